From an optimization exercise on the open Yosys and OpenROAD flow, aimed at small area and a short achievable clock period; shortcuts taken in it are not production practice. Where RTL was checked, it was by simulation tests only, not by an equivalence proof against the original. The runs stand in the order in which they began. Some may have run side by side, so a run need not build on the results above it, and the first need not be the original design. Some runs may be left out. An edit can pass the tests and still lose a function that they never use. No functional check of the RTL was part of runs 2 to 6, 8, 9, 18 to 27, 30, 32, 33, 35, 38 and 46 to 48. The clock port is modelled as an ideal driver; clocking choices that lean on that would not hold on a real chip.

==> flow/design.v <==
`timescale 1ns / 1ps
module top_module(
    input clk,
    input rst,
    input [15:0] sw,
    input btnC,
    output reg [6:0]seg,
    output reg[3:0] an,
    output reg bitti,
    output reg [1:0]p
    );
    localparam ZERO  = 7'b000_0001;   
    localparam ONE   = 7'b100_1111;   
    localparam TWO   = 7'b001_0010;   
    localparam THREE = 7'b000_0110;   
    localparam FOUR  = 7'b100_1100;   
    localparam FIVE  = 7'b010_0100;   
    localparam SIX   = 7'b010_0000;   
    localparam SEVEN = 7'b000_1111;   
    localparam EIGHT = 7'b000_0000;   
    localparam NINE  = 7'b000_0100;   
    localparam A= 7'b000_1000;
    localparam b= 7'b110_0000;
    localparam C= 7'b011_0001;
    localparam d= 7'b100_0010;
    localparam E= 7'b011_0000;
    localparam F= 7'b011_1000;
    reg [3:0] bull;
    reg [3:0] cow;
    reg[15:0] sayi0;
    reg[15:0] sayi1;
    reg[15:0] tahmin;
    reg s0 ,s1;
    reg btnC_prev;
    reg sira;
    integer i;
    integer j;
    wire gir = (btnC == 1'b1 && btnC_prev == 1'b0);
    always@(posedge clk) begin
        if(rst)
            btnC_prev <= 1'b0;
        else
            btnC_prev <= btnC;
    end
    reg [3:0] bull_n, cow_n;
    reg [15:0] sayi0_n, sayi1_n, tahmin_n;
    reg s0_n, s1_n, sira_n, bitti_n;
    reg [1:0] p_n;
    always@(*) begin
        bull_n = bull;
        cow_n = cow;
        sayi0_n = sayi0;
        sayi1_n = sayi1;
        tahmin_n = tahmin;
        s0_n = s0;
        s1_n = s1;
        sira_n = sira;
        bitti_n = bitti;
        p_n = p;
        if(gir == 1'b1) begin
             if(s0_n == 1'b0) begin
                sayi0_n = sw;
                s0_n = 1'b1;
             end
             else if(s1_n == 1'b0) begin
                sayi1_n = sw;
                s1_n = 1'b1;
             end
             else begin
                tahmin_n = sw;
             end
            if(bitti_n == 1'b0 && s1_n == 1'b1 && s0_n == 1'b1) begin
                bull_n = 0;
                cow_n = 0;
                if(sira_n == 1'b0) begin
                    bull_n = bull_n + &(sayi1_n[15:12]~^tahmin_n[15:12]);
                    bull_n = bull_n + &(sayi1_n[11:8]~^tahmin_n[11:8]);
                    bull_n = bull_n + &(sayi1_n[7:4]~^tahmin_n[7:4]);
                    bull_n = bull_n + &(sayi1_n[3:0]~^tahmin_n[3:0]);
                    for(i = 0; i<4; i = i+1) begin
                        for(j = 0; j<4; j = j+1) begin
                             if(i != j) begin
                                cow_n = cow_n + &(tahmin_n[(i*4)+3 -:4]~^sayi1_n[4*j+3 -:4]);
                            end
                        end
                    end
                end
             if(sira_n == 1'b1) begin
                bull_n = bull_n + &(sayi0_n[15:12]~^tahmin_n[15:12]);
                bull_n = bull_n + &(sayi0_n[11:8]~^tahmin_n[11:8]);
                bull_n = bull_n + &(sayi0_n[7:4]~^tahmin_n[7:4]);
                bull_n = bull_n + &(sayi0_n[3:0]~^tahmin_n[3:0]);
                for(i = 0; i<4; i =i+1) begin
                    for(j = 0; j<4; j = j+1) begin
                        if(i != j) begin
                        cow_n = cow_n + &(tahmin_n[(i*4)+3 -:4]~^sayi0_n[4*j+3 -:4]);
                        end
                    end
                end
              end
             if(bull_n == 3'd4) begin
                bitti_n = 1'b1;
             end
                if(sira_n == 0) begin
                    p_n = 2'b10;
                end
                else begin
                    p_n = 2'b00;
                end
            end
            sira_n = ~sira_n;
        end
    end
    always@(posedge clk) begin
        if(rst) begin
            bull <= 4'd0;
            cow <= 4'd0;
            sayi0 <= 16'd0;
            sayi1 <= 16'd0;
            tahmin <= 16'd0;
            s0 <= 1'b0;
            s1 <= 1'b0;
            sira <= 1'b0;
            bitti <= 1'b0;
            p <= 2'b11;
        end
        else begin
            bull <= bull_n;
            cow <= cow_n;
            sayi0 <= sayi0_n;
            sayi1 <= sayi1_n;
            tahmin <= tahmin_n;
            s0 <= s0_n;
            s1 <= s1_n;
            sira <= sira_n;
            bitti <= bitti_n;
            p <= p_n;
        end
    end
    reg[1:0] k;
    always@(posedge clk) begin
      if(rst) begin
         k <= 2'b00;
         an <= 4'b1111;
         seg <= 7'b000_0000;
      end
      else begin
      if(k == 2'b00) begin
         an <= 4'b1110;
        case(cow)
            4'h0:seg <= ZERO;
            4'h1:seg <= ONE;
            4'h2:seg <= TWO;
            4'h3:seg <= THREE;
            4'h4:seg <= FOUR;
            4'h5:seg <= FIVE;
            4'h6:seg <= SIX;
            4'h7:seg <= SEVEN;
            4'h8:seg <= EIGHT;
            4'h9:seg <= NINE;
            4'hA:seg <= A;
            4'hB:seg <= b;
            4'hC:seg <= C;
            4'hD:seg <= d;
            4'hE:seg <= E;
            4'hF:seg <= F;
        endcase
        end
        if(k == 2'b01) begin
            an <= 4'b1101;
            seg <= C;
        end
        if(k == 2'b10) begin
        an <= 4'b1011;
        case(bull)
            4'h0:seg <= ZERO;
            4'h1:seg <= ONE;
            4'h2:seg <= TWO;
            4'h3:seg <= THREE;
            4'h4:seg <= FOUR;
            4'h5:seg <= FIVE;
            4'h6:seg <= SIX;
            4'h7:seg <= SEVEN;
            4'h8:seg <= EIGHT;
            4'h9:seg <= NINE;
            4'hA:seg <= A;
            4'hB:seg <= b;
            4'hC:seg <= C;
            4'hD:seg <= d;
            4'hE:seg <= E;
            4'hF:seg <= F;
        endcase
        end
        if(k == 2'b11) begin
            an <= 4'b0111;
            seg <= b;
        end
        k <= k+1;
      end
    end
endmodule
==> flow/run.sh <==
#!/bin/bash
# synth_recipe.tcl (not shown) runs the flow's synth.tcl, then flattens the netlist and writes it again
# the make line also repeats each setting of config.mk as NAME=value (left out here)
make -C /OpenROAD-flow-scripts/flow DESIGN_CONFIG=/design/flow/config.mk WORK_HOME=/design/flow/orfs CLKGATE_MAP_FILE= SYNTH_SCRIPT=/design/flow/synth_recipe.tcl finish
==> flow/config.mk <==
export PLATFORM = sky130hd
export DESIGN_NAME = top_module
export DESIGN_NICKNAME = top_module
export VERILOG_FILES = /design/flow/design.v
export SDC_FILE = /design/flow/constraint.sdc
export NUM_CORES = 4
export LEC_CHECK = 0
export CAP_MARGIN = 20
export CORE_MARGIN = 2
export CORE_UTILIZATION = 40
export SLEW_MARGIN = 20
==> flow/constraint.sdc <==
create_clock -name core_clock -period 12.5 [get_ports {clk}]
set_input_delay 2.5000 -clock core_clock [delete_from_list [all_inputs] [get_ports {clk}]]
set_output_delay 2.5000 -clock core_clock [all_outputs]
set_load 0.01 [all_outputs]
==> results of run 1 <==
==> final cells by class <==
class                      count  area, sq um
clock buffer                  10          239
tap                          225          282
timing repair buffer         129         1060
sequential                    90         1800
fill                        1598         8460
clock inverter                 5         40.0
inverter                      21         78.8
multi-input combinational    636         5220
==> routing by layer <==
metal  vias up  global-route usage [%]
li1       2958                       -
met3        25                    3.54
met1      2757                    25.5
met5         -                       0
met2       123                    34.7
met4         0                    5.15
==> layout by cell type (no fill, tap or decap), drive strengths merged, types with 4 or more instances in the layout <==
| cell type | instances |
|---|---|
| xor2 | 110 |
| nor2 | 101 |
| buf | 98 |
| dfxtp | 90 |
| ha | 61 |
| mux2i | 59 |
| a211oi | 54 |
| xnor2 | 50 |
| a21oi | 28 |
| nand2 | 27 |
| nor4 | 27 |
| clkdlybuf4s50 | 27 |
| inv | 22 |
| nand3 | 17 |
| o21ai | 12 |
| nor3 | 10 |
| clkbuf | 10 |
| o22ai | 9 |
| nor2b | 8 |
| nand4 | 6 |
| fa | 6 |
| nand2b | 5 |
| xnor3 | 5 |
| a22oi | 4 |
| mux2 | 4 |
| dlymetal6s2s | 4 |
| and2 | 4 |
==> worst paths after layout <==
check                           start     to  depth (start not counted)
worst max-delay path            sw[4]   flop                         44
worst min-delay path            an[3]  an[3]                          1
worst max register to register     s1   flop                         44
worst min register to register  an[3]  an[3]                          1
==> logic make-up after synthesis <==
logic type | Yosys count
AND/OR/NAND/NOR | 216
XOR/XNOR | 167
AO/OA/AOI/OAI | 123
flip-flops | 90
adder cells (fa/ha/maj) | 67
multiplexers | 63
buffers and inverters | 55
==> worst max-delay path: cells and delay by family <==
kind / cells / cell delay, ns
AOI/OAI and AO/OA: 6 / 0.67
xor gates and xnor gates: 2 / 0.39
adders and majority gates: 22 / 6.36
buffers and inverters: 6 / 0.89
muxes: 2 / 0.52
and+or+nand+nor: 6 / 0.95
==> what timing repair did <==
item	CTS	global route
gates resized for setup	8	13
buffers inserted	8	1
setup endpoints to repair	8	8
pin swaps	4	7
==> stage by stage <==
step	hold WS, ns	util, %	cell area (sq um)	TNS, ns
final	0.459	50.7	8710	0
after global placement	0.446	47.6	8180	-4.32
after CTS	0.466	50.0	8590	0
after global routing	0.487	50.7	8710	0
after floorplan	0.433	-	7050	0
after detailed placement	0.447	47.6	8180	-5.40
==> summary.txt, run 1 <==
- Hold bufs inserted after CTS: 0
- Syn_nets: 867
- M1 WL: 8.29 mm
- Syn Inst Count: 781
- Crit Path Class: in -> reg
- Xor-xnor portion of the synthesized cell area: 22.7%
- HP Class: reg -> reg
- Tmin final: 12.01 ns
- Seq cells post-synth: 90
- Met2 routed WL: 8.79 mm
- Slew margin rel.: 33.4%
- Pre-CTS setup slack: -0.776 ns
- Final ANT Viol Nets: 0
- RSZ-0062 raised after global routing: false
- Worst Tran Pin Value: 0.999 ns
- Vias per cell: 5.25
- Top sig layer: met4
- Total wire length: 18.1 mm
- Most common cell in the netlist: xor2_1
- Skew final: 0.00783 ns
- Area of the mapped netlist: 0.00697 sq mm
- CTS Buf Count: 9
- Synth async-reset ratio: 0%
- Vias in the first global route: 5649
- Seq/Total Area, Yosys: 25.9%
- Critical path's slowest cell: fa_1
- Primary FF master, synth: dfxtp_1
- Placed Cells: 1092
- Share of cells above drive strength 1: 17.3%
- Top Ports: 33
- Wirelength per Cell: 16.2 microns
- CTS tree: yes
- Fin crit share: 96.0%
- Max-slew violations: 0
- Global-route wire length before repair: 28.9 mm
- Synth-to-layout area growth: 25.1%
- Most frequent CP cell: ha_4
- Critical Path RT: 12.79 ns
- Syn_area_per_cell: 8.92 sq um
- Nets: 973
- Iteration-0 DRC Markers: 341
- Clock sinks: 90
- Initial DRT Pass Iterations: 5
- Yosys top cell area share: 25.9%
- DIE HEIGHT: 136 microns
- IO Port Bufs: 32
- Final Setup Violations: 0
- Synth area leaders: dfxtp_1 26%, xor2_1 14%, ha_1 11%
- Antenna violations before repair: 0
- Max Cap Viol: 0
- CTS clk-pin slew, worst paths: 0.07 ns
- Die X: 136 microns
- Largest area contributor in the netlist: dfxtp_1
- Overflow after GRT: 0
- Die Area: 0.0185 sq mm
- Startpoint Class: input pin
- Max incr delay on CP: 0.53 ns
- Largest net degree at the start of global routing: 103
- Final Hold Fails: 0
- Via count: 5863
- Number of synthesized flops with an enable pin: 0
- Multiplexer share of the synthesized area: 9.13%
- Ys Warns: 1
- Final worst slack: 0.495 ns
- Clk latency of the worst-skew pair: 0.35 ns
- Antenna diodes: 0
- Largest family of logic cells by synthesized area: XOR/XNOR gates
- Most frequent cells after synthesis: 110 x xor2_1, 100 x nor2_1, 90 x dfxtp_1
- Residual DRC: 0
- Status: complete, no violations
- Hpwl dp: 13.4 mm
- Post-Synth Adder-Cell Area: 12.7%
- Met3 wire len: 722 microns
- Max frequency: 83.3 MHz
- Crit path DAT: 12.29 ns
- Crit end category: flop
- Gpl congestion: 0.828
- Synth unique cells: 52
- CP max FO: 7
- CORE AREA: 0.0172 sq mm
- Layout Cells excl Fill: 1116
- Bufs on Longest Clock Path: 2
- Compound-Gate Fraction of Synth Area: 11.9%
- Row cnt: 48
- H-tree levels: 3
- Simple-gate area share of the yosys netlist: 14.6%
- GRT Util Overall: 19.9%
- Worst R2R Setup Slack: 2.05 ns
- Initial Util: 40.6%
- CTS root buf: clkbuf_16
Power of run 1 is not shown: the default activity estimate is doubtful for this run.
==> run 2, diff against run 1 <==
==> flow/design.v (replaced) <==
`timescale 1ns / 1ps
module top_module(
    input clk,
    input rst,
    input [15:0] sw,
    input btnC,
    output reg [6:0] seg,
    output reg [3:0] an,
    output reg bitti,
    output [1:0] p
    );
    reg btnC_prev;
    reg s0, s1, sira, p1;
    reg [15:0] sayi0, sayi1, g;
    wire gir = btnC & ~btnC_prev;
    wire cmp = gir & s0 & ~bitti;
    wire [15:0] tah = s1 ? sw : 16'd0;
    wire [15:0] sa = sira ? sayi0 : sayi1;
    assign p = {p1, ~s1};
    always @(posedge clk) begin
        if (rst) begin
            btnC_prev <= 1'b0;
            s0 <= 1'b0;
            s1 <= 1'b0;
            sira <= 1'b0;
            p1 <= 1'b1;
            bitti <= 1'b0;
        end else begin
            btnC_prev <= btnC;
            if (gir) begin
                s0 <= 1'b1;
                if (s0) s1 <= 1'b1;
                sira <= ~sira;
            end
            if (cmp) begin
                p1 <= ~sira;
                if (tah == sa) bitti <= 1'b1;
            end
        end
    end
    always @(posedge clk) begin
        if (!s0) sayi0 <= sw;
        if (!s1) sayi1 <= sw;
        if (cmp) g <= tah;
    end
    wire [15:0] sd = p1 ? sayi1 : sayi0;
    reg [2:0] bull;
    reg [3:0] cow;
    integer i, j;
    always @(*) begin
        bull = 3'd0;
        cow = 4'd0;
        for (i = 0; i < 4; i = i + 1)
            for (j = 0; j < 4; j = j + 1)
                if (i == j) bull = bull + (g[4*i +: 4] == sd[4*j +: 4]);
                else cow = cow + (g[4*i +: 4] == sd[4*j +: 4]);
        if (!s1) begin
            bull = 3'd0;
            cow = 4'd0;
        end
    end
    function [6:0] hex(input [3:0] v);
        case (v)
            4'h0: hex = 7'b000_0001;
            4'h1: hex = 7'b100_1111;
            4'h2: hex = 7'b001_0010;
            4'h3: hex = 7'b000_0110;
            4'h4: hex = 7'b100_1100;
            4'h5: hex = 7'b010_0100;
            4'h6: hex = 7'b010_0000;
            4'h7: hex = 7'b000_1111;
            4'h8: hex = 7'b000_0000;
            4'h9: hex = 7'b000_0100;
            4'hA: hex = 7'b000_1000;
            4'hB: hex = 7'b110_0000;
            4'hC: hex = 7'b011_0001;
            4'hD: hex = 7'b100_0010;
            4'hE: hex = 7'b011_0000;
            default: hex = 7'b011_1000;
        endcase
    endfunction
    always @(posedge clk) begin
        if (rst) begin
            an <= 4'b1111;
            seg <= 7'b000_0000;
        end else if (!an[0]) begin
            an <= 4'b1101;
            seg <= 7'b011_0001;
        end else if (!an[1]) begin
            an <= 4'b1011;
            seg <= hex({1'b0, bull});
        end else if (!an[2]) begin
            an <= 4'b0111;
            seg <= 7'b110_0000;
        end else begin
            an <= 4'b1110;
            seg <= hex(cow);
        end
    end
endmodule
==> run 2 against run 1 <==
  * Synthesized cell count down 54%
  * Flip-flop and latch count fell by 25
  * Cell count fell by 52%
  * First-iteration DRC count is 66% lower
  * Worst setup slack better by 6.1 ns
  * Maximum frequency up 100%
  * Clock skew up 0.0050 ns
  * Final area down 44%
  * Global-route usage is 3.0 points lower
  * Wire length down 51%
  * Area after synthesis fell by 40%
  * Core utilization decreased by 3.2 points
  * Critical path type is now reg -> reg
  * Largest cell class unchanged
  * Highest routed layer unchanged
==> summary.txt, run 2 <==
- Area of the mapped netlist: 0.00419 sq mm (-40%)
- Crit end category: flop
- Synth area leaders: edfxtp_1 34%, xor2_1 10%, dfxtp_1 8.1%
- H-tree levels: 3 (unchanged)
- Cts repair resizes: 0 (-8)
- Wirelength per Cell: 16.7 microns (+3.0%)
- Top Ports: 33 (unchanged)
- Antenna violations before repair: 0 (unchanged)
- Multiplexer share of the synthesized area: 9.22% (+0.099 points)
- Overflow after GRT: 0 (unchanged)
- Iteration-0 DRC Markers: 116 (-66%)
- Syn_nets: 401 (-54%)
- Largest family of logic cells by synthesized area: XOR/XNOR gates
- Clk latency of the worst-skew pair: 0.34 ns (about the same)
- Ys Warns: 1 (unchanged)
- Xor-xnor portion of the synthesized cell area: 17.5% (-5.2 points)
- Fill count: 963 (-40%)
- Primary FF master, synth: edfxtp_1
- Yosys top cell area share: 34.4% (+8.5 points)
- Max-slew violations: 0 (unchanged)
- Slew margin rel.: 45.6% (+12 points)
- Setup TNS: 0 ns (unchanged)
- Crit path DAT: 6.15 ns (-6.14 ns)
- RSZ-0062 raised after global routing: false
- Hpwl dp: 6.60 mm (-51%)
- Syn_area_per_cell: 11.7 sq um (+32%)
- Seq/Total Area, Yosys: 42.5% (+17 points)
- Critical Path RT: 12.77 ns (-0.02 ns)
- DIE HEIGHT: 106 microns (-22%)
- Most frequent cells in the layout: 50 x xor2_1, 48 x edfxtp_1, 32 x xnor2_1, 32 x clkdlybuf4s50_1, 24 x mux2i_1
- Syn Inst Count: 357 (-54%)
- Max Cap Viol: 0 (unchanged)
- Most frequent cells after synthesis: 50 x xor2_1, 48 x edfxtp_1, 32 x xnor2_1
- Hold Startpoint: bitti
- Antenna diodes: 0 (unchanged)
- Simple-gate area share of the yosys netlist: 12.1% (-2.5 points)
- Final Setup Violations: 0 (unchanged)
- Max frequency: 170 MHz (+100%)
- Final Hold Fails: 0 (unchanged)
- Gpl congestion: 0.875 (+5.6%)
- Most common cell in the netlist: xor2_1
- Largest area contributor in the netlist: edfxtp_1
- HP Class: reg -> reg
- Via count: 2726 (-54%)
- Post-Synth Adder-Cell Area: 8.90% (-3.8 points)
- CTS Buf Count: 9 (unchanged)
- Crit Path Class: reg -> reg
- Worst R2R Setup Slack: 6.62 ns (+4.57 ns)
- Row cnt: 37 (-23%)
- Share of cells above drive strength 1: 8.82% (-8.5 points)
- Most common cell after layout, fill and taps aside: xor2_1
- Die X: 106 microns (-22%)
- Synth-to-layout area growth: 16.0%
- Compound-Gate Fraction of Synth Area: 5.79% (-6.1 points)
- Initial DRT Pass Iterations: 4 (-1)
- Final ANT Viol Nets: 0 (unchanged)
- Critical R2R Launch: p1
- GRT Util Overall: 16.9% (-3.0 points)
- IO Port Bufs: 32 (unchanged)
- CTS tree: yes
- Worst-case reg-to-reg path depth: 18 (-59%)
- Synth unique cells: 49 (-5.8%)
- Worst Tran Pin Value: 0.793 ns (-0.206 ns)
- Vias per cell: 5.11 (-2.6%)
- Leading registers by flop count: g (16), sayi0 (16), sayi1 (16)
- Hold Path End: bitti
- Status: complete, no violations
- Skew final: 0.0129 ns (+0.00503 ns)
- CORE AREA: 0.0102 sq mm (-40%)
- Postcts setup bufs: 0 (-8)
- Vias in the first global route: 2822 (-50%)
- Synth async-reset ratio: 0% (unchanged)
- Worst reg2reg endpoint: seg[0]
- Hold bufs inserted after CTS: 0 (unchanged)
- Startpoint Class: flop
- Initial Util: 41.0% (+0.42 points)
- Largest net degree at the start of global routing: 33 (-68%)
- Seq cells post-synth: 65 (-28%)
- Bufs on Longest Clock Path: 2 (unchanged)
- Tmin final: 5.88 ns (-6.12 ns)
- Global-route wire length before repair: 14.6 mm (-50%)
- Total wire length: 8.91 mm (-51%)
- Residual DRC: 0 (unchanged)
- WHS Path Cells: 1 (unchanged)
- Fin crit share: 47.0% (-49 points)
- Die Area: 0.0113 sq mm (-39%)
- CTS root buf: clkbuf_8
- Number of synthesized flops with an enable pin: 48 (+48)
- CTS clk-pin slew, worst paths: 0.08 ns (about the same)
- Clock sinks: 65 (-28%)
- CP max FO: 18 (+11)
- Nets: 436 (-55%)
## run 2: cell type report
type	count	area, sq um	share of cell area (%)
Clock inverter	7	133	2.73
Clock buffer	9	124	2.55
Multi-Input combinational cell	264	2240	46.1
Tap cell	136	170	3.50
Timing Repair Buffer	36	350	7.21
Sequential cell	65	1780	36.7
Inverter	16	60.1	1.24
## run 2: layer usage
layer / GRT usage (%) / part of all wire, % / vias to the layer above
li1: - / - / 1329
met1: 21.0 / 46 / 1314
met2: 28.3 / 47 / 58
met3: 3.99 / 3.6 / 25
met4: 7.05 / 3.4 / 0
met5: 0 / 0 / -
## run 2: critical path, stage by stage (launching register included)
cell and delay (ns):
dfxtp_1 0.31, buf_4 0.34, mux2i_1 0.73, xor2_1 0.19, nand4_1 0.12, fa_1 0.51
fa_1 0.52, inv_1 0.05, fa_1 0.50, fa_1 0.49, ha_1 0.23, fa_1 0.54
nand2_1 0.11, inv_1 0.13, ha_1 0.24, or3b_1 0.37, a21oi_1 0.15, o311ai_1 0.10
a31oi_1 0.17
## run 2: cells by family (layout without fill, tap and decap cells)
family,count (synthesis),count (layout)
AO/OA/AOI/OAI,35,35
AND/OR/NAND/NOR,87,87
multiplexers,34,34
adder cells (fa/ha/maj),25,25
flip-flops,65,65
XOR/XNOR,83,83
buffers and inverters,28,68
## run 2: worst max-delay path by stage
stage / startpoint / end / slack [ns] / cells after the start
floorplan: p1 / seg[0] / 7.13 / 19
global placement: p1 / seg[0] / 6.72 / 18
detailed placement: p1 / seg[0] / 6.63 / 18
CTS: p1 / seg[0] / 6.65 / 18
global route: p1 / seg[0] / 6.23 / 18
finish: p1 / seg[0] / 6.62 / 18
## run 2: per-stage QoR
stage	utilization, %	hold WS (ns)	cells	setup WS (ns)	area, sq um
final	47.5	0.511	533	6.62	4860
after global placement	45.0	0.484	517	6.72	4600
after global routing	47.5	0.537	533	6.23	4860
after detailed placement	45.0	0.492	517	6.63	4600
after CTS	47.5	0.510	533	6.65	4860
after floorplan	-	0.486	357	7.13	4190
Power of run 2 is not shown: the default activity estimate is doubtful for this run.
==> run 3, diff against run 2 <==
--- a/flow/design.v
+++ b/flow/design.v
@@ -11,16 +11,23 @@
     );
     reg btnC_prev;
-    reg s0, s1, sira, p1;
-    reg [15:0] sayi0, sayi1, g;
+    reg s0, p0, sira, p1;
+    reg [15:0] sayi0, sayi1;
+    reg [15:0] m;
+    assign p = {p1, p0};
     wire gir = btnC & ~btnC_prev;
     wire cmp = gir & s0 & ~bitti;
-    wire [15:0] tah = s1 ? sw : 16'd0;
+    wire [15:0] tah = p0 ? 16'd0 : sw;
     wire [15:0] sa = sira ? sayi0 : sayi1;
-    assign p = {p1, ~s1};
+    reg [15:0] m_n;
+    integer i, j;
+    always @(*)
+        for (i = 0; i < 4; i = i + 1)
+            for (j = 0; j < 4; j = j + 1)
+                m_n[4*i+j] = tah[4*i +: 4] == sa[4*j +: 4];
     always @(posedge clk) begin
         if (rst) begin
             btnC_prev <= 1'b0;
             s0 <= 1'b0;
-            s1 <= 1'b0;
+            p0 <= 1'b1;
             sira <= 1'b0;
             p1 <= 1'b1;
@@ -30,10 +37,10 @@
             if (gir) begin
                 s0 <= 1'b1;
-                if (s0) s1 <= 1'b1;
+                if (s0) p0 <= 1'b0;
                 sira <= ~sira;
             end
             if (cmp) begin
                 p1 <= ~sira;
-                if (tah == sa) bitti <= 1'b1;
+                if (m_n[0] & m_n[5] & m_n[10] & m_n[15]) bitti <= 1'b1;
             end
         end
@@ -41,23 +48,11 @@
     always @(posedge clk) begin
         if (!s0) sayi0 <= sw;
-        if (!s1) sayi1 <= sw;
-        if (cmp) g <= tah;
+        if (p0) sayi1 <= sw;
+        if (cmp) m <= m_n;
     end
-    wire [15:0] sd = p1 ? sayi1 : sayi0;
-    reg [2:0] bull;
-    reg [3:0] cow;
-    integer i, j;
-    always @(*) begin
-        bull = 3'd0;
-        cow = 4'd0;
-        for (i = 0; i < 4; i = i + 1)
-            for (j = 0; j < 4; j = j + 1)
-                if (i == j) bull = bull + (g[4*i +: 4] == sd[4*j +: 4]);
-                else cow = cow + (g[4*i +: 4] == sd[4*j +: 4]);
-        if (!s1) begin
-            bull = 3'd0;
-            cow = 4'd0;
-        end
-    end
+    wire [2:0] bull = p0 ? 3'd0 : m[0] + m[5] + m[10] + m[15];
+    wire [3:0] cow = p0 ? 4'd0 :
+        m[1] + m[2] + m[3] + m[4] + m[6] + m[7] +
+        m[8] + m[9] + m[11] + m[12] + m[13] + m[14];
     function [6:0] hex(input [3:0] v);
         case (v)
==> run 3 against run 2 <==
  * Still clean on timing, DRC and antenna
  * Wire length decreased by 2.8%
  * First-iteration DRC count rose by 19%
  * Clock skew is 0.0033 ns lower
  * Core utilization shrank 0.62 points
  * Global-route usage fell by 0.73 points
==> summary.txt, run 3 <==
- Number of synthesized flops with an enable pin: 48 (unchanged)
- CTS Buf Count: 9 (unchanged)
- Share of cells above drive strength 1: 10.3% (+1.5 points)
- IO Port Bufs: 32 (unchanged)
- CTS root buf: clkbuf_8
- Crit end category: flop
- RSZ-0062 raised after global routing: false
- Synth unique cells: 52 (+6.1%)
- Bufs on Longest Clock Path: 2 (unchanged)
- Wirelength per Cell: 15.4 microns (-7.8%)
- Via count: 3000 (+10%)
- Die Area: 0.0116 sq mm (+2.2%)
- H-tree levels: 3 (unchanged)
- Residual DRC: 0 (unchanged)
- Tmin final: 4.46 ns (-1.42 ns)
- Most frequent cells in the layout: 48 x edfxtp_1, 32 x clkdlybuf4s50_1, 30 x nor2_1
- CP max FO: 3 (-15)
- Hold bufs inserted after CTS: 0 (unchanged)
- Clock sinks: 65 (unchanged)
- Seq/Total Area, Yosys: 41.6% (-0.93 points)
- Crit Path Class: reg -> reg
- Postcts setup bufs: 0 (unchanged)
- Initial Util: 41.3% (+0.36 points)
- Slew margin rel.: 55.0% (+9.4 points)
- Max Cap Viol: 0 (unchanged)
- Iteration-0 DRC Markers: 138 (+19%)
- Antenna violations before repair: 0 (unchanged)
- Ys Warns: 1 (unchanged)
- Overflow after GRT: 0 (unchanged)
- Final Setup Violations: 0 (unchanged)
- HP Class: reg -> reg
- Syn Inst Count: 395 (+11%)
- Fin crit share: 35.7% (-11 points)
- Synth async-reset ratio: 0% (unchanged)
- Startpoint Class: flop
- Area of the mapped netlist: 0.00429 sq mm (+2.2%)
- Initial DRT Pass Iterations: 4 (unchanged)
- Fill count: 989 (+2.7%)
- Total wire length: 8.66 mm (-2.8%)
- Leading registers by flop count: m (16), sayi0 (16), sayi1 (16)
- Gpl congestion: 0.900 (+2.9%)
- Vias in the first global route: 2918 (+3.4%)
- Hpwl dp: 6.35 mm (-3.9%)
- Largest net degree at the start of global routing: 61 (+85%)
- Synth area leaders: edfxtp_1 34%, dfxtp_1 7.9%, ha_1 5.0%
- Status: complete, no violations
- Row cnt: 37 (unchanged)
- Clk latency of the worst-skew pair: 0.35 ns (about the same)
- Primary FF master, synth: edfxtp_1
- Nets: 465 (+6.7%)
- Top Ports: 33 (unchanged)
- CTS tree: yes
- CORE AREA: 0.0104 sq mm (+1.4%)
- Placed Cells: 546 (+5.6%)
- Global-route wire length before repair: 14.5 mm (-0.75%)
- Seq cells post-synth: 65 (unchanged)
- Yosys top cell area share: 33.6% (-0.75 points)
- Most frequent cells after synthesis: 48 x edfxtp_1, 30 x nor2_1, 23 x a31oi_1, 23 x inv_1, 23 x nand2_1
- Synth-to-layout area growth: 13.5%
- Skew final: 0.00958 ns (-0.00327 ns)
- GRT Util Overall: 16.2% (-0.73 points)
- Die X: 108 microns (+1.1%)
- Final ANT Viol Nets: 0 (unchanged)
- Max frequency: 224 MHz (+32%)
- DIE HEIGHT: 108 microns (+1.1%)
- Largest area contributor in the netlist: edfxtp_1
- Critical Path RT: 12.74 ns (-0.03 ns)
- Most common cell after layout, fill and taps aside: edfxtp_1
- CTS clk-pin slew, worst paths: 0.07 ns (about the same)
- Syn_area_per_cell: 10.8 sq um (-7.6%)
- Most common cell in the netlist: edfxtp_1
- Layout Cells excl Fill: 562 (+5.4%)
- Crit path DAT: 4.70 ns (-1.45 ns)
- Area of the multi-input gates: 0.00229 sq mm (+2.1%)
- Worst Tran Pin Value: 0.674 ns (-0.119 ns)
- Antenna diodes: 0 (unchanged)
- Cts repair resizes: 0 (unchanged)
- Vias per cell: 5.34 (+4.4%)
- Setup TNS: 0 ns (unchanged)
- Register area: 0.00178 sq mm (about the same)
- Final Hold Fails: 0 (unchanged)
- Max-slew violations: 0 (unchanged)
- Syn_nets: 439 (+9.5%)
==> run 3: cell types whose count changed after synthesis, moves of 10 or more <==
| cell | change |
|---|---|
| xnor2_1 | -10 |
| a31oi_1 | +20 |
| mux2i_1 | -20 |
| a2bb2oi_1 | +20 |
| nand4_1 | -13 |
| nand2b_1 | +13 |
| and2_1 | -16 |
| nor3_1 | +19 |
| nor2_1 | +17 |
| xor2_1 | -29 |
| clkbuf_1 | +11 |
| nand2_1 | +10 |
==> run 3: final timing paths <==
path                  to  slack [ns]  cells after the start  from
hold reg to reg       p1        0.50                      2    p1
hold / removal        p1        0.50                      2    p1
setup reg to reg  seg[3]        8.04                     13  m[1]
setup / recovery  seg[3]        8.04                     13  m[1]
==> run 3: metrics by stage <==
step	util, %	area (sq um)	worst slack (ns)	hold WS [ns]
3_5_place_dp	45.2	4680	8.03	0.499
4_1_cts	46.9	4860	8.01	0.514
3_3_place_gp	45.1	4680	7.82	0.476
2_1_floorplan	-	4290	8.22	0.458
5_1_grt	46.9	4860	7.87	0.546
6_report	46.9	4860	8.04	0.503
==> run 3: worst max-delay path, cell delays in order, from the launching register on <==
cell      delay, ns
edfxtp_1       0.40
fa_1           0.51
fa_1           0.51
inv_1          0.05
fa_1           0.45
fa_1           0.49
inv_1          0.04
ha_1           0.20
fa_1           0.55
nand2_1        0.11
ha_1           0.32
inv_1          0.04
mux4_2         0.44
a22o_1         0.23
==> run 3: logic make-up after synthesis <==
logic type	share of synthesized area, %
DFF	41.6
AOI/OAI and AO/OA	13.7
muxes	8.20
and+or+nand+nor	13.6
adders and majority gates	8.70
xor gates and xnor gates	9.17
buffers and inverters	4.99
==> run 3: cell type report <==
cell class,instances,share of cell area [%]
Tap cell,136,3.50
Sequential cell,65,36.7
Timing Repair Buffer,35,7.05
Clock buffer,12,2.78
Inverter,26,2.01
Multi-Input combinational cell,284,47.1
Clock inverter,4,0.901
==> run 3: metal layers <==
metal	up-vias	part of all wire [%]	GRT usage, %
met1	1425	44	19.7
met4	0	2.4	6.59
met2	72	49	27.2
met3	17	4.5	4.30
li1	1486	-	-
met5	-	0	0
Power of run 3 is not shown: the default activity estimate is doubtful for this run.
==> run 4, diff against run 3 <==
--- a/flow/design.v
+++ b/flow/design.v
@@ -7,40 +7,34 @@
     output reg [6:0] seg,
     output reg [3:0] an,
-    output reg bitti,
+    output bitti,
     output [1:0] p
     );
     reg btnC_prev;
-    reg s0, p0, sira, p1;
+    reg [2:0] bull;
+    reg [3:0] cow;
+    reg s0, s1, sira, p1;
     reg [15:0] sayi0, sayi1;
-    reg [15:0] m;
-    assign p = {p1, p0};
     wire gir = btnC & ~btnC_prev;
-    wire cmp = gir & s0 & ~bitti;
-    wire [15:0] tah = p0 ? 16'd0 : sw;
+    wire cmp = gir & s0 & ~bull[2];
+    wire [15:0] tah = s1 ? sw : 16'd0;
     wire [15:0] sa = sira ? sayi0 : sayi1;
-    reg [15:0] m_n;
-    integer i, j;
-    always @(*)
-        for (i = 0; i < 4; i = i + 1)
-            for (j = 0; j < 4; j = j + 1)
-                m_n[4*i+j] = tah[4*i +: 4] == sa[4*j +: 4];
+    assign p = {p1, ~s1};
+    assign bitti = bull[2];
     always @(posedge clk) begin
         if (rst) begin
             btnC_prev <= 1'b0;
             s0 <= 1'b0;
-            p0 <= 1'b1;
+            s1 <= 1'b0;
             sira <= 1'b0;
             p1 <= 1'b1;
-            bitti <= 1'b0;
         end else begin
             btnC_prev <= btnC;
             if (gir) begin
                 s0 <= 1'b1;
-                if (s0) p0 <= 1'b0;
+                if (s0) s1 <= 1'b1;
                 sira <= ~sira;
             end
             if (cmp) begin
                 p1 <= ~sira;
-                if (m_n[0] & m_n[5] & m_n[10] & m_n[15]) bitti <= 1'b1;
             end
         end
@@ -48,11 +42,26 @@
     always @(posedge clk) begin
         if (!s0) sayi0 <= sw;
-        if (p0) sayi1 <= sw;
-        if (cmp) m <= m_n;
+        if (!s1) sayi1 <= sw;
     end
-    wire [2:0] bull = p0 ? 3'd0 : m[0] + m[5] + m[10] + m[15];
-    wire [3:0] cow = p0 ? 4'd0 :
-        m[1] + m[2] + m[3] + m[4] + m[6] + m[7] +
-        m[8] + m[9] + m[11] + m[12] + m[13] + m[14];
+    reg [2:0] bull_n;
+    reg [3:0] cow_n;
+    integer i, j;
+    always @(*) begin
+        bull_n = 3'd0;
+        cow_n = 4'd0;
+        for (i = 0; i < 4; i = i + 1)
+            for (j = 0; j < 4; j = j + 1)
+                if (i == j) bull_n = bull_n + (tah[4*i +: 4] == sa[4*j +: 4]);
+                else cow_n = cow_n + (tah[4*i +: 4] == sa[4*j +: 4]);
+    end
+    always @(posedge clk) begin
+        if (rst) begin
+            bull <= 3'd0;
+            cow <= 4'd0;
+        end else if (cmp) begin
+            bull <= bull_n;
+            cow <= cow_n;
+        end
+    end
     function [6:0] hex(input [3:0] v);
         case (v)
==> run 4 against run 3 <==
  * Still clean on timing, DRC and antenna
  * Worst setup slack got worse by 3.2 ns
  * Maximum frequency fell by 42%
  * Non-clock buffer count fell by 1
  * Wire length rose by 12%
  * First-iteration DRC count rose by 36%
  * Synthesized cell count rose by 12%
  * Die area barely moved
  * Critical path depth rose by 4
  * Clock skew rose by 0.0023 ns
  * Final area fell by 0.18%
  * Area after synthesis barely moved
  * Critical path type is now in -> reg
  * Largest cell class unchanged
  * Highest routed layer unchanged
==> summary.txt, run 4 <==
- CTS tree: yes
- Iteration-0 DRC Markers: 187 (+36%)
- IO Port Bufs: 32 (unchanged)
- Simple-gate area share of the yosys netlist: 15.2% (+1.5 points)
- Initial Util: 41.3% (about the same)
- Met1 GRT Util: 27.2% (+7.5 points)
- Max frequency: 130 MHz (-42%)
- Critical Path RT: 12.74 ns (about the same)
- Met3 Use GR: 3.09% (-1.2 points)
- Seq/Total Area, Yosys: 39.7% (-1.9 points)
- CORE AREA: 0.0104 sq mm (unchanged)
- Overflow after GRT: 0 (unchanged)
- Most common cell after layout, fill and taps aside: nand2_1
- Largest net degree at the start of global routing: 47 (-23%)
- Multiplexer share of the synthesized area: 7.36% (-0.85 points)
- Number of synthesized flops with an enable pin: 32 (-33%)
- Area of the mapped netlist: 0.00429 sq mm (about the same)
- Syn_area_per_cell: 9.70 sq um (-11%)
- CTS clk-pin slew, worst paths: 0.07 ns (about the same)
- Max incr delay on CP: 0.72 ns (+0.17 ns)
- Most frequent cells in the layout: 52 x nand2_1, 37 x dfxtp_1, 32 x clkdlybuf4s50_1, 32 x edfxtp_1, 26 x o22ai_1
- Most frequent CP cell: fa_1
- Crit Path Class: in -> reg
- Yosys top cell area share: 22.4% (-11 points)
- Max-slew violations: 0 (unchanged)
- Hold Slack: 0.452 ns (-0.0503 ns)
- RSZ-0062 raised after global routing: false
- Share of cells above drive strength 1: 10.5% (+0.16 points)
- Total wire length: 9.68 mm (+12%)
- Synth unique cells: 50 (-3.8%)
- DIE HEIGHT: 108 microns (about the same)
- Vias per cell: 5.40 (+1.2%)
- Gpl congestion: 0.872 (-3.1%)
- Syn Inst Count: 442 (+12%)
- Max Cap Viol: 0 (unchanged)
- Fin crit share: 61.6% (+26 points)
- Residual DRC: 0 (unchanged)
- HP Class: reg -> reg
- CTS Buf Count: 9 (unchanged)
- Antenna diodes: 0 (unchanged)
- Tmin final: 7.70 ns (+3.24 ns)
- Startpoint Class: input pin
- Compound-Gate Fraction of Synth Area: 17.6% (+3.8 points)
- Most common cell in the netlist: nand2_1
- GR Util met2: 26.5% (-0.72 points)
- Largest area contributor in the netlist: edfxtp_1
- H-tree levels: 3 (unchanged)
- CTS root buf: clkbuf_8
- Critical path's slowest cell: clkdlybuf4s50_1
- Final Setup Violations: 0 (unchanged)
- CP Cell Sequence: clkdlybuf4s50_1 > xnor2_1 > o32ai_1 > a22o_1 > nand2_1 > fa_1 > fa_1 > fa_1 > inv_1 > fa_1 > ha_1 > fa_1 > xor2_1 > mux2i_2 > nor2_2 > mux2_2 > a22o_1
- GRT Util Overall: 18.6% (+2.4 points)
- CP max FO: 11 (+8)
- Busiest layer in global routing: met1
- Top Family by Delay on Critical Path: adder cells
- Global-route wire length before repair: 16.4 mm (+13%)
- Status: complete, no violations
- Crit end category: flop
- Post-Synth Adder-Cell Area: 8.41% (-0.29 points)
- Crit path DAT: 7.94 ns (+3.24 ns)
- Top Ports: 33 (unchanged)
- Die X: 108 microns (about the same)
- Vias in the first global route: 3205 (+9.8%)
- Register area: 0.00170 sq mm (-4.6%)
- Final worst slack: 4.80 ns (-3.24 ns)
- Syn_nets: 485 (+10%)
- Setup TNS: 0 ns (unchanged)
- Wirelength per Cell: 16.1 microns (+4.2%)
- Worst path bufs/invs: 2 (-1)
- Synth area leaders: edfxtp_1 22%, dfxtp_1 17%, xnor2_1 4.9%
- Final ANT Viol Nets: 0 (unchanged)
- Primary FF master, synth: dfxtp_1
- Ys Warns: 1 (unchanged)
- Final Hold Fails: 0 (unchanged)
- Cts repair resizes: 0 (unchanged)
- Hpwl dp: 6.92 mm (+8.9%)
- Placed inst area: 0.00467 sq mm (-0.32%)
- Row cnt: 37 (unchanged)
- Via count: 3257 (+8.6%)
- Non-Filler Cell Area, Final: 0.00485 sq mm (-0.18%)
- Synth async-reset ratio: 0% (unchanged)
- Area of the multi-input gates: 0.00239 sq mm (+4.2%)
- Skew final: 0.0119 ns (+0.00229 ns)
- Seq cells post-synth: 69 (+6.2%)
- Fill count: 973 (-1.6%)
- Worst Tran Pin Value: 0.980 ns (+0.307 ns)
- Nets: 505 (+8.6%)
- Xor-xnor portion of the synthesized cell area: 7.15% (-2.0 points)
- Die Area: 0.0116 sq mm (about the same)
- Hold bufs inserted after CTS: 0 (unchanged)
- Postcts setup bufs: 0 (unchanged)
- Bufs on Longest Clock Path: 2 (unchanged)
- Clk latency of the worst-skew pair: 0.36 ns (about the same)
- Largest family of logic cells by synthesized area: compound AO/OA/AOI/OAI gates
- Antenna violations before repair: 0 (unchanged)
- Synth-to-layout area growth: 13.2%
- Most frequent cells after synthesis: 52 x nand2_1, 37 x dfxtp_1, 32 x edfxtp_1
- Initial DRT Pass Iterations: 4 (unchanged)
- Clock sinks: 69 (+6.2%)
- Slew margin rel.: 34.4% (-21 points)
- Pre-CTS setup slack: 4.56 ns (-3.47 ns)
-- run 4: cell count changes after synthesis, sizes merged, moves of 11 or more --
cell,change
a22o,+18
a2bb2oi,-21
a31oi,-16
dfxtp,+20
edfxtp,-16
nand2,+29
nor3,-16
o21ai,+13
o22ai,+26
xor2,-11
-- run 4: worst paths after layout --
| kind | start | end | slack (ns) | cells after the start |
|---|---|---|---|---|
| setup / recovery | sw[2] | flop | 4.80 | 17 |
| hold reg to reg | flop | seg[2] | 0.45 | 1 |
| hold / removal | flop | seg[2] | 0.45 | 1 |
| setup reg to reg | sira | flop | 6.46 | 18 |
-- run 4: final cells by class --
cell class	instances	area share, %
multi-input combinational	328	49.2
sequential	69	35.1
timing repair buffer	34	6.91
tap	136	3.51
clock buffer	11	3.12
inverter	20	1.55
clock inverter	5	0.696
-- run 4: kinds of logic after synthesis --
| group | Yosys count |
|---|---|
| AO/OA/AOI/OAI | 113 |
| XOR/XNOR | 35 |
| adder cells (fa/ha/maj) | 24 |
| buffers and inverters | 45 |
| flip-flops | 69 |
| multiplexers | 26 |
| AND/OR/NAND/NOR | 130 |
-- run 4: per-stage QoR --
stage | cells | utilization, %
2_1_floorplan | 442 | -
3_3_place_gp | 587 | 45.0
3_5_place_dp | 587 | 45.0
4_1_cts | 603 | 46.8
5_1_grt | 603 | 46.8
6_report | 603 | 46.8
-- run 4: per-layer routing --
metal	part of all wire [%]	vias to the layer above
li1	-	1624
met1	50	1557
met2	43	63
met3	5.2	13
met4	1.9	0
met5	0	-
Power of run 4 is not shown: the default activity estimate is doubtful for this run.
==> run 5, diff against run 4 <==
==> flow/design.v: back to that of run 3 <==
==> flow/flow/run.sh (new file) <==
#!/bin/bash
# Standard ORFS layout, with plain buffers (not delay cells) on the ports.
set -euo pipefail
bash standard.sh synth > synth.log 2>&1
bash standard.sh "BUFFER_PORTS_ARGS=-buffer_cell sky130_fd_sc_hd__buf_1" finish > layout.log 2>&1
==> flow/standard.sh (new file) <==
#!/bin/bash
# synth_recipe.tcl (not shown) runs the flow's synth.tcl, then flattens the netlist and writes it again
# the make line also repeats each setting of config.mk as NAME=value (left out here)
make -C /OpenROAD-flow-scripts/flow DESIGN_CONFIG=/design/flow/config.mk WORK_HOME=/design/flow/orfs CLKGATE_MAP_FILE= SYNTH_SCRIPT=/design/flow/synth_recipe.tcl "${@:-finish}"
removed: flow/run.sh
==> run 5 against run 4 <==
  * Register-to-register slack improved by 1.6 ns
  * Hold slack gained 0.051 ns
  * Maximum frequency increased by 72%
  * Cell count shrank 7.0%
  * Core utilization down 1.8 points
  * First-iteration DRC count is 42% lower
  * Wire length decreased by 8.5%
  * Synthesized cell count decreased by 11%
  * Critical path type is now reg -> reg
  * Flip-flop and latch count down 4
  * Count of clock-buffer cells in the layout decreased by 2
  * Via count is 7.6% lower
==> summary.txt, run 5 <==
- Status: complete, no violations
- RSZ-0062 raised after global routing: false
- CTS Buf Count: 9 (unchanged)
- Ys Warns: 1 (unchanged)
- Hold Slack: 0.503 ns (+0.0507 ns)
- Fin crit share: 35.7% (-26 points)
- Area of the mapped netlist: 0.00429 sq mm (about the same)
- Worst-case reg-to-reg path depth: 13 (-5)
- Most common cell after layout, fill and taps aside: edfxtp_1
- Most common cell in the netlist: edfxtp_1
- Slew margin rel.: 46.8% (+12 points)
- IO Port Bufs: 32 (unchanged)
- CORE AREA: 0.0104 sq mm (unchanged)
- Gpl congestion: 0.880 (+0.91%)
- Hold Startpoint: p1
- Worst Tran Pin Value: 0.797 ns (-0.184 ns)
- CTS clk-pin slew, worst paths: 0.07 ns (about the same)
- Largest net degree at the start of global routing: 61 (+30%)
- DIE HEIGHT: 108 microns (about the same)
- Hold Path End: p1
- Nets: 464 (-8.1%)
- WHS Path Cells: 2 (+1)
- Max Cap Viol: 0 (unchanged)
- Syn_nets: 439 (-9.5%)
- Leading registers by flop count: m (16), sayi0 (16), sayi1 (16)
- Final Hold Fails: 0 (unchanged)
- Hpwl dp: 6.42 mm (-7.1%)
- Antenna diodes: 0 (unchanged)
- Iteration-0 DRC Markers: 108 (-42%)
- Critical Path RT: 12.74 ns (about the same)
- Crit Path Class: reg -> reg
- Yosys top cell area share: 33.6% (+11 points)
- Setup TNS: 0 ns (unchanged)
- Antenna violations before repair: 0 (unchanged)
- Residual DRC: 0 (unchanged)
- CTS tree: yes
- Synth unique cells: 52 (+4.0%)
- Seq/Total Area, Yosys: 41.6% (+1.9 points)
- CTS root buf: clkbuf_8
- Largest area contributor in the netlist: edfxtp_1
- Die X: 108 microns (about the same)
- Clk latency of the worst-skew pair: 0.34 ns (-0.02 ns)
- Syn_area_per_cell: 10.8 sq um (+12%)
- Cts repair resizes: 0 (unchanged)
- Die Area: 0.0116 sq mm (about the same)
- Via count: 3009 (-7.6%)
- Most frequent cells in the layout: 48 x edfxtp_1, 32 x buf_1, 29 x nor2_1
- Synth-to-layout area growth: 8.82%
- Global-route wire length before repair: 14.3 mm (-13%)
- Worst reg2reg endpoint: seg[3]
- Postcts setup bufs: 0 (unchanged)
- Seq cells post-synth: 65 (-5.8%)
- H-tree levels: 3 (unchanged)
- Top Ports: 33 (unchanged)
- Synth async-reset ratio: 0% (unchanged)
- Synth area leaders: edfxtp_1 34%, dfxtp_1 7.9%, ha_1 5.0%
- HP Class: reg -> reg
- Tmin final: 4.47 ns (-3.23 ns)
- Worst R2R Setup Slack: 8.03 ns (+1.57 ns)
- Vias in the first global route: 2878 (-10%)
- Initial Util: 41.3% (about the same)
- Initial DRT Pass Iterations: 4 (unchanged)
- Critical R2R Launch: m[1]
- Crit path DAT: 4.71 ns (-3.23 ns)
- Vias per cell: 5.36 (-0.70%)
- Most frequent cells after synthesis: 48 x edfxtp_1, 30 x nor2_1, 23 x a31oi_1, 23 x inv_1, 23 x nand2_1
- Fill count: 999 (+2.7%)
- Row cnt: 37 (unchanged)
- Startpoint Class: flop
- Max-slew violations: 0 (unchanged)
- Overflow after GRT: 0 (unchanged)
- Final Setup Violations: 0 (unchanged)
- Max frequency: 224 MHz (+72%)
- Crit end category: flop
- Hold bufs inserted after CTS: 0 (unchanged)
- Skew final: 0.00830 ns (-0.00358 ns)
- Clock sinks: 65 (-5.8%)
- Share of cells above drive strength 1: 10.6% (+0.096 points)
- Primary FF master, synth: edfxtp_1
- Syn Inst Count: 395 (-11%)
- Wirelength per Cell: 15.8 microns (-1.7%)
- Number of synthesized flops with an enable pin: 48 (+50%)
- CP max FO: 3 (-8)
- Final ANT Viol Nets: 0 (unchanged)
- Total wire length: 8.86 mm (-8.5%)
- GRT Util Overall: 16.1% (-2.5 points)
- Bufs on Longest Clock Path: 2 (unchanged)
run 5: changes by cell type after synthesis, moves of 17 or more:
cell,previous run,this run
o22ai_1,26,0
dfxtp_1,37,17
a2bb2oi_1,0,21
nand2_1,52,23
nor3_1,4,21
a22o_1,19,1
run 5: stage by stage:
stage	util (%)	worst slack (ns)	std cells	instance area, sq um
final	45.0	8.03	561	4660
after global placement	43.2	8.14	545	4480
after global routing	45.0	7.86	561	4660
after detailed placement	43.2	8.00	545	4480
after CTS	45.0	8.00	561	4660
after floorplan	-	8.22	395	4290
run 5: worst max-delay path: stages (launching register included):
cell      delay (ns)
edfxtp_1        0.40
fa_1            0.53
fa_1            0.52
inv_1           0.05
fa_1            0.45
fa_1            0.50
inv_1           0.04
ha_1            0.20
fa_1            0.54
nand2_1         0.11
ha_1            0.33
inv_1           0.04
mux4_2          0.44
a22o_1          0.23
run 5: worst max-delay path by stage:
stage	startpoint	to	depth (start not counted)
3_5_place_dp	m[1]	seg[3]	13
2_1_floorplan	m[1]	seg[3]	13
3_3_place_gp	m[1]	seg[3]	13
6_report	m[1]	seg[3]	13
4_1_cts	m[1]	seg[3]	13
5_1_grt	m[1]	seg[3]	13
run 5: routing by layer:
metal | GRT usage, % | routed length, microns | vias to the layer above
li1 | - | - | 1480
met1 | 19.8 | 4000 | 1431
met2 | 26.5 | 4250 | 79
met3 | 3.87 | 353 | 19
met4 | 7.33 | 257 | 0
met5 | 0 | 0 | -
run 5: logic make-up after synthesis:
group / share of synthesized area [%]
DFF: 41.6
xor gates and xnor gates: 9.17
buffers and inverters: 4.99
adders and majority gates: 8.70
AOI/OAI and AO/OA: 13.7
muxes: 8.20
and+or+nand+nor: 13.6
run 5: area by class of cell:
class	instances	area [sq um]	area share (%)
flip-flops and latches	65	1780	38.2
multi-input cells	284	2290	49.2
repair buffers	34	135	2.90
well taps	136	170	3.65
clock inverters	7	61.3	1.31
inverters	26	97.6	2.09
clock buffers	9	124	2.66
Power of run 5 is not shown: the default activity estimate is doubtful for this run.
==> run 6, diff against run 5 <==
--- a/flow/design.v
+++ b/flow/design.v
@@ -11,11 +11,13 @@
     );
     reg btnC_prev;
-    reg s0, p0, sira, p1;
+    reg s0, sira, p0, p1;
+    reg s1n;             
+    reg arm;             
     reg [15:0] sayi0, sayi1;
     reg [15:0] m;
     assign p = {p1, p0};
     wire gir = btnC & ~btnC_prev;
-    wire cmp = gir & s0 & ~bitti;
-    wire [15:0] tah = p0 ? 16'd0 : sw;
+    wire cmp = btnC & arm;
+    wire [15:0] tah = s1n ? 16'd0 : sw;
     wire [15:0] sa = sira ? sayi0 : sayi1;
     reg [15:0] m_n;
@@ -30,12 +32,18 @@
             s0 <= 1'b0;
             p0 <= 1'b1;
+            s1n <= 1'b1;
             sira <= 1'b0;
             p1 <= 1'b1;
             bitti <= 1'b0;
+            arm <= 1'b0;
         end else begin
             btnC_prev <= btnC;
+            arm <= ~btnC & s0 & ~bitti;
             if (gir) begin
                 s0 <= 1'b1;
-                if (s0) p0 <= 1'b0;
+                if (s0) begin
+                    p0 <= 1'b0;
+                    s1n <= 1'b0;
+                end
                 sira <= ~sira;
             end
@@ -48,11 +56,22 @@
     always @(posedge clk) begin
         if (!s0) sayi0 <= sw;
-        if (p0) sayi1 <= sw;
+        if (s1n) sayi1 <= sw;
         if (cmp) m <= m_n;
     end
-    wire [2:0] bull = p0 ? 3'd0 : m[0] + m[5] + m[10] + m[15];
-    wire [3:0] cow = p0 ? 4'd0 :
-        m[1] + m[2] + m[3] + m[4] + m[6] + m[7] +
-        m[8] + m[9] + m[11] + m[12] + m[13] + m[14];
+    wire [2:0] bull = s1n ? 3'd0 : m[0] + m[5] + m[10] + m[15];
+    wire [3:0] rs, rc;
+    genvar r;
+    generate
+        for (r = 0; r < 4; r = r + 1) begin : row
+            wire a = m[4*r + (r+1)%4];
+            wire b = m[4*r + (r+2)%4];
+            wire c = m[4*r + (r+3)%4];
+            assign rs[r] = a ^ b ^ c;
+            assign rc[r] = (a & b) | (a & c) | (b & c);
+        end
+    endgenerate
+    wire [2:0] ss = (rs[0] + rs[1]) + (rs[2] + rs[3]);
+    wire [2:0] sc = (rc[0] + rc[1]) + (rc[2] + rc[3]);
+    wire [3:0] cow = s1n ? 4'd0 : ss + {sc, 1'b0};
     function [6:0] hex(input [3:0] v);
         case (v)
==> run 6 against run 5 <==
  * Count of clock-buffer cells in the layout unchanged
  * Non-clock buffer count did not move
  * Hold slack worse by 0.026 ns
  * Final area increased by 2.5%
  * Core utilization fell by 0.49 points
  * Maximum frequency is 13% higher
  * Critical endpoint is now p[0]
==> summary.txt, run 6 <==
- Status: complete, no violations
- Overflow after GRT: 0 (unchanged)
- Initial DRT Pass Iterations: 5 (+1)
- Hold bufs inserted after CTS: 0 (unchanged)
- Top Ports: 33 (unchanged)
- Initial Util: 40.6% (-0.68 points)
- Synth async-reset ratio: 0% (unchanged)
- Clk latency of the worst-skew pair: 0.35 ns (about the same)
- Most common cell after layout, fill and taps aside: edfxtp_1
- Crit Path Class: reg -> out
- Worst-case reg-to-reg path depth: 11 (-2)
- Hpwl dp: 6.93 mm (+7.9%)
- Ys Warns: 1 (unchanged)
- Synth-to-layout area growth: 9.42%
- Startpoint Class: flop
- Top sig layer: met4
- Tmin final: 3.94 ns (-0.525 ns)
- Pre-CTS setup slack: 8.59 ns (+0.586 ns)
- Max Cap Viol: 0 (unchanged)
- Bufs on Longest Clock Path: 2 (unchanged)
- Placed inst area: 0.00456 sq mm (+1.9%)
- Final worst slack: 8.56 ns (+0.525 ns)
- Critical R2R Launch: m[1]
- Most frequent cells after synthesis: 48 x edfxtp_1, 31 x nor2_1, 27 x inv_1
- CTS root buf: clkbuf_8
- GRT Util Overall: 17.7% (+1.7 points)
- Via count: 3171 (+5.4%)
- Final Setup Violations: 0 (unchanged)
- Final Hold Fails: 0 (unchanged)
- Syn Inst Count: 413 (+4.6%)
- Total wire length: 9.56 mm (+7.9%)
- Worst reg2reg endpoint: seg[3]
- Max frequency: 254 MHz (+13%)
- DIE HEIGHT: 109 microns (+0.93%)
- Number of synthesized flops with an enable pin: 48 (unchanged)
- CTS Buf Count: 9 (unchanged)
- M1 WL: 4.24 mm (+5.9%)
- Die Area: 0.0118 sq mm (+1.9%)
- WHS Path Cells: 1 (-1)
- Largest net degree at the start of global routing: 64 (+4.9%)
- Crit path DAT: 1.44 ns (-3.27 ns)
- Seq/Total Area, Yosys: 41.2% (-0.33 points)
- Syn_nets: 457 (+4.1%)
- Residual DRC: 0 (unchanged)
- Vias in the first global route: 3031 (+5.3%)
- Most frequent cells in the layout: 48 x edfxtp_1, 32 x buf_1, 31 x nor2_1, 27 x inv_1, 26 x nor3_1
- Worst R2R Setup Slack: 8.91 ns (+0.88 ns)
- Cts repair resizes: 0 (unchanged)
- Nets: 482 (+3.9%)
- Postcts setup bufs: 0 (unchanged)
- Iteration-0 DRC Markers: 166 (+54%)
- Worst Tran Pin Value: 0.747 ns (-0.0501 ns)
- H-tree levels: 3 (unchanged)
- CTS tree: yes
- Row cnt: 38 (+2.7%)
- Met3 wire len: 496 microns (+41%)
- Global-route wire length before repair: 15.8 mm (+11%)
- Slew margin rel.: 50.2% (+3.3 points)
- Synth area leaders: edfxtp_1 33%, dfxtp_1 8.2%, ha_1 4.9%
- Skew final: 0.0128 ns (+0.00447 ns)
- Wirelength per Cell: 16.4 microns (+3.8%)
- Hold Path End: p1
- Syn_area_per_cell: 10.6 sq um (-2.5%)
- Critical Path RT: 10.00 ns (-2.74 ns)
- Gpl congestion: 0.898 (+2.0%)
- Antenna diodes: 0 (unchanged)
- Setup TNS: 0 ns (unchanged)
- IO Port Bufs: 32 (unchanged)
- Synth unique cells: 51 (-1.9%)
- Hold Startpoint: sira
- Largest area contributor in the netlist: edfxtp_1
- Final ANT Viol Nets: 0 (unchanged)
- Non-Filler Cell Area, Final: 0.00478 sq mm (+2.5%)
- Antenna violations before repair: 0 (unchanged)
- Primary FF master, synth: edfxtp_1
- Fin crit share: 31.5% (-4.2 points)
- CTS clk-pin slew, worst paths: 0.07 ns (about the same)
- Vias per cell: 5.44 (+1.4%)
- Max-slew violations: 0 (unchanged)
- Most common cell in the netlist: edfxtp_1
- Clock sinks: 66 (+1.5%)
- Seq cells post-synth: 66 (+1.5%)
- Crit end category: primary output
- Area of the mapped netlist: 0.00437 sq mm (+1.9%)
- CORE AREA: 0.0107 sq mm (+3.6%)
- HP Class: reg -> reg
- RSZ-0062 raised after global routing: false
- Die X: 109 microns (+0.93%)
- CP max FO: 63 (+60)
- Yosys top cell area share: 33.0% (-0.64 points)
- Leading registers by flop count: m (16), sayi0 (16), sayi1 (16)
- Share of cells above drive strength 1: 9.03% (-1.6 points)
- Met2 routed WL: 4.62 mm (+8.7%)
==> run 6: per-stage QoR <==
step / instances / utilization, % / hold slack [ns]
global placement: 567 / 42.5 / 0.467
global route: 583 / 44.5 / 0.509
detailed placement: 567 / 42.5 / 0.465
finish: 583 / 44.5 / 0.477
floorplan: 413 / - / 0.456
CTS: 583 / 44.5 / 0.479
==> run 6: worst max path at each step <==
| stage | start | endpoint | slack [ns] | depth (start not counted) |
|---|---|---|---|---|
| 5_1_grt | p0 | p[0] | 8.46 | 2 |
| 4_1_cts | p0 | p[0] | 8.53 | 2 |
| 3_3_place_gp | sw[7] | bitti | 8.66 | 6 |
| 2_1_floorplan | sw[7] | bitti | 8.88 | 6 |
| 6_report | p0 | p[0] | 8.56 | 2 |
| 3_5_place_dp | sw[7] | bitti | 8.59 | 6 |
==> run 6: cell families after synthesis <==
group                      Yosys count  synth area share, %
buffers and inverters               47                 4.98
and+or+nand+nor                    118                 13.9
adders and majority gates           25                 8.54
DFF                                 66                 41.2
AOI/OAI and AO/OA                   92                 15.1
muxes                               21                 7.45
xor gates and xnor gates            44                 8.82
==> run 6: cell type report <==
cell class,count,area [sq um]
multi-input combinational,300,2350
tap,140,175
timing repair buffer,34,135
clock inverter,7,92.6
fill,1057,5970
clock buffer,9,124
inverter,27,101
sequential,66,1800
==> run 6: critical path, cell delays in order, from the launching register on <==
cell	delay, ns
dfxtp_2	0.32
buf_4	0.53
buf_1	0.21
==> run 6: routing by layer <==
layer,up-vias,GRT usage [%]
li1,1556,-
met1,1501,23.0
met2,96,29.0
met3,18,4.40
met4,0,5.86
met5,-,0
Power of run 6 is not shown: the default activity estimate is doubtful for this run.
==> run 7, diff against run 6 <==
--- a/flow/design.v
+++ b/flow/design.v
@@ -12,5 +12,5 @@
     reg btnC_prev;
     reg s0, sira, p0, p1;
-    reg s1n;             
+    reg s1;              
     reg arm;             
     reg [15:0] sayi0, sayi1;
@@ -19,5 +19,5 @@
     wire gir = btnC & ~btnC_prev;
     wire cmp = btnC & arm;
-    wire [15:0] tah = s1n ? 16'd0 : sw;
+    wire [15:0] tah = s1 ? sw : 16'd0;
     wire [15:0] sa = sira ? sayi0 : sayi1;
     reg [15:0] m_n;
@@ -32,5 +32,5 @@
             s0 <= 1'b0;
             p0 <= 1'b1;
-            s1n <= 1'b1;
+            s1 <= 1'b0;
             sira <= 1'b0;
             p1 <= 1'b1;
@@ -44,5 +44,5 @@
                 if (s0) begin
                     p0 <= 1'b0;
-                    s1n <= 1'b0;
+                    s1 <= 1'b1;
                 end
                 sira <= ~sira;
@@ -56,8 +56,8 @@
     always @(posedge clk) begin
         if (!s0) sayi0 <= sw;
-        if (s1n) sayi1 <= sw;
+        if (!s1) sayi1 <= sw;
         if (cmp) m <= m_n;
     end
-    wire [2:0] bull = s1n ? 3'd0 : m[0] + m[5] + m[10] + m[15];
+    wire [2:0] bull = !s1 ? 3'd0 : m[0] + m[5] + m[10] + m[15];
     wire [3:0] rs, rc;
     genvar r;
@@ -73,5 +73,5 @@
     wire [2:0] ss = (rs[0] + rs[1]) + (rs[2] + rs[3]);
     wire [2:0] sc = (rc[0] + rc[1]) + (rc[2] + rc[3]);
-    wire [3:0] cow = s1n ? 4'd0 : ss + {sc, 1'b0};
+    wire [3:0] cow = !s1 ? 4'd0 : ss + {sc, 1'b0};
     function [6:0] hex(input [3:0] v);
         case (v)
==> run 7 against run 6 <==
  * Non-clock buffer count is 1 lower
  * Still clean
  * First-iteration DRC count increased by 7.2%
  * Hold slack lost 0.033 ns
  * Register-to-register slack got worse by 0.11 ns
  * Global-route usage is 0.39 points lower
  * Worst setup slack better by 0.24 ns
  * Largest cell class unchanged
  * Sequential share of layout area increased by 1.9 points
  * Critical path type is now reg -> reg
  * Die area shrank 2.7%
  * Area after synthesis shrank 2.8%
  * Synthesized cell count increased by 2.7%
  * Final area down 3.8%
==> summary.txt, run 7 <==
- Via count: 3145 (-0.82%)
- Most frequent CP cell: fa_1
- Most frequent cells in the layout: 61 x nand2_1, 48 x edfxtp_1, 34 x xnor2_1, 32 x buf_1, 28 x nor2_1
- Syn Inst Count: 424 (+2.7%)
- CTS Buf Count: 9 (unchanged)
- Hpwl dp: 6.84 mm (-1.3%)
- Worst reg2reg endpoint: seg[3]
- M1 WL: 4.00 mm (-5.7%)
- Share of cells above drive strength 1: 9.51% (+0.48 points)
- Clock sinks: 67 (+1.5%)
- Area of the multi-input gates: 0.00221 sq mm (-6.0%)
- Bufs on Longest Clock Path: 2 (unchanged)
- Final Hold Fails: 0 (unchanged)
- Status: complete, no violations
- Global-route wire length before repair: 15.2 mm (-3.9%)
- Placed Cells: 572 (+0.88%)
- Max-slew violations: 0 (unchanged)
- Max frequency: 270 MHz (+6.5%)
- Final Setup Violations: 0 (unchanged)
- Max Cap Viol: 0 (unchanged)
- Layout Cells excl Fill: 588 (+0.86%)
- Overflow after GRT: 0 (unchanged)
- Crit path DAT: 3.99 ns (+2.55 ns)
- Row cnt: 37 (-2.6%)
- Pre-CTS setup slack: 8.55 ns (-0.0340 ns)
- Most common cell after layout, fill and taps aside: nand2_1
- Largest family of logic cells by synthesized area: simple AND/OR/NAND/NOR gates
- Largest area contributor in the netlist: edfxtp_1
- Seq cells post-synth: 67 (+1.5%)
- Postcts setup bufs: 0 (unchanged)
- CP Cell Sequence: fa_1 > fa_1 > ha_1 > inv_1 > fa_1 > nand2b_1 > ha_1 > or4_1 > a211o_1 > nand3_1
- Xor-xnor portion of the synthesized cell area: 8.87% (+0.049 points)
- Ys Warns: 1 (unchanged)
- Top sig layer: met4
- Antenna diodes: 0 (unchanged)
- CTS root buf: clkbuf_8
- CP max FO: 3 (-95%)
- Hold bufs inserted after CTS: 0 (unchanged)
- Leading registers by flop count: m (16), sayi0 (16), sayi1 (16)
- Die Area: 0.0115 sq mm (-2.7%)
- Worst R2R Setup Slack: 8.80 ns (-0.11 ns)
- Max incr delay on CP: 0.55 ns (+0.02 ns)
- DIE HEIGHT: 107 microns (-1.4%)
- Simple-gate area share of the yosys netlist: 15.1% (+1.3 points)
- Setup TNS: 0 ns (unchanged)
- Seq/Total Area, Yosys: 42.9% (+1.7 points)
- Nets: 491 (+1.9%)
- Skew final: 0.0126 ns (-0.000145 ns)
- Compound-Gate Fraction of Synth Area: 13.4% (-1.7 points)
- Antenna violations before repair: 0 (unchanged)
- Worst Tran Pin Value: 1.00 ns (+0.256 ns)
- HP Class: reg -> reg
- Worst-case reg-to-reg path depth: 10 (-1)
- Final worst slack: 8.80 ns (+0.242 ns)
- Slew margin rel.: 33.1% (-17 points)
- Fin crit share: 29.6% (-1.9 points)
- WHS Path Cells: 2 (+1)
- Syn_nets: 468 (+2.4%)
- CTS clk-pin slew, worst paths: 0.07 ns (about the same)
- GRT Util Overall: 17.3% (-0.39 points)
- Hold Startpoint: p0
- Critical R2R Launch: m[1]
- Multiplexer share of the synthesized area: 5.84% (-1.6 points)
- Most common cell in the netlist: nand2_1
- Yosys top cell area share: 34.0% (+0.95 points)
- Critical path's slowest cell: fa_1
- Die X: 107 microns (-1.4%)
- Final ANT Viol Nets: 0 (unchanged)
- Crit end category: flop
- Critical Path RT: 12.79 ns (+2.79 ns)
- Startpoint Class: flop
- Residual DRC: 0 (unchanged)
- CTS tree: yes
- Synth area leaders: edfxtp_1 34%, dfxtp_1 9.0%, xnor2_1 7.0%
- Crit Path Class: reg -> reg
- H-tree levels: 3 (unchanged)
- Fill count: 1009 (-4.5%)
- Met2 routed WL: 4.52 mm (-2.1%)
- Register area: 0.00182 sq mm (+1.1%)
- RSZ-0062 raised after global routing: false
- Initial DRT Pass Iterations: 5 (unchanged)
- IO Port Bufs: 32 (unchanged)
- Largest net degree at the start of global routing: 62 (-3.1%)
- Post-Synth Adder-Cell Area: 8.78% (+0.25 points)
- Tmin final: 3.70 ns (-0.242 ns)
- Hold Slack: 0.444 ns (-0.0329 ns)
- Cts repair resizes: 0 (unchanged)
- Synth async-reset ratio: 0% (unchanged)
- Hold Path End: p0
- Gpl congestion: 0.852 (-5.1%)
- Met3 wire len: 423 microns (-15%)
- Vias per cell: 5.35 (-1.7%)
- CORE AREA: 0.0103 sq mm (-3.9%)
- Wirelength per Cell: 15.7 microns (-4.5%)
- Initial Util: 41.1% (+0.47 points)
- Syn_area_per_cell: 10.0 sq um (-5.3%)
- Primary FF master, synth: edfxtp_1
- Synth-to-layout area growth: 8.34%
- Top Ports: 33 (unchanged)
- Clk latency of the worst-skew pair: 0.35 ns (about the same)
- Iteration-0 DRC Markers: 178 (+7.2%)
- Area of the mapped netlist: 0.00425 sq mm (-2.8%)
- Total wire length: 9.20 mm (-3.7%)
- Number of synthesized flops with an enable pin: 48 (unchanged)
- Vias in the first global route: 3041 (+0.33%)
- Most frequent cells after synthesis: 61 x nand2_1, 48 x edfxtp_1, 34 x xnor2_1
- Synth unique cells: 48 (-5.9%)
[run 7: cell count changes after synthesis, moves of 13 or more]
cell,delta
nor3_1,-23
a2bb2oi_1,-21
a22oi_1,+20
nand2_1,+40
o22ai_1,+23
a31oi_1,-20
xor2_1,-13
[run 7: worst max-delay path, delay by kind of cell, from the launching register on]
kind / cells / cell delay [ns]
AOI/OAI and AO/OA: 1 / 0.32
adders and majority gates: 5 / 2.06
DFF: 1 / 0.40
and+or+nand+nor: 3 / 0.81
buffers and inverters: 1 / 0.05
[run 7: cells by family (layout without fill, tap and decap cells)]
logic type	count (synthesis)	after routing
adders and majority gates	25	25
and+or+nand+nor	136	136
AOI/OAI and AO/OA	85	85
DFF	67	67
muxes	20	20
buffers and inverters	48	76
xor gates and xnor gates	43	43
[run 7: through the flow]
stage / util, % / cell area (sq um)
finish: 44.6 / 4600
global route: 44.6 / 4600
CTS: 44.6 / 4600
detailed placement: 42.9 / 4430
global placement: 42.9 / 4430
floorplan: - / 4250
[run 7: cell type report]
cell class	count	area share, %
inverter	27	2.20
clock inverter	6	0.925
clock buffer	10	2.77
tap	136	3.70
sequential	67	39.6
timing repair buffer	33	2.77
multi-input combinational	309	48.0
[run 7: per-layer routing]
layer	vias up	GRT usage, %
met5	-	0
met3	19	3.53
met1	1482	21.7
met2	97	28.8
li1	1547	-
met4	0	7.79
[run 7: worst max path at each step]
stage	to	depth (start not counted)	start	slack, ns
2_1_floorplan	bitti	6	sw[7]	8.89
3_3_place_gp	seg[2]	7	rst	8.62
3_5_place_dp	bitti	6	sw[11]	8.55
4_1_cts	seg[3]	10	m[1]	8.79
5_1_grt	seg[3]	12	m[12]	8.62
6_report	seg[3]	10	m[1]	8.80
Power of run 7 is not shown: the default activity estimate is doubtful for this run.
==> run 8, diff against run 7 <==
==> flow/design.v (replaced) <==
`timescale 1ns / 1ps
module top_module(
    input clk,
    input rst,
    input [15:0] sw,
    input btnC,
    output reg [6:0] seg,
    output reg [3:0] an,
    output reg bitti,
    output [1:0] p
    );
    reg btnC_prev;
    reg s0, sira, p0, p1;
    reg s1;              
    reg arm;             
    reg [15:0] sayi0, sayi1;
    reg [15:0] m;
    assign p = {p1, p0};
    wire gir = btnC & ~btnC_prev;
    wire cmp = btnC & arm;
    wire [15:0] tah = s1 ? sw : 16'd0;
    wire [15:0] sa = sira ? sayi0 : sayi1;
    reg [15:0] m_n;
    integer i, j;
    always @(*)
        for (i = 0; i < 4; i = i + 1)
            for (j = 0; j < 4; j = j + 1)
                m_n[4*i+j] = tah[4*i +: 4] == sa[4*j +: 4];
    always @(posedge clk) begin
        if (rst) begin
            btnC_prev <= 1'b0;
            s0 <= 1'b0;
            p0 <= 1'b1;
            s1 <= 1'b0;
            sira <= 1'b0;
            p1 <= 1'b1;
            bitti <= 1'b0;
            arm <= 1'b0;
        end else begin
            btnC_prev <= btnC;
            arm <= ~btnC & s0 & ~bitti;
            if (gir) begin
                s0 <= 1'b1;
                if (s0) begin
                    p0 <= 1'b0;
                    s1 <= 1'b1;
                end
                sira <= ~sira;
            end
            if (cmp) begin
                p1 <= ~sira;
                if (m_n[0] & m_n[5] & m_n[10] & m_n[15]) bitti <= 1'b1;
            end
        end
    end
    always @(posedge clk) begin
        if (!s0) sayi0 <= sw;
        if (!s1) sayi1 <= sw;
        if (cmp) m <= m_n;
    end
    wire [2:0] bull = m[0] + m[5] + m[10] + m[15];
    function [1:0] fa(input x, input y, input z);
        fa = {(x & y) | (x & z) | (y & z), x ^ y ^ z};
    endfunction
    wire [1:0] f0 = fa(m[1], m[2], m[3]);
    wire [1:0] f1 = fa(m[4], m[6], m[7]);
    wire [1:0] f2 = fa(m[8], m[9], m[11]);
    wire [1:0] f3 = fa(m[12], m[13], m[14]);
    wire [1:0] f4 = fa(f0[0], f1[0], f2[0]);
    wire c0 = f4[0] ^ f3[0];
    wire h0 = f4[0] & f3[0];
    wire [1:0] f5 = fa(f0[1], f1[1], f2[1]);
    wire [1:0] f6 = fa(f3[1], f4[1], h0);
    wire c1 = f5[0] ^ f6[0];
    wire h1 = f5[0] & f6[0];
    wire [1:0] f7 = fa(f5[1], f6[1], h1);
    wire [3:0] cow = {f7[1], f7[0], c1, c0};
    reg [3:0] v;
    always @(*)
        if (!an[0]) v = 4'hC;
        else if (!an[1]) v = s1 ? {1'b0, bull} : 4'h0;
        else if (!an[2]) v = 4'hB;
        else v = s1 ? cow : 4'h0;
    always @(posedge clk) begin
        if (rst) begin
            an <= 4'b1111;
            seg <= 7'b000_0000;
        end else begin
            an <= {an[2:0], an[3] & ~&an[2:0]};
            case (v)
                4'h0: seg <= 7'b000_0001;
                4'h1: seg <= 7'b100_1111;
                4'h2: seg <= 7'b001_0010;
                4'h3: seg <= 7'b000_0110;
                4'h4: seg <= 7'b100_1100;
                4'h5: seg <= 7'b010_0100;
                4'h6: seg <= 7'b010_0000;
                4'h7: seg <= 7'b000_1111;
                4'h8: seg <= 7'b000_0000;
                4'h9: seg <= 7'b000_0100;
                4'hA: seg <= 7'b000_1000;
                4'hB: seg <= 7'b110_0000;
                4'hC: seg <= 7'b011_0001;
                4'hD: seg <= 7'b100_0010;
                4'hE: seg <= 7'b011_0000;
                default: seg <= 7'b011_1000;
            endcase
        end
    end
endmodule
--- a/flow/config.mk
+++ b/flow/config.mk
@@ -6,6 +6,9 @@
 export NUM_CORES = 4
 export LEC_CHECK = 0
+export ABC_AREA = 1
 export CAP_MARGIN = 20
 export CORE_MARGIN = 2
 export CORE_UTILIZATION = 40
+export CTS_CLUSTER_DIAMETER = 200
+export CTS_CLUSTER_SIZE = 40
 export SLEW_MARGIN = 20
==> run 8 against run 7 <==
  * Clock skew rose by 0.010 ns
  * Maximum frequency fell by 6.0%
  * Cell count fell by 2.6%
  * Sequential share of layout area rose by 3.0 points
  * Critical endpoint is now seg[0]
  * Area after synthesis fell by 8.9%
  * Worst setup slack got worse by 0.24 ns
  * Critical path type unchanged
  * Still clean
  * Wire length fell by 17%
  * Final area fell by 7.1%
  * Non-clock buffer count fell by 1
==> summary.txt, run 8 <==
- Primary FF master, synth: edfxtp_1
- HP Class: reg -> reg
- Die Area: 0.0105 sq mm (-8.6%)
- Vias per cell: 4.52 (-15%)
- Leading registers by flop count: m (16), sayi0 (16), sayi1 (16)
- RSZ-0062 raised after global routing: false
- Most common cell in the netlist: nand2_1
- Most common cell after layout, fill and taps aside: nand2_1
- Row cnt: 35 (-5.4%)
- Critical Path RT: 12.73 ns (-0.06 ns)
- Synth unique cells: 32 (-33%)
- CTS tree: yes
- Seq/Total Area, Yosys: 47.1% (+4.2 points)
- Bufs on Longest Clock Path: 2 (unchanged)
- GRT Util Overall: 16.4% (-0.99 points)
- Postcts setup bufs: 0 (unchanged)
- Clk latency of the worst-skew pair: 0.35 ns (about the same)
- Final Hold Fails: 0 (unchanged)
- Slew margin rel.: 36.6% (+3.5 points)
- Initial Util: 41.5% (+0.34 points)
- Via count: 2591 (-18%)
- Syn Inst Count: 404 (-4.7%)
- Worst Tran Pin Value: 0.949 ns (-0.0539 ns)
- Share of cells above drive strength 1: 11.0% (+1.5 points)
- Register area: 0.00182 sq mm (about the same)
- Status: complete, no violations
- Antenna diodes: 0 (unchanged)
- CORE AREA: 0.00933 sq mm (-9.6%)
- Max-slew violations: 0 (unchanged)
- Top Family by Delay on Critical Path: adder cells
- CTS root buf: clkbuf_8
- Iteration-0 DRC Markers: 72 (-60%)
- Clock sinks: 67 (unchanged)
- Crit end category: flop
- Max frequency: 254 MHz (-6.0%)
- Crit path DAT: 4.17 ns (+0.18 ns)
- H-tree levels: 3 (unchanged)
- Top Ports: 33 (unchanged)
- Skew final: 0.0226 ns (+0.00999 ns)
- Hpwl dp: 5.69 mm (-17%)
- CP max FO: 9 (+6)
- DIE HEIGHT: 102 microns (-4.4%)
- Worst path bufs/invs: 2 (+1)
- Largest net degree at the start of global routing: 23 (-63%)
- Number of synthesized flops with an enable pin: 48 (unchanged)
- Max Cap Viol: 0 (unchanged)
- Most frequent CP cell: fa_1
- Global-route wire length before repair: 12.7 mm (-16%)
- Final ANT Viol Nets: 0 (unchanged)
- Synth async-reset ratio: 0% (unchanged)
- Area of the mapped netlist: 0.00387 sq mm (-8.9%)
- Area of the multi-input gates: 0.00173 sq mm (-22%)
- Synth-to-layout area growth: 10.5%
- Die X: 102 microns (-4.4%)
- Synth area leaders: edfxtp_1 37%, xor2_1 11%, dfxtp_1 9.8%
- Overflow after GRT: 0 (unchanged)
- Crit Path Class: reg -> reg
- Antenna violations before repair: 0 (unchanged)
- Wirelength per Cell: 13.3 microns (-15%)
- CTS Buf Count: 9 (unchanged)
- CP Cell Sequence: fa_1 > fa_1 > ha_1 > fa_1 > ha_1 > inv_1 > fa_1 > o21ai_1 > a21oi_2 > inv_2 > nand2_1 > o21ai_1 > a21oi_1 > nor2_1
- Final Setup Violations: 0 (unchanged)
- Total wire length: 7.62 mm (-17%)
- Setup TNS: 0 ns (unchanged)
- Fin crit share: 31.5% (+1.9 points)
- Hold bufs inserted after CTS: 0 (unchanged)
- Vias in the first global route: 2624 (-14%)
- Max incr delay on CP: 0.58 ns (+0.03 ns)
- Yosys top cell area share: 37.3% (+3.3 points)
- Ys Warns: 1 (unchanged)
- Tmin final: 3.94 ns (+0.237 ns)
- Seq cells post-synth: 67 (unchanged)
- Residual DRC: 0 (unchanged)
- Initial DRT Pass Iterations: 4 (-1)
- Largest area contributor in the netlist: edfxtp_1
- IO Port Bufs: 32 (unchanged)
- Fill count: 902 (-11%)
- Most frequent cells in the layout: 101 x nand2_1, 56 x inv_1, 48 x edfxtp_1, 47 x xor2_1, 32 x buf_1
- Syn_nets: 441 (-5.8%)
- Gpl congestion: 0.917 (+7.6%)
- Critical path's slowest cell: fa_1
- Cts repair resizes: 0 (unchanged)
- Nets: 476 (-3.1%)
- Startpoint Class: flop
- Syn_area_per_cell: 9.57 sq um (-4.4%)
- Most frequent cells after synthesis: 101 x nand2_1, 56 x inv_1, 48 x edfxtp_1
- Hold Slack: 0.456 ns (+0.0119 ns)
- CTS clk-pin slew, worst paths: 0.09 ns (+0.02 ns)
==> run 8: layout make-up <==
cell class,count,share of cell area [%]
Multi-Input combinational cell,267,40.5
Sequential cell,67,42.6
Clock inverter,6,1.17
Clock buffer,10,3.48
Inverter,62,5.62
Timing Repair Buffer,32,2.81
Tap cell,129,3.78
==> run 8: path summary, 6_finish.rpt <==
kind         startpoint  endpoint  slack [ns]  cells past startpoint
max                m[4]    seg[0]        8.56                     14
min                  p0        p0        0.46                      2
max reg2reg        m[4]    seg[0]        8.56                     14
min reg2reg          p0        p0        0.46                      2
==> run 8: logic make-up (layout without fill, tap and decap cells) <==
| logic type | Yosys count | count (layout) | share of synthesized area [%] |
|---|---|---|---|
| simple gates | 177 | 177 | 22.7 |
| buf+inv | 70 | 110 | 8.12 |
| flops | 67 | 67 | 47.1 |
| xor+xnor | 50 | 50 | 11.3 |
| compound gates | 22 | 22 | 3.17 |
| fa+ha+maj | 18 | 18 | 7.57 |
==> run 8: through the flow <==
| step | area, sq um | util, % | setup WS, ns | instances |
|---|---|---|---|---|
| floorplan | 3870 | - | 8.81 | 404 |
| CTS | 4270 | 45.8 | 8.58 | 573 |
| global route | 4270 | 45.8 | 8.34 | 573 |
| finish | 4270 | 45.8 | 8.56 | 573 |
| global placement | 4080 | 43.7 | 8.68 | 557 |
| detailed placement | 4080 | 43.7 | 8.59 | 557 |
==> run 8: metal layers <==
layer  part of all wire, %  wire [microns]  up-vias  GRT usage [%]
met4                   1.1              85        0           4.82
met5                     0               0        -              0
met3                   2.6             201        8           3.90
met2                    49            3770       42           28.9
met1                    47            3560     1188           19.8
li1                      -               -     1353              -
==> run 8: worst min-delay path, stage by stage (launching register included) <==
cell     delay, ns
dfxtp_1       0.32
nand2_1       0.06
nand2_1       0.04
Power of run 8 is not shown: the default activity estimate is doubtful for this run.
==> run 9, diff against run 8 <==
--- a/flow/config.mk
+++ b/flow/config.mk
@@ -10,5 +10,3 @@
 export CORE_MARGIN = 2
 export CORE_UTILIZATION = 40
-export CTS_CLUSTER_DIAMETER = 200
-export CTS_CLUSTER_SIZE = 40
 export SLEW_MARGIN = 20
==> run 9 against run 8 <==
  * Flip-flop and latch count is the same
  * Global-route usage unchanged
  * Worst setup slack did not move
  * Critical endpoint unchanged
  * Cell count did not move
  * Maximum frequency unchanged
  * Largest cell class unchanged
==> summary.txt, run 9 <==
- WHS Path Cells: 2 (unchanged)
- Leading registers by flop count: m (16), sayi0 (16), sayi1 (16)
- IO Port Bufs: 32 (unchanged)
- Busiest layer in global routing: met2
- DIE HEIGHT: 102 microns (unchanged)
- Hpwl dp: 5.69 mm (unchanged)
- Top Family by Delay on Critical Path: adder cells
- Crit Path Class: reg -> reg
- Most frequent cells in the layout: 101 x nand2_1, 56 x inv_1, 48 x edfxtp_1, 47 x xor2_1, 32 x buf_1
- Global-route wire length before repair: 12.7 mm (unchanged)
- Postcts setup bufs: 0 (unchanged)
- Fin crit share: 31.5% (unchanged)
- Slew margin rel.: 36.6% (unchanged)
- Clock sinks: 67 (unchanged)
- Largest area contributor in the netlist: edfxtp_1
- Setup TNS: 0 ns (unchanged)
- Wirelength per Cell: 13.3 microns (unchanged)
- Critical path's slowest cell: fa_1
- Critical R2R Launch: m[4]
- Pre-CTS setup slack: 8.59 ns (unchanged)
- Iteration-0 DRC Markers: 72 (unchanged)
- CTS tree: yes
- Most frequent cells after synthesis: 101 x nand2_1, 56 x inv_1, 48 x edfxtp_1
- CORE AREA: 0.00933 sq mm (unchanged)
- CTS Buf Count: 9 (unchanged)
- Area of the mapped netlist: 0.00387 sq mm (unchanged)
- Status: complete, no violations
- Yosys top cell area share: 37.3% (unchanged)
- Hold Startpoint: p0
- Via count: 2591 (unchanged)
- RSZ-0062 raised after global routing: false
- Max-slew violations: 0 (unchanged)
- Crit path DAT: 4.17 ns (about the same)
- Met1 GRT Util: 19.8% (unchanged)
- Synth async-reset ratio: 0% (unchanged)
- Hold bufs inserted after CTS: 0 (unchanged)
- Top Ports: 33 (unchanged)
- Ys Warns: 1 (unchanged)
- CTS root buf: clkbuf_8
- Die Area: 0.0105 sq mm (unchanged)
- Die X: 102 microns (unchanged)
- Most common cell after layout, fill and taps aside: nand2_1
- Tmin final: 3.94 ns (unchanged)
- Final Hold Fails: 0 (unchanged)
- Synth-to-layout area growth: 10.5% (unchanged)
- Final Setup Violations: 0 (unchanged)
- Most frequent CP cell: fa_1
- Synth unique cells: 32 (unchanged)
- H-tree levels: 3 (unchanged)
- Seq/Total Area, Yosys: 47.1% (unchanged)
- Final worst slack: 8.56 ns (unchanged)
- CP Cell Sequence: fa_1 > fa_1 > ha_1 > fa_1 > ha_1 > inv_1 > fa_1 > o21ai_1 > a21oi_2 > inv_2 > nand2_1 > o21ai_1 > a21oi_1 > nor2_1
- Initial DRT Pass Iterations: 4 (unchanged)
- Critical path depth: 14 (unchanged)
- Gpl congestion: 0.917 (unchanged)
- Max frequency: 254 MHz (unchanged)
- Primary FF master, synth: edfxtp_1
- Critical Path RT: 12.73 ns (about the same)
- Vias in the first global route: 2624 (unchanged)
- GR Util met2: 28.9% (unchanged)
- Startpoint Class: flop
- Skew final: 0.0226 ns (unchanged)
- Seq cells post-synth: 67 (unchanged)
- Residual DRC: 0 (unchanged)
- Cts repair resizes: 0 (unchanged)
- Total wire length: 7.62 mm (unchanged)
- Syn Inst Count: 404 (unchanged)
- Most common cell in the netlist: nand2_1
- Met3 Use GR: 3.90% (unchanged)
- Initial Util: 41.5% (unchanged)
- Max Cap Viol: 0 (unchanged)
- Worst Setup SP: m[4]
- Syn_nets: 441 (unchanged)
- Synth area leaders: edfxtp_1 37%, xor2_1 11%, dfxtp_1 9.8%
- Bufs on Longest Clock Path: 2 (unchanged)
- CTS clk-pin slew, worst paths: 0.09 ns (about the same)
- Largest net degree at the start of global routing: 23 (unchanged)
- GRT Util Overall: 16.4% (unchanged)
- Share of cells above drive strength 1: 11.0% (unchanged)
- Antenna diodes: 0 (unchanged)
- Vias per cell: 4.52 (unchanged)
- Final ANT Viol Nets: 0 (unchanged)
- Overflow after GRT: 0 (unchanged)
- Clk latency of the worst-skew pair: 0.35 ns (about the same)
- HP Class: reg -> reg
- Crit end category: flop
- Antenna violations before repair: 0 (unchanged)
- CP max FO: 9 (unchanged)
- Row cnt: 35 (unchanged)
- Number of synthesized flops with an enable pin: 48 (unchanged)
- Nets: 476 (unchanged)
- Worst-case reg-to-reg path depth: 14 (unchanged)
- Worst path bufs/invs: 2 (unchanged)
- Syn_area_per_cell: 9.57 sq um (unchanged)
- Worst Tran Pin Value: 0.949 ns (unchanged)
- Max incr delay on CP: 0.58 ns (about the same)
run 9: cell counts after synthesis:
Identical to the previous run, type by type.
run 9: worst paths after layout:
path / endpoint / slack, ns
setup reg to reg: seg[0] / 8.56
hold reg to reg: p0 / 0.46
setup / recovery: seg[0] / 8.56
hold / removal: p0 / 0.46
run 9: through the flow:
step                cells  hold WS [ns]  utilization (%)  instance area (sq um)
floorplan             404         0.420                -                   3870
global placement      557         0.439             43.7                   4080
detailed placement    557         0.443             43.7                   4080
CTS                   573         0.460             45.8                   4270
global route          573         0.487             45.8                   4270
finish                573         0.456             45.8                   4270
run 9: worst register-to-register path, cell delays in order, from the launching register on:
cell      delay (ns)
edfxtp_1        0.41
fa_1            0.58
fa_1            0.43
ha_1            0.21
fa_1            0.54
ha_1            0.14
inv_1           0.05
fa_1            0.53
o21ai_1         0.08
a21oi_2         0.34
inv_2           0.12
nand2_1         0.11
o21ai_1         0.08
a21oi_1         0.13
nor2_1          0.05
run 9: kinds of logic (layout without fill, tap and decap cells):
group                      Yosys count  count (layout)  share of synthesized area [%]
xor gates and xnor gates            50              50                           11.3
AOI/OAI and AO/OA                   22              22                           3.17
DFF                                 67              67                           47.1
and+or+nand+nor                    177             177                           22.7
adders and majority gates           18              18                           7.57
buffers and inverters               70             110                           8.12
run 9: final cells by class:
cell class / count / area [sq um]
flip-flops and latches: 67 / 1820
inverters: 62 / 240
fillers: 902 / 5050
multi-input cells: 267 / 1730
clock inverters: 6 / 50.0
repair buffers: 32 / 120
clock buffers: 10 / 149
well taps: 129 / 161
run 9: routing by layer:
metal,up-vias,share of wire [%]
met3,8,2.6
met2,42,49
met5,-,0
met1,1188,47
met4,0,1.1
li1,1353,-
Power of run 9 is not shown: the default activity estimate is doubtful for this run.
==> run 10, diff against run 9 <==
==> flow/design.v: back to that of run 7 <==
==> run 10 against run 9 <==
  * Count of clock-buffer cells in the layout decreased by 1
  * Non-clock buffer count unchanged
  * Sequential share of layout area decreased by 1.6 points
  * First-iteration DRC count increased by 42%
  * Maximum frequency increased by 14%
  * Critical endpoint is now an[1]
  * Die area increased by 4.4%
  * Flip-flop and latch count unchanged
  * Largest cell class is now multi-input gates
  * Worst setup slack improved by 0.49 ns
  * Cell count increased by 7.2%
  * Final area increased by 3.8%
==> summary.txt, run 10 <==
- Status: complete, no violations
- Row cnt: 36 (+2.9%)
- Initial DRT Pass Iterations: 4 (unchanged)
- Antenna violations before repair: 0 (unchanged)
- Top Ports: 33 (unchanged)
- Max Cap Viol: 0 (unchanged)
- Global-route wire length before repair: 13.2 mm (+4.4%)
- Yosys top cell area share: 35.6% (-1.6 points)
- Iteration-0 DRC Markers: 102 (+42%)
- Die Area: 0.0109 sq mm (+4.4%)
- Leading registers by flop count: m (16), sayi0 (16), sayi1 (16)
- Fin crit share: 27.6% (-3.9 points)
- Primary FF master, synth: edfxtp_1
- Syn_area_per_cell: 9.18 sq um (-4.2%)
- Antenna diodes: 0 (unchanged)
- Total wire length: 8.01 mm (+5.1%)
- Final ANT Viol Nets: 0 (unchanged)
- Placed inst area: 0.00426 sq mm (+4.5%)
- Non-Filler Cell Area, Final: 0.00444 sq mm (+3.8%)
- Largest net degree at the start of global routing: 24 (+4.3%)
- Critical path depth: 1 (-13)
- Area of the mapped netlist: 0.00405 sq mm (+4.6%)
- Clk latency of the worst-skew pair: 0.36 ns (about the same)
- Crit end category: primary output
- Tmin final: 3.45 ns (-0.490 ns)
- Most frequent cells after synthesis: 117 x nand2_1, 64 x inv_1, 48 x edfxtp_1
- Residual DRC: 0 (unchanged)
- Overflow after GRT: 0 (unchanged)
- Syn Inst Count: 441 (+9.2%)
- CTS root buf: clkbuf_8
- Slew margin rel.: 39.7% (+3.0 points)
- Top Family by Delay on Critical Path: flip-flops
- IO Port Bufs: 32 (unchanged)
- Largest area contributor in the netlist: edfxtp_1
- CTS clk-pin slew, worst paths: 0.08 ns (about the same)
- Crit path DAT: 0.95 ns (-3.22 ns)
- Fill count: 1029 (+14%)
- Hold bufs inserted after CTS: 0 (unchanged)
- Critical Path RT: 10.00 ns (-2.73 ns)
- Worst R2R Setup Slack: 9.06 ns (+0.50 ns)
- CTS Buf Count: 9 (unchanged)
- Bufs on Longest Clock Path: 2 (unchanged)
- Vias per cell: 4.67 (+3.2%)
- Clock sinks: 67 (unchanged)
- Syn_nets: 485 (+10%)
- Worst reg2reg endpoint: seg[3]
- Area of the multi-input gates: 0.00189 sq mm (+8.9%)
- Share of cells above drive strength 1: 8.73% (-2.3 points)
- Synth async-reset ratio: 0% (unchanged)
- Via count: 2865 (+11%)
- Postcts setup bufs: 0 (unchanged)
- CP Cell Sequence: buf_1
- WHS Path Cells: 1 (-1)
- Final Hold Fails: 0 (unchanged)
- Most frequent cells in the layout: 117 x nand2_1, 64 x inv_1, 48 x edfxtp_1, 47 x xor2_1, 32 x buf_1
- Worst Tran Pin Value: 0.904 ns (-0.0455 ns)
- Cts repair resizes: 0 (unchanged)
- Most common cell in the netlist: nand2_1
- Hpwl dp: 6.23 mm (+9.5%)
- Hold Startpoint: bitti
- Setup TNS: 0 ns (unchanged)
- Nets: 520 (+9.2%)
- H-tree levels: 3 (unchanged)
- CP max FO: 5 (-4)
- CORE AREA: 0.00982 sq mm (+5.3%)
- Max frequency: 290 MHz (+14%)
- Ys Warns: 1 (unchanged)
- Critical path's slowest cell: dfxtp_1
- Worst-case reg-to-reg path depth: 16 (+2)
- Post-route core utilization: 45.2% (-0.64 points)
- Hold Path End: arm
- Number of synthesized flops with an enable pin: 48 (unchanged)
- Critical R2R Launch: m[6]
- Die X: 105 microns (+2.2%)
- Synth-to-layout area growth: 9.65%
- Seq/Total Area, Yosys: 45.0% (-2.1 points)
- Gpl congestion: 0.853 (-7.0%)
- Most common cell after layout, fill and taps aside: nand2_1
- Wirelength per Cell: 13.0 microns (-1.9%)
- Synth unique cells: 29 (-9.4%)
- Vias in the first global route: 2717 (+3.5%)
- HP Class: reg -> reg
- Worst path bufs/invs: 1 (-1)
- Skew final: 0.0126 ns (-0.0101 ns)
- GRT Util Overall: 15.5% (-0.82 points)
- Max-slew violations: 0 (unchanged)
- Final Setup Violations: 0 (unchanged)
- Startpoint Class: flop
- Register area: 0.00182 sq mm (unchanged)
- Synth area leaders: edfxtp_1 36%, nand2_1 11%, xor2_1 10%
- Seq cells post-synth: 67 (unchanged)
- Crit Path Class: reg -> out
- DIE HEIGHT: 105 microns (+2.2%)
- CTS tree: yes
- Max incr delay on CP: 0.42 ns (-0.16 ns)
- Initial Util: 41.2% (-0.25 points)
- RSZ-0062 raised after global routing: false
## run 10: cell count changes in the layout (fill, tap and decap cells not counted), sizes merged, moves of 2 or more
cell / previous run / this run
ha: 9 / 17
o21ai: 8 / 16
inv: 66 / 74
o21bai: 0 / 2
a31oi: 0 / 2
o211ai: 2 / 0
nand2: 122 / 135
## run 10: area by class of cell
cell class,instances,area share [%]
clock inverter,7,1.27
clock buffer,9,2.79
tap,133,3.75
sequential,67,41.1
inverter,68,5.92
timing repair buffer,32,2.71
multi-input combinational,298,42.5
## run 10: worst max path at each step
stage,slack [ns],start,end
after floorplan,9.23,btnC,m[0]
after global placement,8.86,sw[1],bitti
after detailed placement,8.79,sw[0],m[2]
after CTS,9.01,an[1],an[1]
after global routing,8.80,m[6],seg[3]
final,9.05,an[1],an[1]
## run 10: layer usage
metal,track usage (%),vias up,part of all wire [%]
met3,3.56,6,3.4
li1,-,1474,-
met4,5.71,0,1.1
met1,18.4,1334,44
met5,0,-,0
met2,27.5,51,52
## run 10: kinds of logic after synthesis
kind of cell	Yosys count	synth area share, %
AO/OA/AOI/OAI	34	4.55
XOR/XNOR	50	10.8
adder cells (fa/ha/maj)	25	9.21
buffers and inverters	76	8.38
flip-flops	67	45.0
AND/OR/NAND/NOR	189	22.0
## run 10: through the flow
step	hold slack (ns)	setup WS [ns]	std cells
6_report	0.452	9.05	614
5_1_grt	0.490	8.80	614
4_1_cts	0.456	9.01	614
3_5_place_dp	0.438	8.79	598
3_3_place_gp	0.433	8.86	598
2_1_floorplan	0.420	9.23	441
Power of run 10 is not shown: the default activity estimate is doubtful for this run.
==> run 11, diff against run 10 <==
==> flow/design.v (replaced) <==
`timescale 1ns / 1ps
module top_module(
    input clk,
    input rst,
    input [15:0] sw,
    input btnC,
    output reg [6:0] seg,
    output reg [3:0] an,
    output reg bitti,
    output [1:0] p
    );
    reg btnC_prev;
    reg s0, sira, p0, p1;
    reg s1;              
    reg arm;             
    reg [15:0] sayi0, sayi1;
    reg [15:0] m;
    assign p = {p1, p0};
    wire gir = btnC & ~btnC_prev;
    wire cmp = btnC & arm;
    wire [15:0] tah = sw & {16{s1}};
    wire [15:0] sa;
    mux16 smux(.sel(sira), .a(sayi0), .b(sayi1), .y(sa));
    wire [15:0] m_n;
    match_matrix mm(.g(tah), .s(sa), .m(m_n));
    always @(posedge clk) begin
        if (rst) begin
            btnC_prev <= 1'b0;
            s0 <= 1'b0;
            p0 <= 1'b1;
            s1 <= 1'b0;
            sira <= 1'b0;
            p1 <= 1'b1;
            bitti <= 1'b0;
            arm <= 1'b0;
        end else begin
            btnC_prev <= btnC;
            arm <= ~btnC & s0 & ~bitti;
            if (gir) begin
                s0 <= 1'b1;
                if (s0) begin
                    p0 <= 1'b0;
                    s1 <= 1'b1;
                end
                sira <= ~sira;
            end
            if (cmp) begin
                p1 <= ~sira;
                if (m_n[0] & m_n[5] & m_n[10] & m_n[15]) bitti <= 1'b1;
            end
        end
    end
    always @(posedge clk) begin
        if (!s0) sayi0 <= sw;
        if (!s1) sayi1 <= sw;
        if (cmp) m <= m_n;
    end
    wire [3:0] v;
    digit_sel ds(.m(m), .s1(s1), .an(an), .v(v));
    wire [6:0] seg_n;
    hex7 hx(.v(v), .seg(seg_n));
    always @(posedge clk) begin
        if (rst) begin
            an <= 4'b1111;
            seg <= 7'b000_0000;
        end else begin
            an <= {an[2:0], an[3] & ~&an[2:0]};
            seg <= seg_n;
        end
    end
endmodule
module mux16(
    input sel,
    input [15:0] a,
    input [15:0] b,
    output [15:0] y
    );
    assign y = sel ? a : b;
endmodule
module match_matrix(
    input [15:0] g,
    input [15:0] s,
    output [15:0] m
    );
    genvar i, j;
    generate
        for (i = 0; i < 4; i = i + 1) begin : gi
            for (j = 0; j < 4; j = j + 1) begin : gj
                eq4 e(.a(g[4*i +: 4]), .b(s[4*j +: 4]), .y(m[4*i+j]));
            end
        end
    endgenerate
endmodule
module eq4(
    input [3:0] a,
    input [3:0] b,
    output y
    );
    assign y = a == b;
endmodule
module digit_sel(
    input [15:0] m,
    input s1,
    input [3:0] an,
    output reg [3:0] v
    );
    function [1:0] fa(input x, input y, input z);
        fa = {(x & y) | (x & z) | (y & z), x ^ y ^ z};
    endfunction
    wire [2:0] bull = m[0] + m[5] + m[10] + m[15];
    wire [1:0] r0 = fa(m[1], m[2], m[3]);
    wire [1:0] r1 = fa(m[4], m[6], m[7]);
    wire [1:0] r2 = fa(m[8], m[9], m[11]);
    wire [1:0] r3 = fa(m[12], m[13], m[14]);
    wire [2:0] ss = (r0[0] + r1[0]) + (r2[0] + r3[0]);
    wire [2:0] sc = (r0[1] + r1[1]) + (r2[1] + r3[1]);
    wire [3:0] cow = ss + {sc, 1'b0};
    always @(*)
        if (!an[0]) v = 4'hC;
        else if (!an[1]) v = s1 ? {1'b0, bull} : 4'h0;
        else if (!an[2]) v = 4'hB;
        else v = s1 ? cow : 4'h0;
endmodule
module hex7(
    input [3:0] v,
    output [6:0] seg
    );
    assign seg[0] = (~v[3] & ~v[2] & ~v[1]) | (v[3] & v[2]) | (v[2] & v[1] & v[0]);
    assign seg[1] = (~v[3] & ~v[2] & v[0]) | (~v[3] & ~v[2] & v[1]) | (~v[3] & v[1] & v[0]);
    assign seg[2] = (~v[3] & v[0]) | (~v[1] & v[0]) | (~v[3] & v[2] & ~v[1]);
    assign seg[3] = (v[3] & v[1] & ~v[0]) | (v[2] & v[1] & v[0]) | (~v[3] & v[2] & ~v[1] & ~v[0]) | (~v[3] & ~v[2] & ~v[1] & v[0]);
    assign seg[4] = (v[3] & v[2]) | (~v[3] & ~v[2] & v[1] & ~v[0]);
    assign seg[5] = (v[3] & v[2]) | (v[2] & v[1] & ~v[0]) | (v[3] & v[1] & v[0]) | (v[2] & ~v[1] & v[0]);
    assign seg[6] = (v[3] & v[1] & v[0]) | (~v[3] & v[2] & ~v[1] & ~v[0]) | (~v[3] & ~v[2] & ~v[1] & v[0]);
endmodule
--- a/flow/config.mk
+++ b/flow/config.mk
@@ -6,7 +6,8 @@
 export NUM_CORES = 4
 export LEC_CHECK = 0
-export ABC_AREA = 1
+export ABC_AREA = 0
 export CAP_MARGIN = 20
 export CORE_MARGIN = 2
 export CORE_UTILIZATION = 40
 export SLEW_MARGIN = 20
+export SYNTH_HIERARCHICAL = 1
==> run 11 against run 10 <==
  * Still clean on timing, DRC and antenna
  * Register-to-register slack lost 0.40 ns
  * Global-route usage shrank 0.75 points
  * Final area shrank 7.7%
  * Critical endpoint is now seg[5]
  * Largest cell class is now flip-flops and latches
==> summary.txt, run 11 <==
- Critical R2R Launch: m[1]
- Clock sinks: 67 (unchanged)
- Synth async-reset ratio: 0% (unchanged)
- Area of the mapped netlist: 0.00373 sq mm (-7.8%)
- Global-route wire length before repair: 11.2 mm (-16%)
- Top Ports: 33 (unchanged)
- Syn_nets: 317 (-35%)
- CTS Buf Count: 9 (unchanged)
- Hold bufs inserted after CTS: 0 (unchanged)
- Synth unique cells: 45 (+55%)
- Final Hold Fails: 0 (unchanged)
- Worst-case reg-to-reg path depth: 13 (-3)
- Vias per cell: 4.98 (+6.8%)
- H-tree levels: 3 (unchanged)
- Bufs on Longest Clock Path: 2 (unchanged)
- Yosys top cell area share: 38.6% (+3.0 points)
- Final Setup Violations: 0 (unchanged)
- Hpwl dp: 4.84 mm (-22%)
- Number of synthesized flops with an enable pin: 48 (unchanged)
- CORE AREA: 0.00915 sq mm (-6.8%)
- Critical Path RT: 12.75 ns (+2.75 ns)
- Status: complete, no violations
- Worst Tran Pin Value: 1.08 ns (+0.176 ns)
- Ys Warns: 8 (+7)
- Largest net degree at the start of global routing: 22 (-8.3%)
- CTS tree: yes
- Postcts setup bufs: 0 (unchanged)
- Wirelength per Cell: 15.7 microns (+20%)
- Worst R2R Setup Slack: 8.66 ns (-0.40 ns)
- Seq/Total Area, Yosys: 48.8% (+3.8 points)
- Max Cap Viol: 0 (unchanged)
- Total wire length: 6.77 mm (-15%)
- Initial Util: 40.8% (-0.43 points)
- Antenna violations before repair: 0 (unchanged)
- Clk latency of the worst-skew pair: 0.35 ns (about the same)
- Tmin final: 3.84 ns (+0.394 ns)
- Max-slew violations: 0 (unchanged)
- Most common cell in the netlist: xor2_1
- Most frequent cells in the layout: 65 x xor2_1, 48 x edfxtp_1, 32 x buf_1, 19 x dfxtp_1, 17 x and2_1
- Slew margin rel.: 27.9% (-12 points)
- Overflow after GRT: 0 (unchanged)
- Die X: 101 microns (-3.8%)
- Iteration-0 DRC Markers: 56 (-45%)
- Primary FF master, synth: edfxtp_1
- Skew final: 0.0166 ns (+0.00404 ns)
- Leading registers by flop count: m (16), sayi0 (16), sayi1 (16)
- Worst Setup SP: m[1]
- CP max FO: 5 (unchanged)
- Cts repair resizes: 0 (unchanged)
- Setup TNS: 0 ns (unchanged)
- Antenna diodes: 0 (unchanged)
- Row cnt: 35 (-2.8%)
- Placed Cells: 416 (-30%)
- Via count: 2152 (-25%)
- GRT Util Overall: 14.8% (-0.75 points)
- Nets: 349 (-33%)
- CTS root buf: clkbuf_8
- Critical path endpoint: seg[5]
- Most frequent cells after synthesis: 65 x xor2_1, 48 x edfxtp_1, 19 x dfxtp_1
- Gpl congestion: 0.813 (-4.7%)
- Startpoint Class: flop
- Layout Cells excl Fill: 432 (-30%)
- Hold Slack: 0.451 ns (-0.00108 ns)
- Crit end category: flop
- Syn_area_per_cell: 13.1 sq um (+43%)
- Synth-to-layout area growth: 9.69% (about the same)
- Share of cells above drive strength 1: 18.1% (+9.3 points)
- Synth area leaders: edfxtp_1 39%, xor2_1 15%, dfxtp_1 10%
- Max frequency: 260 MHz (-10%)
- Die Area: 0.0101 sq mm (-7.5%)
- Syn Inst Count: 284 (-36%)
- Largest area contributor in the netlist: edfxtp_1
- Residual DRC: 0 (unchanged)
- Seq cells post-synth: 67 (unchanged)
- Vias in the first global route: 2115 (-22%)
- Worst reg2reg endpoint: seg[5]
- Crit Path Class: reg -> reg
- CTS clk-pin slew, worst paths: 0.08 ns (about the same)
- Fin crit share: 30.7% (+3.1 points)
- Most common cell after layout, fill and taps aside: xor2_1
- Crit path DAT: 4.09 ns (+3.14 ns)
- HP Class: reg -> reg
- DIE HEIGHT: 101 microns (-3.8%)
- Final ANT Viol Nets: 0 (unchanged)
- IO Port Bufs: 32 (unchanged)
- RSZ-0062 raised after global routing: false
- Initial DRT Pass Iterations: 4 (unchanged)
## run 11: changes by cell type in the layout (fill, tap and decap cells not counted), moves of 10 or more
cell / before / now
nand3_1: 23 / 2
ha_1: 17 / 6
nand2_1: 117 / 5
nor4_1: 13 / 2
inv_1: 64 / 12
mux2_4: 0 / 10
and2_1: 0 / 17
xor2_1: 47 / 65
nor4_2: 0 / 16
o21ai_0: 15 / 1
nand2_4: 13 / 0
## run 11: Yosys stat by module, one instance, submodules excluded, excerpt
| module | cells inside | flip-flops and latches |
|---|---|---|
| top_module | 119 | 67 |
| mux16 | 18 | 0 |
| hex7 | 26 | 0 |
| digit_sel | 41 | 0 |
| eq4 | 5 | 0 |
## run 11: worst min path at each step
stage | from | endpoint | slack (ns) | cells past startpoint
floorplan | p0 | p0 | 0.43 | 1
global placement | an[3] | an[0] | 0.43 | 1
detailed placement | p0 | p0 | 0.44 | 1
CTS | p0 | p0 | 0.46 | 1
global route | an[3] | an[0] | 0.48 | 1
finish | p0 | p0 | 0.45 | 1
## run 11: critical path: stages, from the launching register on
cell	delay (ns)
edfxtp_1	0.41
fa_1	0.52
fa_1	0.55
ha_1	0.16
inv_1	0.05
fa_1	0.43
nand2_1	0.08
o211ai_1	0.08
a21boi_0	0.61
buf_2	0.29
and2_4	0.19
nor2_1	0.05
o22a_1	0.17
and2b_1	0.16
## run 11: cell type report
type	count	area [sq um]
well taps	111	139
clock buffers	11	174
inverters	14	57.6
clock inverters	5	37.5
fillers	849	5060
repair buffers	33	125
multi-input cells	191	1740
flip-flops and latches	67	1820
## run 11: logic make-up (layout without fill, tap and decap cells)
family,Yosys count,count (layout),synth area share [%]
AOI/OAI and AO/OA,21,21,3.76
xor gates and xnor gates,67,67,15.7
adders and majority gates,15,15,6.60
buffers and inverters,26,63,4.59
DFF,67,67,48.8
muxes,17,17,6.10
and+or+nand+nor,71,71,14.4
## run 11: routing by layer
layer  track usage [%]  up-vias  part of all wire [%]
met3              3.61        7                   2.7
met2              24.6       36                    50
li1                  -     1056                     -
met5                 0        -                     0
met4              5.48        0                   1.3
met1              18.7     1053                    46
## run 11: metrics by stage
| stage | area, sq um | util [%] | worst slack, ns |
|---|---|---|---|
| 3_3_place_gp | 3880 | 42.4 | 8.45 |
| 2_1_floorplan | 3730 | - | 8.96 |
| 3_5_place_dp | 3880 | 42.4 | 8.54 |
| 6_report | 4090 | 44.7 | 8.66 |
| 5_1_grt | 4090 | 44.7 | 8.42 |
| 4_1_cts | 4090 | 44.7 | 8.54 |
Power of run 11 is not shown: the default activity estimate is doubtful for this run.
==> run 12, diff against run 11 <==
--- a/flow/config.mk
+++ b/flow/config.mk
@@ -6,5 +6,5 @@
 export NUM_CORES = 4
 export LEC_CHECK = 0
-export ABC_AREA = 0
+export ABC_AREA = 1
 export CAP_MARGIN = 20
 export CORE_MARGIN = 2
==> run 12 against run 11 <==
  * Count of clock-buffer cells in the layout is 1 lower
  * Core utilization is 0.41 points higher
  * Maximum frequency is 8.3% higher
  * Cell count grew 61%
  * Largest cell class unchanged
  * Highest routed layer unchanged
==> summary.txt, run 12 <==
- Primary FF master, synth: edfxtp_1
- GR Util met2: 27.4% (+2.8 points)
- Synth async-reset ratio: 0% (unchanged)
- Worst Tran Pin Value: 0.856 ns (-0.224 ns)
- Seq cells post-synth: 67 (unchanged)
- Most frequent cells after synthesis: 214 x nand2_1, 109 x inv_1, 48 x edfxtp_1
- Busiest layer in global routing: met2
- Ys Warns: 8 (unchanged)
- Clk latency of the worst-skew pair: 0.36 ns (about the same)
- Crit Path Class: reg -> reg
- Nets: 589 (+69%)
- Hold Path End: an[0]
- Setup TNS: 0 ns (unchanged)
- RSZ-0062 raised after global routing: false
- Worst reg2reg endpoint: seg[0]
- Total wire length: 7.68 mm (+14%)
- Critical Path RT: 12.79 ns (+0.04 ns)
- Die Area: 0.0109 sq mm (+7.4%)
- Global-route wire length before repair: 13.3 mm (+19%)
- Status: complete, no violations
- Via count: 3027 (+41%)
- Initial DRT Pass Iterations: 6 (+2)
- Antenna diodes: 0 (unchanged)
- Hold bufs inserted after CTS: 0 (unchanged)
- Seq/Total Area, Yosys: 45.3% (-3.5 points)
- Max-slew violations: 0 (unchanged)
- Share of cells above drive strength 1: 6.06% (-12 points)
- Syn_area_per_cell: 7.70 sq um (-41%)
- Row cnt: 36 (+2.9%)
- Leading registers by flop count: m (16), sayi0 (16), sayi1 (16)
- CTS Buf Count: 9 (unchanged)
- Overflow after GRT: 0 (unchanged)
- Critical R2R Launch: m[1]
- Vias in the first global route: 2874 (+36%)
- CTS root buf: clkbuf_8
- GRT Util Overall: 15.5% (+0.75 points)
- Tmin final: 3.55 ns (-0.296 ns)
- CP max FO: 7 (+2)
- Synth-to-layout area growth: 9.71% (about the same)
- Hold Startpoint: an[3]
- Gpl congestion: 0.882 (+8.6%)
- Hpwl dp: 5.87 mm (+21%)
- CORE AREA: 0.00977 sq mm (+6.8%)
- Largest area contributor in the netlist: edfxtp_1
- Non-Filler Cell Area, Final: 0.00441 sq mm (+7.8%)
- Startpoint Class: flop
- Synth unique cells: 27 (-40%)
- Placed inst area: 0.00422 sq mm (+8.6%)
- Antenna violations before repair: 0 (unchanged)
- CTS tree: yes
- Most frequent cells in the layout: 214 x nand2_1, 109 x inv_1, 48 x edfxtp_1, 32 x xnor2_1, 32 x buf_1
- Cts repair resizes: 0 (unchanged)
- Iteration-0 DRC Markers: 83 (+48%)
- Max Cap Viol: 0 (unchanged)
- H-tree levels: 3 (unchanged)
- Largest net degree at the start of global routing: 24 (+9.1%)
- Yosys top cell area share: 35.8% (-2.8 points)
- HP Class: reg -> reg
- Critical path's slowest cell: nor3_1
- Area of the mapped netlist: 0.00402 sq mm (+7.7%)
- Die X: 104 microns (+3.6%)
- CP Cell Sequence: fa_1 > fa_1 > ha_1 > inv_1 > fa_1 > inv_1 > a21oi_1 > nor3_1 > nand2_1 > o211ai_1 > inv_1 > nor2_1
- Most common cell after layout, fill and taps aside: nand2_1
- Worst-case reg-to-reg path depth: 12 (-1)
- Fin crit share: 28.4% (-2.4 points)
- Met1 GRT Util: 17.9% (-0.79 points)
- DIE HEIGHT: 104 microns (+3.6%)
- Syn_nets: 555 (+75%)
- Met3 Use GR: 4.64% (+1.0 points)
- Syn Inst Count: 522 (+84%)
- Worst R2R Setup Slack: 8.95 ns (+0.30 ns)
- Max incr delay on CP: 0.68 ns (+0.07 ns)
- Vias per cell: 4.36 (-12%)
- Crit path DAT: 3.83 ns (-0.26 ns)
- Wirelength per Cell: 11.1 microns (-29%)
- Number of synthesized flops with an enable pin: 48 (unchanged)
- Slew margin rel.: 42.5% (+15 points)
- Final Hold Fails: 0 (unchanged)
- Initial Util: 41.1% (+0.36 points)
- Synth area leaders: edfxtp_1 36%, nand2_1 20%, inv_1 10%
- Crit end category: flop
- IO Port Bufs: 32 (unchanged)
- Top Ports: 33 (unchanged)
- Final ANT Viol Nets: 0 (unchanged)
- Final Setup Violations: 0 (unchanged)
- Clock sinks: 67 (unchanged)
- Residual DRC: 0 (unchanged)
- Bufs on Longest Clock Path: 2 (unchanged)
- Skew final: 0.0131 ns (-0.00349 ns)
- CTS clk-pin slew, worst paths: 0.08 ns (about the same)
- Worst Setup SP: m[1]
- Most common cell in the netlist: nand2_1
- Max frequency: 282 MHz (+8.3%)
- Postcts setup bufs: 0 (unchanged)
- WHS Path Cells: 2 (+1)
==> run 12: cell count changes in the layout (fill, tap and decap cells not counted), moves of 16 or more <==
cell     delta
nor2_1     +20
inv_1      +97
and2_1     -17
xor2_1     -64
nor4_2     -16
nand2_1   +209
xnor2_1    +30
==> run 12: routing by layer <==
metal | up-vias | part of all wire [%]
li1 | 1611 | -
met1 | 1377 | 46
met2 | 27 | 49
met3 | 12 | 2.9
met4 | 0 | 1.7
met5 | - | 0
==> run 12: cell type report <==
| cell class | instances | area, sq um |
|---|---|---|
| tap | 133 | 166 |
| multi-input combinational | 332 | 1680 |
| clock buffer | 10 | 149 |
| inverter | 114 | 433 |
| fill | 999 | 5360 |
| clock inverter | 6 | 45.0 |
| sequential | 67 | 1820 |
| timing repair buffer | 32 | 120 |
==> run 12: kinds of logic (layout without fill, tap and decap cells) <==
logic type	after synthesis	count (layout)	synth area share, %
AO/OA/AOI/OAI	15	15	2.18
AND/OR/NAND/NOR	270	270	26.5
XOR/XNOR	33	33	7.19
flip-flops	67	67	45.3
adder cells (fa/ha/maj)	14	14	5.85
buffers and inverters	123	162	13.0
==> run 12: how the worst max path moves through the flow <==
stage / endpoint / depth (start not counted) / slack (ns)
2_1_floorplan: bitti / 9 / 9.16
3_3_place_gp: bitti / 11 / 8.74
3_5_place_dp: bitti / 11 / 8.67
4_1_cts: seg[0] / 12 / 8.97
5_1_grt: seg[6] / 13 / 8.65
6_report: seg[0] / 12 / 8.95
==> run 12: critical path: cells and delay by family, from the launching register on <==
kind	cells	cell delay, ns
simple gates	3	0.91
fa+ha+maj	4	1.73
flops	1	0.40
buf+inv	3	0.18
compound gates	2	0.27
==> run 12: per-module statistics from Yosys (local to each module, per instance), excerpt <==
module | copies in the design | cell area, sq um | cells | flops+latches
eq4 | 16 | 66.3 | 15 | 0
top_module | 1 | 2200 | 151 | 67
hex7 | 1 | 131 | 29 | 0
digit_sel | 1 | 388 | 50 | 0
mux16 | 1 | 244 | 52 | 0
==> run 12: stage by stage <==
| stage | hold WS [ns] | instances | worst slack [ns] | utilization [%] |
|---|---|---|---|---|
| 6_report | 0.474 | 694 | 8.95 | 45.1 |
| 3_5_place_dp | 0.466 | 678 | 8.67 | 43.2 |
| 2_1_floorplan | 0.420 | 522 | 9.16 | - |
| 3_3_place_gp | 0.448 | 678 | 8.74 | 43.2 |
| 5_1_grt | 0.510 | 694 | 8.65 | 45.1 |
| 4_1_cts | 0.480 | 694 | 8.97 | 45.1 |
Power of run 12 is not shown: the default activity estimate is doubtful for this run.
==> run 13, diff against run 12 <==
==> flow/flow/run.sh (replaced) <==
#!/bin/bash
# ORFS layout with plain buffers on the ports, a small clock tree, and after
# clock tree synthesis a resizing pass (flow/post_cts.tcl) that trades slack
# for area and then sizes the critical paths up to a tighter target.
set -euo pipefail
here=$(pwd)
bash standard.sh synth > synth.log 2>&1
bash standard.sh \
  "BUFFER_PORTS_ARGS=-buffer_cell sky130_fd_sc_hd__buf_1" \
  "CTS_ARGS=-sink_clustering_enable -repair_clock_nets -dont_use_dummy_load" \
  "POST_CTS_TCL=$here/flow/post_cts.tcl" \
  finish > layout.log 2>&1
==> flow/flow/margin.txt (new file) <==
9.0
==> flow/flow/post_cts.tcl (new file) <==
set fp [open [file join [file dirname [info script]] margin.txt]]
set margin [string trim [read $fp]]
close $fp
estimate_parasitics -placement
puts "post_cts: worst slack before [worst_slack -max]"
repair_timing -setup -recover_power 100 -setup_margin $margin
estimate_parasitics -placement
puts "post_cts: worst slack after recovery [worst_slack -max]"
repair_timing -setup -setup_margin $margin -skip_last_gasp
estimate_parasitics -placement
puts "post_cts: worst slack after repair [worst_slack -max]"
repair_timing -hold
detailed_placement
check_placement -verbose
estimate_parasitics -placement
puts "post_cts: worst slack final [worst_slack -max] hold [worst_slack -min]"
--- a/flow/config.mk
+++ b/flow/config.mk
@@ -6,8 +6,8 @@
 export NUM_CORES = 4
 export LEC_CHECK = 0
-export ABC_AREA = 1
+export ABC_AREA = 0
 export CAP_MARGIN = 20
 export CORE_MARGIN = 2
-export CORE_UTILIZATION = 40
+export CORE_UTILIZATION = 65
 export SLEW_MARGIN = 20
 export SYNTH_HIERARCHICAL = 1
==> run 13 against run 12 <==
  * Still clean on timing, DRC and antenna
  * Synthesized cell count shrank 46%
  * Hold slack worse by 0.021 ns
  * Global-route usage up 7.5 points
  * Register-to-register slack improved by 0.06 ns
  * Die area down 41%
  * Non-clock buffer count rose by 1
  * Flip-flop and latch count unchanged
  * Critical path depth shrank 5
  * Worst setup slack gained 0.032 ns
  * Final area fell by 10%
  * Sequential share of layout area grew 4.8 points
  * Core utilization is 26 points higher
  * Critical endpoint is now bitti
==> summary.txt, run 13 <==
- Status: complete, no violations
- Seq/Total Area, Yosys: 48.8% (+3.5 points)
- Syn_nets: 317 (-43%)
- Max incr delay on CP: 0.35 ns (-0.33 ns)
- Gpl congestion: 0.805 (-8.8%)
- Total wire length: 6.58 mm (-14%)
- GR Util met2: 34.4% (+7.0 points)
- RSZ-0062 raised after global routing: false
- Yosys top cell area share: 38.6% (+2.8 points)
- Critical Path RT: 12.76 ns (-0.03 ns)
- Die X: 79.8 microns (-23%)
- Final Hold Fails: 0 (unchanged)
- CTS tree: yes
- Crit path DAT: 3.77 ns (-0.06 ns)
- Vias in the first global route: 2112 (-27%)
- Synth-to-layout area growth: 5.97%
- Overflow after GRT: 0 (unchanged)
- Setup TNS: 0 ns (unchanged)
- CTS clk-pin slew, worst paths: 0.07 ns (about the same)
- Max Cap Viol: 0 (unchanged)
- Number of synthesized flops with an enable pin: 48 (unchanged)
- CP Cell Sequence: buf_1 > and2_2 > xor2_1 > nor4_2 > and4_1 > a31oi_1 > nor2_1
- Initial Util: 67.4% (+26 points)
- Seq cells post-synth: 67 (unchanged)
- Global-route wire length before repair: 10.7 mm (-19%)
- Clk latency of the worst-skew pair: 0.34 ns (-0.02 ns)
- Fin crit share: 28.1% (-0.26 points)
- Synth unique cells: 45 (+67%)
- Critical R2R Launch: m[1]
- Critical path depth: 7 (-5)
- Top Ports: 33 (unchanged)
- GRT Util Overall: 23.0% (+7.5 points)
- Row cnt: 27 (-25%)
- Worst path bufs/invs: 1 (-2)
- Leading registers by flop count: m (16), sayi0 (16), sayi1 (16)
- Worst Setup SP: sw[13]
- Largest area contributor in the netlist: edfxtp_1
- Skew final: 0.0185 ns (+0.00538 ns)
- Area of the mapped netlist: 0.00373 sq mm (-7.2%)
- Residual DRC: 0 (unchanged)
- Via count: 2161 (-29%)
- Antenna diodes: 0 (unchanged)
- Largest net degree at the start of global routing: 22 (-8.3%)
- Clock sinks: 67 (unchanged)
- Ys Warns: 8 (unchanged)
- CORE AREA: 0.00554 sq mm (-43%)
- CP max FO: 4 (-3)
- Tmin final: 3.51 ns (-0.0322 ns)
- Busiest layer in global routing: met2
- HP Class: reg -> reg
- Wirelength per Cell: 17.0 microns (+54%)
- Vias per cell: 5.60 (+28%)
- Worst-case reg-to-reg path depth: 12 (unchanged)
- Synth async-reset ratio: 0% (unchanged)
- Hpwl dp: 4.83 mm (-18%)
- Synth area leaders: edfxtp_1 39%, xor2_1 15%, dfxtp_1 10%
- Most frequent cells after synthesis: 65 x xor2_1, 48 x edfxtp_1, 19 x dfxtp_1
- DIE HEIGHT: 79.8 microns (-23%)
- Initial DRT Pass Iterations: 4 (-2)
- Antenna violations before repair: 0 (unchanged)
- Crit Path Class: in -> reg
- Met3 Use GR: 3.62% (-1.0 points)
- Iteration-0 DRC Markers: 129 (+55%)
- WHS Path Cells: 1 (-1)
- Nets: 349 (-41%)
- Hold Startpoint: p0
- Most frequent cells in the layout: 65 x xor2_1, 48 x edfxtp_1, 31 x buf_1, 18 x dfxtp_1, 12 x inv_1
- Primary FF master, synth: edfxtp_1
- Max frequency: 285 MHz (+0.92%)
- Most common cell in the netlist: xor2_1
- Final ANT Viol Nets: 0 (unchanged)
- Crit end category: flop
- Final Setup Violations: 0 (unchanged)
- Top Family by Delay on Critical Path: simple AND/OR/NAND/NOR gates
- Share of cells above drive strength 1: 18.5% (+12 points)
- Die Area: 0.00636 sq mm (-41%)
- Met1 GRT Util: 33.0% (+15 points)
- Most common cell after layout, fill and taps aside: xor2_1
- Syn_area_per_cell: 13.1 sq um (+71%)
- Worst Tran Pin Value: 1.13 ns (+0.276 ns)
- Max-slew violations: 0 (unchanged)
- Critical path's slowest cell: nor4_2
- IO Port Bufs: 32 (unchanged)
- Syn Inst Count: 284 (-46%)
- Slew margin rel.: 24.4% (-18 points)
- Startpoint Class: input pin
-- run 13: changes by cell type in the layout (fill, tap and decap cells not counted), sizes merged, moves of 5 or more --
cell / delta
nand3: -11
nand2: -216
xor2: +64
xnor2: -30
a21oi: -5
and2: +18
inv: -102
nor4: +17
and2b: +9
mux2: +16
nor2: -20
-- run 13: final cells by class --
cell class	instances	area [sq um]
sequential	67	1820
inverter	14	57.6
timing repair buffer	33	128
multi-input combinational	191	1730
tap	72	90.1
clock buffer	9	124
fill	404	1590
-- run 13: metrics by stage --
stage | worst slack (ns) | hold WS (ns) | std cells | instance area [sq um] | util [%]
after global placement | 8.53 | 0.432 | 376 | 3830 | 69.1
after detailed placement | 8.49 | 0.437 | 376 | 3830 | 69.1
after global routing | 8.78 | 0.483 | 386 | 3960 | 71.4
after floorplan | 8.96 | 0.427 | 284 | 3730 | -
final | 8.99 | 0.453 | 386 | 3960 | 71.4
-- run 13: cells by family after synthesis --
kind of cell,count (synthesis),synth area share (%)
simple gates,71,14.4
xor+xnor,67,15.7
fa+ha+maj,15,6.60
buf+inv,26,4.59
mux,17,6.10
compound gates,21,3.76
flops,67,48.8
-- run 13: worst paths after layout --
path / to / slack [ns]
hold / removal: p0 / 0.45
setup / recovery: bitti / 8.99
hold reg to reg: p0 / 0.45
setup reg to reg: seg[5] / 9.01
-- run 13: per-module statistics from Yosys, one instance, submodules excluded, a selection --
module | flops+latches | cells | times used | area (sq um)
hex7 | 0 | 26 | 1 | 181
top_module | 67 | 119 | 1 | 2150
digit_sel | 0 | 41 | 1 | 390
mux16 | 0 | 18 | 1 | 249
eq4 | 0 | 5 | 16 | 47.5
-- run 13: metal layers --
layer  vias to the layer above  wire (microns)
met4                         0             170
met1                      1060            3230
met5                         -               0
met2                        41            3010
li1                       1047               -
met3                        13             165
Power of run 13 is not shown: the default activity estimate is doubtful for this run.
==> run 14, diff against run 13 <==
--- a/flow/config.mk
+++ b/flow/config.mk
@@ -9,5 +9,5 @@
 export CAP_MARGIN = 20
 export CORE_MARGIN = 2
-export CORE_UTILIZATION = 65
+export CORE_UTILIZATION = 40
 export SLEW_MARGIN = 20
 export SYNTH_HIERARCHICAL = 1
==> run 14 against run 13 <==
  * Still clean on timing, DRC and antenna
  * Sequential share of layout area fell by 0.38 points
  * Synthesized cell count did not move
  * Clock skew up 0.015 ns
  * First-iteration DRC count shrank 46%
  * Core utilization shrank 28 points
  * Non-clock buffer count grew 3
  * Wire length is 3.0% higher
  * Worst setup slack worse by 0.037 ns
  * Cell count is 11% higher
  * Via count decreased by 1.7%
  * Count of clock-buffer cells in the layout unchanged
  * Critical path type unchanged
==> summary.txt, run 14 <==
- Antenna violations before repair: 0 (unchanged)
- CORE AREA: 0.00915 sq mm (+65%)
- Iteration-0 DRC Markers: 70 (-46%)
- Final Hold Fails: 0 (unchanged)
- DIE HEIGHT: 101 microns (+26%)
- Vias per cell: 4.96 (-11%)
- Syn_area_per_cell: 13.1 sq um (unchanged)
- Overflow after GRT: 0 (unchanged)
- Total wire length: 6.77 mm (+3.0%)
- Vias in the first global route: 2157 (+2.1%)
- CTS clk-pin slew, worst paths: 0.07 ns (about the same)
- Antenna diodes: 0 (unchanged)
- Global-route wire length before repair: 11.4 mm (+5.9%)
- Skew final: 0.0337 ns (+0.0152 ns)
- HP Class: reg -> reg
- Share of cells above drive strength 1: 15.8% (-2.7 points)
- Syn_nets: 317 (unchanged)
- Row cnt: 35 (+30%)
- Clock sinks: 67 (unchanged)
- Final ANT Viol Nets: 0 (unchanged)
- Initial Util: 40.8% (-27 points)
- Most frequent cells in the layout: 65 x xor2_1, 48 x edfxtp_1, 31 x buf_1, 18 x dfxtp_1, 15 x and2_1
- Final Setup Violations: 0 (unchanged)
- Max-slew violations: 0 (unchanged)
- Most common cell in the netlist: xor2_1
- CP max FO: 4 (unchanged)
- Leading registers by flop count: m (16), sayi0 (16), sayi1 (16)
- Synth area leaders: edfxtp_1 39%, xor2_1 15%, dfxtp_1 10%
- Tmin final: 3.55 ns (+0.0368 ns)
- Startpoint Class: input pin
- Residual DRC: 0 (unchanged)
- CTS tree: yes
- Primary FF master, synth: edfxtp_1
- Worst Tran Pin Value: 1.07 ns (-0.0634 ns)
- Synth unique cells: 45 (unchanged)
- Die Area: 0.0101 sq mm (+59%)
- Die X: 101 microns (+26%)
- Slew margin rel.: 28.6% (+4.2 points)
- Setup TNS: 0 ns (unchanged)
- Crit Path Class: in -> reg
- Most common cell after layout, fill and taps aside: xor2_1
- Nets: 352 (+0.86%)
- Critical Path RT: 12.77 ns (about the same)
- Area of the mapped netlist: 0.00373 sq mm (unchanged)
- Fin crit share: 28.4% (+0.29 points)
- Crit end category: flop
- Largest net degree at the start of global routing: 22 (unchanged)
- Syn Inst Count: 284 (unchanged)
- Ys Warns: 8 (unchanged)
- IO Port Bufs: 32 (unchanged)
- Initial DRT Pass Iterations: 4 (unchanged)
- Seq/Total Area, Yosys: 48.8% (unchanged)
- Largest area contributor in the netlist: edfxtp_1
- Top Ports: 33 (unchanged)
- Wirelength per Cell: 15.8 microns (-7.1%)
- Hpwl dp: 4.84 mm (+0.16%)
- Synth async-reset ratio: 0% (unchanged)
- RSZ-0062 raised after global routing: false
- Synth-to-layout area growth: 6.84%
- Clk latency of the worst-skew pair: 0.34 ns (about the same)
- Via count: 2125 (-1.7%)
- Number of synthesized flops with an enable pin: 48 (unchanged)
- Max Cap Viol: 0 (unchanged)
- GRT Util Overall: 15.0% (-8.0 points)
- Yosys top cell area share: 38.6% (unchanged)
- Most frequent cells after synthesis: 65 x xor2_1, 48 x edfxtp_1, 19 x dfxtp_1
- Status: complete, no violations
- Gpl congestion: 0.813 (+0.94%)
- Crit path DAT: 3.82 ns (+0.05 ns)
- Seq cells post-synth: 67 (unchanged)
- Fill count: 866 (+110%)
- Max frequency: 282 MHz (-1.0%)
[run 14: per-module statistics from Yosys, one instance, submodules excluded, a selection]
module      copies in the design  cells
top_module                     1    119
digit_sel                      1     41
mux16                          1     18
hex7                           1     26
eq4                           16      5
[run 14: kinds of logic after synthesis]
family / after synthesis / synth area share (%)
AND/OR/NAND/NOR: 71 / 14.4
XOR/XNOR: 67 / 15.7
flip-flops: 67 / 48.8
buffers and inverters: 26 / 4.59
AO/OA/AOI/OAI: 21 / 3.76
multiplexers: 17 / 6.10
adder cells (fa/ha/maj): 15 / 6.60
[run 14: metrics by stage]
| stage | setup slack, ns | std cells | cell area (sq um) | utilization [%] | hold WS [ns] |
|---|---|---|---|---|---|
| 2_1_floorplan | 8.96 | 284 | 3730 | - | 0.427 |
| 3_3_place_gp | 8.45 | 415 | 3880 | 42.4 | 0.431 |
| 3_5_place_dp | 8.54 | 416 | 3880 | 42.4 | 0.438 |
| 5_1_grt | 8.85 | 428 | 3990 | 43.6 | 0.482 |
| 6_report | 8.95 | 428 | 3990 | 43.6 | 0.449 |
[run 14: final timing paths]
kind,startpoint,end,slack (ns),cells past startpoint
max reg2reg,m[1],seg[1],9.10,13
min reg2reg,p0,p0,0.45,1
min,p0,p0,0.45,1
max,sw[14],bitti,8.95,7
[run 14: layer usage]
layer / up-vias / GRT usage [%] / share of wire [%]
li1: 1053 / - / -
met1: 1033 / 19.4 / 45
met2: 28 / 24.5 / 51
met3: 11 / 3.33 / 2.4
met4: 0 / 5.90 / 1.9
met5: - / 0 / 0
[run 14: layout make-up]
type | count | area (sq um) | area share, %
tap | 111 | 139 | 3.48
inverter | 14 | 56.3 | 1.41
sequential | 67 | 1820 | 45.7
multi-input combinational | 191 | 1700 | 42.6
clock buffer | 9 | 124 | 3.11
timing repair buffer | 36 | 148 | 3.70
[run 14: worst max-delay path: stages]
cell	delay (ns)
buf_1	0.10
and2_2	0.25
xor2_1	0.16
nor4_2	0.39
and4_1	0.25
a31oi_1	0.08
nor2_1	0.09
Power of run 14 is not shown: the default activity estimate is doubtful for this run.
==> run 15, diff against run 14 <==
==> flow/design.v: back to that of run 7 <==
==> flow/flow/downsize.tcl (new file) <==
# greedy downsizing: each cell to the smallest same-function cell that keeps
# the worst setup slack at or above the floor and adds no slew/cap violation
proc my_downsize {floor} {
  set n 0
  foreach inst [get_cells *] {
    set ref [get_property $inst ref_name]
    if {![regexp {^(sky130_fd_sc_hd__[a-z0-9]+)_([0-9]+)$} $ref -> base size]} { continue }
    if {[string match "*clkbuf*" $base] || [string match "*dfxtp*" $base] || [string match "*edfxtp*" $base]} { continue }
    if {[string match "*buf*" $base] && [regexp {^(input|output)} [get_property $inst full_name]]} { continue }
    set lcs [get_lib_cells -quiet $ref]
    if {[llength $lcs] == 0} { continue }
    set cur_area [get_property [lindex $lcs 0] area]
    set cands {}
    foreach lc [get_lib_cells ${base}_*] {
      set nm [get_property $lc name]
      if {![regexp "^${base}_(\[0-9\]+)\$" $nm]} { continue }
      set a [get_property $lc area]
      if {$a < $cur_area} { lappend cands [list $a $nm] }
    }
    foreach c [lsort -real -index 0 $cands] {
      set nm [lindex $c 1]
      replace_cell $inst $nm
      if {[worst_slack -max] >= $floor && [sta::max_slew_violation_count] == 0 && [sta::max_capacitance_violation_count] == 0} {
        incr n
        set ref $nm
        break
      }
      replace_cell $inst $ref
    }
  }
  return $n
}
==> flow/flow/margin.txt (replaced) <==
9.1
==> flow/flow/post_cts.tcl (replaced) <==
set here [file dirname [info script]]
source [file join $here downsize.tcl]
set fp [open [file join $here margin.txt]]
set margin [string trim [read $fp]]
close $fp
estimate_parasitics -placement
puts "post_cts: worst slack before [worst_slack -max]"
repair_timing -setup -setup_margin $margin -skip_last_gasp
set ws [worst_slack -max]
puts "post_cts: worst slack after repair $ws"
puts "post_cts: downsized [my_downsize [expr {min($ws, $margin)}]] cells"
repair_timing -setup -setup_margin $margin -skip_last_gasp
puts "post_cts: worst slack after downsizing [worst_slack -max]"
repair_timing -hold
detailed_placement
check_placement -verbose
estimate_parasitics -placement
puts "post_cts: worst slack final [worst_slack -max] hold [worst_slack -min]"
--- a/flow/config.mk
+++ b/flow/config.mk
@@ -6,8 +6,7 @@
 export NUM_CORES = 4
 export LEC_CHECK = 0
-export ABC_AREA = 0
+export ABC_AREA = 1
 export CAP_MARGIN = 20
 export CORE_MARGIN = 2
-export CORE_UTILIZATION = 40
+export CORE_UTILIZATION = 65
 export SLEW_MARGIN = 20
-export SYNTH_HIERARCHICAL = 1
==> run 15 against run 14 <==
  * Clock skew is 0.0059 ns lower
  * Highest routed layer unchanged
  * Hold slack better by 0.0071 ns
  * Cell count up 28%
  * Still clean
  * Core utilization up 27 points
  * Maximum frequency is 5.3% higher
  * Final area up 5.1%
  * Via count is 35% higher
  * Largest cell class unchanged
==> summary.txt, run 15 <==
- Residual DRC: 0 (unchanged)
- Top Family by Delay on Critical Path: flip-flops
- M1 WL: 3.38 mm (+11%)
- Register area: 0.00182 sq mm (about the same)
- Top sig layer: met4
- Crit Path Class: reg -> out
- Vias in the first global route: 2771 (+28%)
- Critical R2R Launch: m[6]
- CORE AREA: 0.00596 sq mm (-35%)
- Via count: 2879 (+35%)
- CP max FO: 5 (+1)
- Primary FF master, synth: edfxtp_1
- Crit path DAT: 0.87 ns (-2.95 ns)
- Critical path depth: 1 (-6)
- Global-route wire length before repair: 13.0 mm (+15%)
- Synth async-reset ratio: 0% (unchanged)
- Row cnt: 28 (-20%)
- Yosys top cell area share: 35.6% (-3.0 points)
- Syn Inst Count: 441 (+55%)
- Most common cell after layout, fill and taps aside: nand2_1
- Final Setup Violations: 0 (unchanged)
- Largest net degree at the start of global routing: 24 (+9.1%)
- Synth area leaders: edfxtp_1 36%, nand2_1 11%, xor2_1 10%
- Worst R2R Setup Slack: 9.15 ns (+0.05 ns)
- Hold Path End: p0
- Max frequency: 297 MHz (+5.3%)
- Worst reg2reg endpoint: seg[3]
- Worst path bufs/invs: 1 (unchanged)
- Area of the mapped netlist: 0.00405 sq mm (+8.4%)
- Most frequent cells after synthesis: 117 x nand2_1, 64 x inv_1, 48 x edfxtp_1
- Nets: 520 (+48%)
- Synth-to-layout area growth: 3.59%
- Total wire length: 7.92 mm (+17%)
- Share of cells above drive strength 1: 3.38% (-12 points)
- Critical Path RT: 10.00 ns (-2.77 ns)
- Initial DRT Pass Iterations: 5 (+1)
- Wirelength per Cell: 14.4 microns (-8.8%)
- Gpl congestion: 0.947 (+17%)
- RSZ-0062 raised after global routing: false
- Tmin final: 3.37 ns (-0.180 ns)
- Hold Startpoint: p0
- Clock sinks: 67 (unchanged)
- Max incr delay on CP: 0.37 ns (-0.02 ns)
- Vias per cell: 5.24 (+5.6%)
- Area of the multi-input gates: 0.00177 sq mm (+4.5%)
- Worst Tran Pin Value: 0.889 ns (-0.180 ns)
- Met3 wire len: 424 microns (+160%)
- Status: complete, no violations
- Initial Util: 67.9% (+27 points)
- Most frequent cells in the layout: 135 x nand2_1, 65 x inv_1, 48 x edfxtp_1, 47 x xor2_1, 32 x buf_1
- Ys Warns: 1 (-7)
- HP Class: reg -> reg
- Overflow after GRT: 0 (unchanged)
- Number of synthesized flops with an enable pin: 48 (unchanged)
- Iteration-0 DRC Markers: 112 (+60%)
- Seq cells post-synth: 67 (unchanged)
- Leading registers by flop count: m (16), sayi0 (16), sayi1 (16)
- Max Cap Viol: 0 (unchanged)
- Worst-case reg-to-reg path depth: 16 (+3)
- CP Cell Sequence: buf_1
- Die X: 82.9 microns (-18%)
- GRT Util Overall: 24.2% (+9.2 points)
- Final ANT Viol Nets: 0 (unchanged)
- Syn_nets: 485 (+53%)
- IO Port Bufs: 32 (unchanged)
- Setup TNS: 0 ns (unchanged)
- Largest area contributor in the netlist: edfxtp_1
- Startpoint Class: flop
- Critical path's slowest cell: dfxtp_2
- Slew margin rel.: 40.7% (+12 points)
- Max-slew violations: 0 (unchanged)
- Clk latency of the worst-skew pair: 0.34 ns (about the same)
- Final Hold Fails: 0 (unchanged)
- Seq/Total Area, Yosys: 45.0% (-3.8 points)
- Syn_area_per_cell: 9.18 sq um (-30%)
- Top Ports: 33 (unchanged)
- CTS clk-pin slew, worst paths: 0.08 ns (about the same)
- WHS Path Cells: 2 (+1)
- Antenna diodes: 0 (unchanged)
- Die Area: 0.00687 sq mm (-32%)
- Fin crit share: 27.0% (-1.4 points)
- CTS tree: yes
- Skew final: 0.0278 ns (-0.00590 ns)
- Most common cell in the netlist: nand2_1
- Antenna violations before repair: 0 (unchanged)
- Hpwl dp: 6.06 mm (+25%)
- Met2 routed WL: 3.95 mm (+15%)
- Synth unique cells: 29 (-36%)
- DIE HEIGHT: 82.9 microns (-18%)
- Fill count: 494 (-43%)
- Crit end category: primary output
==> run 15: per-layer routing <==
layer  global-route usage (%)  vias up
li1                         -     1466
met1                     30.2     1322
met2                     41.3       73
met3                     4.27       18
met4                     10.3        0
met5                        0        -
==> run 15: stage by stage <==
stage                     hold slack (ns)  setup WS, ns  utilization [%]  instances  area (sq um)
after floorplan                     0.420          9.23                -        441          4050
after global placement              0.428          8.87             70.3        540          4180
after detailed placement            0.437          8.84             70.3        540          4180
after global routing                0.482          8.88             70.4        549          4190
final                               0.456          9.13             70.4        549          4190
==> run 15: cells by family after synthesis <==
family / synth area share [%]
flops: 45.0
compound gates: 4.55
buf+inv: 8.38
xor+xnor: 10.8
simple gates: 22.0
fa+ha+maj: 9.21
==> run 15: final cells by class <==
| type | count | area share (%) |
|---|---|---|
| flip-flops and latches | 67 | 43.5 |
| multi-input cells | 298 | 42.3 |
| inverters | 68 | 6.09 |
| clock buffers | 9 | 2.96 |
| repair buffers | 32 | 2.87 |
| well taps | 75 | 2.24 |
==> run 15: worst max-delay path by stage <==
stage                        end  slack (ns)   from
final                      an[1]        9.13  an[1]
after global routing      seg[3]        8.88   m[6]
after detailed placement    m[3]        8.84  sw[2]
after global placement     bitti        8.87  sw[0]
after floorplan             m[0]        9.23   btnC
Power of run 15 is not shown: the default activity estimate is doubtful for this run.
==> run 16, diff against run 15 <==
==> flow/design.v: back to that of run 11 <==
==> flow/flow/run.sh (replaced) <==
#!/bin/bash
# ORFS layout with plain buffers on the ports, a small clock tree, and after
# clock tree synthesis a resizing pass (flow/post_cts.tcl) that trades slack
# for area and then sizes the critical paths up to a tighter target; the
# same again after global routing (flow/post_grt.tcl).
set -euo pipefail
here=$(pwd)
bash standard.sh synth > synth.log 2>&1
bash standard.sh \
  "BUFFER_PORTS_ARGS=-buffer_cell sky130_fd_sc_hd__buf_1" \
  "CTS_ARGS=-sink_clustering_enable -repair_clock_nets -dont_use_dummy_load" \
  "POST_CTS_TCL=$here/flow/post_cts.tcl" \
  "POST_GLOBAL_ROUTE_TCL=$here/flow/post_grt.tcl" \
  finish > layout.log 2>&1
==> flow/flow/post_grt.tcl (new file) <==
# Runs at the end of ORFS's global route step (POST_GLOBAL_ROUTE_TCL): the
# same resizing as post_cts.tcl, now with global-route parasitics, then the
# changed nets are routed again.
set here [file dirname [info script]]
source [file join $here downsize.tcl]
set fp [open [file join $here margin.txt]]
set margin [string trim [read $fp]]
close $fp
set_propagated_clock [all_clocks]
estimate_parasitics -global_routing
puts "post_grt: worst slack before [worst_slack -max]"
global_route -start_incremental
repair_timing -setup -setup_margin $margin -skip_last_gasp
set ws [worst_slack -max]
puts "post_grt: worst slack after repair $ws"
puts "post_grt: downsized [my_downsize [expr {min($ws, $margin)}]] cells"
repair_timing -setup -setup_margin $margin -skip_last_gasp
repair_timing -hold
detailed_placement
global_route -end_incremental
check_placement -verbose
estimate_parasitics -global_routing
puts "post_grt: worst slack final [worst_slack -max] hold [worst_slack -min]"
--- a/flow/config.mk
+++ b/flow/config.mk
@@ -6,7 +6,8 @@
 export NUM_CORES = 4
 export LEC_CHECK = 0
-export ABC_AREA = 1
+export ABC_AREA = 0
 export CAP_MARGIN = 20
 export CORE_MARGIN = 2
 export CORE_UTILIZATION = 65
 export SLEW_MARGIN = 20
+export SYNTH_HIERARCHICAL = 1
==> run 16 against run 15 <==
  * Still clean
  * Largest cell class unchanged
  * Clock skew down 0.013 ns
  * Area after synthesis decreased by 7.8%
  * Cell count decreased by 26%
==> summary.txt, run 16 <==
- WHS Path Cells: 1 (-1)
- Final ANT Viol Nets: 0 (unchanged)
- Seq/Total Area, Yosys: 48.8% (+3.8 points)
- Antenna violations before repair: 0 (unchanged)
- Most frequent cells in the layout: 64 x xor2_1, 48 x edfxtp_1, 41 x buf_1, 16 x dfxtp_1
- Critical R2R Launch: m[12]
- Most frequent cells after synthesis: 65 x xor2_1, 48 x edfxtp_1, 19 x dfxtp_1
- Wirelength per Cell: 17.3 microns (+20%)
- Slew margin rel.: 36.6% (-4.0 points)
- Vias in the first global route: 2159 (-22%)
- Syn_area_per_cell: 13.1 sq um (+43%)
- Antenna diodes: 0 (unchanged)
- Xor-xnor portion of the synthesized cell area: 15.7% (+4.9 points)
- Final Hold Fails: 0 (unchanged)
- Seq cells post-synth: 67 (unchanged)
- Final Setup Violations: 0 (unchanged)
- Worst R2R Setup Slack: 9.15 ns (about the same)
- Leading registers by flop count: m (16), sayi0 (16), sayi1 (16)
- Initial Util: 67.4% (-0.57 points)
- Syn_nets: 317 (-35%)
- Hold Path End: p0
- Critical Path RT: 12.69 ns (+2.69 ns)
- Synth unique cells: 45 (+55%)
- Max frequency: 288 MHz (-3.1%)
- Synth area leaders: edfxtp_1 39%, xor2_1 15%, dfxtp_1 10%
- Multiplexer share of the synthesized area: 6.10% (+6.1 points)
- Compound-Gate Fraction of Synth Area: 3.75% (-0.79 points)
- Synth-to-layout area growth: 7.88%
- Die Area: 0.00636 sq mm (-7.4%)
- Setup TNS: 0 ns (unchanged)
- Initial DRT Pass Iterations: 4 (-1)
- Synth async-reset ratio: 0% (unchanged)
- Largest family of logic cells by synthesized area: XOR/XNOR gates
- Status: complete, no violations
- Max Cap Viol: 0 (unchanged)
- Simple-gate area share of the yosys netlist: 14.4% (-7.6 points)
- DIE HEIGHT: 79.8 microns (-3.8%)
- Total wire length: 7.02 mm (-11%)
- Skew final: 0.0145 ns (-0.0133 ns)
- Residual DRC: 0 (unchanged)
- Primary FF master, synth: edfxtp_1
- Area of the mapped netlist: 0.00373 sq mm (-7.8%)
- CTS clk-pin slew, worst paths: 0.07 ns (about the same)
- Clock sinks: 67 (unchanged)
- Hold Startpoint: p0
- Syn Inst Count: 284 (-36%)
- HP Class: reg -> reg
- Vias per cell: 5.58 (+6.4%)
- GRT Util Overall: 23.7% (-0.50 points)
- CTS tree: yes
- Crit path DAT: 3.66 ns (+2.79 ns)
- Crit Path Class: in -> reg
- Most common cell in the netlist: xor2_1
- Number of synthesized flops with an enable pin: 48 (unchanged)
- Worst reg2reg endpoint: seg[3]
- Largest area contributor in the netlist: edfxtp_1
- Worst Tran Pin Value: 0.950 ns (+0.0604 ns)
- CP max FO: 4 (-1)
- Row cnt: 27 (-3.6%)
- Hpwl dp: 4.83 mm (-20%)
- Global-route wire length before repair: 11.0 mm (-15%)
- Yosys top cell area share: 38.6% (+3.0 points)
- Share of cells above drive strength 1: 18.3% (+15 points)
- Nets: 369 (-29%)
- Post-Synth Adder-Cell Area: 6.60% (-2.6 points)
- Tmin final: 3.48 ns (+0.107 ns)
- IO Port Bufs: 32 (unchanged)
- Crit end category: flop
- Ys Warns: 8 (+7)
- Largest net degree at the start of global routing: 22 (-8.3%)
- Most common cell after layout, fill and taps aside: xor2_1
- Die X: 79.8 microns (-3.8%)
- Worst-case reg-to-reg path depth: 13 (-3)
- Via count: 2265 (-21%)
- Gpl congestion: 0.805 (-15%)
- Startpoint Class: input pin
- Iteration-0 DRC Markers: 147 (+31%)
- Top Ports: 33 (unchanged)
- Clk latency of the worst-skew pair: 0.33 ns (about the same)
- Fin crit share: 27.8% (+0.86 points)
- CORE AREA: 0.00554 sq mm (-7.0%)
- Overflow after GRT: 0 (unchanged)
- Max-slew violations: 0 (unchanged)
run 16: cell type report:
cell class                      count  area, sq um
Sequential cell                    67         1830
Multi-Input combinational cell    192         1690
Fill cell                         415         1510
Timing Repair Buffer               52          236
Clock buffer                        9          124
Tap cell                           72         90.1
Inverter                           14         56.3
run 16: worst max-delay path, stage by stage:
cell	delay, ns
buf_1	0.13
and2_0	0.35
xor2_1	0.21
nor4_2	0.06
and4_1	0.19
a31oi_1	0.17
nor2_1	0.05
run 16: worst max-delay path by stage:
stage          cells after the start    from  slack, ns      to
2_1_floorplan                      6  sw[13]       8.96   bitti
3_3_place_gp                      12    m[1]       8.53  seg[5]
3_5_place_dp                      12    m[1]       8.49  seg[5]
6_report                           7   sw[3]       9.02   bitti
run 16: per-module statistics from Yosys (local to each module, per instance), excerpt:
| module | cells | flops+latches | times used |
|---|---|---|---|
| hex7 | 26 | 0 | 1 |
| eq4 | 5 | 0 | 16 |
| top_module | 119 | 67 | 1 |
| mux16 | 18 | 0 | 1 |
| digit_sel | 41 | 0 | 1 |
run 16: stage by stage:
step | instance area [sq um] | hold WS [ns] | instances | utilization, % | setup WS [ns]
finish | 4030 | 0.453 | 406 | 72.7 | 9.02
detailed placement | 3830 | 0.437 | 376 | 69.1 | 8.49
global placement | 3830 | 0.432 | 376 | 69.1 | 8.53
floorplan | 3730 | 0.427 | 284 | - | 8.96
run 16: cells by family (layout without fill, tap and decap cells):
| group | after synthesis | in the layout |
|---|---|---|
| AOI/OAI and AO/OA | 21 | 22 |
| xor gates and xnor gates | 67 | 67 |
| adders and majority gates | 15 | 15 |
| buffers and inverters | 26 | 75 |
| DFF | 67 | 67 |
| muxes | 17 | 17 |
| and+or+nand+nor | 71 | 71 |
run 16: metal layers:
layer | vias up | routed length [microns] | GRT usage [%]
met2 | 55 | 3210 | 35.0
met4 | 0 | 142 | 11.4
met1 | 1109 | 3470 | 34.3
met3 | 10 | 203 | 3.62
met5 | - | 0 | 0
li1 | 1091 | - | -
Power of run 16 is not shown: the default activity estimate is doubtful for this run.
==> run 17, diff against run 16 <==
==> flow/flow/run.sh (replaced) <==
#!/bin/bash
# ORFS layout with plain buffers on the ports, a small clock tree, and after
# clock tree synthesis a resizing pass (flow/post_cts.tcl) that trades slack
# for area and then sizes the critical paths up to a tighter target.
set -euo pipefail
here=$(pwd)
bash standard.sh synth > synth.log 2>&1
bash standard.sh \
  "BUFFER_PORTS_ARGS=-buffer_cell sky130_fd_sc_hd__buf_1" \
  "CTS_ARGS=-sink_clustering_enable -repair_clock_nets -dont_use_dummy_load" \
  "POST_CTS_TCL=$here/flow/post_cts.tcl" \
  finish > layout.log 2>&1
removed: flow/flow/post_grt.tcl
==> run 17 against run 16 <==
  * Still clean
  * Core utilization shrank 1.6 points
  * Synthesized cell count stayed put
  * Flip-flop and latch count stayed put
  * First-iteration DRC count down 18%
  * Final area decreased by 2.1%
  * Die area did not move
  * Register-to-register slack worse by 0.05 ns
  * Critical path type unchanged
  * Largest cell class unchanged
==> summary.txt, run 17 <==
- Clk latency of the worst-skew pair: 0.34 ns (about the same)
- Busiest layer in global routing: met2
- Overflow after GRT: 0 (unchanged)
- HP Class: reg -> reg
- Synth unique cells: 45 (unchanged)
- Skew final: 0.0176 ns (+0.00309 ns)
- Startpoint Class: input pin
- Most common cell after layout, fill and taps aside: xor2_1
- Slew margin rel.: 37.0% (+0.42 points)
- Die Area: 0.00636 sq mm (unchanged)
- Global-route wire length before repair: 11.0 mm (unchanged)
- Vias per cell: 5.62 (+0.73%)
- Worst Tran Pin Value: 0.943 ns (-0.00622 ns)
- Syn_nets: 317 (unchanged)
- Syn_area_per_cell: 13.1 sq um (unchanged)
- RSZ-0062 raised after global routing: false
- Antenna diodes: 0 (unchanged)
- Nets: 357 (-3.3%)
- GR Util met2: 35.0% (unchanged)
- Seq/Total Area, Yosys: 48.8% (unchanged)
- Post-route core utilization: 71.1% (-1.6 points)
- Via count: 2214 (-2.3%)
- CTS clk-pin slew, worst paths: 0.07 ns (about the same)
- Final Setup Violations: 0 (unchanged)
- Iteration-0 DRC Markers: 121 (-18%)
- Yosys top cell area share: 38.6% (unchanged)
- Max-slew violations: 0 (unchanged)
- CORE AREA: 0.00554 sq mm (unchanged)
- Crit Path Class: in -> reg
- Crit path DAT: 3.64 ns (-0.02 ns)
- Fin crit share: 28.3% (+0.49 points)
- Synth async-reset ratio: 0% (unchanged)
- Largest net degree at the start of global routing: 22 (unchanged)
- Met1 GRT Util: 34.3% (unchanged)
- Critical Path RT: 12.60 ns (-0.09 ns)
- Most frequent cells after synthesis: 65 x xor2_1, 48 x edfxtp_1, 19 x dfxtp_1
- DIE HEIGHT: 79.8 microns (unchanged)
- Fill count: 421 (+1.4%)
- Largest area contributor in the netlist: edfxtp_1
- Gpl congestion: 0.805 (unchanged)
- Ys Warns: 8 (unchanged)
- CP max FO: 3 (-1)
- Seq cells post-synth: 67 (unchanged)
- Row cnt: 27 (unchanged)
- Max frequency: 283 MHz (-1.7%)
- Status: complete, no violations
- Final ANT Viol Nets: 0 (unchanged)
- Total wire length: 6.77 mm (-3.6%)
- Synth-to-layout area growth: 5.56%
- Leading registers by flop count: m (16), sayi0 (16), sayi1 (16)
- Clock sinks: 67 (unchanged)
- Initial DRT Pass Iterations: 4 (unchanged)
- GRT Util Overall: 23.7% (unchanged)
- CTS tree: yes
- Most common cell in the netlist: xor2_1
- Synth area leaders: edfxtp_1 39%, xor2_1 15%, dfxtp_1 10%
- Wirelength per Cell: 17.2 microns (-0.71%)
- Residual DRC: 0 (unchanged)
- Die X: 79.8 microns (unchanged)
- Antenna violations before repair: 0 (unchanged)
- Area of the mapped netlist: 0.00373 sq mm (unchanged)
- Tmin final: 3.54 ns (+0.0609 ns)
- Max Cap Viol: 0 (unchanged)
- Hold Slack: 0.453 ns (+0.000532 ns)
- Initial Util: 67.4% (unchanged)
- Most frequent cells in the layout: 65 x xor2_1, 48 x edfxtp_1, 34 x buf_1, 16 x dfxtp_1, 14 x inv_1
- Setup TNS: 0 ns (unchanged)
- Vias in the first global route: 2159 (unchanged)
- Primary FF master, synth: edfxtp_1
- Hpwl dp: 4.83 mm (unchanged)
- Syn Inst Count: 284 (unchanged)
- Final Hold Fails: 0 (unchanged)
- Met3 Use GR: 3.62% (unchanged)
- Crit end category: flop
- Share of cells above drive strength 1: 14.3% (-4.0 points)
- Top Ports: 33 (unchanged)
- IO Port Bufs: 32 (unchanged)
- Number of synthesized flops with an enable pin: 48 (unchanged)
[run 17: changes by cell type in the layout (fill, tap and decap cells not counted), sizes merged]
| cell | change |
|---|---|
| clkinvlp | -1 |
| clkbuf | -4 |
| buf | -7 |
| inv | +1 |
| o2111ai | -1 |
[run 17: area by class of cell]
type	count	area (sq um)	share of cell area (%)
tap	72	90.1	2.29
clock buffer	9	124	3.14
timing repair buffer	41	189	4.80
multi-input combinational	191	1660	42.0
sequential	67	1830	46.4
inverter	14	52.6	1.33
[run 17: critical path: stages]
cell and delay (ns):
buf_1 0.11, and2_0 0.25, buf_1 0.26, xor2_1 0.13
nor4_2 0.40
[run 17: cell families (layout without fill, tap and decap cells)]
kind of cell | count (synthesis) | in the layout | synth area share, %
adder cells (fa/ha/maj) | 15 | 15 | 6.60
buffers and inverters | 26 | 64 | 4.59
AO/OA/AOI/OAI | 21 | 21 | 3.76
multiplexers | 17 | 17 | 6.10
XOR/XNOR | 67 | 67 | 15.7
AND/OR/NAND/NOR | 71 | 71 | 14.4
flip-flops | 67 | 67 | 48.8
[run 17: final timing paths]
kind,slack (ns),cells past startpoint,start,end
min reg2reg,0.45,1,p0,p0
min,0.45,1,p0,p0
max reg2reg,9.10,12,m[1],seg[5]
max,8.96,5,sw[8],m[11]
[run 17: per-module statistics from Yosys, one instance, submodules excluded, a selection]
module / cells / copies in the design / cell area (sq um)
mux16: 18 / 1 / 249
eq4: 5 / 16 / 47.5
hex7: 26 / 1 / 181
digit_sel: 41 / 1 / 390
top_module: 119 / 1 / 2150
[run 17: per-layer routing]
metal	vias up	share of wire [%]
met5	-	0
met4	0	2.7
met3	14	2.7
met2	44	45
met1	1095	49
li1	1061	-
[run 17: through the flow]
step	instance area [sq um]	worst slack, ns	std cells
after floorplan	3730	8.96	284
after global placement	3830	8.53	376
after detailed placement	3830	8.49	376
after global routing	3940	8.87	394
final	3940	8.96	394
Power of run 17 is not shown: the default activity estimate is doubtful for this run.
==> run 18, diff against run 17 <==
--- a/flow/design.v
+++ b/flow/design.v
@@ -13,15 +13,22 @@
     reg s0, sira, p0, p1;
     reg s1;              
-    reg arm;             
+    reg zp;              
+    reg [1:0] k;         
     reg [15:0] sayi0, sayi1;
     reg [15:0] m;
     assign p = {p1, p0};
     wire gir = btnC & ~btnC_prev;
-    wire cmp = btnC & arm;
-    wire [15:0] tah = sw & {16{s1}};
+    wire cmp = gir & s0 & ~bitti;
     wire [15:0] sa;
     mux16 smux(.sel(sira), .a(sayi0), .b(sayi1), .y(sa));
     wire [15:0] m_n;
-    match_matrix mm(.g(tah), .s(sa), .m(m_n));
+    match_matrix mm(.g(sw), .s(sa), .m(m_n));
+    wire [3:0] z;
+    genvar d;
+    generate
+        for (d = 0; d < 4; d = d + 1) begin : zd
+            assign z[d] = ~|sayi0[4*d +: 4];
+        end
+    endgenerate
     always @(posedge clk) begin
         if (rst) begin
@@ -33,8 +40,7 @@
             p1 <= 1'b1;
             bitti <= 1'b0;
-            arm <= 1'b0;
+            zp <= 1'b0;
         end else begin
             btnC_prev <= btnC;
-            arm <= ~btnC & s0 & ~bitti;
             if (gir) begin
                 s0 <= 1'b1;
@@ -47,5 +53,6 @@
             if (cmp) begin
                 p1 <= ~sira;
-                if (m_n[0] & m_n[5] & m_n[10] & m_n[15]) bitti <= 1'b1;
+                zp <= ~s1;
+                if (s1 ? m_n[0] & m_n[5] & m_n[10] & m_n[15] : &z) bitti <= 1'b1;
             end
         end
@@ -57,13 +64,15 @@
     end
     wire [3:0] v;
-    digit_sel ds(.m(m), .s1(s1), .an(an), .v(v));
+    digit_sel ds(.m(m), .z(z), .s1(s1), .zp(zp), .k(k), .v(v));
     wire [6:0] seg_n;
     hex7 hx(.v(v), .seg(seg_n));
     always @(posedge clk) begin
         if (rst) begin
+            k <= 2'd0;
             an <= 4'b1111;
             seg <= 7'b000_0000;
         end else begin
-            an <= {an[2:0], an[3] & ~&an[2:0]};
+            k <= k + 2'd1;
+            an <= ~(4'b0001 << k);
             seg <= seg_n;
         end
@@ -101,6 +110,8 @@
 module digit_sel(
     input [15:0] m,
+    input [3:0] z,
     input s1,
-    input [3:0] an,
+    input zp,
+    input [1:0] k,
     output reg [3:0] v
     );
@@ -108,5 +119,5 @@
         fa = {(x & y) | (x & z) | (y & z), x ^ y ^ z};
     endfunction
-    wire [2:0] bull = m[0] + m[5] + m[10] + m[15];
+    wire [2:0] bm = m[0] + m[5] + m[10] + m[15];
     wire [1:0] r0 = fa(m[1], m[2], m[3]);
     wire [1:0] r1 = fa(m[4], m[6], m[7]);
@@ -115,10 +126,15 @@
     wire [2:0] ss = (r0[0] + r1[0]) + (r2[0] + r3[0]);
     wire [2:0] sc = (r0[1] + r1[1]) + (r2[1] + r3[1]);
-    wire [3:0] cow = ss + {sc, 1'b0};
+    wire [3:0] cm = ss + {sc, 1'b0};
+    wire [2:0] zc = z[0] + z[1] + z[2] + z[3];
+    wire [3:0] bull = zp ? {1'b0, zc} : s1 ? {1'b0, bm} : 4'h0;
+    wire [3:0] cow = zp ? {1'b0, zc} + {zc, 1'b0} : s1 ? cm : 4'h0;
     always @(*)
-        if (!an[0]) v = 4'hC;
-        else if (!an[1]) v = s1 ? {1'b0, bull} : 4'h0;
-        else if (!an[2]) v = 4'hB;
-        else v = s1 ? cow : 4'h0;
+        case (k)
+            2'd0: v = cow;
+            2'd1: v = 4'hC;
+            2'd2: v = bull;
+            default: v = 4'hB;
+        endcase
 endmodule
 module hex7(
==> flow/flow/run.sh (replaced) <==
#!/bin/bash
# ORFS layout with plain buffers on the ports, a small clock tree, and after
# clock tree synthesis a resizing pass (flow/post_cts.tcl) that trades slack
# for area and then sizes the critical paths up to a tighter target; the
# same again after global routing (flow/post_grt.tcl).
set -euo pipefail
here=$(pwd)
bash standard.sh synth > synth.log 2>&1
bash standard.sh \
  "BUFFER_PORTS_ARGS=-buffer_cell sky130_fd_sc_hd__buf_1" \
  "CTS_ARGS=-sink_clustering_enable -repair_clock_nets -dont_use_dummy_load" \
  "POST_CTS_TCL=$here/flow/post_cts.tcl" \
  "POST_GLOBAL_ROUTE_TCL=$here/flow/post_grt.tcl" \
  finish > layout.log 2>&1
--- a/flow/flow/downsize.tcl
+++ b/flow/flow/downsize.tcl
@@ -31,2 +31,38 @@
   return $n
 }
+
+# the largest early or late slew, either edge, at any flip-flop clock pin
+proc my_clock_slew {} {
+  set w 0
+  foreach pin [all_registers -clock_pins -edge_triggered] {
+    foreach e {rise fall} {
+      set s [get_property $pin slew_max_$e]
+      if {$s > $w} { set w $s }
+    }
+  }
+  return $w
+}
+
+# clock buffers to a smaller size where the clock-pin slew stays under
+# max_slew and the worst setup and hold slacks stay at or above the floors
+proc my_downsize_clock {floor max_slew} {
+  set n 0
+  foreach inst [get_cells *] {
+    set ref [get_property $inst ref_name]
+    if {![regexp {^sky130_fd_sc_hd__clkbuf_([0-9]+)$} $ref -> size]} { continue }
+    foreach cand {sky130_fd_sc_hd__clkbuf_2 sky130_fd_sc_hd__clkbuf_4} {
+      regexp {_([0-9]+)$} $cand -> csize
+      if {$csize >= $size} { continue }
+      replace_cell $inst $cand
+      if {[worst_slack -max] >= $floor && [worst_slack -min] >= 0.1 && [my_clock_slew] <= $max_slew
+          && [sta::max_slew_violation_count] == 0 && [sta::max_capacitance_violation_count] == 0} {
+        incr n
+        set ref $cand
+        set size $csize
+        break
+      }
+      replace_cell $inst $ref
+    }
+  }
+  return $n
+}
==> flow/flow/margin.txt (replaced) <==
9.15
--- a/flow/flow/post_cts.tcl
+++ b/flow/flow/post_cts.tcl
@@ -6,4 +6,6 @@
 estimate_parasitics -placement
 puts "post_cts: worst slack before [worst_slack -max]"
+puts "post_cts: clock buffers downsized [my_downsize_clock [expr {[worst_slack -max] - 0.02}] 0.100]"
+puts "post_cts: clock-pin slew [my_clock_slew]"
 repair_timing -setup -setup_margin $margin -skip_last_gasp
 set ws [worst_slack -max]
==> flow/flow/post_grt.tcl (new file) <==
# Runs at the end of ORFS's global route step (POST_GLOBAL_ROUTE_TCL): the
# same resizing as post_cts.tcl, now with global-route parasitics, then the
# changed nets are routed again.
set here [file dirname [info script]]
source [file join $here downsize.tcl]
set fp [open [file join $here margin.txt]]
set margin [string trim [read $fp]]
close $fp
set_propagated_clock [all_clocks]
estimate_parasitics -global_routing
puts "post_grt: worst slack before [worst_slack -max]"
global_route -start_incremental
repair_timing -setup -setup_margin $margin -skip_last_gasp
set ws [worst_slack -max]
puts "post_grt: worst slack after repair $ws"
puts "post_grt: downsized [my_downsize [expr {min($ws, $margin)}]] cells"
repair_timing -setup -setup_margin $margin -skip_last_gasp
repair_timing -hold
detailed_placement
global_route -end_incremental
check_placement -verbose
estimate_parasitics -global_routing
puts "post_grt: worst slack final [worst_slack -max] hold [worst_slack -min]"
==> run 18 against run 17 <==
  * The run now fails in clock tree synthesis (4_1_cts)
  * Synthesized cell count is 8.1% higher
  * Area after synthesis rose by 7.5%
==> summary.txt, run 18 <==
- Largest area contributor in the netlist: edfxtp_1
- Status: stopped before the end
- Seq/Total Area, Yosys: 46.4% (-2.4 points)
- Compound-Gate Fraction of Synth Area: 5.58% (+1.8 points)
- Primary FF master, synth: edfxtp_1
- Most frequent cells after synthesis: 65 x xor2_1, 48 x edfxtp_1, 22 x inv_1
- Area of the mapped netlist: 0.00401 sq mm (+7.5%)
- Number of synthesized flops with an enable pin: 48 (unchanged)
- Last stage: clock tree synthesis (4_1_cts)
- Initial Util: 67.4% (about the same)
- Hpwl dp: 5.48 mm (+13%)
- Xor-xnor portion of the synthesized cell area: 14.6% (-1.1 points)
- First Err: [ERROR EST-0104] inconsistent parasitics state
- Multiplexer share of the synthesized area: 5.80% (-0.30 points)
- Die X: 82.6 microns (+3.5%)
- Most common cell in the netlist: xor2_1
- Pre-CTS setup slack: 8.41 ns (-0.0748 ns)
- Synth area leaders: edfxtp_1 36%, xor2_1 14%, dfxtp_1 10%
- IO Port Bufs: 32 (unchanged)
- Seq cells post-synth: 69 (+3.0%)
- Row cnt: 28 (+3.7%)
- Simple-gate area share of the yosys netlist: 12.7% (-1.8 points)
- Top Ports: 33 (unchanged)
- Syn_area_per_cell: 13.1 sq um (-0.58%)
- Gpl congestion: 0.754 (-6.4%)
- Largest family of logic cells by synthesized area: XOR/XNOR gates
- Post-Synth Adder-Cell Area: 9.83% (+3.2 points)
- Syn Inst Count: 307 (+8.1%)
- Clock sinks: 69 (+3.0%)
- DIE HEIGHT: 82.6 microns (+3.5%)
- Syn_nets: 350 (+10%)
- Synth async-reset ratio: 0% (unchanged)
- Synth unique cells: 49 (+8.9%)
- Yosys top cell area share: 35.9% (-2.7 points)
- Ys Warns: 8 (unchanged)
[run 18: cell types whose count changed after synthesis, moves of 4 or more]
| cell | before | now |
|---|---|---|
| and2_1 | 17 | 0 |
| inv_1 | 12 | 22 |
| nor2b_1 | 2 | 12 |
| and2b_1 | 9 | 0 |
| ha_1 | 6 | 13 |
| a21oi_1 | 3 | 7 |
[run 18: how the worst max path moves through the flow]
stage | end | slack, ns
after floorplan | m[0] | 8.80
after global placement | m[12] | 8.39
after detailed placement | seg[5] | 8.41
[run 18: metrics by stage]
stage | util, % | hold WS [ns] | cells | cell area, sq um
detailed placement | 69.6 | 0.465 | 402 | 4140
global placement | 69.4 | 0.449 | 401 | 4130
floorplan | - | 0.428 | 307 | 4010
[run 18: Yosys stat by module, one instance, submodules excluded, excerpt]
module	copies in the design	flops+latches
digit_sel	1	0
hex7	1	0
top_module	1	69
mux16	1	0
eq4	16	0
[run 18: cell families after synthesis]
group | count (synthesis)
adders and majority gates | 25
xor gates and xnor gates | 67
and+or+nand+nor | 62
AOI/OAI and AO/OA | 30
buffers and inverters | 37
DFF | 69
muxes | 17
==> run 19, diff against run 18 <==
--- a/flow/flow/post_cts.tcl
+++ b/flow/flow/post_cts.tcl
@@ -8,4 +8,5 @@
 puts "post_cts: clock buffers downsized [my_downsize_clock [expr {[worst_slack -max] - 0.02}] 0.100]"
 puts "post_cts: clock-pin slew [my_clock_slew]"
+estimate_parasitics -placement
 repair_timing -setup -setup_margin $margin -skip_last_gasp
 set ws [worst_slack -max]
==> run 19 against run 18 <==
  * The run now finishes clean
  * Synthesized cell count is the same
  * Area after synthesis unchanged
==> summary.txt, run 19 <==
- Status: complete, no violations
- Max Cap Viol: 0
- Vias in the first global route: 2378
- Hpwl dp: 5.48 mm (unchanged)
- Seq cells post-synth: 69 (unchanged)
- WHS Path Cells: 2
- Synth-to-layout area growth: 7.89%
- Iteration-0 DRC Markers: 153
- Hold Path End: p1
- Residual DRC: 0
- Max-slew violations: 0
- Fill count: 443
- Synth area leaders: edfxtp_1 36%, xor2_1 14%, dfxtp_1 10%
- Gpl congestion: 0.754 (unchanged)
- CORE AREA: 0.00596 sq mm
- Met2 routed WL: 3.87 mm
- Final ANT Viol Nets: 0
- Yosys top cell area share: 35.9% (unchanged)
- CP max FO: 4
- Worst Tran Pin Value: 0.900 ns
- Crit Path Class: reg -> reg
- Antenna violations before repair: 0
- Vias per cell: 5.70
- Slew margin rel.: 40.0%
- Post-route core utilization: 72.7%
- Met3 wire len: 379 microns
- Critical Path RT: 12.83 ns
- Via count: 2449
- Skew final: 0.0284 ns
- Most frequent cells after synthesis: 65 x xor2_1, 48 x edfxtp_1, 22 x inv_1
- Syn_area_per_cell: 13.1 sq um (unchanged)
- Synth unique cells: 49 (unchanged)
- Worst R2R Setup Slack: 8.91 ns
- Crit path DAT: 3.92 ns
- Seq/Total Area, Yosys: 46.4% (unchanged)
- Clock sinks: 69 (unchanged)
- Clk latency of the worst-skew pair: 0.47 ns
- Antenna diodes: 0
- DIE HEIGHT: 82.6 microns (unchanged)
- Most frequent cells in the layout: 64 x xor2_1, 48 x edfxtp_1, 18 x inv_1, 16 x nor4_1, 16 x buf_1
- Total wire length: 8.02 mm
- Fin crit share: 28.7%
- Most common cell in the netlist: xor2_1
- Initial Util: 67.4% (unchanged)
- Final Setup Violations: 0
- Crit end category: flop
- GRT Util Overall: 25.5%
- Top Ports: 33 (unchanged)
- CTS tree: yes
- Hold Startpoint: p1
- Synth async-reset ratio: 0% (unchanged)
- Nets: 400
- IO Port Bufs: 32 (unchanged)
- Layout Cells excl Fill: 430
- Worst-case reg-to-reg path depth: 16
- Setup TNS: 0 ns
- Tmin final: 3.59 ns
- M1 WL: 3.76 mm
- Leading registers by flop count: m (16), sayi0 (16), sayi1 (16)
- Final Hold Fails: 0
- Initial DRT Pass Iterations: 4
- Die X: 82.6 microns (unchanged)
- Placed Cells: 402 (unchanged)
- Ys Warns: 8 (unchanged)
- Largest net degree at the start of global routing: 21
- Overflow after GRT: 0
- Primary FF master, synth: edfxtp_1
- Row cnt: 28 (unchanged)
- Max frequency: 278 MHz
- Wirelength per Cell: 18.6 microns
- HP Class: reg -> reg
- Critical R2R Launch: m[1]
- Syn_nets: 350 (unchanged)
- Syn Inst Count: 307 (unchanged)
- Startpoint Class: flop
- Die Area: 0.00682 sq mm
- Most common cell after layout, fill and taps aside: xor2_1
- Global-route wire length before repair: 12.3 mm
- CTS clk-pin slew, worst paths: 0.08 ns
- Share of cells above drive strength 1: 22.8%
- Area of the mapped netlist: 0.00401 sq mm (unchanged)
- Largest area contributor in the netlist: edfxtp_1
- Number of synthesized flops with an enable pin: 48 (unchanged)
- Worst reg2reg endpoint: seg[5]
- Top sig layer: met4
-- run 19: cell counts after synthesis --
No cell type changed its count.
-- run 19: final cells by class --
cell class / instances / area, sq um / share of cell area, %
Multi-Input combinational cell: 201 / 1880 / 43.4
Sequential cell: 69 / 1870 / 43.2
Timing Repair Buffer: 52 / 309 / 7.14
Tap cell: 75 / 93.8 / 2.17
Inverter: 24 / 90.1 / 2.08
Clock buffer: 9 / 83.8 / 1.94
-- run 19: worst max-delay path by stage --
stage	start	endpoint	slack, ns	depth (start not counted)
after floorplan	btnC	m[0]	8.80	2
final	m[1]	seg[5]	8.91	16
after global placement	btnC	m[12]	8.39	3
after detailed placement	m[1]	seg[5]	8.41	14
-- run 19: kinds of logic (layout without fill, tap and decap cells) --
logic type | Yosys count | in the layout | synth area share (%)
DFF | 69 | 69 | 46.4
and+or+nand+nor | 62 | 62 | 12.7
adders and majority gates | 25 | 25 | 9.83
muxes | 17 | 17 | 5.80
buffers and inverters | 37 | 85 | 5.08
AOI/OAI and AO/OA | 30 | 30 | 5.58
xor gates and xnor gates | 67 | 67 | 14.6
-- run 19: Yosys stat by module, one instance, submodules excluded, a selection --
module / flip-flops and latches / cells inside
digit_sel: 0 / 64
hex7: 0 / 26
eq4: 0 / 5
mux16: 0 / 18
top_module: 69 / 119
-- run 19: metal layers --
| layer | global-route usage [%] | up-vias |
|---|---|---|
| li1 | - | 1177 |
| met1 | 35.2 | 1213 |
| met2 | 40.0 | 57 |
| met3 | 6.52 | 2 |
| met4 | 7.38 | 0 |
| met5 | 0 | - |
-- run 19: worst max-delay path, stage by stage (launching register included) --
cell	delay, ns
edfxtp_1	0.42
fa_2	0.59
inv_2	0.04
fa_1	0.51
inv_2	0.05
ha_4	0.15
inv_2	0.05
fa_1	0.43
nor2_1	0.12
a21oi_1	0.07
o41ai_2	0.27
buf_4	0.18
buf_1	0.10
and2_4	0.16
nor2_2	0.03
o22a_1	0.17
nor2b_1	0.12
-- run 19: through the flow --
stage               worst slack [ns]  hold WS, ns  instance area (sq um)
floorplan                       8.80        0.428                   4010
global placement                8.39        0.449                   4130
detailed placement              8.41        0.465                   4140
finish                          8.91        0.527                   4330
Power of run 19 is not shown: the default activity estimate is doubtful for this run.
==> run 20, diff against run 19 <==
--- a/flow/design.v
+++ b/flow/design.v
@@ -13,22 +13,15 @@
     reg s0, sira, p0, p1;
     reg s1;              
-    reg zp;              
-    reg [1:0] k;         
+    reg arm;             
     reg [15:0] sayi0, sayi1;
     reg [15:0] m;
     assign p = {p1, p0};
     wire gir = btnC & ~btnC_prev;
-    wire cmp = gir & s0 & ~bitti;
+    wire cmp = btnC & arm;
+    wire [15:0] tah = sw & {16{s1}};
     wire [15:0] sa;
     mux16 smux(.sel(sira), .a(sayi0), .b(sayi1), .y(sa));
     wire [15:0] m_n;
-    match_matrix mm(.g(sw), .s(sa), .m(m_n));
-    wire [3:0] z;
-    genvar d;
-    generate
-        for (d = 0; d < 4; d = d + 1) begin : zd
-            assign z[d] = ~|sayi0[4*d +: 4];
-        end
-    endgenerate
+    match_matrix mm(.g(tah), .s(sa), .m(m_n));
     always @(posedge clk) begin
         if (rst) begin
@@ -40,7 +33,8 @@
             p1 <= 1'b1;
             bitti <= 1'b0;
-            zp <= 1'b0;
+            arm <= 1'b0;
         end else begin
             btnC_prev <= btnC;
+            arm <= ~btnC & s0 & ~bitti;
             if (gir) begin
                 s0 <= 1'b1;
@@ -53,6 +47,5 @@
             if (cmp) begin
                 p1 <= ~sira;
-                zp <= ~s1;
-                if (s1 ? m_n[0] & m_n[5] & m_n[10] & m_n[15] : &z) bitti <= 1'b1;
+                if (m_n[0] & m_n[5] & m_n[10] & m_n[15]) bitti <= 1'b1;
             end
         end
@@ -64,15 +57,13 @@
     end
     wire [3:0] v;
-    digit_sel ds(.m(m), .z(z), .s1(s1), .zp(zp), .k(k), .v(v));
+    digit_sel ds(.m(m), .s1(s1), .an(an), .v(v));
     wire [6:0] seg_n;
     hex7 hx(.v(v), .seg(seg_n));
     always @(posedge clk) begin
         if (rst) begin
-            k <= 2'd0;
             an <= 4'b1111;
             seg <= 7'b000_0000;
         end else begin
-            k <= k + 2'd1;
-            an <= ~(4'b0001 << k);
+            an <= {an[2:0], an[3] & ~&an[2:0]};
             seg <= seg_n;
         end
@@ -110,8 +101,6 @@
 module digit_sel(
     input [15:0] m,
-    input [3:0] z,
     input s1,
-    input zp,
-    input [1:0] k,
+    input [3:0] an,
     output reg [3:0] v
     );
@@ -119,22 +108,26 @@
         fa = {(x & y) | (x & z) | (y & z), x ^ y ^ z};
     endfunction
-    wire [2:0] bm = m[0] + m[5] + m[10] + m[15];
-    wire [1:0] r0 = fa(m[1], m[2], m[3]);
-    wire [1:0] r1 = fa(m[4], m[6], m[7]);
-    wire [1:0] r2 = fa(m[8], m[9], m[11]);
-    wire [1:0] r3 = fa(m[12], m[13], m[14]);
-    wire [2:0] ss = (r0[0] + r1[0]) + (r2[0] + r3[0]);
-    wire [2:0] sc = (r0[1] + r1[1]) + (r2[1] + r3[1]);
-    wire [3:0] cm = ss + {sc, 1'b0};
-    wire [2:0] zc = z[0] + z[1] + z[2] + z[3];
-    wire [3:0] bull = zp ? {1'b0, zc} : s1 ? {1'b0, bm} : 4'h0;
-    wire [3:0] cow = zp ? {1'b0, zc} + {zc, 1'b0} : s1 ? cm : 4'h0;
+    wire [1:0] d0 = fa(m[0], m[5], m[10]);
+    wire b0 = d0[0] ^ m[15];
+    wire e0 = d0[0] & m[15];
+    wire [2:0] bull = {d0[1] & e0, d0[1] ^ e0, b0};
+    wire [1:0] f0 = fa(m[1], m[2], m[3]);
+    wire [1:0] f1 = fa(m[4], m[6], m[7]);
+    wire [1:0] f2 = fa(m[8], m[9], m[11]);
+    wire [1:0] f3 = fa(m[12], m[13], m[14]);
+    wire [1:0] g0 = fa(f0[0], f1[0], f2[0]);
+    wire [1:0] g1 = fa(f0[1], f1[1], f2[1]);
+    wire c0 = g0[0] ^ f3[0];
+    wire k0 = g0[0] & f3[0];
+    wire [1:0] g2 = fa(g0[1], g1[0], f3[1]);
+    wire c1 = g2[0] ^ k0;
+    wire k1 = g2[0] & k0;
+    wire [1:0] g3 = fa(g1[1], g2[1], k1);
+    wire [3:0] cow = {g3[1], g3[0], c1, c0};
     always @(*)
-        case (k)
-            2'd0: v = cow;
-            2'd1: v = 4'hC;
-            2'd2: v = bull;
-            default: v = 4'hB;
-        endcase
+        if (!an[0]) v = 4'hC;
+        else if (!an[1]) v = s1 ? {1'b0, bull} : 4'h0;
+        else if (!an[2]) v = 4'hB;
+        else v = s1 ? cow : 4'h0;
 endmodule
 module hex7(
==> flow/flow/margin.txt (replaced) <==
9.1
==> run 20 against run 19 <==
  * Global-route usage is 1.7 points lower
  * Die area fell by 7.5%
  * Maximum frequency hardly changed
  * Cell count fell by 9.8%
  * Core utilization is 2.4 points lower
  * Synthesized cell count shrank 8.8%
  * Sequential share of layout area is 4.3 points higher
  * Wire length shrank 16%
  * Count of clock-buffer cells in the layout is the same
  * Largest cell class is now flip-flops and latches
==> summary.txt, run 20 <==
- Most frequent cells in the layout: 65 x xor2_1, 48 x edfxtp_1, 23 x buf_1, 15 x nor4_1, 14 x inv_1
- Top Family by Delay on Critical Path: simple AND/OR/NAND/NOR gates
- Synth-to-layout area growth: 4.74%
- Synth area leaders: edfxtp_1 39%, xor2_1 15%, dfxtp_1 10%
- IO Port Bufs: 32 (unchanged)
- Largest area contributor in the netlist: edfxtp_1
- Vias in the first global route: 2146 (-9.8%)
- Fin crit share: 28.8% (about the same)
- Hold Startpoint: p0
- Seq/Total Area, Yosys: 49.3% (+2.9 points)
- Critical Path RT: 12.90 ns (+0.07 ns)
- Row cnt: 27 (-3.6%)
- Largest net degree at the start of global routing: 24 (+14%)
- Overflow after GRT: 0 (unchanged)
- Startpoint Class: input pin
- Hold Path End: p0
- Vias per cell: 5.56 (-2.4%)
- Residual DRC: 0 (unchanged)
- Syn_nets: 312 (-11%)
- Slew margin rel.: 40.7% (+0.73 points)
- Via count: 2157 (-12%)
- Nets: 350 (-13%)
- Wirelength per Cell: 17.4 microns (-6.8%)
- GRT Util Overall: 23.9% (-1.7 points)
- Multiplexer share of the synthesized area: 6.16% (+0.36 points)
- Clk latency of the worst-skew pair: 0.46 ns (about the same)
- Max frequency: 278 MHz (about the same)
- Die X: 79.4 microns (-3.8%)
- Simple-gate area share of the yosys netlist: 14.2% (+1.5 points)
- Ys Warns: 8 (unchanged)
- Clock sinks: 67 (-2.9%)
- Antenna violations before repair: 0 (unchanged)
- HP Class: reg -> reg
- Seq cells post-synth: 67 (-2.9%)
- Gpl congestion: 0.861 (+14%)
- Primary FF master, synth: edfxtp_1
- Xor-xnor portion of the synthesized cell area: 15.6% (+1.0 points)
- Number of synthesized flops with an enable pin: 48 (unchanged)
- WHS Path Cells: 1 (-1)
- Synth async-reset ratio: 0% (unchanged)
- Final Setup Violations: 0 (unchanged)
- CP Cell Sequence: buf_1 > and2_0 > xor2_1 > nor4_1 > and4_1 > a31oi_1 > nor2_1
- CORE AREA: 0.00551 sq mm (-7.5%)
- Die Area: 0.00630 sq mm (-7.5%)
- Crit end category: flop
- Leading registers by flop count: m (16), sayi0 (16), sayi1 (16)
- Most common cell in the netlist: xor2_1
- Worst Tran Pin Value: 0.888 ns (-0.0122 ns)
- Compound-Gate Fraction of Synth Area: 3.52% (-2.1 points)
- Critical path's slowest cell: nor4_1
- Final Hold Fails: 0 (unchanged)
- Synth unique cells: 45 (-8.2%)
- Worst reg2reg endpoint: seg[1]
- Initial Util: 67.1% (-0.25 points)
- Total wire length: 6.74 mm (-16%)
- Global-route wire length before repair: 11.0 mm (-11%)
- Setup TNS: 0 ns (unchanged)
- Skew final: 0.0392 ns (+0.0107 ns)
- Status: complete, no violations
- Iteration-0 DRC Markers: 126 (-18%)
- Hpwl dp: 4.85 mm (-11%)
- Largest family of logic cells by synthesized area: XOR/XNOR gates
- Final ANT Viol Nets: 0 (unchanged)
- Syn Inst Count: 280 (-8.8%)
- CP max FO: 4 (unchanged)
- Post-Synth Adder-Cell Area: 6.54% (-3.3 points)
- Top Ports: 33 (unchanged)
- Crit Path Class: in -> reg
- Most frequent cells after synthesis: 65 x xor2_1, 48 x edfxtp_1, 19 x dfxtp_1
- Area of the mapped netlist: 0.00369 sq mm (-7.9%)
- Initial DRT Pass Iterations: 4 (unchanged)
- Yosys top cell area share: 39.0% (+3.1 points)
- Max incr delay on CP: 0.43 ns (-0.16 ns)
- CTS clk-pin slew, worst paths: 0.09 ns (about the same)
- Crit path DAT: 4.00 ns (+0.08 ns)
- Most common cell after layout, fill and taps aside: xor2_1
- Hold Slack: 0.460 ns (-0.0665 ns)
- Max Cap Viol: 0 (unchanged)
- Worst R2R Setup Slack: 8.90 ns (about the same)
- Worst path bufs/invs: 1 (-4)
- Max-slew violations: 0 (unchanged)
- Critical R2R Launch: m[6]
- CTS tree: yes
- Tmin final: 3.60 ns (+0.00280 ns)
- Worst-case reg-to-reg path depth: 12 (-4)
- Share of cells above drive strength 1: 16.1% (-6.7 points)
- Antenna diodes: 0 (unchanged)
- Syn_area_per_cell: 13.2 sq um (+0.99%)
- DIE HEIGHT: 79.4 microns (-3.8%)
## run 20: cells by family (layout without fill, tap and decap cells)
| group | Yosys count | in the layout |
|---|---|---|
| AO/OA/AOI/OAI | 19 | 19 |
| multiplexers | 17 | 17 |
| XOR/XNOR | 66 | 66 |
| AND/OR/NAND/NOR | 70 | 70 |
| adder cells (fa/ha/maj) | 14 | 14 |
| flip-flops | 67 | 67 |
| buffers and inverters | 27 | 63 |
## run 20: routing by layer
metal  global-route usage, %  routed length, microns  share of wire, %  up-vias
li1                        -                       -                 -     1040
met1                    32.4                    3140                47     1062
met2                    38.8                    3270                49       43
met3                    3.51                     212               3.1       12
met4                    9.66                     114               1.7        0
met5                       0                       0                 0        -
## run 20: metrics by stage
step,util [%],cell area (sq um),instances,worst slack [ns]
floorplan,-,3690,280,8.96
global placement,69.0,3800,373,8.68
detailed placement,69.0,3800,373,8.64
finish,70.3,3870,388,8.90
## run 20: layout make-up
class                   count  area (sq um)
inverters                  15          56.3
fillers                   438          1640
clock buffers               9          83.8
flip-flops and latches     67          1840
well taps                  72          90.1
multi-input cells         186          1570
repair buffers             39           228
## run 20: worst max-delay path by stage
| stage | slack (ns) | from | cells past startpoint | endpoint |
|---|---|---|---|---|
| after global placement | 8.68 | sw[1] | 7 | bitti |
| after detailed placement | 8.64 | sw[0] | 7 | bitti |
| final | 8.90 | sw[0] | 7 | bitti |
| after floorplan | 8.96 | sw[13] | 6 | bitti |
## run 20: Yosys stat by module (local to each module, per instance), a selection
module / flops+latches / times used
hex7: 0 / 1
digit_sel: 0 / 1
mux16: 0 / 1
top_module: 67 / 1
eq4: 0 / 16
Power of run 20 is not shown: the default activity estimate is doubtful for this run.
==> run 21, diff against run 20 <==
==> flow/flow/run.sh (replaced) <==
#!/bin/bash
# ORFS layout with plain buffers on the ports, a small clock tree, and after
# clock tree synthesis a resizing pass (flow/post_cts.tcl) that trades slack
# for area and then sizes the critical paths up to a tighter target.
set -euo pipefail
here=$(pwd)
bash standard.sh synth > synth.log 2>&1
bash standard.sh \
  "BUFFER_PORTS_ARGS=-buffer_cell sky130_fd_sc_hd__buf_1" \
  "CTS_ARGS=-sink_clustering_enable -repair_clock_nets -dont_use_dummy_load" \
  "POST_CTS_TCL=$here/flow/post_cts.tcl" \
  finish > layout.log 2>&1
removed: flow/flow/post_grt.tcl
==> run 21 against run 20 <==
  * Still clean
  * Critical path depth rose by 8
  * Core utilization is 0.59 points lower
  * Global-route usage unchanged
  * Cell count stayed put
  * Register-to-register slack better by 0.02 ns
  * Worst setup slack better by 0.024 ns
  * Die area unchanged
  * Count of clock-buffer cells in the layout unchanged
  * Non-clock buffer count is the same
  * Sequential share of layout area increased by 0.31 points
  * Final area down 0.84%
  * Synthesized cell count stayed put
==> summary.txt, run 21 <==
- Max-slew violations: 0 (unchanged)
- Area of the mapped netlist: 0.00369 sq mm (unchanged)
- HP Class: reg -> reg
- CP max FO: 8 (+4)
- Placed inst area: 0.00380 sq mm (unchanged)
- Iteration-0 DRC Markers: 130 (+3.2%)
- Total wire length: 6.74 mm (about the same)
- Global-route wire length before repair: 11.0 mm (unchanged)
- Startpoint Class: flop
- Vias per cell: 5.61 (+0.83%)
- Top Ports: 33 (unchanged)
- Overflow after GRT: 0 (unchanged)
- Setup TNS: 0 ns (unchanged)
- Final ANT Viol Nets: 0 (unchanged)
- Worst Tran Pin Value: 0.895 ns (+0.00639 ns)
- Synth unique cells: 45 (unchanged)
- Ys Warns: 8 (unchanged)
- Nets: 350 (unchanged)
- Hpwl dp: 4.85 mm (unchanged)
- Status: complete, no violations
- Final Hold Fails: 0 (unchanged)
- Yosys top cell area share: 39.0% (unchanged)
- DIE HEIGHT: 79.4 microns (unchanged)
- Seq/Total Area, Yosys: 49.3% (unchanged)
- GRT Util Overall: 23.9% (unchanged)
- Row cnt: 27 (unchanged)
- Critical Path RT: 12.90 ns (about the same)
- Antenna violations before repair: 0 (unchanged)
- Crit path DAT: 3.97 ns (-0.03 ns)
- Syn_nets: 312 (unchanged)
- Max frequency: 280 MHz (+0.67%)
- Worst R2R Setup Slack: 8.93 ns (+0.02 ns)
- Tmin final: 3.57 ns (-0.0238 ns)
- Seq cells post-synth: 67 (unchanged)
- Die Area: 0.00630 sq mm (unchanged)
- Vias in the first global route: 2146 (unchanged)
- Initial DRT Pass Iterations: 4 (unchanged)
- Critical R2R Launch: m[8]
- Syn_area_per_cell: 13.2 sq um (unchanged)
- Critical path endpoint: seg[3]
- Fin crit share: 28.6% (-0.19 points)
- Synth async-reset ratio: 0% (unchanged)
- Leading registers by flop count: m (16), sayi0 (16), sayi1 (16)
- Worst Setup SP: m[8]
- Gpl congestion: 0.861 (unchanged)
- Wirelength per Cell: 17.4 microns (about the same)
- Skew final: 0.0387 ns (-0.000457 ns)
- Clk latency of the worst-skew pair: 0.46 ns (about the same)
- Most common cell after layout, fill and taps aside: xor2_1
- Number of synthesized flops with an enable pin: 48 (unchanged)
- Worst reg2reg endpoint: seg[3]
- RSZ-0062 raised after global routing: false
- Primary FF master, synth: edfxtp_1
- Synth area leaders: edfxtp_1 39%, xor2_1 15%, dfxtp_1 10%
- Slew margin rel.: 40.3% (-0.43 points)
- Crit Path Class: reg -> reg
- Most frequent cells in the layout: 65 x xor2_1, 48 x edfxtp_1, 23 x buf_1, 17 x and2_1, 16 x nor4_1
- CTS clk-pin slew, worst paths: 0.09 ns (about the same)
- Final Setup Violations: 0 (unchanged)
- Most frequent cells after synthesis: 65 x xor2_1, 48 x edfxtp_1, 19 x dfxtp_1
- Largest net degree at the start of global routing: 24 (unchanged)
- Max Cap Viol: 0 (unchanged)
- Clock sinks: 67 (unchanged)
- CORE AREA: 0.00551 sq mm (unchanged)
- Non-Filler Cell Area, Final: 0.00384 sq mm (-0.84%)
- Worst-case reg-to-reg path depth: 15 (+3)
- Syn Inst Count: 280 (unchanged)
- Synth-to-layout area growth: 3.86%
- Antenna diodes: 0 (unchanged)
- Residual DRC: 0 (unchanged)
- Fill count: 443 (+1.1%)
- Largest area contributor in the netlist: edfxtp_1
- Share of cells above drive strength 1: 14.6% (-1.6 points)
- Crit end category: flop
- Die X: 79.4 microns (unchanged)
- Most common cell in the netlist: xor2_1
- Initial Util: 67.1% (unchanged)
- IO Port Bufs: 32 (unchanged)
- Via count: 2175 (+0.83%)
- CTS tree: yes
## run 21: how the worst min path moves through the flow
stage | cells after the start | end | start | slack, ns
final | 1 | p0 | p0 | 0.46
after global routing | 1 | p0 | p0 | 0.48
after floorplan | 1 | p0 | p0 | 0.43
after global placement | 1 | p0 | p0 | 0.43
after detailed placement | 1 | p0 | p0 | 0.44
## run 21: critical path, cell delays in order (launching register included)
cell	delay (ns)
edfxtp_1	0.33
inv_1	0.05
fa_1	0.53
inv_1	0.05
fa_2	0.35
fa_1	0.55
ha_1	0.14
inv_1	0.05
fa_1	0.48
nand4b_1	0.12
o211ai_1	0.11
buf_4	0.19
nor4b_1	0.29
a31oi_1	0.08
nand2_1	0.08
and2b_1	0.11
## run 21: kinds of logic after synthesis
| family | synth area share, % |
|---|---|
| adder cells (fa/ha/maj) | 6.54 |
| AND/OR/NAND/NOR | 14.2 |
| flip-flops | 49.3 |
| AO/OA/AOI/OAI | 3.52 |
| XOR/XNOR | 15.6 |
| buffers and inverters | 4.67 |
| multiplexers | 6.16 |
## run 21: area by class of cell
cell class / count / area [sq um] / share of cell area, %
Sequential cell: 67 / 1840 / 47.8
Tap cell: 72 / 90.1 / 2.35
Inverter: 15 / 56.3 / 1.47
Multi-Input combinational cell: 186 / 1570 / 40.8
Timing Repair Buffer: 39 / 206 / 5.38
Clock buffer: 9 / 83.8 / 2.18
## run 21: metrics by stage
step / hold slack, ns / utilization (%) / instances / setup slack (ns)
after global routing: 0.479 / 69.7 / 388 / 8.77
after detailed placement: 0.440 / 69.0 / 373 / 8.64
after global placement: 0.432 / 69.0 / 373 / 8.68
after floorplan: 0.427 / - / 280 / 8.96
final: 0.460 / 69.7 / 388 / 8.93
## run 21: per-module statistics from Yosys, one instance, submodules excluded, a selection
module	times used	cells inside	cell area, sq um	flip-flops and latches
digit_sel	1	37	353	0
hex7	1	26	181	0
eq4	16	5	47.5	0
mux16	1	18	249	0
top_module	1	119	2150	67
## run 21: per-layer routing
metal,wire [microns],GRT usage [%]
met5,0,0
met4,103,9.66
met3,227,3.51
met2,3280,38.8
met1,3130,32.4
Power of run 21 is not shown: the default activity estimate is doubtful for this run.
==> run 22, diff against run 21 <==
--- a/flow/design.v
+++ b/flow/design.v
@@ -57,15 +57,11 @@
     end
     wire [3:0] v;
-    digit_sel ds(.m(m), .s1(s1), .an(an), .v(v));
+    digit_sel ds(.m(m), .s1(s1), .rst(rst), .an(an), .v(v));
     wire [6:0] seg_n;
     hex7 hx(.v(v), .seg(seg_n));
     always @(posedge clk) begin
-        if (rst) begin
-            an <= 4'b1111;
-            seg <= 7'b000_0000;
-        end else begin
-            an <= {an[2:0], an[3] & ~&an[2:0]};
-            seg <= seg_n;
-        end
+        if (rst) an <= 4'b1111;
+        else an <= {an[2:0], an[3] & ~&an[2:0]};
+        seg <= seg_n;
     end
 endmodule
@@ -102,4 +98,5 @@
     input [15:0] m,
     input s1,
+    input rst,
     input [3:0] an,
     output reg [3:0] v
@@ -126,5 +123,6 @@
     wire [3:0] cow = {g3[1], g3[0], c1, c0};
     always @(*)
-        if (!an[0]) v = 4'hC;
+        if (rst) v = 4'h8;
+        else if (!an[0]) v = 4'hC;
         else if (!an[1]) v = s1 ? {1'b0, bull} : 4'h0;
         else if (!an[2]) v = 4'hB;
==> flow/flow/margin.txt (replaced) <==
9.05
--- a/flow/flow/post_cts.tcl
+++ b/flow/flow/post_cts.tcl
@@ -6,7 +6,4 @@
 estimate_parasitics -placement
 puts "post_cts: worst slack before [worst_slack -max]"
-puts "post_cts: clock buffers downsized [my_downsize_clock [expr {[worst_slack -max] - 0.02}] 0.100]"
-puts "post_cts: clock-pin slew [my_clock_slew]"
-estimate_parasitics -placement
 repair_timing -setup -setup_margin $margin -skip_last_gasp
 set ws [worst_slack -max]
==> run 22 against run 21 <==
  * Non-clock buffer count up 6
  * First-iteration DRC count down 30%
  * Count of clock-buffer cells in the layout unchanged
  * Register-to-register slack better by 0.04 ns
  * Die area down 1.7%
  * Critical path depth down 9
  * Synthesized cell count down 3.2%
  * Highest routed layer unchanged
  * Final area about the same
  * Still clean
==> summary.txt, run 22 <==
- Worst path bufs/invs: 2 (-2)
- Synth unique cells: 43 (-4.4%)
- Seq/Total Area, Yosys: 50.2% (+0.90 points)
- Fill count: 441 (-0.45%)
- Status: complete, no violations
- Tmin final: 3.56 ns (-0.0128 ns)
- IO Port Bufs: 32 (unchanged)
- Max Cap Viol: 0 (unchanged)
- Clk latency of the worst-skew pair: 0.35 ns (-0.11 ns)
- Residual DRC: 0 (unchanged)
- Pre-CTS setup slack: 8.25 ns (-0.388 ns)
- Number of synthesized flops with an enable pin: 48 (unchanged)
- Most frequent cells after synthesis: 65 x xor2_1, 48 x edfxtp_1, 19 x dfxtp_1
- Synth async-reset ratio: 0% (unchanged)
- Largest net degree at the start of global routing: 21 (-13%)
- Worst Tran Pin Value: 0.885 ns (-0.00935 ns)
- Most common cell after layout, fill and taps aside: xor2_1
- CTS tree: yes
- Largest area contributor in the netlist: edfxtp_1
- Top Family by Delay on Critical Path: simple AND/OR/NAND/NOR gates
- Critical Path RT: 12.78 ns (-0.12 ns)
- Overflow after GRT: 0 (unchanged)
- Crit path DAT: 3.84 ns (-0.13 ns)
- Crit end category: flop
- Leading registers by flop count: m (16), sayi0 (16), sayi1 (16)
- Placed inst area: 0.00375 sq mm (-1.3%)
- Vias in the first global route: 2155 (+0.42%)
- WHS Path Cells: 1 (unchanged)
- Max frequency: 281 MHz (+0.36%)
- Final Setup Violations: 0 (unchanged)
- CP max FO: 14 (+6)
- Syn_area_per_cell: 13.4 sq um (+1.5%)
- Synth area leaders: edfxtp_1 40%, xor2_1 16%, dfxtp_1 10%
- Setup TNS: 0 ns (unchanged)
- Startpoint Class: input pin
- Yosys top cell area share: 39.7% (+0.71 points)
- Total wire length: 6.73 mm (about the same)
- CTS clk-pin slew, worst paths: 0.08 ns (about the same)
- HP Class: reg -> reg
- Most common cell in the netlist: xor2_1
- Global-route wire length before repair: 10.8 mm (-1.9%)
- Vias per cell: 5.55 (-0.99%)
- Area of the mapped netlist: 0.00363 sq mm (-1.8%)
- Crit Path Class: in -> reg
- Seq cells post-synth: 67 (unchanged)
- Register area: 0.00183 sq mm (-0.41%)
- Synth-to-layout area growth: 5.69%
- Max-slew violations: 0 (unchanged)
- Row cnt: 27 (unchanged)
- Iteration-0 DRC Markers: 91 (-30%)
- Critical path depth: 6 (-9)
- Worst-case reg-to-reg path depth: 11 (-4)
- Critical path's slowest cell: maj3_1
- Non-Filler Cell Area, Final: 0.00383 sq mm (about the same)
- Syn_nets: 303 (-2.9%)
- Most frequent cells in the layout: 65 x xor2_1, 48 x edfxtp_1, 42 x buf_1, 16 x dfxtp_1
- CP Cell Sequence: clkbuf_2 > nand2b_1 > nor2_2 > inv_1 > maj3_1 > nor2_1
- Final ANT Viol Nets: 0 (unchanged)
- Die X: 78.7 microns (-0.86%)
- Skew final: 0.0266 ns (-0.0121 ns)
- Hold Slack: 0.459 ns (-0.00187 ns)
- CORE AREA: 0.00544 sq mm (-1.2%)
- Antenna diodes: 0 (unchanged)
- Area of the multi-input gates: 0.00156 sq mm (about the same)
- Gpl congestion: 0.804 (-6.6%)
- Top Ports: 33 (unchanged)
- Initial DRT Pass Iterations: 6 (+2)
- Syn Inst Count: 271 (-3.2%)
- Final worst slack: 8.94 ns (+0.0128 ns)
- Hpwl dp: 4.78 mm (-1.4%)
- Initial Util: 66.7% (-0.39 points)
- Primary FF master, synth: edfxtp_1
- Fin crit share: 28.5% (-0.10 points)
- Wirelength per Cell: 17.4 microns (+0.17%)
- GRT Util Overall: 23.6% (-0.30 points)
- Die Area: 0.00620 sq mm (-1.7%)
- Via count: 2148 (-1.2%)
- Clock sinks: 67 (unchanged)
- Antenna violations before repair: 0 (unchanged)
- Final Hold Fails: 0 (unchanged)
- DIE HEIGHT: 78.7 microns (-0.86%)
- Ys Warns: 8 (unchanged)
- Max incr delay on CP: 0.38 ns (-0.17 ns)
- Nets: 349 (-0.29%)
- Share of cells above drive strength 1: 12.1% (-2.5 points)
- Slew margin rel.: 40.9% (+0.62 points)
- RSZ-0062 raised after global routing: false
run 22: per-module statistics from Yosys, one instance, submodules excluded, a selection:
| module | flip-flops and latches | cells |
|---|---|---|
| hex7 | 0 | 26 |
| mux16 | 0 | 18 |
| digit_sel | 0 | 36 |
| top_module | 67 | 111 |
| eq4 | 0 | 5 |
run 22: path summary, 6_finish.rpt:
check,start,endpoint,slack (ns)
max,rst,seg[1],8.94
min reg2reg,an[3],an[0],0.46
max reg2reg,m[1],seg[1],8.97
min,an[3],an[0],0.46
run 22: stage by stage:
stage	instances	util (%)
2_1_floorplan	271	-
3_3_place_gp	365	68.9
3_5_place_dp	365	68.9
5_1_grt	387	70.5
6_report	387	70.5
run 22: logic make-up after synthesis:
group           share of synthesized area, %
xor+xnor                                15.9
mux                                     6.62
simple gates                            12.8
fa+ha+maj                               6.66
flops                                   50.2
compound gates                          3.69
buf+inv                                 4.14
run 22: per-layer routing:
metal	track usage [%]	vias up	wire [microns]
met1	31.5	1070	3120
met4	10.5	0	119
met3	3.75	11	171
met2	38.2	39	3320
met5	0	-	0
li1	-	1028	-
run 22: area by class of cell:
| class | count | area share, % |
|---|---|---|
| clock buffer | 9 | 3.23 |
| inverter | 15 | 1.47 |
| multi-input combinational | 179 | 40.8 |
| sequential | 67 | 47.7 |
| tap | 72 | 2.35 |
| timing repair buffer | 45 | 4.50 |
Power of run 22 is not shown: the default activity estimate is doubtful for this run.
==> run 23, diff against run 22 <==
--- a/flow/design.v
+++ b/flow/design.v
@@ -57,11 +57,15 @@
     end
     wire [3:0] v;
-    digit_sel ds(.m(m), .s1(s1), .rst(rst), .an(an), .v(v));
+    digit_sel ds(.m(m), .s1(s1), .an(an), .v(v));
     wire [6:0] seg_n;
     hex7 hx(.v(v), .seg(seg_n));
     always @(posedge clk) begin
-        if (rst) an <= 4'b1111;
-        else an <= {an[2:0], an[3] & ~&an[2:0]};
-        seg <= seg_n;
+        if (rst) begin
+            an <= 4'b1111;
+            seg <= 7'b000_0000;
+        end else begin
+            an <= {an[2:0], an[3] & ~&an[2:0]};
+            seg <= seg_n;
+        end
     end
 endmodule
@@ -98,5 +102,4 @@
     input [15:0] m,
     input s1,
-    input rst,
     input [3:0] an,
     output reg [3:0] v
@@ -123,6 +126,5 @@
     wire [3:0] cow = {g3[1], g3[0], c1, c0};
     always @(*)
-        if (rst) v = 4'h8;
-        else if (!an[0]) v = 4'hC;
+        if (!an[0]) v = 4'hC;
         else if (!an[1]) v = s1 ? {1'b0, bull} : 4'h0;
         else if (!an[2]) v = 4'hB;
==> run 23 against run 22 <==
  * Still clean on timing, DRC and antenna
  * Area after synthesis increased by 1.8%
  * Global-route usage increased by 0.15 points
  * Register-to-register slack is essentially flat
  * Cell count down 0.52%
  * First-iteration DRC count increased by 24%
==> summary.txt, run 23 <==
- Hpwl dp: 4.85 mm (+1.4%)
- CTS tree: yes
- Status: complete, no violations
- CP max FO: 4 (-10)
- Simple-gate area share of the yosys netlist: 14.2% (+1.4 points)
- Most frequent cells after synthesis: 65 x xor2_1, 48 x edfxtp_1, 19 x dfxtp_1
- Max frequency: 283 MHz (+0.73%)
- Synth unique cells: 45 (+4.7%)
- GR Util met2: 37.8% (-0.41 points)
- Synth async-reset ratio: 0% (unchanged)
- Most common cell after layout, fill and taps aside: xor2_1
- Leading registers by flop count: m (16), sayi0 (16), sayi1 (16)
- Row cnt: 27 (unchanged)
- Die X: 79.4 microns (+0.86%)
- Total wire length: 6.72 mm (-0.21%)
- Seq/Total Area, Yosys: 49.3% (-0.90 points)
- Top Ports: 33 (unchanged)
- IO Port Bufs: 32 (unchanged)
- Max Cap Viol: 0 (unchanged)
- Primary FF master, synth: edfxtp_1
- Die Area: 0.00630 sq mm (+1.7%)
- Yosys top cell area share: 39.0% (-0.71 points)
- Busiest layer in global routing: met2
- Met3 Use GR: 4.52% (+0.77 points)
- Wirelength per Cell: 17.4 microns (+0.31%)
- Syn_nets: 312 (+3.0%)
- Syn_area_per_cell: 13.2 sq um (-1.4%)
- Compound-Gate Fraction of Synth Area: 3.52% (-0.17 points)
- Clk latency of the worst-skew pair: 0.34 ns (about the same)
- Most common cell in the netlist: xor2_1
- Critical Path RT: 12.54 ns (-0.24 ns)
- Xor-xnor portion of the synthesized cell area: 15.6% (-0.29 points)
- Seq cells post-synth: 67 (unchanged)
- Slew margin rel.: 40.1% (-0.81 points)
- Final Setup Violations: 0 (unchanged)
- DIE HEIGHT: 79.4 microns (+0.86%)
- Crit end category: flop
- Skew final: 0.0234 ns (-0.00317 ns)
- Antenna diodes: 0 (unchanged)
- Via count: 2148 (unchanged)
- Area of the mapped netlist: 0.00369 sq mm (+1.8%)
- Final ANT Viol Nets: 0 (unchanged)
- Residual DRC: 0 (unchanged)
- Initial Util: 67.1% (+0.39 points)
- Synth-to-layout area growth: 3.25%
- Share of cells above drive strength 1: 9.90% (-2.2 points)
- Synth area leaders: edfxtp_1 39%, xor2_1 15%, dfxtp_1 10%
- Final Hold Fails: 0 (unchanged)
- Crit path DAT: 3.57 ns (-0.27 ns)
- Worst R2R Setup Slack: 8.97 ns (about the same)
- Multiplexer share of the synthesized area: 6.16% (-0.46 points)
- Number of synthesized flops with an enable pin: 48 (unchanged)
- Overflow after GRT: 0 (unchanged)
- Nets: 347 (-0.57%)
- Largest family of logic cells by synthesized area: XOR/XNOR gates
- Tmin final: 3.53 ns (-0.0259 ns)
- Max-slew violations: 0 (unchanged)
- Vias per cell: 5.58 (+0.52%)
- Met1 GRT Util: 32.1% (+0.65 points)
- Post-Synth Adder-Cell Area: 6.54% (-0.12 points)
- Antenna violations before repair: 0 (unchanged)
- Vias in the first global route: 2108 (-2.2%)
- CORE AREA: 0.00551 sq mm (+1.2%)
- Initial DRT Pass Iterations: 4 (-2)
- Ys Warns: 8 (unchanged)
- Largest net degree at the start of global routing: 24 (+14%)
- Setup TNS: 0 ns (unchanged)
- Global-route wire length before repair: 10.9 mm (+0.44%)
- Fin crit share: 28.3% (-0.21 points)
- CTS clk-pin slew, worst paths: 0.08 ns (about the same)
- GRT Util Overall: 23.7% (+0.15 points)
- Gpl congestion: 0.861 (+7.1%)
- Largest area contributor in the netlist: edfxtp_1
- Startpoint Class: input pin
- Syn Inst Count: 280 (+3.3%)
- Iteration-0 DRC Markers: 113 (+24%)
- Fill count: 436 (-1.1%)
- Clock sinks: 67 (unchanged)
- HP Class: reg -> reg
- RSZ-0062 raised after global routing: false
- Worst Tran Pin Value: 0.897 ns (+0.0121 ns)
- Crit Path Class: in -> reg
- Most frequent cells in the layout: 65 x xor2_1, 48 x edfxtp_1, 34 x buf_1, 17 x dfxtp_1, 15 x inv_1
## run 23: changes by cell type after synthesis, sizes merged, moves of 2 or more
cell / change
and2b: +7
mux2: -2
nand2: +4
nor2: -2
## run 23: per-layer routing
layer	share of wire, %	up-vias
met1	48	1068
met2	48	40
met5	0	-
met4	1.5	0
met3	2.8	9
li1	-	1031
## run 23: final timing paths
path,startpoint,end,depth (start not counted)
setup / recovery,sw[5],m[7],4
hold / removal,p0,p0,1
setup reg to reg,m[1],seg[6],12
hold reg to reg,p0,p0,1
## run 23: cell type report
type,instances,area [sq um],area share (%)
Clock buffer,9,124,3.25
Inverter,15,56.3,1.48
Multi-Input combinational cell,186,1580,41.4
Sequential cell,67,1820,47.8
Tap cell,72,90.1,2.36
Timing Repair Buffer,36,140,3.67
## run 23: kinds of logic (layout without fill, tap and decap cells)
kind of cell	count (synthesis)	count (layout)
DFF	67	67
buffers and inverters	27	60
and+or+nand+nor	70	70
xor gates and xnor gates	66	66
muxes	17	17
AOI/OAI and AO/OA	19	19
adders and majority gates	14	14
## run 23: through the flow
step / instances / hold slack (ns) / area [sq um] / util [%] / setup slack (ns)
floorplan: 280 / 0.427 / 3690 / - / 8.96
global placement: 373 / 0.432 / 3800 / 69.0 / 8.68
detailed placement: 373 / 0.440 / 3800 / 69.0 / 8.64
global route: 385 / 0.475 / 3810 / 69.3 / 8.79
finish: 385 / 0.456 / 3810 / 69.3 / 8.97
## run 23: Yosys stat by module (local to each module, per instance), excerpt
module | flops+latches | times used | cells
top_module | 67 | 1 | 119
eq4 | 0 | 16 | 5
hex7 | 0 | 1 | 26
digit_sel | 0 | 1 | 37
mux16 | 0 | 1 | 18
## run 23: worst max-delay path: stages
cell,delay (ns)
buf_1,0.09
and2_1,0.23
xor2_1,0.18
nor4_1,0.58
Power of run 23 is not shown: the default activity estimate is doubtful for this run.
==> run 24, diff against run 23 <==
--- a/flow/config.mk
+++ b/flow/config.mk
@@ -9,5 +9,5 @@
 export CAP_MARGIN = 20
 export CORE_MARGIN = 2
-export CORE_UTILIZATION = 65
+export CORE_UTILIZATION = 75
 export SLEW_MARGIN = 20
 export SYNTH_HIERARCHICAL = 1
==> run 24 against run 23 <==
  * Critical endpoint is now seg[5]
  * Global-route usage rose by 3.4 points
  * Flip-flop and latch count did not move
  * Cell count fell by 1.3%
  * Count of clock-buffer cells in the layout did not move
  * Area after synthesis did not move
  * Sequential share of layout area barely moved
  * Register-to-register slack barely moved
  * Core utilization rose by 11 points
  * Die area fell by 13%
  * Non-clock buffer count did not move
  * Worst setup slack got worse by 0.0011 ns
==> summary.txt, run 24 <==
- Status: complete, no violations
- Crit path DAT: 3.77 ns (+0.20 ns)
- Share of cells above drive strength 1: 11.2% (+1.3 points)
- Max incr delay on CP: 0.53 ns (-0.05 ns)
- Largest net degree at the start of global routing: 24 (unchanged)
- Antenna diodes: 0 (unchanged)
- Syn_nets: 312 (unchanged)
- Worst Tran Pin Value: 0.871 ns (-0.0269 ns)
- Most common cell in the netlist: xor2_1
- CORE AREA: 0.00472 sq mm (-14%)
- Critical path depth: 11 (+7)
- Synth unique cells: 45 (unchanged)
- Most frequent CP cell: fa_1
- Total wire length: 6.68 mm (-0.48%)
- Leading registers by flop count: m (16), sayi0 (16), sayi1 (16)
- HP Class: reg -> reg
- Skew final: 0.0205 ns (-0.00287 ns)
- Vias in the first global route: 2093 (-0.71%)
- Hpwl dp: 4.75 mm (-2.2%)
- Crit end category: flop
- CTS clk-pin slew, worst paths: 0.07 ns (about the same)
- Slew margin rel.: 41.9% (+1.8 points)
- RSZ-0062 raised after global routing: false
- Syn_area_per_cell: 13.2 sq um (unchanged)
- Synth async-reset ratio: 0% (unchanged)
- Die Area: 0.00550 sq mm (-13%)
- Max-slew violations: 0 (unchanged)
- Ys Warns: 8 (unchanged)
- Area of the mapped netlist: 0.00369 sq mm (unchanged)
- Seq cells post-synth: 67 (unchanged)
- GRT Util Overall: 27.1% (+3.4 points)
- Initial DRT Pass Iterations: 4 (unchanged)
- Critical Path RT: 12.73 ns (+0.19 ns)
- Most common cell after layout, fill and taps aside: xor2_1
- Global-route wire length before repair: 10.5 mm (-3.4%)
- Top Ports: 33 (unchanged)
- Seq/Total Area, Yosys: 49.3% (unchanged)
- CP Cell Sequence: fa_2 > fa_1 > fa_1 > ha_2 > nand2_1 > a311oi_1 > buf_4 > and2_1 > nor2_1 > o22a_1 > and2b_1
- Most frequent cells after synthesis: 65 x xor2_1, 48 x edfxtp_1, 19 x dfxtp_1
- Fin crit share: 28.3% (about the same)
- Residual DRC: 0 (unchanged)
- Clock sinks: 67 (unchanged)
- DIE HEIGHT: 74.2 microns (-6.6%)
- IO Port Bufs: 32 (unchanged)
- Number of synthesized flops with an enable pin: 48 (unchanged)
- Synth-to-layout area growth: 3.18% (about the same)
- Worst path bufs/invs: 1 (unchanged)
- Crit Path Class: reg -> reg
- Vias per cell: 5.53 (-0.85%)
- Top Family by Delay on Critical Path: adder cells
- Yosys top cell area share: 39.0% (unchanged)
- Worst-case reg-to-reg path depth: 11 (-1)
- Critical path's slowest cell: fa_1
- Final Setup Violations: 0 (unchanged)
- Fill count: 315 (-28%)
- CTS tree: yes
- Gpl congestion: 0.921 (+7.0%)
- Largest area contributor in the netlist: edfxtp_1
- Overflow after GRT: 0 (unchanged)
- CP max FO: 9 (+5)
- Startpoint Class: flop
- Syn Inst Count: 280 (unchanged)
- WHS Path Cells: 1 (unchanged)
- Nets: 347 (unchanged)
- Max Cap Viol: 0 (unchanged)
- Die X: 74.2 microns (-6.6%)
- Row cnt: 25 (-7.4%)
- Wirelength per Cell: 17.6 microns (+0.83%)
- Synth area leaders: edfxtp_1 39%, xor2_1 15%, dfxtp_1 10%
- Primary FF master, synth: edfxtp_1
- Via count: 2102 (-2.1%)
- Initial Util: 78.2% (+11 points)
- Final ANT Viol Nets: 0 (unchanged)
- Antenna violations before repair: 0 (unchanged)
- Final Hold Fails: 0 (unchanged)
- Clk latency of the worst-skew pair: 0.33 ns (about the same)
- Most frequent cells in the layout: 65 x xor2_1, 48 x edfxtp_1, 34 x buf_1, 17 x dfxtp_1, 16 x and2_1
- Setup TNS: 0 ns (unchanged)
- Max frequency: 283 MHz (about the same)
- Iteration-0 DRC Markers: 147 (+30%)
- Tmin final: 3.53 ns (+0.00107 ns)
run 24: cell types whose count changed in the layout (fill, tap and decap cells not counted), moves of 2 or more:
| cell | previous run | this run |
|---|---|---|
| and2_0 | 2 | 0 |
| and2_1 | 13 | 16 |
| and2_2 | 2 | 0 |
| inv_1 | 15 | 12 |
| inv_2 | 0 | 3 |
run 24: area by class of cell:
cell class	count	area [sq um]	share of cell area [%]
clock buffers	9	124	3.25
flip-flops and latches	67	1820	47.9
well taps	67	83.8	2.20
repair buffers	36	143	3.74
multi-input cells	186	1580	41.5
inverters	15	56.3	1.48
run 24: cells by family after synthesis:
group / synth area share (%)
multiplexers: 6.16
XOR/XNOR: 15.6
AO/OA/AOI/OAI: 3.52
flip-flops: 49.3
buffers and inverters: 4.67
adder cells (fa/ha/maj): 6.54
AND/OR/NAND/NOR: 14.2
run 24: final timing paths:
path | from | to | slack [ns]
max | m[3] | seg[5] | 8.97
min | bitti | arm | 0.47
max reg2reg | m[3] | seg[5] | 8.97
min reg2reg | bitti | arm | 0.47
run 24: metal layers:
metal  global-route usage, %  up-vias  part of all wire, %
li1                        -     1031                    -
met1                    36.1     1001                   45
met2                    42.8       58                   48
met3                    7.59       12                  4.6
met4                    9.90        0                  1.6
met5                       0        -                    0
run 24: worst reg2reg max path, delay by kind of cell (launching register included):
kind                     cells  cell delay [ns]
buffers and inverters        1             0.23
AND/OR/NAND/NOR              4             0.51
flip-flops                   1             0.42
AO/OA/AOI/OAI                2             0.56
adder cells (fa/ha/maj)      4             1.72
run 24: per-stage QoR:
stage / setup WS, ns / hold slack [ns] / util (%) / std cells / instance area, sq um
after floorplan: 8.96 / 0.427 / - / 280 / 3690
after detailed placement: 8.65 / 0.449 / 80.3 / 368 / 3790
final: 8.97 / 0.467 / 80.7 / 380 / 3810
after global placement: 8.70 / 0.435 / 80.3 / 368 / 3790
after global routing: 8.80 / 0.485 / 80.7 / 380 / 3810
run 24: Yosys stat by module, one instance, submodules excluded, excerpt:
module / cells / area, sq um / times used / flip-flops and latches
top_module: 119 / 2150 / 1 / 67
hex7: 26 / 181 / 1 / 0
mux16: 18 / 249 / 1 / 0
digit_sel: 37 / 353 / 1 / 0
eq4: 5 / 47.5 / 16 / 0
Power of run 24 is not shown: the default activity estimate is doubtful for this run.
==> run 25, diff against run 24 <==
==> flow/flow/margin.txt (replaced) <==
8.95
--- a/flow/config.mk
+++ b/flow/config.mk
@@ -9,5 +9,5 @@
 export CAP_MARGIN = 20
 export CORE_MARGIN = 2
-export CORE_UTILIZATION = 75
+export CORE_UTILIZATION = 65
 export SLEW_MARGIN = 20
 export SYNTH_HIERARCHICAL = 1
==> run 25 against run 24 <==
  * Sequential share of layout area increased by 0.19 points
  * Worst setup slack got worse by 0.090 ns
  * Count of clock-buffer cells in the layout unchanged
  * Wire length about the same
  * Maximum frequency decreased by 2.5%
  * Clock skew increased by 0.0031 ns
  * Area after synthesis unchanged
  * Non-clock buffer count unchanged
  * Cell count increased by 1.3%
==> summary.txt, run 25 <==
- Initial Util: 67.1% (-11 points)
- Final Hold Fails: 0 (unchanged)
- Most common cell in the netlist: xor2_1
- Yosys top cell area share: 39.0% (unchanged)
- HP Class: reg -> reg
- Crit path DAT: 3.86 ns (+0.09 ns)
- Ys Warns: 8 (unchanged)
- Residual DRC: 0 (unchanged)
- Antenna violations before repair: 0 (unchanged)
- Setup TNS: 0 ns (unchanged)
- Iteration-0 DRC Markers: 128 (-13%)
- Simple-gate area share of the yosys netlist: 14.2% (unchanged)
- GRT Util Overall: 23.7% (-3.4 points)
- CP max FO: 9 (unchanged)
- Hold Startpoint: p0
- Worst reg2reg endpoint: seg[5]
- Final Setup Violations: 0 (unchanged)
- Xor-xnor portion of the synthesized cell area: 15.6% (unchanged)
- Startpoint Class: flop
- Primary FF master, synth: edfxtp_1
- Skew final: 0.0236 ns (+0.00311 ns)
- CTS tree: yes
- Largest net degree at the start of global routing: 24 (unchanged)
- Worst Tran Pin Value: 0.896 ns (+0.0254 ns)
- Clk latency of the worst-skew pair: 0.34 ns (about the same)
- Syn_nets: 312 (unchanged)
- Row cnt: 27 (+8.0%)
- Largest area contributor in the netlist: edfxtp_1
- IO Port Bufs: 32 (unchanged)
- Post-Synth Adder-Cell Area: 6.54% (unchanged)
- Compound-Gate Fraction of Synth Area: 3.52% (unchanged)
- Syn Inst Count: 280 (unchanged)
- WHS Path Cells: 1 (unchanged)
- Synth async-reset ratio: 0% (unchanged)
- Vias in the first global route: 2089 (-0.19%)
- Worst R2R Setup Slack: 8.88 ns (-0.09 ns)
- Critical R2R Launch: m[3]
- Seq cells post-synth: 67 (unchanged)
- Leading registers by flop count: m (16), sayi0 (16), sayi1 (16)
- Share of cells above drive strength 1: 7.35% (-3.8 points)
- Syn_area_per_cell: 13.2 sq um (unchanged)
- Synth area leaders: edfxtp_1 39%, xor2_1 15%, dfxtp_1 10%
- Clock sinks: 67 (unchanged)
- Most common cell after layout, fill and taps aside: xor2_1
- Status: complete, no violations
- Global-route wire length before repair: 10.9 mm (+3.4%)
- Max-slew violations: 0 (unchanged)
- Wirelength per Cell: 17.4 microns (-1.2%)
- Crit Path Class: reg -> reg
- Initial DRT Pass Iterations: 4 (unchanged)
- Most frequent cells after synthesis: 65 x xor2_1, 48 x edfxtp_1, 19 x dfxtp_1
- Final ANT Viol Nets: 0 (unchanged)
- Worst-case reg-to-reg path depth: 11 (unchanged)
- Area of the mapped netlist: 0.00369 sq mm (unchanged)
- Synth unique cells: 45 (unchanged)
- RSZ-0062 raised after global routing: false
- CORE AREA: 0.00551 sq mm (+17%)
- Die X: 79.4 microns (+7.0%)
- Antenna diodes: 0 (unchanged)
- Total wire length: 6.69 mm (about the same)
- Hpwl dp: 4.85 mm (+2.2%)
- Via count: 2133 (+1.5%)
- Max Cap Viol: 0 (unchanged)
- Hold Path End: p0
- Largest family of logic cells by synthesized area: XOR/XNOR gates
- Die Area: 0.00630 sq mm (+15%)
- Top Ports: 33 (unchanged)
- CTS clk-pin slew, worst paths: 0.08 ns (about the same)
- Tmin final: 3.62 ns (+0.0899 ns)
- Critical Path RT: 12.74 ns (about the same)
- Max frequency: 276 MHz (-2.5%)
- Synth-to-layout area growth: 2.64%
- Gpl congestion: 0.861 (-6.5%)
- Most frequent cells in the layout: 65 x xor2_1, 48 x edfxtp_1, 35 x buf_1, 19 x dfxtp_1
- DIE HEIGHT: 79.4 microns (+7.0%)
- Crit end category: flop
- Number of synthesized flops with an enable pin: 48 (unchanged)
- Slew margin rel.: 40.2% (-1.7 points)
- Vias per cell: 5.54 (+0.16%)
- Nets: 347 (unchanged)
- Seq/Total Area, Yosys: 49.3% (unchanged)
- Overflow after GRT: 0 (unchanged)
- Multiplexer share of the synthesized area: 6.16% (unchanged)
- Fin crit share: 29.0% (+0.72 points)
==> run 25: cell counts after synthesis <==
No cell type changed its count.
==> run 25: final cells by class <==
| type | count | area (sq um) |
|---|---|---|
| multi-input cells | 186 | 1560 |
| well taps | 72 | 90.1 |
| fillers | 442 | 1710 |
| clock buffers | 9 | 124 |
| repair buffers | 36 | 136 |
| inverters | 15 | 56.3 |
| flip-flops and latches | 67 | 1820 |
==> run 25: worst max path at each step <==
| stage | startpoint | cells after the start | endpoint | slack [ns] |
|---|---|---|---|---|
| after floorplan | sw[13] | 6 | bitti | 8.96 |
| after global placement | sw[1] | 7 | bitti | 8.68 |
| after detailed placement | sw[0] | 7 | bitti | 8.64 |
| after global routing | m[3] | 11 | seg[5] | 8.63 |
| final | m[3] | 11 | seg[5] | 8.88 |
==> run 25: modules after synthesis, one instance, submodules excluded, excerpt <==
module	cells inside	flops+latches	cell area (sq um)
mux16	18	0	249
eq4	5	0	47.5
hex7	26	0	181
top_module	119	67	2150
digit_sel	37	0	353
==> run 25: critical path, stage by stage, from the launching register on <==
cell and delay, ns:
edfxtp_1 0.40, fa_2 0.42, fa_1 0.58, fa_1 0.42, ha_1 0.31, nand2_1 0.05
a311oi_1 0.34, buf_1 0.33, and2_0 0.30, nor2_1 0.08, o22a_1 0.17, and2b_1 0.15
==> run 25: kinds of logic after synthesis <==
family	count (synthesis)
xor+xnor	66
fa+ha+maj	14
simple gates	70
compound gates	19
buf+inv	27
mux	17
flops	67
==> run 25: stage by stage <==
step           utilization, %  instance area [sq um]  instances  setup slack, ns  hold WS (ns)
2_1_floorplan               -                   3690        280             8.96         0.427
3_3_place_gp             69.0                   3800        373             8.68         0.432
3_5_place_dp             69.0                   3800        373             8.64         0.440
5_1_grt                  68.9                   3790        385             8.63         0.475
6_report                 68.9                   3790        385             8.88         0.456
==> run 25: per-layer routing <==
layer,up-vias,part of all wire (%),global-route usage (%),routed length [microns]
li1,1030,-,-,-
met1,1051,47,32.3,3140
met2,44,48,37.5,3220
met3,8,3.6,4.52,244
met4,0,1.4,9.66,91
met5,-,0,0,0
Power of run 25 is not shown: the default activity estimate is doubtful for this run.
==> run 26, diff against run 25 <==
--- a/flow/design.v
+++ b/flow/design.v
@@ -56,8 +56,6 @@
         if (cmp) m <= m_n;
     end
-    wire [3:0] v;
-    digit_sel ds(.m(m), .s1(s1), .an(an), .v(v));
     wire [6:0] seg_n;
-    hex7 hx(.v(v), .seg(seg_n));
+    display dp(.m(m), .s1(s1), .an(an), .seg(seg_n));
     always @(posedge clk) begin
         if (rst) begin
@@ -99,46 +97,75 @@
     assign y = a == b;
 endmodule
-module digit_sel(
+module display(
     input [15:0] m,
     input s1,
     input [3:0] an,
-    output reg [3:0] v
+    output reg [6:0] seg
     );
     function [1:0] fa(input x, input y, input z);
         fa = {(x & y) | (x & z) | (y & z), x ^ y ^ z};
     endfunction
-    wire [1:0] d0 = fa(m[0], m[5], m[10]);
-    wire b0 = d0[0] ^ m[15];
-    wire e0 = d0[0] & m[15];
-    wire [2:0] bull = {d0[1] & e0, d0[1] ^ e0, b0};
-    wire [1:0] f0 = fa(m[1], m[2], m[3]);
-    wire [1:0] f1 = fa(m[4], m[6], m[7]);
-    wire [1:0] f2 = fa(m[8], m[9], m[11]);
-    wire [1:0] f3 = fa(m[12], m[13], m[14]);
-    wire [1:0] g0 = fa(f0[0], f1[0], f2[0]);
-    wire [1:0] g1 = fa(f0[1], f1[1], f2[1]);
-    wire c0 = g0[0] ^ f3[0];
-    wire k0 = g0[0] & f3[0];
-    wire [1:0] g2 = fa(g0[1], g1[0], f3[1]);
-    wire c1 = g2[0] ^ k0;
-    wire k1 = g2[0] & k0;
-    wire [1:0] g3 = fa(g1[1], g2[1], k1);
-    wire [3:0] cow = {g3[1], g3[0], c1, c0};
+    wire [1:0] pq = fa(m[0], m[5], m[10]);
+    wire [2:0] bv = {pq[1], m[15], pq[0]};
+    wire [1:0] r0 = fa(m[1], m[2], m[3]);
+    wire [1:0] r1 = fa(m[4], m[6], m[7]);
+    wire [1:0] r2 = fa(m[8], m[9], m[11]);
+    wire [1:0] r3 = fa(m[12], m[13], m[14]);
+    wire [1:0] xy = fa(r0[0], r1[0], r2[0]);
+    wire [1:0] ab = fa(r0[1], r1[1], r2[1]);
+    wire [1:0] w = fa(xy[1], ab[0], r3[1]);
+    wire [1:0] u = {xy[0] & r3[0], xy[0] ^ r3[0]};
+    wire [4:0] cv = {ab[1], w[1], w[0], u[1], u[0]};
+    reg [6:0] segc, segb;
     always @(*)
-        if (!an[0]) v = 4'hC;
-        else if (!an[1]) v = s1 ? {1'b0, bull} : 4'h0;
-        else if (!an[2]) v = 4'hB;
-        else v = s1 ? cow : 4'h0;
+        case (cv)
+            5'd0: segc = 7'b0000001;
+            5'd1: segc = 7'b1001111;
+            5'd2: segc = 7'b0010010;
+            5'd3: segc = 7'b0000110;
+            5'd4: segc = 7'b0010010;
+            5'd5: segc = 7'b0000110;
+            5'd6: segc = 7'b1001100;
+            5'd7: segc = 7'b0100100;
+            5'd8: segc = 7'b1001100;
+            5'd9: segc = 7'b0100100;
+            5'd10: segc = 7'b0100000;
+            5'd11: segc = 7'b0001111;
+            5'd12: segc = 7'b0100000;
+            5'd13: segc = 7'b0001111;
+            5'd14: segc = 7'b0000000;
+            5'd15: segc = 7'b0000100;
+            5'd16: segc = 7'b1001100;
+            5'd17: segc = 7'b0100100;
+            5'd18: segc = 7'b0100000;
+            5'd19: segc = 7'b0001111;
+            5'd20: segc = 7'b0100000;
+            5'd21: segc = 7'b0001111;
+            5'd22: segc = 7'b0000000;
+            5'd23: segc = 7'b0000100;
+            5'd24: segc = 7'b0000000;
+            5'd25: segc = 7'b0000100;
+            5'd26: segc = 7'b0001000;
+            5'd27: segc = 7'b1100000;
+            5'd28: segc = 7'b0001000;
+            5'd29: segc = 7'b1100000;
+            5'd30: segc = 7'b0110001;
+            5'd31: segc = 7'b1000010;
+        endcase
+    always @(*)
+        case (bv)
+            3'd0: segb = 7'b0000001;
+            3'd1: segb = 7'b1001111;
+            3'd2: segb = 7'b1001111;
+            3'd3: segb = 7'b0010010;
+            3'd4: segb = 7'b0010010;
+            3'd5: segb = 7'b0000110;
+            3'd6: segb = 7'b0000110;
+            3'd7: segb = 7'b1001100;
+        endcase
+    always @(*)
+        if (!an[0]) seg = 7'b011_0001;
+        else if (!an[1]) seg = s1 ? segb : 7'b000_0001;
+        else if (!an[2]) seg = 7'b110_0000;
+        else seg = s1 ? segc : 7'b000_0001;
 endmodule
-module hex7(
-    input [3:0] v,
-    output [6:0] seg
-    );
-    assign seg[0] = (~v[3] & ~v[2] & ~v[1]) | (v[3] & v[2]) | (v[2] & v[1] & v[0]);
-    assign seg[1] = (~v[3] & ~v[2] & v[0]) | (~v[3] & ~v[2] & v[1]) | (~v[3] & v[1] & v[0]);
-    assign seg[2] = (~v[3] & v[0]) | (~v[1] & v[0]) | (~v[3] & v[2] & ~v[1]);
-    assign seg[3] = (v[3] & v[1] & ~v[0]) | (v[2] & v[1] & v[0]) | (~v[3] & v[2] & ~v[1] & ~v[0]) | (~v[3] & ~v[2] & ~v[1] & v[0]);
-    assign seg[4] = (v[3] & v[2]) | (~v[3] & ~v[2] & v[1] & ~v[0]);
-    assign seg[5] = (v[3] & v[2]) | (v[2] & v[1] & ~v[0]) | (v[3] & v[1] & v[0]) | (v[2] & ~v[1] & v[0]);
-    assign seg[6] = (v[3] & v[1] & v[0]) | (~v[3] & v[2] & ~v[1] & ~v[0]) | (~v[3] & ~v[2] & ~v[1] & v[0]);
-endmodule
==> flow/flow/margin.txt (replaced) <==
9.2
--- a/flow/config.mk
+++ b/flow/config.mk
@@ -9,5 +9,5 @@
 export CAP_MARGIN = 20
 export CORE_MARGIN = 2
-export CORE_UTILIZATION = 65
+export CORE_UTILIZATION = 70
 export SLEW_MARGIN = 20
 export SYNTH_HIERARCHICAL = 1
==> run 26 against run 25 <==
  * Hold slack better by 0.0014 ns
  * Register-to-register slack better by 0.37 ns
  * Core utilization is 7.6 points higher
  * Global-route usage is 3.3 points higher
  * Sequential share of layout area is 4.4 points lower
  * Worst setup slack better by 0.13 ns
  * First-iteration DRC count stayed put
  * Maximum frequency is 3.7% higher
  * Final area is 11% higher
==> summary.txt, run 26 <==
- Status: complete, no violations
- Worst Setup SP: sw[12]
- Antenna violations before repair: 0 (unchanged)
- Syn_area_per_cell: 12.3 sq um (-7.1%)
- Seq/Total Area, Yosys: 45.7% (-3.6 points)
- Syn Inst Count: 325 (+16%)
- CORE AREA: 0.00551 sq mm (unchanged)
- CP Cell Sequence: buf_1 > and2_1 > xor2_1 > nor4_2 > and4_1 > a31oi_1 > nor2_1
- Clk latency of the worst-skew pair: 0.35 ns (about the same)
- Crit end category: flop
- Total wire length: 7.67 mm (+15%)
- Number of synthesized flops with an enable pin: 48 (unchanged)
- Worst-case reg-to-reg path depth: 9 (-2)
- Synth-to-layout area growth: 5.71%
- Max incr delay on CP: 0.32 ns (-0.26 ns)
- Most common cell in the netlist: xor2_1
- Pre-CTS setup slack: 8.64 ns (+0.000450 ns)
- CP max FO: 4 (-5)
- Startpoint Class: input pin
- Largest net degree at the start of global routing: 29 (+21%)
- Nets: 399 (+15%)
- Hold Startpoint: an[3]
- Final ANT Viol Nets: 0 (unchanged)
- Hpwl dp: 5.40 mm (+11%)
- Critical path's slowest cell: nor4_2
- Crit Path Class: in -> reg
- Share of cells above drive strength 1: 15.5% (+8.1 points)
- Most frequent cells after synthesis: 64 x xor2_1, 48 x edfxtp_1, 20 x inv_1
- Final Hold Fails: 0 (unchanged)
- Row cnt: 27 (unchanged)
- Crit path DAT: 3.76 ns (-0.10 ns)
- Yosys top cell area share: 36.2% (-2.8 points)
- Clock sinks: 67 (unchanged)
- Setup TNS: 0 ns (unchanged)
- Gpl congestion: 0.897 (+4.1%)
- Top Family by Delay on Critical Path: simple AND/OR/NAND/NOR gates
- Synth unique cells: 46 (+2.2%)
- CTS clk-pin slew, worst paths: 0.07 ns (about the same)
- Worst path bufs/invs: 1 (unchanged)
- Seq cells post-synth: 67 (unchanged)
- GRT Util Overall: 27.0% (+3.3 points)
- Worst R2R Setup Slack: 9.25 ns (+0.37 ns)
- Initial DRT Pass Iterations: 4 (unchanged)
- Leading registers by flop count: m (16), sayi0 (16), sayi1 (16)
- IO Port Bufs: 32 (unchanged)
- Vias in the first global route: 2589 (+24%)
- Residual DRC: 0 (unchanged)
- RSZ-0062 raised after global routing: false
- Max frequency: 286 MHz (+3.7%)
- Die Area: 0.00631 sq mm (+0.14%)
- Max Cap Viol: 0 (unchanged)
- Worst reg2reg endpoint: seg[5]
- Via count: 2504 (+17%)
- Slew margin rel.: 37.3% (-2.9 points)
- WHS Path Cells: 1 (unchanged)
- Max-slew violations: 0 (unchanged)
- Skew final: 0.0250 ns (+0.00135 ns)
- Antenna diodes: 0 (unchanged)
- Synth async-reset ratio: 0% (unchanged)
- HP Class: reg -> reg
- Most common cell after layout, fill and taps aside: xor2_1
- Critical Path RT: 12.77 ns (+0.03 ns)
- Fin crit share: 28.0% (-1.0 points)
- Initial Util: 72.4% (+5.3 points)
- Overflow after GRT: 0 (unchanged)
- Final Setup Violations: 0 (unchanged)
- Tmin final: 3.49 ns (-0.129 ns)
- Most frequent cells in the layout: 64 x xor2_1, 48 x edfxtp_1, 27 x buf_1, 20 x inv_1, 13 x nor4_1
- Area of the mapped netlist: 0.00399 sq mm (+7.9%)
- Vias per cell: 5.77 (+4.1%)
- Critical R2R Launch: m[8]
- Largest area contributor in the netlist: edfxtp_1
- Global-route wire length before repair: 12.7 mm (+17%)
- CTS tree: yes
- Worst Tran Pin Value: 0.939 ns (+0.0434 ns)
- Top Ports: 33 (unchanged)
- DIE HEIGHT: 79.5 microns (about the same)
- Primary FF master, synth: edfxtp_1
- Syn_nets: 360 (+15%)
- Hold Path End: an[0]
- Final worst slack: 9.01 ns (+0.129 ns)
- Iteration-0 DRC Markers: 128 (unchanged)
- Wirelength per Cell: 17.7 microns (+1.7%)
- Synth area leaders: edfxtp_1 36%, xor2_1 14%, dfxtp_1 9.5%
- Die X: 79.5 microns (about the same)
- Ys Warns: 8 (unchanged)
[run 26: cell types whose count changed in the layout (fill, tap and decap cells not counted), sizes merged, moves of 3 or more]
cell / previous run / this run
inv: 15 / 20
nand2b: 0 / 3
ha: 4 / 8
mux2i: 1 / 6
o21ai: 4 / 8
clkbuf: 9 / 17
a21oi: 3 / 7
[run 26: worst max path at each step]
stage                     cells after the start     to  slack, ns
final                                         7  bitti       9.01
after global placement                        7  bitti       8.68
after global routing                          7  bitti       8.89
after floorplan                               6  bitti       8.96
after detailed placement                      7  bitti       8.64
[run 26: per-stage QoR]
stage | util [%] | hold slack [ns] | instance area, sq um | std cells
final | 76.5 | 0.458 | 4210 | 434
after global routing | 76.5 | 0.469 | 4210 | 434
after detailed placement | 73.6 | 0.438 | 4050 | 414
after global placement | 73.6 | 0.428 | 4050 | 414
after floorplan | - | 0.427 | 3990 | 325
[run 26: logic make-up (layout without fill, tap and decap cells)]
family,Yosys count,count (layout),synth area share [%]
adders and majority gates,16,16,6.53
and+or+nand+nor,79,79,13.9
DFF,67,67,45.7
muxes,22,22,6.97
xor gates and xnor gates,67,67,14.7
buffers and inverters,35,72,5.46
AOI/OAI and AO/OA,39,39,6.69
[run 26: metal layers]
metal  GRT usage [%]  vias up  share of wire, %
met5               0        -                 0
met2            44.6       67                51
met3            4.86       18               3.4
met4            13.6        0               2.5
met1            34.0     1202                44
li1                -     1217                 -
[run 26: layout make-up]
cell class / instances / area (sq um)
multi-input cells: 223 / 1860
flip-flops and latches: 67 / 1840
fillers: 404 / 1290
repair buffers: 43 / 228
clock buffers: 9 / 124
well taps: 72 / 90.1
inverters: 20 / 75.1
[run 26: modules after synthesis, one instance, submodules excluded, a selection]
module      copies in the design  cells inside  flip-flops and latches
top_module                     1           119                      67
display                        1           108                       0
mux16                          1            18                       0
eq4                           16             5                       0
Power of run 26 is not shown: the default activity estimate is doubtful for this run.
==> run 27, diff against run 26 <==
==> flow/design.v (replaced) <==
`timescale 1ns / 1ps
module top_module(
    input clk,
    input rst,
    input [15:0] sw,
    input btnC,
    output reg [6:0] seg,
    output reg [3:0] an,
    output reg bitti,
    output [1:0] p
    );
    reg btnC_prev;
    reg s0, sira, p0, p1;
    reg s1;              
    reg arm;             
    reg [15:0] sayi0, sayi1;
    reg [15:0] m;
    assign p = {p1, p0};
    wire gir = btnC & ~btnC_prev;
    wire cmp = btnC & arm;
    wire [15:0] tah = sw & {16{s1}};
    wire [15:0] sa;
    mux16 smux(.sel(sira), .a(sayi0), .b(sayi1), .y(sa));
    wire [15:0] m_n;
    match_matrix mm(.g(tah), .s(sa), .m(m_n));
    always @(posedge clk) begin
        if (rst) begin
            btnC_prev <= 1'b0;
            s0 <= 1'b0;
            p0 <= 1'b1;
            s1 <= 1'b0;
            sira <= 1'b0;
            p1 <= 1'b1;
            bitti <= 1'b0;
            arm <= 1'b0;
        end else begin
            btnC_prev <= btnC;
            arm <= ~btnC & s0 & ~bitti;
            if (gir) begin
                s0 <= 1'b1;
                if (s0) begin
                    p0 <= 1'b0;
                    s1 <= 1'b1;
                end
                sira <= ~sira;
            end
            if (cmp) begin
                p1 <= ~sira;
                if (m_n[0] & m_n[5] & m_n[10] & m_n[15]) bitti <= 1'b1;
            end
        end
    end
    always @(posedge clk) begin
        if (!s0) sayi0 <= sw;
        if (!s1) sayi1 <= sw;
        if (cmp) m <= m_n;
    end
    function [1:0] fa(input x, input y, input z);
        fa = {(x & y) | (x & z) | (y & z), x ^ y ^ z};
    endfunction
    wire [1:0] d0 = fa(m[0], m[5], m[10]);
    wire b0 = d0[0] ^ m[15];
    wire e0 = d0[0] & m[15];
    wire [2:0] bull = {d0[1] & e0, d0[1] ^ e0, b0};
    wire [1:0] f0 = fa(m[1], m[2], m[3]);
    wire [1:0] f1 = fa(m[4], m[6], m[7]);
    wire [1:0] f2 = fa(m[8], m[9], m[11]);
    wire [1:0] f3 = fa(m[12], m[13], m[14]);
    wire [1:0] g0 = fa(f0[0], f1[0], f2[0]);
    wire [1:0] g1 = fa(f0[1], f1[1], f2[1]);
    wire c0 = g0[0] ^ f3[0];
    wire k0 = g0[0] & f3[0];
    wire [1:0] g2 = fa(g0[1], g1[0], f3[1]);
    wire c1 = g2[0] ^ k0;
    wire k1 = g2[0] & k0;
    wire [1:0] g3 = fa(g1[1], g2[1], k1);
    wire [3:0] cow = {g3[1], g3[0], c1, c0};
    reg [3:0] v;
    always @(*)
        if (!an[0]) v = 4'hC;
        else if (!an[1]) v = s1 ? {1'b0, bull} : 4'h0;
        else if (!an[2]) v = 4'hB;
        else v = s1 ? cow : 4'h0;
    wire [6:0] seg_n;
    assign seg_n[0] = (~v[3] & ~v[2] & ~v[1]) | (v[3] & v[2]) | (v[2] & v[1] & v[0]);
    assign seg_n[1] = (~v[3] & ~v[2] & v[0]) | (~v[3] & ~v[2] & v[1]) | (~v[3] & v[1] & v[0]);
    assign seg_n[2] = (~v[3] & v[0]) | (~v[1] & v[0]) | (~v[3] & v[2] & ~v[1]);
    assign seg_n[3] = (v[3] & v[1] & ~v[0]) | (v[2] & v[1] & v[0]) | (~v[3] & v[2] & ~v[1] & ~v[0]) | (~v[3] & ~v[2] & ~v[1] & v[0]);
    assign seg_n[4] = (v[3] & v[2]) | (~v[3] & ~v[2] & v[1] & ~v[0]);
    assign seg_n[5] = (v[3] & v[2]) | (v[2] & v[1] & ~v[0]) | (v[3] & v[1] & v[0]) | (v[2] & ~v[1] & v[0]);
    assign seg_n[6] = (v[3] & v[1] & v[0]) | (~v[3] & v[2] & ~v[1] & ~v[0]) | (~v[3] & ~v[2] & ~v[1] & v[0]);
    always @(posedge clk) begin
        if (rst) begin
            an <= 4'b1111;
            seg <= 7'b000_0000;
        end else begin
            an <= {an[2:0], an[3] & ~&an[2:0]};
            seg <= seg_n;
        end
    end
endmodule
module mux16(
    input sel,
    input [15:0] a,
    input [15:0] b,
    output [15:0] y
    );
    assign y = sel ? a : b;
endmodule
module match_matrix(
    input [15:0] g,
    input [15:0] s,
    output [15:0] m
    );
    genvar i, j;
    generate
        for (i = 0; i < 4; i = i + 1) begin : gi
            for (j = 0; j < 4; j = j + 1) begin : gj
                eq4 e(.a(g[4*i +: 4]), .b(s[4*j +: 4]), .y(m[4*i+j]));
            end
        end
    endgenerate
endmodule
module eq4(
    input [3:0] a,
    input [3:0] b,
    output y
    );
    assign y = a == b;
endmodule
==> flow/flow/margin.txt (replaced) <==
9.05
==> run 27 against run 26 <==
  * Final area shrank 8.1%
  * Largest cell class is now flip-flops and latches
  * Area after synthesis shrank 7.2%
  * Wire length shrank 11%
==> summary.txt, run 27 <==
- Register area: 0.00183 sq mm (-0.61%)
- Largest net degree at the start of global routing: 27 (-6.9%)
- Final ANT Viol Nets: 0 (unchanged)
- Row cnt: 26 (-3.7%)
- Iteration-0 DRC Markers: 114 (-11%)
- Max Cap Viol: 0 (unchanged)
- Crit end category: flop
- Max frequency: 278 MHz (-2.8%)
- Initial Util: 72.4% (about the same)
- Simple-gate area share of the yosys netlist: 13.1% (-0.82 points)
- Final Hold Fails: 0 (unchanged)
- RSZ-0062 raised after global routing: false
- Met2 routed WL: 3.33 mm (-14%)
- Most common cell after layout, fill and taps aside: xor2_1
- Area of the mapped netlist: 0.00370 sq mm (-7.2%)
- Most common cell in the netlist: xor2_1
- Skew final: 0.0252 ns (+0.000249 ns)
- Largest area contributor in the netlist: edfxtp_1
- Final Setup Violations: 0 (unchanged)
- CORE AREA: 0.00511 sq mm (-7.2%)
- Fin crit share: 28.8% (+0.80 points)
- IO Port Bufs: 32 (unchanged)
- Ys Warns: 7 (-1)
- Top sig layer: met4
- Antenna violations before repair: 0 (unchanged)
- Tmin final: 3.59 ns (+0.101 ns)
- Residual DRC: 0 (unchanged)
- Initial DRT Pass Iterations: 4 (unchanged)
- Via count: 2187 (-13%)
- Number of synthesized flops with an enable pin: 48 (unchanged)
- Top Ports: 33 (unchanged)
- Syn_area_per_cell: 13.1 sq um (+7.0%)
- Met3 wire len: 264 microns (+1.9%)
- Max incr delay on CP: 0.35 ns (+0.03 ns)
- DIE HEIGHT: 76.7 microns (-3.5%)
- Post-Synth Adder-Cell Area: 6.22% (-0.31 points)
- Startpoint Class: input pin
- Die X: 76.7 microns (-3.5%)
- Gpl congestion: 0.893 (-0.39%)
- Status: complete, no violations
- Multiplexer share of the synthesized area: 6.46% (-0.51 points)
- CTS clk-pin slew, worst paths: 0.07 ns (about the same)
- Nets: 349 (-13%)
- Most frequent cells in the layout: 64 x xor2_1, 48 x edfxtp_1, 32 x buf_1, 17 x and2_1, 17 x dfxtp_1
- CP max FO: 4 (unchanged)
- M1 WL: 3.15 mm (-5.5%)
- Primary FF master, synth: edfxtp_1
- Seq/Total Area, Yosys: 49.3% (+3.5 points)
- Area of the multi-input gates: 0.00164 sq mm (-12%)
- Crit path DAT: 3.84 ns (+0.08 ns)
- Wirelength per Cell: 17.6 microns (-0.16%)
- Worst-case reg-to-reg path depth: 14 (+5)
- Yosys top cell area share: 39.0% (+2.8 points)
- CP Cell Sequence: buf_1 > and2_0 > xor2_1 > nor4_2 > nand4_1 > nor2_1 > nor2_1 > nor2_1
- Syn_nets: 314 (-13%)
- WHS Path Cells: 1 (unchanged)
- Critical Path RT: 12.75 ns (-0.02 ns)
- Xor-xnor portion of the synthesized cell area: 15.6% (+0.90 points)
- Synth async-reset ratio: 0% (unchanged)
- Fill count: 386 (-4.5%)
- Total wire length: 6.79 mm (-11%)
- Max-slew violations: 0 (unchanged)
- Clock sinks: 67 (unchanged)
- Antenna diodes: 0 (unchanged)
- Largest family of logic cells by synthesized area: XOR/XNOR gates
- Slew margin rel.: 28.9% (-8.4 points)
- Syn Inst Count: 282 (-13%)
- Hpwl dp: 4.98 mm (-7.8%)
- Leading registers by flop count: m (16), sayi0 (16), sayi1 (16)
- CTS tree: yes
- GRT Util Overall: 26.1% (-0.91 points)
- Vias per cell: 5.68 (-1.5%)
- Most frequent CP cell: nor2_1
- Die Area: 0.00588 sq mm (-6.8%)
- Share of cells above drive strength 1: 13.0% (-2.5 points)
- Synth unique cells: 47 (+2.2%)
- Setup TNS: 0 ns (unchanged)
- Overflow after GRT: 0 (unchanged)
- Synth area leaders: edfxtp_1 39%, xor2_1 15%, dfxtp_1 10%
- Critical path's slowest cell: and2_0
- Most frequent cells after synthesis: 64 x xor2_1, 48 x edfxtp_1, 19 x dfxtp_1
- Worst Tran Pin Value: 1.06 ns (+0.116 ns)
- Crit Path Class: in -> reg
- HP Class: reg -> reg
- Vias in the first global route: 2352 (-9.2%)
- Clk latency of the worst-skew pair: 0.33 ns (-0.02 ns)
- Synth-to-layout area growth: 4.63%
- Seq cells post-synth: 67 (unchanged)
- Compound-Gate Fraction of Synth Area: 5.85% (-0.84 points)
- Global-route wire length before repair: 11.6 mm (-8.5%)
## run 27: worst max-delay path, delay by kind of cell
family | cells | cell delay, ns
AND/OR/NAND/NOR | 6 | 1.06
buffers and inverters | 1 | 0.13
XOR/XNOR | 1 | 0.13
## run 27: routing by layer
layer	track usage, %	up-vias
met5	0	-
met4	8.36	0
met3	6.59	4
met2	41.7	51
met1	35.2	1071
li1	-	1061
## run 27: modules after synthesis (local to each module, per instance), a selection
module	times used	flops+latches	cells inside
top_module	1	67	184
eq4	16	0	5
mux16	1	0	18
## run 27: layout make-up
type | instances | share of cell area (%)
clock buffer | 9 | 3.20
inverter | 15 | 1.45
tap | 70 | 2.26
timing repair buffer | 34 | 3.43
sequential | 67 | 47.2
multi-input combinational | 190 | 42.5
## run 27: worst paths after layout
path | to | slack, ns | start
worst max-delay path | bitti | 8.91 | sw[4]
worst min-delay path | p1 | 0.46 | p1
worst max register to register | seg[4] | 8.92 | m[8]
worst min register to register | p1 | 0.46 | p1
## run 27: metrics by stage
| step | hold slack (ns) | cells | cell area, sq um | utilization [%] | worst slack [ns] |
|---|---|---|---|---|---|
| after global placement | 0.431 | 374 | 3830 | 75.1 | 8.71 |
| after global routing | 0.502 | 385 | 3870 | 75.8 | 8.77 |
| after detailed placement | 0.449 | 374 | 3830 | 75.1 | 8.66 |
| final | 0.465 | 385 | 3870 | 75.8 | 8.91 |
| after floorplan | 0.428 | 282 | 3700 | - | 8.96 |
## run 27: kinds of logic after synthesis
kind of cell / after synthesis
buffers and inverters: 25
DFF: 67
xor gates and xnor gates: 66
and+or+nand+nor: 65
muxes: 18
AOI/OAI and AO/OA: 28
adders and majority gates: 13
Power of run 27 is not shown: the default activity estimate is doubtful for this run.
==> run 28, diff against run 27 <==
==> flow/design.v (replaced) <==
`timescale 1ns / 1ps
module top_module(
    input clk,
    input rst,
    input [15:0] sw,
    input btnC,
    output reg [6:0] seg,
    output reg [3:0] an,
    output reg bitti,
    output [1:0] p
    );
    reg btnC_prev;
    reg s0, sira, p0, p1;
    reg s1;              
    reg arm;             
    reg [15:0] sayi0, sayi1;
    reg [15:0] m;
    assign p = {p1, p0};
    wire gir = btnC & ~btnC_prev;
    wire cmp = btnC & arm;
    wire [15:0] tah_n = ~(sw & {16{s1}});
    wire [15:0] sa;
    mux16 smux(.sel(sira), .a(sayi0), .b(sayi1), .y(sa));
    wire [15:0] m_n;
    match_matrix mm(.g_n(tah_n), .s(sa), .m(m_n));
    always @(posedge clk) begin
        if (rst) begin
            btnC_prev <= 1'b0;
            s0 <= 1'b0;
            p0 <= 1'b1;
            s1 <= 1'b0;
            sira <= 1'b0;
            p1 <= 1'b1;
            arm <= 1'b0;
        end else begin
            btnC_prev <= btnC;
            arm <= ~btnC & s0 & ~bitti;
            if (gir) begin
                s0 <= 1'b1;
                if (s0) begin
                    p0 <= 1'b0;
                    s1 <= 1'b1;
                end
                sira <= ~sira;
            end
            if (cmp) p1 <= ~sira;
        end
    end
    wire win = btnC & arm & ~rst;
    always @(posedge clk)
        bitti <= (bitti & ~rst) | (win & m_n[0] & m_n[5] & m_n[10] & m_n[15]);
    always @(posedge clk) begin
        if (!s0) sayi0 <= sw;
        if (!s1) sayi1 <= sw;
        if (cmp) m <= m_n;
    end
    wire [3:0] v;
    digit_sel ds(.m(m), .s1(s1), .an(an), .v(v));
    wire [6:0] seg_n;
    hex7 hx(.v(v), .seg(seg_n));
    always @(posedge clk) begin
        if (rst) begin
            an <= 4'b1111;
            seg <= 7'b000_0000;
        end else begin
            an <= {an[2:0], an[3] & ~&an[2:0]};
            seg <= seg_n;
        end
    end
endmodule
module mux16(
    input sel,
    input [15:0] a,
    input [15:0] b,
    output [15:0] y
    );
    assign y = sel ? a : b;
endmodule
module match_matrix(
    input [15:0] g_n,
    input [15:0] s,
    output [15:0] m
    );
    genvar i, j;
    generate
        for (i = 0; i < 4; i = i + 1) begin : gi
            for (j = 0; j < 4; j = j + 1) begin : gj
                eq4 e(.a_n(g_n[4*i +: 4]), .b(s[4*j +: 4]), .y(m[4*i+j]));
            end
        end
    endgenerate
endmodule
module eq4(
    input [3:0] a_n,
    input [3:0] b,
    output y
    );
    assign y = a_n == ~b;
endmodule
module digit_sel(
    input [15:0] m,
    input s1,
    input [3:0] an,
    output reg [3:0] v
    );
    function [1:0] fa(input x, input y, input z);
        fa = {(x & y) | (x & z) | (y & z), x ^ y ^ z};
    endfunction
    wire [1:0] d0 = fa(m[0], m[5], m[10]);
    wire b0 = d0[0] ^ m[15];
    wire e0 = d0[0] & m[15];
    wire [2:0] bull = {d0[1] & e0, d0[1] ^ e0, b0};
    wire [1:0] f0 = fa(m[1], m[2], m[3]);
    wire [1:0] f1 = fa(m[4], m[6], m[7]);
    wire [1:0] f2 = fa(m[8], m[9], m[11]);
    wire [1:0] f3 = fa(m[12], m[13], m[14]);
    wire [1:0] g0 = fa(f0[0], f1[0], f2[0]);
    wire [1:0] g1 = fa(f0[1], f1[1], f2[1]);
    wire c0 = g0[0] ^ f3[0];
    wire k0 = g0[0] & f3[0];
    wire [1:0] g2 = fa(g0[1], g1[0], f3[1]);
    wire c1 = g2[0] ^ k0;
    wire k1 = g2[0] & k0;
    wire [1:0] g3 = fa(g1[1], g2[1], k1);
    wire [3:0] cow = {g3[1], g3[0], c1, c0};
    always @(*)
        if (!an[0]) v = 4'hC;
        else if (!an[1]) v = s1 ? {1'b0, bull} : 4'h0;
        else if (!an[2]) v = 4'hB;
        else v = s1 ? cow : 4'h0;
endmodule
module hex7(
    input [3:0] v,
    output [6:0] seg
    );
    assign seg[0] = (~v[3] & ~v[2] & ~v[1]) | (v[3] & v[2]) | (v[2] & v[1] & v[0]);
    assign seg[1] = (~v[3] & ~v[2] & v[0]) | (~v[3] & ~v[2] & v[1]) | (~v[3] & v[1] & v[0]);
    assign seg[2] = (~v[3] & v[0]) | (~v[1] & v[0]) | (~v[3] & v[2] & ~v[1]);
    assign seg[3] = (v[3] & v[1] & ~v[0]) | (v[2] & v[1] & v[0]) | (~v[3] & v[2] & ~v[1] & ~v[0]) | (~v[3] & ~v[2] & ~v[1] & v[0]);
    assign seg[4] = (v[3] & v[2]) | (~v[3] & ~v[2] & v[1] & ~v[0]);
    assign seg[5] = (v[3] & v[2]) | (v[2] & v[1] & ~v[0]) | (v[3] & v[1] & v[0]) | (v[2] & ~v[1] & v[0]);
    assign seg[6] = (v[3] & v[1] & v[0]) | (~v[3] & v[2] & ~v[1] & ~v[0]) | (~v[3] & ~v[2] & ~v[1] & v[0]);
endmodule
==> flow/flow/margin.txt (replaced) <==
9.15
==> run 28 against run 27 <==
  * Still clean on timing, DRC and antenna
  * Cell count down 0.26%
  * Wire length down 6.4%
  * Worst setup slack better by 0.058 ns
  * Hold slack got worse by 0.011 ns
  * Synthesized cell count decreased by 0.35%
  * First-iteration DRC count is 19% higher
  * Flip-flop and latch count unchanged
  * Core utilization grew 3.4 points
  * Count of clock-buffer cells in the layout is the same
  * Sequential share of layout area is 0.94 points higher
  * Critical path type unchanged
  * Highest routed layer unchanged
==> summary.txt, run 28 <==
- Crit end category: flop
- Die Area: 0.00567 sq mm (-3.6%)
- Final worst slack: 8.96 ns (+0.0577 ns)
- Die X: 75.3 microns (-1.8%)
- Setup TNS: 0 ns (unchanged)
- Crit Path Class: in -> reg
- Residual DRC: 0 (unchanged)
- Tmin final: 3.54 ns (-0.0577 ns)
- Critical R2R Launch: m[3]
- Max Cap Viol: 0 (unchanged)
- Antenna violations before repair: 0 (unchanged)
- Wirelength per Cell: 16.5 microns (-6.2%)
- Top Ports: 33 (unchanged)
- Critical path's slowest cell: nor4_2
- Worst Setup SP: sw[10]
- GR Util met2: 41.2% (-0.51 points)
- Critical Path RT: 12.77 ns (+0.02 ns)
- Share of cells above drive strength 1: 12.6% (-0.40 points)
- Hold Startpoint: p0
- Hold Slack: 0.453 ns (-0.0114 ns)
- Yosys top cell area share: 40.5% (+1.5 points)
- Final Hold Fails: 0 (unchanged)
- Busiest layer in global routing: met2
- Seq/Total Area, Yosys: 51.2% (+1.9 points)
- Clock sinks: 67 (unchanged)
- Ys Warns: 8 (+1)
- Slew margin rel.: 42.2% (+13 points)
- Synth area leaders: edfxtp_1 40%, xnor2_1 16%, dfxtp_1 11%
- Status: complete, no violations
- Row cnt: 25 (-3.8%)
- CTS tree: yes
- RSZ-0062 raised after global routing: false
- Met1 GRT Util: 33.8% (-1.4 points)
- Nets: 351 (+0.57%)
- IO Port Bufs: 32 (unchanged)
- Post-route core utilization: 79.1% (+3.4 points)
- Fill count: 324 (-16%)
- Worst R2R Setup Slack: 8.97 ns (+0.05 ns)
- Syn_nets: 313 (-0.32%)
- GRT Util Overall: 25.8% (-0.25 points)
- Seq cells post-synth: 67 (unchanged)
- Leading registers by flop count: m (16), sayi0 (16), sayi1 (16)
- Crit path DAT: 3.80 ns (-0.04 ns)
- Number of synthesized flops with an enable pin: 48 (unchanged)
- Startpoint Class: input pin
- Total wire length: 6.35 mm (-6.4%)
- Synth-to-layout area growth: 7.10%
- Critical path endpoint: bitti
- Final Setup Violations: 0 (unchanged)
- Clk latency of the worst-skew pair: 0.34 ns (about the same)
- Skew final: 0.0192 ns (-0.00604 ns)
- Largest net degree at the start of global routing: 24 (-11%)
- Most common cell after layout, fill and taps aside: xnor2_1
- Synth unique cells: 43 (-8.5%)
- Critical path depth: 7 (-1)
- Initial DRT Pass Iterations: 4 (unchanged)
- Overflow after GRT: 0 (unchanged)
- Max frequency: 283 MHz (+1.6%)
- Met3 Use GR: 7.41% (+0.82 points)
- Worst Tran Pin Value: 0.866 ns (-0.190 ns)
- Fin crit share: 28.3% (-0.46 points)
- Max incr delay on CP: 0.34 ns (about the same)
- Final ANT Viol Nets: 0 (unchanged)
- Pre-CTS setup slack: 8.45 ns (-0.210 ns)
- Syn_area_per_cell: 12.7 sq um (-3.4%)
- HP Class: reg -> reg
- Initial Util: 73.9% (+1.5 points)
- Most frequent cells after synthesis: 65 x xnor2_1, 48 x edfxtp_1, 23 x nand2_1
- Vias per cell: 5.54 (-2.4%)
- Max-slew violations: 0 (unchanged)
- Worst-case reg-to-reg path depth: 12 (-2)
- Worst path bufs/invs: 1 (unchanged)
- Global-route wire length before repair: 10.2 mm (-12%)
- Via count: 2128 (-2.7%)
- Hpwl dp: 4.57 mm (-8.3%)
- Most common cell in the netlist: xnor2_1
- Most frequent cells in the layout: 65 x xnor2_1, 48 x edfxtp_1, 32 x buf_1, 23 x nand2_1
- Iteration-0 DRC Markers: 136 (+19%)
- Syn Inst Count: 281 (-0.35%)
- Primary FF master, synth: edfxtp_1
- Synth async-reset ratio: 0% (unchanged)
- Largest area contributor in the netlist: edfxtp_1
- CP Cell Sequence: buf_1 > nand2_1 > xnor2_1 > nor4_2 > and4_1 > a31oi_1 > nor2_1
- CP max FO: 4 (unchanged)
- Area of the mapped netlist: 0.00356 sq mm (-3.8%)
- Worst reg2reg endpoint: seg[1]
- Top Family by Delay on Critical Path: simple AND/OR/NAND/NOR gates
- Gpl congestion: 0.960 (+7.5%)
- Vias in the first global route: 2105 (-11%)
- CTS clk-pin slew, worst paths: 0.07 ns (about the same)
- CORE AREA: 0.00482 sq mm (-5.7%)
- Antenna diodes: 0 (unchanged)
- DIE HEIGHT: 75.3 microns (-1.8%)
[run 28: changes by cell type in the layout (fill, tap and decap cells not counted), sizes merged, moves of 3 or more]
cell / change
a211oi: -3
a21oi: -4
and2: -17
and2b: +8
clkbuf: +5
nand2: +17
xnor2: +63
xor2: -63
[run 28: routing by layer]
layer / vias up / wire, microns
li1: 1041 / -
met1: 1009 / 2790
met2: 64 / 3040
met3: 14 / 387
met4: 0 / 135
met5: - / 0
[run 28: cell type report]
type | instances | area, sq um | share of cell area [%]
sequential | 67 | 1840 | 48.1
multi-input combinational | 186 | 1550 | 40.5
timing repair buffer | 40 | 168 | 4.40
clock buffer | 9 | 124 | 3.25
tap | 67 | 83.8 | 2.20
inverter | 15 | 56.3 | 1.48
[run 28: modules after synthesis (local to each module, per instance), excerpt]
module | copies in the design | flip-flops and latches
hex7 | 1 | 0
digit_sel | 1 | 0
mux16 | 1 | 0
top_module | 1 | 67
eq4 | 16 | 0
[run 28: worst min-delay path by stage]
stage / slack [ns] / to / depth (start not counted)
6_report: 0.45 / p0 / 1
5_1_grt: 0.49 / p1 / 1
3_5_place_dp: 0.44 / p0 / 1
3_3_place_gp: 0.43 / p0 / 1
2_1_floorplan: 0.43 / p0 / 1
[run 28: cell families after synthesis]
| family | count (synthesis) | share of synthesized area (%) |
|---|---|---|
| simple gates | 70 | 10.8 |
| flops | 67 | 51.2 |
| xor+xnor | 66 | 16.2 |
| buf+inv | 28 | 4.99 |
| compound gates | 19 | 3.66 |
| mux | 17 | 6.40 |
| fa+ha+maj | 14 | 6.78 |
[run 28: per-stage QoR]
step	cell area, sq um	instances
after floorplan	3560	281
after global placement	3650	368
after detailed placement	3650	368
after global routing	3810	384
final	3810	384
Power of run 28 is not shown: the default activity estimate is doubtful for this run.
==> run 29, diff against run 28 <==
==> flow/flow/margin.txt (replaced) <==
9.05
==> run 29 against run 28 <==
  * Still clean on timing, DRC and antenna
  * Area after synthesis unchanged
  * Sequential share of layout area increased by 0.13 points
  * Global-route usage barely moved
  * Register-to-register slack got worse by 0.02 ns
  * Core utilization shrank 0.70 points
  * First-iteration DRC count fell by 10%
  * Count of clock-buffer cells in the layout did not move
  * Via count fell by 0.61%
  * Hold slack is essentially flat
  * Non-clock buffer count fell by 3
  * Flip-flop and latch count unchanged
  * Critical endpoint is now seg[1]
  * Highest routed layer unchanged
==> summary.txt, run 29 <==
- Crit path DAT: 3.84 ns (+0.04 ns)
- Synth async-reset ratio: 0% (unchanged)
- Status: complete, no violations
- Max incr delay on CP: 0.53 ns (+0.19 ns)
- Area of the mapped netlist: 0.00356 sq mm (unchanged)
- Compound-Gate Fraction of Synth Area: 3.66% (unchanged)
- Multiplexer share of the synthesized area: 6.40% (unchanged)
- Critical path's slowest cell: fa_1
- Max-slew violations: 0 (unchanged)
- Synth area leaders: edfxtp_1 40%, xnor2_1 16%, dfxtp_1 11%
- Largest family of logic cells by synthesized area: XOR/XNOR gates
- Die X: 75.3 microns (unchanged)
- RSZ-0062 raised after global routing: false
- Total wire length: 6.39 mm (+0.52%)
- CP Cell Sequence: fa_2 > fa_1 > fa_1 > ha_2 > inv_2 > fa_1 > nand4b_1 > o211ai_1 > buf_4 > maj3_1 > nor2_1 > and2b_1
- Initial DRT Pass Iterations: 4 (unchanged)
- Number of synthesized flops with an enable pin: 48 (unchanged)
- Final Setup Violations: 0 (unchanged)
- Worst Tran Pin Value: 0.861 ns (-0.00420 ns)
- Syn_area_per_cell: 12.7 sq um (unchanged)
- Critical Path RT: 12.79 ns (+0.02 ns)
- Overflow after GRT: 0 (unchanged)
- Syn Inst Count: 281 (unchanged)
- Top Ports: 33 (unchanged)
- HP Class: reg -> reg
- Syn_nets: 313 (unchanged)
- Max frequency: 282 MHz (-0.41%)
- CORE AREA: 0.00482 sq mm (unchanged)
- Gpl congestion: 0.960 (unchanged)
- Global-route wire length before repair: 10.2 mm (about the same)
- CTS clk-pin slew, worst paths: 0.07 ns (about the same)
- Nets: 348 (-0.85%)
- CTS tree: yes
- Crit Path Class: reg -> reg
- Most frequent CP cell: fa_1
- Clk latency of the worst-skew pair: 0.34 ns (about the same)
- Yosys top cell area share: 40.5% (unchanged)
- Most frequent cells in the layout: 65 x xnor2_1, 48 x edfxtp_1, 35 x buf_1, 22 x nand2_1, 17 x dfxtp_1
- Antenna diodes: 0 (unchanged)
- Synth-to-layout area growth: 6.15%
- Tmin final: 3.55 ns (+0.0147 ns)
- Non-Filler Cell Area, Final: 0.00378 sq mm (-0.89%)
- CP max FO: 8 (+4)
- IO Port Bufs: 32 (unchanged)
- Setup TNS: 0 ns (unchanged)
- Most common cell after layout, fill and taps aside: xnor2_1
- Via count: 2115 (-0.61%)
- Max Cap Viol: 0 (unchanged)
- Hpwl dp: 4.57 mm (unchanged)
- Vias per cell: 5.55 (+0.17%)
- Most common cell in the netlist: xnor2_1
- Slew margin rel.: 42.5% (+0.28 points)
- Share of cells above drive strength 1: 10.5% (-2.1 points)
- GRT Util Overall: 25.8% (+0.028 points)
- Iteration-0 DRC Markers: 122 (-10%)
- Largest net degree at the start of global routing: 24 (unchanged)
- DIE HEIGHT: 75.3 microns (unchanged)
- Post-Synth Adder-Cell Area: 6.78% (unchanged)
- Xor-xnor portion of the synthesized cell area: 16.2% (unchanged)
- Row cnt: 25 (unchanged)
- Seq cells post-synth: 67 (unchanged)
- Initial Util: 73.9% (unchanged)
- Primary FF master, synth: edfxtp_1
- Seq/Total Area, Yosys: 51.2% (unchanged)
- Fin crit share: 28.4% (+0.12 points)
- Vias in the first global route: 2106 (+0.048%)
- Leading registers by flop count: m (16), sayi0 (16), sayi1 (16)
- Synth unique cells: 43 (unchanged)
- Skew final: 0.0194 ns (+0.000210 ns)
- Final Hold Fails: 0 (unchanged)
- Placed inst area: 0.00365 sq mm (unchanged)
- Residual DRC: 0 (unchanged)
- Final ANT Viol Nets: 0 (unchanged)
- Die Area: 0.00567 sq mm (unchanged)
- Simple-gate area share of the yosys netlist: 10.8% (unchanged)
- Clock sinks: 67 (unchanged)
- Startpoint Class: flop
- Most frequent cells after synthesis: 65 x xnor2_1, 48 x edfxtp_1, 23 x nand2_1
- Largest area contributor in the netlist: edfxtp_1
- Wirelength per Cell: 16.8 microns (+1.3%)
- Antenna violations before repair: 0 (unchanged)
- Crit end category: flop
- Ys Warns: 8 (unchanged)
run 29: per-module statistics from Yosys, one instance, submodules excluded, a selection:
module / cells / area (sq um) / times used / flip-flops and latches
mux16: 18 / 249 / 1 / 0
eq4: 5 / 41.3 / 16 / 0
digit_sel: 37 / 353 / 1 / 0
top_module: 120 / 2120 / 1 / 67
hex7: 26 / 181 / 1 / 0
run 29: kinds of logic (layout without fill, tap and decap cells):
kind of cell / count (synthesis) / after routing
compound gates: 19 / 19
xor+xnor: 66 / 66
fa+ha+maj: 14 / 14
buf+inv: 28 / 61
flops: 67 / 67
mux: 17 / 17
simple gates: 70 / 70
run 29: worst max-delay path: cells and delay by family, from the launching register on:
kind	cells	cell delay (ns)
AO/OA/AOI/OAI	1	0.10
buffers and inverters	2	0.21
flip-flops	1	0.41
AND/OR/NAND/NOR	3	0.33
adder cells (fa/ha/maj)	6	2.47
run 29: cell type report:
cell class,instances,area (sq um)
sequential,67,1820
multi-input combinational,186,1540
fill,332,1040
timing repair buffer,37,146
clock buffer,9,124
tap,67,83.8
inverter,15,56.3
run 29: routing by layer:
metal  global-route usage, %  wire length [microns]
met5                       0                      0
met4                    9.36                     97
met3                    7.80                    348
met2                    41.4                   3090
met1                    33.7                   2850
run 29: stage by stage:
stage,hold slack [ns],std cells,setup WS [ns],utilization (%)
floorplan,0.427,281,9.03,-
global placement,0.432,368,8.55,75.9
detailed placement,0.439,368,8.45,75.9
global route,0.486,381,8.83,78.4
finish,0.453,381,8.95,78.4
run 29: final timing paths:
| path | depth (start not counted) | from | slack [ns] | end |
|---|---|---|---|---|
| min | 1 | p0 | 0.45 | p0 |
| max | 12 | m[1] | 8.95 | seg[1] |
| min reg2reg | 1 | p0 | 0.45 | p0 |
| max reg2reg | 12 | m[1] | 8.95 | seg[1] |
Power of run 29 is not shown: the default activity estimate is doubtful for this run.
==> run 30, diff against run 29 <==
--- a/flow/design.v
+++ b/flow/design.v
@@ -48,6 +48,8 @@
     end
     wire win = btnC & arm & ~rst;
+    wire bitti_n;
+    win_set ws(.keep(bitti & ~rst), .win(win), .d({m_n[15], m_n[10], m_n[5], m_n[0]}), .y(bitti_n));
     always @(posedge clk)
-        bitti <= (bitti & ~rst) | (win & m_n[0] & m_n[5] & m_n[10] & m_n[15]);
+        bitti <= bitti_n;
     always @(posedge clk) begin
         if (!s0) sayi0 <= sw;
@@ -142,2 +144,10 @@
     assign seg[6] = (v[3] & v[1] & v[0]) | (~v[3] & v[2] & ~v[1] & ~v[0]) | (~v[3] & ~v[2] & ~v[1] & v[0]);
 endmodule
+module win_set(
+    input keep,
+    input win,
+    input [3:0] d,
+    output y
+    );
+    assign y = ~((~win | ~&d) & ~keep);
+endmodule
==> run 30 against run 29 <==
  * Still clean
  * Synthesized cell count fell by 0.36%
  * Final area fell by 0.46%
  * First-iteration DRC count rose by 26%
  * Wire length rose by 2.7%
  * Hold slack improved by 0.017 ns
  * Register-to-register slack got worse by 0.02 ns
  * Die area barely moved
  * Critical path depth rose by 1
  * Core utilization fell by 0.36 points
  * Clock skew fell by 0.0027 ns
  * Area after synthesis fell by 0.11%
  * Maximum frequency fell by 0.45%
==> summary.txt, run 30 <==
- Status: complete, no violations
- Nets: 344 (-1.1%)
- Residual DRC: 0 (unchanged)
- Area of the mapped netlist: 0.00356 sq mm (-0.11%)
- Wirelength per Cell: 17.4 microns (+3.8%)
- Critical path's slowest cell: fa_1
- Antenna violations before repair: 0 (unchanged)
- Clock sinks: 67 (unchanged)
- CORE AREA: 0.00482 sq mm (unchanged)
- RSZ-0062 raised after global routing: false
- Largest area contributor in the netlist: edfxtp_1
- Skew final: 0.0167 ns (-0.00275 ns)
- Critical path endpoint: seg[3]
- Top Ports: 33 (unchanged)
- Total wire length: 6.56 mm (+2.7%)
- Setup TNS: 0 ns (unchanged)
- Overflow after GRT: 0 (unchanged)
- Final ANT Viol Nets: 0 (unchanged)
- Final Hold Fails: 0 (unchanged)
- Most frequent cells after synthesis: 64 x xnor2_1, 48 x edfxtp_1, 21 x nand2_1
- Gpl congestion: 0.962 (+0.20%)
- Vias per cell: 5.62 (+1.3%)
- Leading registers by flop count: m (16), sayi0 (16), sayi1 (16)
- Synth unique cells: 46 (+7.0%)
- IO Port Bufs: 32 (unchanged)
- Antenna diodes: 0 (unchanged)
- Worst Tran Pin Value: 0.845 ns (-0.0162 ns)
- Most common cell in the netlist: xnor2_1
- Seq/Total Area, Yosys: 51.2% (+0.054 points)
- Vias in the first global route: 2060 (-2.2%)
- Global-route wire length before repair: 10.3 mm (+0.74%)
- Number of synthesized flops with an enable pin: 48 (unchanged)
- Max frequency: 280 MHz (-0.45%)
- Via count: 2120 (+0.24%)
- Syn Inst Count: 280 (-0.36%)
- Synth area leaders: edfxtp_1 41%, xnor2_1 16%, dfxtp_1 11%
- Seq cells post-synth: 67 (unchanged)
- Most common cell after layout, fill and taps aside: xnor2_1
- GRT Util Overall: 26.0% (+0.17 points)
- Crit path DAT: 3.76 ns (-0.08 ns)
- Worst reg2reg endpoint: seg[3]
- Initial Util: 73.8% (-0.078 points)
- Row cnt: 25 (unchanged)
- Syn_nets: 312 (-0.32%)
- CP Cell Sequence: fa_2 > fa_1 > fa_1 > ha_1 > inv_1 > fa_1 > nand4b_1 > o211ai_1 > buf_4 > nor4b_2 > a31oi_1 > nand2_1 > nor2b_1
- Most frequent cells in the layout: 64 x xnor2_1, 48 x edfxtp_1, 32 x buf_1, 21 x nand2_1, 18 x dfxtp_1
- Yosys top cell area share: 40.5% (+0.043 points)
- Share of cells above drive strength 1: 9.68% (-0.83 points)
- Crit Path Class: reg -> reg
- Crit end category: flop
- Fin crit share: 28.5% (+0.13 points)
- Most frequent CP cell: fa_1
- Synth async-reset ratio: 0% (unchanged)
- CTS clk-pin slew, worst paths: 0.07 ns (about the same)
- Worst-case reg-to-reg path depth: 13 (+1)
- Syn_area_per_cell: 12.7 sq um (+0.25%)
- Worst R2R Setup Slack: 8.93 ns (-0.02 ns)
- Hpwl dp: 4.72 mm (+3.4%)
- Initial DRT Pass Iterations: 4 (unchanged)
- Ys Warns: 8 (unchanged)
- Die X: 75.3 microns (about the same)
- Critical Path RT: 12.70 ns (-0.09 ns)
- Synth-to-layout area growth: 5.77%
- Max-slew violations: 0 (unchanged)
- CTS tree: yes
- Critical R2R Launch: m[4]
- Slew margin rel.: 43.7% (+1.2 points)
- DIE HEIGHT: 75.3 microns (about the same)
- Worst Setup SP: m[4]
- Iteration-0 DRC Markers: 154 (+26%)
- CP max FO: 7 (-1)
- Clk latency of the worst-skew pair: 0.34 ns (about the same)
- Max incr delay on CP: 0.54 ns (about the same)
- Die Area: 0.00567 sq mm (about the same)
- HP Class: reg -> reg
- Final Setup Violations: 0 (unchanged)
- Largest net degree at the start of global routing: 22 (-8.3%)
- Startpoint Class: flop
- Max Cap Viol: 0 (unchanged)
- Tmin final: 3.57 ns (+0.0161 ns)
- Primary FF master, synth: edfxtp_1
==> run 30: cell count changes after synthesis, sizes merged, moves of 2 or more <==
cell	delta
and2b	-8
o21ai	+2
nand2	-2
nor2	-4
nor2b	+9
==> run 30: cell type report <==
cell class	count	area [sq um]
multi-input cells	186	1550
clock buffers	9	124
flip-flops and latches	67	1820
fillers	337	1060
inverters	14	52.6
repair buffers	34	133
well taps	67	83.8
==> run 30: worst max-delay path, delay by kind of cell, from the launching register on <==
family	cells	cell delay (ns)
fa+ha+maj	5	2.01
flops	1	0.42
simple gates	4	0.42
compound gates	2	0.33
buf+inv	2	0.26
==> run 30: per-module statistics from Yosys (local to each module, per instance), excerpt <==
module | flops+latches | cells | cell area (sq um)
top_module | 67 | 119 | 2100
win_set | 0 | 2 | 15.0
mux16 | 0 | 18 | 249
digit_sel | 0 | 35 | 349
eq4 | 0 | 5 | 41.3
hex7 | 0 | 26 | 181
==> run 30: metrics by stage <==
| step | hold slack (ns) | instances | cell area, sq um | setup slack, ns | util [%] |
|---|---|---|---|---|---|
| after global placement | 0.427 | 366 | 3650 | 8.73 | 75.8 |
| after floorplan | 0.428 | 280 | 3560 | 9.08 | - |
| after detailed placement | 0.458 | 366 | 3650 | 8.66 | 75.8 |
| after global routing | 0.488 | 377 | 3760 | 8.75 | 78.1 |
| final | 0.470 | 377 | 3760 | 8.93 | 78.1 |
==> run 30: cells by family (layout without fill, tap and decap cells) <==
logic type / after synthesis / after routing / synth area share, %
compound gates: 21 / 21 / 4.01
xor+xnor: 65 / 65 / 16.0
fa+ha+maj: 14 / 14 / 6.79
buf+inv: 27 / 57 / 4.64
flops: 67 / 67 / 51.2
mux: 18 / 18 / 6.69
simple gates: 68 / 68 / 10.6
==> run 30: worst min path at each step <==
stage	startpoint	end	slack, ns	cells past startpoint
after floorplan	p0	p0	0.43	1
after global placement	an[3]	an[0]	0.43	1
after detailed placement	an[3]	an[0]	0.46	1
after global routing	bitti	arm	0.49	1
final	bitti	arm	0.47	1
==> run 30: layer usage <==
metal | up-vias | global-route usage, % | share of wire [%]
met5 | - | 0 | 0
met1 | 1018 | 36.5 | 47
met3 | 11 | 4.15 | 4.5
met4 | 0 | 10.1 | 1.6
met2 | 63 | 41.0 | 47
li1 | 1028 | - | -
Power of run 30 is not shown: the default activity estimate is doubtful for this run.
==> run 31, diff against run 30 <==
--- a/flow/design.v
+++ b/flow/design.v
@@ -122,8 +122,11 @@
     wire k0 = g0[0] & f3[0];
     wire [1:0] g2 = fa(g0[1], g1[0], f3[1]);
-    wire c1 = g2[0] ^ k0;
-    wire k1 = g2[0] & k0;
-    wire [1:0] g3 = fa(g1[1], g2[1], k1);
-    wire [3:0] cow = {g3[1], g3[0], c1, c0};
+    wire c1, k1, h, c2, c3;
+    g_xor2 x1(.a(g2[0]), .b(k0), .y(c1));
+    g_and2 a1(.a(g2[0]), .b(k0), .y(k1));
+    g_xor2 x2(.a(g1[1]), .b(g2[1]), .y(h));
+    g_xor2 x3(.a(h), .b(k1), .y(c2));
+    g_maj3 j3(.a(g1[1]), .b(g2[1]), .c(k1), .y(c3));
+    wire [3:0] cow = {c3, c2, c1, c0};
     always @(*)
         if (!an[0]) v = 4'hC;
@@ -150,4 +153,21 @@
     output y
     );
-    assign y = ~((~win | ~&d) & ~keep);
+    wire nd;
+    g_nand4 n(.a(d), .y(nd));
+    g_o21ai o(.a1(~win), .a2(nd), .b1(~keep), .y(y));
 endmodule
+module g_xor2(input a, input b, output y);
+    assign y = a ^ b;
+endmodule
+module g_and2(input a, input b, output y);
+    assign y = a & b;
+endmodule
+module g_maj3(input a, input b, input c, output y);
+    assign y = (a & b) | (a & c) | (b & c);
+endmodule
+module g_nand4(input [3:0] a, output y);
+    assign y = ~&a;
+endmodule
+module g_o21ai(input a1, input a2, input b1, output y);
+    assign y = ~((a1 | a2) & b1);
+endmodule
==> flow/flow/margin.txt (replaced) <==
9.2
==> run 31 against run 30 <==
  * Maximum frequency is 3.9% higher
  * Via count increased by 5.8%
  * Final area rose by 3.8%
  * Global-route usage increased by 2.3 points
  * Still clean on timing, DRC and antenna
  * Die area is essentially flat
  * Worst setup slack better by 0.13 ns
  * Non-clock buffer count rose by 18
  * Critical path type is now in -> reg
  * Area after synthesis about the same
  * Hold slack worse by 0.016 ns
  * Clock skew increased by 0.0084 ns
==> summary.txt, run 31 <==
- Status: complete, no violations
- Antenna diodes: 0 (unchanged)
- Most frequent cells in the layout: 64 x xnor2_1, 48 x edfxtp_1, 35 x buf_1, 20 x nand2_1, 17 x nor4_1
- Multiplexer share of the synthesized area: 6.69% (about the same)
- Seq/Total Area, Yosys: 51.3% (about the same)
- Post-route core utilization: 81.0% (+3.0 points)
- Final Setup Violations: 0 (unchanged)
- CTS tree: yes
- Final worst slack: 9.07 ns (+0.134 ns)
- GRT Util Overall: 28.3% (+2.3 points)
- Largest family of logic cells by synthesized area: XOR/XNOR gates
- IO Port Bufs: 32 (unchanged)
- Startpoint Class: input pin
- Syn_area_per_cell: 12.6 sq um (-0.43%)
- Critical Path RT: 12.57 ns (-0.13 ns)
- Number of synthesized flops with an enable pin: 48 (unchanged)
- Fin crit share: 27.5% (-1.1 points)
- Share of cells above drive strength 1: 15.5% (+5.8 points)
- Max Cap Viol: 0 (unchanged)
- Max-slew violations: 0 (unchanged)
- Top Ports: 33 (unchanged)
- Skew final: 0.0250 ns (+0.00836 ns)
- Initial Util: 73.8% (about the same)
- Pre-CTS setup slack: 8.61 ns (-0.0452 ns)
- Largest area contributor in the netlist: edfxtp_1
- Crit end category: flop
- Xor-xnor portion of the synthesized cell area: 16.8% (+0.75 points)
- Placed Cells: 367 (+0.27%)
- Initial DRT Pass Iterations: 4 (unchanged)
- Hpwl dp: 4.76 mm (+0.92%)
- Synth area leaders: edfxtp_1 41%, xnor2_1 16%, dfxtp_1 11%
- Area of the multi-input gates: 0.00155 sq mm (+0.41%)
- Largest net degree at the start of global routing: 22 (unchanged)
- Vias per cell: 5.65 (+0.43%)
- Register area: 0.00184 sq mm (+0.69%)
- Max incr delay on CP: 0.47 ns (-0.07 ns)
- Syn Inst Count: 281 (+0.36%)
- Primary FF master, synth: edfxtp_1
- Tmin final: 3.43 ns (-0.134 ns)
- Crit Path Class: in -> reg
- Syn_nets: 311 (-0.32%)
- Simple-gate area share of the yosys netlist: 10.5% (-0.098 points)
- Setup TNS: 0 ns (unchanged)
- Clk latency of the worst-skew pair: 0.35 ns (about the same)
- Residual DRC: 0 (unchanged)
- Most common cell in the netlist: xnor2_1
- CTS clk-pin slew, worst paths: 0.07 ns (about the same)
- Nets: 362 (+5.2%)
- Global-route wire length before repair: 11.1 mm (+7.5%)
- RSZ-0062 raised after global routing: false
- Synth async-reset ratio: 0% (unchanged)
- CORE AREA: 0.00482 sq mm (unchanged)
- Post-Synth Adder-Cell Area: 6.20% (-0.59 points)
- Overflow after GRT: 0 (unchanged)
- Slew margin rel.: 44.7% (+1.1 points)
- Fill count: 325 (-3.6%)
- Vias in the first global route: 2239 (+8.7%)
- Final Hold Fails: 0 (unchanged)
- Layout Cells excl Fill: 397 (+5.3%)
- Wirelength per Cell: 17.5 microns (+0.48%)
- Worst Tran Pin Value: 0.829 ns (-0.0161 ns)
- Synth unique cells: 47 (+2.2%)
- DIE HEIGHT: 75.3 microns (about the same)
- Final ANT Viol Nets: 0 (unchanged)
- Via count: 2242 (+5.8%)
- Crit path DAT: 3.50 ns (-0.26 ns)
- Leading registers by flop count: m (16), sayi0 (16), sayi1 (16)
- Most common cell after layout, fill and taps aside: xnor2_1
- CP max FO: 4 (-3)
- Die X: 75.3 microns (about the same)
- Antenna violations before repair: 0 (unchanged)
- Critical path's slowest cell: nor4_1
- Max frequency: 291 MHz (+3.9%)
- Synth-to-layout area growth: 9.86%
- Seq cells post-synth: 67 (unchanged)
- Gpl congestion: 0.888 (-7.7%)
- Most frequent cells after synthesis: 64 x xnor2_1, 48 x edfxtp_1, 20 x nand2_1
- Clock sinks: 67 (unchanged)
- Ys Warns: 8 (unchanged)
- Area of the mapped netlist: 0.00355 sq mm (about the same)
- Row cnt: 25 (unchanged)
- HP Class: reg -> reg
- Die Area: 0.00566 sq mm (about the same)
- Total wire length: 6.94 mm (+5.8%)
- Yosys top cell area share: 40.6% (about the same)
- Iteration-0 DRC Markers: 136 (-12%)
- CP Cell Sequence: buf_1 > nand2_1 > xnor2_1 > nor4_1
- Compound-Gate Fraction of Synth Area: 4.12% (+0.11 points)
==> run 31: cell families (layout without fill, tap and decap cells) <==
group | Yosys count | count (layout)
xor+xnor | 68 | 68
flops | 67 | 67
simple gates | 67 | 67
buf+inv | 26 | 74
compound gates | 22 | 23
mux | 18 | 18
fa+ha+maj | 13 | 13
==> run 31: path summary, 6_finish.rpt <==
| check | start | to | slack [ns] | cells after the start |
|---|---|---|---|---|
| max | sw[0] | m[2] | 9.07 | 4 |
| min | bitti | arm | 0.45 | 1 |
| max reg2reg | m[1] | seg[6] | 9.14 | 11 |
| min reg2reg | bitti | arm | 0.45 | 1 |
==> run 31: worst max-delay path: cells and delay by family <==
| kind | cells | cell delay, ns |
|---|---|---|
| buffers and inverters | 1 | 0.13 |
| AND/OR/NAND/NOR | 2 | 0.66 |
| XOR/XNOR | 1 | 0.21 |
==> run 31: routing by layer <==
layer	global-route usage (%)	routed length (microns)
met4	9.55	114
met2	45.8	3450
met3	9.64	391
met5	0	0
met1	36.0	2980
==> run 31: stage by stage <==
stage | hold slack, ns | instance area [sq um]
after floorplan | 0.428 | 3550
after global placement | 0.435 | 3650
after detailed placement | 0.464 | 3650
after global routing | 0.477 | 3900
final | 0.454 | 3900
==> run 31: final cells by class <==
class                           instances  share of cell area, %
Clock buffer                            9                   3.17
Multi-Input combinational cell        189                   39.7
Inverter                               13                   1.35
Tap cell                               67                   2.15
Sequential cell                        67                   47.0
Timing Repair Buffer                   52                   6.57
==> run 31: per-module statistics from Yosys (local to each module, per instance), excerpt <==
module      times used  cells inside  flops+latches
top_module           1           119             67
g_maj3               1             1              0
g_nand4              1             1              0
eq4                 16             5              0
g_xor2               3             1              0
digit_sel            1            29              0
g_and2               1             1              0
g_o21ai              1             1              0
hex7                 1            26              0
win_set              1             2              0
mux16                1            18              0
Power of run 31 is not shown: the default activity estimate is doubtful for this run.
==> run 32, diff against run 31 <==
--- a/flow/design.v
+++ b/flow/design.v
@@ -117,9 +117,10 @@
     wire [1:0] f2 = fa(m[8], m[9], m[11]);
     wire [1:0] f3 = fa(m[12], m[13], m[14]);
-    wire [1:0] g0 = fa(f0[0], f1[0], f2[0]);
-    wire [1:0] g1 = fa(f0[1], f1[1], f2[1]);
+    wire [1:0] g0, g1, g2;
+    g_fa s0(.a(f0[0]), .b(f1[0]), .c(f2[0]), .s(g0[0]), .co(g0[1]));
+    g_fa s1a(.a(f0[1]), .b(f1[1]), .c(f2[1]), .s(g1[0]), .co(g1[1]));
     wire c0 = g0[0] ^ f3[0];
     wire k0 = g0[0] & f3[0];
-    wire [1:0] g2 = fa(g0[1], g1[0], f3[1]);
+    g_fa s2(.a(g0[1]), .b(g1[0]), .c(f3[1]), .s(g2[0]), .co(g2[1]));
     wire c1, k1, h, c2, c3;
     g_xor2 x1(.a(g2[0]), .b(k0), .y(c1));
@@ -157,4 +158,10 @@
     g_o21ai o(.a1(~win), .a2(nd), .b1(~keep), .y(y));
 endmodule
+module g_fa(input a, input b, input c, output s, output co);
+    wire h;
+    g_xor2 x0(.a(a), .b(b), .y(h));
+    g_xor2 x1(.a(h), .b(c), .y(s));
+    g_maj3 j(.a(a), .b(b), .c(c), .y(co));
+endmodule
 module g_xor2(input a, input b, output y);
     assign y = a ^ b;
==> flow/flow/margin.txt (replaced) <==
9.25
==> run 32 against run 31 <==
  * Cell count shrank 0.50%
  * Still clean on timing, DRC and antenna
  * Flip-flop and latch count unchanged
  * Area after synthesis increased by 0.56%
  * Largest cell class unchanged
  * Worst setup slack gained 0.029 ns
==> summary.txt, run 32 <==
- Initial DRT Pass Iterations: 4 (unchanged)
- Syn Inst Count: 286 (+1.8%)
- Most common cell after layout, fill and taps aside: xnor2_1
- Crit end category: flop
- Share of cells above drive strength 1: 19.4% (+3.9 points)
- Skew final: 0.0262 ns (+0.00123 ns)
- Hpwl dp: 4.47 mm (-6.2%)
- Synth area leaders: edfxtp_1 40%, xnor2_1 16%, dfxtp_1 11%
- Worst Tran Pin Value: 0.883 ns (+0.0542 ns)
- Max frequency: 294 MHz (+0.86%)
- CORE AREA: 0.00501 sq mm (+4.0%)
- Synth async-reset ratio: 0% (unchanged)
- CTS tree: yes
- Seq/Total Area, Yosys: 51.0% (-0.29 points)
- Area of the mapped netlist: 0.00357 sq mm (+0.56%)
- Clock sinks: 67 (unchanged)
- Die Area: 0.00569 sq mm (+0.53%)
- Syn_nets: 313 (+0.64%)
- Max Cap Viol: 0 (unchanged)
- Overflow after GRT: 0 (unchanged)
- Crit Path Class: in -> reg
- Largest net degree at the start of global routing: 22 (unchanged)
- Status: complete, no violations
- Die X: 75.5 microns (+0.27%)
- Largest area contributor in the netlist: edfxtp_1
- Global-route wire length before repair: 10.3 mm (-7.0%)
- Vias per cell: 5.47 (-3.1%)
- Final ANT Viol Nets: 0 (unchanged)
- Row cnt: 26 (+4.0%)
- Antenna diodes: 0 (unchanged)
- Wirelength per Cell: 16.2 microns (-7.2%)
- HP Class: reg -> reg
- DIE HEIGHT: 75.5 microns (+0.27%)
- Via count: 2162 (-3.6%)
- Crit path DAT: 3.67 ns (+0.17 ns)
- Seq cells post-synth: 67 (unchanged)
- Slew margin rel.: 41.0% (-3.7 points)
- Max-slew violations: 0 (unchanged)
- CP Cell Sequence: buf_1 > nand2_1 > xnor2_1 > nor4_2 > nand4_1 > o21ai_1
- Residual DRC: 0 (unchanged)
- Startpoint Class: input pin
- Gpl congestion: 0.884 (-0.45%)
- Total wire length: 6.40 mm (-7.7%)
- Syn_area_per_cell: 12.5 sq um (-1.2%)
- Leading registers by flop count: m (16), sayi0 (16), sayi1 (16)
- Most frequent cells after synthesis: 64 x xnor2_1, 48 x edfxtp_1, 19 x dfxtp_1, 19 x nand2_1, 18 x nor4_1
- Critical Path RT: 12.76 ns (+0.19 ns)
- Top Ports: 33 (unchanged)
- Antenna violations before repair: 0 (unchanged)
- Most common cell in the netlist: xnor2_1
- Final Setup Violations: 0 (unchanged)
- RSZ-0062 raised after global routing: false
- Setup TNS: 0 ns (unchanged)
- CP max FO: 4 (unchanged)
- Primary FF master, synth: edfxtp_1
- Ys Warns: 8 (unchanged)
- Most frequent cells in the layout: 62 x xnor2_1, 48 x edfxtp_1, 22 x buf_1, 14 x nand2_1
- Fill count: 334 (+2.8%)
- Synth-to-layout area growth: 11.2%
- Vias in the first global route: 2169 (-3.1%)
- Fin crit share: 27.2% (-0.24 points)
- CTS clk-pin slew, worst paths: 0.07 ns (about the same)
- GRT Util Overall: 25.6% (-2.7 points)
- Iteration-0 DRC Markers: 161 (+18%)
- Worst path bufs/invs: 1 (unchanged)
- Top Family by Delay on Critical Path: simple AND/OR/NAND/NOR gates
- Number of synthesized flops with an enable pin: 48 (unchanged)
- Max incr delay on CP: 0.36 ns (-0.11 ns)
- Nets: 354 (-2.2%)
- Initial Util: 71.3% (-2.4 points)
- Tmin final: 3.40 ns (-0.0294 ns)
- IO Port Bufs: 32 (unchanged)
- Critical path's slowest cell: nor4_2
- Final Hold Fails: 0 (unchanged)
- Synth unique cells: 45 (-4.3%)
- Yosys top cell area share: 40.3% (-0.23 points)
- Clk latency of the worst-skew pair: 0.34 ns (about the same)
==> run 32: layout make-up <==
class                           count  area [sq um]  share of cell area (%)
Sequential cell                    67          1840                    46.3
Multi-Input combinational cell    194          1640                    41.2
Timing Repair Buffer               42           235                    5.92
Clock buffer                        9           124                    3.12
Tap cell                           70          87.6                    2.20
Inverter                           13          52.6                    1.32
==> run 32: stage by stage <==
stage	setup slack (ns)	hold WS (ns)	cell area, sq um	utilization (%)	instances
finish	9.10	0.457	3970	79.3	395
global route	8.99	0.484	3970	79.3	395
detailed placement	8.62	0.438	3690	73.7	377
global placement	8.71	0.432	3690	73.7	377
floorplan	9.11	0.428	3570	-	286
==> run 32: layer usage <==
layer  vias to the layer above  global-route usage (%)  part of all wire, %
li1                       1069                       -                    -
met1                      1035                    33.9                   46
met2                        52                    40.5                   49
met3                         6                    6.75                  4.0
met4                         0                    10.7                 0.91
met5                         -                       0                    0
==> run 32: path summary, 6_finish.rpt <==
| check | from | cells after the start | to | slack (ns) |
|---|---|---|---|---|
| min | p0 | 1 | p0 | 0.46 |
| min reg2reg | p0 | 1 | p0 | 0.46 |
| max reg2reg | m[11] | 13 | seg[3] | 9.19 |
| max | sw[12] | 6 | bitti | 9.10 |
==> run 32: cells by family (layout without fill, tap and decap cells) <==
family / Yosys count / in the layout / synth area share [%]
buffers and inverters: 25 / 64 / 4.20
and+or+nand+nor: 68 / 68 / 10.7
DFF: 67 / 67 / 51.0
xor gates and xnor gates: 74 / 74 / 18.1
muxes: 18 / 18 / 6.65
AOI/OAI and AO/OA: 21 / 21 / 3.89
adders and majority gates: 13 / 13 / 5.43
==> run 32: Yosys stat by module (local to each module, per instance), a selection <==
module | cells | area, sq um | flops+latches | copies in the design
g_xor2 | 1 | 8.76 | 0 | 9
g_o21ai | 1 | 5.00 | 0 | 1
g_and2 | 1 | 6.26 | 0 | 1
hex7 | 26 | 181 | 0 | 1
eq4 | 5 | 41.3 | 0 | 16
digit_sel | 25 | 233 | 0 | 1
g_maj3 | 1 | 11.3 | 0 | 4
g_nand4 | 1 | 6.26 | 0 | 1
mux16 | 18 | 249 | 0 | 1
win_set | 2 | 7.51 | 0 | 1
Power of run 32 is not shown: the default activity estimate is doubtful for this run.
==> run 33, diff against run 32 <==
==> flow/flow/margin.txt (replaced) <==
9.15
==> run 33 against run 32 <==
  * Via count rose by 0.37%
  * Final area fell by 3.4%
  * Still clean
  * Synthesized cell count is the same
  * First-iteration DRC count down 16%
  * Sequential share of layout area increased by 1.4 points
  * Clock skew decreased by 0.0025 ns
  * Largest cell class unchanged
==> summary.txt, run 33 <==
- CP max FO: 12 (+8)
- Most frequent cells in the layout: 62 x xnor2_1, 48 x edfxtp_1, 29 x buf_1, 17 x nand2_1, 16 x dfxtp_1
- Xor-xnor portion of the synthesized cell area: 18.1% (unchanged)
- Hold Startpoint: p0
- Global-route wire length before repair: 10.1 mm (-1.5%)
- Vias per cell: 5.59 (+2.2%)
- Compound-Gate Fraction of Synth Area: 3.89% (unchanged)
- Most frequent cells after synthesis: 64 x xnor2_1, 48 x edfxtp_1, 19 x dfxtp_1, 19 x nand2_1, 18 x nor4_1
- Crit Path Class: reg -> reg
- Busiest layer in global routing: met2
- Syn_nets: 313 (unchanged)
- Most common cell after layout, fill and taps aside: xnor2_1
- Worst Tran Pin Value: 0.857 ns (-0.0266 ns)
- Max frequency: 292 MHz (-0.64%)
- Seq cells post-synth: 67 (unchanged)
- Critical R2R Launch: m[8]
- Nets: 347 (-2.0%)
- Slew margin rel.: 42.8% (+1.8 points)
- Worst Setup SP: m[8]
- Antenna diodes: 0 (unchanged)
- Clk latency of the worst-skew pair: 0.34 ns (about the same)
- Die Area: 0.00569 sq mm (unchanged)
- Clock sinks: 67 (unchanged)
- Syn_area_per_cell: 12.5 sq um (unchanged)
- Number of synthesized flops with an enable pin: 48 (unchanged)
- Leading registers by flop count: m (16), sayi0 (16), sayi1 (16)
- IO Port Bufs: 32 (unchanged)
- Final ANT Viol Nets: 0 (unchanged)
- Synth async-reset ratio: 0% (unchanged)
- Initial Util: 71.3% (unchanged)
- Residual DRC: 0 (unchanged)
- Primary FF master, synth: edfxtp_1
- Post-Synth Adder-Cell Area: 5.43% (unchanged)
- Share of cells above drive strength 1: 12.3% (-7.1 points)
- Most common cell in the netlist: xnor2_1
- Simple-gate area share of the yosys netlist: 10.7% (unchanged)
- Skew final: 0.0238 ns (-0.00248 ns)
- Synth-to-layout area growth: 7.39%
- Tmin final: 3.43 ns (+0.0219 ns)
- Max-slew violations: 0 (unchanged)
- RSZ-0062 raised after global routing: false
- Wirelength per Cell: 16.0 microns (-1.1%)
- Via count: 2170 (+0.37%)
- Startpoint Class: flop
- GRT Util Overall: 25.1% (-0.53 points)
- Syn Inst Count: 286 (unchanged)
- Seq/Total Area, Yosys: 51.0% (unchanged)
- Met1 GRT Util: 33.6% (-0.26 points)
- Synth unique cells: 45 (unchanged)
- Critical Path RT: 12.77 ns (about the same)
- Met3 Use GR: 6.75% (unchanged)
- Area of the mapped netlist: 0.00357 sq mm (unchanged)
- Max Cap Viol: 0 (unchanged)
- Setup TNS: 0 ns (unchanged)
- HP Class: reg -> reg
- DIE HEIGHT: 75.5 microns (unchanged)
- Multiplexer share of the synthesized area: 6.65% (unchanged)
- Fill count: 357 (+6.9%)
- GR Util met2: 38.6% (-1.9 points)
- CTS tree: yes
- CORE AREA: 0.00501 sq mm (unchanged)
- Die X: 75.5 microns (unchanged)
- Final Hold Fails: 0 (unchanged)
- Initial DRT Pass Iterations: 4 (unchanged)
- Largest family of logic cells by synthesized area: XOR/XNOR gates
- Largest net degree at the start of global routing: 22 (unchanged)
- Final Setup Violations: 0 (unchanged)
- Vias in the first global route: 2137 (-1.5%)
- Yosys top cell area share: 40.3% (unchanged)
- Largest area contributor in the netlist: edfxtp_1
- Hpwl dp: 4.47 mm (unchanged)
- Antenna violations before repair: 0 (unchanged)
- Total wire length: 6.22 mm (-2.8%)
- Iteration-0 DRC Markers: 135 (-16%)
- Crit end category: flop
- Status: complete, no violations
- Row cnt: 26 (unchanged)
- CTS clk-pin slew, worst paths: 0.07 ns (about the same)
- Overflow after GRT: 0 (unchanged)
- Fin crit share: 27.4% (+0.17 points)
- Crit path DAT: 3.69 ns (+0.02 ns)
- Synth area leaders: edfxtp_1 40%, xnor2_1 16%, dfxtp_1 11%
- Top Ports: 33 (unchanged)
- Ys Warns: 8 (unchanged)
- Gpl congestion: 0.884 (unchanged)
## run 33: cell families after synthesis
logic type | count (synthesis)
fa+ha+maj | 13
simple gates | 68
compound gates | 21
mux | 18
xor+xnor | 74
buf+inv | 25
flops | 67
## run 33: worst paths after layout
check | to | slack [ns] | cells past startpoint
max reg2reg | seg[3] | 9.07 | 13
max | seg[3] | 9.07 | 13
min | p0 | 0.46 | 1
min reg2reg | p0 | 0.46 | 1
## run 33: critical path, stage by stage (launching register included)
cell and delay, ns:
edfxtp_1 0.42, fa_1 0.53, maj3_1 0.41, xor2_1 0.17, xor2_1 0.16, and2_1 0.19
maj3_1 0.36, a21boi_0 0.17, o21ai_0 0.09, buf_2 0.19, nor4b_1 0.39, a31oi_1 0.10
nand2_1 0.08, nor2b_1 0.11
## run 33: layout make-up
| class | count | area (sq um) | area share (%) |
|---|---|---|---|
| clock buffer | 9 | 124 | 3.23 |
| timing repair buffer | 35 | 141 | 3.68 |
| inverter | 13 | 52.6 | 1.37 |
| multi-input combinational | 194 | 1600 | 41.7 |
| sequential | 67 | 1830 | 47.7 |
| tap | 70 | 87.6 | 2.28 |
## run 33: modules after synthesis (local to each module, per instance), a selection
module	cells	copies in the design	cell area [sq um]	flops+latches
top_module	119	1	2100	67
digit_sel	25	1	233	0
g_and2	1	1	6.26	0
win_set	2	1	7.51	0
g_o21ai	1	1	5.00	0
g_xor2	1	9	8.76	0
g_nand4	1	1	6.26	0
hex7	26	1	181	0
## run 33: metal layers
metal  vias to the layer above  wire length (microns)  part of all wire [%]
li1                       1060                      -                     -
met1                      1044                   2870                    46
met2                        55                   2930                    47
met3                        11                    322                   5.2
met4                         0                    101                   1.6
met5                         -                      0                     0
## run 33: stage by stage
| stage | hold WS (ns) | util, % | cell area, sq um | cells | setup WS [ns] |
|---|---|---|---|---|---|
| finish | 0.455 | 76.6 | 3840 | 388 | 9.07 |
| global route | 0.478 | 76.6 | 3840 | 388 | 8.95 |
| detailed placement | 0.438 | 73.7 | 3690 | 377 | 8.62 |
| global placement | 0.432 | 73.7 | 3690 | 377 | 8.71 |
| floorplan | 0.428 | - | 3570 | 286 | 9.11 |
Power of run 33 is not shown: the default activity estimate is doubtful for this run.
==> run 34, diff against run 33 <==
--- a/flow/design.v
+++ b/flow/design.v
@@ -117,10 +117,9 @@
     wire [1:0] f2 = fa(m[8], m[9], m[11]);
     wire [1:0] f3 = fa(m[12], m[13], m[14]);
-    wire [1:0] g0, g1, g2;
-    g_fa s0(.a(f0[0]), .b(f1[0]), .c(f2[0]), .s(g0[0]), .co(g0[1]));
-    g_fa s1a(.a(f0[1]), .b(f1[1]), .c(f2[1]), .s(g1[0]), .co(g1[1]));
+    wire [1:0] g0 = fa(f0[0], f1[0], f2[0]);
+    wire [1:0] g1 = fa(f0[1], f1[1], f2[1]);
     wire c0 = g0[0] ^ f3[0];
     wire k0 = g0[0] & f3[0];
-    g_fa s2(.a(g0[1]), .b(g1[0]), .c(f3[1]), .s(g2[0]), .co(g2[1]));
+    wire [1:0] g2 = fa(g0[1], g1[0], f3[1]);
     wire c1, k1, h, c2, c3;
     g_xor2 x1(.a(g2[0]), .b(k0), .y(c1));
@@ -158,10 +157,4 @@
     g_o21ai o(.a1(~win), .a2(nd), .b1(~keep), .y(y));
 endmodule
-module g_fa(input a, input b, input c, output s, output co);
-    wire h;
-    g_xor2 x0(.a(a), .b(b), .y(h));
-    g_xor2 x1(.a(h), .b(c), .y(s));
-    g_maj3 j(.a(a), .b(b), .c(c), .y(co));
-endmodule
 module g_xor2(input a, input b, output y);
     assign y = a ^ b;
==> flow/flow/margin.txt (replaced) <==
9.1
==> run 34 against run 33 <==
  * Still clean
  * Final area is 1.5% lower
  * Area after synthesis is 0.56% lower
  * Register-to-register slack worse by 0.04 ns
  * Critical endpoint unchanged
==> summary.txt, run 34 <==
- Status: complete, no violations
- Gpl congestion: 0.888 (+0.45%)
- Clock sinks: 67 (unchanged)
- Primary FF master, synth: edfxtp_1
- Largest net degree at the start of global routing: 22 (unchanged)
- Critical path endpoint: seg[3]
- CTS tree: yes
- Most frequent cells after synthesis: 64 x xnor2_1, 48 x edfxtp_1, 20 x nand2_1
- Worst Tran Pin Value: 0.820 ns (-0.0369 ns)
- Row cnt: 25 (-3.8%)
- WHS Path Cells: 1 (unchanged)
- Worst R2R Setup Slack: 9.03 ns (-0.04 ns)
- Yosys top cell area share: 40.6% (+0.23 points)
- Global-route wire length before repair: 10.6 mm (+4.4%)
- CORE AREA: 0.00482 sq mm (-3.8%)
- Residual DRC: 0 (unchanged)
- Synth async-reset ratio: 0% (unchanged)
- DIE HEIGHT: 75.3 microns (-0.27%)
- CP max FO: 9 (-3)
- Largest area contributor in the netlist: edfxtp_1
- Crit path DAT: 3.66 ns (-0.03 ns)
- GRT Util Overall: 27.1% (+2.0 points)
- Final ANT Viol Nets: 0 (unchanged)
- Placed inst area: 0.00365 sq mm (-1.1%)
- Syn Inst Count: 281 (-1.7%)
- Antenna violations before repair: 0 (unchanged)
- Crit Path Class: reg -> reg
- Total wire length: 6.61 mm (+6.3%)
- Max incr delay on CP: 0.58 ns (+0.05 ns)
- IO Port Bufs: 32 (unchanged)
- HP Class: reg -> reg
- Setup TNS: 0 ns (unchanged)
- Synth-to-layout area growth: 6.34%
- Most frequent CP cell: fa_1
- Seq/Total Area, Yosys: 51.3% (+0.29 points)
- Ys Warns: 8 (unchanged)
- Max frequency: 288 MHz (-1.2%)
- Max-slew violations: 0 (unchanged)
- Met3 Use GR: 9.64% (+2.9 points)
- Via count: 2146 (-1.1%)
- Non-Filler Cell Area, Final: 0.00378 sq mm (-1.5%)
- Area of the mapped netlist: 0.00355 sq mm (-0.56%)
- Initial Util: 73.8% (+2.4 points)
- Wirelength per Cell: 17.4 microns (+8.3%)
- Worst reg2reg endpoint: seg[3]
- CP Cell Sequence: fa_1 > fa_1 > fa_1 > and2_1 > xor2_1 > nand4_1 > o211ai_1 > buf_1 > nor4b_1 > a31oi_1 > nand2_1 > nor2b_1
- Syn_area_per_cell: 12.6 sq um (+1.2%)
- Post-route core utilization: 78.4% (+1.8 points)
- Critical R2R Launch: m[1]
- Placed Cells: 367 (-2.7%)
- Skew final: 0.0242 ns (+0.000432 ns)
- Vias per cell: 5.63 (+0.71%)
- Final Setup Violations: 0 (unchanged)
- Critical path depth: 12 (-1)
- Layout Cells excl Fill: 381 (-1.8%)
- Vias in the first global route: 2125 (-0.56%)
- Most frequent cells in the layout: 64 x xnor2_1, 48 x edfxtp_1, 33 x buf_1, 20 x nand2_1, 16 x dfxtp_1
- Startpoint Class: flop
- Most common cell in the netlist: xnor2_1
- Number of synthesized flops with an enable pin: 48 (unchanged)
- Seq cells post-synth: 67 (unchanged)
- Clk latency of the worst-skew pair: 0.35 ns (about the same)
- RSZ-0062 raised after global routing: false
- Slew margin rel.: 45.3% (+2.5 points)
- GR Util met2: 43.0% (+4.4 points)
- Syn_nets: 311 (-0.64%)
- Die X: 75.3 microns (-0.27%)
- Crit end category: flop
- Critical path's slowest cell: fa_1
- Synth area leaders: edfxtp_1 41%, xnor2_1 16%, dfxtp_1 11%
- Iteration-0 DRC Markers: 130 (-3.7%)
- Final Hold Fails: 0 (unchanged)
- Worst-case reg-to-reg path depth: 12 (-1)
- Antenna diodes: 0 (unchanged)
- Critical Path RT: 12.69 ns (-0.08 ns)
- Synth unique cells: 47 (+4.4%)
- Share of cells above drive strength 1: 10.2% (-2.1 points)
- Top Family by Delay on Critical Path: adder cells
- Met1 GRT Util: 35.3% (+1.7 points)
- Busiest layer in global routing: met2
- Tmin final: 3.47 ns (+0.0433 ns)
- Top Ports: 33 (unchanged)
- Die Area: 0.00566 sq mm (-0.53%)
- Overflow after GRT: 0 (unchanged)
- Max Cap Viol: 0 (unchanged)
- Worst Setup SP: m[1]
- Hpwl dp: 4.76 mm (+6.6%)
- Most common cell after layout, fill and taps aside: xnor2_1
- Leading registers by flop count: m (16), sayi0 (16), sayi1 (16)
- Worst path bufs/invs: 1 (unchanged)
- CTS clk-pin slew, worst paths: 0.06 ns (about the same)
- Nets: 346 (-0.29%)
- Initial DRT Pass Iterations: 4 (unchanged)
- Fin crit share: 27.8% (+0.35 points)
-- run 34: cell count changes after synthesis, sizes merged --
cell	change
xor2	-6
fa	+3
maj3	-3
buf	+1
nand2	+1
nand3	-1
nand3b	-1
o211ai	+1
-- run 34: layout make-up --
class / instances / area, sq um
Inverter: 13 / 48.8
Timing Repair Buffer: 36 / 139
Tap cell: 67 / 83.8
Sequential cell: 67 / 1830
Clock buffer: 9 / 124
Multi-Input combinational cell: 189 / 1560
Fill cell: 350 / 1040
-- run 34: metrics by stage --
step                      worst slack [ns]  hold WS [ns]
final                                 9.03         0.478
after global routing                  8.80         0.490
after detailed placement              8.61         0.464
after global placement                8.72         0.435
after floorplan                       9.11         0.428
-- run 34: cells by family after synthesis --
logic type | after synthesis | synth area share (%)
xor+xnor | 68 | 16.8
mux | 18 | 6.69
simple gates | 67 | 10.5
buf+inv | 26 | 4.44
compound gates | 22 | 4.12
fa+ha+maj | 13 | 6.20
flops | 67 | 51.3
-- run 34: routing by layer --
layer,up-vias,routed length [microns]
met2,70,3160
met4,0,136
met5,-,0
met3,13,348
met1,1024,2960
li1,1039,-
-- run 34: Yosys stat by module (local to each module, per instance), a selection --
module / flip-flops and latches / area (sq um) / cells / copies in the design
g_maj3: 0 / 11.3 / 1 / 1
g_and2: 0 / 6.26 / 1 / 1
mux16: 0 / 249 / 18 / 1
g_nand4: 0 / 6.26 / 1 / 1
top_module: 67 / 2100 / 119 / 1
hex7: 0 / 181 / 26 / 1
g_xor2: 0 / 8.76 / 1 / 3
g_o21ai: 0 / 5.00 / 1 / 1
digit_sel: 0 / 299 / 29 / 1
-- run 34: worst min path at each step --
| stage | startpoint | to | slack, ns |
|---|---|---|---|
| 2_1_floorplan | p0 | p0 | 0.43 |
| 3_3_place_gp | p0 | p0 | 0.43 |
| 3_5_place_dp | an[3] | an[0] | 0.46 |
| 5_1_grt | p0 | p0 | 0.49 |
| 6_report | an[3] | an[0] | 0.48 |
Power of run 34 is not shown: the default activity estimate is doubtful for this run.
==> run 35, diff against run 34 <==
--- a/flow/design.v
+++ b/flow/design.v
@@ -117,9 +117,10 @@
     wire [1:0] f2 = fa(m[8], m[9], m[11]);
     wire [1:0] f3 = fa(m[12], m[13], m[14]);
-    wire [1:0] g0 = fa(f0[0], f1[0], f2[0]);
-    wire [1:0] g1 = fa(f0[1], f1[1], f2[1]);
+    wire [1:0] g0, g1, g2;
+    g_fa s0(.a(f0[0]), .b(f1[0]), .c(f2[0]), .s(g0[0]), .co(g0[1]));
+    g_fa s1a(.a(f0[1]), .b(f1[1]), .c(f2[1]), .s(g1[0]), .co(g1[1]));
     wire c0 = g0[0] ^ f3[0];
     wire k0 = g0[0] & f3[0];
-    wire [1:0] g2 = fa(g0[1], g1[0], f3[1]);
+    g_fa s2(.a(g0[1]), .b(g1[0]), .c(f3[1]), .s(g2[0]), .co(g2[1]));
     wire c1, k1, h, c2, c3;
     g_xor2 x1(.a(g2[0]), .b(k0), .y(c1));
@@ -157,4 +158,10 @@
     g_o21ai o(.a1(~win), .a2(nd), .b1(~keep), .y(y));
 endmodule
+module g_fa(input a, input b, input c, output s, output co);
+    wire h;
+    g_xor2 x0(.a(a), .b(b), .y(h));
+    g_xor2 x1(.a(h), .b(c), .y(s));
+    g_maj3 j(.a(a), .b(b), .c(c), .y(co));
+endmodule
 module g_xor2(input a, input b, output y);
     assign y = a ^ b;
--- a/flow/config.mk
+++ b/flow/config.mk
@@ -9,5 +9,5 @@
 export CAP_MARGIN = 20
 export CORE_MARGIN = 2
-export CORE_UTILIZATION = 70
+export CORE_UTILIZATION = 80
 export SLEW_MARGIN = 20
 export SYNTH_HIERARCHICAL = 1
==> run 35 against run 34 <==
  * Non-clock buffer count shrank 3
  * Cell count down 3.4%
  * Sequential share of layout area is 0.24 points higher
  * Highest routed layer unchanged
==> summary.txt, run 35 <==
- Syn_area_per_cell: 12.5 sq um (-1.2%)
- Overflow after GRT: 0 (unchanged)
- Most common cell after layout, fill and taps aside: xnor2_1
- Final Hold Fails: 0 (unchanged)
- Slew margin rel.: 39.7% (-5.6 points)
- Seq cells post-synth: 67 (unchanged)
- Via count: 2302 (+7.3%)
- Area of the mapped netlist: 0.00357 sq mm (+0.56%)
- Crit Path Class: in -> reg
- Seq/Total Area, Yosys: 51.0% (-0.29 points)
- Ys Warns: 8 (unchanged)
- GRT Util Overall: 31.8% (+4.7 points)
- Most frequent cells after synthesis: 64 x xnor2_1, 48 x edfxtp_1, 19 x dfxtp_1, 19 x nand2_1, 18 x nor4_1
- Leading registers by flop count: m (16), sayi0 (16), sayi1 (16)
- Setup TNS: 0 ns (unchanged)
- Syn Inst Count: 286 (+1.8%)
- Hpwl dp: 5.05 mm (+6.0%)
- Max incr delay on CP: 0.38 ns (-0.20 ns)
- Worst Tran Pin Value: 0.905 ns (+0.0854 ns)
- Worst R2R Setup Slack: 9.01 ns (-0.02 ns)
- Iteration-0 DRC Markers: 202 (+55%)
- Worst reg2reg endpoint: seg[3]
- Max frequency: 283 MHz (-1.7%)
- Critical path endpoint: bitti
- RSZ-0062 raised after global routing: false
- Die X: 70.8 microns (-5.9%)
- CP max FO: 4 (-5)
- WHS Path Cells: 1 (unchanged)
- Wirelength per Cell: 20.1 microns (+16%)
- Synth unique cells: 45 (-4.3%)
- Synth area leaders: edfxtp_1 40%, xnor2_1 16%, dfxtp_1 11%
- Nets: 345 (-0.29%)
- Die Area: 0.00502 sq mm (-11%)
- Fill count: 215 (-39%)
- Tmin final: 3.53 ns (+0.0594 ns)
- Post-Synth Adder-Cell Area: 5.43% (-0.77 points)
- Gpl congestion: 0.924 (+4.1%)
- Primary FF master, synth: edfxtp_1
- Status: complete, no violations
- Largest net degree at the start of global routing: 22 (unchanged)
- Final ANT Viol Nets: 0 (unchanged)
- Final Setup Violations: 0 (unchanged)
- Critical R2R Launch: m[4]
- Largest family of logic cells by synthesized area: XOR/XNOR gates
- CORE AREA: 0.00432 sq mm (-10%)
- Antenna diodes: 0 (unchanged)
- Global-route wire length before repair: 11.8 mm (+11%)
- DIE HEIGHT: 70.8 microns (-5.9%)
- Number of synthesized flops with an enable pin: 48 (unchanged)
- Critical Path RT: 12.76 ns (+0.07 ns)
- Share of cells above drive strength 1: 8.54% (-1.6 points)
- CTS clk-pin slew, worst paths: 0.07 ns (about the same)
- Synth async-reset ratio: 0% (unchanged)
- Clk latency of the worst-skew pair: 0.35 ns (about the same)
- Vias per cell: 6.26 (+11%)
- Worst Setup SP: sw[5]
- Simple-gate area share of the yosys netlist: 10.7% (+0.19 points)
- Critical path's slowest cell: nor4_2
- Largest area contributor in the netlist: edfxtp_1
- Synth-to-layout area growth: 5.15%
- Top Family by Delay on Critical Path: simple AND/OR/NAND/NOR gates
- HP Class: reg -> reg
- Crit end category: flop
- Most common cell in the netlist: xnor2_1
- Multiplexer share of the synthesized area: 6.65% (-0.037 points)
- CTS tree: yes
- Clock sinks: 67 (unchanged)
- Max-slew violations: 0 (unchanged)
- Syn_nets: 313 (+0.64%)
- Residual DRC: 0 (unchanged)
- Row cnt: 24 (-4.0%)
- Vias in the first global route: 2379 (+12%)
- Yosys top cell area share: 40.3% (-0.23 points)
- Most frequent cells in the layout: 64 x xnor2_1, 48 x edfxtp_1, 33 x buf_1, 19 x nand2_1
- Initial Util: 82.6% (+8.9 points)
- Worst-case reg-to-reg path depth: 14 (+2)
- Startpoint Class: input pin
- Skew final: 0.0259 ns (+0.00165 ns)
- Initial DRT Pass Iterations: 5 (+1)
- Top Ports: 33 (unchanged)
- CP Cell Sequence: buf_1 > nand2_1 > xnor2_1 > nor4_2 > nand4_1 > o21ai_1
- Max Cap Viol: 0 (unchanged)
- Critical path depth: 6 (-6)
- Compound-Gate Fraction of Synth Area: 3.89% (-0.23 points)
- Total wire length: 7.40 mm (+12%)
- Worst path bufs/invs: 1 (unchanged)
- Antenna violations before repair: 0 (unchanged)
- IO Port Bufs: 32 (unchanged)
- Crit path DAT: 3.79 ns (+0.13 ns)
- Xor-xnor portion of the synthesized cell area: 18.1% (+1.4 points)
- Fin crit share: 28.2% (+0.48 points)
==> run 35: area by class of cell <==
cell class | instances | area, sq um | area share (%)
timing repair buffer | 33 | 124 | 3.30
sequential | 67 | 1830 | 48.6
tap | 52 | 65.1 | 1.73
clock buffer | 9 | 124 | 3.30
inverter | 13 | 52.6 | 1.40
multi-input combinational | 194 | 1570 | 41.7
==> run 35: metrics by stage <==
step / worst slack, ns / util, % / area, sq um / cells / hold slack (ns)
2_1_floorplan: 9.11 / - / 3570 / 286 / 0.428
3_3_place_gp: 8.73 / 84.9 / 3670 / 359 / 0.434
3_5_place_dp: 8.62 / 84.9 / 3670 / 359 / 0.444
5_1_grt: 8.76 / 86.9 / 3760 / 368 / 0.476
6_report: 8.97 / 86.9 / 3760 / 368 / 0.453
==> run 35: worst register-to-register path, cell delays in order (launching register included) <==
cell	delay (ns)
edfxtp_1	0.39
fa_1	0.47
xor2_1	0.20
xor2_1	0.25
xor2_1	0.19
xor2_1	0.24
and2_1	0.20
maj3_1	0.19
a21boi_0	0.08
o21ai_0	0.25
buf_1	0.43
nor4b_1	0.11
a31oi_1	0.17
nand2_1	0.06
nor2b_1	0.12
==> run 35: cell families after synthesis <==
kind of cell / count (synthesis)
flops: 67
simple gates: 68
xor+xnor: 74
buf+inv: 25
mux: 18
compound gates: 21
fa+ha+maj: 13
==> run 35: modules after synthesis, one instance, submodules excluded, a selection <==
module | times used | flip-flops and latches | area [sq um] | cells
top_module | 1 | 67 | 2100 | 119
mux16 | 1 | 0 | 249 | 18
digit_sel | 1 | 0 | 233 | 25
hex7 | 1 | 0 | 181 | 26
eq4 | 16 | 0 | 41.3 | 5
g_maj3 | 4 | 0 | 11.3 | 1
g_xor2 | 9 | 0 | 8.76 | 1
win_set | 1 | 0 | 7.51 | 2
g_and2 | 1 | 0 | 6.26 | 1
g_nand4 | 1 | 0 | 6.26 | 1
g_o21ai | 1 | 0 | 5.00 | 1
==> run 35: worst min path at each step <==
stage          start  endpoint  slack, ns
5_1_grt        an[3]     an[0]       0.48
2_1_floorplan     p0        p0       0.43
6_report       an[3]     an[0]       0.45
3_3_place_gp   an[3]     an[0]       0.43
3_5_place_dp      p0        p0       0.44
==> run 35: routing by layer <==
layer / part of all wire (%) / track usage [%]
met1: 40 / 39.5
met2: 51 / 55.7
met3: 6.9 / 5.98
met4: 1.9 / 12.2
met5: 0 / 0
Power of run 35 is not shown: the default activity estimate is doubtful for this run.
==> run 36, diff against run 35 <==
--- a/flow/design.v
+++ b/flow/design.v
@@ -117,10 +117,9 @@
     wire [1:0] f2 = fa(m[8], m[9], m[11]);
     wire [1:0] f3 = fa(m[12], m[13], m[14]);
-    wire [1:0] g0, g1, g2;
-    g_fa s0(.a(f0[0]), .b(f1[0]), .c(f2[0]), .s(g0[0]), .co(g0[1]));
-    g_fa s1a(.a(f0[1]), .b(f1[1]), .c(f2[1]), .s(g1[0]), .co(g1[1]));
+    wire [1:0] g0 = fa(f0[0], f1[0], f2[0]);
+    wire [1:0] g1 = fa(f0[1], f1[1], f2[1]);
     wire c0 = g0[0] ^ f3[0];
     wire k0 = g0[0] & f3[0];
-    g_fa s2(.a(g0[1]), .b(g1[0]), .c(f3[1]), .s(g2[0]), .co(g2[1]));
+    wire [1:0] g2 = fa(g0[1], g1[0], f3[1]);
     wire c1, k1, h, c2, c3;
     g_xor2 x1(.a(g2[0]), .b(k0), .y(c1));
@@ -158,10 +157,4 @@
     g_o21ai o(.a1(~win), .a2(nd), .b1(~keep), .y(y));
 endmodule
-module g_fa(input a, input b, input c, output s, output co);
-    wire h;
-    g_xor2 x0(.a(a), .b(b), .y(h));
-    g_xor2 x1(.a(h), .b(c), .y(s));
-    g_maj3 j(.a(a), .b(b), .c(c), .y(co));
-endmodule
 module g_xor2(input a, input b, output y);
     assign y = a ^ b;
==> flow/flow/margin.txt (replaced) <==
9.05
--- a/flow/config.mk
+++ b/flow/config.mk
@@ -9,5 +9,5 @@
 export CAP_MARGIN = 20
 export CORE_MARGIN = 2
-export CORE_UTILIZATION = 80
+export CORE_UTILIZATION = 70
 export SLEW_MARGIN = 20
 export SYNTH_HIERARCHICAL = 1
==> run 36 against run 35 <==
  * Critical path depth up 5
  * Largest cell class unchanged
  * Still clean on timing, DRC and antenna
  * Register-to-register slack about the same
  * Hold slack better by 0.025 ns
  * Sequential share of layout area about the same
==> summary.txt, run 36 <==
- Most frequent cells after synthesis: 64 x xnor2_1, 48 x edfxtp_1, 20 x nand2_1
- DIE HEIGHT: 75.3 microns (+6.2%)
- Most frequent cells in the layout: 64 x xnor2_1, 48 x edfxtp_1, 36 x buf_1, 20 x nand2_1, 18 x dfxtp_1
- Row cnt: 25 (+4.2%)
- Skew final: 0.0247 ns (-0.00112 ns)
- Crit path DAT: 3.75 ns (-0.04 ns)
- Ys Warns: 8 (unchanged)
- Wirelength per Cell: 17.2 microns (-14%)
- Syn Inst Count: 281 (-1.7%)
- Hold Startpoint: an[3]
- Clock sinks: 67 (unchanged)
- Crit end category: flop
- Antenna diodes: 0 (unchanged)
- Tmin final: 3.49 ns (-0.0421 ns)
- Gpl congestion: 0.888 (-3.9%)
- Worst Tran Pin Value: 0.827 ns (-0.0784 ns)
- Setup TNS: 0 ns (unchanged)
- Seq/Total Area, Yosys: 51.3% (+0.29 points)
- Antenna violations before repair: 0 (unchanged)
- Final Setup Violations: 0 (unchanged)
- Synth area leaders: edfxtp_1 41%, xnor2_1 16%, dfxtp_1 11%
- Primary FF master, synth: edfxtp_1
- CTS clk-pin slew, worst paths: 0.06 ns (about the same)
- Critical R2R Launch: m[1]
- GRT Util Overall: 26.9% (-5.0 points)
- Crit Path Class: reg -> reg
- Die X: 75.3 microns (+6.2%)
- Number of synthesized flops with an enable pin: 48 (unchanged)
- Largest net degree at the start of global routing: 22 (unchanged)
- Global-route wire length before repair: 10.5 mm (-11%)
- Initial DRT Pass Iterations: 4 (-1)
- Critical Path RT: 12.77 ns (about the same)
- Final ANT Viol Nets: 0 (unchanged)
- Residual DRC: 0 (unchanged)
- Synth unique cells: 47 (+4.4%)
- Synth-to-layout area growth: 5.60%
- CTS tree: yes
- Syn_area_per_cell: 12.6 sq um (+1.2%)
- Status: complete, no violations
- Fin crit share: 27.9% (-0.34 points)
- Share of cells above drive strength 1: 7.99% (-0.56 points)
- Final Hold Fails: 0 (unchanged)
- Startpoint Class: flop
- Slew margin rel.: 44.8% (+5.1 points)
- Max frequency: 287 MHz (+1.2%)
- Clk latency of the worst-skew pair: 0.35 ns (about the same)
- Seq cells post-synth: 67 (unchanged)
- IO Port Bufs: 32 (unchanged)
- Max-slew violations: 0 (unchanged)
- Yosys top cell area share: 40.6% (+0.23 points)
- CP max FO: 10 (+6)
- Top Ports: 33 (unchanged)
- Synth async-reset ratio: 0% (unchanged)
- RSZ-0062 raised after global routing: false
- Max Cap Viol: 0 (unchanged)
- Fill count: 353 (+64%)
- CORE AREA: 0.00482 sq mm (+11%)
- Most common cell after layout, fill and taps aside: xnor2_1
- Nets: 345 (unchanged)
- Iteration-0 DRC Markers: 104 (-49%)
- Largest area contributor in the netlist: edfxtp_1
- HP Class: reg -> reg
- Leading registers by flop count: m (16), sayi0 (16), sayi1 (16)
- Hpwl dp: 4.76 mm (-5.6%)
- Area of the mapped netlist: 0.00355 sq mm (-0.56%)
- Initial Util: 73.8% (-8.9 points)
- Overflow after GRT: 0 (unchanged)
- Total wire length: 6.55 mm (-11%)
- Vias per cell: 5.59 (-11%)
- Most common cell in the netlist: xnor2_1
- Syn_nets: 311 (-0.64%)
- Die Area: 0.00566 sq mm (+13%)
- Vias in the first global route: 2108 (-11%)
- Via count: 2124 (-7.7%)
- Worst Setup SP: m[1]
run 36: critical path, stage by stage (launching register included):
cell,delay [ns]
edfxtp_1,0.40
fa_1,0.51
fa_1,0.46
fa_1,0.51
and2_1,0.21
maj3_2,0.31
a21boi_0,0.23
o21ai_2,0.18
nor4b_1,0.35
a31oi_1,0.07
nand2_1,0.07
nor2b_1,0.11
run 36: kinds of logic (layout without fill, tap and decap cells):
group / count (synthesis) / after routing / share of synthesized area [%]
xor gates and xnor gates: 68 / 68 / 16.8
DFF: 67 / 67 / 51.3
and+or+nand+nor: 67 / 67 / 10.5
adders and majority gates: 13 / 13 / 6.20
buffers and inverters: 26 / 58 / 4.44
AOI/OAI and AO/OA: 22 / 22 / 4.12
muxes: 18 / 18 / 6.69
run 36: modules after synthesis, one instance, submodules excluded, a selection:
module | area, sq um | flip-flops and latches | copies in the design
hex7 | 181 | 0 | 1
top_module | 2100 | 67 | 1
g_xor2 | 8.76 | 0 | 3
g_nand4 | 6.26 | 0 | 1
g_maj3 | 11.3 | 0 | 1
g_o21ai | 5.00 | 0 | 1
g_and2 | 6.26 | 0 | 1
win_set | 7.51 | 0 | 1
eq4 | 41.3 | 0 | 16
digit_sel | 299 | 0 | 1
mux16 | 249 | 0 | 1
run 36: routing by layer:
layer,up-vias,GRT usage (%),share of wire (%)
met5,-,0,0
met4,0,8.97,1.7
met1,1013,34.9,45
li1,1036,-,-
met2,63,42.4,48
met3,12,9.64,5.6
run 36: cell type report:
cell class / count / area (sq um) / area share, %
Multi-Input combinational cell: 188 / 1540 / 41.0
Clock buffer: 9 / 124 / 3.30
Sequential cell: 67 / 1820 / 48.6
Inverter: 13 / 48.8 / 1.30
Tap cell: 67 / 83.8 / 2.23
Timing Repair Buffer: 36 / 135 / 3.60
run 36: final timing paths:
path | end | slack, ns | depth (start not counted)
hold / removal | an[0] | 0.48 | 1
setup reg to reg | seg[3] | 9.01 | 11
hold reg to reg | an[0] | 0.48 | 1
setup / recovery | seg[3] | 9.01 | 11
run 36: through the flow:
| step | std cells | hold slack, ns | utilization [%] | area (sq um) | worst slack, ns |
|---|---|---|---|---|---|
| after floorplan | 281 | 0.428 | - | 3550 | 9.11 |
| after global placement | 367 | 0.435 | 75.8 | 3650 | 8.72 |
| after detailed placement | 367 | 0.464 | 75.8 | 3650 | 8.61 |
| after global routing | 380 | 0.490 | 77.9 | 3750 | 8.74 |
| final | 380 | 0.478 | 77.9 | 3750 | 9.01 |
Power of run 36 is not shown: the default activity estimate is doubtful for this run.
==> run 37, diff against run 36 <==
==> flow/flow/margin.txt (replaced) <==
9.15
==> run 37 against run 36 <==
  * Still clean on timing, DRC and antenna
  * Global-route usage is 0.37 points higher
  * Sequential share of layout area is 0.39 points lower
  * Count of clock-buffer cells in the layout stayed put
  * Critical path type is now in -> reg
==> summary.txt, run 37 <==
- Largest net degree at the start of global routing: 22 (unchanged)
- Hpwl dp: 4.76 mm (unchanged)
- Setup TNS: 0 ns (unchanged)
- Skew final: 0.0237 ns (-0.00107 ns)
- Max Cap Viol: 0 (unchanged)
- Synth unique cells: 47 (unchanged)
- Tmin final: 3.47 ns (-0.0184 ns)
- Crit path DAT: 3.73 ns (-0.02 ns)
- Die X: 75.3 microns (unchanged)
- Syn_nets: 311 (unchanged)
- Seq cells post-synth: 67 (unchanged)
- Top Ports: 33 (unchanged)
- Seq/Total Area, Yosys: 51.3% (unchanged)
- Startpoint Class: input pin
- Placed Cells: 367 (unchanged)
- Die Area: 0.00566 sq mm (unchanged)
- Fin crit share: 27.7% (-0.15 points)
- Syn Inst Count: 281 (unchanged)
- Max frequency: 288 MHz (+0.53%)
- Crit end category: flop
- Slew margin rel.: 44.6% (-0.16 points)
- Synth-to-layout area growth: 7.11%
- Gpl congestion: 0.888 (unchanged)
- Overflow after GRT: 0 (unchanged)
- Antenna diodes: 0 (unchanged)
- Via count: 2147 (+1.1%)
- Most frequent cells after synthesis: 64 x xnor2_1, 48 x edfxtp_1, 20 x nand2_1
- Wirelength per Cell: 17.5 microns (+1.2%)
- Total wire length: 6.69 mm (+2.0%)
- Clock sinks: 67 (unchanged)
- Clk latency of the worst-skew pair: 0.35 ns (about the same)
- CTS clk-pin slew, worst paths: 0.07 ns (about the same)
- Iteration-0 DRC Markers: 147 (+41%)
- Worst Tran Pin Value: 0.829 ns (+0.00241 ns)
- HP Class: reg -> reg
- RSZ-0062 raised after global routing: false
- Final Hold Fails: 0 (unchanged)
- Initial Util: 73.8% (unchanged)
- Vias per cell: 5.61 (+0.29%)
- Final ANT Viol Nets: 0 (unchanged)
- Final Setup Violations: 0 (unchanged)
- Residual DRC: 0 (unchanged)
- Hold Slack: 0.439 ns (-0.0387 ns)
- Number of synthesized flops with an enable pin: 48 (unchanged)
- Global-route wire length before repair: 10.6 mm (+1.3%)
- Yosys top cell area share: 40.6% (unchanged)
- Ys Warns: 8 (unchanged)
- CORE AREA: 0.00482 sq mm (unchanged)
- IO Port Bufs: 32 (unchanged)
- Area of the mapped netlist: 0.00355 sq mm (unchanged)
- Vias in the first global route: 2132 (+1.1%)
- Nets: 348 (+0.87%)
- Leading registers by flop count: m (16), sayi0 (16), sayi1 (16)
- DIE HEIGHT: 75.3 microns (unchanged)
- Share of cells above drive strength 1: 12.0% (+4.0 points)
- Antenna violations before repair: 0 (unchanged)
- Largest area contributor in the netlist: edfxtp_1
- Primary FF master, synth: edfxtp_1
- Most frequent cells in the layout: 64 x xnor2_1, 48 x edfxtp_1, 30 x buf_1, 20 x nand2_1
- Syn_area_per_cell: 12.6 sq um (unchanged)
- Synth area leaders: edfxtp_1 41%, xnor2_1 16%, dfxtp_1 11%
- Crit Path Class: in -> reg
- Most common cell after layout, fill and taps aside: xnor2_1
- Max-slew violations: 0 (unchanged)
- Critical Path RT: 12.77 ns (about the same)
- Status: complete, no violations
- Initial DRT Pass Iterations: 4 (unchanged)
- CP max FO: 4 (-6)
- CTS tree: yes
- Synth async-reset ratio: 0% (unchanged)
- GRT Util Overall: 27.2% (+0.37 points)
- Layout Cells excl Fill: 383 (+0.79%)
- Row cnt: 25 (unchanged)
- Most common cell in the netlist: xnor2_1
## run 37: modules after synthesis (local to each module, per instance), excerpt
module	area, sq um	times used	cells	flops+latches
g_nand4	6.26	1	1	0
digit_sel	299	1	29	0
win_set	7.51	1	2	0
g_o21ai	5.00	1	1	0
top_module	2100	1	119	67
mux16	249	1	18	0
g_and2	6.26	1	1	0
eq4	41.3	16	5	0
hex7	181	1	26	0
g_maj3	11.3	1	1	0
g_xor2	8.76	3	1	0
## run 37: path summary, 6_finish.rpt
| check | start | endpoint | slack [ns] | depth (start not counted) |
|---|---|---|---|---|
| worst min register to register | bitti | arm | 0.44 | 1 |
| worst max register to register | m[1] | seg[3] | 9.04 | 11 |
| worst max-delay path | sw[15] | bitti | 9.03 | 6 |
| worst min-delay path | bitti | arm | 0.44 | 1 |
## run 37: final cells by class
cell class | instances | area [sq um]
timing repair buffer | 38 | 153
sequential | 67 | 1830
tap | 67 | 83.8
fill | 348 | 1010
multi-input combinational | 189 | 1560
inverter | 13 | 48.8
clock buffer | 9 | 124
## run 37: logic make-up after synthesis
logic type                 share of synthesized area (%)
buffers and inverters                               4.44
adders and majority gates                           6.20
AOI/OAI and AO/OA                                   4.12
muxes                                               6.69
xor gates and xnor gates                            16.8
and+or+nand+nor                                     10.5
DFF                                                 51.3
## run 37: critical path, cell delays in order
cell and delay [ns]:
buf_1 0.14, nand2_1 0.21, xnor2_1 0.23, nor4_1 0.35, nand4_1 0.15, o21ai_1 0.16
## run 37: per-stage QoR
stage / util, % / area (sq um) / worst slack, ns
floorplan: - / 3550 / 9.11
global placement: 75.8 / 3650 / 8.72
detailed placement: 75.8 / 3650 / 8.61
global route: 79.0 / 3810 / 8.83
finish: 79.0 / 3810 / 9.03
## run 37: metal layers
layer,GRT usage [%],share of wire (%),up-vias
met3,9.64,5.4,11
met2,43.4,48,64
met1,35.2,45,1027
met5,0,0,-
met4,8.97,1.7,0
li1,-,-,1045
Power of run 37 is not shown: the default activity estimate is doubtful for this run.
==> run 38, diff against run 37 <==
--- a/flow/design.v
+++ b/flow/design.v
@@ -117,9 +117,10 @@
     wire [1:0] f2 = fa(m[8], m[9], m[11]);
     wire [1:0] f3 = fa(m[12], m[13], m[14]);
-    wire [1:0] g0 = fa(f0[0], f1[0], f2[0]);
-    wire [1:0] g1 = fa(f0[1], f1[1], f2[1]);
+    wire [1:0] g0, g1, g2;
+    g_fa s0(.a(f0[0]), .b(f1[0]), .c(f2[0]), .s(g0[0]), .co(g0[1]));
+    g_fa s1a(.a(f0[1]), .b(f1[1]), .c(f2[1]), .s(g1[0]), .co(g1[1]));
     wire c0 = g0[0] ^ f3[0];
     wire k0 = g0[0] & f3[0];
-    wire [1:0] g2 = fa(g0[1], g1[0], f3[1]);
+    g_fa s2(.a(g0[1]), .b(g1[0]), .c(f3[1]), .s(g2[0]), .co(g2[1]));
     wire c1, k1, h, c2, c3;
     g_xor2 x1(.a(g2[0]), .b(k0), .y(c1));
@@ -157,4 +158,10 @@
     g_o21ai o(.a1(~win), .a2(nd), .b1(~keep), .y(y));
 endmodule
+module g_fa(input a, input b, input c, output s, output co);
+    wire h;
+    g_xor2 x0(.a(a), .b(b), .y(h));
+    g_xor2 x1(.a(h), .b(c), .y(s));
+    g_maj3 j(.a(a), .b(b), .c(c), .y(co));
+endmodule
 module g_xor2(input a, input b, output y);
     assign y = a ^ b;
==> flow/flow/margin.txt (replaced) <==
9.1
==> run 38 against run 37 <==
  * First-iteration DRC count is 4.1% lower
  * Final area is 0.76% lower
  * Synthesized cell count is 1.8% higher
  * Hold slack better by 0.010 ns
  * Critical path depth is 7 higher
  * Register-to-register slack worse by 0.03 ns
  * Worst setup slack worse by 0.025 ns
==> summary.txt, run 38 <==
- Status: complete, no violations
- Final Hold Fails: 0 (unchanged)
- Global-route wire length before repair: 9.99 mm (-5.9%)
- Final ANT Viol Nets: 0 (unchanged)
- Compound-Gate Fraction of Synth Area: 3.89% (-0.23 points)
- Gpl congestion: 0.884 (-0.45%)
- Vias in the first global route: 2094 (-1.8%)
- Worst Tran Pin Value: 0.842 ns (+0.0131 ns)
- Max incr delay on CP: 0.53 ns (+0.18 ns)
- Post-route core utilization: 75.4% (-3.6 points)
- Primary FF master, synth: edfxtp_1
- Seq/Total Area, Yosys: 51.0% (-0.29 points)
- Largest family of logic cells by synthesized area: XOR/XNOR gates
- Die X: 75.5 microns (+0.27%)
- Seq cells post-synth: 67 (unchanged)
- Yosys top cell area share: 40.3% (-0.23 points)
- Antenna diodes: 0 (unchanged)
- Synth-to-layout area growth: 5.71%
- Vias per cell: 5.56 (-0.78%)
- Nets: 345 (-0.86%)
- Leading registers by flop count: m (16), sayi0 (16), sayi1 (16)
- Startpoint Class: flop
- Top Ports: 33 (unchanged)
- HP Class: reg -> reg
- Wirelength per Cell: 15.9 microns (-8.7%)
- CP max FO: 12 (+8)
- Hold Slack: 0.450 ns (+0.0105 ns)
- Most frequent cells in the layout: 64 x xnor2_1, 48 x edfxtp_1, 33 x buf_1, 19 x nand2_1, 16 x dfxtp_1
- Final Setup Violations: 0 (unchanged)
- Initial Util: 71.3% (-2.4 points)
- Largest area contributor in the netlist: edfxtp_1
- Crit path DAT: 3.76 ns (+0.03 ns)
- Max-slew violations: 0 (unchanged)
- Ys Warns: 8 (unchanged)
- Syn_area_per_cell: 12.5 sq um (-1.2%)
- CORE AREA: 0.00501 sq mm (+4.0%)
- RSZ-0062 raised after global routing: false
- Clk latency of the worst-skew pair: 0.34 ns (about the same)
- Syn Inst Count: 286 (+1.8%)
- Setup TNS: 0 ns (unchanged)
- Share of cells above drive strength 1: 7.91% (-4.1 points)
- Post-Synth Adder-Cell Area: 5.43% (-0.77 points)
- Syn_nets: 313 (+0.64%)
- Hpwl dp: 4.47 mm (-6.2%)
- Fin crit share: 27.9% (+0.20 points)
- Residual DRC: 0 (unchanged)
- Synth area leaders: edfxtp_1 40%, xnor2_1 16%, dfxtp_1 11%
- Worst R2R Setup Slack: 9.01 ns (-0.03 ns)
- Overflow after GRT: 0 (unchanged)
- Simple-gate area share of the yosys netlist: 10.7% (+0.19 points)
- Total wire length: 6.16 mm (-7.9%)
- Initial DRT Pass Iterations: 4 (unchanged)
- Synth unique cells: 45 (-4.3%)
- Most common cell after layout, fill and taps aside: xnor2_1
- IO Port Bufs: 32 (unchanged)
- CTS tree: yes
- Most frequent cells after synthesis: 64 x xnor2_1, 48 x edfxtp_1, 19 x dfxtp_1, 19 x nand2_1, 18 x nor4_1
- Crit end category: flop
- Iteration-0 DRC Markers: 141 (-4.1%)
- Non-Filler Cell Area, Final: 0.00378 sq mm (-0.76%)
- Max Cap Viol: 0 (unchanged)
- Row cnt: 26 (+4.0%)
- CP Cell Sequence: fa_1 > maj3_1 > xor2_1 > xor2_1 > and2_1 > maj3_1 > a21boi_0 > o21ai_0 > buf_1 > nor4b_1 > a31oi_1 > nand2_1 > nor2b_1
- Area of the mapped netlist: 0.00357 sq mm (+0.56%)
- Synth async-reset ratio: 0% (unchanged)
- Die Area: 0.00569 sq mm (+0.53%)
- Critical path's slowest cell: fa_1
- DIE HEIGHT: 75.5 microns (+0.27%)
- Max frequency: 286 MHz (-0.71%)
- CTS clk-pin slew, worst paths: 0.07 ns (about the same)
- Most common cell in the netlist: xnor2_1
- Tmin final: 3.49 ns (+0.0249 ns)
- Antenna violations before repair: 0 (unchanged)
- Crit Path Class: reg -> reg
- Skew final: 0.0249 ns (+0.00126 ns)
- Via count: 2147 (unchanged)
- Multiplexer share of the synthesized area: 6.65% (-0.037 points)
- Clock sinks: 67 (unchanged)
- Number of synthesized flops with an enable pin: 48 (unchanged)
- Xor-xnor portion of the synthesized cell area: 18.1% (+1.4 points)
- Placed inst area: 0.00369 sq mm (+1.1%)
- Slew margin rel.: 43.8% (-0.88 points)
- Critical Path RT: 12.77 ns (about the same)
- GRT Util Overall: 24.8% (-2.4 points)
- Largest net degree at the start of global routing: 22 (unchanged)
run 38: path summary, 6_finish.rpt:
path                                to  start  cells after the start
worst max-delay path            seg[3]   m[8]                     13
worst min-delay path               arm  bitti                      1
worst max register to register  seg[3]   m[8]                     13
worst min register to register     arm  bitti                      1
run 38: cell type report:
class	instances	area, sq um
sequential	67	1830
clock buffer	9	124
inverter	13	48.8
fill	365	1230
timing repair buffer	33	124
multi-input combinational	194	1570
tap	70	87.6
run 38: metrics by stage:
| stage | std cells | worst slack [ns] |
|---|---|---|
| after floorplan | 286 | 9.11 |
| after global placement | 377 | 8.71 |
| after detailed placement | 377 | 8.62 |
| after global routing | 386 | 8.80 |
| final | 386 | 9.01 |
run 38: cell families after synthesis:
group	after synthesis
buffers and inverters	25
muxes	18
xor gates and xnor gates	74
and+or+nand+nor	68
adders and majority gates	13
DFF	67
AOI/OAI and AO/OA	21
run 38: Yosys stat by module (local to each module, per instance), excerpt:
| module | cell area (sq um) | times used | cells inside | flops+latches |
|---|---|---|---|---|
| top_module | 2100 | 1 | 119 | 67 |
| mux16 | 249 | 1 | 18 | 0 |
| digit_sel | 233 | 1 | 25 | 0 |
| hex7 | 181 | 1 | 26 | 0 |
| eq4 | 41.3 | 16 | 5 | 0 |
| g_maj3 | 11.3 | 4 | 1 | 0 |
| g_xor2 | 8.76 | 9 | 1 | 0 |
| win_set | 7.51 | 1 | 2 | 0 |
| g_and2 | 6.26 | 1 | 1 | 0 |
| g_nand4 | 6.26 | 1 | 1 | 0 |
| g_o21ai | 5.00 | 1 | 1 | 0 |
run 38: per-layer routing:
layer	up-vias	global-route usage, %	routed length, microns
met3	11	6.75	270
met2	54	38.1	2910
li1	1056	-	-
met1	1026	33.3	2880
met4	0	11.1	92
met5	-	0	0
run 38: critical path, delay by kind of cell (launching register included):
kind,cells,cell delay [ns]
and+or+nand+nor,4,0.77
AOI/OAI and AO/OA,3,0.36
buffers and inverters,1,0.24
DFF,1,0.42
xor gates and xnor gates,2,0.33
adders and majority gates,3,1.30
Power of run 38 is not shown: the default activity estimate is doubtful for this run.
==> run 39, diff against run 38 <==
--- a/flow/design.v
+++ b/flow/design.v
@@ -20,8 +20,8 @@
     wire cmp = btnC & arm;
     wire [15:0] tah_n = ~(sw & {16{s1}});
-    wire [15:0] sa;
-    mux16 smux(.sel(sira), .a(sayi0), .b(sayi1), .y(sa));
+    wire [15:0] sa_n;    
+    mux16 smux(.sel(sira), .a(sayi0), .b(sayi1), .y_n(sa_n));
     wire [15:0] m_n;
-    match_matrix mm(.g_n(tah_n), .s(sa), .m(m_n));
+    match_matrix mm(.g_n(tah_n), .s_n(sa_n), .m(m_n));
     always @(posedge clk) begin
         if (rst) begin
@@ -75,11 +75,11 @@
     input [15:0] a,
     input [15:0] b,
-    output [15:0] y
+    output [15:0] y_n
     );
-    assign y = sel ? a : b;
+    assign y_n = ~(sel ? a : b);
 endmodule
 module match_matrix(
     input [15:0] g_n,
-    input [15:0] s,
+    input [15:0] s_n,
     output [15:0] m
     );
@@ -88,5 +88,5 @@
         for (i = 0; i < 4; i = i + 1) begin : gi
             for (j = 0; j < 4; j = j + 1) begin : gj
-                eq4 e(.a_n(g_n[4*i +: 4]), .b(s[4*j +: 4]), .y(m[4*i+j]));
+                eq4 e(.a(g_n[4*i +: 4]), .b(s_n[4*j +: 4]), .y(m[4*i+j]));
             end
         end
@@ -94,9 +94,9 @@
 endmodule
 module eq4(
-    input [3:0] a_n,
+    input [3:0] a,
     input [3:0] b,
     output y
     );
-    assign y = a_n == ~b;
+    assign y = a == b;
 endmodule
 module digit_sel(
@@ -117,10 +117,9 @@
     wire [1:0] f2 = fa(m[8], m[9], m[11]);
     wire [1:0] f3 = fa(m[12], m[13], m[14]);
-    wire [1:0] g0, g1, g2;
-    g_fa s0(.a(f0[0]), .b(f1[0]), .c(f2[0]), .s(g0[0]), .co(g0[1]));
-    g_fa s1a(.a(f0[1]), .b(f1[1]), .c(f2[1]), .s(g1[0]), .co(g1[1]));
+    wire [1:0] g0 = fa(f0[0], f1[0], f2[0]);
+    wire [1:0] g1 = fa(f0[1], f1[1], f2[1]);
     wire c0 = g0[0] ^ f3[0];
     wire k0 = g0[0] & f3[0];
-    g_fa s2(.a(g0[1]), .b(g1[0]), .c(f3[1]), .s(g2[0]), .co(g2[1]));
+    wire [1:0] g2 = fa(g0[1], g1[0], f3[1]);
     wire c1, k1, h, c2, c3;
     g_xor2 x1(.a(g2[0]), .b(k0), .y(c1));
@@ -158,10 +157,4 @@
     g_o21ai o(.a1(~win), .a2(nd), .b1(~keep), .y(y));
 endmodule
-module g_fa(input a, input b, input c, output s, output co);
-    wire h;
-    g_xor2 x0(.a(a), .b(b), .y(h));
-    g_xor2 x1(.a(h), .b(c), .y(s));
-    g_maj3 j(.a(a), .b(b), .c(c), .y(co));
-endmodule
 module g_xor2(input a, input b, output y);
     assign y = a ^ b;
==> run 39 against run 38 <==
  * Via count is 0.51% lower
  * Core utilization is 0.61 points lower
  * Final area is 0.17% lower
  * Count of clock-buffer cells in the layout stayed put
  * Critical endpoint unchanged
==> summary.txt, run 39 <==
- Critical Path RT: 12.76 ns (about the same)
- Share of cells above drive strength 1: 7.94% (+0.025 points)
- Syn_nets: 311 (-0.64%)
- Total wire length: 6.40 mm (+3.9%)
- DIE HEIGHT: 75.7 microns (+0.30%)
- CP Cell Sequence: fa_1 > inv_1 > fa_1 > inv_1 > fa_1 > and2_1 > maj3_2 > a21boi_2 > o21ai_1 > nor4b_1 > a31oi_1 > nand2_1 > nor2b_1
- Setup TNS: 0 ns (unchanged)
- Hpwl dp: 4.62 mm (+3.2%)
- Synth async-reset ratio: 0% (unchanged)
- Worst Tran Pin Value: 1.05 ns (+0.208 ns)
- Placed inst area: 0.00370 sq mm (+0.20%)
- Initial Util: 71.3% (about the same)
- Max frequency: 289 MHz (+0.94%)
- Most frequent cells in the layout: 68 x xor2_1, 48 x edfxtp_1, 37 x buf_1, 19 x nand2_1, 18 x mux2i_1
- IO Port Bufs: 32 (unchanged)
- Final ANT Viol Nets: 0 (unchanged)
- Via count: 2136 (-0.51%)
- Antenna violations before repair: 0 (unchanged)
- Busiest layer in global routing: met2
- Overflow after GRT: 0 (unchanged)
- Crit end category: flop
- Startpoint Class: flop
- Die Area: 0.00573 sq mm (+0.60%)
- Non-Filler Cell Area, Final: 0.00377 sq mm (-0.17%)
- GRT Util Overall: 24.8% (unchanged)
- Yosys top cell area share: 40.1% (-0.25 points)
- Register area: 0.00183 sq mm (unchanged)
- Crit Path Class: reg -> reg
- Fin crit share: 27.7% (-0.26 points)
- Met3 Use GR: 5.95% (-0.79 points)
- Residual DRC: 0 (unchanged)
- Synth area leaders: edfxtp_1 40%, xor2_1 17%, dfxtp_1 11%
- Wirelength per Cell: 16.6 microns (+4.2%)
- Most frequent CP cell: fa_1
- Area of the mapped netlist: 0.00360 sq mm (+0.63%)
- HP Class: reg -> reg
- Initial DRT Pass Iterations: 4 (unchanged)
- Final Setup Violations: 0 (unchanged)
- Number of synthesized flops with an enable pin: 48 (unchanged)
- Global-route wire length before repair: 10.0 mm (about the same)
- Gpl congestion: 0.885 (+0.14%)
- Skew final: 0.0220 ns (-0.00296 ns)
- Most common cell after layout, fill and taps aside: xor2_1
- RSZ-0062 raised after global routing: false
- Antenna diodes: 0 (unchanged)
- Leading registers by flop count: m (16), sayi0 (16), sayi1 (16)
- Largest area contributor in the netlist: edfxtp_1
- CP max FO: 6 (-6)
- Die X: 75.7 microns (+0.30%)
- Max incr delay on CP: 0.44 ns (-0.09 ns)
- CTS tree: yes
- Primary FF master, synth: edfxtp_1
- Vias per cell: 5.55 (-0.25%)
- Most frequent cells after synthesis: 68 x xor2_1, 48 x edfxtp_1, 20 x nand2_1
- Tmin final: 3.46 ns (-0.0324 ns)
- GR Util met2: 38.4% (+0.29 points)
- Seq/Total Area, Yosys: 50.7% (-0.32 points)
- Synth unique cells: 45 (unchanged)
- Max Cap Viol: 0 (unchanged)
- Ys Warns: 8 (unchanged)
- Top Ports: 33 (unchanged)
- Final Hold Fails: 0 (unchanged)
- Max-slew violations: 0 (unchanged)
- Syn_area_per_cell: 12.8 sq um (+2.4%)
- Iteration-0 DRC Markers: 119 (-16%)
- Critical path's slowest cell: fa_1
- Fill count: 355 (-2.7%)
- Slew margin rel.: 29.9% (-14 points)
- Clock sinks: 67 (unchanged)
- Clk latency of the worst-skew pair: 0.33 ns (about the same)
- Crit path DAT: 3.72 ns (-0.04 ns)
- Row cnt: 26 (unchanged)
- Vias in the first global route: 2066 (-1.3%)
- CORE AREA: 0.00504 sq mm (+0.65%)
- Status: complete, no violations
- CTS clk-pin slew, worst paths: 0.07 ns (about the same)
- Met1 GRT Util: 34.0% (+0.70 points)
- Syn Inst Count: 281 (-1.7%)
- Most common cell in the netlist: xor2_1
- Area of the multi-input gates: 0.00154 sq mm (-1.4%)
- Largest net degree at the start of global routing: 22 (unchanged)
- Seq cells post-synth: 67 (unchanged)
- Synth-to-layout area growth: 4.87%
- Nets: 347 (+0.58%)
[run 39: cell types whose count changed in the layout (fill, tap and decap cells not counted), sizes merged, moves of 3 or more]
cell   change
xnor2     -64
xor2      +58
mux2      -16
mux2i     +16
buf        +4
fa         +3
maj3       -3
[run 39: worst paths after layout]
check | slack (ns) | startpoint | end | cells after the start
max reg2reg | 9.04 | m[4] | seg[3] | 13
min reg2reg | 0.46 | p0 | p0 | 1
min | 0.46 | p0 | p0 | 1
max | 9.04 | m[4] | seg[3] | 13
[run 39: cells by family after synthesis]
| logic type | count (synthesis) | share of synthesized area (%) |
|---|---|---|
| AOI/OAI and AO/OA | 22 | 4.07 |
| xor gates and xnor gates | 68 | 16.6 |
| adders and majority gates | 13 | 6.12 |
| buffers and inverters | 26 | 4.38 |
| DFF | 67 | 50.7 |
| muxes | 18 | 5.01 |
| and+or+nand+nor | 67 | 13.2 |
[run 39: critical path, delay by kind of cell (launching register included)]
family	cells	cell delay [ns]
AO/OA/AOI/OAI	3	0.45
adder cells (fa/ha/maj)	4	1.61
buffers and inverters	2	0.19
flip-flops	1	0.41
AND/OR/NAND/NOR	4	0.73
[run 39: per-module statistics from Yosys, one instance, submodules excluded, excerpt]
module,cell area (sq um),times used,cells
digit_sel,299,1,29
eq4,47.5,16,5
g_and2,6.26,1,1
g_maj3,11.3,1,1
g_nand4,6.26,1,1
g_o21ai,5.00,1,1
g_xor2,8.76,3,1
hex7,181,1,26
mux16,191,1,18
top_module,2100,1,119
win_set,7.51,1,2
[run 39: area by class of cell]
class,count,area share (%)
Multi-Input combinational cell,189,40.9
Tap cell,70,2.32
Timing Repair Buffer,37,3.68
Sequential cell,67,48.5
Clock buffer,9,3.28
Inverter,13,1.29
[run 39: per-layer routing]
metal	share of wire (%)	vias up
li1	-	1039
met1	46	1045
met2	49	42
met3	3.7	10
met4	1.4	0
met5	0	-
[run 39: stage by stage]
stage | hold slack [ns] | utilization [%] | cells | setup slack (ns)
finish | 0.461 | 74.8 | 385 | 9.04
global route | 0.473 | 74.8 | 385 | 8.79
detailed placement | 0.449 | 73.4 | 370 | 8.74
global placement | 0.433 | 73.4 | 370 | 8.80
floorplan | 0.428 | - | 281 | 9.12
Power of run 39 is not shown: the default activity estimate is doubtful for this run.
==> run 40, diff against run 39 <==
==> flow/flow/run.sh (replaced) <==
#!/bin/bash
# The standard ORFS layout (standard.sh) with three changes: plain
# buffers (not delay cells) on the ports, no dummy loads in the clock tree,
# and after clock tree synthesis a resizing pass (flow/post_cts.tcl) that
# sizes the critical paths up to a tighter target and then downsizes the
# cells that are larger than the timing needs. Each step's full output goes
# to its own log here (synth.log, layout.log) and to ORFS's logs/.
set -euo pipefail
here=$(pwd)
bash standard.sh synth > synth.log 2>&1
bash standard.sh \
  "BUFFER_PORTS_ARGS=-buffer_cell sky130_fd_sc_hd__buf_1" \
  "CTS_ARGS=-sink_clustering_enable -repair_clock_nets -dont_use_dummy_load" \
  "POST_CTS_TCL=$here/flow/post_cts.tcl" \
  finish > layout.log 2>&1
--- a/flow/flow/downsize.tcl
+++ b/flow/flow/downsize.tcl
@@ -32,37 +32,2 @@
 }
 
-# the largest early or late slew, either edge, at any flip-flop clock pin
-proc my_clock_slew {} {
-  set w 0
-  foreach pin [all_registers -clock_pins -edge_triggered] {
-    foreach e {rise fall} {
-      set s [get_property $pin slew_max_$e]
-      if {$s > $w} { set w $s }
-    }
-  }
-  return $w
-}
-
-# clock buffers to a smaller size where the clock-pin slew stays under
-# max_slew and the worst setup and hold slacks stay at or above the floors
-proc my_downsize_clock {floor max_slew} {
-  set n 0
-  foreach inst [get_cells *] {
-    set ref [get_property $inst ref_name]
-    if {![regexp {^sky130_fd_sc_hd__clkbuf_([0-9]+)$} $ref -> size]} { continue }
-    foreach cand {sky130_fd_sc_hd__clkbuf_2 sky130_fd_sc_hd__clkbuf_4} {
-      regexp {_([0-9]+)$} $cand -> csize
-      if {$csize >= $size} { continue }
-      replace_cell $inst $cand
-      if {[worst_slack -max] >= $floor && [worst_slack -min] >= 0.1 && [my_clock_slew] <= $max_slew
-          && [sta::max_slew_violation_count] == 0 && [sta::max_capacitance_violation_count] == 0} {
-        incr n
-        set ref $cand
-        set size $csize
-        break
-      }
-      replace_cell $inst $ref
-    }
-  }
-  return $n
-}
==> run 40 against run 39 <==
  * Final area did not move
  * Maximum frequency unchanged
  * Synthesized cell count did not move
  * Critical path depth unchanged
  * Via count did not move
  * Worst setup slack is the same
  * Cell count did not move
  * Register-to-register slack barely moved
  * Non-clock buffer count stayed put
  * Area after synthesis unchanged
  * Flip-flop and latch count unchanged
  * First-iteration DRC count is the same
==> summary.txt, run 40 <==
- Crit Path Class: reg -> reg
- Final Hold Fails: 0 (unchanged)
- CTS tree: yes
- CORE AREA: 0.00504 sq mm (unchanged)
- Most common cell in the netlist: xor2_1
- Hpwl dp: 4.62 mm (unchanged)
- Clock sinks: 67 (unchanged)
- Synth area leaders: edfxtp_1 40%, xor2_1 17%, dfxtp_1 11%
- Critical R2R Launch: m[4]
- Die X: 75.7 microns (unchanged)
- Crit end category: flop
- IO Port Bufs: 32 (unchanged)
- Gpl congestion: 0.885 (unchanged)
- Vias in the first global route: 2066 (unchanged)
- Top Ports: 33 (unchanged)
- CTS clk-pin slew, worst paths: 0.07 ns (about the same)
- Synth async-reset ratio: 0% (unchanged)
- Skew final: 0.0220 ns (unchanged)
- Residual DRC: 0 (unchanged)
- Max frequency: 289 MHz (unchanged)
- Max Cap Viol: 0 (unchanged)
- Critical Path RT: 12.76 ns (about the same)
- Antenna violations before repair: 0 (unchanged)
- Worst-case reg-to-reg path depth: 13 (unchanged)
- HP Class: reg -> reg
- Fill count: 355 (unchanged)
- Hold Slack: 0.461 ns (unchanged)
- Register area: 0.00183 sq mm (unchanged)
- Iteration-0 DRC Markers: 119 (unchanged)
- Most frequent cells after synthesis: 68 x xor2_1, 48 x edfxtp_1, 20 x nand2_1
- Largest area contributor in the netlist: edfxtp_1
- Wirelength per Cell: 16.6 microns (unchanged)
- Max incr delay on CP: 0.44 ns (about the same)
- Clk latency of the worst-skew pair: 0.33 ns (about the same)
- Startpoint Class: flop
- Global-route wire length before repair: 10.0 mm (unchanged)
- Area of the mapped netlist: 0.00360 sq mm (unchanged)
- Critical path's slowest cell: fa_1
- Most frequent CP cell: fa_1
- Initial Util: 71.3% (unchanged)
- Final Setup Violations: 0 (unchanged)
- Tmin final: 3.46 ns (unchanged)
- Worst R2R Setup Slack: 9.04 ns (about the same)
- Final ANT Viol Nets: 0 (unchanged)
- GRT Util Overall: 24.8% (unchanged)
- Worst Setup SP: m[4]
- Yosys top cell area share: 40.1% (unchanged)
- Total wire length: 6.40 mm (unchanged)
- Via count: 2136 (unchanged)
- Synth unique cells: 45 (unchanged)
- Primary FF master, synth: edfxtp_1
- Vias per cell: 5.55 (unchanged)
- Seq cells post-synth: 67 (unchanged)
- Antenna diodes: 0 (unchanged)
- Status: complete, no violations
- Syn Inst Count: 281 (unchanged)
- Syn_nets: 311 (unchanged)
- Largest net degree at the start of global routing: 22 (unchanged)
- Max-slew violations: 0 (unchanged)
- Critical path depth: 13 (unchanged)
- Synth-to-layout area growth: 4.87% (unchanged)
- Most frequent cells in the layout: 68 x xor2_1, 48 x edfxtp_1, 37 x buf_1, 19 x nand2_1, 18 x mux2i_1
- Nets: 347 (unchanged)
- Worst path bufs/invs: 2 (unchanged)
- Die Area: 0.00573 sq mm (unchanged)
- Critical path endpoint: seg[3]
- Setup TNS: 0 ns (unchanged)
- Top Family by Delay on Critical Path: adder cells
- CP max FO: 6 (unchanged)
- Slew margin rel.: 29.9% (unchanged)
- DIE HEIGHT: 75.7 microns (unchanged)
- CP Cell Sequence: fa_1 > inv_1 > fa_1 > inv_1 > fa_1 > and2_1 > maj3_2 > a21boi_2 > o21ai_1 > nor4b_1 > a31oi_1 > nand2_1 > nor2b_1
- Row cnt: 26 (unchanged)
- Share of cells above drive strength 1: 7.94% (unchanged)
- Most common cell after layout, fill and taps aside: xor2_1
- Area of the multi-input gates: 0.00154 sq mm (unchanged)
- Syn_area_per_cell: 12.8 sq um (unchanged)
- Fin crit share: 27.7% (unchanged)
- Worst reg2reg endpoint: seg[3]
- Ys Warns: 8 (unchanged)
- Seq/Total Area, Yosys: 50.7% (unchanged)
- Number of synthesized flops with an enable pin: 48 (unchanged)
- Leading registers by flop count: m (16), sayi0 (16), sayi1 (16)
- Initial DRT Pass Iterations: 4 (unchanged)
- Overflow after GRT: 0 (unchanged)
- Crit path DAT: 3.72 ns (about the same)
- RSZ-0062 raised after global routing: false
- Worst Tran Pin Value: 1.05 ns (unchanged)
==> run 40: through the flow <==
| step | utilization, % | setup slack, ns | instance area [sq um] | cells |
|---|---|---|---|---|
| 5_1_grt | 74.8 | 8.79 | 3770 | 385 |
| 6_report | 74.8 | 9.04 | 3770 | 385 |
| 2_1_floorplan | - | 9.12 | 3600 | 281 |
| 3_5_place_dp | 73.4 | 8.74 | 3700 | 370 |
| 3_3_place_gp | 73.4 | 8.80 | 3700 | 370 |
==> run 40: cells by family after synthesis <==
group | after synthesis | share of synthesized area, %
fa+ha+maj | 13 | 6.12
buf+inv | 26 | 4.38
mux | 18 | 5.01
xor+xnor | 68 | 16.6
compound gates | 22 | 4.07
flops | 67 | 50.7
simple gates | 67 | 13.2
==> run 40: metal layers <==
| metal | share of wire, % | wire [microns] | GRT usage (%) |
|---|---|---|---|
| met5 | 0 | 0 | 0 |
| met4 | 1.4 | 91 | 10.1 |
| met3 | 3.7 | 234 | 5.95 |
| met2 | 49 | 3130 | 38.4 |
| met1 | 46 | 2950 | 34.0 |
==> run 40: how the worst min path moves through the flow <==
| stage | endpoint | from | depth (start not counted) |
|---|---|---|---|
| global route | arm | bitti | 1 |
| detailed placement | p0 | p0 | 1 |
| floorplan | p0 | p0 | 1 |
| finish | p0 | p0 | 1 |
| global placement | p0 | p0 | 1 |
==> run 40: final cells by class <==
cell class,instances,share of cell area (%)
inverter,13,1.29
tap,70,2.32
multi-input combinational,189,40.9
sequential,67,48.5
timing repair buffer,37,3.68
clock buffer,9,3.28
==> run 40: worst register-to-register path, stage by stage (launching register included) <==
cell and delay [ns]:
edfxtp_1 0.41, fa_1 0.43, inv_1 0.10, fa_1 0.43
inv_1 0.09, fa_1 0.44, and2_1 0.20, maj3_2 0.31
a21boi_2 0.18, o21ai_1 0.19, nor4b_1 0.35, a31oi_1 0.08
nand2_1 0.07, nor2b_1 0.11
==> run 40: modules after synthesis (local to each module, per instance), excerpt <==
module / copies in the design / cells
top_module: 1 / 119
digit_sel: 1 / 29
mux16: 1 / 18
hex7: 1 / 26
eq4: 16 / 5
g_maj3: 1 / 1
g_xor2: 3 / 1
win_set: 1 / 2
g_and2: 1 / 1
g_nand4: 1 / 1
g_o21ai: 1 / 1
Power of run 40 is not shown: the default activity estimate is doubtful for this run.
==> run 41, diff against run 40 <==
--- a/flow/flow/post_cts.tcl
+++ b/flow/flow/post_cts.tcl
@@ -10,5 +10,5 @@
 puts "post_cts: worst slack after repair $ws"
 puts "post_cts: downsized [my_downsize [expr {min($ws, $margin)}]] cells"
-repair_timing -setup -setup_margin $margin -skip_last_gasp
+repair_timing -setup -setup_margin $margin
 puts "post_cts: worst slack after downsizing [worst_slack -max]"
 repair_timing -hold
==> run 41 against run 40 <==
  * Still clean
  * Global-route usage did not move
  * Cell count did not move
  * Count of clock-buffer cells in the layout did not move
  * Clock skew did not move
  * Die area did not move
  * Hold slack did not move
  * Register-to-register slack barely moved
  * Worst setup slack did not move
  * Area after synthesis did not move
  * Wire length did not move
  * First-iteration DRC count did not move
  * Critical path depth did not move
==> summary.txt, run 41 <==
- Worst path bufs/invs: 2 (unchanged)
- Top Family by Delay on Critical Path: adder cells
- Synth unique cells: 45 (unchanged)
- Final Hold Fails: 0 (unchanged)
- Seq cells post-synth: 67 (unchanged)
- Hold Path End: p0
- Hold Slack: 0.461 ns (unchanged)
- Syn_nets: 311 (unchanged)
- Crit end category: flop
- Largest area contributor in the netlist: edfxtp_1
- CP max FO: 6 (unchanged)
- Area of the mapped netlist: 0.00360 sq mm (unchanged)
- CTS tree: yes
- Final Setup Violations: 0 (unchanged)
- Clk latency of the worst-skew pair: 0.33 ns (about the same)
- Syn Inst Count: 281 (unchanged)
- Share of cells above drive strength 1: 7.94% (unchanged)
- Worst R2R Setup Slack: 9.04 ns (about the same)
- Antenna diodes: 0 (unchanged)
- Iteration-0 DRC Markers: 119 (unchanged)
- Gpl congestion: 0.885 (unchanged)
- Initial Util: 71.3% (unchanged)
- Crit path DAT: 3.72 ns (about the same)
- Critical R2R Launch: m[4]
- CP Cell Sequence: fa_1 > inv_1 > fa_1 > inv_1 > fa_1 > and2_1 > maj3_2 > a21boi_2 > o21ai_1 > nor4b_1 > a31oi_1 > nand2_1 > nor2b_1
- Critical path's slowest cell: fa_1
- Via count: 2136 (unchanged)
- CORE AREA: 0.00504 sq mm (unchanged)
- Setup TNS: 0 ns (unchanged)
- Initial DRT Pass Iterations: 4 (unchanged)
- Total wire length: 6.40 mm (unchanged)
- Vias in the first global route: 2066 (unchanged)
- Synth area leaders: edfxtp_1 40%, xor2_1 17%, dfxtp_1 11%
- Max incr delay on CP: 0.44 ns (about the same)
- Post-route core utilization: 74.8% (unchanged)
- Final ANT Viol Nets: 0 (unchanged)
- Vias per cell: 5.55 (unchanged)
- Most frequent cells in the layout: 68 x xor2_1, 48 x edfxtp_1, 37 x buf_1, 19 x nand2_1, 18 x mux2i_1
- Critical Path RT: 12.76 ns (about the same)
- Top Ports: 33 (unchanged)
- Synth-to-layout area growth: 4.87% (unchanged)
- DIE HEIGHT: 75.7 microns (unchanged)
- Row cnt: 26 (unchanged)
- Max-slew violations: 0 (unchanged)
- Worst reg2reg endpoint: seg[3]
- Most frequent CP cell: fa_1
- Ys Warns: 8 (unchanged)
- Number of synthesized flops with an enable pin: 48 (unchanged)
- Tmin final: 3.46 ns (unchanged)
- RSZ-0062 raised after global routing: false
- Synth async-reset ratio: 0% (unchanged)
- Die Area: 0.00573 sq mm (unchanged)
- CTS clk-pin slew, worst paths: 0.07 ns (about the same)
- Yosys top cell area share: 40.1% (unchanged)
- Skew final: 0.0220 ns (unchanged)
- GRT Util Overall: 24.8% (unchanged)
- Most common cell in the netlist: xor2_1
- Wirelength per Cell: 16.6 microns (unchanged)
- Most common cell after layout, fill and taps aside: xor2_1
- Clock sinks: 67 (unchanged)
- Status: complete, no violations
- Overflow after GRT: 0 (unchanged)
- WHS Path Cells: 1 (unchanged)
- Slew margin rel.: 29.9% (unchanged)
- Primary FF master, synth: edfxtp_1
- Crit Path Class: reg -> reg
- Fin crit share: 27.7% (unchanged)
- Worst Tran Pin Value: 1.05 ns (unchanged)
- Hpwl dp: 4.62 mm (unchanged)
- Worst Setup SP: m[4]
- Die X: 75.7 microns (unchanged)
- Max frequency: 289 MHz (unchanged)
- Leading registers by flop count: m (16), sayi0 (16), sayi1 (16)
- IO Port Bufs: 32 (unchanged)
- Largest net degree at the start of global routing: 22 (unchanged)
- Seq/Total Area, Yosys: 50.7% (unchanged)
- Hold Startpoint: p0
- Fill count: 355 (unchanged)
- Syn_area_per_cell: 12.8 sq um (unchanged)
- Antenna violations before repair: 0 (unchanged)
- Residual DRC: 0 (unchanged)
- Nets: 347 (unchanged)
- Startpoint Class: flop
- Worst-case reg-to-reg path depth: 13 (unchanged)
- Global-route wire length before repair: 10.0 mm (unchanged)
- Max Cap Viol: 0 (unchanged)
- HP Class: reg -> reg
- Most frequent cells after synthesis: 68 x xor2_1, 48 x edfxtp_1, 20 x nand2_1
## run 41: cell counts after synthesis
Identical to the previous run, type by type.
## run 41: Yosys stat by module, one instance, submodules excluded, excerpt
module / copies in the design / cells inside / flops+latches
g_and2: 1 / 1 / 0
hex7: 1 / 26 / 0
g_xor2: 3 / 1 / 0
eq4: 16 / 5 / 0
g_maj3: 1 / 1 / 0
digit_sel: 1 / 29 / 0
g_nand4: 1 / 1 / 0
top_module: 1 / 119 / 67
mux16: 1 / 18 / 0
g_o21ai: 1 / 1 / 0
win_set: 1 / 2 / 0
## run 41: per-layer routing
metal	track usage, %	up-vias	share of wire (%)
met1	34.0	1045	46
li1	-	1039	-
met5	0	-	0
met2	38.4	42	49
met4	10.1	0	1.4
met3	5.95	10	3.7
## run 41: metrics by stage
step                      worst slack [ns]  instance area (sq um)  std cells
after detailed placement              8.74                   3700        370
final                                 9.04                   3770        385
after global placement                8.80                   3700        370
after global routing                  8.79                   3770        385
after floorplan                       9.12                   3600        281
## run 41: layout make-up
cell class / count / area, sq um / area share [%]
Tap cell: 70 / 87.6 / 2.32
Inverter: 13 / 48.8 / 1.29
Clock buffer: 9 / 124 / 3.28
Multi-Input combinational cell: 189 / 1540 / 40.9
Sequential cell: 67 / 1830 / 48.5
Timing Repair Buffer: 37 / 139 / 3.68
## run 41: worst max path at each step
stage                  end  cells past startpoint
floorplan            bitti                      5
global placement     bitti                      6
detailed placement   bitti                      6
global route        seg[3]                     14
finish              seg[3]                     13
## run 41: worst register-to-register path: cells and delay by family (launching register included)
family,cells,cell delay [ns]
adder cells (fa/ha/maj),4,1.61
AO/OA/AOI/OAI,3,0.45
buffers and inverters,2,0.19
flip-flops,1,0.41
AND/OR/NAND/NOR,4,0.73
## run 41: kinds of logic after synthesis
| kind of cell | synth area share (%) |
|---|---|
| xor+xnor | 16.6 |
| simple gates | 13.2 |
| flops | 50.7 |
| buf+inv | 4.38 |
| compound gates | 4.07 |
| mux | 5.01 |
| fa+ha+maj | 6.12 |
Power of run 41 is not shown: the default activity estimate is doubtful for this run.
==> run 42, diff against run 41 <==
--- a/flow/flow/run.sh
+++ b/flow/flow/run.sh
@@ -13,3 +13,4 @@
   "CTS_ARGS=-sink_clustering_enable -repair_clock_nets -dont_use_dummy_load" \
   "POST_CTS_TCL=$here/flow/post_cts.tcl" \
+  "POST_GLOBAL_ROUTE_TCL=$here/flow/post_grt.tcl" \
   finish > layout.log 2>&1
--- a/flow/flow/post_cts.tcl
+++ b/flow/flow/post_cts.tcl
@@ -10,5 +10,5 @@
 puts "post_cts: worst slack after repair $ws"
 puts "post_cts: downsized [my_downsize [expr {min($ws, $margin)}]] cells"
-repair_timing -setup -setup_margin $margin
+repair_timing -setup -setup_margin $margin -skip_last_gasp
 puts "post_cts: worst slack after downsizing [worst_slack -max]"
 repair_timing -hold
==> flow/flow/post_grt.tcl (new file) <==
# Runs at the end of ORFS's global route step (POST_GLOBAL_ROUTE_TCL): the
# setup repair of post_cts.tcl again, with global-route parasitics; the nets
# it changes are routed again.
set fp [open [file join [file dirname [info script]] margin.txt]]
set margin [string trim [read $fp]]
close $fp
set_propagated_clock [all_clocks]
estimate_parasitics -global_routing
puts "post_grt: worst slack before [worst_slack -max]"
global_route -start_incremental
repair_timing -setup -setup_margin $margin -skip_last_gasp
repair_timing -hold
detailed_placement
global_route -end_incremental
estimate_parasitics -global_routing
puts "post_grt: worst slack final [worst_slack -max] hold [worst_slack -min]"
==> run 42 against run 41 <==
  * Flip-flop and latch count stayed put
  * Worst setup slack improved by 0.041 ns
  * Largest cell class unchanged
  * Still clean on timing, DRC and antenna
  * Count of clock-buffer cells in the layout unchanged
  * Synthesized cell count unchanged
  * Hold slack worse by 0.00068 ns
  * Wire length increased by 4.8%
  * Core utilization grew 6.7 points
  * Critical endpoint is now m[1]
  * Non-clock buffer count up 21
  * Register-to-register slack better by 0.21 ns
==> summary.txt, run 42 <==
- Final Setup Violations: 0 (unchanged)
- Hpwl dp: 4.62 mm (unchanged)
- Die Area: 0.00573 sq mm (unchanged)
- Total wire length: 6.71 mm (+4.8%)
- Initial Util: 71.3% (unchanged)
- CP Cell Sequence: clkbuf_2 > nand2_2 > buf_4 > xor2_1 > nor4_1
- Max Cap Viol: 0 (unchanged)
- Startpoint Class: input pin
- Synth unique cells: 45 (unchanged)
- Skew final: 0.0218 ns (-0.000220 ns)
- Crit Path Class: in -> reg
- Setup TNS: 0 ns (unchanged)
- Critical Path RT: 12.59 ns (-0.17 ns)
- Hold Startpoint: bitti
- Largest area contributor in the netlist: edfxtp_1
- Gpl congestion: 0.885 (unchanged)
- Top Family by Delay on Critical Path: simple AND/OR/NAND/NOR gates
- Nets: 368 (+6.1%)
- Critical path's slowest cell: nor4_1
- Seq/Total Area, Yosys: 50.7% (unchanged)
- Wirelength per Cell: 16.5 microns (-0.61%)
- Most frequent cells in the layout: 60 x xor2_1, 48 x edfxtp_1, 22 x buf_4, 21 x buf_1, 18 x mux2i_1
- Initial DRT Pass Iterations: 4 (unchanged)
- Residual DRC: 0 (unchanged)
- CTS clk-pin slew, worst paths: 0.06 ns (about the same)
- Crit path DAT: 3.51 ns (-0.21 ns)
- Fin crit share: 27.4% (-0.33 points)
- GRT Util Overall: 24.8% (unchanged)
- Overflow after GRT: 0 (unchanged)
- Largest net degree at the start of global routing: 22 (unchanged)
- Antenna diodes: 0 (unchanged)
- DIE HEIGHT: 75.7 microns (unchanged)
- Synth area leaders: edfxtp_1 40%, xor2_1 17%, dfxtp_1 11%
- Vias in the first global route: 2066 (unchanged)
- Worst R2R Setup Slack: 9.25 ns (+0.21 ns)
- Slew margin rel.: 15.3% (-15 points)
- Synth async-reset ratio: 0% (unchanged)
- Clock sinks: 67 (unchanged)
- Leading registers by flop count: m (16), sayi0 (16), sayi1 (16)
- Row cnt: 26 (unchanged)
- Vias per cell: 5.58 (+0.64%)
- Most frequent cells after synthesis: 68 x xor2_1, 48 x edfxtp_1, 20 x nand2_1
- Synth-to-layout area growth: 14.3%
- Most common cell in the netlist: xor2_1
- Worst Tran Pin Value: 1.27 ns (+0.218 ns)
- Most common cell after layout, fill and taps aside: xor2_1
- Worst reg2reg endpoint: seg[5]
- Via count: 2267 (+6.1%)
- Syn_nets: 311 (unchanged)
- Clk latency of the worst-skew pair: 0.34 ns (about the same)
- Syn Inst Count: 281 (unchanged)
- Worst path bufs/invs: 2 (unchanged)
- Final ANT Viol Nets: 0 (unchanged)
- Area of the mapped netlist: 0.00360 sq mm (unchanged)
- Seq cells post-synth: 67 (unchanged)
- Max frequency: 292 MHz (+1.2%)
- Die X: 75.7 microns (unchanged)
- Max-slew violations: 0 (unchanged)
- Top Ports: 33 (unchanged)
- Syn_area_per_cell: 12.8 sq um (unchanged)
- Tmin final: 3.42 ns (-0.0414 ns)
- Crit end category: flop
- HP Class: reg -> reg
- Number of synthesized flops with an enable pin: 48 (unchanged)
- Antenna violations before repair: 0 (unchanged)
- Share of cells above drive strength 1: 28.0% (+20 points)
- Status: complete, no violations
- Placed inst area: 0.00370 sq mm (unchanged)
- Fill count: 310 (-13%)
- CORE AREA: 0.00504 sq mm (unchanged)
- IO Port Bufs: 32 (unchanged)
- Primary FF master, synth: edfxtp_1
- Max incr delay on CP: 0.40 ns (-0.04 ns)
- Critical R2R Launch: m[1]
- Final Hold Fails: 0 (unchanged)
- CP max FO: 4 (-2)
- WHS Path Cells: 1 (unchanged)
- Worst-case reg-to-reg path depth: 10 (-3)
- Yosys top cell area share: 40.1% (unchanged)
- Non-Filler Cell Area, Final: 0.00411 sq mm (+9.0%)
- Ys Warns: 8 (unchanged)
- Iteration-0 DRC Markers: 159 (+34%)
- Hold Path End: arm
- Global-route wire length before repair: 10.0 mm (unchanged)
- CTS tree: yes
[run 42: cell counts after synthesis]
Identical to the previous run, type by type.
[run 42: metal layers]
| metal | track usage [%] | vias to the layer above | part of all wire, % |
|---|---|---|---|
| li1 | - | 1075 | - |
| met5 | 0 | - | 0 |
| met2 | 38.4 | 72 | 50 |
| met1 | 34.0 | 1106 | 42 |
| met4 | 10.1 | 0 | 2.0 |
| met3 | 5.95 | 14 | 5.8 |
[run 42: through the flow]
step | setup slack (ns) | utilization [%] | hold WS [ns] | cells
final | 9.08 | 81.5 | 0.460 | 406
after floorplan | 9.12 | - | 0.428 | 281
after global placement | 8.80 | 73.4 | 0.433 | 370
after detailed placement | 8.74 | 73.4 | 0.449 | 370
[run 42: how the worst max path moves through the flow]
| stage | start | endpoint | slack (ns) | cells past startpoint |
|---|---|---|---|---|
| 3_5_place_dp | sw[13] | bitti | 8.74 | 6 |
| 2_1_floorplan | sw[13] | bitti | 9.12 | 5 |
| 3_3_place_gp | sw[1] | bitti | 8.80 | 6 |
| 6_report | sw[3] | m[1] | 9.08 | 5 |
[run 42: cells by family after synthesis]
group | Yosys count | synth area share [%]
XOR/XNOR | 68 | 16.6
AND/OR/NAND/NOR | 67 | 13.2
flip-flops | 67 | 50.7
buffers and inverters | 26 | 4.38
AO/OA/AOI/OAI | 22 | 4.07
multiplexers | 18 | 5.01
adder cells (fa/ha/maj) | 13 | 6.12
[run 42: cell type report]
type / count / area, sq um / share of cell area, %
sequential: 67 / 1830 / 44.6
multi-input combinational: 189 / 1690 / 41.2
timing repair buffer: 58 / 319 / 7.76
clock buffer: 9 / 124 / 3.01
tap: 70 / 87.6 / 2.13
inverter: 13 / 52.6 / 1.28
[run 42: per-module statistics from Yosys, one instance, submodules excluded, excerpt]
module	cell area (sq um)	cells	times used
hex7	181	26	1
mux16	191	18	1
eq4	47.5	5	16
g_xor2	8.76	1	3
win_set	7.51	2	1
g_and2	6.26	1	1
g_o21ai	5.00	1	1
g_maj3	11.3	1	1
g_nand4	6.26	1	1
[run 42: worst reg2reg max path, cell delays in order (launching register included)]
cell	delay, ns
edfxtp_1	0.39
fa_1	0.52
fa_2	0.41
fa_1	0.58
xor2_1	0.18
mux2i_1	0.12
o21ai_2	0.29
and2_1	0.27
nor2_1	0.07
o22a_1	0.17
nor2b_1	0.12
Power of run 42 is not shown: the default activity estimate is doubtful for this run.
==> run 43, diff against run 42 <==
--- a/flow/flow/run.sh
+++ b/flow/flow/run.sh
@@ -13,4 +13,3 @@
   "CTS_ARGS=-sink_clustering_enable -repair_clock_nets -dont_use_dummy_load" \
   "POST_CTS_TCL=$here/flow/post_cts.tcl" \
-  "POST_GLOBAL_ROUTE_TCL=$here/flow/post_grt.tcl" \
   finish > layout.log 2>&1
==> flow/flow/margin.txt (replaced) <==
9.15
--- a/flow/flow/post_cts.tcl
+++ b/flow/flow/post_cts.tcl
@@ -14,4 +14,8 @@
 repair_timing -hold
 detailed_placement
+estimate_parasitics -placement
+repair_timing -setup -setup_margin $margin -skip_last_gasp
+repair_timing -hold
+detailed_placement
 check_placement -verbose
 estimate_parasitics -placement
removed: flow/flow/post_grt.tcl
==> run 43 against run 42 <==
  * Area after synthesis did not move
  * Flip-flop and latch count is the same
  * Count of clock-buffer cells in the layout stayed put
  * Hold slack got worse by 0.031 ns
  * Die area did not move
==> summary.txt, run 43 <==
- Status: complete, no violations
- Initial DRT Pass Iterations: 4 (unchanged)
- RSZ-0062 raised after global routing: false
- Wirelength per Cell: 16.6 microns (+0.21%)
- Row cnt: 26 (unchanged)
- Worst Tran Pin Value: 1.05 ns (-0.221 ns)
- Most frequent cells after synthesis: 68 x xor2_1, 48 x edfxtp_1, 20 x nand2_1
- Largest area contributor in the netlist: edfxtp_1
- Vias per cell: 5.51 (-1.3%)
- Crit end category: flop
- Worst reg2reg endpoint: seg[3]
- Initial Util: 71.3% (unchanged)
- Max-slew violations: 0 (unchanged)
- Compound-Gate Fraction of Synth Area: 4.07% (unchanged)
- Iteration-0 DRC Markers: 135 (-15%)
- CTS clk-pin slew, worst paths: 0.07 ns (about the same)
- Synth unique cells: 45 (unchanged)
- Skew final: 0.0219 ns (+0.000120 ns)
- Hold Path End: arm
- Startpoint Class: input pin
- Vias in the first global route: 2151 (+4.1%)
- Overflow after GRT: 0 (unchanged)
- Max frequency: 293 MHz (about the same)
- Syn Inst Count: 281 (unchanged)
- Syn_nets: 311 (unchanged)
- Register area: 0.00183 sq mm (about the same)
- Critical Path RT: 12.58 ns (about the same)
- Seq cells post-synth: 67 (unchanged)
- Worst R2R Setup Slack: 9.16 ns (-0.09 ns)
- IO Port Bufs: 32 (unchanged)
- Largest family of logic cells by synthesized area: XOR/XNOR gates
- Crit path DAT: 3.50 ns (about the same)
- Total wire length: 6.54 mm (-2.5%)
- Syn_area_per_cell: 12.8 sq um (unchanged)
- Setup TNS: 0 ns (unchanged)
- WHS Path Cells: 1 (unchanged)
- Synth area leaders: edfxtp_1 40%, xor2_1 17%, dfxtp_1 11%
- CORE AREA: 0.00504 sq mm (unchanged)
- Tmin final: 3.42 ns (-0.00278 ns)
- Seq/Total Area, Yosys: 50.7% (unchanged)
- Yosys top cell area share: 40.1% (unchanged)
- Most frequent cells in the layout: 68 x xor2_1, 48 x edfxtp_1, 38 x buf_1, 18 x mux2i_1, 16 x nand2_1
- Share of cells above drive strength 1: 12.9% (-15 points)
- Layout Cells excl Fill: 395 (-2.7%)
- Hold Startpoint: bitti
- Synth async-reset ratio: 0% (unchanged)
- Simple-gate area share of the yosys netlist: 13.2% (unchanged)
- Post-Synth Adder-Cell Area: 6.12% (unchanged)
- Area of the mapped netlist: 0.00360 sq mm (unchanged)
- Primary FF master, synth: edfxtp_1
- Residual DRC: 0 (unchanged)
- Slew margin rel.: 30.0% (+15 points)
- Ys Warns: 8 (unchanged)
- Antenna diodes: 0 (unchanged)
- Max Cap Viol: 0 (unchanged)
- Area of the multi-input gates: 0.00157 sq mm (-7.5%)
- DIE HEIGHT: 75.7 microns (unchanged)
- Final Setup Violations: 0 (unchanged)
- Fill count: 342 (+10%)
- Clk latency of the worst-skew pair: 0.34 ns (about the same)
- Nets: 357 (-3.0%)
- Synth-to-layout area growth: 7.38%
- Hpwl dp: 4.62 mm (unchanged)
- Final worst slack: 9.08 ns (+0.00278 ns)
- Pre-CTS setup slack: 8.74 ns (unchanged)
- Number of synthesized flops with an enable pin: 48 (unchanged)
- CTS tree: yes
- Leading registers by flop count: m (16), sayi0 (16), sayi1 (16)
- Global-route wire length before repair: 10.3 mm (+3.3%)
- Multiplexer share of the synthesized area: 5.01% (unchanged)
- GRT Util Overall: 25.6% (+0.82 points)
- Most common cell after layout, fill and taps aside: xor2_1
- CP max FO: 3 (-1)
- Hold Slack: 0.430 ns (-0.0307 ns)
- Placed Cells: 370 (unchanged)
- Clock sinks: 67 (unchanged)
- Via count: 2178 (-3.9%)
- Most common cell in the netlist: xor2_1
- Xor-xnor portion of the synthesized cell area: 16.6% (unchanged)
- Gpl congestion: 0.885 (unchanged)
- Worst-case reg-to-reg path depth: 13 (+3)
- Antenna violations before repair: 0 (unchanged)
- Die Area: 0.00573 sq mm (unchanged)
- Crit Path Class: in -> reg
- Top Ports: 33 (unchanged)
- Fin crit share: 27.3% (about the same)
- HP Class: reg -> reg
- Final ANT Viol Nets: 0 (unchanged)
- Final Hold Fails: 0 (unchanged)
- Critical R2R Launch: m[7]
- Die X: 75.7 microns (unchanged)
- Largest net degree at the start of global routing: 22 (unchanged)
==> run 43: cell families (layout without fill, tap and decap cells) <==
family | after synthesis | count (layout)
buffers and inverters | 26 | 70
xor gates and xnor gates | 68 | 68
muxes | 18 | 18
AOI/OAI and AO/OA | 22 | 22
adders and majority gates | 13 | 13
DFF | 67 | 67
and+or+nand+nor | 67 | 67
==> run 43: how the worst max path moves through the flow <==
| stage | start | endpoint | slack (ns) | cells past startpoint |
|---|---|---|---|---|
| global placement | sw[1] | bitti | 8.80 | 6 |
| global route | m[7] | seg[3] | 8.96 | 14 |
| floorplan | sw[13] | bitti | 9.12 | 5 |
| finish | sw[10] | m[9] | 9.08 | 5 |
| detailed placement | sw[13] | bitti | 8.74 | 6 |
==> run 43: per-module statistics from Yosys (local to each module, per instance), excerpt <==
module,flip-flops and latches,cells
mux16,0,18
hex7,0,26
eq4,0,5
g_maj3,0,1
win_set,0,2
g_nand4,0,1
g_and2,0,1
g_o21ai,0,1
==> run 43: stage by stage <==
step                      instance area, sq um  util [%]
after detailed placement                  3700      73.4
after floorplan                           3600         -
after global placement                    3700      73.4
final                                     3860      76.6
after global routing                      3860      76.6
==> run 43: worst max-delay path, stage by stage <==
cell and delay, ns:
buf_1 0.10, nand2_1 0.11, buf_1 0.23, xor2_1 0.17
nor4_1 0.39
==> run 43: layout make-up <==
type / count / area share, %
multi-input cells: 188 / 40.6
inverters: 13 / 1.26
flip-flops and latches: 67 / 47.5
repair buffers: 48 / 5.18
well taps: 70 / 2.27
clock buffers: 9 / 3.21
==> run 43: metal layers <==
| metal | up-vias | global-route usage, % | part of all wire, % |
|---|---|---|---|
| li1 | 1058 | - | - |
| met3 | 14 | 6.61 | 5.6 |
| met4 | 0 | 11.1 | 2.2 |
| met5 | - | 0 | 0 |
| met1 | 1045 | 33.7 | 43 |
| met2 | 61 | 40.5 | 49 |
Power of run 43 is not shown: the default activity estimate is doubtful for this run.
==> run 44, diff against run 43 <==
==> flow/flow/margin.txt (replaced) <==
9.1
==> run 44 against run 43 <==
  * Register-to-register slack about the same
  * Final area shrank 1.8%
  * Die area did not move
  * Wire length down 2.9%
  * Critical path type unchanged
  * Maximum frequency shrank 0.33%
  * Cell count decreased by 2.5%
  * Sequential share of layout area increased by 0.73 points
  * Worst setup slack worse by 0.011 ns
==> summary.txt, run 44 <==
- Final Setup Violations: 0 (unchanged)
- Largest net degree at the start of global routing: 22 (unchanged)
- Most frequent cells after synthesis: 68 x xor2_1, 48 x edfxtp_1, 20 x nand2_1
- Total wire length: 6.35 mm (-2.9%)
- Yosys top cell area share: 40.1% (unchanged)
- Top Ports: 33 (unchanged)
- Row cnt: 26 (unchanged)
- Max incr delay on CP: 0.35 ns (-0.04 ns)
- Share of cells above drive strength 1: 9.84% (-3.1 points)
- Synth-to-layout area growth: 5.39%
- Skew final: 0.0235 ns (+0.00161 ns)
- Overflow after GRT: 0 (unchanged)
- Synth unique cells: 45 (unchanged)
- Syn_area_per_cell: 12.8 sq um (unchanged)
- Wirelength per Cell: 16.5 microns (-0.35%)
- Die Area: 0.00573 sq mm (unchanged)
- Top Family by Delay on Critical Path: simple AND/OR/NAND/NOR gates
- Final ANT Viol Nets: 0 (unchanged)
- Antenna violations before repair: 0 (unchanged)
- Via count: 2135 (-2.0%)
- Max Cap Viol: 0 (unchanged)
- CTS clk-pin slew, worst paths: 0.06 ns (about the same)
- Syn_nets: 311 (unchanged)
- Crit path DAT: 3.69 ns (+0.19 ns)
- Setup TNS: 0 ns (unchanged)
- Critical path's slowest cell: nor4_2
- Initial DRT Pass Iterations: 4 (unchanged)
- HP Class: reg -> reg
- Worst Tran Pin Value: 1.06 ns (+0.00851 ns)
- Vias in the first global route: 2058 (-4.3%)
- Most common cell in the netlist: xor2_1
- RSZ-0062 raised after global routing: false
- Seq/Total Area, Yosys: 50.7% (unchanged)
- Synth area leaders: edfxtp_1 40%, xor2_1 17%, dfxtp_1 11%
- Leading registers by flop count: m (16), sayi0 (16), sayi1 (16)
- Max-slew violations: 0 (unchanged)
- Gpl congestion: 0.885 (unchanged)
- Clock sinks: 67 (unchanged)
- Critical Path RT: 12.76 ns (+0.18 ns)
- Initial Util: 71.3% (unchanged)
- CTS tree: yes
- Die X: 75.7 microns (unchanged)
- Iteration-0 DRC Markers: 133 (-1.5%)
- Seq cells post-synth: 67 (unchanged)
- CP max FO: 4 (+1)
- Max frequency: 292 MHz (-0.33%)
- Number of synthesized flops with an enable pin: 48 (unchanged)
- Largest area contributor in the netlist: edfxtp_1
- Syn Inst Count: 281 (unchanged)
- Crit Path Class: in -> reg
- Slew margin rel.: 29.5% (-0.57 points)
- Global-route wire length before repair: 9.99 mm (-3.3%)
- Area of the mapped netlist: 0.00360 sq mm (unchanged)
- Final Hold Fails: 0 (unchanged)
- Nets: 347 (-2.8%)
- Most common cell after layout, fill and taps aside: xor2_1
- Hpwl dp: 4.62 mm (unchanged)
- IO Port Bufs: 32 (unchanged)
- Worst path bufs/invs: 1 (-1)
- Tmin final: 3.43 ns (+0.0113 ns)
- Antenna diodes: 0 (unchanged)
- Startpoint Class: input pin
- Clk latency of the worst-skew pair: 0.34 ns (about the same)
- Crit end category: flop
- Synth async-reset ratio: 0% (unchanged)
- Most frequent cells in the layout: 68 x xor2_1, 48 x edfxtp_1, 36 x buf_1, 18 x mux2i_1
- GRT Util Overall: 24.8% (-0.82 points)
- Ys Warns: 8 (unchanged)
- Vias per cell: 5.55 (+0.57%)
- Status: complete, no violations
- CP Cell Sequence: buf_1 > nand2_1 > xor2_1 > nor4_2 > nand4_1 > o21ai_1
- Residual DRC: 0 (unchanged)
- CORE AREA: 0.00504 sq mm (unchanged)
- Primary FF master, synth: edfxtp_1
- DIE HEIGHT: 75.7 microns (unchanged)
- Fin crit share: 27.4% (+0.090 points)
[run 44: cell counts after synthesis]
No cell type changed its count.
[run 44: per-layer routing]
layer / vias to the layer above / global-route usage [%] / part of all wire [%]
met4: 0 / 10.1 / 1.7
met5: - / 0 / 0
met1: 1027 / 34.1 / 45
li1: 1041 / - / -
met3: 11 / 5.95 / 4.7
met2: 56 / 38.3 / 49
[run 44: cells by family after synthesis]
kind of cell / count (synthesis) / share of synthesized area [%]
multiplexers: 18 / 5.01
AND/OR/NAND/NOR: 67 / 13.2
AO/OA/AOI/OAI: 22 / 4.07
flip-flops: 67 / 50.7
buffers and inverters: 26 / 4.38
XOR/XNOR: 68 / 16.6
adder cells (fa/ha/maj): 13 / 6.12
[run 44: worst paths after layout]
check         start  cells after the start  slack, ns      to
max          sw[12]                      6       9.07   bitti
min reg2reg      p0                      1       0.46      p0
max reg2reg    m[4]                     10       9.16  seg[5]
min              p0                      1       0.46      p0
[run 44: area by class of cell]
cell class / instances / area (sq um)
Fill cell: 351 / 1250
Sequential cell: 67 / 1830
Tap cell: 70 / 87.6
Inverter: 13 / 48.8
Timing Repair Buffer: 37 / 140
Multi-Input combinational cell: 189 / 1560
Clock buffer: 9 / 124
[run 44: through the flow]
stage	hold WS, ns	instance area [sq um]	utilization [%]	worst slack (ns)	std cells
after floorplan	0.428	3600	-	9.12	281
after global placement	0.433	3700	73.4	8.80	370
after detailed placement	0.449	3700	73.4	8.74	370
after global routing	0.473	3790	75.2	8.93	385
final	0.461	3790	75.2	9.07	385
[run 44: Yosys stat by module, one instance, submodules excluded, excerpt]
module / cells inside / times used
g_maj3: 1 / 1
g_nand4: 1 / 1
win_set: 2 / 1
g_xor2: 1 / 3
digit_sel: 29 / 1
g_and2: 1 / 1
mux16: 18 / 1
g_o21ai: 1 / 1
eq4: 5 / 16
Power of run 44 is not shown: the default activity estimate is doubtful for this run.
==> run 45, diff against run 44 <==
==> flow/flow/margin.txt (replaced) <==
9.05
==> run 45 against run 44 <==
  * Area after synthesis unchanged
  * Flip-flop and latch count unchanged
  * Via count decreased by 0.19%
  * Core utilization decreased by 0.42 points
  * Synthesized cell count unchanged
  * Clock skew decreased by 0.0028 ns
  * Final area decreased by 0.56%
  * Critical path type is now reg -> out
  * Sequential share of layout area increased by 0.14 points
  * Hold slack about the same
  * Count of clock-buffer cells in the layout unchanged
  * Die area unchanged
  * Worst setup slack got worse by 0.024 ns
  * Still clean on timing, DRC and antenna
  * Largest cell class unchanged
==> summary.txt, run 45 <==
- Global-route wire length before repair: 9.99 mm (unchanged)
- Die X: 75.7 microns (unchanged)
- Gpl congestion: 0.885 (unchanged)
- Slew margin rel.: 31.1% (+1.6 points)
- Post-route core utilization: 74.7% (-0.42 points)
- Skew final: 0.0207 ns (-0.00278 ns)
- Row cnt: 26 (unchanged)
- Max-slew violations: 0 (unchanged)
- Antenna diodes: 0 (unchanged)
- HP Class: reg -> reg
- CTS clk-pin slew, worst paths: 0.06 ns (about the same)
- Initial DRT Pass Iterations: 4 (unchanged)
- Max incr delay on CP: 0.45 ns (+0.10 ns)
- Leading registers by flop count: m (16), sayi0 (16), sayi1 (16)
- Status: complete, no violations
- Final Setup Violations: 0 (unchanged)
- Crit Path Class: reg -> out
- Crit end category: primary output
- Largest net degree at the start of global routing: 22 (unchanged)
- Area of the mapped netlist: 0.00360 sq mm (unchanged)
- Critical R2R Launch: m[4]
- CP Cell Sequence: buf_1
- Total wire length: 6.37 mm (+0.36%)
- Critical path depth: 1 (-5)
- Hold Slack: 0.461 ns (-0.000468 ns)
- Critical path's slowest cell: dfxtp_1
- Wirelength per Cell: 16.6 microns (+0.62%)
- Synth async-reset ratio: 0% (unchanged)
- Via count: 2131 (-0.19%)
- CP max FO: 8 (+4)
- Synth-to-layout area growth: 4.80%
- Critical Path RT: 10.00 ns (-2.76 ns)
- Vias in the first global route: 2058 (unchanged)
- Die Area: 0.00573 sq mm (unchanged)
- Most frequent cells after synthesis: 68 x xor2_1, 48 x edfxtp_1, 20 x nand2_1
- Seq cells post-synth: 67 (unchanged)
- CORE AREA: 0.00504 sq mm (unchanged)
- Synth unique cells: 45 (unchanged)
- Largest area contributor in the netlist: edfxtp_1
- Antenna violations before repair: 0 (unchanged)
- Final Hold Fails: 0 (unchanged)
- Hold Startpoint: p0
- Top Family by Delay on Critical Path: flip-flops
- Share of cells above drive strength 1: 7.32% (-2.5 points)
- Most common cell in the netlist: xor2_1
- Worst-case reg-to-reg path depth: 12 (+2)
- Yosys top cell area share: 40.1% (unchanged)
- CTS tree: yes
- DIE HEIGHT: 75.7 microns (unchanged)
- Worst path bufs/invs: 1 (unchanged)
- Ys Warns: 8 (unchanged)
- Residual DRC: 0 (unchanged)
- Overflow after GRT: 0 (unchanged)
- Hpwl dp: 4.62 mm (unchanged)
- Max frequency: 290 MHz (-0.70%)
- Worst Tran Pin Value: 1.03 ns (-0.0241 ns)
- Nets: 346 (-0.29%)
- Clk latency of the worst-skew pair: 0.34 ns (about the same)
- Clock sinks: 67 (unchanged)
- Tmin final: 3.45 ns (+0.0240 ns)
- Setup TNS: 0 ns (unchanged)
- Number of synthesized flops with an enable pin: 48 (unchanged)
- RSZ-0062 raised after global routing: false
- GRT Util Overall: 24.9% (+0.028 points)
- Iteration-0 DRC Markers: 137 (+3.0%)
- Vias per cell: 5.55 (about the same)
- IO Port Bufs: 32 (unchanged)
- WHS Path Cells: 1 (unchanged)
- Startpoint Class: flop
- Max Cap Viol: 0 (unchanged)
- Worst Setup SP: an[0]
- Top Ports: 33 (unchanged)
- Syn_nets: 311 (unchanged)
- Initial Util: 71.3% (unchanged)
- Syn_area_per_cell: 12.8 sq um (unchanged)
- Most common cell after layout, fill and taps aside: xor2_1
- Final ANT Viol Nets: 0 (unchanged)
- Seq/Total Area, Yosys: 50.7% (unchanged)
- Synth area leaders: edfxtp_1 40%, xor2_1 17%, dfxtp_1 11%
- Syn Inst Count: 281 (unchanged)
- Crit path DAT: 0.95 ns (-2.74 ns)
- Primary FF master, synth: edfxtp_1
- Most frequent cells in the layout: 68 x xor2_1, 48 x edfxtp_1, 36 x buf_1, 20 x nand2_1
- Fin crit share: 27.6% (+0.19 points)
-- run 45: cell counts after synthesis --
Identical to the previous run, type by type.
-- run 45: final timing paths --
| check | end | slack, ns |
|---|---|---|
| worst max register to register | seg[3] | 9.07 |
| worst min-delay path | p0 | 0.46 |
| worst min register to register | p0 | 0.46 |
| worst max-delay path | an[0] | 9.05 |
-- run 45: logic make-up after synthesis --
kind of cell | Yosys count | share of synthesized area (%)
compound gates | 22 | 4.07
fa+ha+maj | 13 | 6.12
xor+xnor | 68 | 16.6
mux | 18 | 5.01
flops | 67 | 50.7
buf+inv | 26 | 4.38
simple gates | 67 | 13.2
-- run 45: stage by stage --
| stage | instances | worst slack (ns) | instance area, sq um |
|---|---|---|---|
| finish | 384 | 9.05 | 3770 |
| global route | 384 | 8.79 | 3770 |
| detailed placement | 370 | 8.74 | 3700 |
| global placement | 370 | 8.80 | 3700 |
| floorplan | 281 | 9.12 | 3600 |
-- run 45: area by class of cell --
cell class	count	area (sq um)
flip-flops and latches	67	1820
clock buffers	9	124
multi-input cells	189	1550
fillers	355	1270
repair buffers	36	135
well taps	70	87.6
inverters	13	48.8
-- run 45: routing by layer --
metal | track usage, % | share of wire, % | vias to the layer above
li1 | - | - | 1039
met1 | 34.0 | 45 | 1035
met2 | 38.2 | 50 | 47
met3 | 6.08 | 4.5 | 10
met4 | 10.5 | 1.3 | 0
met5 | 0 | 0 | -
-- run 45: Yosys stat by module (local to each module, per instance), excerpt --
module,flops+latches,cells inside
digit_sel,0,29
eq4,0,5
g_and2,0,1
g_maj3,0,1
g_nand4,0,1
g_o21ai,0,1
g_xor2,0,1
hex7,0,26
mux16,0,18
top_module,67,119
win_set,0,2
Power of run 45 is not shown: the default activity estimate is doubtful for this run.
==> run 46, diff against run 45 <==
--- a/flow/design.v
+++ b/flow/design.v
@@ -11,5 +11,5 @@
     );
     reg btnC_prev;
-    reg s0, sira, p0, p1;
+    reg sira, p0, p1;
     reg s1;              
     reg arm;             
@@ -17,4 +17,5 @@
     reg [15:0] m;
     assign p = {p1, p0};
+    wire s0 = sira | s1;
     wire gir = btnC & ~btnC_prev;
     wire cmp = btnC & arm;
@@ -27,5 +28,4 @@
         if (rst) begin
             btnC_prev <= 1'b0;
-            s0 <= 1'b0;
             p0 <= 1'b1;
             s1 <= 1'b0;
@@ -37,5 +37,4 @@
             arm <= ~btnC & s0 & ~bitti;
             if (gir) begin
-                s0 <= 1'b1;
                 if (s0) begin
                     p0 <= 1'b0;
==> flow/flow/margin.txt (replaced) <==
9.1
==> run 46 against run 45 <==
  * Final area shrank 0.27%
  * Worst setup slack improved by 0.0032 ns
  * Via count decreased by 0.14%
  * Count of clock-buffer cells in the layout unchanged
  * Flip-flop and latch count shrank 1
  * Critical endpoint is now m[11]
==> summary.txt, run 46 <==
- Status: complete, no violations
- Iteration-0 DRC Markers: 70 (-49%)
- Critical path's slowest cell: nor4_1
- Setup TNS: 0 ns (unchanged)
- Slew margin rel.: 32.1% (+1.0 points)
- Final Hold Fails: 0 (unchanged)
- CP Cell Sequence: buf_1 > nand2_1 > xor2_1 > nor4_1
- Antenna diodes: 0 (unchanged)
- Gpl congestion: 0.776 (-12%)
- GRT Util Overall: 24.9% (+0.063 points)
- Primary FF master, synth: edfxtp_1
- Max incr delay on CP: 0.44 ns (about the same)
- Startpoint Class: input pin
- Syn_area_per_cell: 12.8 sq um (+0.37%)
- Most frequent cells in the layout: 68 x xor2_1, 48 x edfxtp_1, 41 x buf_1, 19 x nand2_1, 18 x mux2i_1
- Worst path bufs/invs: 1 (unchanged)
- Yosys top cell area share: 40.2% (+0.14 points)
- Overflow after GRT: 0 (unchanged)
- IO Port Bufs: 32 (unchanged)
- CORE AREA: 0.00501 sq mm (-0.65%)
- Via count: 2128 (-0.14%)
- Max-slew violations: 0 (unchanged)
- DIE HEIGHT: 75.6 microns (-0.17%)
- Tmin final: 3.45 ns (-0.00324 ns)
- Max Cap Viol: 0 (unchanged)
- Clock sinks: 66 (-1.5%)
- CP max FO: 4 (-4)
- Max frequency: 290 MHz (about the same)
- Met2 routed WL: 3.14 mm (-0.66%)
- Synth unique cells: 41 (-8.9%)
- Ys Warns: 8 (unchanged)
- Pre-CTS setup slack: 8.68 ns (-0.0584 ns)
- Most common cell after layout, fill and taps aside: xor2_1
- CTS clk-pin slew, worst paths: 0.06 ns (about the same)
- Fin crit share: 27.6% (about the same)
- CTS tree: yes
- Residual DRC: 0 (unchanged)
- Initial Util: 71.5% (+0.21 points)
- Antenna violations before repair: 0 (unchanged)
- Clk latency of the worst-skew pair: 0.34 ns (about the same)
- Vias in the first global route: 2134 (+3.7%)
- Critical Path RT: 12.58 ns (+2.58 ns)
- Seq cells post-synth: 66 (-1.5%)
- Skew final: 0.0255 ns (+0.00479 ns)
- Nets: 349 (+0.87%)
- Share of cells above drive strength 1: 7.26% (-0.069 points)
- Final Setup Violations: 0 (unchanged)
- Crit end category: flop
- Top sig layer: met4
- Top Family by Delay on Critical Path: simple AND/OR/NAND/NOR gates
- RSZ-0062 raised after global routing: false
- Die Area: 0.00571 sq mm (-0.33%)
- Global-route wire length before repair: 10.1 mm (+1.5%)
- Die X: 75.6 microns (-0.17%)
- Syn_nets: 309 (-0.64%)
- Top Ports: 33 (unchanged)
- M1 WL: 2.88 mm (+1.5%)
- Initial DRT Pass Iterations: 4 (unchanged)
- Leading registers by flop count: m (16), sayi0 (16), sayi1 (16)
- Largest net degree at the start of global routing: 25 (+14%)
- Largest area contributor in the netlist: edfxtp_1
- Hpwl dp: 4.51 mm (-2.4%)
- Crit path DAT: 3.53 ns (+2.58 ns)
- HP Class: reg -> reg
- Total wire length: 6.27 mm (-1.7%)
- Synth async-reset ratio: 0% (unchanged)
- Crit Path Class: in -> reg
- Wirelength per Cell: 16.2 microns (-2.4%)
- Area of the mapped netlist: 0.00358 sq mm (-0.35%)
- Seq/Total Area, Yosys: 50.3% (-0.38 points)
- Met3 wire len: 177 microns (-39%)
- Synth area leaders: edfxtp_1 40%, xor2_1 17%, dfxtp_1 10%
- Number of synthesized flops with an enable pin: 48 (unchanged)
- Vias per cell: 5.50 (-0.91%)
- Row cnt: 26 (unchanged)
- Most frequent cells after synthesis: 68 x xor2_1, 48 x edfxtp_1, 20 x nand2_1
- Synth-to-layout area growth: 4.89% (about the same)
- Final worst slack: 9.05 ns (+0.00324 ns)
- Most common cell in the netlist: xor2_1
- Final ANT Viol Nets: 0 (unchanged)
- Syn Inst Count: 279 (-0.71%)
- Worst Tran Pin Value: 1.02 ns (-0.0139 ns)
==> run 46: worst reg2reg max path, stage by stage, from the launching register on <==
cell      delay, ns
edfxtp_1       0.39
fa_1           0.52
fa_1           0.47
fa_1           0.52
and2_1         0.20
maj3_1         0.35
a21boi_1       0.18
o21ai_2        0.16
nor4_1         0.27
a21o_1         0.11
nor2b_1        0.13
==> run 46: area by class of cell <==
| cell class | count | area [sq um] |
|---|---|---|
| sequential | 66 | 1810 |
| multi-input combinational | 188 | 1530 |
| fill | 366 | 1250 |
| timing repair buffer | 42 | 159 |
| clock buffer | 9 | 124 |
| tap | 70 | 87.6 |
| inverter | 12 | 45.0 |
==> run 46: per-layer routing <==
layer,up-vias,GRT usage (%)
met2,41,43.0
met1,1037,31.8
met4,0,8.19
li1,1043,-
met3,7,4.76
met5,-,0
==> run 46: logic make-up (layout without fill, tap and decap cells) <==
logic type      Yosys count  after routing  synth area share [%]
mux                      18             18                  5.03
flops                    66             66                  50.3
buf+inv                  25             63                  4.89
compound gates           20             20                  3.60
fa+ha+maj                13             13                  6.15
simple gates             68             68                  13.2
xor+xnor                 69             69                  16.9
==> run 46: per-stage QoR <==
step	std cells	hold WS, ns	utilization, %	cell area (sq um)
final	387	0.452	75.0	3760
after global routing	387	0.485	75.0	3760
after detailed placement	369	0.443	73.3	3670
after global placement	369	0.437	73.3	3670
after floorplan	279	0.427	-	3580
==> run 46: per-module statistics from Yosys, one instance, submodules excluded, a selection <==
module	flip-flops and latches	cells inside
g_o21ai	0	1
hex7	0	26
eq4	0	5
g_nand4	0	1
top_module	66	117
digit_sel	0	29
g_maj3	0	1
g_and2	0	1
g_xor2	0	1
mux16	0	18
win_set	0	2
==> run 46: path summary, 6_finish.rpt <==
path | slack [ns] | cells after the start | start | to
setup / recovery | 9.05 | 4 | sw[9] | m[11]
hold / removal | 0.45 | 1 | an[3] | an[0]
setup reg to reg | 9.12 | 10 | m[1] | seg[4]
hold reg to reg | 0.45 | 1 | an[3] | an[0]
Power of run 46 is not shown: the default activity estimate is doubtful for this run.
==> run 47, diff against run 46 <==
--- a/flow/design.v
+++ b/flow/design.v
@@ -11,5 +11,5 @@
     );
     reg btnC_prev;
-    reg sira, p0, p1;
+    reg s0, sira, p0, p1;
     reg s1;              
     reg arm;             
@@ -17,5 +17,4 @@
     reg [15:0] m;
     assign p = {p1, p0};
-    wire s0 = sira | s1;
     wire gir = btnC & ~btnC_prev;
     wire cmp = btnC & arm;
@@ -28,4 +27,5 @@
         if (rst) begin
             btnC_prev <= 1'b0;
+            s0 <= 1'b0;
             p0 <= 1'b1;
             s1 <= 1'b0;
@@ -37,4 +37,5 @@
             arm <= ~btnC & s0 & ~bitti;
             if (gir) begin
+                s0 <= 1'b1;
                 if (s0) begin
                     p0 <= 1'b0;
@@ -116,9 +117,10 @@
     wire [1:0] f2 = fa(m[8], m[9], m[11]);
     wire [1:0] f3 = fa(m[12], m[13], m[14]);
-    wire [1:0] g0 = fa(f0[0], f1[0], f2[0]);
-    wire [1:0] g1 = fa(f0[1], f1[1], f2[1]);
+    wire [1:0] g0, g1, g2;
+    g_fa ad0(.a(f0[0]), .b(f1[0]), .c(f2[0]), .s(g0[0]), .co(g0[1]));
+    g_fa ad1(.a(f0[1]), .b(f1[1]), .c(f2[1]), .s(g1[0]), .co(g1[1]));
     wire c0 = g0[0] ^ f3[0];
     wire k0 = g0[0] & f3[0];
-    wire [1:0] g2 = fa(g0[1], g1[0], f3[1]);
+    g_fa ad2(.a(g0[1]), .b(g1[0]), .c(f3[1]), .s(g2[0]), .co(g2[1]));
     wire c1, k1, h, c2, c3;
     g_xor2 x1(.a(g2[0]), .b(k0), .y(c1));
@@ -156,4 +158,10 @@
     g_o21ai o(.a1(~win), .a2(nd), .b1(~keep), .y(y));
 endmodule
+module g_fa(input a, input b, input c, output s, output co);
+    wire h;
+    g_xor2 x0(.a(a), .b(b), .y(h));
+    g_xor2 x1(.a(h), .b(c), .y(s));
+    g_maj3 j(.a(a), .b(b), .c(c), .y(co));
+endmodule
 module g_xor2(input a, input b, output y);
     assign y = a ^ b;
==> run 47 against run 46 <==
  * Via count is 2.4% higher
  * Maximum frequency is 0.86% lower
  * Worst setup slack worse by 0.030 ns
  * Largest cell class unchanged
  * Still clean
  * Cell count stayed put
  * Final area is 0.50% higher
  * Register-to-register slack worse by 0.03 ns
  * Highest routed layer unchanged
  * Synthesized cell count is 2.5% higher
  * Area after synthesis is 0.91% higher
  * Hold slack worse by 0.0017 ns
  * Wire length is 6.3% higher
==> summary.txt, run 47 <==
- Via count: 2179 (+2.4%)
- Crit end category: flop
- Number of synthesized flops with an enable pin: 48 (unchanged)
- Largest net degree at the start of global routing: 22 (-12%)
- Synth async-reset ratio: 0% (unchanged)
- WHS Path Cells: 1 (unchanged)
- Seq cells post-synth: 67 (+1.5%)
- Final worst slack: 9.02 ns (-0.0298 ns)
- Most frequent cells after synthesis: 74 x xor2_1, 48 x edfxtp_1, 19 x dfxtp_1, 19 x nand2_1, 18 x mux2i_1
- Critical Path RT: 12.56 ns (-0.02 ns)
- Vias in the first global route: 2037 (-4.5%)
- Antenna violations before repair: 0 (unchanged)
- Post-route core utilization: 74.9% (-0.11 points)
- Overflow after GRT: 0 (unchanged)
- Max frequency: 287 MHz (-0.86%)
- Syn Inst Count: 286 (+2.5%)
- Area of the multi-input gates: 0.00156 sq mm (+1.7%)
- Syn_area_per_cell: 12.6 sq um (-1.6%)
- Fin crit share: 27.8% (+0.24 points)
- Critical R2R Launch: m[4]
- DIE HEIGHT: 75.9 microns (+0.42%)
- CTS tree: yes
- Max Cap Viol: 0 (unchanged)
- Skew final: 0.0211 ns (-0.00441 ns)
- CP Cell Sequence: buf_1 > nand2_1 > xor2_1 > nor4_1
- Hold Path End: an[0]
- Nets: 346 (-0.86%)
- Most common cell in the netlist: xor2_1
- Pre-CTS setup slack: 8.72 ns (+0.0429 ns)
- Tmin final: 3.48 ns (+0.0298 ns)
- Worst R2R Setup Slack: 9.09 ns (-0.03 ns)
- Top Ports: 33 (unchanged)
- Clock sinks: 67 (+1.5%)
- Startpoint Class: input pin
- Most frequent cells in the layout: 74 x xor2_1, 48 x edfxtp_1, 33 x buf_1, 18 x nand2_1, 18 x mux2i_1
- Slew margin rel.: 28.1% (-4.0 points)
- Final Hold Fails: 0 (unchanged)
- Area of the mapped netlist: 0.00362 sq mm (+0.91%)
- Synth area leaders: edfxtp_1 40%, xor2_1 18%, dfxtp_1 11%
- Final Setup Violations: 0 (unchanged)
- RSZ-0062 raised after global routing: false
- Placed Cells: 377 (+2.2%)
- Status: complete, no violations
- Hpwl dp: 4.69 mm (+4.2%)
- Register area: 0.00183 sq mm (+1.0%)
- Worst-case reg-to-reg path depth: 12 (+2)
- CP max FO: 4 (unchanged)
- Seq/Total Area, Yosys: 50.4% (+0.10 points)
- Fill count: 371 (+1.4%)
- Initial Util: 71.7% (+0.18 points)
- Synth-to-layout area growth: 4.46%
- Largest area contributor in the netlist: edfxtp_1
- Die X: 75.9 microns (+0.42%)
- Total wire length: 6.66 mm (+6.3%)
- HP Class: reg -> reg
- Hold Startpoint: an[3]
- Row cnt: 26 (unchanged)
- Syn_nets: 313 (+1.3%)
- Crit path DAT: 3.54 ns (about the same)
- Critical path's slowest cell: nor4_1
- Initial DRT Pass Iterations: 4 (unchanged)
- Max incr delay on CP: 0.50 ns (+0.06 ns)
- Setup TNS: 0 ns (unchanged)
- Final ANT Viol Nets: 0 (unchanged)
- Yosys top cell area share: 39.9% (-0.36 points)
- Worst Tran Pin Value: 1.08 ns (+0.0585 ns)
- Ys Warns: 8 (unchanged)
- Gpl congestion: 0.886 (+14%)
- CTS clk-pin slew, worst paths: 0.06 ns (about the same)
- Antenna diodes: 0 (unchanged)
- Most common cell after layout, fill and taps aside: xor2_1
- Crit Path Class: in -> reg
- Vias per cell: 5.63 (+2.4%)
- GRT Util Overall: 24.9% (about the same)
- Synth unique cells: 43 (+4.9%)
- Layout Cells excl Fill: 387 (unchanged)
- IO Port Bufs: 32 (unchanged)
- Primary FF master, synth: edfxtp_1
- Leading registers by flop count: m (16), sayi0 (16), sayi1 (16)
- Iteration-0 DRC Markers: 117 (+67%)
- Clk latency of the worst-skew pair: 0.34 ns (about the same)
- Die Area: 0.00576 sq mm (+0.85%)
- Max-slew violations: 0 (unchanged)
- Global-route wire length before repair: 10.2 mm (+0.20%)
- Worst reg2reg endpoint: seg[5]
- Wirelength per Cell: 17.2 microns (+6.3%)
- Residual DRC: 0 (unchanged)
- Share of cells above drive strength 1: 7.26% (unchanged)
- CORE AREA: 0.00504 sq mm (+0.65%)
[run 47: changes by cell type after synthesis, sizes merged, moves of 2 or more]
cell,delta
xor2,+6
nor2,-4
buf,-3
fa,-3
maj3,+3
clkbuf,+2
nand3b,+2
[run 47: through the flow]
step	instance area (sq um)	hold WS, ns
detailed placement	3730	0.439
floorplan	3620	0.428
global placement	3730	0.428
finish	3780	0.451
global route	3780	0.482
[run 47: layer usage]
metal	vias to the layer above	global-route usage (%)	part of all wire, %
met3	8	5.42	4.4
met1	1055	35.0	48
li1	1055	-	-
met2	61	37.3	47
met5	-	0	0
met4	0	11.3	1.3
[run 47: layout make-up]
| class | count | share of cell area [%] |
|---|---|---|
| Clock buffer | 9 | 3.28 |
| Inverter | 13 | 1.29 |
| Timing Repair Buffer | 34 | 3.41 |
| Sequential cell | 67 | 48.4 |
| Multi-Input combinational cell | 194 | 41.3 |
| Tap cell | 70 | 2.32 |
[run 47: how the worst max path moves through the flow]
stage,startpoint,end,cells past startpoint
3_5_place_dp,sw[13],bitti,6
6_report,sw[5],m[7],4
5_1_grt,m[4],seg[5],12
2_1_floorplan,sw[13],bitti,5
3_3_place_gp,sw[13],bitti,6
[run 47: per-module statistics from Yosys (local to each module, per instance), excerpt]
module	flops+latches	cells inside
eq4	0	5
g_o21ai	0	1
hex7	0	26
g_maj3	0	1
g_nand4	0	1
win_set	0	2
g_xor2	0	1
mux16	0	18
g_and2	0	1
top_module	67	119
digit_sel	0	25
[run 47: cell families after synthesis]
| family | synth area share, % |
|---|---|
| xor gates and xnor gates | 17.9 |
| muxes | 4.98 |
| DFF | 50.4 |
| and+or+nand+nor | 13.4 |
| adders and majority gates | 5.36 |
| buffers and inverters | 4.15 |
| AOI/OAI and AO/OA | 3.84 |
[run 47: critical path: cells and delay by family]
| kind | cells | cell delay [ns] |
|---|---|---|
| buffers and inverters | 1 | 0.12 |
| xor gates and xnor gates | 1 | 0.23 |
| and+or+nand+nor | 2 | 0.69 |
Power of run 47 is not shown: the default activity estimate is doubtful for this run.
==> run 48, diff against run 47 <==
==> flow/flow/margin.txt (replaced) <==
9.15
==> run 48 against run 47 <==
  * Count of clock-buffer cells in the layout stayed put
  * Via count is 1.2% higher
  * Highest routed layer unchanged
  * Still clean
  * Critical path type unchanged
  * Maximum frequency is 2.2% higher
  * Wire length is 0.32% higher
==> summary.txt, run 48 <==
- Via count: 2206 (+1.2%)
- Syn_area_per_cell: 12.6 sq um (unchanged)
- Gpl congestion: 0.886 (unchanged)
- Final Hold Fails: 0 (unchanged)
- Ys Warns: 8 (unchanged)
- Vias per cell: 5.58 (-0.81%)
- Fill count: 355 (-4.3%)
- Largest net degree at the start of global routing: 22 (unchanged)
- Non-Filler Cell Area, Final: 0.00386 sq mm (+2.2%)
- Seq/Total Area, Yosys: 50.4% (unchanged)
- Initial DRT Pass Iterations: 4 (unchanged)
- Total wire length: 6.68 mm (+0.32%)
- CTS tree: yes
- Register area: 0.00183 sq mm (+0.21%)
- Residual DRC: 0 (unchanged)
- Crit path DAT: 3.48 ns (-0.06 ns)
- Iteration-0 DRC Markers: 91 (-22%)
- Wirelength per Cell: 16.9 microns (-1.7%)
- Global-route wire length before repair: 10.3 mm (+1.4%)
- Hpwl dp: 4.69 mm (unchanged)
- IO Port Bufs: 32 (unchanged)
- Seq cells post-synth: 67 (unchanged)
- Most frequent cells in the layout: 74 x xor2_1, 48 x edfxtp_1, 34 x buf_1, 18 x mux2i_1, 15 x dfxtp_1
- Max frequency: 294 MHz (+2.2%)
- Tmin final: 3.40 ns (-0.0756 ns)
- Die X: 75.9 microns (unchanged)
- Max Cap Viol: 0 (unchanged)
- Critical Path RT: 12.58 ns (+0.02 ns)
- CTS clk-pin slew, worst paths: 0.07 ns (about the same)
- GRT Util Overall: 25.3% (+0.34 points)
- Antenna violations before repair: 0 (unchanged)
- CP max FO: 4 (unchanged)
- Most common cell in the netlist: xor2_1
- Worst Tran Pin Value: 1.05 ns (-0.0282 ns)
- Die Area: 0.00576 sq mm (unchanged)
- Final Setup Violations: 0 (unchanged)
- Nets: 354 (+2.3%)
- Vias in the first global route: 2094 (+2.8%)
- Syn_nets: 313 (unchanged)
- CORE AREA: 0.00504 sq mm (unchanged)
- Placed inst area: 0.00373 sq mm (unchanged)
- Synth area leaders: edfxtp_1 40%, xor2_1 18%, dfxtp_1 11%
- Area of the mapped netlist: 0.00362 sq mm (unchanged)
- Initial Util: 71.7% (unchanged)
- Antenna diodes: 0 (unchanged)
- Crit Path Class: in -> reg
- Setup TNS: 0 ns (unchanged)
- Leading registers by flop count: m (16), sayi0 (16), sayi1 (16)
- Clk latency of the worst-skew pair: 0.33 ns (about the same)
- Top Ports: 33 (unchanged)
- Syn Inst Count: 286 (unchanged)
- Max-slew violations: 0 (unchanged)
- DIE HEIGHT: 75.9 microns (unchanged)
- Clock sinks: 67 (unchanged)
- Most common cell after layout, fill and taps aside: xor2_1
- Number of synthesized flops with an enable pin: 48 (unchanged)
- Largest area contributor in the netlist: edfxtp_1
- Skew final: 0.0204 ns (-0.000699 ns)
- Share of cells above drive strength 1: 12.6% (+5.4 points)
- Slew margin rel.: 30.0% (+1.9 points)
- Synth async-reset ratio: 0% (unchanged)
- Hold Slack: 0.431 ns (-0.0193 ns)
- Status: complete, no violations
- Crit end category: flop
- RSZ-0062 raised after global routing: false
- HP Class: reg -> reg
- Area of the multi-input gates: 0.00160 sq mm (+2.4%)
- Yosys top cell area share: 39.9% (unchanged)
- Synth-to-layout area growth: 6.75%
- Row cnt: 26 (unchanged)
- Final ANT Viol Nets: 0 (unchanged)
- Most frequent cells after synthesis: 74 x xor2_1, 48 x edfxtp_1, 19 x dfxtp_1, 19 x nand2_1, 18 x mux2i_1
- Overflow after GRT: 0 (unchanged)
- Fin crit share: 27.2% (-0.61 points)
- Synth unique cells: 43 (unchanged)
- Primary FF master, synth: edfxtp_1
- Startpoint Class: input pin
run 48: layout make-up:
| cell class | count | share of cell area [%] |
|---|---|---|
| Timing Repair Buffer | 42 | 4.41 |
| Clock buffer | 9 | 3.21 |
| Multi-Input combinational cell | 194 | 41.4 |
| Sequential cell | 67 | 47.5 |
| Inverter | 13 | 1.26 |
| Tap cell | 70 | 2.27 |
run 48: modules after synthesis (local to each module, per instance), excerpt:
module      cells inside  area [sq um]  flops+latches
g_o21ai                1          5.00              0
win_set                2          7.51              0
g_xor2                 1          8.76              0
mux16                 18           191              0
g_and2                 1          6.26              0
digit_sel             25           233              0
top_module           119          2100             67
g_nand4                1          6.26              0
hex7                  26           181              0
g_maj3                 1          11.3              0
eq4                    5          47.5              0
run 48: stage by stage:
step,utilization (%),cells,worst slack [ns]
6_report,76.6,395,9.10
5_1_grt,76.6,395,8.91
3_5_place_dp,74.1,377,8.72
3_3_place_gp,74.1,377,8.79
2_1_floorplan,-,286,9.12
run 48: worst paths after layout:
kind         start     end  slack (ns)  cells past startpoint
max          sw[8]    m[9]        9.10                      4
min          bitti     arm        0.43                      1
max reg2reg   m[8]  seg[3]        9.20                     13
min reg2reg  bitti     arm        0.43                      1
run 48: critical path, cell delays in order:
cell and delay (ns):
buf_1 0.13, nand2_1 0.16, xor2_1 0.23, nor4_1 0.46
run 48: logic make-up (layout without fill, tap and decap cells):
kind of cell / count (synthesis) / in the layout / synth area share, %
XOR/XNOR: 74 / 74 / 17.9
flip-flops: 67 / 67 / 50.4
adder cells (fa/ha/maj): 13 / 13 / 5.36
AND/OR/NAND/NOR: 68 / 68 / 13.4
AO/OA/AOI/OAI: 21 / 21 / 3.84
multiplexers: 18 / 18 / 4.98
buffers and inverters: 25 / 64 / 4.15
run 48: metal layers:
| metal | vias up | global-route usage, % | part of all wire, % |
|---|---|---|---|
| li1 | 1069 | - | - |
| met3 | 7 | 4.89 | 3.8 |
| met1 | 1070 | 35.4 | 48 |
| met4 | 0 | 11.1 | 1.2 |
| met5 | - | 0 | 0 |
| met2 | 60 | 38.5 | 47 |
Power of run 48 is not shown: the default activity estimate is doubtful for this run.

## what the ideal ports hide
The flow's constraints put no driver on any port. The routed layouts listed below were extracted and timed again, unchanged, in two steps. Step 1 (the two cells are an assumption about what drives the block):
set clk [get_ports {clk}]
set_driving_cell -lib_cell sky130_fd_sc_hd__clkbuf_16 $clk
set_driving_cell -lib_cell sky130_fd_sc_hd__buf_2 [delete_from_list [all_inputs] $clk]
Step 2 times the ports against the registers' clock, not the clock port: input delays grow and output delays shrink by t, the midpoint of the rising clock arrivals with the driver on. a / b / c = ideal ports / drivers / drivers and shift; a / b = the first two.
run	shift t [ns]	slack for setup (ns)	worst register clock-pin slew, ns	cell pins on the clock port's net
run 1	0.382	0.495 / 0.503 / 0.121	0.07 / 0.07	1
run 2	0.365	6.620 / 6.620 / 6.620	0.08 / 0.08	1
run 3	0.380	8.040 / 8.040 / 8.040	0.07 / 0.07	1
run 4	0.384	4.802 / 4.809 / 4.425	0.08 / 0.08	1
run 5	0.374	8.032 / 8.032 / 8.032	0.07 / 0.07	1
run 6	0.373	8.558 / 8.525 / 8.559	0.08 / 0.08	1
run 7	0.379	8.799 / 8.799 / 8.529	0.08 / 0.08	1
run 8	0.372	8.562 / 8.562 / 8.562	0.09 / 0.09	1
run 9	0.372	8.562 / 8.562 / 8.562	0.09 / 0.09	1
run 10	0.379	9.053 / 9.023 / 8.749	0.09 / 0.09	1
run 11	0.368	8.659 / 8.659 / 8.581	0.08 / 0.08	1
run 12	0.387	8.955 / 8.955 / 8.711	0.08 / 0.08	1
run 13	0.357	8.987 / 8.997 / 8.640	0.07 / 0.07	1
run 14	0.358	8.950 / 8.962 / 8.604	0.08 / 0.08	1
run 15	0.356	9.131 / 9.104 / 8.816	0.08 / 0.08	1
run 16	0.354	9.023 / 9.029 / 8.675	0.07 / 0.07	1
run 17	0.358	8.962 / 8.971 / 8.613	0.07 / 0.07	1
run 19	0.484	8.908 / 8.908 / 8.529	0.09 / 0.09	1
run 20	0.474	8.905 / 8.908 / 8.438	0.09 / 0.09	1
run 21	0.471	8.929 / 8.929 / 8.612	0.09 / 0.09	1
run 22	0.364	8.942 / 8.948 / 8.584	0.08 / 0.08	1
run 23	0.361	8.967 / 8.971 / 8.618	0.08 / 0.08	1
run 24	0.351	8.966 / 8.959 / 8.609	0.07 / 0.07	1
run 25	0.360	8.876 / 8.876 / 8.587	0.08 / 0.08	1
run 26	0.363	9.006 / 9.014 / 8.651	0.07 / 0.07	1
run 27	0.353	8.905 / 8.914 / 8.562	0.08 / 0.08	1
run 28	0.362	8.963 / 8.966 / 8.607	0.07 / 0.07	1
run 29	0.362	8.948 / 8.948 / 8.599	0.07 / 0.07	1
run 30	0.357	8.932 / 8.932 / 8.659	0.07 / 0.07	1
run 31	0.368	9.066 / 9.075 / 8.706	0.07 / 0.07	1
run 32	0.357	9.096 / 9.093 / 8.736	0.07 / 0.07	1
run 33	0.356	9.074 / 9.074 / 8.734	0.07 / 0.07	1
run 34	0.366	9.031 / 9.030 / 8.703	0.07 / 0.07	1
run 35	0.364	8.971 / 8.975 / 8.611	0.08 / 0.08	1
run 36	0.366	9.013 / 9.013 / 8.648	0.07 / 0.07	1
run 37	0.366	9.032 / 9.039 / 8.673	0.07 / 0.07	1
run 38	0.360	9.007 / 9.007 / 8.696	0.07 / 0.07	1
run 39	0.347	9.039 / 9.039 / 8.700	0.07 / 0.07	1
run 40	0.347	9.039 / 9.039 / 8.700	0.07 / 0.07	1
run 41	0.347	9.039 / 9.039 / 8.700	0.07 / 0.07	1
run 42	0.356	9.081 / 9.076 / 8.720	0.07 / 0.07	1
run 43	0.353	9.083 / 9.087 / 8.734	0.07 / 0.07	1
run 44	0.353	9.072 / 9.079 / 8.726	0.07 / 0.07	1
run 45	0.353	9.048 / 9.020 / 8.713	0.07 / 0.07	1
run 46	0.350	9.051 / 9.054 / 8.704	0.07 / 0.07	1
run 47	0.358	9.021 / 9.028 / 8.669	0.07 / 0.07	1
run 48	0.354	9.097 / 9.102 / 8.749	0.07 / 0.07	1
After both steps every run listed still meets setup and hold. The setup slack of run 20, which loses most, moves by +0.003 ns with the drivers and by -0.467 ns with both steps.
